This design comes from an exercise in tuning for small area and a short achievable clock period on the open sky130 flow, not from production work.
RTL that was checked went through simulation tests only; none was proved equivalent to the original.
The runs stand in the order in which they began. Some may have run side by side, so a run need not build on the results above it, and the first need not be the original design.
Not every run is shown, and edits may drop behaviour that the tests do not exercise.
The RTL of runs 2 to 6 and 14 was laid out without a check of its function.
Power figures rest on the tool's default switching activity, not on a simulated workload.

==> flow/design.v <==
module addition_1(i_arg_A, i_arg_B, cache_status, cache_result);
	parameter M = 8;
	parameter K = 8;
	input logic [M-1:0] i_arg_A;
	input logic [M-1:0] i_arg_B;
	output logic [K-1:0] cache_result;
	output logic [3:0] cache_status;
	logic [M-1:0] cache_B;
	logic [M:0] cache;
	always_comb begin
		cache_status = 4'b0;
		cache_result = 8'b0;
		cache_B = ~(i_arg_B);
		cache = '0;
		if((i_arg_A[M-1] == 0) & (cache_B[M-1] == 0)) begin
			cache = i_arg_A + cache_B;
			if(cache[M-1] == 1) begin
				cache_status = 4'b1001;
				cache_result = 8'b0;
			end else begin
				cache_result = cache[M-1:0];
			end
		end
		if((i_arg_A[M-1] == 0) & (cache_B[M-1] == 1)) begin
			if((i_arg_A[M-2:0]) > cache_B[M-2:0]) begin
				cache_result = {1'b0, (i_arg_A[M-2:0] - cache_B[M-2:0])};
			end else begin
				cache_result = {1'b1, (cache_B[M-2:0] - i_arg_A[M-2:0])};
			end
		end
		if((i_arg_A[M-1] == 1) & (cache_B[M-1] == 0)) begin
			if((i_arg_A[M-2:0]) > cache_B[M-2:0]) begin
				cache_result = {1'b1, (i_arg_A[M-2:0] - cache_B[M-2:0])};
			end else begin
				cache_result = {1'b0, (cache_B[M-2:0] - i_arg_A[M-2:0])};
			end
		end
		if((i_arg_A[M-1] == 1) & (cache_B[M-1] == 1)) begin
			cache = i_arg_A[M-2:0] + cache_B[M-2:0];
			if(cache[M-1] == 1) begin
				cache_status = 4'b1001;
				cache_result = 8'b0;
			end else begin
				cache_result = {1'b1, cache[M-2:0]};
			end
		end
	end
endmodule
module division_1(i_arg_A, i_arg_B, cache_status, cache_result);
	parameter M = 8;
	parameter K = 8;
	input logic [M-1:0] i_arg_A;
	input logic [M-1:0] i_arg_B;
	output logic [K-1:0] cache_result;
	output logic [3:0] cache_status;
	always_comb begin
		cache_status = 4'b0;
		cache_result = 8'b0;
		if(i_arg_B == 8'b0) begin
			cache_status = 4'b1000;
			cache_result = 8'b0;
		end
		else begin
			if(i_arg_B[M-2:0] == '0) cache_result = {(i_arg_A[M-1] ^ i_arg_B[M-1]), {(M-1){1'b1}}};
			else cache_result = {(i_arg_A[M-1] ^ i_arg_B[M-1]), (i_arg_A[M-2:0] / i_arg_B[M-2:0])};
		end
	end	
endmodule
module right_shift_1(i_arg_A, i_arg_B, cache_status, cache_result);
	parameter M = 8;
	parameter K = 8;
	input logic [M-1:0] i_arg_A;
	input logic [M-1:0] i_arg_B;
	output logic [K-1:0] cache_result;
	output logic [3:0] cache_status;
	always_comb begin
		cache_status = 4'b0;
		cache_result = 8'b0;
		if(i_arg_B[M-1] == 0) begin
			cache_status = 4'b1000;
			cache_result = 8'b0;
		end
		else begin
			cache_result = i_arg_A >> ~(i_arg_B);
		end
	end
endmodule
module zm_to_u2(i_arg_A, i_arg_B, cache_status, cache_result);
	parameter M = 8;
	parameter K = 8;
	input logic [M-1:0] i_arg_A;
	input logic [M-1:0] i_arg_B;
	output logic [K-1:0] cache_result;
	output logic [3:0] cache_status;
	always_comb begin
		cache_status = 4'b0;
		cache_result = 8'b0;
		if(i_arg_A[M-1] == 0) begin
			cache_result = i_arg_A;
		end
		else begin
			cache_result = {1'b1, ~(i_arg_A[M-2:0]) + 1'b1};
		end
	end
endmodule
module absolute (i_arg_B, cache_result, cache_status);
    parameter M = 8;
    parameter K = 8;
    input logic signed [M-1:0] i_arg_B;
    output logic [K-1:0] cache_result;
    output logic [3:0] cache_status;
    always_comb
    begin
        cache_result = '0;
        cache_status = '0;
        begin
            if (i_arg_B >= 0) 
                begin
                    cache_result = i_arg_B;
                end 
            else 
                begin
                    cache_result = -i_arg_B;
                end
        end
        if (cache_result === (1 << M) - 1)
            cache_status[2] = 1;  
        if (~(^cache_result) && cache_result != 0)
            cache_status[1] = 1;  
        if (i_arg_B < -(2**(M-1)) || i_arg_B >= 2**(M-1)) begin
            cache_status[0] = 1;  
        end
    end
endmodule
module comparison_1 (i_arg_A, i_arg_B, cache_result, cache_status);
    parameter M = 8;
    parameter K = 8;
    input logic signed [M-1:0] i_arg_A;
    input logic signed [M-1:0] i_arg_B;
    output logic [K-1:0] cache_result;
    output logic [3:0] cache_status;
    always_comb 
    begin
        cache_status = '0;
        cache_result = '0;
        if ((~i_arg_A) >= i_arg_B) begin
            cache_result = 1;
            if (((i_arg_A >>> (M-1)) == 1) && ((i_arg_B >>> (M-1)) == 1) && ((cache_result >>> (K-1)) == 0) ||
            ((i_arg_A >>> (M-1)) == 0) && ((i_arg_B >>> (M-1)) == 0) && ((cache_result >>> (K-1)) == 1))
            begin
                cache_status[3] = 1;
            end
        end
    end
endmodule
module division (i_arg_A, i_arg_B, cache_result, cache_status);
    parameter M = 8;
    parameter K = 8;
    input logic signed [M-1:0] i_arg_A, i_arg_B;
    output logic [K-1:0] cache_result;
    output logic [3:0] cache_status;
    logic signed [K-1:0] s_divid;
    always_comb
    begin
        cache_status = '0;
        cache_result = '0;
        s_divid = '0;
        if (i_arg_B !== 0) 
        begin
            s_divid = i_arg_A / i_arg_B;
            if (s_divid <= K-1) 
            begin
                cache_result = s_divid;
            end 
            else
                cache_status[3] = 1;  
        end 
        else
            cache_status[0] = 1;
        if (cache_result === (1 << K) - 1)
            cache_status[2] = 1;  
        if (~(^cache_result) && cache_result != 0)
            cache_status[1] = 1;  
    end
endmodule
module right_shift_2 (i_arg_A, i_arg_B, cache_result, cache_status);
    parameter M = 8;
    parameter K = 8;
    input logic signed [M-1:0] i_arg_A, i_arg_B;
    output logic [K-1:0] cache_result;
    output logic [3:0] cache_status;
    logic [M-1:0] s_s;
    always_comb
    begin
        cache_result = '0;
        cache_status = '0;
        s_s = '0;
        if (i_arg_B >= 0)
        begin
            s_s = ~i_arg_A >> i_arg_B;
            if (s_s <= K-1)
            begin
                cache_result = s_s;
            end
            else
                cache_status[3] = 1;  
        end
        else
            cache_status[0] = 1;  
        if (cache_result === (1 << K) - 1)
            cache_status[2] = 1;  
        if (~(^cache_result) && cache_result != 0)
            cache_status[1] = 1;  
    end
endmodule
module add_bit(i_arg_A, i_arg_B, cache_status, cache_result);
	parameter M = 8;
	parameter K = 8;
	input logic [M-1:0] i_arg_A;
	input logic [M-1:0] i_arg_B;
	output logic [K-1:0] cache_result;
	output logic [3:0] cache_status;
	logic [M-1:0] sum;
	logic signed [M-1:0] s_A, s_B;
	always_comb begin
		cache_status = 4'b0;
		cache_result = 8'b0;
		sum = '0;
        s_A = $signed(i_arg_A);
        s_B = $signed(i_arg_B);
        if ((s_A + s_B) > ((2**(M-1)) - 1)) begin
        	cache_status = 4'b1001;
    		cache_result = 8'b0;
        end 
        else if ((s_A + s_B) < -(2**(M-1))) begin
        	cache_status = 4'b1001;
    		cache_result = 8'b0;
        end else begin
        sum = s_A + s_B;
        sum = (sum & ~(1 << s_B));
        cache_result = sum;
        end
	end
endmodule
module comparison_2(i_arg_A, i_arg_B, cache_status, cache_result);
	parameter M = 8;
	parameter K = 8;
	input logic [M-1:0] i_arg_A;
	input logic [M-1:0] i_arg_B;
	output logic [K-1:0] cache_result;
	output logic [3:0] cache_status;
	logic [M-1:0] comp_A, comp_B;
	always_comb begin
		cache_status = 4'b0;
		cache_result = 8'b0;
		comp_A = '0;
		comp_B = '0;
        if ((i_arg_A[M-1] == 1) && (i_arg_B[M-1] == 0)) 
        begin
        	cache_result = 2'b01; 
        end else 
        if (((i_arg_A[M-1] == 0) && (i_arg_B[M-1] == 1)) || (i_arg_A == i_arg_B)) 
        begin
             cache_result = 0;  
        end else if ((i_arg_A[M-1] == 0) && (i_arg_B[M-1] == 0)) 
        begin
        	if (i_arg_A < i_arg_B) 
        	begin
        		cache_result = 2'b01; 
        	end else 
        	begin 
            	cache_result = 0;
        	end
        end else if ((i_arg_A[M-1] == 1) && (i_arg_B[M-1] == 1)) 
        begin
            comp_A = i_arg_A;
            comp_B = i_arg_B;
            comp_A[M-1] = 0;
            comp_B[M-1] = 0;
        	if (comp_A > comp_B) 
        	begin
            	cache_result = 1;
        	end else 
        	begin
            	cache_result = 0;
        	end
        end
	end
endmodule
module sub_and_mul(i_arg_A, i_arg_B, cache_status, cache_result);
	parameter M = 8;
	parameter K = 8;
	input logic [M-1:0] i_arg_A;
	input logic [M-1:0] i_arg_B;
	output logic [K-1:0] cache_result;
	output logic [3:0] cache_status;
	logic [M-1:0] cache;
	logic [M-1:0] sum;
	logic signed [M-1:0] s_A, s_B;
	always_comb begin
		cache_status = 4'b0;
		cache_result = 8'b0;
		sum = '0;
		cache = (i_arg_B << 1);
        s_A = $signed(i_arg_A);
        s_B = $signed(cache);
        if ((s_A - s_B) > ((2**(M-1)) - 1)) 
        begin
        	cache_status = 4'b1001;
    		cache_result = 8'b0;
        end 
        else if ((s_A - s_B) < -(2**(M-1))) 
        begin
        	cache_status = 4'b1001;
    		cache_result = 8'b0;
        end else begin
        	sum = s_A - s_B;
        	cache_result = sum;
        end
	end
endmodule
module u2_to_zm(i_arg_A, i_arg_B, cache_status, cache_result);
	parameter M = 8;
	parameter K = 8;
	input logic [M-1:0] i_arg_A;
	input logic [M-1:0] i_arg_B;
	output logic [K-1:0] cache_result;
	output logic [3:0] cache_status;
	always_comb begin
		cache_status = 4'b0;
		cache_result = 8'b0;
    	if (i_arg_A == 8'b10000000) begin
    		cache_status = 4'b1001;
    		cache_result = {1'b1, ~(i_arg_A[M-2:0]) + 1'b1};
    	end
    	else if(i_arg_A[M-1] == 1) 
    	begin
        	cache_result = {1'b1, ~(i_arg_A[M-2:0]) + 1'b1};
    	end 
    	else begin
        	cache_result = i_arg_A;
    	end
	end
endmodule
module new_alu(i_op, i_arg_A, i_arg_B, i_clk, i_reset, o_result, o_status, o_op_rdy, o_alu_error);
	parameter N = 4;
	parameter M = 8;
	parameter K = 8;
	input logic [N-1:0] i_op;
	input logic [M-1:0] i_arg_A;
	input logic [M-1:0] i_arg_B;
	input logic i_clk;
	input logic i_reset;
	output logic [K-1:0] o_result;
	output logic [3:0] o_status;
	output logic o_op_rdy;
	output logic o_alu_error;
	logic [K-1:0] finale_cache_result;
	logic [3:0] finale_cache_status;
	logic cache_op_ready;
	logic cache_alu_error;
	logic [3:0] M_addition_status, M_division_status, M_right_shift_status, M_zm_to_u2_status;
	logic [M-1:0] M_addition_result, M_division_result, M_right_shift_result, M_zm_to_u2_result;
	logic [3:0] A_sub_and_mul_status, A_comparison_2_status, A_add_bit_status, A_u2_to_zm_status;
	logic [M-1:0] A_sub_and_mul_result, A_comparison_2_result, A_add_bit_result, A_u2_to_zm_result;
	logic [3:0] K_absolute_status, K_comparison_1_status, K_division_status, K_right_shift_2_status;
	logic [M-1:0] K_absolute_result, K_comparison_1_result, K_division_result, K_right_shift_2_result;
	addition_1 #(.M(M), .K(K)) mod_addition_1(.i_arg_A(i_arg_A), .i_arg_B(i_arg_B), .cache_status(M_addition_status), .cache_result(M_addition_result));
	division_1 #(.M(M), .K(K)) mod_division_1(.i_arg_A(i_arg_A), .i_arg_B(i_arg_B), .cache_status(M_division_status), .cache_result(M_division_result));
	right_shift_1 #(.M(M), .K(K)) mod_right_shift_1(.i_arg_A(i_arg_A), .i_arg_B(i_arg_B), .cache_status(M_right_shift_status), .cache_result(M_right_shift_result));
	zm_to_u2 #(.M(M), .K(K)) mod_zm_to_u2(.i_arg_A(i_arg_A), .i_arg_B(i_arg_B), .cache_status(M_zm_to_u2_status), .cache_result(M_zm_to_u2_result));
	sub_and_mul #(.M(M), .K(K)) mod_sub_and_mul(.i_arg_A(i_arg_A), .i_arg_B(i_arg_B), .cache_status(A_sub_and_mul_status), .cache_result(A_sub_and_mul_result));
	comparison_2 #(.M(M), .K(K)) mod_comparison_2(.i_arg_A(i_arg_A), .i_arg_B(i_arg_B), .cache_status(A_comparison_2_status), .cache_result(A_comparison_2_result));	
	add_bit #(.M(M), .K(K)) mod_add_bit(.i_arg_A(i_arg_A), .i_arg_B(i_arg_B), .cache_status(A_add_bit_status), .cache_result(A_add_bit_result));	
	u2_to_zm #(.M(M), .K(K)) mod_u2_to_zm(.i_arg_A(i_arg_A), .i_arg_B(i_arg_B), .cache_status(A_u2_to_zm_status), .cache_result(A_u2_to_zm_result));
	absolute #(.M(M), .K(K)) mod_absolute(.i_arg_B(i_arg_B), .cache_status(K_absolute_status), .cache_result(K_absolute_result));
	comparison_1 #(.M(M), .K(K)) mod_comparison_1(.i_arg_A(i_arg_A), .i_arg_B(i_arg_B), .cache_status(K_comparison_1_status), .cache_result(K_comparison_1_result));	
	division #(.M(M), .K(K)) mod_division(.i_arg_A(i_arg_A), .i_arg_B(i_arg_B), .cache_status(K_division_status), .cache_result(K_division_result));	
	right_shift_2 #(.M(M), .K(K)) mod_right_shift_2(.i_arg_A(i_arg_A), .i_arg_B(i_arg_B), .cache_status(K_right_shift_2_status), .cache_result(K_right_shift_2_result));
	always_comb begin
		finale_cache_status = 4'b0;
		finale_cache_result = 8'b0;
		cache_op_ready = 1'b0;
		cache_alu_error = 1'b0;
		case(i_op[3:2])
			2'b00 : begin
				case(i_op[1:0])
					2'b00 : begin
						finale_cache_status = M_right_shift_status;
						finale_cache_result = M_right_shift_result;
					end
					2'b01 : begin
						finale_cache_status = M_addition_status;
						finale_cache_result = M_addition_result;
					end
					2'b10 : begin
						finale_cache_status = M_division_status;
						finale_cache_result = M_division_result;
					end
					2'b11 : begin
						finale_cache_status = M_zm_to_u2_status;
						finale_cache_result = M_zm_to_u2_result;
					end
				endcase
			end
			2'b01 : begin
				case(i_op[1:0])
					2'b00 : begin
						finale_cache_status = A_sub_and_mul_status;
						finale_cache_result = A_sub_and_mul_result;
					end
					2'b01 : begin
						finale_cache_status = A_comparison_2_status;
						finale_cache_result = A_comparison_2_result;
					end
					2'b10 : begin
						finale_cache_status = A_add_bit_status;
						finale_cache_result = A_add_bit_result;
					end
					2'b11 : begin
						finale_cache_status = A_u2_to_zm_status;
						finale_cache_result = A_u2_to_zm_result;
					end
				endcase
			end
			2'b10 : begin
				case(i_op[1:0])
					2'b00 : begin
						finale_cache_status = K_absolute_status;
						finale_cache_result = K_absolute_result;
					end
					2'b01 : begin
						finale_cache_status = K_comparison_1_status;
						finale_cache_result = K_comparison_1_result;
					end
					2'b10 : begin
						finale_cache_status = K_division_status;
						finale_cache_result = K_division_result;
					end
					2'b11 : begin
						finale_cache_status = K_right_shift_2_status;
						finale_cache_result = K_right_shift_2_result;
					end
				endcase
			end
		endcase
		if(finale_cache_result == 8'b0) begin
			finale_cache_status[1] = 1'b1;
		end
		if(^finale_cache_result == 1'b1) begin
			finale_cache_status[2] = 1'b1;
		end
		if(i_reset == 1'b0) begin
			finale_cache_status = 4'b0;
			finale_cache_result = 8'b0;
		end
		if(finale_cache_status[0] == 1) begin
			cache_op_ready = 1'b0;
			cache_alu_error = 1'b1;
		end else begin
			cache_op_ready = 1'b1;
			cache_alu_error = 1'b0;
		end
	end
    always_ff @(posedge i_clk) begin
    	o_result <= finale_cache_result;
    	o_status <= finale_cache_status;
    	o_op_rdy <= cache_op_ready;
		o_alu_error <= cache_alu_error;
    end
endmodule
==> flow/run.sh <==
#!/bin/bash
# synth_recipe.tcl (not shown) runs the flow's synth.tcl, then flattens the netlist and writes it again
# the make line also repeats each setting of config.mk as NAME=value (left out here)
make -C /OpenROAD-flow-scripts/flow DESIGN_CONFIG=/design/flow/config.mk WORK_HOME=/design/flow/orfs CLKGATE_MAP_FILE= SYNTH_SCRIPT=/design/flow/synth_recipe.tcl finish
==> flow/config.mk <==
export PLATFORM = sky130hd
export DESIGN_NAME = new_alu
export DESIGN_NICKNAME = new_alu
export VERILOG_FILES = /design/flow/design.v
export SDC_FILE = /design/flow/constraint.sdc
export NUM_CORES = 4
export LEC_CHECK = 0
export CAP_MARGIN = 20
export CORE_MARGIN = 2
export CORE_UTILIZATION = 40
export SLEW_MARGIN = 20
==> flow/constraint.sdc <==
create_clock -name core_clock -period 18.0 [get_ports {i_clk}]
set_input_delay 3.6000 -clock core_clock [delete_from_list [all_inputs] [get_ports {i_clk}]]
set_output_delay 3.6000 -clock core_clock [all_outputs]
set_load 0.01 [all_outputs]
==> summary.md, run 1 <==
The flow ran to the end and the layout has no timing, DRC or antenna violations. The critical setup path kind is input port to flip-flop. The run gives 0 as the number of nets still failing antenna checks after routing. Clock-pin slew on the worst setup and hold paths: 0.04 ns. The starting utilization of the core area was 41.1%.

In this run the biggest area consumer among cell types represents 21.2% of the synthesized area. The most used flip-flop cell after synthesis is sky130_fd_sc_hd__dfxtp_1. By area the synthesized netlist is led by sky130_fd_sc_hd__ha_1 21%, sky130_fd_sc_hd__xnor2_1 6.7%, sky130_fd_sc_hd__a21oi_1 4.8%.

The die is 135 µm wide. STA puts the critical path data required time at 18.11 ns. The largest single stage delay on the critical path is 0.48 ns. The worst hold path belongs to the class input port to flip-flop. The logs give 0 for the final count of hold timing violations and 3.32 nW for the leakage power total. The worst endpoint data arrival time came out at 17.45 ns. No sink is reached through more buffers than the 2 on the longest clock path. The met2 usage was 41.3%; the synthesis warning total was 13.

After detailed routing, the average wire length per cell comes to 20.0 µm. The pin count of the biggest net entering global routing was 34; the vertical extent of the die was 135 µm. In this run, the clock network consumes 6.0% of the power. The cell sitting at the root of the clock tree is a sky130_fd_sc_hd__clkbuf_16.

The logs give 0 for the initial antenna violation count and 7960 µm² for the summed area of non-filler cells in the final layout. The number of cells on the worst hold path is 2. The overall global routing resource usage was 26.7%.

Max-cap violations in this run came to 0. In the post-synthesis netlist, the cell with the most instances is sky130_fd_sc_hd__ha_1. In the synthesized netlist the async set-or-reset flop fraction comes to 0%.

The count of state elements after synthesis was 13; the post-placement cell area was 7630 µm². Along the worst path, the maximum fanout reaches 9. STA classifies the critical path endpoint as a flip-flop. For the power dissipated by switching net loads, the log shows 334 µW. Relative to the synthesized area, the layout overhead comes to 16.5%. The CTS H-tree depth is 1, and the final clock period utilization by the worst path is 96.3%. The quantity of I/O buffers inserted on ports was 35. The routed design could run at a clock period as short as 17.34 ns.

On the critical path the largest part of the delay comes from compound AO/OA/AOI/OAI gates. Measured against its own limit, the worst slew margin works out to 31.0%. For the pin with the worst max-slew slack, the measured transition is 1.01 ns. The fraction of met1 tracks used by global routing was 37.6%; the total congestion overflow after global routing was 0. The aggregate negative setup slack came out at 0 ns. TritonCTS built the clock tree. Summed over all instances, the cell type with the most area after synthesis is sky130_fd_sc_hd__ha_1. Of the total power, the share spent switching nets is 50.4%. For the detailed-route DRC error count, the log shows 0.

The detailed router finished its first iteration with 862 violations. The tree built by TritonCTS fans out to 13 sinks. STA classifies the critical path startpoint as an input port. The number of iterations in the first detailed-routing pass came out at 5.

Summing over every cut layer, the via total after detailed routing is 7708. The worst-case hold path end point was o_result[0]. Counting the fill cells in the layout gives 1722. In this run, synthesis inferred 0 flip-flops with an integrated enable.

The share of total power in sequential cells was 5.0%. After floorplanning, the core was sized to cover 16600 µm². On the critical path, the stage with the largest delay is an instance of sky130_fd_sc_hd__clkdlybuf4s50_1. The number of placement rows is 47.

The tools report the final setup violation count as 0. Most frequent cell on the critical path: sky130_fd_sc_hd__ha_1. For the final number of max-transition violations, the log shows 0. The startpoint identified for the worst hold timing path is i_reset. The fraction of final layout cells sized beyond drive strength 1 came out at 12.9%. For the via count of the first global-routing pass, the log shows 7105. The critical path launch point was i_arg_B[1]. The net count of the finished layout is 1165. The placer congestion estimate came out at 1.01.

The distinct cell type count of the synthesized netlist came out at 86. The first global-routing pass estimated 38500 µm of wire. The internal power summed over all cells is 329 µW, and the half-perimeter wire length after detailed placement is 20000 µm.

Together, buffers and inverters on the worst path number 4. For the sequential-to-total area share from yosys stat, the log shows 3.81%. The floorplan step defined a die boundary enclosing 18200 µm². During I/O placement, the number of pins put on the boundary was 36. Clock tree synthesis inserted a total of 3 buffers. After global routing, the most crowded layer is met2. The tools report the maximum ir drop on the vdd rail as 0.0634 mV. In the synthesized netlist, the cells that appear most often are 116 x sky130_fd_sc_hd__ha_1, 87 x sky130_fd_sc_hd__nor2_1, 79 x sky130_fd_sc_hd__nand2_1. The logs give 958 for the cell count after synthesis and 57.7 MHz for the maximum clock frequency.

After detailed routing, the number of vias per cell comes to 6.21. Of the total power, combinational logic draws 89.0%. Dividing total power by cell area gives a power density of 83.3 nW/µm². Global routing consumed, on the met3 layer, 3.90% of the routing resources. The post-synthesis average cell area is 7.14 µm². The tools report the antenna cell count as 0. Wires add up to 24900 µm. The synthesized area came out at 6840 µm².
==> power groups by stage <==
stage	clock network, mW	logic [mW]	registers (mW)
floorplan	0	0.408	0.0353
global placement	0	0.538	0.0334
detailed placement	0	0.541	0.0334
CTS	0.0408	0.545	0.0329
global route	0.0418	0.654	0.0330
finish	0.0401	0.591	0.0329
==> state kept, by name, indices dropped and copies added, names as in the netlist <==
register	count
o_result	8
o_op_rdy	1
o_status	4
==> per-layer routing <==
metal,share of wire [%],vias to the layer above
met5,0,-
li1,-,3718
met1,44,3557
met2,43,356
met4,3.8,0
met3,8.9,77
==> stage by stage <==
| stage | instances | hold WS, ns | total power [mW] | worst slack, ns | util (%) |
|---|---|---|---|---|---|
| 2_1_floorplan | 962 | 3.71 | 0.444 | 0.245 | - |
| 3_3_place_gp | 1224 | 4.33 | 0.572 | 0.225 | 45.9 |
| 3_5_place_dp | 1224 | 4.33 | 0.574 | -0.225 | 45.9 |
| 4_1_cts | 1228 | 4.10 | 0.619 | 0.119 | 46.4 |
| 5_1_grt | 1242 | 4.12 | 0.729 | -0.172 | 47.9 |
| 6_report | 1242 | 4.12 | 0.664 | 0.663 | 47.9 |
==> cell type report <==
type	instances	area (µm²)	share of cell area, %
Multi-Input combinational cell	848	6320	79.4
Inverter	66	248	3.11
Timing Repair Buffer	91	781	9.80
Clock buffer	4	78.8	0.990
Tap cell	220	275	3.46
Sequential cell	13	260	3.27
==> worst max-delay path by stage <==
stage | end | slack (ns) | depth (start not counted)
6_report | o_status[1] | 0.66 | 60
3_5_place_dp | o_status[1] | -0.22 | 65
5_1_grt | o_status[1] | -0.17 | 64
4_1_cts | o_status[1] | 0.12 | 65
3_3_place_gp | o_status[1] | 0.23 | 65
2_1_floorplan | o_status[1] | 0.25 | 64
==> cell usage in the layout (no fill, tap or decap), types with 11 or more instances in the layout <==
master / instances
sky130_fd_sc_hd__clkdlybuf4s50_1: 34
sky130_fd_sc_hd__buf_4: 54
sky130_fd_sc_hd__ha_1: 113
sky130_fd_sc_hd__o31ai_1: 17
sky130_fd_sc_hd__nand4_1: 11
sky130_fd_sc_hd__xnor2_1: 50
sky130_fd_sc_hd__a211oi_1: 22
sky130_fd_sc_hd__dfxtp_1: 13
sky130_fd_sc_hd__nand3_1: 15
sky130_fd_sc_hd__nand2_1: 78
sky130_fd_sc_hd__a21o_1: 17
sky130_fd_sc_hd__o21a_1: 34
sky130_fd_sc_hd__o211ai_1: 20
sky130_fd_sc_hd__nor2_1: 84
sky130_fd_sc_hd__nor2b_1: 11
sky130_fd_sc_hd__mux2_2: 19
sky130_fd_sc_hd__inv_1: 61
sky130_fd_sc_hd__a21oi_1: 65
sky130_fd_sc_hd__o21ai_0: 54
sky130_fd_sc_hd__nor3_1: 35
==> what timing repair did <==
item / 4_1_cts / 5_1_grt
hold buffers: 0 / 0
resized for setup: 2 / 32
setup buffers: 0 / 14
endpoints found under the setup margin: 1 / 2
pin swaps: 0 / 16
==> kinds of logic (layout without fill, tap and decap cells) <==
logic type,after synthesis,after routing,share of synthesized area [%]
AOI/OAI and AO/OA,330,330,33.3
and+or+nand+nor,303,303,21.6
adders and majority gates,120,120,22.4
buffers and inverters,101,161,5.97
xor gates and xnor gates,58,58,7.43
muxes,32,32,5.44
DFF,13,13,3.81
other,1,5,0.0549
==> run 2, diff against run 1 <==
==> flow/design.v (replaced) <==
module alu_core(i_op, i_arg_A, i_arg_B, res, st);
  input  [3:0] i_op;
  input  [7:0] i_arg_A;
  input  [7:0] i_arg_B;
  output [7:0] res;
  output [3:0] st;
  wire new_n33, new_n34, new_n35, new_n36, new_n37, new_n38, new_n39,
    new_n40, new_n41, new_n42, new_n43, new_n44, new_n45, new_n46, new_n47,
    new_n48, new_n49, new_n50, new_n51, new_n52, new_n53, new_n54, new_n55,
    new_n56, new_n57, new_n58, new_n59, new_n60, new_n61, new_n62, new_n63,
    new_n64, new_n65, new_n66, new_n67, new_n68, new_n69, new_n70, new_n71,
    new_n72, new_n73, new_n74, new_n75, new_n76, new_n77, new_n78, new_n79,
    new_n80, new_n81, new_n82, new_n83, new_n84, new_n85, new_n86, new_n87,
    new_n88, new_n89, new_n90, new_n91, new_n92, new_n93, new_n94, new_n95,
    new_n96, new_n97, new_n98, new_n99, new_n100, new_n101, new_n102,
    new_n103, new_n104, new_n105, new_n106, new_n107, new_n108, new_n109,
    new_n110, new_n111, new_n112, new_n113, new_n114, new_n115, new_n116,
    new_n117, new_n118, new_n119, new_n120, new_n121, new_n122, new_n123,
    new_n124, new_n125, new_n126, new_n127, new_n128, new_n129, new_n130,
    new_n131, new_n132, new_n133, new_n134, new_n135, new_n136, new_n137,
    new_n138, new_n139, new_n140, new_n141, new_n142, new_n143, new_n144,
    new_n145, new_n146, new_n147, new_n148, new_n149, new_n150, new_n151,
    new_n152, new_n153, new_n154, new_n155, new_n156, new_n157, new_n158,
    new_n159, new_n160, new_n161, new_n162, new_n163, new_n164, new_n165,
    new_n166, new_n167, new_n168, new_n169, new_n170, new_n171, new_n172,
    new_n173, new_n174, new_n175, new_n176, new_n177, new_n178, new_n179,
    new_n180, new_n181, new_n182, new_n183, new_n184, new_n185, new_n186,
    new_n187, new_n188, new_n189, new_n190, new_n191, new_n192, new_n193,
    new_n194, new_n195, new_n196, new_n197, new_n198, new_n199, new_n200,
    new_n201, new_n202, new_n203, new_n204, new_n205, new_n206, new_n207,
    new_n208, new_n209, new_n210, new_n211, new_n212, new_n213, new_n214,
    new_n215, new_n216, new_n217, new_n218, new_n219, new_n220, new_n221,
    new_n222, new_n223, new_n224, new_n225, new_n226, new_n227, new_n228,
    new_n229, new_n230, new_n231, new_n232, new_n233, new_n234, new_n235,
    new_n236, new_n237, new_n238, new_n239, new_n240, new_n241, new_n242,
    new_n243, new_n244, new_n245, new_n246, new_n247, new_n248, new_n249,
    new_n250, new_n251, new_n252, new_n253, new_n254, new_n255, new_n256,
    new_n257, new_n258, new_n259, new_n260, new_n261, new_n262, new_n263,
    new_n264, new_n265, new_n266, new_n267, new_n268, new_n269, new_n270,
    new_n271, new_n272, new_n273, new_n274, new_n275, new_n276, new_n277,
    new_n278, new_n279, new_n280, new_n281, new_n282, new_n283, new_n284,
    new_n285, new_n286, new_n287, new_n288, new_n289, new_n290, new_n291,
    new_n292, new_n293, new_n294, new_n295, new_n296, new_n297, new_n298,
    new_n299, new_n300, new_n301, new_n302, new_n303, new_n304, new_n305,
    new_n306, new_n307, new_n308, new_n309, new_n310, new_n311, new_n312,
    new_n313, new_n314, new_n315, new_n316, new_n317, new_n318, new_n319,
    new_n320, new_n321, new_n322, new_n323, new_n324, new_n325, new_n326,
    new_n327, new_n328, new_n329, new_n330, new_n331, new_n332, new_n333,
    new_n334, new_n335, new_n336, new_n337, new_n338, new_n339, new_n340,
    new_n341, new_n342, new_n343, new_n344, new_n345, new_n346, new_n347,
    new_n348, new_n349, new_n350, new_n351, new_n352, new_n353, new_n354,
    new_n355, new_n356, new_n357, new_n358, new_n359, new_n360, new_n361,
    new_n362, new_n363, new_n364, new_n365, new_n366, new_n367, new_n368,
    new_n369, new_n370, new_n371, new_n372, new_n373, new_n374, new_n375,
    new_n376, new_n377, new_n378, new_n379, new_n380, new_n381, new_n382,
    new_n383, new_n384, new_n385, new_n386, new_n387, new_n388, new_n389,
    new_n390, new_n391, new_n392, new_n393, new_n394, new_n395, new_n396,
    new_n397, new_n398, new_n399, new_n400, new_n401, new_n402, new_n403,
    new_n404, new_n405, new_n406, new_n407, new_n408, new_n409, new_n410,
    new_n411, new_n412, new_n413, new_n414, new_n415, new_n416, new_n417,
    new_n418, new_n419, new_n420, new_n421, new_n422, new_n423, new_n424,
    new_n425, new_n426, new_n427, new_n428, new_n429, new_n430, new_n431,
    new_n432, new_n433, new_n434, new_n435, new_n436, new_n437, new_n438,
    new_n439, new_n440, new_n441, new_n442, new_n443, new_n444, new_n445,
    new_n446, new_n447, new_n448, new_n449, new_n450, new_n451, new_n452,
    new_n453, new_n454, new_n455, new_n456, new_n457, new_n458, new_n459,
    new_n460, new_n461, new_n462, new_n463, new_n464, new_n465, new_n466,
    new_n467, new_n468, new_n469, new_n470, new_n471, new_n472, new_n473,
    new_n474, new_n475, new_n476, new_n477, new_n478, new_n479, new_n480,
    new_n481, new_n482, new_n483, new_n484, new_n485, new_n486, new_n487,
    new_n488, new_n489, new_n490, new_n491, new_n492, new_n493, new_n494,
    new_n495, new_n496, new_n497, new_n498, new_n499, new_n500, new_n501,
    new_n502, new_n503, new_n504, new_n505, new_n506, new_n507, new_n508,
    new_n509, new_n510, new_n511, new_n512, new_n513, new_n514, new_n515,
    new_n516, new_n517, new_n518, new_n519, new_n520, new_n521, new_n522,
    new_n523, new_n524, new_n525, new_n526, new_n527, new_n528, new_n529,
    new_n530, new_n531, new_n532, new_n533, new_n534, new_n535, new_n536,
    new_n537, new_n538, new_n539, new_n540, new_n541, new_n542, new_n543,
    new_n544, new_n545, new_n546, new_n547, new_n548, new_n549, new_n550,
    new_n551, new_n552, new_n553, new_n554, new_n555, new_n556, new_n557,
    new_n558, new_n559, new_n560, new_n561, new_n562, new_n563, new_n564,
    new_n565, new_n566, new_n567, new_n568, new_n569, new_n570, new_n571,
    new_n572, new_n573, new_n574, new_n575, new_n576, new_n577, new_n578,
    new_n579, new_n580, new_n581, new_n582, new_n583, new_n584, new_n585,
    new_n586, new_n587, new_n588, new_n589, new_n590, new_n591, new_n592,
    new_n593, new_n594, new_n595, new_n596, new_n597, new_n598, new_n599,
    new_n600, new_n601, new_n602, new_n603, new_n604, new_n605, new_n606,
    new_n607, new_n608, new_n609, new_n610, new_n611, new_n612, new_n613,
    new_n615, new_n616, new_n617, new_n618, new_n619, new_n620, new_n621,
    new_n622, new_n623, new_n624, new_n625, new_n626, new_n627, new_n628,
    new_n629, new_n630, new_n631, new_n632, new_n633, new_n634, new_n635,
    new_n636, new_n637, new_n638, new_n639, new_n640, new_n641, new_n642,
    new_n643, new_n644, new_n645, new_n646, new_n647, new_n648, new_n649,
    new_n650, new_n651, new_n652, new_n653, new_n654, new_n655, new_n656,
    new_n658, new_n659, new_n660, new_n661, new_n662, new_n663, new_n664,
    new_n665, new_n666, new_n667, new_n668, new_n669, new_n670, new_n671,
    new_n672, new_n673, new_n674, new_n675, new_n676, new_n677, new_n678,
    new_n679, new_n680, new_n681, new_n682, new_n683, new_n684, new_n685,
    new_n686, new_n687, new_n688, new_n689, new_n690, new_n691, new_n692,
    new_n693, new_n695, new_n696, new_n697, new_n698, new_n699, new_n700,
    new_n701, new_n702, new_n703, new_n704, new_n705, new_n706, new_n707,
    new_n708, new_n709, new_n710, new_n711, new_n712, new_n713, new_n714,
    new_n715, new_n716, new_n717, new_n718, new_n719, new_n720, new_n721,
    new_n722, new_n723, new_n724, new_n726, new_n727, new_n728, new_n729,
    new_n730, new_n731, new_n732, new_n733, new_n734, new_n735, new_n736,
    new_n737, new_n738, new_n739, new_n740, new_n741, new_n742, new_n743,
    new_n744, new_n745, new_n746, new_n747, new_n748, new_n749, new_n750,
    new_n751, new_n752, new_n753, new_n755, new_n756, new_n757, new_n758,
    new_n759, new_n760, new_n761, new_n762, new_n763, new_n764, new_n765,
    new_n766, new_n767, new_n768, new_n769, new_n770, new_n771, new_n772,
    new_n773, new_n774, new_n775, new_n776, new_n777, new_n778, new_n779,
    new_n780, new_n781, new_n782, new_n783, new_n784, new_n786, new_n787,
    new_n788, new_n789, new_n790, new_n791, new_n792, new_n793, new_n794,
    new_n795, new_n796, new_n797, new_n798, new_n799, new_n800, new_n801,
    new_n802, new_n803, new_n804, new_n805, new_n806, new_n807, new_n808,
    new_n809, new_n810, new_n811, new_n812, new_n814, new_n815, new_n816,
    new_n817, new_n818, new_n819, new_n820, new_n821, new_n822, new_n823,
    new_n824, new_n825, new_n826, new_n827, new_n828, new_n829, new_n830,
    new_n831, new_n832, new_n833, new_n834, new_n835, new_n836, new_n837,
    new_n838, new_n839, new_n841, new_n842, new_n843, new_n844, new_n845,
    new_n846, new_n847, new_n848, new_n849, new_n850, new_n851, new_n853,
    new_n854, new_n855, new_n856, new_n857, new_n858, new_n859, new_n860,
    new_n861, new_n862, new_n863, new_n864, new_n865, new_n866, new_n867,
    new_n868, new_n869, new_n870, new_n871, new_n872, new_n873, new_n874,
    new_n875, new_n876, new_n877, new_n878, new_n880, new_n881, new_n882,
    new_n883, new_n885, new_n886, new_n887, new_n888, new_n889, new_n890,
    new_n891;
  assign new_n33 = ~i_op[0] & i_op[1];
  assign new_n34 = ~i_op[2] & i_op[3];
  assign new_n35 = new_n33 & new_n34;
  assign new_n36 = i_arg_B[5] & i_arg_B[7];
  assign new_n37 = ~i_arg_B[0] & ~i_arg_B[1];
  assign new_n38 = ~i_arg_B[2] & new_n37;
  assign new_n39 = ~i_arg_B[3] & new_n38;
  assign new_n40 = ~i_arg_B[4] & new_n39;
  assign new_n41 = i_arg_B[7] & ~new_n40;
  assign new_n42 = ~new_n36 & ~new_n41;
  assign new_n43 = ~i_arg_B[6] & new_n42;
  assign new_n44 = i_arg_B[6] & ~new_n42;
  assign new_n45 = ~new_n43 & ~new_n44;
  assign new_n46 = new_n35 & new_n45;
  assign new_n47 = i_arg_B[6] & ~new_n35;
  assign new_n48 = ~new_n46 & ~new_n47;
  assign new_n49 = i_arg_B[7] & ~new_n37;
  assign new_n50 = ~i_arg_B[2] & new_n49;
  assign new_n51 = i_arg_B[2] & ~new_n49;
  assign new_n52 = ~new_n50 & ~new_n51;
  assign new_n53 = new_n35 & ~new_n52;
  assign new_n54 = i_arg_B[2] & ~new_n35;
  assign new_n55 = ~new_n53 & ~new_n54;
  assign new_n56 = i_arg_B[7] & new_n35;
  assign new_n57 = i_arg_B[1] & ~new_n56;
  assign new_n58 = i_arg_B[0] & i_arg_B[1];
  assign new_n59 = new_n49 & ~new_n58;
  assign new_n60 = new_n35 & new_n59;
  assign new_n61 = ~new_n57 & ~new_n60;
  assign new_n62 = i_arg_B[5] & new_n41;
  assign new_n63 = ~i_arg_B[5] & ~new_n41;
  assign new_n64 = ~new_n62 & ~new_n63;
  assign new_n65 = new_n35 & new_n64;
  assign new_n66 = i_arg_B[5] & ~new_n35;
  assign new_n67 = ~new_n65 & ~new_n66;
  assign new_n68 = new_n48 & new_n67;
  assign new_n69 = ~i_arg_B[4] & ~new_n35;
  assign new_n70 = i_arg_B[7] & ~new_n39;
  assign new_n71 = i_arg_B[4] & new_n70;
  assign new_n72 = ~i_arg_B[4] & ~new_n70;
  assign new_n73 = ~new_n71 & ~new_n72;
  assign new_n74 = new_n35 & ~new_n73;
  assign new_n75 = ~new_n69 & ~new_n74;
  assign new_n76 = new_n68 & ~new_n75;
  assign new_n77 = i_arg_B[7] & ~new_n38;
  assign new_n78 = i_arg_B[3] & new_n77;
  assign new_n79 = ~i_arg_B[3] & ~new_n77;
  assign new_n80 = ~new_n78 & ~new_n79;
  assign new_n81 = new_n35 & new_n80;
  assign new_n82 = i_arg_B[3] & ~new_n35;
  assign new_n83 = ~new_n81 & ~new_n82;
  assign new_n84 = new_n76 & new_n83;
  assign new_n85 = new_n55 & new_n84;
  assign new_n86 = new_n61 & new_n85;
  assign new_n87 = ~i_arg_A[0] & ~i_arg_A[1];
  assign new_n88 = ~i_arg_A[2] & new_n87;
  assign new_n89 = ~i_arg_A[3] & new_n88;
  assign new_n90 = ~i_arg_A[4] & new_n89;
  assign new_n91 = ~i_arg_A[5] & new_n90;
  assign new_n92 = i_arg_A[7] & new_n91;
  assign new_n93 = ~i_arg_A[6] & new_n92;
  assign new_n94 = new_n35 & new_n93;
  assign new_n95 = new_n85 & new_n94;
  assign new_n96 = ~new_n86 & ~new_n95;
  assign new_n97 = i_arg_B[0] & ~new_n96;
  assign new_n98 = i_arg_A[7] & ~new_n91;
  assign new_n99 = i_arg_A[6] & new_n98;
  assign new_n100 = ~i_arg_A[6] & ~new_n98;
  assign new_n101 = ~new_n99 & ~new_n100;
  assign new_n102 = new_n35 & new_n101;
  assign new_n103 = i_arg_A[6] & ~new_n35;
  assign new_n104 = ~new_n102 & ~new_n103;
  assign new_n105 = ~new_n97 & ~new_n104;
  assign new_n106 = new_n61 & new_n105;
  assign new_n107 = i_arg_A[7] & ~new_n90;
  assign new_n108 = i_arg_A[5] & new_n107;
  assign new_n109 = ~i_arg_A[5] & ~new_n107;
  assign new_n110 = ~new_n108 & ~new_n109;
  assign new_n111 = new_n35 & new_n110;
  assign new_n112 = i_arg_A[5] & ~new_n35;
  assign new_n113 = ~new_n111 & ~new_n112;
  assign new_n114 = i_arg_B[0] & new_n113;
  assign new_n115 = ~new_n61 & ~new_n105;
  assign new_n116 = ~new_n106 & ~new_n115;
  assign new_n117 = ~new_n114 & new_n116;
  assign new_n118 = ~new_n106 & ~new_n117;
  assign new_n119 = new_n55 & ~new_n118;
  assign new_n120 = i_arg_B[0] & new_n86;
  assign new_n121 = new_n94 & ~new_n120;
  assign new_n122 = new_n61 & new_n121;
  assign new_n123 = i_arg_B[0] & ~new_n122;
  assign new_n124 = new_n104 & new_n123;
  assign new_n125 = ~new_n96 & ~new_n124;
  assign new_n126 = ~new_n61 & new_n125;
  assign new_n127 = new_n121 & ~new_n126;
  assign new_n128 = ~new_n119 & ~new_n127;
  assign new_n129 = new_n84 & ~new_n118;
  assign new_n130 = ~new_n85 & ~new_n129;
  assign new_n131 = ~new_n128 & ~new_n130;
  assign new_n132 = new_n114 & ~new_n116;
  assign new_n133 = ~new_n117 & ~new_n132;
  assign new_n134 = new_n131 & new_n133;
  assign new_n135 = new_n105 & ~new_n131;
  assign new_n136 = ~new_n119 & ~new_n130;
  assign new_n137 = new_n127 & ~new_n136;
  assign new_n138 = ~new_n134 & ~new_n135;
  assign new_n139 = ~new_n55 & new_n138;
  assign new_n140 = ~i_arg_A[4] & ~new_n35;
  assign new_n141 = i_arg_A[7] & ~new_n89;
  assign new_n142 = i_arg_A[4] & new_n141;
  assign new_n143 = ~i_arg_A[4] & ~new_n141;
  assign new_n144 = ~new_n142 & ~new_n143;
  assign new_n145 = new_n35 & ~new_n144;
  assign new_n146 = ~new_n140 & ~new_n145;
  assign new_n147 = i_arg_B[0] & ~new_n146;
  assign new_n148 = i_arg_B[0] & new_n131;
  assign new_n149 = ~new_n113 & ~new_n148;
  assign new_n150 = new_n113 & new_n148;
  assign new_n151 = ~new_n149 & ~new_n150;
  assign new_n152 = new_n61 & ~new_n151;
  assign new_n153 = ~new_n61 & new_n151;
  assign new_n154 = ~new_n152 & ~new_n153;
  assign new_n155 = ~new_n147 & new_n154;
  assign new_n156 = new_n55 & ~new_n138;
  assign new_n157 = ~new_n152 & ~new_n156;
  assign new_n158 = ~new_n155 & new_n157;
  assign new_n159 = ~new_n139 & ~new_n158;
  assign new_n160 = new_n83 & new_n159;
  assign new_n161 = ~new_n137 & ~new_n160;
  assign new_n162 = ~new_n83 & ~new_n159;
  assign new_n163 = new_n76 & ~new_n162;
  assign new_n164 = ~new_n161 & new_n163;
  assign new_n165 = new_n135 & ~new_n164;
  assign new_n166 = ~new_n134 & ~new_n165;
  assign new_n167 = ~new_n83 & new_n166;
  assign new_n168 = ~new_n151 & ~new_n164;
  assign new_n169 = new_n147 & ~new_n154;
  assign new_n170 = ~new_n155 & ~new_n169;
  assign new_n171 = new_n164 & new_n170;
  assign new_n172 = ~new_n168 & ~new_n171;
  assign new_n173 = new_n55 & ~new_n172;
  assign new_n174 = ~new_n55 & new_n172;
  assign new_n175 = ~new_n173 & ~new_n174;
  assign new_n176 = i_arg_B[0] & new_n164;
  assign new_n177 = new_n146 & ~new_n176;
  assign new_n178 = ~new_n146 & new_n176;
  assign new_n179 = ~new_n177 & ~new_n178;
  assign new_n180 = new_n61 & ~new_n179;
  assign new_n181 = ~i_arg_A[3] & ~new_n35;
  assign new_n182 = i_arg_A[7] & ~new_n88;
  assign new_n183 = i_arg_A[3] & new_n182;
  assign new_n184 = ~i_arg_A[3] & ~new_n182;
  assign new_n185 = ~new_n183 & ~new_n184;
  assign new_n186 = new_n35 & ~new_n185;
  assign new_n187 = ~new_n181 & ~new_n186;
  assign new_n188 = i_arg_B[0] & ~new_n187;
  assign new_n189 = ~new_n61 & new_n179;
  assign new_n190 = ~new_n180 & ~new_n189;
  assign new_n191 = ~new_n188 & new_n190;
  assign new_n192 = ~new_n180 & ~new_n191;
  assign new_n193 = new_n175 & ~new_n192;
  assign new_n194 = new_n83 & ~new_n166;
  assign new_n195 = ~new_n173 & ~new_n194;
  assign new_n196 = ~new_n193 & new_n195;
  assign new_n197 = ~new_n167 & ~new_n196;
  assign new_n198 = ~new_n160 & new_n163;
  assign new_n199 = new_n137 & ~new_n198;
  assign new_n200 = ~new_n75 & new_n199;
  assign new_n201 = ~new_n197 & ~new_n200;
  assign new_n202 = new_n68 & new_n137;
  assign new_n203 = ~new_n76 & ~new_n202;
  assign new_n204 = ~new_n201 & ~new_n203;
  assign new_n205 = new_n165 & ~new_n204;
  assign new_n206 = new_n68 & new_n75;
  assign new_n207 = new_n197 & new_n206;
  assign new_n208 = new_n76 & ~new_n197;
  assign new_n209 = new_n199 & ~new_n208;
  assign new_n210 = ~new_n207 & new_n209;
  assign new_n211 = new_n68 & new_n210;
  assign new_n212 = ~new_n134 & ~new_n205;
  assign new_n213 = new_n75 & new_n212;
  assign new_n214 = ~new_n179 & ~new_n204;
  assign new_n215 = new_n188 & ~new_n190;
  assign new_n216 = ~new_n191 & ~new_n215;
  assign new_n217 = new_n204 & new_n216;
  assign new_n218 = ~new_n214 & ~new_n217;
  assign new_n219 = new_n55 & ~new_n218;
  assign new_n220 = ~new_n55 & new_n218;
  assign new_n221 = ~new_n219 & ~new_n220;
  assign new_n222 = i_arg_B[0] & new_n204;
  assign new_n223 = new_n187 & ~new_n222;
  assign new_n224 = ~new_n187 & new_n222;
  assign new_n225 = ~new_n223 & ~new_n224;
  assign new_n226 = new_n61 & ~new_n225;
  assign new_n227 = ~i_arg_A[2] & ~new_n35;
  assign new_n228 = i_arg_A[7] & ~new_n87;
  assign new_n229 = i_arg_A[2] & new_n228;
  assign new_n230 = ~i_arg_A[2] & ~new_n228;
  assign new_n231 = ~new_n229 & ~new_n230;
  assign new_n232 = new_n35 & ~new_n231;
  assign new_n233 = ~new_n227 & ~new_n232;
  assign new_n234 = i_arg_B[0] & ~new_n233;
  assign new_n235 = ~new_n61 & new_n225;
  assign new_n236 = ~new_n226 & ~new_n235;
  assign new_n237 = ~new_n234 & new_n236;
  assign new_n238 = ~new_n226 & ~new_n237;
  assign new_n239 = new_n221 & ~new_n238;
  assign new_n240 = ~new_n219 & ~new_n239;
  assign new_n241 = new_n172 & ~new_n204;
  assign new_n242 = ~new_n175 & new_n192;
  assign new_n243 = ~new_n193 & ~new_n242;
  assign new_n244 = new_n204 & ~new_n243;
  assign new_n245 = ~new_n241 & ~new_n244;
  assign new_n246 = ~new_n83 & ~new_n245;
  assign new_n247 = ~new_n240 & ~new_n246;
  assign new_n248 = ~new_n75 & ~new_n212;
  assign new_n249 = new_n83 & new_n245;
  assign new_n250 = ~new_n248 & ~new_n249;
  assign new_n251 = ~new_n247 & new_n250;
  assign new_n252 = ~new_n213 & ~new_n251;
  assign new_n253 = new_n48 & new_n252;
  assign new_n254 = ~new_n67 & ~new_n199;
  assign new_n255 = new_n253 & ~new_n254;
  assign new_n256 = ~new_n211 & ~new_n255;
  assign new_n257 = new_n205 & new_n256;
  assign new_n258 = new_n68 & ~new_n252;
  assign new_n259 = ~new_n67 & new_n253;
  assign new_n260 = new_n210 & ~new_n259;
  assign new_n261 = ~new_n258 & new_n260;
  assign new_n262 = new_n48 & new_n261;
  assign new_n263 = ~new_n48 & ~new_n199;
  assign new_n264 = ~new_n134 & ~new_n257;
  assign new_n265 = ~new_n67 & new_n264;
  assign new_n266 = ~new_n245 & new_n256;
  assign new_n267 = ~new_n246 & ~new_n249;
  assign new_n268 = new_n240 & new_n267;
  assign new_n269 = ~new_n240 & ~new_n267;
  assign new_n270 = ~new_n268 & ~new_n269;
  assign new_n271 = ~new_n256 & new_n270;
  assign new_n272 = ~new_n266 & ~new_n271;
  assign new_n273 = ~new_n75 & new_n272;
  assign new_n274 = new_n75 & ~new_n272;
  assign new_n275 = ~new_n273 & ~new_n274;
  assign new_n276 = new_n218 & new_n256;
  assign new_n277 = ~new_n221 & new_n238;
  assign new_n278 = ~new_n239 & ~new_n277;
  assign new_n279 = ~new_n256 & ~new_n278;
  assign new_n280 = ~new_n276 & ~new_n279;
  assign new_n281 = new_n83 & new_n280;
  assign new_n282 = ~new_n83 & ~new_n280;
  assign new_n283 = ~new_n225 & new_n256;
  assign new_n284 = new_n234 & ~new_n236;
  assign new_n285 = ~new_n237 & ~new_n284;
  assign new_n286 = ~new_n256 & new_n285;
  assign new_n287 = ~new_n283 & ~new_n286;
  assign new_n288 = new_n55 & ~new_n287;
  assign new_n289 = ~new_n55 & new_n287;
  assign new_n290 = ~new_n288 & ~new_n289;
  assign new_n291 = i_arg_B[0] & ~new_n256;
  assign new_n292 = ~new_n233 & new_n291;
  assign new_n293 = new_n233 & ~new_n291;
  assign new_n294 = ~new_n292 & ~new_n293;
  assign new_n295 = new_n61 & ~new_n294;
  assign new_n296 = ~i_arg_A[1] & ~new_n35;
  assign new_n297 = i_arg_A[0] & i_arg_A[7];
  assign new_n298 = ~i_arg_A[1] & ~new_n297;
  assign new_n299 = i_arg_A[1] & new_n297;
  assign new_n300 = ~new_n298 & ~new_n299;
  assign new_n301 = new_n35 & ~new_n300;
  assign new_n302 = ~new_n296 & ~new_n301;
  assign new_n303 = i_arg_B[0] & ~new_n302;
  assign new_n304 = ~new_n61 & new_n294;
  assign new_n305 = ~new_n295 & ~new_n304;
  assign new_n306 = ~new_n303 & new_n305;
  assign new_n307 = ~new_n295 & ~new_n306;
  assign new_n308 = new_n290 & ~new_n307;
  assign new_n309 = ~new_n288 & ~new_n308;
  assign new_n310 = ~new_n282 & ~new_n309;
  assign new_n311 = ~new_n281 & ~new_n310;
  assign new_n312 = new_n275 & ~new_n311;
  assign new_n313 = new_n67 & ~new_n264;
  assign new_n314 = ~new_n273 & ~new_n313;
  assign new_n315 = ~new_n312 & new_n314;
  assign new_n316 = ~new_n265 & ~new_n315;
  assign new_n317 = ~new_n263 & new_n316;
  assign new_n318 = ~new_n262 & ~new_n317;
  assign new_n319 = new_n257 & new_n318;
  assign new_n320 = ~new_n134 & ~new_n319;
  assign new_n321 = new_n48 & ~new_n320;
  assign new_n322 = new_n272 & new_n318;
  assign new_n323 = ~new_n275 & new_n311;
  assign new_n324 = ~new_n312 & ~new_n323;
  assign new_n325 = ~new_n318 & new_n324;
  assign new_n326 = ~new_n322 & ~new_n325;
  assign new_n327 = ~new_n67 & new_n326;
  assign new_n328 = ~new_n48 & new_n320;
  assign new_n329 = new_n67 & ~new_n326;
  assign new_n330 = ~new_n280 & new_n318;
  assign new_n331 = ~new_n281 & ~new_n282;
  assign new_n332 = ~new_n309 & new_n331;
  assign new_n333 = new_n309 & ~new_n331;
  assign new_n334 = ~new_n332 & ~new_n333;
  assign new_n335 = ~new_n318 & ~new_n334;
  assign new_n336 = ~new_n330 & ~new_n335;
  assign new_n337 = new_n75 & ~new_n336;
  assign new_n338 = new_n294 & new_n318;
  assign new_n339 = new_n303 & ~new_n305;
  assign new_n340 = ~new_n306 & ~new_n339;
  assign new_n341 = ~new_n318 & ~new_n340;
  assign new_n342 = ~new_n338 & ~new_n341;
  assign new_n343 = new_n55 & new_n342;
  assign new_n344 = ~i_arg_A[0] & i_arg_B[0];
  assign new_n345 = new_n61 & ~new_n344;
  assign new_n346 = ~new_n61 & new_n344;
  assign new_n347 = i_arg_B[0] & ~new_n318;
  assign new_n348 = new_n302 & new_n347;
  assign new_n349 = ~new_n302 & ~new_n347;
  assign new_n350 = ~new_n348 & ~new_n349;
  assign new_n351 = ~new_n346 & new_n350;
  assign new_n352 = ~new_n345 & ~new_n351;
  assign new_n353 = ~new_n343 & new_n352;
  assign new_n354 = ~new_n55 & ~new_n342;
  assign new_n355 = new_n287 & new_n318;
  assign new_n356 = ~new_n290 & new_n307;
  assign new_n357 = ~new_n308 & ~new_n356;
  assign new_n358 = ~new_n318 & ~new_n357;
  assign new_n359 = ~new_n355 & ~new_n358;
  assign new_n360 = ~new_n83 & ~new_n359;
  assign new_n361 = ~new_n354 & ~new_n360;
  assign new_n362 = ~new_n353 & new_n361;
  assign new_n363 = ~new_n75 & new_n336;
  assign new_n364 = new_n83 & new_n359;
  assign new_n365 = ~new_n363 & ~new_n364;
  assign new_n366 = ~new_n362 & new_n365;
  assign new_n367 = ~new_n337 & ~new_n366;
  assign new_n368 = ~new_n329 & ~new_n367;
  assign new_n369 = ~new_n328 & ~new_n368;
  assign new_n370 = ~new_n327 & new_n369;
  assign new_n371 = new_n48 & new_n316;
  assign new_n372 = ~new_n318 & ~new_n371;
  assign new_n373 = new_n261 & ~new_n372;
  assign new_n374 = ~new_n370 & ~new_n373;
  assign new_n375 = ~new_n321 & new_n374;
  assign new_n376 = ~i_arg_B[5] & ~i_arg_B[6];
  assign new_n377 = ~i_arg_B[3] & ~i_arg_B[7];
  assign new_n378 = ~i_arg_B[4] & new_n377;
  assign new_n379 = new_n376 & new_n378;
  assign new_n380 = ~i_arg_B[2] & new_n379;
  assign new_n381 = new_n37 & new_n380;
  assign new_n382 = ~i_op[2] & ~i_op[3];
  assign new_n383 = new_n33 & new_n382;
  assign new_n384 = ~new_n381 & new_n383;
  assign new_n385 = ~i_arg_A[7] & ~i_arg_B[7];
  assign new_n386 = i_arg_A[7] & i_arg_B[7];
  assign new_n387 = ~new_n385 & ~new_n386;
  assign new_n388 = ~new_n131 & ~new_n164;
  assign new_n389 = ~new_n125 & new_n388;
  assign new_n390 = ~new_n204 & new_n389;
  assign new_n391 = ~new_n387 & ~new_n390;
  assign new_n392 = new_n40 & new_n376;
  assign new_n393 = new_n391 & ~new_n392;
  assign new_n394 = new_n35 & ~new_n392;
  assign new_n395 = new_n56 & new_n93;
  assign new_n396 = ~new_n394 & ~new_n395;
  assign new_n397 = ~new_n393 & ~new_n396;
  assign new_n398 = ~new_n384 & ~new_n397;
  assign new_n399 = ~new_n375 & ~new_n398;
  assign new_n400 = ~i_op[0] & ~i_op[1];
  assign new_n401 = i_op[2] & ~i_op[3];
  assign new_n402 = new_n400 & new_n401;
  assign new_n403 = ~i_arg_B[5] & new_n402;
  assign new_n404 = i_op[0] & ~i_op[1];
  assign new_n405 = ~i_op[3] & new_n404;
  assign new_n406 = ~i_op[2] & ~new_n387;
  assign new_n407 = new_n405 & ~new_n406;
  assign new_n408 = i_arg_B[6] & new_n407;
  assign new_n409 = ~i_arg_B[6] & ~new_n407;
  assign new_n410 = ~new_n408 & ~new_n409;
  assign new_n411 = ~new_n402 & new_n410;
  assign new_n412 = ~new_n403 & ~new_n411;
  assign new_n413 = i_arg_A[6] & ~new_n412;
  assign new_n414 = ~i_arg_A[6] & new_n412;
  assign new_n415 = ~new_n413 & ~new_n414;
  assign new_n416 = i_arg_B[4] & new_n402;
  assign new_n417 = ~i_arg_B[5] & new_n407;
  assign new_n418 = i_arg_B[5] & ~new_n407;
  assign new_n419 = ~new_n417 & ~new_n418;
  assign new_n420 = ~new_n402 & new_n419;
  assign new_n421 = ~new_n416 & ~new_n420;
  assign new_n422 = i_arg_A[5] & new_n421;
  assign new_n423 = ~i_arg_A[5] & ~new_n421;
  assign new_n424 = ~i_arg_B[3] & new_n402;
  assign new_n425 = i_arg_B[4] & new_n407;
  assign new_n426 = ~i_arg_B[4] & ~new_n407;
  assign new_n427 = ~new_n425 & ~new_n426;
  assign new_n428 = ~new_n402 & new_n427;
  assign new_n429 = ~new_n424 & ~new_n428;
  assign new_n430 = i_arg_A[4] & ~new_n429;
  assign new_n431 = ~i_arg_A[4] & new_n429;
  assign new_n432 = ~new_n430 & ~new_n431;
  assign new_n433 = i_arg_B[2] & new_n402;
  assign new_n434 = ~i_arg_B[3] & new_n407;
  assign new_n435 = i_arg_B[3] & ~new_n407;
  assign new_n436 = ~new_n434 & ~new_n435;
  assign new_n437 = ~new_n402 & new_n436;
  assign new_n438 = ~new_n433 & ~new_n437;
  assign new_n439 = i_arg_A[3] & new_n438;
  assign new_n440 = ~i_arg_A[3] & ~new_n438;
  assign new_n441 = i_arg_B[1] & new_n402;
  assign new_n442 = ~i_arg_B[2] & new_n407;
  assign new_n443 = i_arg_B[2] & ~new_n407;
  assign new_n444 = ~new_n442 & ~new_n443;
  assign new_n445 = ~new_n402 & new_n444;
  assign new_n446 = ~new_n441 & ~new_n445;
  assign new_n447 = i_arg_A[2] & new_n446;
  assign new_n448 = ~i_arg_A[2] & ~new_n446;
  assign new_n449 = ~new_n447 & ~new_n448;
  assign new_n450 = ~i_arg_B[0] & new_n402;
  assign new_n451 = i_arg_B[1] & ~new_n407;
  assign new_n452 = ~i_arg_B[1] & new_n407;
  assign new_n453 = ~new_n451 & ~new_n452;
  assign new_n454 = ~new_n402 & ~new_n453;
  assign new_n455 = ~new_n450 & ~new_n454;
  assign new_n456 = i_arg_A[1] & ~new_n455;
  assign new_n457 = ~i_arg_A[1] & new_n455;
  assign new_n458 = ~new_n456 & ~new_n457;
  assign new_n459 = i_arg_B[0] & new_n407;
  assign new_n460 = ~i_arg_B[0] & ~new_n407;
  assign new_n461 = ~new_n459 & ~new_n460;
  assign new_n462 = ~new_n402 & ~new_n461;
  assign new_n463 = i_arg_A[0] & ~new_n462;
  assign new_n464 = ~i_arg_A[0] & new_n462;
  assign new_n465 = ~new_n463 & ~new_n464;
  assign new_n466 = i_op[2] & ~i_arg_A[7];
  assign new_n467 = ~new_n406 & ~new_n466;
  assign new_n468 = new_n405 & ~new_n467;
  assign new_n469 = ~new_n402 & ~new_n468;
  assign new_n470 = new_n465 & ~new_n469;
  assign new_n471 = ~new_n463 & ~new_n470;
  assign new_n472 = new_n458 & ~new_n471;
  assign new_n473 = ~new_n456 & ~new_n472;
  assign new_n474 = new_n449 & ~new_n473;
  assign new_n475 = ~new_n447 & ~new_n474;
  assign new_n476 = ~new_n440 & ~new_n475;
  assign new_n477 = ~new_n439 & ~new_n476;
  assign new_n478 = new_n432 & ~new_n477;
  assign new_n479 = ~new_n430 & ~new_n478;
  assign new_n480 = ~new_n423 & ~new_n479;
  assign new_n481 = ~new_n422 & ~new_n480;
  assign new_n482 = new_n415 & ~new_n481;
  assign new_n483 = ~new_n413 & ~new_n482;
  assign new_n484 = ~i_arg_B[6] & new_n402;
  assign new_n485 = i_arg_B[7] & ~new_n405;
  assign new_n486 = ~new_n402 & new_n485;
  assign new_n487 = ~new_n484 & ~new_n486;
  assign new_n488 = ~new_n483 & new_n487;
  assign new_n489 = new_n483 & ~new_n487;
  assign new_n490 = ~new_n488 & ~new_n489;
  assign new_n491 = ~i_arg_A[7] & ~new_n490;
  assign new_n492 = i_arg_B[6] & new_n491;
  assign new_n493 = i_arg_A[7] & ~new_n405;
  assign new_n494 = ~new_n490 & ~new_n493;
  assign new_n495 = new_n490 & new_n493;
  assign new_n496 = ~new_n494 & ~new_n495;
  assign new_n497 = i_arg_A[7] & ~i_arg_B[6];
  assign new_n498 = new_n496 & new_n497;
  assign new_n499 = ~new_n492 & ~new_n498;
  assign new_n500 = new_n402 & new_n499;
  assign new_n501 = i_op[0] & i_op[1];
  assign new_n502 = ~i_op[3] & new_n501;
  assign new_n503 = ~new_n500 & ~new_n502;
  assign new_n504 = i_arg_A[0] & ~new_n503;
  assign new_n505 = ~new_n465 & new_n469;
  assign new_n506 = ~new_n470 & ~new_n505;
  assign new_n507 = new_n387 & ~new_n496;
  assign new_n508 = new_n382 & new_n404;
  assign new_n509 = ~new_n507 & new_n508;
  assign new_n510 = i_arg_B[7] & new_n496;
  assign new_n511 = ~new_n491 & ~new_n510;
  assign new_n512 = ~new_n387 & ~new_n511;
  assign new_n513 = new_n401 & ~new_n512;
  assign new_n514 = new_n33 & new_n513;
  assign new_n515 = ~new_n381 & new_n514;
  assign new_n516 = ~new_n509 & ~new_n515;
  assign new_n517 = new_n506 & ~new_n516;
  assign new_n518 = ~new_n386 & new_n496;
  assign new_n519 = new_n34 & ~new_n385;
  assign new_n520 = new_n404 & new_n519;
  assign new_n521 = ~new_n518 & new_n520;
  assign new_n522 = new_n401 & new_n404;
  assign new_n523 = new_n511 & new_n522;
  assign new_n524 = new_n34 & new_n400;
  assign new_n525 = i_arg_B[0] & new_n524;
  assign new_n526 = ~new_n523 & ~new_n525;
  assign new_n527 = ~new_n521 & new_n526;
  assign new_n528 = ~new_n517 & new_n527;
  assign new_n529 = ~new_n504 & new_n528;
  assign new_n530 = new_n382 & new_n400;
  assign new_n531 = i_arg_B[3] & new_n530;
  assign new_n532 = i_arg_B[4] & new_n36;
  assign new_n533 = i_arg_B[6] & new_n532;
  assign new_n534 = new_n531 & new_n533;
  assign new_n535 = ~i_arg_B[0] & ~new_n534;
  assign new_n536 = i_arg_B[0] & new_n534;
  assign new_n537 = ~new_n535 & ~new_n536;
  assign new_n538 = i_arg_A[6] & ~new_n534;
  assign new_n539 = ~i_arg_A[6] & new_n534;
  assign new_n540 = ~new_n538 & ~new_n539;
  assign new_n541 = new_n537 & ~new_n540;
  assign new_n542 = i_arg_A[5] & ~new_n534;
  assign new_n543 = ~i_arg_A[5] & new_n534;
  assign new_n544 = ~new_n542 & ~new_n543;
  assign new_n545 = ~new_n537 & ~new_n544;
  assign new_n546 = ~new_n541 & ~new_n545;
  assign new_n547 = ~i_arg_B[1] & ~new_n534;
  assign new_n548 = i_arg_B[1] & new_n534;
  assign new_n549 = ~new_n547 & ~new_n548;
  assign new_n550 = ~new_n546 & new_n549;
  assign new_n551 = i_arg_B[2] & new_n534;
  assign new_n552 = ~i_arg_B[2] & ~new_n534;
  assign new_n553 = ~new_n551 & ~new_n552;
  assign new_n554 = ~i_arg_A[3] & ~new_n534;
  assign new_n555 = i_arg_A[3] & new_n534;
  assign new_n556 = ~new_n554 & ~new_n555;
  assign new_n557 = ~new_n537 & new_n556;
  assign new_n558 = ~i_arg_A[4] & ~new_n534;
  assign new_n559 = i_arg_A[4] & new_n534;
  assign new_n560 = ~new_n558 & ~new_n559;
  assign new_n561 = new_n537 & new_n560;
  assign new_n562 = ~new_n557 & ~new_n561;
  assign new_n563 = ~new_n549 & ~new_n562;
  assign new_n564 = ~new_n553 & ~new_n563;
  assign new_n565 = ~new_n550 & new_n564;
  assign new_n566 = ~i_arg_A[7] & ~new_n534;
  assign new_n567 = i_arg_A[7] & new_n534;
  assign new_n568 = ~new_n566 & ~new_n567;
  assign new_n569 = ~new_n537 & ~new_n568;
  assign new_n570 = ~new_n549 & new_n569;
  assign new_n571 = new_n553 & new_n570;
  assign new_n572 = ~new_n565 & ~new_n571;
  assign new_n573 = ~new_n537 & new_n560;
  assign new_n574 = new_n537 & ~new_n544;
  assign new_n575 = ~new_n573 & ~new_n574;
  assign new_n576 = ~new_n549 & new_n575;
  assign new_n577 = new_n537 & ~new_n568;
  assign new_n578 = ~new_n537 & new_n540;
  assign new_n579 = ~new_n577 & ~new_n578;
  assign new_n580 = ~new_n576 & new_n579;
  assign new_n581 = new_n546 & ~new_n549;
  assign new_n582 = new_n580 & ~new_n581;
  assign new_n583 = ~new_n569 & new_n582;
  assign new_n584 = ~new_n553 & ~new_n583;
  assign new_n585 = new_n572 & ~new_n584;
  assign new_n586 = new_n34 & new_n501;
  assign new_n587 = new_n379 & new_n586;
  assign new_n588 = new_n585 & new_n587;
  assign new_n589 = ~new_n534 & ~new_n588;
  assign new_n590 = new_n549 & ~new_n579;
  assign new_n591 = ~new_n576 & ~new_n590;
  assign new_n592 = new_n553 & ~new_n591;
  assign new_n593 = new_n537 & ~new_n556;
  assign new_n594 = i_arg_A[2] & ~new_n534;
  assign new_n595 = ~i_arg_A[2] & new_n534;
  assign new_n596 = ~new_n594 & ~new_n595;
  assign new_n597 = ~new_n537 & new_n596;
  assign new_n598 = ~new_n593 & ~new_n597;
  assign new_n599 = new_n549 & new_n598;
  assign new_n600 = i_arg_A[1] & ~new_n534;
  assign new_n601 = ~i_arg_A[1] & new_n534;
  assign new_n602 = ~new_n600 & ~new_n601;
  assign new_n603 = new_n537 & new_n602;
  assign new_n604 = ~i_arg_A[0] & new_n37;
  assign new_n605 = i_arg_A[0] & new_n536;
  assign new_n606 = ~new_n604 & ~new_n605;
  assign new_n607 = ~new_n603 & new_n606;
  assign new_n608 = ~new_n549 & new_n607;
  assign new_n609 = ~new_n553 & ~new_n608;
  assign new_n610 = ~new_n599 & new_n609;
  assign new_n611 = ~new_n592 & ~new_n610;
  assign new_n612 = ~new_n589 & ~new_n611;
  assign new_n613 = new_n529 & ~new_n612;
  assign res[0] = new_n399 | ~new_n613;
  assign new_n615 = ~new_n318 & new_n384;
  assign new_n616 = i_arg_B[1] & ~i_arg_B[7];
  assign new_n617 = ~new_n59 & ~new_n616;
  assign new_n618 = new_n524 & ~new_n617;
  assign new_n619 = ~new_n458 & new_n471;
  assign new_n620 = ~new_n472 & ~new_n619;
  assign new_n621 = i_arg_B[0] & ~i_arg_B[1];
  assign new_n622 = new_n380 & new_n621;
  assign new_n623 = new_n514 & ~new_n622;
  assign new_n624 = ~new_n500 & ~new_n623;
  assign new_n625 = new_n620 & ~new_n624;
  assign new_n626 = new_n549 & new_n562;
  assign new_n627 = ~new_n537 & ~new_n602;
  assign new_n628 = new_n537 & ~new_n596;
  assign new_n629 = ~new_n549 & ~new_n628;
  assign new_n630 = ~new_n627 & new_n629;
  assign new_n631 = ~new_n626 & ~new_n630;
  assign new_n632 = ~new_n553 & ~new_n631;
  assign new_n633 = new_n549 & new_n569;
  assign new_n634 = ~new_n581 & ~new_n633;
  assign new_n635 = new_n553 & ~new_n634;
  assign new_n636 = ~new_n632 & ~new_n635;
  assign new_n637 = ~new_n589 & ~new_n636;
  assign new_n638 = new_n300 & new_n502;
  assign new_n639 = ~new_n637 & ~new_n638;
  assign new_n640 = ~new_n625 & new_n639;
  assign new_n641 = ~new_n618 & new_n640;
  assign new_n642 = ~new_n387 & new_n496;
  assign new_n643 = new_n506 & new_n642;
  assign new_n644 = new_n620 & new_n643;
  assign new_n645 = ~new_n507 & new_n620;
  assign new_n646 = ~new_n643 & ~new_n645;
  assign new_n647 = new_n508 & ~new_n646;
  assign new_n648 = ~new_n644 & new_n647;
  assign new_n649 = new_n641 & ~new_n648;
  assign new_n650 = ~new_n615 & new_n649;
  assign new_n651 = ~new_n391 & new_n394;
  assign new_n652 = ~new_n375 & new_n387;
  assign new_n653 = new_n318 & new_n652;
  assign new_n654 = ~new_n318 & ~new_n652;
  assign new_n655 = ~new_n653 & ~new_n654;
  assign new_n656 = new_n651 & ~new_n655;
  assign res[1] = ~new_n650 | new_n656;
  assign new_n658 = ~new_n256 & new_n384;
  assign new_n659 = ~new_n449 & new_n473;
  assign new_n660 = ~new_n474 & ~new_n659;
  assign new_n661 = ~new_n506 & ~new_n620;
  assign new_n662 = new_n642 & ~new_n661;
  assign new_n663 = new_n660 & new_n662;
  assign new_n664 = ~new_n507 & new_n660;
  assign new_n665 = ~new_n662 & ~new_n664;
  assign new_n666 = new_n508 & ~new_n665;
  assign new_n667 = ~new_n663 & new_n666;
  assign new_n668 = ~new_n52 & new_n524;
  assign new_n669 = new_n231 & new_n502;
  assign new_n670 = ~new_n668 & ~new_n669;
  assign new_n671 = new_n549 & new_n575;
  assign new_n672 = ~new_n549 & ~new_n598;
  assign new_n673 = ~new_n553 & ~new_n672;
  assign new_n674 = ~new_n671 & new_n673;
  assign new_n675 = ~new_n549 & ~new_n579;
  assign new_n676 = new_n553 & ~new_n675;
  assign new_n677 = ~new_n674 & ~new_n676;
  assign new_n678 = ~new_n589 & new_n677;
  assign new_n679 = new_n670 & ~new_n678;
  assign new_n680 = ~new_n667 & new_n679;
  assign new_n681 = ~i_arg_B[0] & i_arg_B[1];
  assign new_n682 = new_n380 & new_n681;
  assign new_n683 = new_n514 & ~new_n682;
  assign new_n684 = ~new_n500 & ~new_n683;
  assign new_n685 = new_n660 & ~new_n684;
  assign new_n686 = new_n680 & ~new_n685;
  assign new_n687 = ~new_n658 & new_n686;
  assign new_n688 = new_n318 & new_n375;
  assign new_n689 = new_n387 & ~new_n688;
  assign new_n690 = new_n256 & new_n689;
  assign new_n691 = ~new_n256 & ~new_n689;
  assign new_n692 = ~new_n690 & ~new_n691;
  assign new_n693 = new_n651 & ~new_n692;
  assign res[2] = ~new_n687 | new_n693;
  assign new_n695 = new_n204 & new_n384;
  assign new_n696 = ~new_n660 & new_n661;
  assign new_n697 = new_n642 & ~new_n696;
  assign new_n698 = ~new_n439 & ~new_n440;
  assign new_n699 = new_n475 & ~new_n698;
  assign new_n700 = ~new_n475 & new_n698;
  assign new_n701 = ~new_n699 & ~new_n700;
  assign new_n702 = new_n697 & new_n701;
  assign new_n703 = ~new_n507 & new_n701;
  assign new_n704 = ~new_n697 & ~new_n703;
  assign new_n705 = new_n508 & ~new_n704;
  assign new_n706 = ~new_n702 & new_n705;
  assign new_n707 = new_n58 & new_n380;
  assign new_n708 = new_n514 & ~new_n707;
  assign new_n709 = ~new_n500 & ~new_n708;
  assign new_n710 = new_n701 & ~new_n709;
  assign new_n711 = new_n534 & ~new_n572;
  assign new_n712 = new_n185 & new_n502;
  assign new_n713 = ~new_n711 & ~new_n712;
  assign new_n714 = new_n80 & new_n524;
  assign new_n715 = new_n713 & ~new_n714;
  assign new_n716 = ~new_n710 & new_n715;
  assign new_n717 = ~new_n706 & new_n716;
  assign new_n718 = ~new_n695 & new_n717;
  assign new_n719 = new_n256 & new_n688;
  assign new_n720 = new_n387 & ~new_n719;
  assign new_n721 = new_n204 & new_n720;
  assign new_n722 = ~new_n204 & ~new_n720;
  assign new_n723 = new_n651 & ~new_n722;
  assign new_n724 = ~new_n721 & new_n723;
  assign res[3] = ~new_n718 | new_n724;
  assign new_n726 = new_n164 & new_n384;
  assign new_n727 = ~new_n432 & new_n477;
  assign new_n728 = ~new_n478 & ~new_n727;
  assign new_n729 = i_arg_B[2] & new_n379;
  assign new_n730 = new_n37 & new_n729;
  assign new_n731 = new_n514 & ~new_n730;
  assign new_n732 = ~new_n500 & ~new_n731;
  assign new_n733 = new_n728 & ~new_n732;
  assign new_n734 = new_n696 & ~new_n701;
  assign new_n735 = new_n642 & ~new_n734;
  assign new_n736 = new_n728 & new_n735;
  assign new_n737 = ~new_n507 & new_n728;
  assign new_n738 = ~new_n735 & ~new_n737;
  assign new_n739 = ~new_n736 & ~new_n738;
  assign new_n740 = new_n508 & new_n739;
  assign new_n741 = new_n551 & ~new_n591;
  assign new_n742 = new_n73 & new_n524;
  assign new_n743 = ~new_n741 & ~new_n742;
  assign new_n744 = new_n144 & new_n502;
  assign new_n745 = new_n743 & ~new_n744;
  assign new_n746 = ~new_n740 & new_n745;
  assign new_n747 = ~new_n733 & new_n746;
  assign new_n748 = ~new_n726 & new_n747;
  assign new_n749 = new_n387 & ~new_n722;
  assign new_n750 = new_n164 & new_n749;
  assign new_n751 = ~new_n164 & ~new_n749;
  assign new_n752 = ~new_n750 & ~new_n751;
  assign new_n753 = new_n651 & new_n752;
  assign res[4] = ~new_n748 | new_n753;
  assign new_n755 = ~new_n422 & ~new_n423;
  assign new_n756 = new_n479 & ~new_n755;
  assign new_n757 = ~new_n479 & new_n755;
  assign new_n758 = ~new_n756 & ~new_n757;
  assign new_n759 = new_n621 & new_n729;
  assign new_n760 = new_n514 & ~new_n759;
  assign new_n761 = ~new_n500 & ~new_n760;
  assign new_n762 = new_n758 & ~new_n761;
  assign new_n763 = new_n131 & new_n384;
  assign new_n764 = new_n110 & new_n502;
  assign new_n765 = new_n64 & new_n524;
  assign new_n766 = ~new_n764 & ~new_n765;
  assign new_n767 = ~new_n763 & new_n766;
  assign new_n768 = ~new_n762 & new_n767;
  assign new_n769 = ~new_n728 & new_n734;
  assign new_n770 = new_n642 & ~new_n769;
  assign new_n771 = ~new_n507 & new_n758;
  assign new_n772 = ~new_n770 & ~new_n771;
  assign new_n773 = new_n758 & new_n770;
  assign new_n774 = new_n508 & ~new_n773;
  assign new_n775 = ~new_n772 & new_n774;
  assign new_n776 = new_n551 & ~new_n634;
  assign new_n777 = ~new_n775 & ~new_n776;
  assign new_n778 = new_n768 & new_n777;
  assign new_n779 = ~new_n164 & new_n722;
  assign new_n780 = new_n387 & ~new_n779;
  assign new_n781 = new_n131 & new_n780;
  assign new_n782 = ~new_n131 & ~new_n780;
  assign new_n783 = ~new_n781 & ~new_n782;
  assign new_n784 = new_n651 & new_n783;
  assign res[5] = ~new_n778 | new_n784;
  assign new_n786 = ~new_n415 & new_n481;
  assign new_n787 = ~new_n482 & ~new_n786;
  assign new_n788 = new_n681 & new_n729;
  assign new_n789 = new_n514 & ~new_n788;
  assign new_n790 = ~new_n758 & new_n769;
  assign new_n791 = new_n642 & ~new_n790;
  assign new_n792 = new_n509 & ~new_n791;
  assign new_n793 = ~new_n500 & ~new_n792;
  assign new_n794 = ~new_n789 & new_n793;
  assign new_n795 = new_n787 & ~new_n794;
  assign new_n796 = new_n508 & new_n791;
  assign new_n797 = ~new_n787 & new_n796;
  assign new_n798 = new_n125 & new_n384;
  assign new_n799 = new_n551 & new_n675;
  assign new_n800 = new_n45 & new_n524;
  assign new_n801 = new_n101 & new_n502;
  assign new_n802 = ~new_n800 & ~new_n801;
  assign new_n803 = ~new_n799 & new_n802;
  assign new_n804 = ~new_n798 & new_n803;
  assign new_n805 = ~new_n797 & new_n804;
  assign new_n806 = ~new_n795 & new_n805;
  assign new_n807 = new_n388 & new_n722;
  assign new_n808 = new_n387 & ~new_n807;
  assign new_n809 = new_n125 & new_n808;
  assign new_n810 = ~new_n125 & ~new_n808;
  assign new_n811 = ~new_n809 & ~new_n810;
  assign new_n812 = new_n651 & new_n811;
  assign res[6] = ~new_n806 | new_n812;
  assign new_n814 = new_n58 & new_n729;
  assign new_n815 = new_n514 & ~new_n814;
  assign new_n816 = ~new_n500 & ~new_n815;
  assign new_n817 = ~new_n496 & ~new_n816;
  assign new_n818 = i_arg_B[0] & ~new_n94;
  assign new_n819 = new_n86 & ~new_n818;
  assign new_n820 = new_n387 & ~new_n390;
  assign new_n821 = ~new_n819 & ~new_n820;
  assign new_n822 = ~new_n720 & new_n821;
  assign new_n823 = new_n394 & ~new_n822;
  assign new_n824 = ~new_n787 & new_n790;
  assign new_n825 = ~new_n496 & ~new_n824;
  assign new_n826 = ~i_arg_B[7] & new_n825;
  assign new_n827 = i_arg_B[7] & ~new_n825;
  assign new_n828 = ~new_n826 & ~new_n827;
  assign new_n829 = new_n509 & new_n828;
  assign new_n830 = new_n384 & new_n387;
  assign new_n831 = i_arg_B[7] & new_n524;
  assign new_n832 = new_n392 & new_n831;
  assign new_n833 = ~new_n830 & ~new_n832;
  assign new_n834 = new_n551 & new_n570;
  assign new_n835 = i_arg_A[7] & new_n502;
  assign new_n836 = ~new_n834 & ~new_n835;
  assign new_n837 = new_n833 & new_n836;
  assign new_n838 = ~new_n829 & new_n837;
  assign new_n839 = ~new_n823 & new_n838;
  assign res[7] = new_n817 | ~new_n839;
  assign new_n841 = new_n507 & new_n508;
  assign new_n842 = new_n33 & new_n512;
  assign new_n843 = new_n93 & new_n501;
  assign new_n844 = ~new_n842 & ~new_n843;
  assign new_n845 = new_n401 & ~new_n844;
  assign new_n846 = new_n402 & ~new_n499;
  assign new_n847 = ~new_n845 & ~new_n846;
  assign new_n848 = ~new_n841 & new_n847;
  assign new_n849 = i_arg_B[7] & new_n586;
  assign new_n850 = new_n35 & new_n381;
  assign new_n851 = ~new_n849 & ~new_n850;
  assign st[0] = ~new_n848 | ~new_n851;
  assign new_n853 = ~res[2] & ~res[3];
  assign new_n854 = res[2] & res[3];
  assign new_n855 = ~new_n853 & ~new_n854;
  assign new_n856 = ~res[0] & ~res[1];
  assign new_n857 = res[0] & res[1];
  assign new_n858 = ~new_n856 & ~new_n857;
  assign new_n859 = new_n855 & ~new_n858;
  assign new_n860 = ~new_n855 & new_n858;
  assign new_n861 = ~new_n859 & ~new_n860;
  assign new_n862 = ~res[4] & ~res[5];
  assign new_n863 = res[4] & res[5];
  assign new_n864 = ~new_n862 & ~new_n863;
  assign new_n865 = ~res[6] & ~res[7];
  assign new_n866 = res[6] & res[7];
  assign new_n867 = ~new_n865 & ~new_n866;
  assign new_n868 = new_n864 & ~new_n867;
  assign new_n869 = ~new_n864 & new_n867;
  assign new_n870 = ~new_n868 & ~new_n869;
  assign new_n871 = ~new_n861 & ~new_n870;
  assign new_n872 = new_n861 & new_n870;
  assign new_n873 = ~new_n871 & ~new_n872;
  assign new_n874 = new_n34 & ~new_n873;
  assign new_n875 = ~new_n34 & new_n853;
  assign new_n876 = new_n856 & new_n875;
  assign new_n877 = new_n865 & new_n876;
  assign new_n878 = new_n862 & new_n877;
  assign st[1] = new_n874 | new_n878;
  assign new_n880 = new_n854 & new_n857;
  assign new_n881 = new_n863 & new_n866;
  assign new_n882 = new_n880 & new_n881;
  assign new_n883 = new_n35 & new_n882;
  assign st[2] = new_n873 | new_n883;
  assign new_n885 = new_n383 & new_n392;
  assign new_n886 = ~new_n530 & ~new_n885;
  assign new_n887 = ~i_arg_B[7] & ~new_n886;
  assign new_n888 = ~new_n585 & new_n587;
  assign new_n889 = ~new_n887 & ~new_n888;
  assign new_n890 = new_n848 & new_n889;
  assign new_n891 = new_n391 & new_n394;
  assign st[3] = ~new_n890 | new_n891;
endmodule
module new_alu(i_op, i_arg_A, i_arg_B, i_clk, i_reset, o_result, o_status, o_op_rdy, o_alu_error);
	input  logic [3:0] i_op;
	input  logic [7:0] i_arg_A;
	input  logic [7:0] i_arg_B;
	input  logic       i_clk;
	input  logic       i_reset;
	output logic [7:0] o_result;
	output logic [3:0] o_status;
	output logic       o_op_rdy;
	output logic       o_alu_error;
	logic [7:0] res;
	logic [3:0] st;
	alu_core core(.i_op(i_op), .i_arg_A(i_arg_A), .i_arg_B(i_arg_B), .res(res), .st(st));
	always_ff @(posedge i_clk) begin
		if (!i_reset) begin
			o_result <= 8'd0;
			o_status <= 4'd0;
		end else begin
			o_result <= res;
			o_status <= st;
		end
	end
	assign o_alu_error = o_status[0];
	assign o_op_rdy = ~o_status[0];
endmodule
==> summary.md, run 2 <==
The post-route netlist has 13.9% of its cells at a drive strength greater than 1. Counting along the longest clock path gives a buffer depth of 2. The flip-flop count of the largest register after layout is 8, and the relative slew slack is 34.1%. The run gives 4690 µm² as the synthesized area.

For the via count of the first global-routing pass, the log shows 5059. The number of iterations in the first detailed-routing pass was 6; the starting utilization of the core area was 41.0%. After detailed routing, the average wire length per cell comes to 20.8 µm.

The number of antenna diodes in the final layout is 0. Based on the critical path, the design can be clocked at up to 58.5 MHz. The cell chosen for the clock root was sky130_fd_sc_hd__clkbuf_16. The share of total power in sequential cells is 11.4%, and the vertical extent of the die is 112 µm. The class of the most critical hold timing path is input port to flip-flop. Summed over all nets, the switching power comes to 129 µW. Aggregate negative setup slack: 0 ns.

The critical setup path kind is input port to flip-flop. The worst setup path is launched from an input port. In the final design database the tool counted 755 nets. Leaving out fill and tap cells, the most frequent cells in the layout are 76 x sky130_fd_sc_hd__nor2_1, 65 x sky130_fd_sc_hd__nand2_1, 51 x sky130_fd_sc_hd__a21oi_1.

The first routing iteration left 609 violations. The number of top-level design ports came out at 36. Global routing finished with a remaining overflow of 0. Number of nets still failing antenna checks after routing: 0. The final clock period utilization by the worst path works out to 95.0%. Via-per-instance ratio: 6.43. TritonCTS sink count: 12. The run gives 1 as the CTS H-tree depth.

In the final layout, the registers with the most flip-flops are o_result (8), o_status (4). The dominant cell by count in the synthesized netlist is sky130_fd_sc_hd__nor2_1. The post-synthesis average cell area was 6.91 µm²; the die outline width was 112 µm. The internal portion of the total power is 138 µW. In the routed design, unresolved DRC markers number 0.

The run gives 0.901 ns as the final worst setup slack. Of all nets on the critical path, the largest fanout is 10. TritonCTS created 3 clock buffers.

The synthesized design contains 0 enable-type register cells. The final count of hold timing violations is 0, and the fill cell total of the finished layout is 1200. Combinational logic burns 71.6% of the power. The synthesis warning total is 1, and the placer congestion estimate is 0.966. The power density over the cells came out at 48.8 nW/µm². The tools report the total wire length as 17500 µm. Summed over all instances, the cell type with the most area after synthesis is sky130_fd_sc_hd__nor2_1. The quantity of I/O buffers inserted on ports is 35.

The total area inside the core boundary comes to 11400 µm². The number of placement rows is 39, and the half-perimeter wire length after detailed placement is 13700 µm. The logs give 0 for the initial antenna violation count and 0.126 ns for the setup slack at placement. STA classifies the critical path endpoint as a flip-flop.

The layout-stage area growth over the synthesis result was 17.0%; the clock power share was 16.9%. Clock-pin slew was measured on the worst setup and hold paths at 0.04 ns. The run gives 0 as the final number of max-transition violations. The flip-flop cell with the highest count after synthesis was sky130_fd_sc_hd__dfxtp_1.

After clock tree synthesis, the flow added hold-fix buffers numbering 0. Summing the sequential cell areas from Yosys gives 5.13% of the chip area. Ranked by flip-flop count, first place goes to o_result.

The cell that appears most often on the critical path is sky130_fd_sc_hd__nor2_1. Subtracting the final worst setup slack from the clock period gives 17.10 ns. The flow ran to the end and the layout has no timing, DRC or antenna violations.

The maximum ir drop on the vdd rail is 0.0712 mV. The pin count of the biggest net entering global routing is 26, and the worst endpoint data arrival time is 17.21 ns. The largest incremental delay on the critical path was 0.49 ns; the via count of the routed design was 5417. For this design the static power due to leakage is 2.12 nW. Summed over its instances, the top area cell type makes up 6.17% of the synthesized netlist area. TritonCTS built the clock tree.

Leaving out fill and tap cells, the most frequent cell in the layout is sky130_fd_sc_hd__nor2_1. Global routing used 27.1% of the available tracks. Data on the critical path is required at its endpoint by 18.11 ns.

Sorting the synthesized cells by area gives the leading types as sky130_fd_sc_hd__nor2_1 6.2%, sky130_fd_sc_hd__fa_1 6.0%, sky130_fd_sc_hd__a21oi_1 5.4%. Synthesis instantiated 92 different standard cells from the library. The share of flip-flops with an asynchronous set or reset was 0%. The tool flagged a number of max-cap violations equal to 0. The die covers 12600 µm². The run gives 678 as the cell count after synthesis.

The first global-routing pass estimated 27700 µm of wire. The slew at the pin with the worst max-slew slack is 0.987 ns, and the final setup violation count is 0. Ranked by instance count, the synthesized netlist is headed by 77 x sky130_fd_sc_hd__nor2_1, 65 x sky130_fd_sc_hd__nand2_1, 51 x sky130_fd_sc_hd__a21oi_1. Critical-path cell with the highest stage delay: sky130_fd_sc_hd__clkdlybuf4s50_1. The count of state elements after synthesis came out at 12. The switching part of the total was 48.3%.
-- run 2: cell count changes in the layout (fill, tap and decap cells not counted), moves of 11 or more --
| cell | delta |
|---|---|
| sky130_fd_sc_hd__mux2_2 | -16 |
| sky130_fd_sc_hd__inv_1 | -32 |
| sky130_fd_sc_hd__buf_4 | -28 |
| sky130_fd_sc_hd__nor3_1 | -20 |
| sky130_fd_sc_hd__o21ai_0 | -11 |
| sky130_fd_sc_hd__a21o_1 | -11 |
| sky130_fd_sc_hd__a21oi_1 | -14 |
| sky130_fd_sc_hd__xnor2_1 | -22 |
| sky130_fd_sc_hd__o21a_1 | -23 |
| sky130_fd_sc_hd__ha_1 | -94 |
| sky130_fd_sc_hd__nand2_1 | -13 |
| sky130_fd_sc_hd__o31ai_1 | -16 |
-- run 2: worst paths after layout --
kind,from,end,slack (ns),cells past startpoint
worst max-delay path,i_op[2],o_status[1],0.90,60
worst min-delay path,i_op[0],o_status[0],3.96,4
-- run 2: cell type report --
class                      instances  area, µm²  area share, %
clock buffer                       4       88.8           1.62
inverter                          35        131           2.40
multi-input combinational        586       4260           77.7
sequential                        12        240           4.38
tap                              143        179           3.26
timing repair buffer              62        582           10.6
-- run 2: metal layers --
layer | vias to the layer above | part of all wire [%] | GRT usage (%)
met4 | 0 | 3.3 | 9.35
met2 | 274 | 44 | 41.6
met1 | 2576 | 46 | 39.8
met5 | - | 0 | 0
li1 | 2524 | - | -
met3 | 43 | 7.0 | 2.27
-- run 2: metrics by stage --
stage | util [%] | cell area (µm²) | cells | hold WS (ns) | power [mW]
6_report | 48.0 | 5480 | 842 | 3.96 | 0.267
5_1_grt | 48.0 | 5480 | 842 | 3.98 | 0.288
4_1_cts | 46.0 | 5250 | 834 | 4.12 | 0.256
3_5_place_dp | 45.2 | 5160 | 830 | 4.34 | 0.210
3_3_place_gp | 45.2 | 5160 | 830 | 4.34 | 0.208
2_1_floorplan | - | 4690 | 678 | 3.90 | 0.161
-- run 2: critical path: cells and delay by family --
family	cells	cell delay (ns)
simple gates	14	2.60
compound gates	24	5.12
fa+ha+maj	11	3.45
xor+xnor	3	0.53
mux	3	0.92
buf+inv	5	0.97
-- run 2: cell families after synthesis --
logic type      count (synthesis)  share of synthesized area [%]
xor+xnor                       44                           8.70
flops                          12                           5.13
mux                            20                           4.59
fa+ha+maj                      33                           11.1
simple gates                  253                           27.2
buf+inv                        81                           7.23
compound gates                235                           36.1
-- run 2: repair_timing --
| action | 4_1_cts | 5_1_grt |
|---|---|---|
| buffers inserted | 0 | 7 |
| gates resized for setup | 0 | 36 |
| setup endpoints to repair | 0 | 4 |
-- run 2: power by group through the flow --
| stage | Clock [mW] | Sequential, mW | Combinational (mW) |
|---|---|---|---|
| after CTS | 0.0461 | 0.0307 | 0.180 |
| after global routing | 0.0471 | 0.0308 | 0.210 |
| after detailed placement | 0 | 0.0312 | 0.179 |
| after global placement | 0 | 0.0311 | 0.177 |
| after floorplan | 0 | 0.0328 | 0.128 |
| final | 0.0452 | 0.0306 | 0.192 |
==> run 3, diff against run 2 <==
--- a/flow/config.mk
+++ b/flow/config.mk
@@ -6,4 +6,5 @@
 export NUM_CORES = 4
 export LEC_CHECK = 0
+export ABC_AREA = 1
 export CAP_MARGIN = 20
 export CORE_MARGIN = 2
==> summary.md, run 3 <==
Entering global routing, the biggest net connects 20 pins. The cell that appears most often on the critical path is sky130_fd_sc_hd__nand2_1. The top cell type by area accounts for 15.5% of the synthesized area. In this run the worst path has a maximum fanout of 10. The tools report the area of the die as 10300 µm². The largest individual stage delay along the critical path comes from the cell sky130_fd_sc_hd__clkdlybuf4s50_1. The run finished with no timing, DRC or antenna violations. For the total congestion overflow after global routing, the log shows 0. Final number of max-transition violations: 0. The layout-stage area growth over the synthesis result works out to 12.7%. For this block, the initial DRC count from the detailed router was 374. The relative slew slack is 50.7%. The repair_antennas step left the layout with diodes totalling 0. The tools report the max-cap violation count as 0.

Flip-flop cell with the highest count after synthesis: sky130_fd_sc_hd__dfxtp_1. Summing the areas of all fa, ha and maj instances in the mapped netlist gives 13.6% of the synthesized area. In the layout the commonest cells are 157 x sky130_fd_sc_hd__nand2_1, 99 x sky130_fd_sc_hd__inv_1, 55 x sky130_fd_sc_hd__nor2_1.

For the first-pass GRT wire length, the log shows 20800 µm. The post-synthesis share of cell area spent on xor and xnor gates works out to 5.48%. After layout, the minimum clock period comes to 15.55 ns. Across every metal layer, demand over resource in global routing totals 25.4%.

The tools report the number of nets still failing antenna checks after routing as 0. The internal power summed over all cells is 99.3 µW, and the vertical extent of the die is 102 µm. Sequential cells were found to cover 6.30% of the synthesized design area. In this run, synthesis produced a sequential element count of 12. The logs give 0 for the final count of hold timing violations and 103 µW for the power dissipated by switching net loads. For the worst setup path, the data arrival time is 15.67 ns. The summed area of non-filler cells in the final layout is 4300 µm², and the TritonCTS sink count is 12. The dominant cell by count in the synthesized netlist was sky130_fd_sc_hd__nand2_1. By area the synthesized netlist is led by sky130_fd_sc_hd__nand2_1 15%, sky130_fd_sc_hd__inv_1 9.7%, sky130_fd_sc_hd__fa_1 7.4%. In this run the worst setup path terminates at o_status[2].

Quantity of I/O buffers inserted on ports: 35. The floorplan has 35 rows. Counting along the longest clock path gives a buffer depth of 2. After Yosys synthesis, and, or, nand and nor cells account for 40.5% of the synthesized area. By area, the combinational part of the netlist is dominated by simple AND/OR/NAND/NOR gates. For the post-placement cell area, the log shows 4260 µm².

The final layout contains 730 nets. The aggregate negative setup slack was 0 ns; the synthesized area was 3810 µm². The largest registers in the layout are o_result (8), o_status (4). For this design the top-level I/O count stands at 36.

Critical path launch point: i_arg_B[1]. Synthesis instantiated 50 different standard cells from the library. The CTS H-tree depth is 1, and the post-synthesis average cell area is 5.90 µm². For the pin with the worst max-slew slack, the measured transition is 0.730 ns. Via count of the first global-routing pass: 4080.

By count the netlist is led by 157 x sky130_fd_sc_hd__nand2_1, 99 x sky130_fd_sc_hd__inv_1, 55 x sky130_fd_sc_hd__nor2_1. The routed layout has 4321 vias. Leaving out fill and tap cells, the most frequent cell in the layout is sky130_fd_sc_hd__nand2_1. Setup repair after global routing left no endpoint under its margin.

The placer congestion estimate is 0.942, and the critical path data required time is 18.13 ns. The design draws 202 µW. For the leakage power total, the log shows 2.11 nW. The first detailed-routing pass took 5 iterations. Counting the buffers created by CTS gives 3. The tools report the post-cts repair resize count as 0. The critical path is of the input port to flip-flop type.

For this run, the slowest stage of the critical path takes 0.70 ns. The clock-pin slew on the worst setup and hold paths is 0.04 ns. The flip-flop count of the largest register after layout was 8; the starting utilization of the core area was 41.3%. The class of the most critical hold timing path was input port to flip-flop.

The post-CTS setup buffer count is 0, and the synthesis warning total is 1. The half-perimeter wire length after detailed placement was 10500 µm; the final setup violation count was 0. The number of flops mapped to enable cells by yosys was 0.

Measured along the x axis, the die boundary spans 102 µm. The routed design has 12600 µm of wire. Combinational logic is responsible for 74.0% of the overall power. TritonCTS built the clock tree. The wire length per cell after detailed routing was 15.7 µm; the core footprint was 9240 µm². The final non-filler cell total is 802. After clock tree synthesis, the flow added hold-fix buffers numbering 0. The origin of the worst min-delay path is i_reset. The root buffer cell chosen for the clock tree is sky130_fd_sc_hd__clkbuf_8. STA classifies the critical path startpoint as an input port.

After synthesis, the share of flip-flops with an asynchronous set or reset is 0%. After detailed routing, the number of vias per cell comes to 5.39. The final clock period utilization by the worst path is 86.4%, and the final worst hold slack is 3.97 ns. Maximum clock frequency: 64.3 MHz. The post-synthesis compound-gate area fraction is 19.8%, and the cell count after synthesis is 646. The worst hold path passes through 3 cells. The tools report the kind of capture point of the worst setup path as a flip-flop.

Power spread over the standard cell area amounts to 47.0 nW/µm². For this run, design rule violations remaining after detail routing come to 0. Across the VDD grid, the largest voltage drop is 0.0211 mV. The logs give 10.9% for the clock power share and 15.1% for the share of total power in sequential cells. For the initial antenna violation count, the log shows 0.

The synthesized design spends more area on one cell type than any other, namely sky130_fd_sc_hd__nand2_1. The mux share of post-synthesis cell area is 0.788%. Net switching is 50.9% of the power. The number of placed instances, taps included is 799. Counting flops per register, the top entry is o_result.

In the final layout, the share of cells above drive strength 1 is 10.3%.
run 3: cell count changes after synthesis, sizes merged, moves of 11 or more:
cell and change:
nand2 +117, inv +80, a21oi -33, nand3 +27, xnor2 -24, buf -17
clkbuf -17, nor2 -17, a211oi -14, and2 -11, mux2i -11, nor3 -11
o21a -11
run 3: kinds of logic after synthesis:
logic type / after synthesis
AND/OR/NAND/NOR: 324
buffers and inverters: 128
AO/OA/AOI/OAI: 123
adder cells (fa/ha/maj): 33
XOR/XNOR: 23
flip-flops: 12
multiplexers: 3
run 3: worst min path at each step:
stage	to	slack, ns
after CTS	o_status[2]	3.97
after global routing	o_status[2]	4.00
after global placement	o_status[2]	4.22
after detailed placement	o_status[2]	4.21
after floorplan	o_status[2]	3.70
final	o_status[2]	3.97
run 3: final cells by class:
| class | count | area, µm² |
|---|---|---|
| fillers | 1007 | 4940 |
| repair buffers | 36 | 358 |
| clock buffers | 3 | 41.3 |
| well taps | 129 | 161 |
| inverters | 116 | 438 |
| flip-flops and latches | 12 | 240 |
| multi-input cells | 506 | 3060 |
run 3: per-stage QoR:
stage / setup slack, ns / utilization, %
final: 2.45 / 46.5
after CTS: 2.49 / 46.5
after global routing: 1.04 / 46.5
after detailed placement: 2.26 / 46.1
after global placement: 2.49 / 46.1
after floorplan: 4.30 / -
run 3: layer usage:
layer  up-vias  wire [µm]  part of all wire, %  global-route usage (%)
met3        12        736                  5.8                    1.45
met4         0        197                  1.6                    4.99
li1       2168          -                    -                       -
met2       137       5740                   46                    42.4
met5         -          0                    0                       0
met1      2004       5930                   47                    36.4
run 3: worst max-delay path, delay by kind of cell:
family	cells	cell delay (ns)
AOI/OAI and AO/OA	7	0.82
xor gates and xnor gates	6	1.08
adders and majority gates	12	3.98
buffers and inverters	9	1.22
and+or+nand+nor	52	4.92
run 3: power groups by stage:
stage | clock (mW) | combinational [mW] | sequential, mW
after global routing | 0.0236 | 0.170 | 0.0308
after global placement | 0 | 0.146 | 0.0310
final | 0.0219 | 0.150 | 0.0306
after floorplan | 0 | 0.104 | 0.0329
after CTS | 0.0227 | 0.148 | 0.0306
after detailed placement | 0 | 0.147 | 0.0311
==> run 4, diff against run 3 <==
--- a/flow/config.mk
+++ b/flow/config.mk
@@ -6,5 +6,6 @@
 export NUM_CORES = 4
 export LEC_CHECK = 0
-export ABC_AREA = 1
+export ABC_AREA = 0
+export ABC_CLOCK_PERIOD_IN_PS = 6000
 export CAP_MARGIN = 20
 export CORE_MARGIN = 2
==> summary.md, run 4 <==
The worst setup path is of the input port to flip-flop kind. The cell area that synthesis handed to floorplanning was 4690 µm². The tools report the detailed-route DRC error count as 0. The floorplan has 39 rows. The number of placed instances, taps included, is 830. The number of flops mapped to enable cells by yosys was 0; the antenna cell count was 0.

The run gives 12 as the TritonCTS sink count. After synthesis, the netlist uses 92 different library cells. The cell chosen for the clock root is sky130_fd_sc_hd__clkbuf_16. Number of cells on the worst hold path: 4.

Routability-driven placement finished with a final weighted congestion of 0.966. For this configuration, the core starts out at a cell density of 41.0%. Ranked by instance count, the synthesized netlist is headed by 77 x sky130_fd_sc_hd__nor2_1, 65 x sky130_fd_sc_hd__nand2_1, 51 x sky130_fd_sc_hd__a21oi_1. At the worst endpoint, the required time is 18.11 ns. Counting stages on the worst path, the most repeated cell is sky130_fd_sc_hd__nor2_1. Leaving out fill and tap cells, the most frequent cell in the layout is sky130_fd_sc_hd__nor2_1.

In the final routed layout, each cell accounts on average for 20.8 µm. The routed layout has 5417 vias. The worst setup path is captured at a flip-flop.

Ranked by total cell area, the synthesized netlist is headed by sky130_fd_sc_hd__nor2_1 6.2%, sky130_fd_sc_hd__fa_1 6.0%, sky130_fd_sc_hd__a21oi_1 5.4%. After synthesis, flip-flops and latches occupy 5.13% of the total area. The switching part of the total is 48.3%, and the CTS H-tree depth is 1. The number of nets still failing antenna checks after routing is 0, and the layout-stage area growth over the synthesis result is 17.0%. The class of the most critical hold timing path is input port to flip-flop. Entering global routing, the biggest net connects 26 pins.

Flip-flop cell with the highest count after synthesis: sky130_fd_sc_hd__dfxtp_1. In this run the worst path has a maximum fanout of 10. Before antenna repair, the detailed router went through 6 iterations. The top-area cell type share of the netlist area was 6.17%; the maximum ir drop on the vdd rail was 0.0712 mV. The fraction of power consumed by combinational cells was 71.6%. The critical-path cell with the highest stage delay is sky130_fd_sc_hd__clkdlybuf4s50_1.

The power dissipated by switching net loads came out at 129 µW. In the finished design, the share of the clock period the worst path needs comes to 95.0%. In the final layout, the share of cells above drive strength 1 is 13.9%. The largest total area in the synthesized netlist belongs to sky130_fd_sc_hd__nor2_1. The synthesized design contains 12 register bits. Setup violations remaining at the end of the flow were counted as 0.

The worst setup path is launched from an input port. For the pin with the worst max-slew slack, the measured transition is 0.987 ns. The logs give 755 for the number of nets in the finished design and 58.5 MHz for the maximum clock frequency. The run gives 11400 µm² as the core footprint. In the layout the commonest cells are 76 x sky130_fd_sc_hd__nor2_1, 65 x sky130_fd_sc_hd__nand2_1, 51 x sky130_fd_sc_hd__a21oi_1. The floorplan step defined a die boundary enclosing 12600 µm². Using the TritonRoute via totals, the vias-per-cell ratio works out to 6.43. The synthesis warning total is 1, and the clock-pin slew on the worst setup and hold paths is 0.04 ns.

Global routing used 27.1% of the available tracks. The run gives 0 as the final count of hold timing violations. The total congestion overflow after global routing came out at 0.

The flow ran to the end and the layout has no timing, DRC or antenna violations. In the synthesized netlist the async set-or-reset flop fraction comes to 0%. The share of total power in sequential cells is 11.4%. For the final number of max-transition violations, the log shows 0.

The leakage power total came out at 2.12 nW. In this run, the number of DRC markers left after iteration 0 of detailed routing was 609. The buffer depth of the longest clock path came out at 2.

In the post-synthesis netlist, the cell with the most instances is sky130_fd_sc_hd__nor2_1. The half-perimeter wire length after detailed placement came out at 13700 µm. The register with the most flip-flops in the layout has 8 of them.

Headroom to the max-slew limit came out at 34.1%. The tool flagged a number of max-cap violations equal to 0. The tools report the post-route total power as 267 µW.

The initial antenna violation count is 0. The register with the most flip-flops in the final layout is o_result. Counting every instance in the synthesized netlist gives 678. The number of top-level design ports was 36; the post-synthesis average cell area was 6.91 µm². In the final layout, the registers with the most flip-flops are o_result (8), o_status (4).

The number of clock buffers added by TritonCTS is 3. The largest incremental delay on the critical path is 0.49 ns, and the via count of the first global-routing pass is 5059. The logs give 27700 µm for the first-pass GRT wire length and 138 µW for the internal power summed over all cells. The run gives 17.21 ns as the worst endpoint data arrival time. Dividing total power by cell area gives a power density of 48.8 nW/µm². The clock network burns 16.9% of the power. Hold timing on the final database bottoms out at a slack of 3.96 ns. The quantity of I/O buffers inserted on ports was 35. The aggregate negative setup slack came out at 0 ns. The die is 112 µm wide. TritonCTS built the clock tree. The vertical extent of the die came out at 112 µm.

Final critical-path required period: 17.10 ns. The placed instances occupy a cell area of 5160 µm². Summing all non-filler instances in the final layout gives an area of 5480 µm². The final non-filler cell total was 842; the total wire length was 17500 µm.
[run 4: final timing paths]
| check | slack (ns) | end | startpoint |
|---|---|---|---|
| setup / recovery | 0.90 | o_status[1] | i_op[2] |
| hold / removal | 3.96 | o_status[0] | i_op[0] |
[run 4: stage by stage]
stage	setup slack (ns)	utilization, %
final	0.901	48.0
after global routing	-0.0277	48.0
after CTS	0.299	46.0
after detailed placement	0.126	45.2
after global placement	0.444	45.2
after floorplan	2.30	-
[run 4: critical path, delay by kind of cell]
family	cells	cell delay [ns]
AO/OA/AOI/OAI	24	5.12
adder cells (fa/ha/maj)	11	3.45
AND/OR/NAND/NOR	14	2.60
buffers and inverters	5	0.97
multiplexers	3	0.92
XOR/XNOR	3	0.53
[run 4: routing by layer]
layer / share of wire [%] / vias up / GRT usage (%)
li1: - / 2524 / -
met1: 46 / 2576 / 39.8
met2: 44 / 274 / 41.6
met3: 7.0 / 43 / 2.27
met4: 3.3 / 0 / 9.35
met5: 0 / - / 0
[run 4: power by group through the flow]
stage                     Combinational, mW  Sequential [mW]  Clock, mW
final                                 0.192           0.0306     0.0452
after global routing                  0.210           0.0308     0.0471
after CTS                             0.180           0.0307     0.0461
after detailed placement              0.179           0.0312          0
after global placement                0.177           0.0311          0
after floorplan                       0.128           0.0328          0
[run 4: what timing repair did]
action                     4_1_cts  5_1_grt
hold buffers                     0        0
setup endpoints to repair        0        4
setup buffers                    0        7
resized for setup                0       36
[run 4: cell type report]
type                            instances  area [µm²]
Sequential cell                        12         240
Tap cell                              143         179
Fill cell                            1200        5940
Multi-Input combinational cell        586        4260
Clock buffer                            4        88.8
Timing Repair Buffer                   62         582
Inverter                               35         131
[run 4: cell families after synthesis]
kind of cell,count (synthesis),synth area share [%]
xor+xnor,44,8.70
mux,20,4.59
buf+inv,81,7.23
simple gates,253,27.2
compound gates,235,36.1
fa+ha+maj,33,11.1
flops,12,5.13
==> run 5, diff against run 4 <==
--- a/flow/config.mk
+++ b/flow/config.mk
@@ -6,5 +6,5 @@
 export NUM_CORES = 4
 export LEC_CHECK = 0
-export ABC_AREA = 0
+export ABC_AREA = 1
 export ABC_CLOCK_PERIOD_IN_PS = 6000
 export CAP_MARGIN = 20
==> summary.md, run 5 <==
The flow ran to the end and the layout has no timing, DRC or antenna violations. The top cell type by area accounts for 15.5% of the synthesized area. Once the clock tree was built, the setup fixing pass inserted 0 buffers.

The worst setup path is captured at a flip-flop. In this run the static leakage power is 2.11 nW. The number of clock buffers inserted by TritonCTS came out at 3. The final count of hold timing violations is 0, and the number of nets still failing antenna checks after routing is 0.

Entering global routing, the biggest net connects 20 pins. TritonCTS built the clock tree. VDD sags by at most 0.0211 mV.

For the area of the die, the log shows 10300 µm². The min-delay analysis places its worst path in the category input port to flip-flop. In this run the tightest slew margin relative to its limit is 50.7%. The logs give 18.13 ns for the critical path data required time and 0 for the initial antenna violation count.

A synthesized cell averages 5.90 µm². The detailed router used layers up to and including met4. The final clock period utilization by the worst path is 86.4%. The worst hold path begins at i_reset. For this run, design rule violations remaining after detail routing come to 0. The placed instances occupy a cell area of 4260 µm². Summed over all nets, wire length on met3 after detailed routing comes to 736 µm.

The maximum fanout encountered on the critical timing path was 10; the synthesized area was 3810 µm². The final critical-path required period was 15.55 ns. The path with the worst hold slack has its endpoint at o_status[2].

Summing the sequential cell areas from Yosys gives 6.30% of the chip area. Most frequent standard cell in the layout excluding fill and tap cells: sky130_fd_sc_hd__nand2_1. Half-perimeter wire length after detailed placement: 10500 µm. Pin placement for this block handled 36 I/O pins. The first global-routing pass estimated 20800 µm of wire. For the cell count after synthesis, the log shows 646.

Setup violations remaining at the end of the flow were counted as 0. The distinct cell type count of the synthesized netlist is 50, and the final number of max-transition violations is 0. In this design, the stage delay of the slowest critical-path cell is 0.70 ns. The tools report the cell chosen for the clock root as sky130_fd_sc_hd__clkbuf_8. The setup slack at placement was 2.26 ns.

The critical path in this run is classified as input port to flip-flop. For this run, the total global-route usage over all layers was measured as 25.4%. The flip-flop count of the largest register after layout was 8. Detailed routing inserted a total of 4321 vias. The register with the most flip-flops in the final layout is o_result.

Summing all flip-flop and latch instances after layout gives 240 µm². The die is 102 µm wide. The die is 102 µm tall. The number of cells on the worst hold path was 3; the fill cell total of the finished layout was 1007. The run gives 1 as the synthesis warning total.

The count of state elements after synthesis is 12, and the wire length the detailed router placed on met1 is 5930 µm. The critical path launch point type is an input port. The maximum clock frequency is 64.3 MHz, and the iteration-0 DRC count of the detailed router is 374. The quantity of I/O buffers inserted on ports is 35, and the number of iterations in the first detailed-routing pass is 5.

The TritonCTS sink count came out at 12. Across the run, the number of max-cap violations was 0. The logs give 3060 µm² for the area of the multi-input gates and 2 for the buffer depth of the longest clock path. Dividing the detail-routed wire length by the instance count gives 15.7 µm. The number of placement rows came out at 35. The largest individual stage delay along the critical path comes from the cell sky130_fd_sc_hd__clkdlybuf4s50_1.

The post-cts repair resize count was 0. The slew at the pin with the worst max-slew slack works out to 0.730 ns. The share of flip-flops with an asynchronous set or reset was 0%. Among all cell types in the netlist, the one instantiated most often is sky130_fd_sc_hd__nand2_1. By area the synthesized netlist is led by sky130_fd_sc_hd__nand2_1 15%, sky130_fd_sc_hd__inv_1 9.7%, sky130_fd_sc_hd__fa_1 7.4%.

Setup repair after global routing left no endpoint under its margin. The tools report the number of nets in the finished design as 730. The biggest area contributor in the post-synthesis netlist is sky130_fd_sc_hd__nand2_1.

Summed over all layers, the routed wires come to 12600 µm. The fraction of final layout cells sized beyond drive strength 1 came out at 10.3%. The core region is 9240 µm². The largest registers in the layout are o_result (8), o_status (4). The clock-pin slew on the worst setup and hold paths was 0.04 ns; the layout-stage area growth over the synthesis result was 12.7%.

Once the floorplan was initialized, standard cells occupied 41.3% of the core. The number of flops mapped to enable cells by yosys was 0; the total length of routed met2 wires was 5740 µm. For the CTS H-tree depth, the log shows 1. The logs give 4080 for the via count of the first global-routing pass and 0 ns for the aggregate negative setup slack. For this run, the leading register cell type out of synthesis is sky130_fd_sc_hd__dfxtp_1. Data on the critical path arrives at its endpoint at 15.67 ns.

Sorting the synthesized cells by how often they occur yields 157 x sky130_fd_sc_hd__nand2_1, 99 x sky130_fd_sc_hd__inv_1, 55 x sky130_fd_sc_hd__nor2_1. The most numerous cell type found on the critical path is sky130_fd_sc_hd__nand2_1. For this run the aggregate overflow at the end of global routing stands at 0.

In the routed layout, each cell is associated on average with a via count of 5.39. The post-route total power came out at 202 µW. The top cell types in the final layout, fill and taps aside, are 157 x sky130_fd_sc_hd__nand2_1, 99 x sky130_fd_sc_hd__inv_1, 55 x sky130_fd_sc_hd__nor2_1. The tools report the placer congestion estimate as 0.942. 0 antenna diodes ended up in the layout. Power spread over the standard cell area amounts to 47.0 nW/µm². The final worst setup slack is 2.45 ns, and the summed area of non-filler cells in the final layout is 4300 µm².

The number of hold buffers added after CTS was 0.
run 5: power breakdown:
| group | total (mW) | switching [mW] | internal (mW) |
|---|---|---|---|
| Combinational | 0.150 | 0.0948 | 0.0548 |
| Clock | 0.0219 | 0.00741 | 0.0145 |
| Sequential | 0.0306 | 0.000661 | 0.0299 |
| Total | 0.202 | 0.103 | 0.0993 |
run 5: critical path, delay by kind of cell:
| family | cells | cell delay (ns) |
|---|---|---|
| AND/OR/NAND/NOR | 52 | 4.92 |
| buffers and inverters | 9 | 1.22 |
| XOR/XNOR | 6 | 1.08 |
| adder cells (fa/ha/maj) | 12 | 3.98 |
| AO/OA/AOI/OAI | 7 | 0.82 |
run 5: layout make-up:
type / count / area share (%)
timing repair buffer: 36 / 8.33
clock buffer: 3 / 0.961
multi-input combinational: 506 / 71.2
sequential: 12 / 5.59
tap: 129 / 3.76
inverter: 116 / 10.2
run 5: worst max-delay path by stage:
| stage | startpoint | end | slack (ns) | cells past startpoint |
|---|---|---|---|---|
| after global placement | i_arg_B[1] | o_status[2] | 2.49 | 86 |
| final | i_arg_B[1] | o_status[2] | 2.45 | 86 |
| after floorplan | i_arg_B[1] | o_status[2] | 4.30 | 86 |
| after detailed placement | i_arg_B[1] | o_status[2] | 2.26 | 86 |
| after CTS | i_arg_B[1] | o_status[2] | 2.49 | 86 |
| after global routing | i_arg_B[1] | o_status[2] | 1.04 | 86 |
run 5: logic make-up after synthesis:
group	share of synthesized area (%)
and+or+nand+nor	40.5
xor gates and xnor gates	5.48
adders and majority gates	13.6
muxes	0.788
AOI/OAI and AO/OA	19.8
DFF	6.30
buffers and inverters	13.5
run 5: routing by layer:
metal | track usage [%] | up-vias
met1 | 36.4 | 2004
li1 | - | 2168
met5 | 0 | -
met3 | 1.45 | 12
met2 | 42.4 | 137
met4 | 4.99 | 0
run 5: through the flow:
step	util, %	instances	hold WS (ns)
floorplan	-	646	3.70
global placement	46.1	799	4.22
detailed placement	46.1	799	4.21
CTS	46.5	802	3.97
global route	46.5	802	4.00
finish	46.5	802	3.97
==> run 6: too many edits to list; what changed since run 5 <==
flow/design.v: 1013 -> 1382 lines; modules unchanged: 1
  alu_core: edited, 988 -> 1357 lines, shown in part
==> module alu_core as of run 6, first 28 of 1357 lines <==
module alu_core(i_op, i_arg_A, i_arg_B, res, st);
  input  [3:0] i_op;
  input  [7:0] i_arg_A;
  input  [7:0] i_arg_B;
  output [7:0] res;
  output [3:0] st;
  wire new_n33, new_n34, new_n35, new_n36, new_n37, new_n38, new_n39,
    new_n40, new_n41, new_n42, new_n43, new_n44, new_n45, new_n46, new_n47,
    new_n48, new_n49, new_n50, new_n51, new_n52, new_n53, new_n54, new_n55,
    new_n56, new_n57, new_n58, new_n59, new_n60, new_n61, new_n62, new_n63,
    new_n64, new_n65, new_n66, new_n67, new_n68, new_n69, new_n70, new_n71,
    new_n72, new_n73, new_n74, new_n75, new_n76, new_n77, new_n78, new_n79,
    new_n80, new_n81, new_n82, new_n83, new_n84, new_n85, new_n86, new_n87,
    new_n88, new_n89, new_n90, new_n91, new_n92, new_n93, new_n94, new_n95,
    new_n96, new_n97, new_n98, new_n99, new_n100, new_n101, new_n102,
    new_n103, new_n104, new_n105, new_n106, new_n107, new_n108, new_n109,
    new_n110, new_n111, new_n112, new_n113, new_n114, new_n115, new_n116,
    new_n117, new_n118, new_n119, new_n120, new_n121, new_n122, new_n123,
    new_n124, new_n125, new_n126, new_n127, new_n128, new_n129, new_n130,
    new_n131, new_n132, new_n133, new_n134, new_n135, new_n136, new_n137,
    new_n138, new_n139, new_n140, new_n141, new_n142, new_n143, new_n144,
    new_n145, new_n146, new_n147, new_n148, new_n149, new_n150, new_n151,
    new_n152, new_n153, new_n154, new_n155, new_n156, new_n157, new_n158,
    new_n159, new_n160, new_n161, new_n162, new_n163, new_n164, new_n165,
    new_n166, new_n167, new_n168, new_n169, new_n170, new_n171, new_n172,
    new_n173, new_n174, new_n175, new_n176, new_n177, new_n178, new_n179,
    new_n180, new_n181, new_n182, new_n183, new_n184, new_n185, new_n186,
    new_n187, new_n188, new_n189, new_n190, new_n191, new_n192, new_n193,
removed: flow/run.sh
==> flow/flow/run.sh (new file) <==
#!/bin/bash
# The standard layout, with Yosys's full/half-adder cell extraction turned off
# (ADDER_MAP_FILE empty) so that ABC maps the adders' logic with the rest.
set -euo pipefail
bash standard.sh ADDER_MAP_FILE= finish > standard.log 2>&1
==> flow/standard.sh (new file) <==
#!/bin/bash
# synth_recipe.tcl (not shown) runs the flow's synth.tcl, then flattens the netlist and writes it again
# the make line also repeats each setting of config.mk as NAME=value (left out here)
make -C /OpenROAD-flow-scripts/flow DESIGN_CONFIG=/design/flow/config.mk WORK_HOME=/design/flow/orfs CLKGATE_MAP_FILE= SYNTH_SCRIPT=/design/flow/synth_recipe.tcl "${@:-finish}"
--- a/flow/config.mk
+++ b/flow/config.mk
@@ -7,5 +7,4 @@
 export LEC_CHECK = 0
 export ABC_AREA = 1
-export ABC_CLOCK_PERIOD_IN_PS = 6000
 export CAP_MARGIN = 20
 export CORE_MARGIN = 2
==> summary.md, run 6 <==
The slowest stage of the critical path belongs to the cell sky130_fd_sc_hd__clkdlybuf4s50_1. The logs give 0 for the final count of hold timing violations and 0 ns for the aggregate negative setup slack. Across every metal layer, demand over resource in global routing totals 25.8%.

For the distinct cell type count of the synthesized netlist, the log shows 56. The number of antenna diodes in the final layout is 0. Of the available clock period, the critical path in the final layout requires 56.7%. The die covers 11800 µm².

The worst pin sits at a relative slew slack of 36.9%. The flip-flop count of the largest register after layout came out at 8. Maximum clock frequency: 98.0 MHz. Among all flip-flop cells after synthesis, the most frequent one is sky130_fd_sc_hd__dfxtp_1.

The detailed-route DRC error count was 0. Clock-pin slew was measured on the worst setup and hold paths at 0.05 ns. Routability-driven placement finished with a final weighted congestion of 0.953. TritonCTS built the clock tree.

The tools report the buffer depth of the longest clock path as 2. The flow ran to the end and the layout has no timing, DRC or antenna violations. The synthesized design spends more area on one cell type than any other, namely sky130_fd_sc_hd__nand2_1. The floorplan step set the die width to 109 µm. The critical path launch point type is an input port.

The logs give 5 for the number of iterations in the first detailed-routing pass and 20 for the pin count of the biggest net entering global routing. The post-route netlist has 9.77% of its cells at a drive strength greater than 1. Number of flops mapped to enable cells by yosys: 0. Leaving out fill and tap cells, the most frequent cell in the layout is sky130_fd_sc_hd__nand2_1. The CTS H-tree depth was 1. The routed layout has 5620 vias. The share of flip-flops with an asynchronous set or reset was 0%. Sorting the synthesized cells by area gives the leading types as sky130_fd_sc_hd__nand2_1 25%, sky130_fd_sc_hd__nand3_1 12%, sky130_fd_sc_hd__inv_1 8.4%.

The register with the most flip-flops was o_result. The run gives 3 as the number of clock buffers inserted by TritonCTS. Class of the most critical hold timing path: input port to flip-flop. The power density over the cells was 46.8 nW/µm². The worst setup path is captured at a flip-flop. The tools report the worst endpoint data arrival time as 10.37 ns.

The worst setup path is of the input port to flip-flop kind. STA puts the critical path data required time at 18.16 ns. The hold-fix buffer count after cts was 0; the max-cap violation count was 0.

The logs give 10800 µm² for the core footprint and 229 µW for the post-route total power. The final worst hold slack was 4.00 ns. The maximum fanout encountered on the critical timing path is 14, and the synthesis warning total is 1.

Setup repair after global routing left no endpoint under its margin. Dividing the synthesized area by the synthesized cell count gives 5.13 µm². The number of placement rows is 38, and the via count of the first global-routing pass is 4956.

The cell area that synthesis handed to floorplanning was 4400 µm². The final layout contains routed wiring with a total length of 14900 µm. The initial antenna violation count was 0; the sequential-to-total area share from yosys stat was 5.47%. Once detailed placement completed, the half-perimeter wirelength came to 12200 µm.

For this run, the slowest stage of the critical path takes 0.69 ns. 36 I/O pins were placed. For the pin with the worst max-slew slack, the measured transition is 0.939 ns.

The net count of the finished layout is 903. The post-cts repair resize count was 0. The dominant cell by count in the synthesized netlist was sky130_fd_sc_hd__nand2_1. The cell sitting at the root of the clock tree is a sky130_fd_sc_hd__clkbuf_8. Using the TritonRoute via totals, the vias-per-cell ratio works out to 5.51.

The final critical-path required period is 10.21 ns, and the vertical extent of the die is 109 µm. After technology mapping, the gate count stands at 856. In this run, synthesis produced a sequential element count of 12. In this design, the critical path's most frequently occurring cell is sky130_fd_sc_hd__nand2_1.

For this run the aggregate overflow at the end of global routing stands at 0. Number of nets still failing antenna checks after routing: 0. The maximum ir drop on the vdd rail was 0.0366 mV; the final setup violation count was 0. The starting utilization of the core area is 40.7%. The post-CTS setup buffer count was 0; the layout-stage area growth over the synthesis result was 11.4%. Summed over its instances, the top area cell type makes up 24.8% of the synthesized netlist area. The largest registers in the layout are o_result (8), o_status (4). The library cells used most frequently in the layout, excluding fill and tap cells, are 290 x sky130_fd_sc_hd__nand2_1, 108 x sky130_fd_sc_hd__nand3_1, 98 x sky130_fd_sc_hd__inv_1. The first global-routing pass estimated 24800 µm of wire. TritonCTS sink count: 12. By count the netlist is led by 290 x sky130_fd_sc_hd__nand2_1, 108 x sky130_fd_sc_hd__nand3_1, 98 x sky130_fd_sc_hd__inv_1. In this run the tool buffered the top-level ports with 35 buffer cells. For the final number of max-transition violations, the log shows 0.

The wire length per cell after detailed routing is 14.6 µm, and the iteration-0 DRC count of the detailed router is 536. Summed over all cells, the static leakage comes to 2.50 nW.
## run 6: changes by cell type after synthesis, moves of 5 or more
cell,change
sky130_fd_sc_hd__a21oi_1,+5
sky130_fd_sc_hd__a31oi_1,-6
sky130_fd_sc_hd__fa_1,-14
sky130_fd_sc_hd__ha_1,-19
sky130_fd_sc_hd__nand2_1,+133
sky130_fd_sc_hd__nand3_1,+60
sky130_fd_sc_hd__nor2_1,+11
sky130_fd_sc_hd__o21ai_1,+5
sky130_fd_sc_hd__or2_2,+9
sky130_fd_sc_hd__xor2_1,+15
## run 6: power breakdown
part	switching (mW)	leakage (nW)	internal, mW
combinational	0.114	2.38	0.0578
clock	0.00832	0.0288	0.0192
sequential	0.000616	0.0982	0.0294
total	0.123	2.50	0.106
## run 6: worst max-delay path: cells and delay by family
kind | cells | cell delay, ns
compound gates | 2 | 0.33
buf+inv | 4 | 1.03
simple gates | 43 | 5.35
## run 6: cell type report
| type | instances | area, µm² |
|---|---|---|
| fillers | 1220 | 5900 |
| multi-input cells | 707 | 3600 |
| inverters | 120 | 455 |
| repair buffers | 37 | 365 |
| flip-flops and latches | 12 | 240 |
| well taps | 140 | 175 |
| clock buffers | 4 | 55.1 |
## run 6: worst paths after layout
path | start | end | cells past startpoint
min | i_reset | o_status[2] | 3
max | i_arg_B[2] | o_status[1] | 49
## run 6: per-layer routing
layer	global-route usage, %	up-vias	routed length (µm)
met2	41.1	243	6430
met5	0	-	0
met4	4.49	0	183
li1	-	2850	-
met3	0.777	18	1100
met1	39.1	2509	7200
## run 6: cell families after synthesis
kind of cell               synth area share (%)
adders and majority gates                 0.455
AOI/OAI and AO/OA                          18.0
and+or+nand+nor                            56.0
DFF                                        5.47
xor gates and xnor gates                   7.54
buffers and inverters                      12.6
## run 6: metrics by stage
| step | cells | setup WS (ns) | util, % | cell area (µm²) |
|---|---|---|---|---|
| global placement | 1016 | 7.68 | 44.8 | 4840 |
| finish | 1020 | 7.79 | 45.4 | 4890 |
| detailed placement | 1016 | 7.70 | 44.8 | 4840 |
| global route | 1020 | 7.07 | 45.4 | 4890 |
| floorplan | 856 | 9.87 | - | 4400 |
| CTS | 1020 | 7.92 | 45.4 | 4890 |
==> run 7: too many edits to list; what changed since run 6 <==
flow/design.v: 1382 -> 1087 lines; modules unchanged: 1
  alu_core: edited, 1357 -> 1062 lines, shown in part
==> module alu_core as of run 7, first 28 of 1062 lines <==
module alu_core(i_op, i_arg_A, i_arg_B, res, st);
  input  [3:0] i_op;
  input  [7:0] i_arg_A;
  input  [7:0] i_arg_B;
  output [7:0] res;
  output [3:0] st;
  wire new_n33, new_n34, new_n35, new_n36, new_n37, new_n38, new_n39,
    new_n40, new_n41, new_n42, new_n43, new_n44, new_n45, new_n46, new_n47,
    new_n48, new_n49, new_n50, new_n51, new_n52, new_n53, new_n54, new_n55,
    new_n56, new_n57, new_n58, new_n59, new_n60, new_n61, new_n62, new_n63,
    new_n64, new_n65, new_n66, new_n67, new_n68, new_n69, new_n70, new_n71,
    new_n72, new_n73, new_n74, new_n75, new_n76, new_n77, new_n78, new_n79,
    new_n80, new_n81, new_n82, new_n83, new_n84, new_n85, new_n86, new_n87,
    new_n88, new_n89, new_n90, new_n91, new_n92, new_n93, new_n94, new_n95,
    new_n96, new_n97, new_n98, new_n99, new_n100, new_n101, new_n102,
    new_n103, new_n104, new_n105, new_n106, new_n107, new_n108, new_n109,
    new_n110, new_n111, new_n112, new_n113, new_n114, new_n115, new_n116,
    new_n117, new_n118, new_n119, new_n120, new_n121, new_n122, new_n123,
    new_n124, new_n125, new_n126, new_n127, new_n128, new_n129, new_n130,
    new_n131, new_n132, new_n133, new_n134, new_n135, new_n136, new_n137,
    new_n138, new_n139, new_n140, new_n141, new_n142, new_n143, new_n144,
    new_n145, new_n146, new_n147, new_n148, new_n149, new_n150, new_n151,
    new_n152, new_n153, new_n154, new_n155, new_n156, new_n157, new_n158,
    new_n159, new_n160, new_n161, new_n162, new_n163, new_n164, new_n165,
    new_n166, new_n167, new_n168, new_n169, new_n170, new_n171, new_n172,
    new_n173, new_n174, new_n175, new_n176, new_n177, new_n178, new_n179,
    new_n180, new_n181, new_n182, new_n183, new_n184, new_n185, new_n186,
    new_n187, new_n188, new_n189, new_n190, new_n191, new_n192, new_n193,
==> summary.md, run 7 <==
The flow ran to the end and the layout has no timing, DRC or antenna violations. Critical setup path kind: input port to flip-flop. Relative to the synthesized area, the layout overhead comes to 12.1%. For this run, the slowest stage of the critical path takes 0.86 ns. The commonest cells after synthesis are 268 x sky130_fd_sc_hd__nand2_1, 108 x sky130_fd_sc_hd__inv_1, 99 x sky130_fd_sc_hd__nand3_1. The run gives 0 ns as the aggregate negative setup slack.

The most numerous cell type found on the critical path is sky130_fd_sc_hd__nand2_1. The synthesized area is 4160 µm². The run gives 7.94 ns as the final worst setup slack.

After clock tree synthesis, the flow added hold-fix buffers numbering 0. The largest registers in the layout are o_result (8), o_status (4). Input and output buffers added on the ports amount to 35. After clock tree synthesis, the repair step resized 0 gates. The final count of hold timing violations was 0. The tools report the origin of the worst min-delay path as i_reset.

TritonCTS built the clock tree. After detailed routing, the average wire length per cell comes to 15.7 µm. The tools report the TritonCTS sink count as 12.

The run gives 5107 as the via count of the first global-routing pass. At the worst endpoint, the arrival time is 10.23 ns. The total area inside the core boundary comes to 10200 µm². In this run the worst hold path is classified as input port to flip-flop. The initial utilization of the core area, before any placement, comes to 40.8%. The final number of max-transition violations came out at 0. In this run, synthesis inferred 0 flip-flops with an integrated enable. Die outline width: 106 µm. The post-CTS setup buffer count was 0. The top-area cell type share of the netlist area is 24.2%, and the final clock period utilization by the worst path is 55.9%. The critical-path cell with the highest stage delay was sky130_fd_sc_hd__clkdlybuf4s50_1. The flip-flop count of the largest register after layout is 8, and the antenna cell count is 0.

The congestion estimate from routability-driven global placement came to 0.960. The tree is rooted in a sky130_fd_sc_hd__clkbuf_8. Number of placement rows: 37. The maximum fanout encountered on the critical timing path is 22. The pin count of the biggest net entering global routing was 23.

The via-per-instance ratio came out at 5.48. The summed area of non-filler cells in the final layout is 4660 µm², and the buffer depth of the longest clock path is 2. The flip-flop cell with the highest count after synthesis was sky130_fd_sc_hd__dfxtp_1.

At the worst endpoint, the required time is 18.17 ns. The total wire length is 15400 µm, and the number of nets in the finished design is 866. The maximum clock frequency is 99.4 MHz, and the detailed-route DRC error count is 0. The tools report the cell count after synthesis as 816.

The vertical extent of the die works out to 106 µm. The logs give 11200 µm² for the area of the die and 1 for the CTS H-tree depth. Yosys mapped the design onto 50 distinct sky130hd cell types. The relative slew slack is 41.5%. Synthesis warning total: 1.

For this run the aggregate overflow at the end of global routing stands at 0. The overall global routing resource usage was 27.5%; the post-synthesis average cell area was 5.09 µm². The clock period could shrink to 10.06 ns. After clock tree synthesis, the clock-pin slew on the worst setup and hold paths is 0.05 ns. The worst setup path is captured at a flip-flop.

At the placement stage, the worst setup path has a slack of 7.86 ns. The share of flip-flops with an asynchronous set or reset works out to 0%. Setup repair after global routing left no endpoint under its margin.

The register with the most flip-flops in the final layout is o_result. Of the cells placed in the final design, the portion with a size suffix greater than 1 is 9.86%. For the initial antenna violation count, the log shows 0. Synthesis inferred 12 register bits.

In the post-synthesis netlist, the biggest area contributors are sky130_fd_sc_hd__nand2_1 24%, sky130_fd_sc_hd__nand3_1 12%, sky130_fd_sc_hd__inv_1 9.8%. Max-cap violation count: 0. In this run the cell area measured after placement is 4620 µm².

Counting the buffers created by CTS gives 3. The top cell type by total area after synthesis is sky130_fd_sc_hd__nand2_1. The detail route stage leaves a number of antenna-violating nets equal to 0.

The first TritonRoute pass finished after 6 iterations. At the pin with the least slew margin, the transition time is 0.875 ns. Sequential cells were found to cover 5.78% of the synthesized design area.

Across the VDD grid, the largest voltage drop is 0.0426 mV. Most frequent standard cell in the layout excluding fill and tap cells: sky130_fd_sc_hd__nand2_1. The power density over the cells came out at 46.7 nW/µm². The top cell types in the final layout, fill and taps aside, are 268 x sky130_fd_sc_hd__nand2_1, 108 x sky130_fd_sc_hd__inv_1, 99 x sky130_fd_sc_hd__nand3_1. The half-perimeter wire length after detailed placement came out at 12900 µm. Counting instances, the worst hold path has a depth of 2. The dominant cell by count in the synthesized netlist was sky130_fd_sc_hd__nand2_1. The logs give 2.42 nW for the leakage power total and 25200 µm for the first-pass GRT wire length. The number of top-level design ports was 36.

For this block, the via count after detailed routing is 5362. The path with the worst hold slack has its endpoint at o_status[3]. The detailed router finished its first iteration with 377 violations. Setup violations remaining at the end of the flow were counted as 0.

STA classifies the critical path startpoint as an input port.
run 7: cell count changes after synthesis, sizes merged, moves of 5 or more:
cell and change:
xor2 -8, or2 +5, o21ai -14, nand2 -16
nor2 -5, buf -7, nand3 -7
run 7: cell type report:
| cell class | count | area, µm² |
|---|---|---|
| Clock buffer | 3 | 41.3 |
| Fill cell | 1157 | 5530 |
| Inverter | 120 | 450 |
| Multi-Input combinational cell | 672 | 3410 |
| Sequential cell | 12 | 240 |
| Tap cell | 136 | 170 |
| Timing Repair Buffer | 35 | 350 |
run 7: per-layer routing:
layer  wire, µm  vias up  part of all wire [%]  GRT usage (%)
li1           -     2720                     -              -
met4        422        0                   2.7           7.71
met5          0        -                     0              0
met1       6860     2418                    45           35.8
met2       7200      192                    47           47.8
met3        893       32                   5.8           3.43
run 7: per-stage QoR:
| step | cells | power, mW | utilization (%) | hold WS, ns |
|---|---|---|---|---|
| 5_1_grt | 978 | 0.239 | 45.7 | 3.95 |
| 2_1_floorplan | 816 | 0.146 | - | 3.72 |
| 3_5_place_dp | 975 | 0.191 | 45.3 | 4.19 |
| 4_1_cts | 978 | 0.216 | 45.7 | 3.94 |
| 3_3_place_gp | 975 | 0.191 | 45.3 | 4.18 |
| 6_report | 978 | 0.217 | 45.7 | 3.94 |
run 7: critical path: cells and delay by family:
family / cells / cell delay, ns
AOI/OAI and AO/OA: 2 / 0.41
buffers and inverters: 4 / 1.14
and+or+nand+nor: 42 / 5.06
run 7: logic make-up after synthesis:
group	count (synthesis)	share of synthesized area, %
AOI/OAI and AO/OA	120	17.9
xor gates and xnor gates	31	6.53
buffers and inverters	132	12.2
DFF	12	5.78
muxes	1	0.241
and+or+nand+nor	520	57.3
run 7: worst max-delay path by stage:
| stage | slack (ns) | endpoint | startpoint |
|---|---|---|---|
| after floorplan | 10.16 | o_status[1] | i_arg_A[7] |
| after CTS | 8.08 | o_status[1] | i_arg_B[0] |
| final | 7.94 | o_status[1] | i_arg_B[0] |
| after global placement | 8.03 | o_status[1] | i_arg_B[0] |
| after detailed placement | 7.86 | o_status[1] | i_arg_B[0] |
| after global routing | 7.28 | o_status[1] | i_arg_B[0] |
run 7: report_power, final:
part / internal [mW] / leakage (nW) / switching [mW]
sequential: 0.0296 / 0.0983 / 0.000913
clock: 0.0147 / 0.0216 / 0.00878
combinational: 0.0550 / 2.30 / 0.108
==> run 8, diff against run 7 <==
==> flow/flow/run.sh (replaced) <==
#!/bin/bash
# The standard layout, with two changes:
# - Yosys's full/half-adder cell extraction off (ADDER_MAP_FILE empty), so that
#   ABC maps the adders' logic together with the rest;
# - repair_timing aims at 9 ns of setup slack (SETUP_SLACK_MARGIN), i.e. it
#   keeps sizing and buffering until the paths fit in 18 - 9 ns.
set -euo pipefail
bash standard.sh ADDER_MAP_FILE= SETUP_SLACK_MARGIN=9 finish > standard.log 2>&1
==> summary.md, run 8 <==
The quantity of I/O buffers inserted on ports came out at 35. For this run, the number of standard cells in the final layout without fillers is 1024. The worst setup path is launched from an input port. The most frequent cell on the critical path is sky130_fd_sc_hd__nand2_1.

The count of nets left with antenna violations once routing finished came out at 0. The count of state elements after synthesis was 12; the number of clock buffers inserted by TritonCTS was 3. The tools report the critical path launch point as i_arg_B[1]. The startpoint identified for the worst hold timing path is i_op[2].

The placer congestion estimate is 0.960, and the via count of the first global-routing pass is 5144. The number of placement rows is 37, and the power density over the cells is 44.9 nW/µm². In this run the biggest area consumer among cell types represents 24.2% of the synthesized area.

The routed layout has 5665 vias. In the final timing run, aggregate negative setup slack is 0 ns. The logs give 36 for the number of top-level design ports and 0 for the initial antenna violation count. After filler insertion, the fill cell instance count of the layout stands at 1098. Among all flip-flop cells after synthesis, the most frequent one is sky130_fd_sc_hd__dfxtp_1. TritonCTS built the clock tree. The core footprint was 10200 µm²; the final setup violation count was 0. The run gives 4160 µm² as the synthesized area. Final number of max-transition violations: 0.

The final layout contains routed wiring with a total length of 16400 µm. For the leakage power total, the log shows 2.81 nW. The dominant cell by count in the synthesized netlist was sky130_fd_sc_hd__nand2_1.

Of all cell types, the one taking the most synthesized area is sky130_fd_sc_hd__nand2_1. The tree is rooted in a sky130_fd_sc_hd__clkbuf_8. The initial utilization of the core area, before any placement, comes to 40.8%. The final count of hold timing violations is 0, and the CTS H-tree depth is 1. The die outline width came out at 106 µm. In the layout the commonest cells are 242 x sky130_fd_sc_hd__nand2_1, 98 x sky130_fd_sc_hd__inv_1, 84 x sky130_fd_sc_hd__nand3_1. Entering global routing, the biggest net connects 23 pins. Setup repair after global routing left no endpoint under its margin.

Along the worst hold path, the cell count comes to 4. Synthesis produced 816 cells. Of the synthesized area, sequential elements account for 5.78%. The area of the die was 11200 µm². The worst path needs 8.58 ns of the cycle, external delays included. Along the worst path, the maximum fanout reaches 9. Critical setup path kind: input port to flip-flop. After global routing the overflow that remains totals 0. Of the available clock period, the critical path in the final layout requires 47.7%. On the worst path, the slowest cell contributes a delay of 0.26 ns. In the final routed layout, each cell accounts on average for 16.1 µm.

In the final layout, the registers with the most flip-flops are o_result (8), o_status (4). The first global-routing pass estimated 25400 µm of wire. Max-cap violations in this run came to 0.

The run gives 7.86 ns as the setup slack at placement. The overall global routing resource usage came out at 27.7%. On the critical path, the stage with the largest delay is an instance of sky130_fd_sc_hd__or2_0. The slew at the pin with the worst max-slew slack is 0.789 ns. Timing would allow up to 117 MHz. Across the VDD grid, the largest voltage drop is 0.0426 mV.

The post-route netlist has 23.9% of its cells at a drive strength greater than 1. The floorplan step set the die height to 106 µm. The run gives 12900 µm as the half-perimeter wire length after detailed placement. The flip-flop count of the largest register after layout is 8.

Data on the critical path arrives at its endpoint at 8.75 ns. The run gives 50 as the distinct cell type count of the synthesized netlist. The layout-stage area growth over the synthesis result was 30.1%. The tools report the kind of capture point of the worst setup path as a flip-flop.

The critical path data required time was 18.17 ns. The number of iterations in the first detailed-routing pass is 5, and the clock-pin slew on the worst setup and hold paths is 0.05 ns. The register with the most flip-flops was o_result.

After layout, the worst setup slack is 9.42 ns. The number of antenna diodes in the final layout is 0. For this run, design rule violations remaining after detail routing come to 0. Clock tree synthesis found a total of 12 sinks.

The run finished with no timing, DRC or antenna violations. The logs give 1 for the synthesis warning total and 2 for the buffer depth of the longest clock path. The run gives 396 as the iteration-0 DRC count of the detailed router. The average instance in the mapped netlist occupies 5.09 µm². The most frequent standard cell in the layout excluding fill and tap cells is sky130_fd_sc_hd__nand2_1. The number of nets in the finished design was 912. The relative slew slack is 47.2%.

The path class of the tightest hold or removal check is input port to flip-flop. After synthesis, the share of flip-flops with an asynchronous set or reset is 0%. The commonest cells after synthesis are 268 x sky130_fd_sc_hd__nand2_1, 108 x sky130_fd_sc_hd__inv_1, 99 x sky130_fd_sc_hd__nand3_1. Sorting the synthesized cells by area gives the leading types as sky130_fd_sc_hd__nand2_1 24%, sky130_fd_sc_hd__nand3_1 12%, sky130_fd_sc_hd__inv_1 9.8%. Counting flops with a built-in enable in the synthesized netlist gives 0. In the routed layout, each cell is associated on average with a via count of 5.53. The number of placed instances, taps included was 975.
run 8: cell counts after synthesis:
Identical to the previous run, type by type.
run 8: report_power, final:
part	internal (mW)	total (mW)	leakage (nW)	switching (mW)
Sequential	0.0296	0.0305	0.0983	0.000910
Clock	0.0146	0.0233	0.0216	0.00865
Combinational	0.0672	0.189	2.69	0.121
Total	0.111	0.242	2.81	0.131
run 8: worst paths after layout:
check	to	slack (ns)
worst min-delay path	o_status[1]	3.75
worst max-delay path	o_status[1]	9.42
run 8: worst max-delay path, delay by kind of cell:
kind | cells | cell delay [ns]
AND/OR/NAND/NOR | 40 | 3.82
buffers and inverters | 6 | 0.75
AO/OA/AOI/OAI | 4 | 0.56
run 8: final cells by class:
type	instances	area (µm²)	area share (%)
tap	136	170	3.15
clock buffer	3	41.3	0.764
multi-input combinational	672	3800	70.3
timing repair buffer	81	692	12.8
inverter	120	462	8.54
sequential	12	240	4.44
run 8: kinds of logic (layout without fill, tap and decap cells):
group / Yosys count / count (layout) / synth area share (%)
XOR/XNOR: 31 / 31 / 6.53
multiplexers: 1 / 1 / 0.241
flip-flops: 12 / 12 / 5.78
AND/OR/NAND/NOR: 520 / 520 / 57.3
buffers and inverters: 132 / 204 / 12.2
AO/OA/AOI/OAI: 120 / 120 / 17.9
run 8: timing repair:
action	in CTS	in global routing
pin swaps	6	29
setup endpoints to repair	10	7
buffers inserted	9	37
gates resized for setup	38	119
hold buffers	0	0
run 8: stage by stage:
stage	util (%)	power [mW]	instance area [µm²]	hold slack [ns]
after floorplan	-	0.146	4160	3.72
after global placement	45.3	0.191	4620	4.18
after detailed placement	45.3	0.191	4620	4.19
after CTS	47.2	0.220	4800	3.91
after global routing	53.1	0.264	5410	3.76
final	53.1	0.242	5410	3.75
run 8: routing by layer:
layer	GRT usage (%)	vias up	part of all wire, %	wire (µm)
met4	7.24	0	2.6	421
met2	48.8	200	48	7970
met1	35.8	2610	44	7260
met3	3.25	35	4.8	786
met5	0	-	0	0
li1	-	2820	-	-
==> run 9, diff against run 8 <==
==> flow/flow/run.sh (replaced) <==
#!/bin/bash
# The standard layout (standard.sh), with these changes:
# - Yosys's full/half-adder cell extraction off (ADDER_MAP_FILE empty), so that
#   ABC maps the adders' logic together with the rest;
# - the port buffers are sky130_fd_sc_hd__buf_2 cells;
# - repair_timing aims at 9 ns of setup slack (SETUP_SLACK_MARGIN).
set -euo pipefail
bash standard.sh ADDER_MAP_FILE= "BUFFER_PORTS_ARGS=-buffer_cell sky130_fd_sc_hd__buf_2" SETUP_SLACK_MARGIN=9 finish > standard.log 2>&1
--- a/flow/config.mk
+++ b/flow/config.mk
@@ -9,4 +9,4 @@
 export CAP_MARGIN = 20
 export CORE_MARGIN = 2
-export CORE_UTILIZATION = 40
+export CORE_UTILIZATION = 70
 export SLEW_MARGIN = 20
==> summary.md, run 9 <==
TritonCTS built the clock tree. After clock tree synthesis, the clock-pin slew on the worst setup and hold paths is 0.06 ns. The number of nets in the finished design was 901. The most common cell in the synthesized netlist is sky130_fd_sc_hd__nand2_1.

The run gives 5820 µm² as the core footprint. The maximum fanout encountered on the critical timing path works out to 22. Prior to clock tree synthesis, the placed netlist has a worst setup slack of 8.83 ns. The fraction of final layout cells sized beyond drive strength 1 came out at 23.3%.

The via count of the routed design was 6303; the CTS H-tree depth was 1. In this run the tool buffered the top-level ports with 35 buffer cells. The final worst setup slack was 8.89 ns. Using the TritonRoute via totals, the vias-per-cell ratio works out to 6.62. The first global-routing pass estimated 22700 µm of wire. Synthesis produced a netlist whose cell count is 816. After synthesis, the cell types taking the most area are sky130_fd_sc_hd__nand2_1 24%, sky130_fd_sc_hd__nand3_1 12%, sky130_fd_sc_hd__inv_1 9.8%.

Relative to the synthesized area, the layout overhead comes to 20.2%. The synthesis warning total is 1, and the pin count of the biggest net entering global routing is 23. The design draws 240 µW. The run gives 9.28 ns as the worst endpoint data arrival time. The critical path launch point type was an input port. Global routing finished with a remaining overflow of 0.

After synthesis the cells add up to 4160 µm². For the number of iterations in the first detailed-routing pass, the log shows 8. Ranked by instance count, the synthesized netlist is headed by 268 x sky130_fd_sc_hd__nand2_1, 108 x sky130_fd_sc_hd__inv_1, 99 x sky130_fd_sc_hd__nand3_1. The final count of hold timing violations was 0. For the pin with the worst max-slew slack, the measured transition is 0.724 ns.

Leaving out fill and tap cells, the most frequent cell in the layout is sky130_fd_sc_hd__nand2_1. The HPWL after detailed placement is 11400 µm. TritonCTS created 3 clock buffers.

The tools report the placer congestion estimate as 1.06. Setup violations remaining at the end of the flow were counted as 0. The layout has 386 filler cells. Buffers inserted to repair hold after CTS numbered 0. The TritonCTS sink count came out at 12.

Once the floorplan was initialized, standard cells occupied 71.5% of the core. The maximum ir drop on the vdd rail came out at 0.0743 mV. The class of the most critical hold timing path is input port to flip-flop. In this run the core area contains 28 standard-cell rows. The worst path in the final design needs a cycle of 9.11 ns, including I/O delays and setup. For the overall global routing resource usage, the log shows 43.2%. The largest registers in the layout are o_result (8), o_status (4).

Among all flip-flop cells after synthesis, the most frequent one is sky130_fd_sc_hd__dfxtp_1. The worst setup path is captured at a flip-flop. The critical path data required time was 18.18 ns; the relative slew slack was 51.6%.

The iteration-0 DRC count of the detailed router is 1041. The maximum clock frequency is 110 MHz, and the share of flip-flops with an asynchronous set or reset is 0%. The post-synthesis average cell area was 5.09 µm². The biggest area contributor in the post-synthesis netlist is sky130_fd_sc_hd__nand2_1.

For the final non-filler cell total, the log shows 952. The number of flops mapped to enable cells by yosys is 0. Dividing the final minimum period by the clock period gives 50.6%. The largest single stage delay on the critical path is 0.30 ns.

The logs give 4370 µm² for the post-placement cell area and 4941 for the via count of the first global-routing pass. Counting along the longest clock path gives a buffer depth of 2. After routing the design area is 4990 µm². The sequential-to-total area share from yosys stat is 5.78%. The most frequent cell on the critical path was sky130_fd_sc_hd__nand2_1. Together, buffers and inverters on the worst path number 6.

The antenna cell count was 0; the total wire length was 16600 µm. The leakage power total was 2.66 nW; the top-area cell type share of the netlist area was 24.2%. The slowest stage of the critical path belongs to the cell sky130_fd_sc_hd__clkbuf_4.

CTS placed an instance of sky130_fd_sc_hd__clkbuf_8 at the clock tree root. In the final timing run, aggregate negative setup slack is 0 ns. The flip-flop count of the largest register after layout came out at 8. More flip-flops sit in one register than any other, and that register is o_result. Setup repair after global routing left no endpoint under its margin. The initial antenna violation count is 0, and the count of state elements after synthesis is 12. Broken down by cell family, the worst path's largest delay share belongs to simple AND/OR/NAND/NOR gates. The area of the die is 6570 µm², and the number of placed instances, taps included is 914. The critical setup path kind is input port to flip-flop.

The run gives 0 as the number of nets still failing antenna checks after routing. The tool flagged a number of max-cap violations equal to 0. Power density over the cells: 48.1 nW/µm². The number of different library cells used by synthesis comes to 50. The die is 81.0 µm wide. From bottom edge to top edge, the die measures 81.0 µm. Final number of max-transition violations: 0.

In the layout the commonest cells are 251 x sky130_fd_sc_hd__nand2_1, 102 x sky130_fd_sc_hd__inv_1, 85 x sky130_fd_sc_hd__nand3_1. The flow ran to the end and the layout has no timing, DRC or antenna violations. The wire length per cell after detailed routing is 17.4 µm.

For this run, design rule violations remaining after detail routing come to 0. In this run the count of I/O pins placed on the die edge is 36.
[run 9: cell types whose count changed in the layout (fill, tap and decap cells not counted), sizes merged]
cell and change:
buf +18, clkbuf -1, clkdlybuf4s18 -1, clkdlybuf4s50 -18, clkinvlp +2, dlymetal6s2s -9
inv -2
[run 9: per-stage QoR]
step,hold slack (ns),util (%)
finish,3.58,85.9
detailed placement,3.82,75.1
CTS,3.57,75.8
global route,3.60,85.9
global placement,3.82,75.1
floorplan,3.72,-
[run 9: cell type report]
type,count,area [µm²],area share [%]
Multi-Input combinational cell,672,3700,74.2
Inverter,120,467,9.35
Timing Repair Buffer,70,448,8.97
Sequential cell,12,240,4.81
Tap cell,75,93.8,1.88
Clock buffer,3,41.3,0.827
[run 9: power by group]
group	internal [mW]	total, mW	switching (mW)
Sequential	0.0296	0.0303	0.000769
Clock	0.0148	0.0254	0.0106
Combinational	0.0591	0.184	0.125
Total	0.103	0.240	0.136
[run 9: final timing paths]
check	from	to	depth (start not counted)	slack, ns
worst max-delay path	i_arg_B[0]	o_status[1]	51	8.89
worst min-delay path	i_reset	o_status[3]	2	3.58
[run 9: metal layers]
layer	vias up	GRT usage, %	share of wire, %
li1	2791	-	-
met1	2671	54.2	34
met3	209	8.00	14
met4	0	25.9	8.8
met5	-	0	0
met2	632	68.3	43
[run 9: cell families after synthesis]
| kind of cell | synth area share [%] |
|---|---|
| and+or+nand+nor | 57.3 |
| buffers and inverters | 12.2 |
| AOI/OAI and AO/OA | 17.9 |
| xor gates and xnor gates | 6.53 |
| DFF | 5.78 |
| muxes | 0.241 |
[run 9: timing repair]
action / 4_1_cts / 5_1_grt
resized for setup: 0 / 84
setup endpoints to repair: 0 / 4
buffers inserted: 0 / 35
==> run 10, diff against run 9 <==
==> flow/flow/run.sh (replaced) <==
#!/bin/bash
# The standard layout (standard.sh), with these changes:
# - Yosys's full/half-adder cell extraction off (ADDER_MAP_FILE empty), so that
#   ABC maps the adders' logic together with the rest;
# - the port buffers are sky130_fd_sc_hd__buf_2 cells;
# - repair_timing aims at 0 ns of setup slack (SETUP_SLACK_MARGIN).
set -euo pipefail
bash standard.sh ADDER_MAP_FILE= "BUFFER_PORTS_ARGS=-buffer_cell sky130_fd_sc_hd__buf_2" SETUP_SLACK_MARGIN=0 finish > standard.log 2>&1
==> summary.md, run 10 <==
The cell chosen for the clock root is sky130_fd_sc_hd__clkbuf_8. The tools report the fill cell total of the finished layout as 501. The CTS H-tree depth is 1. By instance count, the leading cell after synthesis is sky130_fd_sc_hd__nand2_1. After clock tree synthesis, the clock-pin slew on the worst setup and hold paths is 0.05 ns. The largest incremental delay on the critical path is 0.39 ns. The net count of the finished layout is 866. Post-CTS repair changed the size of 0 cells. Entering global routing, the biggest net connects 23 pins.

The register with the most flip-flops in the layout has 8 of them. For this design, the sink count on the clock tree is 12. The run gives 0 as the total congestion overflow after global routing. The fraction of final layout cells sized beyond drive strength 1 works out to 14.0%.

The total buffers and inverters traversed by the critical path was 4. The logs give 36 for the number of top-level design ports and 110 MHz for the maximum clock frequency. At the end of the flow the core is filled with cells to 75.8%. The via count of the first global-routing pass is 4941. The largest registers in the layout are o_result (8), o_status (4).

Synthesis warning total: 1. The run gives 3 as the number of clock buffers inserted by TritonCTS. The origin of the worst min-delay path is i_reset.

For the placer congestion estimate, the log shows 1.06. The clock passes through at most 2 buffers. The logs give 636 for the iteration-0 DRC count of the detailed router and 0 for the final number of max-transition violations.

For this block, the via count after detailed routing is 5607. The run gives 0 as the number of nets still failing antenna checks after routing. The slowest stage of the critical path belongs to the cell sky130_fd_sc_hd__nand2_1. The tools report the kind of capture point of the worst setup path as a flip-flop.

The tools report the final setup violation count as 0. After synthesis, the share of flip-flops with an asynchronous set or reset is 0%. The first detailed-routing pass took 8 iterations.

The run gives 9.28 ns as the worst endpoint data arrival time. For the finished layout, the period the worst path requires is 9.10 ns. The critical path in this run is classified as input port to flip-flop. For the half-perimeter wire length after detailed placement, the log shows 11400 µm. Buffers inserted to repair hold after CTS numbered 0. With fillers left out, the area of the finished cells amounts to 4410 µm².

The top cell type by total area after synthesis is sky130_fd_sc_hd__nand2_1. Counting every instance in the synthesized netlist gives 816. IR analysis of the VDD net gives a maximum drop of 0.0702 mV. The run gives 28 as the number of placement rows.

The logs give 6570 µm² for the area of the die and 0 ns for the aggregate negative setup slack. The top cell types in the final layout, fill and taps aside, are 268 x sky130_fd_sc_hd__nand2_1, 108 x sky130_fd_sc_hd__inv_1, 99 x sky130_fd_sc_hd__nand3_1. Class of the most critical hold timing path: input port to flip-flop. In this run the cell area of the synthesized design comes to 4160 µm².

By count the netlist is led by 268 x sky130_fd_sc_hd__nand2_1, 108 x sky130_fd_sc_hd__inv_1, 99 x sky130_fd_sc_hd__nand3_1. The post-CTS setup buffer count was 0; the starting utilization of the core area was 71.5%. The post-synthesis average cell area works out to 5.09 µm².

The first global-routing pass estimated 22700 µm of wire. For this run, design rule violations remaining after detail routing come to 0. Power density over the cells: 48.1 nW/µm². Ranked by total cell area, the synthesized netlist is headed by sky130_fd_sc_hd__nand2_1 24%, sky130_fd_sc_hd__nand3_1 12%, sky130_fd_sc_hd__inv_1 9.8%. The initial antenna violation count was 0. The total wire length was 13900 µm. Leaving out fill and tap cells, the most frequent cell in the layout is sky130_fd_sc_hd__nand2_1.

Using the TritonRoute via totals, the vias-per-cell ratio works out to 6.11. The most numerous cell type found on the critical path is sky130_fd_sc_hd__nand2_1. Of all nets on the critical path, the largest fanout is 22.

The final count of hold timing violations came out at 0. At the pin with the least slew margin, the transition time is 0.739 ns. Max-cap violations in this run came to 0.

The flow ran to the end and the layout has no timing, DRC or antenna violations. The tools report the relative slew slack as 50.6%. Measured along the x axis, the die boundary spans 81.0 µm. The wire length per cell after detailed routing works out to 15.2 µm. The distinct cell type count of the synthesized netlist is 50, and the number of cells on the worst hold path is 2. The die is 81.0 µm tall.

The quantity of I/O buffers inserted on ports works out to 35. The core footprint was 5820 µm²; the layout-stage area growth over the synthesis result was 6.08%. On the critical path the largest part of the delay comes from simple AND/OR/NAND/NOR gates.

Setup repair after global routing left no endpoint under its margin. More flip-flops sit in one register than any other, and that register is o_result. The completed layout was analyzed and its total power is 212 µW. The number of flops mapped to enable cells by yosys is 0, and the critical path data required time is 18.17 ns. For this run, the leading register cell type out of synthesis is sky130_fd_sc_hd__dfxtp_1. Of the available clock period, the critical path in the final layout requires 50.6%. The sequential-to-total area share from yosys stat is 5.78%, and the leakage power total is 2.44 nW. The worst setup path is launched from an input port. Overall global routing resource usage: 43.2%. The top-area cell type share of the netlist area was 24.2%; the post-placement cell area was 4370 µm². The synthesized design contains 12 register bits. TritonCTS built the clock tree. The repair_antennas step left the layout with diodes totalling 0. The worst-case hold path end point was o_status[3].
-- run 10: cell counts after synthesis --
Identical to the previous run, type by type.
-- run 10: cells by family after synthesis --
logic type,synth area share (%)
AO/OA/AOI/OAI,17.9
AND/OR/NAND/NOR,57.3
XOR/XNOR,6.53
flip-flops,5.78
buffers and inverters,12.2
multiplexers,0.241
-- run 10: how the worst max path moves through the flow --
stage / start / to / slack (ns) / depth (start not counted)
after floorplan: i_arg_A[7] / o_status[1] / 10.16 / 45
after global placement: i_arg_B[0] / o_status[1] / 8.99 / 49
after CTS: i_arg_B[0] / o_status[1] / 9.06 / 49
after detailed placement: i_arg_B[0] / o_status[1] / 8.83 / 49
after global routing: i_arg_B[0] / o_status[1] / 8.29 / 52
final: i_arg_B[0] / o_status[1] / 8.90 / 49
-- run 10: metrics by stage --
step | instances | hold WS [ns] | worst slack [ns]
after floorplan | 816 | 3.72 | 10.16
after global placement | 914 | 3.82 | 8.99
after detailed placement | 914 | 3.82 | 8.83
after CTS | 917 | 3.57 | 9.06
after global routing | 917 | 3.60 | 8.29
final | 917 | 3.59 | 8.90
-- run 10: report_power, final --
part           switching (mW)  total [mW]  internal, mW
combinational           0.107       0.157        0.0498
sequential           0.000726      0.0303        0.0296
clock                 0.00982      0.0246        0.0147
-- run 10: layout make-up --
cell class	count	area (µm²)	area share (%)
Sequential cell	12	240	5.45
Tap cell	75	93.8	2.13
Clock buffer	3	41.3	0.937
Inverter	120	450	10.2
Timing Repair Buffer	35	175	3.97
Multi-Input combinational cell	672	3410	77.3
-- run 10: metal layers --
layer / GRT usage (%) / vias to the layer above / part of all wire [%]
li1: - / 2719 / -
met1: 54.2 / 2412 / 39
met2: 68.3 / 399 / 45
met3: 8.00 / 77 / 11
met4: 25.9 / 0 / 5.5
met5: 0 / - / 0
==> run 11, diff against run 10 <==
==> flow/flow/run.sh (replaced) <==
#!/bin/bash
# The standard layout (standard.sh), with these changes:
# - Yosys's full/half-adder cell extraction off (ADDER_MAP_FILE empty), so that
#   ABC maps the adders' logic together with the rest;
# - the port buffers are sky130_fd_sc_hd__buf_2 cells;
# - extra make settings: RECOVER_POWER=100 SETUP_SLACK_MARGIN=8.5
set -euo pipefail
bash standard.sh ADDER_MAP_FILE= "BUFFER_PORTS_ARGS=-buffer_cell sky130_fd_sc_hd__buf_2" RECOVER_POWER=100 SETUP_SLACK_MARGIN=8.5 finish > standard.log 2>&1
==> summary.md, run 11 <==
The flow ran to the end and the layout has no timing, DRC or antenna violations. The filler cells instantiated in the layout total 520. The flip-flop count of the largest register after layout was 8; the max-cap violation count was 0.

The post-route netlist has 11.3% of its cells at a drive strength greater than 1. The half-perimeter wire length after detailed placement came out at 11400 µm. After synthesis, the cell types taking the most area are sky130_fd_sc_hd__nand2_1 24%, sky130_fd_sc_hd__nand3_1 12%, sky130_fd_sc_hd__inv_1 9.8%. Measured along the x axis, the die boundary spans 81.0 µm. In the detailed route, the total length drawn on met2 is 6150 µm. After the flow finishes, the layout carries non-filler instances totaling 917. For this run, the post-layout net count is 866. The critical path launch point type was an input port. The class of the most critical hold timing path is input port to flip-flop. The register with the most flip-flops was o_result. The synthesis warning total came out at 1. The final critical-path required period came out at 9.68 ns. The top routing layer in use is met4.

The clock passes through at most 2 buffers. A synthesized cell averages 5.09 µm². Buffers inserted during clock tree synthesis total 3. The post-synthesis compound-gate area fraction is 17.9%.

STA classifies the critical path endpoint as a flip-flop. The run gives 4941 as the via count of the first global-routing pass. For the worst endpoint data arrival time, the log shows 9.85 ns. Global routing finished with a remaining overflow of 0.

For this design, the sink count on the clock tree is 12. The wire length the detailed router placed on met1 was 5360 µm; the quantity of I/O buffers inserted on ports was 35. In the layout the commonest cells are 269 x sky130_fd_sc_hd__nand2_1, 110 x sky130_fd_sc_hd__inv_1, 100 x sky130_fd_sc_hd__nand3_1.

Wire segments on met3 add up to 1630 µm in the final route. The share of total power dissipated in the clock network is 11.7%. For this block, the initial DRC count from the detailed router was 573. In the routed design, unresolved DRC markers number 0.

The worst path meets setup with 8.32 ns of slack. The critical-path cell with the highest stage delay was sky130_fd_sc_hd__clkbuf_1. The power density over the cells was 48.2 nW/µm²; the initial antenna violation count was 0. For the utilization after layout, the log shows 75.1%.

The run gives 5672 as the via count of the routed design. The logs give 914 for the number of placed instances, taps included and 71.5% for the starting utilization of the core area. The largest total area in the synthesized netlist belongs to sky130_fd_sc_hd__nand2_1.

The share of synthesized area in the top cell type comes to 24.2%. Sequential cells burn 14.4% of the power. Counting instances in the post-synthesis netlist gives the leading cell types as 268 x sky130_fd_sc_hd__nand2_1, 108 x sky130_fd_sc_hd__inv_1, 99 x sky130_fd_sc_hd__nand3_1. The final clock period utilization by the worst path works out to 53.8%.

In the final layout, the registers with the most flip-flops are o_result (8), o_status (4). The die is 81.0 µm tall. The tools report the critical path data required time as 18.17 ns. Setup repair after global routing left no endpoint under its margin. The run gives 816 as the cell count after synthesis.

Prior to clock tree synthesis, the placed netlist has a worst setup slack of 8.83 ns. The critical path in this run is classified as input port to flip-flop. The layout-stage area growth over the synthesis result came out at 5.12%. The run gives 1 as the CTS H-tree depth. The mux share of post-synthesis cell area was 0.241%; the post-synthesis adder-cell area fraction was 0%.

The relative slew slack is 50.6%, and the leakage power total is 2.38 nW. The core footprint was 5820 µm²; the wire length per cell after detailed routing was 15.3 µm. After detailed routing, the number of vias per cell comes to 6.19.

For the final setup violation count, the log shows 0. The flip-flop cell with the highest count after synthesis is sky130_fd_sc_hd__dfxtp_1. In the synthesized netlist the async set-or-reset flop fraction comes to 0%. The library cell used most frequently in the layout, excluding fill and tap cells, is sky130_fd_sc_hd__nand2_1. For the final routed database, the setup TNS stands at 0 ns. After clock tree synthesis, the clock-pin slew on the worst setup and hold paths is 0.05 ns. The first global-routing pass estimated 22700 µm of wire. TritonCTS built the clock tree.

Entering global routing, the biggest net connects 23 pins. The count of state elements after synthesis works out to 12. The maximum ir drop on the vdd rail is 0.0697 mV, and the synthesized area is 4160 µm². The total wire length is 14000 µm. The tools report the cell chosen for the clock root as sky130_fd_sc_hd__clkbuf_8. Of the total synthesized cell area, the portion taken by XOR and XNOR cells is 6.53%.

The logs give 5.78% for the sequential-to-total area share from yosys stat and 118 µW for the power dissipated by switching net loads. Dominant cell by count in the synthesized netlist: sky130_fd_sc_hd__nand2_1. Final count of hold timing violations: 0. The internal portion of the total power is 92.8 µW. The die covers 6570 µm². In this run the remaining antenna-violating nets after routing total 0. The congestion estimate from routability-driven global placement came to 1.06.

Maximum fanout encountered on the critical timing path: 9. Combinational family with the most area after synthesis: simple AND/OR/NAND/NOR gates. The final number of max-transition violations is 0, and the hold-fix buffer count after cts is 0.

The number of antenna diodes in the final layout is 0. 36 I/O pins were placed. In this design, the stage delay of the slowest critical-path cell is 0.38 ns. Switching part of the total: 55.9%. The tools report the maximum clock frequency as 103 MHz.

The share of synthesized cell area in and, or, nand and nor gates works out to 57.3%. The run gives 43.2% as the overall global routing resource usage. Per report_power, the combinational group accounts for 73.9% of the total.

By instance count, the cell type seen most on the critical path is sky130_fd_sc_hd__nand2_1. The number of placement rows is 28. For the pin with the worst max-slew slack, the measured transition is 0.739 ns. Distinct cell type count of the synthesized netlist: 50. The design draws 210 µW.

The first detailed-routing pass ran for 6 iterations. In this run, synthesis inferred 0 flip-flops with an integrated enable.
-- run 11: cell counts after synthesis --
Identical to the previous run, type by type.
-- run 11: metrics by stage --
| step | hold WS, ns | area, µm² |
|---|---|---|
| after floorplan | 3.72 | 4160 |
| after global placement | 3.82 | 4370 |
| after detailed placement | 3.82 | 4370 |
| after CTS | 3.57 | 4410 |
| after global routing | 3.60 | 4370 |
| final | 3.58 | 4370 |
-- run 11: worst paths after layout --
| path | start | end | depth (start not counted) |
|---|---|---|---|
| hold / removal | i_reset | o_status[3] | 2 |
| setup / recovery | i_arg_A[7] | o_status[1] | 47 |
-- run 11: cell families after synthesis --
logic type	after synthesis
compound gates	120
simple gates	520
flops	12
mux	1
buf+inv	132
xor+xnor	31
-- run 11: power groups by stage --
| stage | combinational (mW) | clock (mW) | sequential (mW) |
|---|---|---|---|
| 5_1_grt | 0.173 | 0.0261 | 0.0307 |
| 3_3_place_gp | 0.148 | 0 | 0.0306 |
| 2_1_floorplan | 0.114 | 0 | 0.0325 |
| 3_5_place_dp | 0.152 | 0 | 0.0309 |
| 4_1_cts | 0.152 | 0.0250 | 0.0303 |
| 6_report | 0.155 | 0.0246 | 0.0304 |
-- run 11: metal layers --
layer	GRT usage, %	vias up
li1	-	2722
met4	25.9	0
met1	54.2	2417
met5	0	-
met3	8.00	95
met2	68.3	438
-- run 11: timing repair --
action,4_1_cts,5_1_grt
buffers inserted,0,0
resized for setup,0,2
setup endpoints to repair,0,2
-- run 11: critical path, delay by kind of cell --
kind | cells | cell delay (ns)
AO/OA/AOI/OAI | 10 | 1.79
buffers and inverters | 6 | 1.07
AND/OR/NAND/NOR | 31 | 3.39
-- run 11: area by class of cell --
cell class                 count  area (µm²)  share of cell area, %
sequential                    12         240                   5.50
clock buffer                   3        41.3                  0.945
multi-input combinational    672        3380                   77.5
timing repair buffer          35         159                   3.64
tap                           75        93.8                   2.15
inverter                     120         450                   10.3
## Run 12: large edit since run 11, in outline
flow/design.v: 1087 -> 1136 lines; modules unchanged: 0
  alu_core: edited, 1062 -> 1088 lines, shown in part
  new_alu: edited, 25 -> 48 lines
==> module alu_core, changes in run 12, first 30 of 2138 lines <==
@@ -1,1062 +1,1088 @@
-module alu_core(i_op, i_arg_A, i_arg_B, res, st);
-  input  [3:0] i_op;
-  input  [7:0] i_arg_A;
-  input  [7:0] i_arg_B;
+module alu_core(i_op, i_arg_A, i_arg_B, res, ctl);
+  input [3:0] i_op;
+  input [7:0] i_arg_A;
+  input [7:0] i_arg_B;
   output [7:0] res;
-  output [3:0] st;
-  wire new_n33, new_n34, new_n35, new_n36, new_n37, new_n38, new_n39,
-    new_n40, new_n41, new_n42, new_n43, new_n44, new_n45, new_n46, new_n47,
-    new_n48, new_n49, new_n50, new_n51, new_n52, new_n53, new_n54, new_n55,
-    new_n56, new_n57, new_n58, new_n59, new_n60, new_n61, new_n62, new_n63,
-    new_n64, new_n65, new_n66, new_n67, new_n68, new_n69, new_n70, new_n71,
-    new_n72, new_n73, new_n74, new_n75, new_n76, new_n77, new_n78, new_n79,
-    new_n80, new_n81, new_n82, new_n83, new_n84, new_n85, new_n86, new_n87,
-    new_n88, new_n89, new_n90, new_n91, new_n92, new_n93, new_n94, new_n95,
-    new_n96, new_n97, new_n98, new_n99, new_n100, new_n101, new_n102,
-    new_n103, new_n104, new_n105, new_n106, new_n107, new_n108, new_n109,
-    new_n110, new_n111, new_n112, new_n113, new_n114, new_n115, new_n116,
-    new_n117, new_n118, new_n119, new_n120, new_n121, new_n122, new_n123,
-    new_n124, new_n125, new_n126, new_n127, new_n128, new_n129, new_n130,
-    new_n131, new_n132, new_n133, new_n134, new_n135, new_n136, new_n137,
-    new_n138, new_n139, new_n140, new_n141, new_n142, new_n143, new_n144,
-    new_n145, new_n146, new_n147, new_n148, new_n149, new_n150, new_n151,
-    new_n152, new_n153, new_n154, new_n155, new_n156, new_n157, new_n158,
-    new_n159, new_n160, new_n161, new_n162, new_n163, new_n164, new_n165,
-    new_n166, new_n167, new_n168, new_n169, new_n170, new_n171, new_n172,
==> module new_alu as of run 12 <==
module new_alu(i_op, i_arg_A, i_arg_B, i_clk, i_reset, o_result, o_status, o_op_rdy, o_alu_error);
	input  logic [3:0] i_op;
	input  logic [7:0] i_arg_A;
	input  logic [7:0] i_arg_B;
	input  logic       i_clk;
	input  logic       i_reset;
	output logic [7:0] o_result;
	output logic [3:0] o_status;
	output logic       o_op_rdy;
	output logic       o_alu_error;
	logic [7:0] res;
	logic [4:0] ctl;
	alu_core core(.i_op(i_op), .i_arg_A(i_arg_A), .i_arg_B(i_arg_B), .res(res), .ctl(ctl));
	logic [7:0] r_res;
	logic r_neg, r_st3, r_st0;
	logic [1:0] r_cls;
	always_ff @(posedge i_clk) begin
		if (!i_reset) begin
			r_res <= 8'd0;
			r_neg <= 1'b0;
			r_st3 <= 1'b0;
			r_st0 <= 1'b0;
			r_cls <= 2'b01;
		end else begin
			r_res <= res;
			r_neg <= ctl[4];
			r_cls <= ctl[3:2];
			r_st3 <= ctl[1];
			r_st0 <= ctl[0];
		end
	end
	logic [7:0] low;
	always_comb
		for (int i = 0; i < 8; i++) begin
			low[i] = 1'b0;
			for (int j = 0; j < i; j++)
				low[i] = low[i] | r_res[j];
		end
	assign o_result = r_res ^ ({8{r_neg}} & low);
	logic par;
	assign par = ^o_result;
	assign o_status = {r_st3,
	                   par | (r_cls == 2'b11 && o_result == 8'hFF),
	                   r_cls[1] ? ~par : (~r_cls[0] && o_result == 8'd0),
	                   r_st0};
	assign o_alu_error = r_st0;
	assign o_op_rdy = ~r_st0;
endmodule
==> flow/flow/run.sh (replaced) <==
#!/bin/bash
# The standard layout (standard.sh), with two changes:
# - Yosys's full/half-adder cell extraction is off (ADDER_MAP_FILE empty), so
#   that ABC maps the adders' logic together with the rest of the logic;
# - the port buffers are sky130_fd_sc_hd__buf_2 cells (BUFFER_PORTS_ARGS).
set -euo pipefail
bash standard.sh ADDER_MAP_FILE= "BUFFER_PORTS_ARGS=-buffer_cell sky130_fd_sc_hd__buf_2" finish > standard.log 2>&1
==> summary.md, run 12 <==
The cell area that synthesis handed to floorplanning was 4240 µm². The run finished with no timing, DRC or antenna violations. For the iteration-0 DRC count of the detailed router, the log shows 569.

The top cell type by total area after synthesis was sky130_fd_sc_hd__nand2_1. The logs give 21700 µm for the first-pass GRT wire length and 0 for the post-CTS setup buffer count. After clock tree synthesis, the clock-pin slew on the worst setup and hold paths is 0.06 ns.

The core footprint came out at 5890 µm². The logs give 0 for the hold-fix buffer count after cts and 780 for the cell count after synthesis. The slowest stage of the critical path belongs to the cell sky130_fd_sc_hd__xor2_2. Counting I/O delays and the setup requirement, the final critical path takes 8.10 ns. The sequential-to-total area share from yosys stat was 6.13%. The pin count of the biggest net entering global routing is 20. The overall global routing resource usage is 41.6%, and the placer congestion estimate is 1.08. The detailed-route DRC error count came out at 0. The commonest cells after synthesis are 228 x sky130_fd_sc_hd__nand2_1, 92 x sky130_fd_sc_hd__inv_1, 71 x sky130_fd_sc_hd__nand3_1.

The dominant cell by count in the synthesized netlist was sky130_fd_sc_hd__nand2_1. The final number of max-transition violations is 0, and the final count of hold timing violations is 0. The number of top-level design ports was 36. The floorplan step set the die width to 81.9 µm. The flip-flop count of the largest register after layout was 8; the vertical extent of the die was 81.9 µm. In the final layout, the registers with the most flip-flops are r_res (8), r_cls (2).

In this run the worst path has a maximum fanout of 11. In the synthesized netlist the dominant register cell turns out to be sky130_fd_sc_hd__dfxtp_1. The first TritonRoute pass finished after 7 iterations. The initial antenna violation count is 0. The tools report the total wire length as 14000 µm.

Setup repair after global routing left no endpoint under its margin. The worst setup path is of the input port to flip-flop kind. The layout-stage area growth over the synthesis result came out at 5.87%.

The worst setup path is launched from an input port. The synthesis warning total was 1; the power density over the cells was 48.2 nW/µm². r_res holds more flip-flops than any other register.

For this block, the via count after detailed routing is 5445. The top cell types in the final layout, fill and taps aside, are 228 x sky130_fd_sc_hd__nand2_1, 92 x sky130_fd_sc_hd__inv_1, 71 x sky130_fd_sc_hd__nand3_1. The die covers 6700 µm². The tools report the cell chosen for the clock root as sky130_fd_sc_hd__clkbuf_8. Critical path launch point: i_op[2]. Averaged over all synthesized cells, the footprint is 5.44 µm². The worst path uses 45.0% of the clock period. Via-per-instance ratio: 6.18. At the pin with the least slew margin, the transition time is 0.727 ns. Total congestion overflow after global routing: 0. The share of flip-flops with an asynchronous set or reset is 0%. The worst setup path is captured at a flip-flop. The largest single stage delay on the critical path is 0.57 ns. Setup violations remaining at the end of the flow were counted as 0.

The wire length per cell after detailed routing works out to 15.9 µm. The number of nets still failing antenna checks after routing is 0, and the max-cap violation count is 0. For hold timing, the worst endpoint is r_cls[0].

Timing would allow up to 123 MHz. At the worst endpoint, the required time is 18.19 ns. Distinct cell type count of the synthesized netlist: 54.

Class of the most critical hold timing path: input port to flip-flop. The fraction of final layout cells sized beyond drive strength 1 works out to 17.7%. Once the clock tree was built, the resizer swapped 0 gates to a different size.

After synthesis, the cell types taking the most area are sky130_fd_sc_hd__nand2_1 20%, sky130_fd_sc_hd__nand3_1 8.4%, sky130_fd_sc_hd__inv_1 8.1%. For the final routed database, the setup TNS stands at 0 ns. The logs give 4755 for the via count of the first global-routing pass and 72.1% for the starting utilization of the core area.

TritonCTS built the clock tree. Relative slew slack: 51.4%. The logs give 0 for the antenna cell count and 11400 µm for the half-perimeter wire length after detailed placement. Origin of the worst min-delay path: i_reset. At the end of the flow, the number of nets in the layout was 829. Clock tree synthesis inserted a total of 3 buffers. Maximum ir drop on the vdd rail: 0.0373 mV. Summed over all cells, the static leakage comes to 2.38 nW.

Input and output buffers added on the ports amount to 35. Counting stages on the worst path, the most repeated cell is sky130_fd_sc_hd__nand2_1. The buffer depth of the longest clock path is 2, and the number of flops mapped to enable cells by yosys is 0. The tools report the CTS H-tree depth as 1.

The worst hold path passes through 2 cells. The run gives 8.29 ns as the worst endpoint data arrival time. The synthesized design devotes to its leading area cell type 20.2% of total area.

The floorplan has 28 rows. The library cell used most frequently in the layout, excluding fill and tap cells, is sky130_fd_sc_hd__nand2_1. The TritonCTS sink count was 13. Setup slack closes at 9.90 ns. Timing analysis after detailed placement gives a worst setup slack of 9.81 ns.

In this run, synthesis produced a sequential element count of 13.
run 12: worst max-delay path, delay by kind of cell:
kind,cells,cell delay (ns)
AO/OA/AOI/OAI,4,0.62
XOR/XNOR,1,0.57
buffers and inverters,4,0.43
AND/OR/NAND/NOR,32,3.01
run 12: routing by layer:
metal	GRT usage [%]	vias to the layer above	wire length, µm
li1	-	2599	-
met1	47.7	2371	5350
met2	68.9	385	6330
met3	9.34	90	1440
met4	27.2	0	868
met5	0	-	0
run 12: stage by stage:
step	util, %	power (mW)	hold slack [ns]	std cells	instance area (µm²)
after floorplan	-	0.150	3.67	780	4240
after global placement	75.6	0.180	3.81	877	4450
after detailed placement	75.6	0.184	3.82	877	4450
after CTS	76.3	0.211	3.56	881	4490
after global routing	76.3	0.234	3.57	881	4490
final	76.3	0.216	3.56	881	4490
run 12: worst max-delay path by stage:
stage	slack (ns)	endpoint
finish	9.90	r_res[0]
CTS	10.02	r_res[0]
floorplan	10.87	r_res[0]
detailed placement	9.81	r_res[0]
global placement	9.95	r_res[0]
global route	9.42	r_res[1]
run 12: kinds of logic after synthesis:
kind of cell | after synthesis | share of synthesized area (%)
compound gates | 143 | 21.5
xor+xnor | 49 | 11.3
buf+inv | 127 | 11.9
flops | 13 | 6.13
mux | 1 | 0.236
simple gates | 447 | 48.9
run 12: cell type report:
cell class,instances,area (µm²)
Fill cell,502,1390
Timing Repair Buffer,36,183
Tap cell,75,93.8
Clock buffer,3,41.3
Sequential cell,13,260
Clock inverter,1,5.00
Inverter,113,427
Multi-Input combinational cell,640,3480
run 12: where the power goes:
part	internal (mW)	total (mW)	leakage, nW	switching [mW]
logic	0.0512	0.157	2.25	0.106
clock network	0.0153	0.0275	0.0255	0.0121
registers	0.0306	0.0320	0.106	0.00137
==> run 13, diff against run 12 <==
--- a/flow/config.mk
+++ b/flow/config.mk
@@ -10,3 +10,4 @@
 export CORE_MARGIN = 2
 export CORE_UTILIZATION = 70
+export PLACE_DENSITY = 0.85
 export SLEW_MARGIN = 20
==> summary.md, run 13 <==
The flow ran to the end and the layout has no timing, DRC or antenna violations. More flip-flops sit in one register than any other, and that register is r_res. During I/O placement, the number of pins put on the boundary was 36. For the distinct cell type count of the synthesized netlist, the log shows 54. Number of placement rows: 28. The via count of the routed design was 5388; the maximum ir drop on the vdd rail was 0.0343 mV. The tools report the worst endpoint data arrival time as 8.24 ns. The top cell type by total area after synthesis was sky130_fd_sc_hd__nand2_1. The class of the most critical hold timing path was input port to flip-flop. The family with the most delay on the worst path was simple AND/OR/NAND/NOR gates. The run gives 9.94 ns as the final worst setup slack.

The number of iterations in the first detailed-routing pass is 6. 0 antenna diodes ended up in the layout. By area the synthesized netlist is led by sky130_fd_sc_hd__nand2_1 20%, sky130_fd_sc_hd__nand3_1 8.4%, sky130_fd_sc_hd__inv_1 8.1%. The tools report the aggregate negative setup slack as 0 ns. The most frequent cell on the critical path was sky130_fd_sc_hd__nand2_1. The post-placement cell area was 4450 µm²; the post-CTS setup buffer count was 0. The clock-pin slew on the worst setup and hold paths works out to 0.05 ns. The detail route stage leaves a number of antenna-violating nets equal to 0.

After synthesis the netlist holds a flip-flop and latch count of 13. For this run, the top clock speed supported by timing is 124 MHz. For this run, asynchronously set or reset flops after synthesis account for 0%. The final worst hold slack came out at 3.57 ns.

Ranked by instance count, the synthesized netlist is headed by 228 x sky130_fd_sc_hd__nand2_1, 92 x sky130_fd_sc_hd__inv_1, 71 x sky130_fd_sc_hd__nand3_1. Setup repair after global routing left no endpoint under its margin. The congestion estimate from routability-driven global placement came to 1.12. The number of flops mapped to enable cells by yosys is 0, and the via count of the first global-routing pass is 4762. The worst pin sits at a relative slew slack of 51.9%. The run gives 0 as the final number of max-transition violations.

The worst setup path is launched from an input port. The tree is rooted in a sky130_fd_sc_hd__clkbuf_8. The CTS H-tree depth was 1; the number of clock buffers inserted by TritonCTS was 3. The setup slack at placement was 9.84 ns; the core footprint was 5890 µm².

In the final layout, the multi-input gates occupy 3480 µm². Cells with a size suffix above 1 make up 17.6% of the layout. The area of the die is 6700 µm², and the slew at the pin with the worst max-slew slack is 0.720 ns. The run gives 72.1% as the starting utilization of the core area. In this run the static leakage power is 2.37 nW.

The first-pass GRT wire length is 21600 µm. For the max-cap violation count, the log shows 0. The worst setup path is of the input port to flip-flop kind. The worst setup path is captured at a flip-flop. The run gives 11300 µm as the half-perimeter wire length after detailed placement.

The filler cells instantiated in the layout total 512. The via-per-instance ratio works out to 6.12. For the final count of hold timing violations, the log shows 0. Most frequent standard cell in the layout excluding fill and tap cells: sky130_fd_sc_hd__nand2_1. The quantity of I/O buffers inserted on ports was 35; the vertical extent of the die was 81.9 µm. The layout-stage area growth over the synthesis result is 5.84%, and the post-synthesis average cell area is 5.44 µm².

The design draws 215 µW. The logs give 18.17 ns for the critical path data required time and 13 for the TritonCTS sink count. The total buffers and inverters traversed by the critical path was 4. Setup violations remaining at the end of the flow were counted as 0. For the total congestion overflow after global routing, the log shows 0. Critical-path cell with the highest stage delay: sky130_fd_sc_hd__xor2_2. The cell count after synthesis was 780. Across every metal layer, demand over resource in global routing totals 40.8%. The largest registers in the layout are r_res (8), r_cls (2). The run gives 20 as the pin count of the biggest net entering global routing.

TritonCTS built the clock tree. The final clock period utilization by the worst path came out at 44.8%. The register with the most flip-flops in the layout has 8 of them. The run gives 494 as the iteration-0 DRC count of the detailed router. Dominant cell by count in the synthesized netlist: sky130_fd_sc_hd__nand2_1. For the synthesis warning total, the log shows 1.

The final critical-path required period works out to 8.06 ns. Among all flip-flop cells after synthesis, the most frequent one is sky130_fd_sc_hd__dfxtp_1. For this design the ratio of total power to cell area is 47.8 nW/µm². The buffer depth of the longest clock path is 2. The wire length per cell after detailed routing was 15.6 µm; the post-cts repair resize count was 0. For the number of nets in the finished design, the log shows 829. The maximum fanout encountered on the critical timing path came out at 11. The library cells used most frequently in the layout, excluding fill and tap cells, are 228 x sky130_fd_sc_hd__nand2_1, 92 x sky130_fd_sc_hd__inv_1, 71 x sky130_fd_sc_hd__nand3_1.

The sequential-to-total area share from yosys stat was 6.13%; the summed area of non-filler cells in the final layout was 4490 µm². The initial antenna violation count came out at 0. Across the whole layout, storage elements account for 260 µm².

The top-area cell type share of the netlist area works out to 20.2%. Measured along the x axis, the die boundary spans 81.9 µm. The detailed-route DRC error count is 0.

The synthesized area is 4240 µm², and the largest incremental delay on the critical path is 0.57 ns. The total wire length is 13700 µm. In this run, post-CTS hold repair placed 0 buffers.
[run 13: worst paths after layout]
kind | startpoint | end | slack, ns | cells past startpoint
setup / recovery | i_op[2] | r_res[0] | 9.94 | 41
hold / removal | i_reset | r_cls[0] | 3.57 | 2
[run 13: routing by layer]
metal / global-route usage (%) / vias to the layer above / share of wire (%) / wire (µm)
li1: - / 2595 / - / -
met1: 49.5 / 2335 / 38 / 5200
met2: 67.0 / 380 / 45 / 6120
met3: 7.80 / 78 / 11 / 1560
met4: 23.5 / 0 / 6.2 / 845
met5: 0 / - / 0 / 0
[run 13: metrics by stage]
step	instances	util, %
finish	881	76.3
global route	881	76.3
CTS	881	76.3
detailed placement	877	75.6
global placement	877	75.6
floorplan	780	-
[run 13: cell families (layout without fill, tap and decap cells)]
family | after synthesis | after routing | synth area share (%)
buffers and inverters | 127 | 153 | 11.9
flip-flops | 13 | 13 | 6.13
AND/OR/NAND/NOR | 447 | 447 | 48.9
multiplexers | 1 | 1 | 0.236
AO/OA/AOI/OAI | 143 | 143 | 21.5
XOR/XNOR | 49 | 49 | 11.3
[run 13: area by class of cell]
type,instances,area share [%]
clock buffer,4,1.00
sequential,13,5.79
multi-input combinational,640,77.5
timing repair buffer,36,4.07
inverter,113,9.50
tap,75,2.09
[run 13: power breakdown]
group / internal (mW) / switching, mW
registers: 0.0306 / 0.00121
logic: 0.0512 / 0.106
clock network: 0.0156 / 0.00963
total: 0.0974 / 0.117
==> run 14, diff against run 13 <==
==> flow/design.v (replaced) <==
module alu_core(i_op, i_arg_A, i_arg_B, res, ctl);
  input [3:0] i_op;
  input [7:0] i_arg_A;
  input [7:0] i_arg_B;
  output [7:0] res;
  output [4:0] ctl;
  wire new_n34, new_n37, new_n38, new_n39, new_n40, new_n41, new_n42,
    new_n43, new_n44, new_n45, new_n46, new_n47, new_n48, new_n49, new_n50,
    new_n51, new_n52, new_n53, new_n54, new_n55, new_n56, new_n57, new_n58,
    new_n59, new_n60, new_n61, new_n62, new_n63, new_n64, new_n65, new_n66,
    new_n67, new_n68, new_n69, new_n70, new_n71, new_n72, new_n73, new_n74,
    new_n75, new_n76, new_n77, new_n78, new_n79, new_n80, new_n81, new_n82,
    new_n83, new_n84, new_n85, new_n86, new_n87, new_n88, new_n89, new_n90,
    new_n91, new_n92, new_n93, new_n94, new_n95, new_n96, new_n97, new_n98,
    new_n99, new_n100, new_n101, new_n102, new_n103, new_n104, new_n105,
    new_n106, new_n107, new_n108, new_n109, new_n110, new_n111, new_n112,
    new_n113, new_n114, new_n115, new_n116, new_n117, new_n118, new_n119,
    new_n120, new_n121, new_n122, new_n123, new_n124, new_n125, new_n126,
    new_n127, new_n128, new_n129, new_n130, new_n131, new_n132, new_n133,
    new_n134, new_n135, new_n136, new_n137, new_n138, new_n139, new_n140,
    new_n141, new_n142, new_n143, new_n144, new_n145, new_n146, new_n147,
    new_n148, new_n149, new_n150, new_n151, new_n152, new_n153, new_n154,
    new_n155, new_n156, new_n157, new_n158, new_n159, new_n160, new_n161,
    new_n162, new_n163, new_n164, new_n165, new_n166, new_n167, new_n168,
    new_n169, new_n170, new_n171, new_n172, new_n173, new_n174, new_n175,
    new_n176, new_n177, new_n178, new_n179, new_n180, new_n181, new_n182,
    new_n183, new_n184, new_n185, new_n186, new_n187, new_n188, new_n189,
    new_n190, new_n191, new_n192, new_n193, new_n194, new_n195, new_n196,
    new_n197, new_n198, new_n199, new_n200, new_n201, new_n202, new_n203,
    new_n204, new_n205, new_n206, new_n207, new_n208, new_n209, new_n210,
    new_n211, new_n212, new_n213, new_n214, new_n215, new_n216, new_n217,
    new_n218, new_n219, new_n220, new_n221, new_n222, new_n223, new_n224,
    new_n225, new_n226, new_n227, new_n228, new_n229, new_n230, new_n231,
    new_n232, new_n233, new_n234, new_n235, new_n236, new_n237, new_n238,
    new_n239, new_n240, new_n241, new_n242, new_n243, new_n244, new_n245,
    new_n246, new_n247, new_n248, new_n249, new_n250, new_n251, new_n252,
    new_n253, new_n254, new_n255, new_n256, new_n257, new_n258, new_n259,
    new_n260, new_n261, new_n262, new_n263, new_n264, new_n265, new_n266,
    new_n267, new_n268, new_n269, new_n270, new_n271, new_n272, new_n273,
    new_n274, new_n275, new_n276, new_n277, new_n278, new_n279, new_n280,
    new_n281, new_n282, new_n283, new_n284, new_n285, new_n286, new_n287,
    new_n288, new_n289, new_n290, new_n291, new_n292, new_n293, new_n294,
    new_n295, new_n296, new_n297, new_n298, new_n299, new_n300, new_n301,
    new_n302, new_n303, new_n304, new_n305, new_n306, new_n307, new_n308,
    new_n309, new_n310, new_n311, new_n312, new_n313, new_n314, new_n315,
    new_n316, new_n317, new_n318, new_n319, new_n320, new_n321, new_n322,
    new_n323, new_n324, new_n325, new_n326, new_n327, new_n328, new_n329,
    new_n330, new_n331, new_n332, new_n333, new_n334, new_n335, new_n336,
    new_n337, new_n338, new_n339, new_n340, new_n341, new_n342, new_n343,
    new_n344, new_n345, new_n346, new_n347, new_n348, new_n349, new_n350,
    new_n351, new_n352, new_n353, new_n354, new_n355, new_n356, new_n357,
    new_n358, new_n359, new_n360, new_n361, new_n362, new_n363, new_n364,
    new_n365, new_n366, new_n367, new_n368, new_n369, new_n370, new_n371,
    new_n372, new_n373, new_n374, new_n375, new_n376, new_n377, new_n378,
    new_n379, new_n380, new_n381, new_n382, new_n383, new_n384, new_n385,
    new_n386, new_n387, new_n388, new_n389, new_n390, new_n391, new_n392,
    new_n393, new_n394, new_n395, new_n396, new_n397, new_n398, new_n399,
    new_n400, new_n401, new_n402, new_n403, new_n404, new_n405, new_n406,
    new_n407, new_n408, new_n409, new_n410, new_n411, new_n412, new_n413,
    new_n414, new_n415, new_n416, new_n417, new_n418, new_n419, new_n420,
    new_n421, new_n422, new_n423, new_n424, new_n425, new_n426, new_n427,
    new_n428, new_n429, new_n430, new_n431, new_n432, new_n433, new_n434,
    new_n435, new_n436, new_n437, new_n438, new_n439, new_n440, new_n441,
    new_n442, new_n443, new_n444, new_n445, new_n446, new_n447, new_n448,
    new_n449, new_n450, new_n451, new_n452, new_n453, new_n454, new_n455,
    new_n456, new_n457, new_n458, new_n459, new_n460, new_n461, new_n462,
    new_n463, new_n464, new_n465, new_n466, new_n467, new_n468, new_n469,
    new_n470, new_n471, new_n472, new_n473, new_n474, new_n475, new_n476,
    new_n477, new_n478, new_n479, new_n480, new_n481, new_n482, new_n483,
    new_n484, new_n485, new_n486, new_n487, new_n488, new_n489, new_n490,
    new_n491, new_n492, new_n493, new_n494, new_n495, new_n496, new_n497,
    new_n498, new_n499, new_n500, new_n501, new_n502, new_n503, new_n504,
    new_n505, new_n506, new_n507, new_n508, new_n509, new_n510, new_n511,
    new_n512, new_n513, new_n514, new_n515, new_n516, new_n517, new_n518,
    new_n519, new_n520, new_n521, new_n522, new_n523, new_n524, new_n525,
    new_n526, new_n527, new_n528, new_n529, new_n530, new_n531, new_n532,
    new_n533, new_n534, new_n535, new_n536, new_n537, new_n538, new_n539,
    new_n540, new_n541, new_n542, new_n543, new_n544, new_n545, new_n546,
    new_n547, new_n548, new_n549, new_n550, new_n551, new_n552, new_n553,
    new_n554, new_n555, new_n556, new_n557, new_n558, new_n559, new_n560,
    new_n561, new_n562, new_n563, new_n564, new_n565, new_n566, new_n567,
    new_n568, new_n569, new_n570, new_n571, new_n572, new_n573, new_n574,
    new_n575, new_n576, new_n577, new_n578, new_n579, new_n580, new_n581,
    new_n582, new_n583, new_n584, new_n585, new_n586, new_n587, new_n588,
    new_n589, new_n590, new_n591, new_n592, new_n593, new_n594, new_n595,
    new_n596, new_n597, new_n598, new_n599, new_n600, new_n601, new_n602,
    new_n603, new_n604, new_n605, new_n606, new_n607, new_n608, new_n609,
    new_n610, new_n611, new_n612, new_n613, new_n614, new_n615, new_n616,
    new_n617, new_n618, new_n619, new_n620, new_n621, new_n622, new_n623,
    new_n624, new_n625, new_n626, new_n627, new_n628, new_n629, new_n630,
    new_n631, new_n632, new_n633, new_n634, new_n635, new_n636, new_n637,
    new_n638, new_n639, new_n640, new_n641, new_n642, new_n643, new_n644,
    new_n645, new_n646, new_n647, new_n648, new_n649, new_n650, new_n651,
    new_n652, new_n653, new_n654, new_n655, new_n656, new_n657, new_n658,
    new_n659, new_n660, new_n661, new_n662, new_n663, new_n664, new_n665,
    new_n666, new_n667, new_n668, new_n669, new_n670, new_n671, new_n672,
    new_n673, new_n674, new_n675, new_n676, new_n677, new_n678, new_n679,
    new_n680, new_n681, new_n682, new_n683, new_n684, new_n685, new_n686,
    new_n687, new_n688, new_n689, new_n690, new_n691, new_n692, new_n693,
    new_n694, new_n695, new_n696, new_n697, new_n698, new_n699, new_n700,
    new_n701, new_n702, new_n703, new_n704, new_n705, new_n706, new_n707,
    new_n708, new_n709, new_n710, new_n711, new_n712, new_n713, new_n714,
    new_n715, new_n716, new_n717, new_n718, new_n719, new_n720, new_n721,
    new_n722, new_n723, new_n724, new_n725, new_n726, new_n727, new_n728,
    new_n729, new_n730, new_n731, new_n732, new_n733, new_n734, new_n735,
    new_n737, new_n738, new_n739, new_n740, new_n741, new_n742, new_n743,
    new_n744, new_n745, new_n746, new_n747, new_n748, new_n749, new_n750,
    new_n751, new_n752, new_n753, new_n754, new_n755, new_n756, new_n757,
    new_n758, new_n759, new_n760, new_n761, new_n762, new_n763, new_n764,
    new_n765, new_n766, new_n767, new_n768, new_n769, new_n771, new_n772,
    new_n773, new_n774, new_n775, new_n776, new_n777, new_n778, new_n779,
    new_n780, new_n781, new_n782, new_n783, new_n784, new_n785, new_n786,
    new_n787, new_n788, new_n789, new_n790, new_n791, new_n792, new_n793,
    new_n794, new_n795, new_n797, new_n798, new_n799, new_n800, new_n801,
    new_n802, new_n803, new_n804, new_n805, new_n806, new_n807, new_n808,
    new_n809, new_n811, new_n812, new_n813, new_n814, new_n815, new_n816,
    new_n818, new_n819, new_n820, new_n821, new_n822, new_n823, new_n824,
    new_n825, new_n826, new_n827, new_n828, new_n829, new_n830, new_n831,
    new_n832, new_n833, new_n834, new_n835, new_n837, new_n838, new_n839,
    new_n840, new_n841, new_n842, new_n843, new_n844, new_n845, new_n846,
    new_n847, new_n848, new_n849, new_n850, new_n851, new_n852, new_n853,
    new_n855, new_n856, new_n857, new_n858, new_n859, new_n860, new_n861,
    new_n862, new_n863, new_n864, new_n865, new_n866, new_n867, new_n868,
    new_n869, new_n870, new_n871, new_n872, new_n874, new_n875, new_n876,
    new_n877, new_n878, new_n879, new_n880, new_n881, new_n882, new_n883,
    new_n884, new_n885, new_n886, new_n887, new_n888, new_n889, new_n890,
    new_n891, new_n892, new_n893, new_n894, new_n895, new_n896, new_n897,
    new_n899, new_n900, new_n901, new_n902, new_n903, new_n904, new_n905,
    new_n906, new_n907, new_n908, new_n909, new_n911, new_n912, new_n913,
    new_n914, new_n915, new_n916, new_n917, new_n918;
  assign new_n34 = ~i_op[0] & i_op[1];
  assign ctl[3] = ~i_op[2] & i_op[3];
  assign ctl[2] = new_n34 & ctl[3];
  assign new_n37 = ~i_arg_B[0] & ~i_arg_B[1];
  assign new_n38 = ~i_arg_B[2] & new_n37;
  assign new_n39 = ~i_arg_B[3] & ~i_arg_B[4];
  assign new_n40 = new_n38 & new_n39;
  assign new_n41 = ~i_arg_B[5] & ~i_arg_B[6];
  assign new_n42 = new_n40 & new_n41;
  assign new_n43 = ctl[2] & ~new_n42;
  assign new_n44 = i_arg_A[7] & i_arg_B[7];
  assign new_n45 = ~i_arg_A[7] & ~i_arg_B[7];
  assign new_n46 = ~new_n44 & ~new_n45;
  assign new_n47 = ~i_arg_A[0] & ~i_arg_A[1];
  assign new_n48 = ~i_arg_A[2] & new_n47;
  assign new_n49 = ~i_arg_A[3] & new_n48;
  assign new_n50 = ~i_arg_A[4] & new_n49;
  assign new_n51 = ~i_arg_A[5] & new_n50;
  assign new_n52 = i_op[0] & i_op[1];
  assign new_n53 = ~i_op[3] & new_n52;
  assign new_n54 = ~ctl[2] & ~new_n53;
  assign new_n55 = i_arg_A[7] & ~new_n54;
  assign new_n56 = ~new_n51 & new_n55;
  assign new_n57 = i_arg_A[6] & ~new_n56;
  assign new_n58 = ~i_arg_A[6] & new_n56;
  assign new_n59 = ~new_n57 & ~new_n58;
  assign new_n60 = i_arg_B[7] & ctl[3];
  assign new_n61 = ~i_op[0] & new_n60;
  assign new_n62 = ~new_n37 & new_n61;
  assign new_n63 = i_arg_B[2] & ~new_n62;
  assign new_n64 = ~i_arg_B[2] & new_n62;
  assign new_n65 = ~new_n63 & ~new_n64;
  assign new_n66 = ~new_n59 & new_n65;
  assign new_n67 = i_arg_B[0] & i_arg_B[1];
  assign new_n68 = new_n62 & ~new_n67;
  assign new_n69 = i_arg_B[1] & ~new_n61;
  assign new_n70 = ~new_n68 & ~new_n69;
  assign new_n71 = ~new_n50 & new_n55;
  assign new_n72 = i_arg_A[5] & ~new_n71;
  assign new_n73 = ~i_arg_A[5] & new_n71;
  assign new_n74 = ~new_n72 & ~new_n73;
  assign new_n75 = ~new_n70 & ~new_n74;
  assign new_n76 = new_n66 & new_n75;
  assign new_n77 = i_arg_A[7] & new_n51;
  assign new_n78 = ~i_arg_A[6] & new_n77;
  assign new_n79 = ctl[2] & new_n78;
  assign new_n80 = new_n59 & ~new_n79;
  assign new_n81 = new_n70 & ~new_n74;
  assign new_n82 = ~new_n65 & ~new_n79;
  assign new_n83 = ~new_n38 & new_n61;
  assign new_n84 = i_arg_B[3] & ~new_n83;
  assign new_n85 = ~i_arg_B[3] & new_n83;
  assign new_n86 = ~new_n84 & ~new_n85;
  assign new_n87 = ~new_n82 & new_n86;
  assign new_n88 = ~new_n81 & ~new_n87;
  assign new_n89 = ~new_n66 & new_n88;
  assign new_n90 = new_n65 & new_n86;
  assign new_n91 = new_n70 & new_n90;
  assign new_n92 = ~new_n89 & ~new_n91;
  assign new_n93 = ~new_n80 & new_n92;
  assign new_n94 = ~new_n49 & new_n55;
  assign new_n95 = i_arg_A[4] & ~new_n94;
  assign new_n96 = ~i_arg_A[4] & new_n94;
  assign new_n97 = ~new_n95 & ~new_n96;
  assign new_n98 = ~new_n93 & new_n97;
  assign new_n99 = ~new_n76 & ~new_n98;
  assign new_n100 = i_arg_B[0] & ~new_n99;
  assign new_n101 = ~new_n70 & new_n74;
  assign new_n102 = new_n97 & new_n101;
  assign new_n103 = new_n79 & new_n86;
  assign new_n104 = new_n65 & new_n103;
  assign new_n105 = new_n102 & new_n104;
  assign new_n106 = ~i_arg_B[0] & i_arg_B[1];
  assign new_n107 = new_n90 & new_n106;
  assign new_n108 = new_n74 & new_n107;
  assign new_n109 = ~i_arg_B[5] & new_n40;
  assign new_n110 = new_n61 & ~new_n109;
  assign new_n111 = i_arg_B[6] & new_n110;
  assign new_n112 = ~i_arg_B[6] & ~new_n110;
  assign new_n113 = ~new_n111 & ~new_n112;
  assign new_n114 = ~new_n40 & new_n61;
  assign new_n115 = ~i_arg_B[5] & ~new_n114;
  assign new_n116 = i_arg_B[5] & new_n114;
  assign new_n117 = ~new_n115 & ~new_n116;
  assign new_n118 = ~new_n113 & ~new_n117;
  assign new_n119 = ~i_arg_B[3] & new_n38;
  assign new_n120 = new_n61 & ~new_n119;
  assign new_n121 = i_arg_B[4] & ~new_n120;
  assign new_n122 = ~i_arg_B[4] & new_n120;
  assign new_n123 = ~new_n121 & ~new_n122;
  assign new_n124 = new_n118 & new_n123;
  assign new_n125 = new_n59 & ~new_n65;
  assign new_n126 = ~new_n37 & ~new_n81;
  assign new_n127 = new_n125 & ~new_n126;
  assign new_n128 = ~new_n79 & ~new_n86;
  assign new_n129 = ~new_n101 & ~new_n125;
  assign new_n130 = ~new_n66 & ~new_n129;
  assign new_n131 = ~new_n103 & new_n130;
  assign new_n132 = ~new_n128 & ~new_n131;
  assign new_n133 = ~new_n127 & new_n132;
  assign new_n134 = new_n124 & new_n133;
  assign new_n135 = ~new_n108 & new_n134;
  assign new_n136 = ~new_n105 & new_n135;
  assign new_n137 = ~new_n100 & new_n136;
  assign new_n138 = i_arg_B[0] & new_n97;
  assign new_n139 = ~new_n81 & new_n138;
  assign new_n140 = ~new_n103 & new_n139;
  assign new_n141 = ~new_n101 & ~new_n140;
  assign new_n142 = ~new_n59 & ~new_n65;
  assign new_n143 = ~new_n141 & new_n142;
  assign new_n144 = ~new_n86 & ~new_n101;
  assign new_n145 = ~new_n37 & ~new_n144;
  assign new_n146 = new_n66 & ~new_n145;
  assign new_n147 = ~new_n139 & new_n146;
  assign new_n148 = ~new_n143 & ~new_n147;
  assign new_n149 = new_n124 & ~new_n148;
  assign new_n150 = new_n124 & ~new_n128;
  assign new_n151 = ~new_n59 & ~new_n150;
  assign new_n152 = ~new_n149 & ~new_n151;
  assign new_n153 = new_n86 & ~new_n152;
  assign new_n154 = ~new_n86 & new_n152;
  assign new_n155 = ~new_n153 & ~new_n154;
  assign new_n156 = new_n70 & ~new_n97;
  assign new_n157 = ~new_n125 & ~new_n156;
  assign new_n158 = ~new_n87 & ~new_n157;
  assign new_n159 = ~new_n37 & new_n150;
  assign new_n160 = ~new_n158 & new_n159;
  assign new_n161 = ~new_n74 & ~new_n160;
  assign new_n162 = i_arg_B[0] & new_n59;
  assign new_n163 = new_n75 & ~new_n97;
  assign new_n164 = ~new_n102 & ~new_n163;
  assign new_n165 = new_n104 & ~new_n164;
  assign new_n166 = new_n162 & new_n165;
  assign new_n167 = ~new_n66 & ~new_n79;
  assign new_n168 = new_n86 & ~new_n167;
  assign new_n169 = ~new_n125 & new_n168;
  assign new_n170 = new_n75 & ~new_n169;
  assign new_n171 = ~new_n65 & new_n74;
  assign new_n172 = new_n103 & new_n171;
  assign new_n173 = new_n70 & new_n172;
  assign new_n174 = ~new_n170 & ~new_n173;
  assign new_n175 = new_n138 & ~new_n174;
  assign new_n176 = ~new_n166 & ~new_n175;
  assign new_n177 = new_n124 & ~new_n176;
  assign new_n178 = ~i_arg_B[0] & new_n86;
  assign new_n179 = new_n66 & ~new_n178;
  assign new_n180 = ~new_n128 & new_n179;
  assign new_n181 = ~new_n103 & ~new_n180;
  assign new_n182 = new_n124 & ~new_n138;
  assign new_n183 = new_n101 & new_n182;
  assign new_n184 = new_n103 & ~new_n125;
  assign new_n185 = new_n183 & ~new_n184;
  assign new_n186 = ~new_n181 & new_n185;
  assign new_n187 = ~new_n177 & ~new_n186;
  assign new_n188 = ~new_n161 & new_n187;
  assign new_n189 = new_n65 & ~new_n188;
  assign new_n190 = ~new_n79 & new_n86;
  assign new_n191 = new_n81 & new_n142;
  assign new_n192 = new_n66 & new_n101;
  assign new_n193 = ~new_n191 & ~new_n192;
  assign new_n194 = new_n190 & ~new_n193;
  assign new_n195 = new_n65 & new_n74;
  assign new_n196 = ~new_n70 & ~new_n195;
  assign new_n197 = ~new_n125 & ~new_n196;
  assign new_n198 = new_n103 & ~new_n197;
  assign new_n199 = ~new_n194 & ~new_n198;
  assign new_n200 = new_n124 & ~new_n199;
  assign new_n201 = new_n97 & ~new_n200;
  assign new_n202 = ~new_n182 & ~new_n201;
  assign new_n203 = new_n81 & new_n125;
  assign new_n204 = ~new_n76 & ~new_n203;
  assign new_n205 = new_n132 & new_n204;
  assign new_n206 = i_arg_B[0] & new_n205;
  assign new_n207 = ~new_n97 & ~new_n206;
  assign new_n208 = ~new_n202 & ~new_n207;
  assign new_n209 = new_n70 & ~new_n208;
  assign new_n210 = ~new_n48 & new_n55;
  assign new_n211 = ~i_arg_A[3] & ~new_n210;
  assign new_n212 = i_arg_A[3] & new_n210;
  assign new_n213 = ~new_n211 & ~new_n212;
  assign new_n214 = i_arg_B[0] & ~new_n213;
  assign new_n215 = ~new_n70 & new_n208;
  assign new_n216 = ~new_n209 & ~new_n215;
  assign new_n217 = ~new_n214 & new_n216;
  assign new_n218 = ~new_n209 & ~new_n217;
  assign new_n219 = ~new_n65 & new_n188;
  assign new_n220 = ~new_n189 & ~new_n219;
  assign new_n221 = ~new_n218 & new_n220;
  assign new_n222 = ~new_n189 & ~new_n221;
  assign new_n223 = new_n155 & ~new_n222;
  assign new_n224 = ~new_n130 & ~new_n138;
  assign new_n225 = ~new_n86 & ~new_n224;
  assign new_n226 = ~new_n119 & new_n124;
  assign new_n227 = ~new_n225 & new_n226;
  assign new_n228 = new_n79 & ~new_n227;
  assign new_n229 = new_n123 & new_n228;
  assign new_n230 = ~new_n153 & ~new_n229;
  assign new_n231 = ~new_n223 & new_n230;
  assign new_n232 = new_n79 & new_n118;
  assign new_n233 = ~new_n124 & ~new_n232;
  assign new_n234 = ~new_n231 & ~new_n233;
  assign new_n235 = ~new_n74 & new_n90;
  assign new_n236 = ~new_n79 & new_n235;
  assign new_n237 = ~new_n82 & new_n178;
  assign new_n238 = ~new_n236 & ~new_n237;
  assign new_n239 = ~new_n59 & ~new_n238;
  assign new_n240 = new_n87 & ~new_n126;
  assign new_n241 = ~new_n166 & ~new_n240;
  assign new_n242 = ~new_n239 & new_n241;
  assign new_n243 = new_n124 & ~new_n242;
  assign new_n244 = ~new_n91 & ~new_n104;
  assign new_n245 = new_n124 & ~new_n244;
  assign new_n246 = ~new_n162 & new_n245;
  assign new_n247 = ~new_n243 & ~new_n246;
  assign new_n248 = ~new_n234 & new_n247;
  assign new_n249 = ~new_n137 & new_n248;
  assign new_n250 = ~new_n46 & ~new_n249;
  assign new_n251 = new_n43 & ~new_n250;
  assign new_n252 = new_n39 & new_n41;
  assign new_n253 = ~i_arg_B[7] & new_n252;
  assign new_n254 = new_n38 & new_n253;
  assign new_n255 = ~i_op[2] & ~i_op[3];
  assign new_n256 = new_n34 & new_n255;
  assign new_n257 = ~new_n254 & new_n256;
  assign new_n258 = ~new_n251 & ~new_n257;
  assign new_n259 = i_arg_B[7] & new_n79;
  assign new_n260 = ~new_n42 & new_n250;
  assign new_n261 = new_n259 & ~new_n260;
  assign new_n262 = new_n258 & ~new_n261;
  assign new_n263 = ~new_n117 & new_n123;
  assign new_n264 = new_n117 & ~new_n123;
  assign new_n265 = ~new_n263 & ~new_n264;
  assign new_n266 = ~new_n86 & ~new_n123;
  assign new_n267 = ~new_n65 & ~new_n86;
  assign new_n268 = ~new_n90 & ~new_n267;
  assign new_n269 = ~i_arg_B[0] & new_n65;
  assign new_n270 = ~new_n70 & ~new_n269;
  assign new_n271 = new_n268 & new_n270;
  assign new_n272 = ~new_n267 & ~new_n271;
  assign new_n273 = new_n86 & new_n123;
  assign new_n274 = ~new_n272 & ~new_n273;
  assign new_n275 = ~new_n266 & ~new_n274;
  assign new_n276 = new_n265 & ~new_n275;
  assign new_n277 = new_n118 & ~new_n276;
  assign new_n278 = ~new_n265 & new_n275;
  assign new_n279 = ~new_n276 & ~new_n278;
  assign new_n280 = new_n228 & ~new_n279;
  assign new_n281 = ~new_n266 & ~new_n273;
  assign new_n282 = new_n272 & ~new_n281;
  assign new_n283 = ~new_n272 & new_n281;
  assign new_n284 = ~new_n282 & ~new_n283;
  assign new_n285 = new_n152 & new_n284;
  assign new_n286 = ~new_n268 & ~new_n270;
  assign new_n287 = ~new_n271 & ~new_n286;
  assign new_n288 = ~new_n188 & ~new_n287;
  assign new_n289 = new_n188 & new_n287;
  assign new_n290 = ~new_n288 & ~new_n289;
  assign new_n291 = ~new_n65 & ~new_n106;
  assign new_n292 = new_n65 & new_n106;
  assign new_n293 = ~new_n291 & ~new_n292;
  assign new_n294 = ~new_n208 & new_n293;
  assign new_n295 = i_arg_B[0] & new_n70;
  assign new_n296 = ~new_n106 & ~new_n295;
  assign new_n297 = new_n213 & new_n296;
  assign new_n298 = ~new_n47 & new_n55;
  assign new_n299 = i_arg_A[2] & ~new_n298;
  assign new_n300 = ~i_arg_A[2] & new_n298;
  assign new_n301 = ~new_n299 & ~new_n300;
  assign new_n302 = i_arg_B[0] & new_n301;
  assign new_n303 = ~new_n213 & ~new_n296;
  assign new_n304 = ~new_n297 & ~new_n303;
  assign new_n305 = ~new_n302 & new_n304;
  assign new_n306 = ~new_n297 & ~new_n305;
  assign new_n307 = new_n208 & ~new_n293;
  assign new_n308 = ~new_n294 & ~new_n307;
  assign new_n309 = ~new_n306 & new_n308;
  assign new_n310 = ~new_n294 & ~new_n309;
  assign new_n311 = new_n290 & ~new_n310;
  assign new_n312 = ~new_n152 & ~new_n284;
  assign new_n313 = ~new_n288 & ~new_n312;
  assign new_n314 = ~new_n311 & new_n313;
  assign new_n315 = ~new_n285 & ~new_n314;
  assign new_n316 = new_n280 & new_n315;
  assign new_n317 = new_n277 & new_n316;
  assign new_n318 = ~new_n117 & new_n228;
  assign new_n319 = new_n59 & ~new_n123;
  assign new_n320 = new_n123 & ~new_n152;
  assign new_n321 = new_n86 & ~new_n188;
  assign new_n322 = new_n65 & ~new_n208;
  assign new_n323 = new_n70 & new_n213;
  assign new_n324 = ~new_n70 & ~new_n213;
  assign new_n325 = ~new_n323 & ~new_n324;
  assign new_n326 = ~new_n302 & new_n325;
  assign new_n327 = ~new_n323 & ~new_n326;
  assign new_n328 = ~new_n65 & new_n208;
  assign new_n329 = ~new_n322 & ~new_n328;
  assign new_n330 = ~new_n327 & new_n329;
  assign new_n331 = ~new_n322 & ~new_n330;
  assign new_n332 = ~new_n86 & new_n188;
  assign new_n333 = ~new_n321 & ~new_n332;
  assign new_n334 = ~new_n331 & new_n333;
  assign new_n335 = ~new_n321 & ~new_n334;
  assign new_n336 = ~new_n320 & new_n335;
  assign new_n337 = ~new_n319 & ~new_n336;
  assign new_n338 = ~new_n318 & ~new_n337;
  assign new_n339 = new_n117 & ~new_n228;
  assign new_n340 = ~new_n113 & ~new_n339;
  assign new_n341 = ~new_n338 & new_n340;
  assign new_n342 = new_n118 & new_n337;
  assign new_n343 = new_n341 & ~new_n342;
  assign new_n344 = new_n228 & ~new_n234;
  assign new_n345 = ~new_n343 & new_n344;
  assign new_n346 = ~new_n317 & ~new_n345;
  assign new_n347 = new_n113 & new_n346;
  assign new_n348 = new_n327 & ~new_n329;
  assign new_n349 = ~new_n330 & ~new_n348;
  assign new_n350 = new_n341 & new_n349;
  assign new_n351 = ~new_n208 & ~new_n341;
  assign new_n352 = ~new_n234 & ~new_n351;
  assign new_n353 = ~new_n350 & new_n352;
  assign new_n354 = ~new_n228 & ~new_n278;
  assign new_n355 = ~new_n280 & ~new_n315;
  assign new_n356 = new_n277 & ~new_n355;
  assign new_n357 = ~new_n354 & new_n356;
  assign new_n358 = new_n214 & ~new_n216;
  assign new_n359 = ~new_n217 & ~new_n358;
  assign new_n360 = new_n234 & ~new_n359;
  assign new_n361 = ~new_n357 & ~new_n360;
  assign new_n362 = ~new_n353 & new_n361;
  assign new_n363 = new_n306 & ~new_n308;
  assign new_n364 = ~new_n309 & ~new_n363;
  assign new_n365 = new_n357 & new_n364;
  assign new_n366 = ~new_n362 & ~new_n365;
  assign new_n367 = new_n86 & ~new_n366;
  assign new_n368 = new_n302 & ~new_n325;
  assign new_n369 = ~new_n326 & ~new_n368;
  assign new_n370 = new_n341 & new_n369;
  assign new_n371 = new_n213 & ~new_n341;
  assign new_n372 = ~new_n234 & ~new_n371;
  assign new_n373 = ~new_n370 & new_n372;
  assign new_n374 = ~i_arg_B[0] & new_n213;
  assign new_n375 = ~new_n214 & ~new_n374;
  assign new_n376 = new_n234 & new_n375;
  assign new_n377 = ~new_n357 & ~new_n376;
  assign new_n378 = ~new_n373 & new_n377;
  assign new_n379 = new_n302 & ~new_n304;
  assign new_n380 = ~new_n305 & ~new_n379;
  assign new_n381 = new_n357 & new_n380;
  assign new_n382 = ~new_n378 & ~new_n381;
  assign new_n383 = new_n65 & ~new_n382;
  assign new_n384 = i_arg_A[0] & new_n55;
  assign new_n385 = i_arg_A[1] & new_n384;
  assign new_n386 = ~i_arg_A[1] & ~new_n384;
  assign new_n387 = ~new_n385 & ~new_n386;
  assign new_n388 = i_arg_B[0] & ~new_n387;
  assign new_n389 = ~new_n70 & new_n388;
  assign new_n390 = new_n70 & ~new_n388;
  assign new_n391 = ~new_n234 & new_n341;
  assign new_n392 = ~new_n357 & ~new_n391;
  assign new_n393 = i_arg_B[0] & ~new_n392;
  assign new_n394 = new_n301 & new_n393;
  assign new_n395 = ~new_n301 & ~new_n393;
  assign new_n396 = ~new_n394 & ~new_n395;
  assign new_n397 = ~new_n390 & new_n396;
  assign new_n398 = ~new_n389 & ~new_n397;
  assign new_n399 = ~new_n383 & ~new_n398;
  assign new_n400 = ~new_n86 & new_n366;
  assign new_n401 = ~new_n65 & new_n382;
  assign new_n402 = ~new_n400 & ~new_n401;
  assign new_n403 = ~new_n399 & new_n402;
  assign new_n404 = ~new_n188 & ~new_n341;
  assign new_n405 = new_n331 & ~new_n333;
  assign new_n406 = ~new_n334 & ~new_n405;
  assign new_n407 = new_n341 & new_n406;
  assign new_n408 = ~new_n404 & ~new_n407;
  assign new_n409 = ~new_n234 & ~new_n408;
  assign new_n410 = new_n218 & ~new_n220;
  assign new_n411 = ~new_n221 & ~new_n410;
  assign new_n412 = new_n234 & new_n411;
  assign new_n413 = ~new_n357 & ~new_n412;
  assign new_n414 = ~new_n409 & new_n413;
  assign new_n415 = ~new_n290 & new_n310;
  assign new_n416 = ~new_n311 & ~new_n415;
  assign new_n417 = new_n357 & ~new_n416;
  assign new_n418 = ~new_n414 & ~new_n417;
  assign new_n419 = new_n123 & new_n418;
  assign new_n420 = ~new_n403 & ~new_n419;
  assign new_n421 = ~new_n367 & new_n420;
  assign new_n422 = ~new_n123 & ~new_n418;
  assign new_n423 = ~new_n152 & ~new_n341;
  assign new_n424 = ~new_n155 & new_n222;
  assign new_n425 = ~new_n223 & new_n234;
  assign new_n426 = ~new_n424 & new_n425;
  assign new_n427 = ~new_n423 & ~new_n426;
  assign new_n428 = new_n117 & new_n427;
  assign new_n429 = ~new_n422 & ~new_n428;
  assign new_n430 = ~new_n421 & new_n429;
  assign new_n431 = ~new_n117 & ~new_n427;
  assign new_n432 = ~new_n113 & ~new_n346;
  assign new_n433 = ~new_n431 & ~new_n432;
  assign new_n434 = ~new_n430 & new_n433;
  assign new_n435 = ~new_n347 & ~new_n434;
  assign new_n436 = ~new_n113 & ~new_n427;
  assign new_n437 = new_n86 & ~new_n382;
  assign new_n438 = ~i_arg_A[0] & i_arg_B[0];
  assign new_n439 = ~i_arg_A[1] & new_n438;
  assign new_n440 = new_n387 & ~new_n438;
  assign new_n441 = ~new_n70 & ~new_n440;
  assign new_n442 = ~new_n439 & ~new_n441;
  assign new_n443 = new_n65 & new_n442;
  assign new_n444 = ~new_n65 & ~new_n442;
  assign new_n445 = ~new_n396 & ~new_n444;
  assign new_n446 = ~new_n443 & ~new_n445;
  assign new_n447 = ~new_n437 & new_n446;
  assign new_n448 = ~new_n123 & new_n366;
  assign new_n449 = ~new_n86 & new_n382;
  assign new_n450 = ~new_n448 & ~new_n449;
  assign new_n451 = ~new_n447 & new_n450;
  assign new_n452 = ~new_n117 & new_n418;
  assign new_n453 = new_n123 & ~new_n366;
  assign new_n454 = ~new_n452 & ~new_n453;
  assign new_n455 = ~new_n451 & new_n454;
  assign new_n456 = new_n113 & new_n427;
  assign new_n457 = new_n117 & ~new_n418;
  assign new_n458 = ~new_n456 & ~new_n457;
  assign new_n459 = ~new_n455 & new_n458;
  assign new_n460 = new_n346 & ~new_n459;
  assign new_n461 = ~new_n436 & new_n460;
  assign new_n462 = ~new_n435 & ~new_n461;
  assign new_n463 = new_n113 & new_n276;
  assign new_n464 = new_n113 & new_n117;
  assign new_n465 = ~new_n118 & ~new_n464;
  assign new_n466 = ~new_n264 & ~new_n276;
  assign new_n467 = ~new_n465 & new_n466;
  assign new_n468 = new_n465 & ~new_n466;
  assign new_n469 = ~new_n467 & ~new_n468;
  assign new_n470 = ~new_n427 & ~new_n469;
  assign new_n471 = new_n279 & ~new_n418;
  assign new_n472 = new_n427 & new_n469;
  assign new_n473 = ~new_n279 & new_n418;
  assign new_n474 = ~new_n287 & ~new_n382;
  assign new_n475 = ~new_n296 & ~new_n440;
  assign new_n476 = ~new_n439 & ~new_n475;
  assign new_n477 = new_n293 & new_n476;
  assign new_n478 = ~new_n293 & ~new_n476;
  assign new_n479 = ~new_n396 & ~new_n478;
  assign new_n480 = ~new_n477 & ~new_n479;
  assign new_n481 = ~new_n474 & new_n480;
  assign new_n482 = new_n284 & new_n366;
  assign new_n483 = new_n287 & new_n382;
  assign new_n484 = ~new_n482 & ~new_n483;
  assign new_n485 = ~new_n481 & new_n484;
  assign new_n486 = ~new_n284 & ~new_n366;
  assign new_n487 = ~new_n485 & ~new_n486;
  assign new_n488 = ~new_n473 & new_n487;
  assign new_n489 = ~new_n472 & ~new_n488;
  assign new_n490 = ~new_n471 & new_n489;
  assign new_n491 = new_n123 & ~new_n274;
  assign new_n492 = ~new_n113 & new_n491;
  assign new_n493 = new_n465 & ~new_n492;
  assign new_n494 = ~new_n463 & new_n493;
  assign new_n495 = ~new_n346 & ~new_n494;
  assign new_n496 = ~new_n490 & ~new_n495;
  assign new_n497 = ~new_n470 & new_n496;
  assign new_n498 = new_n346 & new_n493;
  assign new_n499 = ~new_n464 & ~new_n498;
  assign new_n500 = ~new_n497 & new_n499;
  assign new_n501 = ~new_n463 & new_n500;
  assign new_n502 = ~new_n462 & ~new_n501;
  assign new_n503 = ~new_n262 & ~new_n502;
  assign new_n504 = ~i_op[0] & ~i_op[1];
  assign new_n505 = i_arg_B[3] & i_arg_B[4];
  assign new_n506 = new_n255 & new_n505;
  assign new_n507 = i_arg_B[5] & i_arg_B[7];
  assign new_n508 = i_arg_B[6] & new_n507;
  assign new_n509 = new_n506 & new_n508;
  assign new_n510 = new_n504 & new_n509;
  assign new_n511 = ctl[3] & new_n52;
  assign new_n512 = new_n253 & new_n511;
  assign new_n513 = ~i_arg_B[0] & ~new_n510;
  assign new_n514 = i_arg_B[0] & new_n510;
  assign new_n515 = ~new_n513 & ~new_n514;
  assign new_n516 = ~i_arg_A[4] & ~new_n510;
  assign new_n517 = i_arg_A[4] & new_n510;
  assign new_n518 = ~new_n516 & ~new_n517;
  assign new_n519 = new_n515 & new_n518;
  assign new_n520 = ~i_arg_A[3] & ~new_n510;
  assign new_n521 = i_arg_A[3] & new_n510;
  assign new_n522 = ~new_n520 & ~new_n521;
  assign new_n523 = ~new_n515 & new_n522;
  assign new_n524 = ~new_n519 & ~new_n523;
  assign new_n525 = i_arg_B[1] & ~new_n510;
  assign new_n526 = ~i_arg_B[1] & new_n510;
  assign new_n527 = ~new_n525 & ~new_n526;
  assign new_n528 = ~new_n524 & new_n527;
  assign new_n529 = ~i_arg_B[2] & ~new_n510;
  assign new_n530 = i_arg_B[2] & new_n510;
  assign new_n531 = ~new_n529 & ~new_n530;
  assign new_n532 = ~i_arg_A[6] & ~new_n510;
  assign new_n533 = i_arg_A[6] & new_n510;
  assign new_n534 = ~new_n532 & ~new_n533;
  assign new_n535 = new_n515 & new_n534;
  assign new_n536 = ~i_arg_A[5] & ~new_n510;
  assign new_n537 = i_arg_A[5] & new_n510;
  assign new_n538 = ~new_n536 & ~new_n537;
  assign new_n539 = ~new_n515 & new_n538;
  assign new_n540 = ~new_n535 & ~new_n539;
  assign new_n541 = ~new_n527 & ~new_n540;
  assign new_n542 = ~new_n531 & ~new_n541;
  assign new_n543 = ~new_n528 & new_n542;
  assign new_n544 = ~i_arg_A[7] & ~new_n510;
  assign new_n545 = i_arg_A[7] & new_n510;
  assign new_n546 = ~new_n544 & ~new_n545;
  assign new_n547 = ~new_n515 & ~new_n546;
  assign new_n548 = new_n527 & new_n547;
  assign new_n549 = new_n531 & new_n548;
  assign new_n550 = ~new_n543 & ~new_n549;
  assign new_n551 = new_n515 & new_n538;
  assign new_n552 = ~new_n515 & new_n518;
  assign new_n553 = ~new_n551 & ~new_n552;
  assign new_n554 = new_n527 & new_n553;
  assign new_n555 = new_n515 & new_n546;
  assign new_n556 = ~new_n515 & new_n534;
  assign new_n557 = ~new_n555 & ~new_n556;
  assign new_n558 = new_n527 & new_n540;
  assign new_n559 = ~new_n547 & ~new_n558;
  assign new_n560 = ~new_n557 & new_n559;
  assign new_n561 = ~new_n554 & new_n560;
  assign new_n562 = ~new_n531 & ~new_n561;
  assign new_n563 = new_n550 & ~new_n562;
  assign new_n564 = new_n512 & new_n563;
  assign new_n565 = ~new_n510 & ~new_n564;
  assign new_n566 = ~i_arg_A[2] & ~new_n510;
  assign new_n567 = i_arg_A[2] & new_n510;
  assign new_n568 = ~new_n566 & ~new_n567;
  assign new_n569 = ~new_n515 & ~new_n568;
  assign new_n570 = new_n515 & ~new_n522;
  assign new_n571 = ~new_n569 & ~new_n570;
  assign new_n572 = ~new_n527 & ~new_n571;
  assign new_n573 = ~i_arg_A[1] & ~new_n510;
  assign new_n574 = i_arg_A[1] & new_n510;
  assign new_n575 = ~new_n573 & ~new_n574;
  assign new_n576 = new_n515 & new_n575;
  assign new_n577 = i_arg_A[0] & new_n513;
  assign new_n578 = new_n527 & ~new_n577;
  assign new_n579 = ~i_arg_A[0] & new_n514;
  assign new_n580 = new_n578 & ~new_n579;
  assign new_n581 = ~new_n576 & new_n580;
  assign new_n582 = ~new_n531 & ~new_n581;
  assign new_n583 = ~new_n572 & new_n582;
  assign new_n584 = ~new_n527 & new_n557;
  assign new_n585 = ~new_n554 & ~new_n584;
  assign new_n586 = new_n531 & new_n585;
  assign new_n587 = ~new_n583 & ~new_n586;
  assign new_n588 = ~new_n565 & new_n587;
  assign new_n589 = new_n42 & new_n259;
  assign new_n590 = ctl[3] & new_n504;
  assign new_n591 = i_arg_B[0] & new_n590;
  assign new_n592 = i_arg_A[0] & new_n53;
  assign new_n593 = ~new_n591 & ~new_n592;
  assign new_n594 = ~new_n589 & new_n593;
  assign new_n595 = ~new_n588 & new_n594;
  assign new_n596 = i_op[0] & ~i_op[1];
  assign new_n597 = ~i_op[3] & new_n596;
  assign new_n598 = ~i_op[2] & ~new_n46;
  assign new_n599 = new_n597 & ~new_n598;
  assign new_n600 = ~i_arg_B[0] & new_n599;
  assign new_n601 = i_op[2] & ~i_op[3];
  assign new_n602 = new_n504 & new_n601;
  assign new_n603 = i_arg_B[0] & ~new_n599;
  assign new_n604 = ~new_n602 & ~new_n603;
  assign new_n605 = ~new_n600 & new_n604;
  assign new_n606 = i_arg_A[0] & ~new_n605;
  assign new_n607 = ~i_arg_A[0] & new_n605;
  assign new_n608 = ~new_n606 & ~new_n607;
  assign new_n609 = i_arg_B[5] & new_n602;
  assign new_n610 = ~i_arg_B[6] & new_n599;
  assign new_n611 = i_arg_B[6] & ~new_n599;
  assign new_n612 = ~new_n610 & ~new_n611;
  assign new_n613 = ~new_n602 & new_n612;
  assign new_n614 = ~new_n609 & ~new_n613;
  assign new_n615 = ~i_arg_A[6] & ~new_n614;
  assign new_n616 = i_arg_A[6] & new_n614;
  assign new_n617 = ~new_n615 & ~new_n616;
  assign new_n618 = i_arg_B[3] & new_n602;
  assign new_n619 = ~i_arg_B[4] & new_n599;
  assign new_n620 = i_arg_B[4] & ~new_n599;
  assign new_n621 = ~new_n619 & ~new_n620;
  assign new_n622 = ~new_n602 & new_n621;
  assign new_n623 = ~new_n618 & ~new_n622;
  assign new_n624 = i_arg_A[4] & new_n623;
  assign new_n625 = ~i_arg_A[4] & ~new_n623;
  assign new_n626 = ~new_n624 & ~new_n625;
  assign new_n627 = i_arg_B[4] & new_n602;
  assign new_n628 = ~i_arg_B[5] & new_n599;
  assign new_n629 = i_arg_B[5] & ~new_n599;
  assign new_n630 = ~new_n628 & ~new_n629;
  assign new_n631 = ~new_n602 & new_n630;
  assign new_n632 = ~new_n627 & ~new_n631;
  assign new_n633 = ~i_arg_A[5] & ~new_n632;
  assign new_n634 = i_arg_A[5] & new_n632;
  assign new_n635 = ~new_n633 & ~new_n634;
  assign new_n636 = new_n626 & new_n635;
  assign new_n637 = new_n617 & new_n636;
  assign new_n638 = ~i_arg_B[2] & new_n602;
  assign new_n639 = ~i_arg_B[3] & new_n599;
  assign new_n640 = i_arg_B[3] & ~new_n599;
  assign new_n641 = ~new_n639 & ~new_n640;
  assign new_n642 = ~new_n602 & ~new_n641;
  assign new_n643 = ~new_n638 & ~new_n642;
  assign new_n644 = ~i_arg_A[3] & new_n643;
  assign new_n645 = i_arg_A[3] & ~new_n643;
  assign new_n646 = ~i_arg_B[1] & new_n602;
  assign new_n647 = ~i_arg_B[2] & new_n599;
  assign new_n648 = i_arg_B[2] & ~new_n599;
  assign new_n649 = ~new_n647 & ~new_n648;
  assign new_n650 = ~new_n602 & ~new_n649;
  assign new_n651 = ~new_n646 & ~new_n650;
  assign new_n652 = i_arg_A[2] & ~new_n651;
  assign new_n653 = ~new_n645 & ~new_n652;
  assign new_n654 = ~new_n644 & ~new_n653;
  assign new_n655 = ~new_n644 & ~new_n645;
  assign new_n656 = ~i_arg_A[2] & new_n651;
  assign new_n657 = ~new_n652 & ~new_n656;
  assign new_n658 = ~i_arg_B[0] & new_n602;
  assign new_n659 = ~i_arg_B[1] & new_n599;
  assign new_n660 = i_arg_B[1] & ~new_n599;
  assign new_n661 = ~new_n659 & ~new_n660;
  assign new_n662 = ~new_n602 & ~new_n661;
  assign new_n663 = ~new_n658 & ~new_n662;
  assign new_n664 = i_arg_A[1] & ~new_n663;
  assign new_n665 = ~i_arg_A[1] & new_n663;
  assign new_n666 = new_n606 & ~new_n665;
  assign new_n667 = ~new_n664 & ~new_n666;
  assign new_n668 = new_n657 & ~new_n667;
  assign new_n669 = new_n655 & new_n668;
  assign new_n670 = ~new_n654 & ~new_n669;
  assign new_n671 = new_n637 & ~new_n670;
  assign new_n672 = ~new_n624 & ~new_n634;
  assign new_n673 = ~new_n615 & ~new_n633;
  assign new_n674 = ~new_n672 & new_n673;
  assign new_n675 = ~new_n616 & ~new_n674;
  assign new_n676 = ~new_n671 & new_n675;
  assign new_n677 = ~i_op[2] & new_n597;
  assign new_n678 = ~new_n46 & new_n677;
  assign new_n679 = ~new_n676 & new_n678;
  assign new_n680 = i_op[0] & i_arg_A[7];
  assign new_n681 = ~i_op[1] & new_n601;
  assign new_n682 = ~new_n680 & new_n681;
  assign new_n683 = ~new_n679 & ~new_n682;
  assign new_n684 = new_n608 & ~new_n683;
  assign new_n685 = ~new_n608 & new_n683;
  assign new_n686 = ~new_n684 & ~new_n685;
  assign new_n687 = ~new_n606 & ~new_n684;
  assign new_n688 = ~new_n665 & ~new_n687;
  assign new_n689 = ~new_n664 & ~new_n688;
  assign new_n690 = new_n657 & ~new_n689;
  assign new_n691 = new_n653 & ~new_n690;
  assign new_n692 = ~new_n644 & ~new_n691;
  assign new_n693 = new_n637 & new_n692;
  assign new_n694 = new_n675 & ~new_n693;
  assign new_n695 = i_arg_B[7] & ~new_n597;
  assign new_n696 = ~new_n602 & ~new_n695;
  assign new_n697 = i_arg_B[6] & new_n602;
  assign new_n698 = ~new_n696 & ~new_n697;
  assign new_n699 = new_n694 & new_n698;
  assign new_n700 = ~new_n694 & ~new_n698;
  assign new_n701 = ~new_n699 & ~new_n700;
  assign new_n702 = ~i_arg_A[7] & ~new_n701;
  assign new_n703 = i_arg_B[6] & new_n702;
  assign new_n704 = i_arg_A[7] & ~new_n597;
  assign new_n705 = ~new_n701 & new_n704;
  assign new_n706 = new_n701 & ~new_n704;
  assign new_n707 = ~new_n705 & ~new_n706;
  assign new_n708 = i_arg_A[7] & ~new_n707;
  assign new_n709 = ~i_arg_B[6] & new_n708;
  assign new_n710 = ~new_n703 & ~new_n709;
  assign new_n711 = new_n602 & new_n710;
  assign new_n712 = i_arg_B[7] & ~new_n707;
  assign new_n713 = ~new_n702 & ~new_n712;
  assign new_n714 = ~new_n46 & ~new_n713;
  assign new_n715 = new_n34 & ~new_n714;
  assign new_n716 = new_n601 & new_n715;
  assign new_n717 = ~new_n254 & new_n716;
  assign new_n718 = ~new_n711 & ~new_n717;
  assign new_n719 = new_n686 & ~new_n718;
  assign new_n720 = ~new_n46 & new_n676;
  assign new_n721 = ~new_n686 & ~new_n720;
  assign new_n722 = new_n46 & new_n707;
  assign new_n723 = ~new_n720 & ~new_n722;
  assign new_n724 = new_n686 & ~new_n723;
  assign new_n725 = new_n255 & ~new_n724;
  assign new_n726 = ~new_n721 & new_n725;
  assign new_n727 = new_n601 & new_n713;
  assign new_n728 = ~new_n44 & ~new_n707;
  assign new_n729 = ctl[3] & ~new_n45;
  assign new_n730 = ~new_n728 & new_n729;
  assign new_n731 = ~new_n727 & ~new_n730;
  assign new_n732 = ~new_n726 & new_n731;
  assign new_n733 = new_n596 & ~new_n732;
  assign new_n734 = ~new_n719 & ~new_n733;
  assign new_n735 = new_n595 & new_n734;
  assign res[0] = new_n503 | ~new_n735;
  assign new_n737 = ~new_n258 & new_n435;
  assign new_n738 = new_n676 & new_n678;
  assign new_n739 = ~new_n664 & ~new_n665;
  assign new_n740 = new_n687 & new_n739;
  assign new_n741 = ~new_n687 & ~new_n739;
  assign new_n742 = ~new_n740 & ~new_n741;
  assign new_n743 = new_n738 & new_n742;
  assign new_n744 = new_n53 & new_n387;
  assign new_n745 = ~new_n70 & new_n590;
  assign new_n746 = ~new_n527 & new_n547;
  assign new_n747 = ~new_n558 & ~new_n746;
  assign new_n748 = new_n531 & new_n747;
  assign new_n749 = ~new_n515 & new_n575;
  assign new_n750 = new_n515 & new_n568;
  assign new_n751 = ~new_n749 & ~new_n750;
  assign new_n752 = new_n527 & new_n751;
  assign new_n753 = new_n524 & ~new_n527;
  assign new_n754 = ~new_n531 & ~new_n753;
  assign new_n755 = ~new_n752 & new_n754;
  assign new_n756 = ~new_n748 & ~new_n755;
  assign new_n757 = ~new_n565 & new_n756;
  assign new_n758 = ~new_n745 & ~new_n757;
  assign new_n759 = ~new_n744 & new_n758;
  assign new_n760 = ~new_n743 & new_n759;
  assign new_n761 = i_arg_B[0] & ~i_arg_B[1];
  assign new_n762 = ~i_arg_B[2] & new_n253;
  assign new_n763 = new_n761 & new_n762;
  assign new_n764 = new_n716 & ~new_n763;
  assign new_n765 = new_n677 & new_n723;
  assign new_n766 = ~new_n711 & ~new_n765;
  assign new_n767 = ~new_n764 & new_n766;
  assign new_n768 = ~new_n742 & ~new_n767;
  assign new_n769 = new_n760 & ~new_n768;
  assign res[1] = new_n737 | ~new_n769;
  assign new_n771 = new_n53 & ~new_n301;
  assign new_n772 = ~new_n657 & new_n689;
  assign new_n773 = ~new_n690 & ~new_n772;
  assign new_n774 = new_n106 & new_n762;
  assign new_n775 = new_n716 & ~new_n774;
  assign new_n776 = ~new_n711 & ~new_n775;
  assign new_n777 = new_n773 & ~new_n776;
  assign new_n778 = ~new_n720 & ~new_n773;
  assign new_n779 = ~new_n723 & new_n773;
  assign new_n780 = new_n677 & ~new_n779;
  assign new_n781 = ~new_n778 & new_n780;
  assign new_n782 = ~new_n258 & ~new_n392;
  assign new_n783 = ~new_n527 & new_n553;
  assign new_n784 = new_n527 & ~new_n571;
  assign new_n785 = ~new_n531 & ~new_n784;
  assign new_n786 = ~new_n783 & new_n785;
  assign new_n787 = new_n527 & new_n557;
  assign new_n788 = new_n531 & ~new_n787;
  assign new_n789 = ~new_n786 & ~new_n788;
  assign new_n790 = ~new_n565 & new_n789;
  assign new_n791 = ~new_n65 & new_n590;
  assign new_n792 = ~new_n790 & ~new_n791;
  assign new_n793 = ~new_n782 & new_n792;
  assign new_n794 = ~new_n781 & new_n793;
  assign new_n795 = ~new_n777 & new_n794;
  assign res[2] = new_n771 | ~new_n795;
  assign new_n797 = ~new_n652 & ~new_n690;
  assign new_n798 = ~new_n655 & ~new_n797;
  assign new_n799 = new_n655 & new_n797;
  assign new_n800 = ~new_n798 & ~new_n799;
  assign new_n801 = new_n67 & new_n762;
  assign new_n802 = new_n716 & ~new_n801;
  assign new_n803 = new_n766 & ~new_n802;
  assign new_n804 = ~new_n800 & ~new_n803;
  assign new_n805 = ~new_n723 & ~new_n800;
  assign new_n806 = new_n738 & ~new_n805;
  assign new_n807 = new_n53 & new_n213;
  assign new_n808 = ~new_n86 & new_n590;
  assign new_n809 = ~new_n807 & ~new_n808;
  assign ctl[4] = new_n43 & new_n46;
  assign new_n811 = ~new_n257 & ~ctl[4];
  assign new_n812 = new_n234 & ~new_n811;
  assign new_n813 = new_n510 & ~new_n550;
  assign new_n814 = ~new_n812 & ~new_n813;
  assign new_n815 = new_n809 & new_n814;
  assign new_n816 = ~new_n806 & new_n815;
  assign res[3] = new_n804 | ~new_n816;
  assign new_n818 = new_n626 & new_n692;
  assign new_n819 = ~new_n626 & ~new_n692;
  assign new_n820 = ~new_n818 & ~new_n819;
  assign new_n821 = i_arg_B[2] & new_n253;
  assign new_n822 = new_n37 & new_n821;
  assign new_n823 = new_n716 & ~new_n822;
  assign new_n824 = new_n766 & ~new_n823;
  assign new_n825 = new_n820 & ~new_n824;
  assign new_n826 = new_n137 & ~new_n258;
  assign new_n827 = ~new_n123 & new_n590;
  assign new_n828 = new_n53 & ~new_n97;
  assign new_n829 = ~new_n827 & ~new_n828;
  assign new_n830 = ~new_n826 & new_n829;
  assign new_n831 = ~new_n825 & new_n830;
  assign new_n832 = ~new_n723 & new_n820;
  assign new_n833 = new_n738 & ~new_n832;
  assign new_n834 = new_n530 & ~new_n585;
  assign new_n835 = ~new_n833 & ~new_n834;
  assign res[4] = ~new_n831 | ~new_n835;
  assign new_n837 = ~new_n624 & ~new_n818;
  assign new_n838 = new_n635 & new_n837;
  assign new_n839 = ~new_n635 & ~new_n837;
  assign new_n840 = ~new_n838 & ~new_n839;
  assign new_n841 = new_n761 & new_n821;
  assign new_n842 = new_n716 & ~new_n841;
  assign new_n843 = new_n766 & ~new_n842;
  assign new_n844 = ~new_n840 & ~new_n843;
  assign new_n845 = new_n530 & ~new_n747;
  assign new_n846 = new_n117 & new_n590;
  assign new_n847 = new_n53 & ~new_n74;
  assign new_n848 = ~new_n846 & ~new_n847;
  assign new_n849 = ~new_n845 & new_n848;
  assign new_n850 = new_n243 & ~new_n258;
  assign new_n851 = new_n738 & new_n840;
  assign new_n852 = ~new_n850 & ~new_n851;
  assign new_n853 = new_n849 & new_n852;
  assign res[5] = new_n844 | ~new_n853;
  assign new_n855 = new_n106 & new_n821;
  assign new_n856 = new_n716 & ~new_n855;
  assign new_n857 = new_n766 & ~new_n856;
  assign new_n858 = new_n672 & ~new_n818;
  assign new_n859 = ~new_n633 & ~new_n858;
  assign new_n860 = ~new_n617 & new_n859;
  assign new_n861 = new_n617 & ~new_n859;
  assign new_n862 = ~new_n860 & ~new_n861;
  assign new_n863 = ~new_n857 & ~new_n862;
  assign new_n864 = new_n530 & new_n787;
  assign new_n865 = new_n113 & new_n590;
  assign new_n866 = new_n53 & ~new_n59;
  assign new_n867 = ~new_n865 & ~new_n866;
  assign new_n868 = ~new_n864 & new_n867;
  assign new_n869 = new_n246 & ~new_n258;
  assign new_n870 = new_n738 & new_n862;
  assign new_n871 = ~new_n869 & ~new_n870;
  assign new_n872 = new_n868 & new_n871;
  assign res[6] = new_n863 | ~new_n872;
  assign new_n874 = new_n67 & new_n821;
  assign new_n875 = new_n716 & ~new_n874;
  assign new_n876 = ~new_n711 & ~new_n875;
  assign new_n877 = new_n707 & ~new_n876;
  assign new_n878 = new_n530 & new_n548;
  assign new_n879 = i_arg_A[7] & new_n53;
  assign new_n880 = new_n46 & new_n257;
  assign new_n881 = ~new_n879 & ~new_n880;
  assign new_n882 = ~new_n878 & new_n881;
  assign new_n883 = new_n60 & new_n504;
  assign new_n884 = new_n42 & new_n883;
  assign new_n885 = i_arg_B[0] & ~new_n78;
  assign new_n886 = new_n91 & new_n124;
  assign new_n887 = ~new_n885 & new_n886;
  assign new_n888 = new_n251 & new_n887;
  assign new_n889 = new_n44 & new_n676;
  assign new_n890 = new_n46 & ~new_n708;
  assign new_n891 = new_n45 & ~new_n676;
  assign new_n892 = new_n677 & ~new_n891;
  assign new_n893 = ~new_n890 & new_n892;
  assign new_n894 = ~new_n889 & new_n893;
  assign new_n895 = ~new_n888 & ~new_n894;
  assign new_n896 = ~new_n884 & new_n895;
  assign new_n897 = new_n882 & new_n896;
  assign res[7] = new_n877 | ~new_n897;
  assign new_n899 = ctl[2] & new_n254;
  assign new_n900 = new_n504 & ~new_n710;
  assign new_n901 = new_n34 & new_n714;
  assign new_n902 = new_n52 & new_n78;
  assign new_n903 = ~new_n901 & ~new_n902;
  assign new_n904 = ~new_n900 & new_n903;
  assign new_n905 = new_n601 & ~new_n904;
  assign new_n906 = new_n677 & new_n722;
  assign new_n907 = ~new_n905 & ~new_n906;
  assign new_n908 = i_arg_B[7] & new_n511;
  assign new_n909 = new_n907 & ~new_n908;
  assign ctl[0] = new_n899 | ~new_n909;
  assign new_n911 = new_n512 & ~new_n563;
  assign new_n912 = i_op[1] & ~new_n42;
  assign new_n913 = ~i_op[0] & new_n255;
  assign new_n914 = ~new_n912 & new_n913;
  assign new_n915 = ~i_arg_B[7] & new_n914;
  assign new_n916 = ~new_n911 & ~new_n915;
  assign new_n917 = new_n43 & new_n250;
  assign new_n918 = new_n907 & ~new_n917;
  assign ctl[1] = ~new_n916 | ~new_n918;
endmodule
module new_alu(i_op, i_arg_A, i_arg_B, i_clk, i_reset, o_result, o_status, o_op_rdy, o_alu_error);
	input  logic [3:0] i_op;
	input  logic [7:0] i_arg_A;
	input  logic [7:0] i_arg_B;
	input  logic       i_clk;
	input  logic       i_reset;
	output logic [7:0] o_result;
	output logic [3:0] o_status;
	output logic       o_op_rdy;
	output logic       o_alu_error;
	logic [7:0] res;
	logic [4:0] ctl;
	alu_core core(.i_op(i_op), .i_arg_A(i_arg_A), .i_arg_B(i_arg_B), .res(res), .ctl(ctl));
	logic [7:0] r_res;
	logic r_neg, r_st3, r_st0;
	logic [1:0] r_cls;
	always_ff @(posedge i_clk) begin
		if (!i_reset) begin
			r_res <= 8'd0;
			r_neg <= 1'b0;
			r_st3 <= 1'b0;
			r_st0 <= 1'b0;
			r_cls <= 2'b01;
		end else begin
			r_res <= res;
			r_neg <= ctl[4];
			r_cls <= ctl[3:2];
			r_st3 <= ctl[1];
			r_st0 <= ctl[0];
		end
	end
	logic [7:0] low;
	always_comb
		for (int i = 0; i < 8; i++) begin
			low[i] = 1'b0;
			for (int j = 0; j < i; j++)
				low[i] = low[i] | r_res[j];
		end
	assign o_result = r_res ^ ({8{r_neg}} & low);
	logic par;
	assign par = ^o_result;
	assign o_status = {r_st3,
	                   par | (r_cls == 2'b11 && o_result == 8'hFF),
	                   r_cls[1] ? ~par : (~r_cls[0] && o_result == 8'd0),
	                   r_st0};
	assign o_alu_error = r_st0;
	assign o_op_rdy = ~r_st0;
endmodule
==> summary.md, run 14 <==
TritonCTS built the clock tree. The most common cell in the synthesized netlist is sky130_fd_sc_hd__nand2_1. Across all layers, the routed design uses 5616 vias. Ranked by instance count, the synthesized netlist is headed by 239 x sky130_fd_sc_hd__nand2_1, 87 x sky130_fd_sc_hd__inv_1, 63 x sky130_fd_sc_hd__nand3_1. The design draws 206 µW.

After clock tree synthesis, the clock-pin slew on the worst setup and hold paths is 0.06 ns. The synthesized netlist occupies a cell area of 4420 µm². The library cells used most frequently in the layout, excluding fill and tap cells, are 239 x sky130_fd_sc_hd__nand2_1, 87 x sky130_fd_sc_hd__inv_1, 63 x sky130_fd_sc_hd__nand3_1.

Port buffering added 35 buffers. The synthesized design contains 0 enable-type register cells. Layout-stage area growth over the synthesis result: 4.59%. Family with the most delay on the worst path: simple AND/OR/NAND/NOR gates. The aggregate negative setup slack came out at 0 ns. Switching part of the total: 54.5%. For the finished layout, the period the worst path requires is 7.47 ns. The tools report the via count of the first global-routing pass as 5085. The tool flagged a number of max-cap violations equal to 0.

Once detailed placement completed, the half-perimeter wirelength came to 11200 µm. In this run the static leakage power is 2.41 nW. The final count of hold timing violations was 0. The summed area of non-filler cells in the final layout was 4620 µm².

The floorplan has 28 rows. In this run the clock root is driven by a sky130_fd_sc_hd__clkbuf_8. Dividing the detail-routed wire length by the instance count gives 15.4 µm.

The routed design has 14000 µm of wire. For the buffer depth of the longest clock path, the log shows 2. Along the worst hold path, the cell count comes to 2. The run gives 0 as the detailed-route DRC error count.

In the final design database the tool counted 855 nets. At the placement stage, the worst setup path has a slack of 10.47 ns. The critical path is of the input port to flip-flop type. The clock power share was 12.6%. The final setup violation count came out at 0. The tools report the CTS H-tree depth as 1. The most frequent standard cell in the layout excluding fill and tap cells is sky130_fd_sc_hd__nand2_1. The initial utilization of the core area, before any placement, comes to 73.3%. Measured along the y axis, the die boundary spans 83.4 µm. The logs give 3 for the number of clock buffers inserted by TritonCTS and 0 for the initial antenna violation count. Global routing used 39.1% of the available tracks across all layers. Synthesis handed over a netlist of 808 instances.

Class of the most critical hold timing path: input port to flip-flop. Setup repair after global routing left no endpoint under its margin. Of the available clock period, the critical path in the final layout requires 41.5%.

Registers are responsible for 15.4% of the overall power. The tools report the first-pass GRT wire length as 23200 µm. Based on the critical path, the design can be clocked at up to 134 MHz.

The number of top-level design ports was 36; the final number of max-transition violations was 0. For this design the ratio of total power to cell area is 44.6 nW/µm². The top-area cell type share of the netlist area came out at 20.3%. Across the VDD grid, the largest voltage drop is 0.0643 mV.

The placer congestion estimate came out at 1.10. For this design the total switching power over the nets is 112 µW. For this design, the sink count on the clock tree is 13. The die outline width is 83.4 µm. The distinct cell type count of the synthesized netlist came out at 59. The iteration-0 DRC count of the detailed router is 763, and the largest incremental delay on the critical path is 0.34 ns. The internal power summed over all cells came out at 93.7 µW. By area the synthesized netlist is led by sky130_fd_sc_hd__nand2_1 20%, sky130_fd_sc_hd__inv_1 7.4%, sky130_fd_sc_hd__nand3_1 7.1%. Kind of capture point of the worst setup path: a flip-flop. The via-per-instance ratio is 6.19, and the post-placement cell area is 4570 µm². The register with the most flip-flops was r_res.

Post-CTS repair changed the size of 0 cells. Along the worst path, the maximum fanout reaches 18. The most used flip-flop cell after synthesis is sky130_fd_sc_hd__dfxtp_1.

The critical path launch point type is an input port. The fraction of final layout cells sized beyond drive strength 1 was 19.2%. The startpoint identified for the worst hold timing path is i_reset. The region available for standard cell placement spans 6030 µm².

Entering global routing, the biggest net connects 19 pins. The critical path contains buffers and inverters numbering 6 combined. Buffers inserted to repair hold after CTS numbered 0. The most frequent cell on the critical path was sky130_fd_sc_hd__nand2_1. Flip-flop count of the largest register after layout: 8.

The largest registers in the layout are r_res (8), r_cls (2). Once detail routing completed, the nets flagged for antenna violations numbered 0. Top cell type by total area after synthesis: sky130_fd_sc_hd__nand2_1. The logs give 54.1% for the relative slew slack and 72.0% for the fraction of power consumed by combinational cells. Worst-case hold path end point: r_cls[0]. Of all flip-flops after synthesis, the portion carrying an async set or reset was 0%. The final worst setup slack is 10.53 ns, and the synthesis warning total is 1.

Global routing finished with a remaining overflow of 0. The slew at the pin with the worst max-slew slack was 0.687 ns; the post-synthesis average cell area was 5.47 µm². Sequential-to-total area share from yosys stat: 5.89%.

After synthesis the netlist holds a flip-flop and latch count of 13. For the worst setup path, the data arrival time is 7.59 ns. The slowest stage of the critical path is the sky130_fd_sc_hd__clkinv_2 cell. 0 antenna diodes ended up in the layout. The tools report the fill cell total of the finished layout as 543. For this run, the detailed router's first-pass iteration total came to 7. Data on the critical path is required at its endpoint by 18.13 ns.

The flow ran to the end and the layout has no timing, DRC or antenna violations. The die covers 6960 µm². The post-CTS setup buffer count was 0.
-- run 14: layout make-up --
type	count	area (µm²)	area share (%)
clock buffers	4	45.0	0.975
flip-flops and latches	13	260	5.63
repair buffers	35	175	3.79
multi-input cells	669	3630	78.5
well taps	75	93.8	2.03
inverters	111	418	9.05
-- run 14: per-layer routing --
metal | track usage, % | vias to the layer above | wire (µm)
met5 | 0 | - | 0
met4 | 12.8 | 0 | 403
met3 | 3.88 | 56 | 1770
met2 | 65.1 | 393 | 6270
met1 | 52.9 | 2476 | 5540
li1 | - | 2691 | -
-- run 14: worst max path at each step --
stage               start        to  slack (ns)  cells past startpoint
4_1_cts        i_arg_B[0]  r_res[0]       10.67                     37
5_1_grt        i_arg_B[0]  r_res[0]       10.04                     37
2_1_floorplan  i_arg_B[7]  r_res[1]       11.51                     33
6_report       i_arg_B[0]  r_res[0]       10.53                     36
3_3_place_gp   i_arg_B[0]  r_res[0]       10.55                     37
3_5_place_dp   i_arg_B[0]  r_res[0]       10.47                     36
-- run 14: power by group through the flow --
stage	logic (mW)	registers, mW	clock network, mW
6_report	0.148	0.0317	0.0260
4_1_cts	0.144	0.0316	0.0263
3_5_place_dp	0.143	0.0322	0
3_3_place_gp	0.140	0.0322	0
5_1_grt	0.163	0.0318	0.0272
2_1_floorplan	0.112	0.0321	0
-- run 14: kinds of logic (layout without fill, tap and decap cells) --
group           after synthesis  after routing  share of synthesized area [%]
xor+xnor                     38             38                           7.71
simple gates                482            482                           53.9
mux                           2              2                          0.453
buf+inv                     126            150                           12.0
flops                        13             13                           5.89
compound gates              147            147                           20.0
-- run 14: stage by stage --
step                std cells  hold slack (ns)  utilization [%]
CTS                       907             3.57             76.7
finish                    907             3.57             76.7
floorplan                 808             3.67                -
detailed placement        903             3.83             75.9
global route              907             3.58             76.7
global placement          903             3.81             75.9
==> run 15, diff against run 14 <==
==> flow/design.v (replaced) <==
module alu_core(i_op, i_arg_A, i_arg_B, res, ctl);
  input [3:0] i_op;
  input [7:0] i_arg_A;
  input [7:0] i_arg_B;
  output [7:0] res;
  output [4:0] ctl;
  wire new_n35, new_n36, new_n37, new_n38, new_n39, new_n40, new_n41,
    new_n42, new_n43, new_n44, new_n45, new_n46, new_n47, new_n48, new_n49,
    new_n50, new_n51, new_n52, new_n54, new_n55, new_n56, new_n57, new_n58,
    new_n59, new_n60, new_n61, new_n62, new_n63, new_n64, new_n65, new_n66,
    new_n67, new_n68, new_n69, new_n70, new_n71, new_n72, new_n73, new_n74,
    new_n75, new_n76, new_n77, new_n78, new_n79, new_n80, new_n81, new_n82,
    new_n83, new_n84, new_n85, new_n86, new_n87, new_n88, new_n89, new_n90,
    new_n91, new_n92, new_n93, new_n94, new_n95, new_n96, new_n97, new_n98,
    new_n99, new_n100, new_n101, new_n102, new_n103, new_n104, new_n105,
    new_n106, new_n107, new_n108, new_n109, new_n110, new_n111, new_n112,
    new_n113, new_n114, new_n115, new_n116, new_n117, new_n118, new_n119,
    new_n120, new_n121, new_n122, new_n123, new_n124, new_n125, new_n126,
    new_n127, new_n128, new_n129, new_n130, new_n131, new_n132, new_n133,
    new_n134, new_n135, new_n136, new_n137, new_n138, new_n139, new_n140,
    new_n141, new_n142, new_n143, new_n144, new_n145, new_n146, new_n147,
    new_n148, new_n149, new_n150, new_n151, new_n152, new_n153, new_n154,
    new_n155, new_n156, new_n157, new_n158, new_n159, new_n160, new_n161,
    new_n162, new_n163, new_n164, new_n165, new_n166, new_n167, new_n168,
    new_n169, new_n170, new_n171, new_n172, new_n173, new_n174, new_n175,
    new_n176, new_n177, new_n178, new_n179, new_n180, new_n181, new_n182,
    new_n183, new_n184, new_n185, new_n186, new_n187, new_n188, new_n189,
    new_n190, new_n191, new_n192, new_n193, new_n194, new_n195, new_n196,
    new_n197, new_n198, new_n199, new_n200, new_n201, new_n202, new_n203,
    new_n204, new_n205, new_n206, new_n207, new_n208, new_n209, new_n210,
    new_n211, new_n212, new_n213, new_n214, new_n215, new_n216, new_n217,
    new_n218, new_n219, new_n220, new_n221, new_n222, new_n223, new_n224,
    new_n225, new_n226, new_n227, new_n228, new_n229, new_n230, new_n231,
    new_n232, new_n233, new_n234, new_n235, new_n236, new_n237, new_n238,
    new_n239, new_n240, new_n241, new_n242, new_n243, new_n244, new_n245,
    new_n246, new_n247, new_n248, new_n249, new_n250, new_n251, new_n252,
    new_n253, new_n254, new_n255, new_n256, new_n257, new_n258, new_n259,
    new_n260, new_n261, new_n262, new_n263, new_n264, new_n265, new_n266,
    new_n267, new_n268, new_n269, new_n270, new_n271, new_n272, new_n273,
    new_n274, new_n275, new_n276, new_n277, new_n278, new_n279, new_n280,
    new_n281, new_n282, new_n283, new_n284, new_n285, new_n286, new_n287,
    new_n288, new_n289, new_n290, new_n291, new_n292, new_n293, new_n294,
    new_n295, new_n296, new_n297, new_n298, new_n299, new_n300, new_n301,
    new_n302, new_n303, new_n304, new_n305, new_n306, new_n307, new_n308,
    new_n309, new_n310, new_n311, new_n312, new_n313, new_n314, new_n315,
    new_n316, new_n317, new_n318, new_n319, new_n320, new_n321, new_n322,
    new_n323, new_n324, new_n325, new_n326, new_n327, new_n328, new_n329,
    new_n330, new_n331, new_n332, new_n333, new_n334, new_n335, new_n336,
    new_n337, new_n338, new_n339, new_n340, new_n341, new_n342, new_n343,
    new_n344, new_n345, new_n346, new_n347, new_n348, new_n349, new_n350,
    new_n351, new_n352, new_n353, new_n354, new_n355, new_n356, new_n357,
    new_n358, new_n359, new_n360, new_n361, new_n362, new_n363, new_n364,
    new_n365, new_n366, new_n367, new_n368, new_n369, new_n370, new_n371,
    new_n372, new_n373, new_n374, new_n375, new_n376, new_n377, new_n378,
    new_n379, new_n380, new_n381, new_n382, new_n383, new_n384, new_n385,
    new_n386, new_n387, new_n388, new_n389, new_n390, new_n391, new_n392,
    new_n393, new_n394, new_n395, new_n396, new_n397, new_n398, new_n399,
    new_n400, new_n401, new_n402, new_n403, new_n404, new_n405, new_n406,
    new_n407, new_n408, new_n409, new_n410, new_n411, new_n412, new_n413,
    new_n414, new_n415, new_n416, new_n417, new_n418, new_n419, new_n420,
    new_n421, new_n422, new_n423, new_n424, new_n425, new_n426, new_n427,
    new_n428, new_n429, new_n430, new_n431, new_n432, new_n433, new_n434,
    new_n435, new_n436, new_n437, new_n438, new_n439, new_n440, new_n441,
    new_n442, new_n443, new_n444, new_n445, new_n446, new_n447, new_n448,
    new_n449, new_n450, new_n451, new_n452, new_n453, new_n454, new_n455,
    new_n456, new_n457, new_n458, new_n459, new_n460, new_n461, new_n462,
    new_n463, new_n464, new_n465, new_n466, new_n467, new_n468, new_n469,
    new_n470, new_n471, new_n472, new_n473, new_n474, new_n475, new_n476,
    new_n477, new_n478, new_n479, new_n480, new_n481, new_n482, new_n483,
    new_n484, new_n485, new_n486, new_n487, new_n488, new_n489, new_n490,
    new_n491, new_n492, new_n493, new_n494, new_n495, new_n496, new_n497,
    new_n498, new_n499, new_n500, new_n501, new_n502, new_n503, new_n504,
    new_n505, new_n506, new_n507, new_n508, new_n509, new_n510, new_n511,
    new_n512, new_n513, new_n514, new_n515, new_n516, new_n517, new_n518,
    new_n519, new_n520, new_n521, new_n522, new_n523, new_n524, new_n525,
    new_n526, new_n527, new_n528, new_n529, new_n530, new_n531, new_n532,
    new_n533, new_n534, new_n535, new_n536, new_n537, new_n538, new_n539,
    new_n540, new_n541, new_n542, new_n543, new_n544, new_n545, new_n546,
    new_n547, new_n548, new_n549, new_n550, new_n551, new_n552, new_n553,
    new_n554, new_n555, new_n556, new_n557, new_n558, new_n559, new_n560,
    new_n561, new_n562, new_n563, new_n564, new_n565, new_n566, new_n567,
    new_n568, new_n569, new_n570, new_n571, new_n572, new_n573, new_n574,
    new_n575, new_n576, new_n577, new_n578, new_n579, new_n580, new_n581,
    new_n582, new_n583, new_n584, new_n585, new_n586, new_n587, new_n588,
    new_n589, new_n590, new_n591, new_n592, new_n593, new_n594, new_n595,
    new_n596, new_n597, new_n598, new_n599, new_n600, new_n601, new_n602,
    new_n603, new_n604, new_n605, new_n606, new_n607, new_n608, new_n609,
    new_n610, new_n611, new_n612, new_n613, new_n614, new_n615, new_n616,
    new_n617, new_n618, new_n619, new_n620, new_n621, new_n622, new_n623,
    new_n624, new_n625, new_n626, new_n627, new_n628, new_n629, new_n631,
    new_n632, new_n633, new_n634, new_n635, new_n636, new_n637, new_n638,
    new_n639, new_n640, new_n641, new_n642, new_n643, new_n644, new_n645,
    new_n646, new_n647, new_n648, new_n649, new_n650, new_n651, new_n652,
    new_n653, new_n654, new_n655, new_n656, new_n657, new_n658, new_n659,
    new_n660, new_n661, new_n662, new_n663, new_n664, new_n666, new_n667,
    new_n668, new_n669, new_n670, new_n671, new_n672, new_n673, new_n674,
    new_n675, new_n676, new_n677, new_n678, new_n679, new_n680, new_n681,
    new_n682, new_n683, new_n684, new_n686, new_n687, new_n688, new_n689,
    new_n690, new_n691, new_n692, new_n694, new_n695, new_n696, new_n697,
    new_n698, new_n699, new_n700, new_n701, new_n702, new_n703, new_n705,
    new_n706, new_n707, new_n708, new_n709, new_n710, new_n711, new_n712,
    new_n713, new_n714, new_n715, new_n716, new_n717, new_n718, new_n719,
    new_n721, new_n722, new_n723, new_n724, new_n725, new_n726, new_n727,
    new_n728, new_n729, new_n730, new_n731, new_n732, new_n733, new_n734,
    new_n735, new_n736, new_n738, new_n739, new_n740, new_n741, new_n742,
    new_n743, new_n744, new_n745, new_n746, new_n747, new_n748, new_n749,
    new_n750, new_n751, new_n752, new_n753, new_n755, new_n756, new_n757,
    new_n758, new_n759, new_n760, new_n761, new_n762, new_n763, new_n764,
    new_n765, new_n766, new_n767, new_n768, new_n769, new_n770, new_n771,
    new_n772, new_n774, new_n775, new_n776, new_n777, new_n778, new_n779,
    new_n780, new_n781, new_n782, new_n783, new_n784, new_n786, new_n787,
    new_n788, new_n789, new_n790, new_n791, new_n792;
  assign ctl[3] = ~i_op[2] & i_op[3];
  assign new_n35 = i_arg_B[7] & ctl[3];
  assign new_n36 = ~i_arg_B[0] & ~i_arg_B[1];
  assign new_n37 = new_n35 & ~new_n36;
  assign new_n38 = i_arg_B[2] & ~new_n37;
  assign new_n39 = ~i_arg_B[2] & new_n37;
  assign new_n40 = ~new_n38 & ~new_n39;
  assign new_n41 = i_arg_B[0] & ~i_arg_B[1];
  assign new_n42 = new_n35 & ~new_n41;
  assign new_n43 = ~i_arg_B[1] & ~new_n35;
  assign new_n44 = ~new_n42 & ~new_n43;
  assign new_n45 = i_arg_B[0] & new_n44;
  assign new_n46 = ~new_n36 & ~new_n45;
  assign new_n47 = ~i_arg_A[0] & ~i_arg_A[1];
  assign new_n48 = ~i_arg_A[2] & new_n47;
  assign new_n49 = ~i_arg_A[3] & new_n48;
  assign new_n50 = ~i_arg_A[4] & new_n49;
  assign new_n51 = ~i_arg_A[5] & new_n50;
  assign new_n52 = ~i_op[0] & i_op[1];
  assign ctl[2] = ctl[3] & new_n52;
  assign new_n54 = i_op[0] & i_op[1];
  assign new_n55 = ~i_op[3] & new_n54;
  assign new_n56 = ~ctl[2] & ~new_n55;
  assign new_n57 = i_arg_A[7] & ~new_n56;
  assign new_n58 = ~new_n51 & new_n57;
  assign new_n59 = i_arg_A[6] & ~new_n58;
  assign new_n60 = ~i_arg_A[6] & new_n58;
  assign new_n61 = ~new_n59 & ~new_n60;
  assign new_n62 = ~new_n49 & new_n57;
  assign new_n63 = i_arg_A[4] & ~new_n62;
  assign new_n64 = ~i_arg_A[4] & new_n62;
  assign new_n65 = ~new_n63 & ~new_n64;
  assign new_n66 = i_arg_B[0] & new_n65;
  assign new_n67 = new_n40 & ~new_n45;
  assign new_n68 = ~i_arg_B[0] & i_arg_B[1];
  assign new_n69 = ~i_arg_B[2] & new_n36;
  assign new_n70 = ~i_arg_B[3] & new_n69;
  assign new_n71 = new_n35 & ~new_n70;
  assign new_n72 = ~i_arg_B[3] & ~new_n71;
  assign new_n73 = i_arg_B[3] & new_n35;
  assign new_n74 = ~new_n69 & new_n73;
  assign new_n75 = ~new_n72 & ~new_n74;
  assign new_n76 = ~new_n44 & ~new_n68;
  assign new_n77 = ~new_n40 & ~new_n76;
  assign new_n78 = ~new_n75 & ~new_n77;
  assign new_n79 = ~new_n68 & new_n78;
  assign new_n80 = new_n67 & new_n79;
  assign new_n81 = ~i_arg_A[6] & i_arg_A[7];
  assign new_n82 = new_n51 & new_n81;
  assign new_n83 = ctl[2] & new_n82;
  assign new_n84 = ~new_n75 & new_n83;
  assign new_n85 = new_n40 & new_n84;
  assign new_n86 = ~new_n80 & ~new_n85;
  assign new_n87 = ~new_n50 & new_n57;
  assign new_n88 = i_arg_A[5] & ~new_n87;
  assign new_n89 = ~i_arg_A[5] & new_n87;
  assign new_n90 = ~new_n88 & ~new_n89;
  assign new_n91 = ~new_n44 & ~new_n90;
  assign new_n92 = new_n44 & new_n90;
  assign new_n93 = ~new_n84 & ~new_n92;
  assign new_n94 = ~new_n91 & new_n93;
  assign new_n95 = new_n86 & ~new_n94;
  assign new_n96 = new_n66 & ~new_n95;
  assign new_n97 = ~new_n76 & new_n90;
  assign new_n98 = new_n61 & new_n97;
  assign new_n99 = new_n40 & ~new_n98;
  assign new_n100 = ~new_n61 & ~new_n97;
  assign new_n101 = ~new_n84 & ~new_n100;
  assign new_n102 = ~new_n99 & new_n101;
  assign new_n103 = new_n40 & new_n45;
  assign new_n104 = ~new_n90 & new_n103;
  assign new_n105 = ~new_n61 & new_n104;
  assign new_n106 = new_n40 & new_n68;
  assign new_n107 = new_n90 & new_n106;
  assign new_n108 = ~i_arg_B[3] & ~i_arg_B[4];
  assign new_n109 = new_n69 & new_n108;
  assign new_n110 = new_n35 & ~new_n109;
  assign new_n111 = i_arg_B[5] & new_n35;
  assign new_n112 = ~new_n110 & ~new_n111;
  assign new_n113 = i_arg_B[6] & ~new_n112;
  assign new_n114 = ~i_arg_B[6] & new_n112;
  assign new_n115 = ~new_n113 & ~new_n114;
  assign new_n116 = ~i_arg_B[5] & ~new_n110;
  assign new_n117 = i_arg_B[5] & new_n110;
  assign new_n118 = ~new_n116 & ~new_n117;
  assign new_n119 = i_arg_B[4] & ~new_n71;
  assign new_n120 = ~i_arg_B[4] & new_n71;
  assign new_n121 = ~new_n119 & ~new_n120;
  assign new_n122 = ~new_n118 & new_n121;
  assign new_n123 = ~new_n115 & new_n122;
  assign new_n124 = new_n75 & ~new_n83;
  assign new_n125 = new_n123 & ~new_n124;
  assign new_n126 = ~new_n107 & new_n125;
  assign new_n127 = ~new_n105 & new_n126;
  assign new_n128 = ~new_n102 & new_n127;
  assign new_n129 = ~new_n96 & new_n128;
  assign new_n130 = new_n36 & new_n84;
  assign new_n131 = new_n129 & ~new_n130;
  assign new_n132 = i_arg_B[0] & new_n61;
  assign new_n133 = new_n123 & ~new_n132;
  assign new_n134 = ~new_n86 & new_n133;
  assign new_n135 = new_n61 & ~new_n76;
  assign new_n136 = i_arg_B[0] & new_n90;
  assign new_n137 = ~new_n135 & ~new_n136;
  assign new_n138 = new_n83 & new_n103;
  assign new_n139 = ~new_n137 & ~new_n138;
  assign new_n140 = ~new_n40 & ~new_n83;
  assign new_n141 = ~new_n75 & new_n123;
  assign new_n142 = ~new_n140 & new_n141;
  assign new_n143 = ~new_n139 & new_n142;
  assign new_n144 = ~new_n134 & ~new_n143;
  assign new_n145 = ~new_n131 & new_n144;
  assign new_n146 = ~new_n61 & new_n145;
  assign new_n147 = ~new_n40 & ~new_n68;
  assign new_n148 = ~new_n44 & new_n147;
  assign new_n149 = ~new_n65 & new_n148;
  assign new_n150 = ~new_n36 & ~new_n149;
  assign new_n151 = ~new_n145 & new_n150;
  assign new_n152 = ~i_arg_B[1] & ~i_arg_B[2];
  assign new_n153 = i_arg_B[1] & i_arg_B[2];
  assign new_n154 = ~new_n152 & ~new_n153;
  assign new_n155 = ~new_n68 & new_n154;
  assign new_n156 = new_n84 & new_n155;
  assign new_n157 = new_n151 & new_n156;
  assign new_n158 = ~new_n90 & ~new_n151;
  assign new_n159 = ~new_n66 & new_n97;
  assign new_n160 = new_n131 & new_n159;
  assign new_n161 = ~new_n158 & ~new_n160;
  assign new_n162 = ~new_n157 & new_n161;
  assign new_n163 = new_n75 & ~new_n155;
  assign new_n164 = ~new_n79 & ~new_n163;
  assign new_n165 = ~new_n80 & ~new_n164;
  assign new_n166 = new_n162 & new_n165;
  assign new_n167 = ~new_n162 & ~new_n165;
  assign new_n168 = ~new_n106 & ~new_n147;
  assign new_n169 = ~new_n48 & new_n57;
  assign new_n170 = i_arg_A[3] & ~new_n169;
  assign new_n171 = ~i_arg_A[3] & new_n169;
  assign new_n172 = ~new_n170 & ~new_n171;
  assign new_n173 = new_n46 & new_n172;
  assign new_n174 = ~new_n47 & new_n57;
  assign new_n175 = i_arg_A[2] & ~new_n174;
  assign new_n176 = ~i_arg_A[2] & new_n174;
  assign new_n177 = ~new_n175 & ~new_n176;
  assign new_n178 = i_arg_B[0] & new_n177;
  assign new_n179 = new_n76 & ~new_n173;
  assign new_n180 = new_n45 & new_n172;
  assign new_n181 = ~new_n179 & ~new_n180;
  assign new_n182 = new_n178 & ~new_n181;
  assign new_n183 = ~new_n173 & ~new_n182;
  assign new_n184 = ~new_n168 & ~new_n183;
  assign new_n185 = new_n66 & new_n129;
  assign new_n186 = i_arg_B[0] & new_n128;
  assign new_n187 = ~new_n65 & ~new_n186;
  assign new_n188 = ~new_n185 & ~new_n187;
  assign new_n189 = new_n168 & new_n183;
  assign new_n190 = new_n188 & ~new_n189;
  assign new_n191 = ~new_n184 & ~new_n190;
  assign new_n192 = ~new_n167 & ~new_n191;
  assign new_n193 = ~new_n166 & ~new_n192;
  assign new_n194 = ~new_n67 & new_n75;
  assign new_n195 = ~new_n78 & ~new_n194;
  assign new_n196 = new_n121 & ~new_n195;
  assign new_n197 = ~new_n121 & new_n195;
  assign new_n198 = ~new_n196 & ~new_n197;
  assign new_n199 = ~new_n193 & new_n198;
  assign new_n200 = new_n146 & ~new_n199;
  assign new_n201 = new_n76 & ~new_n178;
  assign new_n202 = new_n45 & new_n177;
  assign new_n203 = ~new_n172 & ~new_n202;
  assign new_n204 = ~new_n201 & ~new_n203;
  assign new_n205 = new_n40 & ~new_n204;
  assign new_n206 = ~new_n40 & new_n204;
  assign new_n207 = ~new_n188 & ~new_n206;
  assign new_n208 = ~new_n205 & ~new_n207;
  assign new_n209 = new_n75 & new_n208;
  assign new_n210 = new_n123 & ~new_n209;
  assign new_n211 = new_n83 & ~new_n210;
  assign new_n212 = new_n193 & ~new_n198;
  assign new_n213 = ~new_n211 & ~new_n212;
  assign new_n214 = ~new_n200 & new_n213;
  assign new_n215 = new_n121 & ~new_n194;
  assign new_n216 = ~new_n78 & ~new_n215;
  assign new_n217 = new_n123 & ~new_n216;
  assign new_n218 = ~new_n214 & new_n217;
  assign new_n219 = ~new_n46 & new_n218;
  assign new_n220 = ~new_n75 & ~new_n208;
  assign new_n221 = new_n162 & ~new_n220;
  assign new_n222 = ~new_n121 & ~new_n146;
  assign new_n223 = ~new_n209 & ~new_n222;
  assign new_n224 = ~new_n221 & new_n223;
  assign new_n225 = new_n121 & new_n146;
  assign new_n226 = ~new_n118 & new_n211;
  assign new_n227 = ~new_n225 & ~new_n226;
  assign new_n228 = ~new_n224 & new_n227;
  assign new_n229 = ~new_n115 & ~new_n228;
  assign new_n230 = new_n118 & ~new_n211;
  assign new_n231 = new_n229 & ~new_n230;
  assign new_n232 = new_n121 & new_n211;
  assign new_n233 = ~new_n180 & ~new_n188;
  assign new_n234 = ~new_n179 & ~new_n233;
  assign new_n235 = ~new_n40 & new_n234;
  assign new_n236 = ~new_n162 & ~new_n235;
  assign new_n237 = new_n40 & ~new_n234;
  assign new_n238 = ~new_n75 & new_n146;
  assign new_n239 = ~new_n237 & ~new_n238;
  assign new_n240 = ~new_n236 & new_n239;
  assign new_n241 = ~new_n121 & ~new_n211;
  assign new_n242 = new_n75 & ~new_n146;
  assign new_n243 = ~new_n241 & ~new_n242;
  assign new_n244 = ~new_n240 & new_n243;
  assign new_n245 = new_n232 & ~new_n244;
  assign new_n246 = ~new_n232 & new_n244;
  assign new_n247 = ~new_n245 & ~new_n246;
  assign new_n248 = new_n231 & new_n247;
  assign new_n249 = ~new_n201 & ~new_n202;
  assign new_n250 = new_n248 & new_n249;
  assign new_n251 = new_n231 & ~new_n247;
  assign new_n252 = i_arg_B[0] & new_n251;
  assign new_n253 = ~new_n218 & ~new_n252;
  assign new_n254 = ~new_n250 & new_n253;
  assign new_n255 = ~new_n219 & ~new_n254;
  assign new_n256 = new_n178 & new_n218;
  assign new_n257 = new_n172 & ~new_n256;
  assign new_n258 = ~new_n172 & new_n256;
  assign new_n259 = ~new_n257 & ~new_n258;
  assign new_n260 = new_n255 & new_n259;
  assign new_n261 = ~new_n255 & ~new_n259;
  assign new_n262 = ~new_n260 & ~new_n261;
  assign new_n263 = ~new_n40 & ~new_n262;
  assign new_n264 = i_arg_A[0] & new_n57;
  assign new_n265 = i_arg_A[1] & ~new_n264;
  assign new_n266 = ~i_arg_A[1] & new_n264;
  assign new_n267 = ~new_n265 & ~new_n266;
  assign new_n268 = i_arg_B[0] & new_n267;
  assign new_n269 = new_n76 & ~new_n268;
  assign new_n270 = ~new_n218 & ~new_n248;
  assign new_n271 = i_arg_B[0] & ~new_n270;
  assign new_n272 = new_n177 & ~new_n271;
  assign new_n273 = ~new_n177 & new_n271;
  assign new_n274 = ~new_n272 & ~new_n273;
  assign new_n275 = ~new_n269 & ~new_n274;
  assign new_n276 = new_n44 & new_n268;
  assign new_n277 = ~new_n275 & ~new_n276;
  assign new_n278 = ~new_n263 & new_n277;
  assign new_n279 = ~new_n184 & ~new_n189;
  assign new_n280 = new_n218 & ~new_n279;
  assign new_n281 = new_n181 & new_n251;
  assign new_n282 = ~new_n205 & ~new_n206;
  assign new_n283 = new_n248 & new_n282;
  assign new_n284 = ~new_n218 & ~new_n283;
  assign new_n285 = ~new_n281 & new_n284;
  assign new_n286 = ~new_n280 & ~new_n285;
  assign new_n287 = new_n188 & new_n286;
  assign new_n288 = ~new_n188 & ~new_n286;
  assign new_n289 = ~new_n287 & ~new_n288;
  assign new_n290 = ~new_n75 & ~new_n289;
  assign new_n291 = new_n40 & new_n262;
  assign new_n292 = ~new_n290 & ~new_n291;
  assign new_n293 = ~new_n278 & new_n292;
  assign new_n294 = ~new_n235 & ~new_n237;
  assign new_n295 = new_n251 & new_n294;
  assign new_n296 = ~new_n209 & ~new_n220;
  assign new_n297 = new_n248 & new_n296;
  assign new_n298 = ~new_n295 & ~new_n297;
  assign new_n299 = ~new_n162 & new_n298;
  assign new_n300 = new_n162 & ~new_n298;
  assign new_n301 = ~new_n299 & ~new_n300;
  assign new_n302 = ~new_n218 & ~new_n301;
  assign new_n303 = ~new_n121 & ~new_n302;
  assign new_n304 = new_n75 & new_n289;
  assign new_n305 = ~new_n303 & ~new_n304;
  assign new_n306 = ~new_n293 & new_n305;
  assign new_n307 = new_n146 & ~new_n231;
  assign new_n308 = ~new_n118 & new_n307;
  assign new_n309 = new_n121 & new_n302;
  assign new_n310 = ~new_n308 & ~new_n309;
  assign new_n311 = ~new_n306 & new_n310;
  assign new_n312 = ~new_n83 & new_n115;
  assign new_n313 = new_n118 & ~new_n307;
  assign new_n314 = ~new_n312 & ~new_n313;
  assign new_n315 = ~new_n311 & new_n314;
  assign new_n316 = new_n118 & ~new_n121;
  assign new_n317 = ~new_n122 & ~new_n316;
  assign new_n318 = new_n216 & ~new_n317;
  assign new_n319 = ~new_n216 & new_n317;
  assign new_n320 = ~new_n318 & ~new_n319;
  assign new_n321 = new_n302 & new_n320;
  assign new_n322 = new_n165 & ~new_n262;
  assign new_n323 = i_arg_B[0] & new_n47;
  assign new_n324 = ~i_arg_A[0] & i_arg_B[0];
  assign new_n325 = ~new_n267 & ~new_n324;
  assign new_n326 = new_n46 & ~new_n325;
  assign new_n327 = ~new_n323 & ~new_n326;
  assign new_n328 = ~new_n168 & ~new_n327;
  assign new_n329 = new_n168 & new_n327;
  assign new_n330 = ~new_n274 & ~new_n329;
  assign new_n331 = ~new_n328 & ~new_n330;
  assign new_n332 = ~new_n322 & new_n331;
  assign new_n333 = ~new_n198 & ~new_n289;
  assign new_n334 = ~new_n165 & new_n262;
  assign new_n335 = ~new_n333 & ~new_n334;
  assign new_n336 = ~new_n332 & new_n335;
  assign new_n337 = new_n198 & new_n289;
  assign new_n338 = ~new_n302 & ~new_n320;
  assign new_n339 = ~new_n337 & ~new_n338;
  assign new_n340 = ~new_n336 & new_n339;
  assign new_n341 = ~new_n321 & ~new_n340;
  assign new_n342 = new_n321 & new_n340;
  assign new_n343 = ~new_n341 & ~new_n342;
  assign new_n344 = new_n315 & new_n343;
  assign new_n345 = new_n211 & ~new_n229;
  assign new_n346 = ~new_n216 & new_n308;
  assign new_n347 = ~new_n345 & ~new_n346;
  assign new_n348 = ~new_n344 & new_n347;
  assign new_n349 = new_n118 & ~new_n215;
  assign new_n350 = ~new_n115 & ~new_n349;
  assign new_n351 = ~new_n348 & new_n350;
  assign new_n352 = ~new_n115 & new_n345;
  assign new_n353 = ~new_n315 & ~new_n352;
  assign new_n354 = ~new_n75 & new_n262;
  assign new_n355 = new_n40 & new_n274;
  assign new_n356 = ~new_n76 & ~new_n325;
  assign new_n357 = ~new_n323 & ~new_n356;
  assign new_n358 = ~new_n355 & ~new_n357;
  assign new_n359 = ~new_n40 & ~new_n274;
  assign new_n360 = ~new_n358 & ~new_n359;
  assign new_n361 = ~new_n354 & ~new_n360;
  assign new_n362 = new_n75 & ~new_n262;
  assign new_n363 = ~new_n121 & new_n289;
  assign new_n364 = ~new_n362 & ~new_n363;
  assign new_n365 = ~new_n361 & new_n364;
  assign new_n366 = ~new_n118 & new_n302;
  assign new_n367 = new_n121 & ~new_n289;
  assign new_n368 = ~new_n366 & ~new_n367;
  assign new_n369 = ~new_n365 & new_n368;
  assign new_n370 = new_n118 & ~new_n302;
  assign new_n371 = new_n115 & ~new_n146;
  assign new_n372 = ~new_n370 & ~new_n371;
  assign new_n373 = ~new_n369 & new_n372;
  assign new_n374 = ~new_n115 & new_n307;
  assign new_n375 = ~new_n345 & ~new_n374;
  assign new_n376 = ~new_n373 & new_n375;
  assign new_n377 = new_n353 & ~new_n376;
  assign new_n378 = ~new_n351 & ~new_n377;
  assign new_n379 = i_arg_A[7] & i_arg_B[7];
  assign new_n380 = ~i_arg_A[7] & ~i_arg_B[7];
  assign new_n381 = ~new_n379 & ~new_n380;
  assign new_n382 = new_n145 & ~new_n251;
  assign new_n383 = ~new_n381 & ~new_n382;
  assign new_n384 = ~i_arg_B[5] & ~i_arg_B[6];
  assign new_n385 = new_n109 & new_n384;
  assign new_n386 = ctl[2] & ~new_n385;
  assign new_n387 = ~new_n383 & new_n386;
  assign new_n388 = ~i_op[2] & ~i_op[3];
  assign new_n389 = ~i_arg_B[7] & new_n385;
  assign new_n390 = new_n52 & ~new_n389;
  assign new_n391 = new_n388 & new_n390;
  assign new_n392 = ~new_n387 & ~new_n391;
  assign new_n393 = ~new_n378 & ~new_n392;
  assign new_n394 = i_op[0] & ~i_op[1];
  assign new_n395 = i_op[0] & i_arg_A[7];
  assign new_n396 = i_op[2] & ~new_n395;
  assign new_n397 = ~i_op[0] & ~i_op[1];
  assign new_n398 = i_op[2] & ~i_op[3];
  assign new_n399 = new_n397 & new_n398;
  assign new_n400 = ~i_op[3] & new_n394;
  assign new_n401 = ~i_op[2] & new_n400;
  assign new_n402 = ~new_n381 & new_n401;
  assign new_n403 = new_n400 & ~new_n402;
  assign new_n404 = ~new_n399 & ~new_n403;
  assign new_n405 = i_arg_B[6] & new_n404;
  assign new_n406 = ~i_arg_B[5] & new_n399;
  assign new_n407 = ~i_arg_B[6] & new_n403;
  assign new_n408 = ~new_n406 & ~new_n407;
  assign new_n409 = ~new_n405 & new_n408;
  assign new_n410 = ~i_arg_A[6] & new_n409;
  assign new_n411 = ~i_arg_B[5] & new_n404;
  assign new_n412 = i_arg_B[4] & new_n399;
  assign new_n413 = i_arg_B[5] & new_n403;
  assign new_n414 = ~new_n412 & ~new_n413;
  assign new_n415 = ~new_n411 & new_n414;
  assign new_n416 = ~i_arg_A[5] & ~new_n415;
  assign new_n417 = ~i_arg_B[4] & new_n404;
  assign new_n418 = i_arg_B[3] & new_n399;
  assign new_n419 = i_arg_B[4] & new_n403;
  assign new_n420 = ~new_n418 & ~new_n419;
  assign new_n421 = ~new_n417 & new_n420;
  assign new_n422 = i_arg_A[4] & new_n421;
  assign new_n423 = ~new_n416 & new_n422;
  assign new_n424 = i_arg_A[6] & ~new_n409;
  assign new_n425 = i_arg_A[5] & new_n415;
  assign new_n426 = ~new_n424 & ~new_n425;
  assign new_n427 = ~new_n423 & new_n426;
  assign new_n428 = ~new_n410 & ~new_n427;
  assign new_n429 = i_arg_B[3] & new_n404;
  assign new_n430 = ~i_arg_B[2] & new_n399;
  assign new_n431 = ~i_arg_B[3] & new_n403;
  assign new_n432 = ~new_n430 & ~new_n431;
  assign new_n433 = ~new_n429 & new_n432;
  assign new_n434 = i_arg_A[3] & ~new_n433;
  assign new_n435 = i_arg_B[2] & new_n404;
  assign new_n436 = ~i_arg_B[1] & new_n399;
  assign new_n437 = ~i_arg_B[2] & new_n403;
  assign new_n438 = ~new_n436 & ~new_n437;
  assign new_n439 = ~new_n435 & new_n438;
  assign new_n440 = ~i_arg_A[2] & new_n439;
  assign new_n441 = ~i_arg_B[1] & new_n404;
  assign new_n442 = i_arg_B[0] & new_n399;
  assign new_n443 = i_arg_B[1] & new_n403;
  assign new_n444 = ~new_n442 & ~new_n443;
  assign new_n445 = ~new_n441 & new_n444;
  assign new_n446 = ~i_arg_A[1] & ~new_n445;
  assign new_n447 = i_arg_B[0] & ~new_n403;
  assign new_n448 = i_arg_A[0] & new_n447;
  assign new_n449 = ~new_n446 & new_n448;
  assign new_n450 = i_arg_A[2] & ~new_n439;
  assign new_n451 = i_arg_A[1] & new_n445;
  assign new_n452 = ~new_n450 & ~new_n451;
  assign new_n453 = ~new_n449 & new_n452;
  assign new_n454 = ~new_n440 & ~new_n453;
  assign new_n455 = ~new_n434 & ~new_n454;
  assign new_n456 = ~new_n416 & ~new_n425;
  assign new_n457 = ~new_n410 & ~new_n424;
  assign new_n458 = new_n456 & new_n457;
  assign new_n459 = ~i_arg_A[4] & ~new_n421;
  assign new_n460 = ~new_n422 & ~new_n459;
  assign new_n461 = ~i_arg_A[3] & new_n433;
  assign new_n462 = new_n460 & ~new_n461;
  assign new_n463 = new_n458 & new_n462;
  assign new_n464 = ~new_n455 & new_n463;
  assign new_n465 = ~new_n428 & ~new_n464;
  assign new_n466 = ~new_n396 & new_n465;
  assign new_n467 = ~i_op[1] & ~new_n466;
  assign new_n468 = ~i_arg_B[0] & ~new_n404;
  assign new_n469 = ~new_n447 & ~new_n468;
  assign new_n470 = i_arg_A[0] & ~new_n469;
  assign new_n471 = ~i_arg_A[0] & new_n469;
  assign new_n472 = ~new_n470 & ~new_n471;
  assign new_n473 = new_n467 & ~new_n472;
  assign new_n474 = ~new_n467 & new_n472;
  assign new_n475 = ~new_n473 & ~new_n474;
  assign new_n476 = ~new_n440 & ~new_n450;
  assign new_n477 = ~new_n446 & ~new_n451;
  assign new_n478 = new_n467 & ~new_n471;
  assign new_n479 = ~new_n470 & ~new_n478;
  assign new_n480 = new_n477 & ~new_n479;
  assign new_n481 = ~new_n451 & ~new_n480;
  assign new_n482 = new_n476 & ~new_n481;
  assign new_n483 = ~new_n450 & ~new_n482;
  assign new_n484 = ~new_n461 & ~new_n483;
  assign new_n485 = ~new_n434 & ~new_n484;
  assign new_n486 = new_n460 & ~new_n485;
  assign new_n487 = new_n458 & new_n486;
  assign new_n488 = ~new_n428 & ~new_n487;
  assign new_n489 = ~i_arg_B[6] & new_n399;
  assign new_n490 = i_arg_B[7] & ~new_n400;
  assign new_n491 = ~new_n399 & new_n490;
  assign new_n492 = ~new_n489 & ~new_n491;
  assign new_n493 = new_n488 & ~new_n492;
  assign new_n494 = ~new_n488 & new_n492;
  assign new_n495 = ~new_n493 & ~new_n494;
  assign new_n496 = i_arg_A[7] & ~new_n400;
  assign new_n497 = new_n495 & ~new_n496;
  assign new_n498 = ~new_n495 & new_n496;
  assign new_n499 = ~new_n497 & ~new_n498;
  assign new_n500 = ~new_n381 & ~new_n499;
  assign new_n501 = ~new_n475 & new_n500;
  assign new_n502 = new_n381 & new_n499;
  assign new_n503 = new_n401 & ~new_n502;
  assign new_n504 = new_n475 & ~new_n500;
  assign new_n505 = new_n503 & ~new_n504;
  assign new_n506 = ~new_n501 & new_n505;
  assign new_n507 = i_arg_A[7] & ~new_n490;
  assign new_n508 = ~new_n381 & new_n495;
  assign new_n509 = new_n507 & ~new_n508;
  assign new_n510 = ~new_n507 & new_n508;
  assign new_n511 = ~new_n509 & ~new_n510;
  assign new_n512 = new_n398 & ~new_n511;
  assign new_n513 = ~new_n379 & ~new_n502;
  assign new_n514 = ctl[3] & ~new_n513;
  assign new_n515 = ~new_n512 & ~new_n514;
  assign new_n516 = ~new_n506 & new_n515;
  assign new_n517 = new_n394 & ~new_n516;
  assign new_n518 = i_arg_A[7] & ~i_arg_B[6];
  assign new_n519 = ~i_arg_A[7] & i_arg_B[6];
  assign new_n520 = ~new_n518 & ~new_n519;
  assign new_n521 = ~new_n495 & ~new_n520;
  assign new_n522 = new_n399 & ~new_n521;
  assign new_n523 = ~new_n381 & new_n511;
  assign new_n524 = new_n52 & new_n398;
  assign new_n525 = ~new_n523 & new_n524;
  assign new_n526 = ~new_n389 & new_n525;
  assign new_n527 = ~new_n522 & ~new_n526;
  assign new_n528 = ~new_n475 & ~new_n527;
  assign new_n529 = i_arg_B[5] & i_arg_B[6];
  assign new_n530 = i_arg_B[7] & new_n529;
  assign new_n531 = i_arg_B[3] & i_arg_B[4];
  assign new_n532 = new_n388 & new_n531;
  assign new_n533 = new_n397 & new_n532;
  assign new_n534 = new_n530 & new_n533;
  assign new_n535 = i_arg_B[1] & ~new_n534;
  assign new_n536 = ~i_arg_B[1] & new_n534;
  assign new_n537 = ~new_n535 & ~new_n536;
  assign new_n538 = ~i_arg_B[0] & ~new_n534;
  assign new_n539 = ~i_arg_A[7] & ~new_n538;
  assign new_n540 = i_arg_B[0] & new_n534;
  assign new_n541 = i_arg_A[7] & ~new_n540;
  assign new_n542 = ~new_n539 & ~new_n541;
  assign new_n543 = ~new_n537 & new_n542;
  assign new_n544 = ~i_arg_B[0] & new_n534;
  assign new_n545 = ~i_arg_A[6] & new_n544;
  assign new_n546 = ~i_arg_A[5] & new_n540;
  assign new_n547 = ~new_n545 & ~new_n546;
  assign new_n548 = i_arg_A[5] & new_n538;
  assign new_n549 = i_arg_B[0] & ~new_n534;
  assign new_n550 = i_arg_A[6] & new_n549;
  assign new_n551 = ~new_n548 & ~new_n550;
  assign new_n552 = new_n547 & new_n551;
  assign new_n553 = new_n537 & new_n552;
  assign new_n554 = ~new_n543 & ~new_n553;
  assign new_n555 = i_arg_A[5] & new_n544;
  assign new_n556 = i_arg_A[4] & new_n540;
  assign new_n557 = ~new_n555 & ~new_n556;
  assign new_n558 = ~i_arg_A[4] & new_n538;
  assign new_n559 = ~i_arg_A[5] & new_n549;
  assign new_n560 = ~new_n558 & ~new_n559;
  assign new_n561 = new_n557 & new_n560;
  assign new_n562 = new_n537 & ~new_n561;
  assign new_n563 = i_arg_A[6] & new_n540;
  assign new_n564 = i_arg_A[7] & new_n544;
  assign new_n565 = ~new_n563 & ~new_n564;
  assign new_n566 = ~i_arg_A[7] & new_n549;
  assign new_n567 = ~i_arg_A[6] & new_n538;
  assign new_n568 = ~new_n566 & ~new_n567;
  assign new_n569 = new_n565 & new_n568;
  assign new_n570 = ~new_n542 & new_n569;
  assign new_n571 = ~new_n562 & new_n570;
  assign new_n572 = new_n554 & new_n571;
  assign new_n573 = ~i_arg_B[2] & ~new_n572;
  assign new_n574 = new_n154 & ~new_n537;
  assign new_n575 = new_n552 & new_n574;
  assign new_n576 = ~new_n154 & new_n537;
  assign new_n577 = ~i_arg_A[4] & new_n544;
  assign new_n578 = ~i_arg_A[3] & new_n540;
  assign new_n579 = ~new_n577 & ~new_n578;
  assign new_n580 = i_arg_A[3] & new_n538;
  assign new_n581 = i_arg_A[4] & new_n549;
  assign new_n582 = ~new_n580 & ~new_n581;
  assign new_n583 = new_n579 & new_n582;
  assign new_n584 = new_n576 & new_n583;
  assign new_n585 = new_n154 & new_n537;
  assign new_n586 = new_n542 & new_n585;
  assign new_n587 = ~new_n584 & ~new_n586;
  assign new_n588 = ~new_n575 & new_n587;
  assign new_n589 = ~i_arg_B[7] & new_n108;
  assign new_n590 = new_n384 & new_n589;
  assign new_n591 = ctl[3] & new_n54;
  assign new_n592 = new_n590 & new_n591;
  assign new_n593 = new_n588 & new_n592;
  assign new_n594 = ~new_n573 & new_n593;
  assign new_n595 = ~new_n534 & ~new_n594;
  assign new_n596 = ~new_n537 & ~new_n569;
  assign new_n597 = ~new_n562 & ~new_n596;
  assign new_n598 = i_arg_B[2] & new_n534;
  assign new_n599 = ~i_arg_B[2] & ~new_n534;
  assign new_n600 = ~new_n598 & ~new_n599;
  assign new_n601 = ~new_n597 & new_n600;
  assign new_n602 = i_arg_A[3] & new_n544;
  assign new_n603 = i_arg_A[2] & new_n540;
  assign new_n604 = ~new_n602 & ~new_n603;
  assign new_n605 = ~i_arg_A[2] & new_n538;
  assign new_n606 = ~i_arg_A[3] & new_n549;
  assign new_n607 = ~new_n605 & ~new_n606;
  assign new_n608 = new_n604 & new_n607;
  assign new_n609 = new_n574 & ~new_n608;
  assign new_n610 = ~i_arg_A[1] & new_n68;
  assign new_n611 = ~i_arg_A[1] & new_n41;
  assign new_n612 = i_arg_A[0] & ~i_arg_B[1];
  assign new_n613 = ~new_n324 & ~new_n612;
  assign new_n614 = ~new_n611 & ~new_n613;
  assign new_n615 = ~new_n610 & ~new_n614;
  assign new_n616 = new_n576 & new_n615;
  assign new_n617 = ~new_n609 & ~new_n616;
  assign new_n618 = ~new_n601 & new_n617;
  assign new_n619 = ~new_n595 & ~new_n618;
  assign new_n620 = i_arg_B[7] & new_n385;
  assign new_n621 = new_n83 & new_n620;
  assign new_n622 = ctl[3] & new_n397;
  assign new_n623 = i_arg_B[0] & new_n622;
  assign new_n624 = i_arg_A[0] & new_n55;
  assign new_n625 = ~new_n623 & ~new_n624;
  assign new_n626 = ~new_n621 & new_n625;
  assign new_n627 = ~new_n619 & new_n626;
  assign new_n628 = ~new_n528 & new_n627;
  assign new_n629 = ~new_n517 & new_n628;
  assign res[0] = new_n393 | ~new_n629;
  assign new_n631 = ~new_n353 & ~new_n392;
  assign new_n632 = ~new_n500 & new_n503;
  assign new_n633 = ~new_n522 & ~new_n632;
  assign new_n634 = new_n590 & new_n633;
  assign new_n635 = ~i_arg_B[2] & new_n634;
  assign new_n636 = new_n41 & new_n635;
  assign new_n637 = ~new_n477 & new_n479;
  assign new_n638 = ~new_n480 & ~new_n637;
  assign new_n639 = ~new_n525 & new_n633;
  assign new_n640 = new_n638 & ~new_n639;
  assign new_n641 = ~new_n636 & new_n640;
  assign new_n642 = new_n402 & new_n465;
  assign new_n643 = ~new_n638 & new_n642;
  assign new_n644 = new_n554 & new_n600;
  assign new_n645 = new_n574 & ~new_n583;
  assign new_n646 = i_arg_A[1] & new_n538;
  assign new_n647 = i_arg_A[2] & new_n549;
  assign new_n648 = ~new_n646 & ~new_n647;
  assign new_n649 = new_n152 & ~new_n648;
  assign new_n650 = i_arg_B[0] & i_arg_B[1];
  assign new_n651 = ~i_arg_A[1] & new_n650;
  assign new_n652 = ~i_arg_A[2] & new_n68;
  assign new_n653 = ~new_n651 & ~new_n652;
  assign new_n654 = new_n598 & ~new_n653;
  assign new_n655 = ~new_n649 & ~new_n654;
  assign new_n656 = ~new_n645 & new_n655;
  assign new_n657 = ~new_n644 & new_n656;
  assign new_n658 = ~new_n595 & new_n657;
  assign new_n659 = ~new_n76 & new_n622;
  assign new_n660 = new_n55 & ~new_n267;
  assign new_n661 = ~new_n659 & ~new_n660;
  assign new_n662 = ~new_n658 & new_n661;
  assign new_n663 = ~new_n643 & new_n662;
  assign new_n664 = ~new_n641 & new_n663;
  assign res[1] = new_n631 | ~new_n664;
  assign new_n666 = new_n68 & new_n635;
  assign new_n667 = ~new_n476 & new_n481;
  assign new_n668 = ~new_n482 & ~new_n667;
  assign new_n669 = ~new_n639 & new_n668;
  assign new_n670 = ~new_n666 & new_n669;
  assign new_n671 = ~new_n270 & ~new_n392;
  assign new_n672 = new_n642 & ~new_n668;
  assign new_n673 = ~new_n561 & new_n574;
  assign new_n674 = new_n576 & ~new_n608;
  assign new_n675 = ~new_n569 & new_n585;
  assign new_n676 = ~new_n674 & ~new_n675;
  assign new_n677 = ~new_n673 & new_n676;
  assign new_n678 = ~new_n595 & ~new_n677;
  assign new_n679 = new_n55 & ~new_n177;
  assign new_n680 = ~new_n40 & new_n622;
  assign new_n681 = ~new_n679 & ~new_n680;
  assign new_n682 = ~new_n678 & new_n681;
  assign new_n683 = ~new_n672 & new_n682;
  assign new_n684 = ~new_n671 & new_n683;
  assign res[2] = new_n670 | ~new_n684;
  assign new_n686 = new_n635 & new_n650;
  assign new_n687 = ~new_n434 & ~new_n461;
  assign new_n688 = ~new_n483 & new_n687;
  assign new_n689 = new_n483 & ~new_n687;
  assign new_n690 = ~new_n688 & ~new_n689;
  assign new_n691 = ~new_n639 & new_n690;
  assign new_n692 = ~new_n686 & new_n691;
  assign ctl[4] = new_n381 & new_n386;
  assign new_n694 = ~new_n391 & ~ctl[4];
  assign new_n695 = new_n251 & ~new_n694;
  assign new_n696 = new_n642 & ~new_n690;
  assign new_n697 = new_n534 & ~new_n588;
  assign new_n698 = new_n75 & new_n622;
  assign new_n699 = new_n55 & ~new_n172;
  assign new_n700 = ~new_n698 & ~new_n699;
  assign new_n701 = ~new_n697 & new_n700;
  assign new_n702 = ~new_n696 & new_n701;
  assign new_n703 = ~new_n695 & new_n702;
  assign res[3] = new_n692 | ~new_n703;
  assign new_n705 = i_arg_B[2] & new_n634;
  assign new_n706 = new_n36 & new_n705;
  assign new_n707 = ~new_n460 & new_n485;
  assign new_n708 = ~new_n486 & ~new_n707;
  assign new_n709 = ~new_n639 & new_n708;
  assign new_n710 = ~new_n706 & new_n709;
  assign new_n711 = new_n131 & ~new_n392;
  assign new_n712 = new_n642 & ~new_n708;
  assign new_n713 = ~new_n597 & new_n598;
  assign new_n714 = ~new_n121 & new_n622;
  assign new_n715 = new_n55 & ~new_n65;
  assign new_n716 = ~new_n714 & ~new_n715;
  assign new_n717 = ~new_n713 & new_n716;
  assign new_n718 = ~new_n712 & new_n717;
  assign new_n719 = ~new_n711 & new_n718;
  assign res[4] = new_n710 | ~new_n719;
  assign new_n721 = new_n41 & new_n705;
  assign new_n722 = ~new_n422 & ~new_n486;
  assign new_n723 = new_n456 & ~new_n722;
  assign new_n724 = ~new_n456 & new_n722;
  assign new_n725 = ~new_n723 & ~new_n724;
  assign new_n726 = ~new_n639 & new_n725;
  assign new_n727 = ~new_n721 & new_n726;
  assign new_n728 = new_n143 & ~new_n392;
  assign new_n729 = new_n642 & ~new_n725;
  assign new_n730 = ~new_n554 & new_n598;
  assign new_n731 = new_n118 & new_n622;
  assign new_n732 = new_n55 & ~new_n90;
  assign new_n733 = ~new_n731 & ~new_n732;
  assign new_n734 = ~new_n730 & new_n733;
  assign new_n735 = ~new_n729 & new_n734;
  assign new_n736 = ~new_n728 & new_n735;
  assign res[5] = new_n727 | ~new_n736;
  assign new_n738 = new_n68 & new_n705;
  assign new_n739 = ~new_n425 & ~new_n723;
  assign new_n740 = new_n457 & new_n739;
  assign new_n741 = ~new_n457 & ~new_n739;
  assign new_n742 = ~new_n740 & ~new_n741;
  assign new_n743 = ~new_n639 & ~new_n742;
  assign new_n744 = ~new_n738 & new_n743;
  assign new_n745 = new_n642 & new_n742;
  assign new_n746 = new_n134 & ~new_n392;
  assign new_n747 = new_n55 & ~new_n61;
  assign new_n748 = new_n115 & new_n622;
  assign new_n749 = new_n153 & ~new_n565;
  assign new_n750 = ~new_n748 & ~new_n749;
  assign new_n751 = ~new_n747 & new_n750;
  assign new_n752 = ~new_n746 & new_n751;
  assign new_n753 = ~new_n745 & new_n752;
  assign res[6] = new_n744 | ~new_n753;
  assign new_n755 = i_arg_B[0] & new_n153;
  assign new_n756 = new_n590 & new_n755;
  assign new_n757 = new_n525 & ~new_n756;
  assign new_n758 = ~new_n522 & ~new_n757;
  assign new_n759 = new_n499 & ~new_n758;
  assign new_n760 = new_n503 & ~new_n511;
  assign new_n761 = new_n82 & new_n123;
  assign new_n762 = new_n80 & new_n761;
  assign new_n763 = new_n387 & new_n762;
  assign new_n764 = new_n153 & new_n540;
  assign new_n765 = ~new_n55 & ~new_n764;
  assign new_n766 = i_arg_A[7] & ~new_n765;
  assign new_n767 = new_n381 & new_n391;
  assign new_n768 = new_n620 & new_n622;
  assign new_n769 = ~new_n767 & ~new_n768;
  assign new_n770 = ~new_n766 & new_n769;
  assign new_n771 = ~new_n763 & new_n770;
  assign new_n772 = ~new_n760 & new_n771;
  assign res[7] = new_n759 | ~new_n772;
  assign new_n774 = new_n401 & new_n502;
  assign new_n775 = new_n52 & new_n523;
  assign new_n776 = new_n54 & new_n82;
  assign new_n777 = new_n397 & new_n521;
  assign new_n778 = ~new_n776 & ~new_n777;
  assign new_n779 = ~new_n775 & new_n778;
  assign new_n780 = new_n398 & ~new_n779;
  assign new_n781 = ~new_n774 & ~new_n780;
  assign new_n782 = new_n35 & new_n54;
  assign new_n783 = ctl[2] & new_n389;
  assign new_n784 = ~new_n782 & ~new_n783;
  assign ctl[0] = ~new_n781 | ~new_n784;
  assign new_n786 = ~i_op[0] & ~i_arg_B[7];
  assign new_n787 = new_n388 & new_n786;
  assign new_n788 = ~new_n390 & new_n787;
  assign new_n789 = ~new_n592 & ~new_n788;
  assign new_n790 = ~new_n594 & ~new_n789;
  assign new_n791 = new_n383 & new_n386;
  assign new_n792 = ~new_n790 & ~new_n791;
  assign ctl[1] = ~new_n781 | ~new_n792;
endmodule
module new_alu(i_op, i_arg_A, i_arg_B, i_clk, i_reset, o_result, o_status, o_op_rdy, o_alu_error);
	input  logic [3:0] i_op;
	input  logic [7:0] i_arg_A;
	input  logic [7:0] i_arg_B;
	input  logic       i_clk;
	input  logic       i_reset;
	output logic [7:0] o_result;
	output logic [3:0] o_status;
	output logic       o_op_rdy;
	output logic       o_alu_error;
	logic [7:0] res;
	logic [4:0] ctl;
	alu_core core(.i_op(i_op), .i_arg_A(i_arg_A), .i_arg_B(i_arg_B), .res(res), .ctl(ctl));
	logic [7:0] r_res;
	logic r_neg, r_st3, r_st0;
	logic [1:0] r_cls;
	always_ff @(posedge i_clk) begin
		if (!i_reset) begin
			r_res <= 8'd0;
			r_neg <= 1'b0;
			r_st3 <= 1'b0;
			r_st0 <= 1'b0;
			r_cls <= 2'b01;
		end else begin
			r_res <= res;
			r_neg <= ctl[4];
			r_cls <= ctl[3:2];
			r_st3 <= ctl[1];
			r_st0 <= ctl[0];
		end
	end
	logic [7:0] low;
	always_comb
		for (int i = 0; i < 8; i++) begin
			low[i] = 1'b0;
			for (int j = 0; j < i; j++)
				low[i] = low[i] | r_res[j];
		end
	assign o_result = r_res ^ ({8{r_neg}} & low);
	logic par;
	assign par = ^o_result;
	assign o_status = {r_st3,
	                   par | (r_cls == 2'b11 && o_result == 8'hFF),
	                   r_cls[1] ? ~par : (~r_cls[0] && o_result == 8'd0),
	                   r_st0};
	assign o_alu_error = r_st0;
	assign o_op_rdy = ~r_st0;
endmodule
==> summary.md, run 15 <==
The layout-stage area growth over the synthesis result came out at 5.84%. The worst hold path was traced through 2 stages. The critical-path cell with the highest stage delay was sky130_fd_sc_hd__a2111oi_0. The iteration-0 DRC count of the detailed router came out at 614. For this configuration, the core starts out at a cell density of 73.7%. The die is 78.0 µm wide. Using the TritonRoute via totals, the vias-per-cell ratio works out to 6.28. The final critical-path required period was 7.83 ns. Port buffering added 35 buffers. For the summed area of non-filler cells in the final layout, the log shows 4060 µm². The via count of the first global-routing pass is 4616, and the antenna cell count is 0. The aggregate negative setup slack was 0 ns.

Once detail routing completed, the nets flagged for antenna violations numbered 0. Across the run, the number of max-cap violations was 0. The worst setup path is captured at a flip-flop. The number of iterations in the first detailed-routing pass is 6.

STA classifies the critical path startpoint as an input port. For the fill cell total of the finished layout, the log shows 445. TritonCTS built the clock tree. The post-route total power came out at 185 µW. Summing every instance area after synthesis gives 3840 µm².

In the synthesized netlist, the number of instances is 741. The floorplan step defined a core boundary enclosing 5200 µm². Hold timing on the final database bottoms out at a slack of 3.57 ns.

The final number of max-transition violations was 0; the CTS H-tree depth was 1. Summing over every cut layer, the via total after detailed routing is 5265. The die is 78.0 µm tall. The maximum ir drop on the vdd rail was 0.0335 mV; the post-synthesis average cell area was 5.18 µm². Clock-pin slew was measured on the worst setup and hold paths at 0.05 ns.

The flip-flop cell with the highest count after synthesis was sky130_fd_sc_hd__dfxtp_1. For the TritonCTS sink count, the log shows 13. Register with the most flip-flops: r_res. For this design the top-level I/O count stands at 36. The class of the most critical hold timing path was input port to flip-flop.

Top-area cell type share of the netlist area: 23.9%. Timing analysis after detailed placement gives a worst setup slack of 10.28 ns. The run gives 0 as the post-cts repair resize count. Setup repair after global routing left no endpoint under its margin. The half-perimeter wire length after detailed placement came out at 10300 µm. The commonest cells after synthesis are 244 x sky130_fd_sc_hd__nand2_1, 95 x sky130_fd_sc_hd__inv_1, 70 x sky130_fd_sc_hd__nor2_1. Headroom to the max-slew limit came out at 48.0%.

The logs give 0 for the final setup violation count and 86.4 µW for the internal power summed over all cells. The origin of the worst min-delay path was i_reset. Registers are responsible for 17.2% of the overall power. Leaving out fill and tap cells, the most frequent cell in the layout is sky130_fd_sc_hd__nand2_1.

The flow ran to the end and the layout has no timing, DRC or antenna violations. The tools report the total wire length as 12700 µm. The worst hold path terminates at r_cls[0]. The final count of hold timing violations was 0. For the number of placement rows, the log shows 26. Hold-fix buffer count after cts: 0. The maximum fanout encountered on the critical timing path was 18; the flip-flop count of the largest register after layout was 8. The run gives 98.6 µW as the power dissipated by switching net loads. The run gives 18.09 ns as the critical path data required time. The tools report the number of nets in the finished design as 791. The final critical path takes up 43.5% of the cycle. At the pin with the least slew margin, the transition time is 0.775 ns. Yosys mapped the design onto 48 distinct sky130hd cell types. After layout, the worst setup slack is 10.17 ns.

In the final layout, the share of cells above drive strength 1 is 14.1%. In this run the deepest clock path goes through 2 buffers. The tools report the detailed-route DRC error count as 0. Leaving out fill and tap cells, the most frequent cells in the layout are 244 x sky130_fd_sc_hd__nand2_1, 95 x sky130_fd_sc_hd__inv_1, 70 x sky130_fd_sc_hd__nor2_1.

Sorting the synthesized cells by area gives the leading types as sky130_fd_sc_hd__nand2_1 24%, sky130_fd_sc_hd__inv_1 9.3%, sky130_fd_sc_hd__nand3_1 8.6%. The biggest area contributor in the post-synthesis netlist is sky130_fd_sc_hd__nand2_1. In this run switching power makes up 53.3% of total power. The first global-routing pass estimated 20700 µm of wire. The synthesized design contains 13 register bits.

For the synthesis warning total, the log shows 1. The tree is rooted in a sky130_fd_sc_hd__clkbuf_8. Counting stages on the worst path, the most repeated cell is sky130_fd_sc_hd__nand2_1.

Based on the critical path, the design can be clocked at up to 128 MHz. The share of flip-flops with an asynchronous set or reset is 0%, and the worst endpoint data arrival time is 7.92 ns. In this run, synthesis inferred 0 flip-flops with an integrated enable.

Power spread over the standard cell area amounts to 45.6 nW/µm². In this run, CTS created clock tree buffers numbering 3. Largest incremental delay on the critical path: 0.52 ns.

The dominant cell by count in the synthesized netlist is sky130_fd_sc_hd__nand2_1. The initial antenna violation count is 0, and the area of the die is 6090 µm². Summed over all layers, the global routing overflow is 0. The clock power share was 13.4%; the placer congestion estimate was 1.10. The overall global routing resource usage came out at 40.9%. The run gives 0 as the post-CTS setup buffer count.

Combinational logic burns 69.5% of the power. The pin count of the biggest net entering global routing is 19. In the final layout, the registers with the most flip-flops are r_res (8), r_cls (2). The wire length per cell after detailed routing was 15.1 µm; the sequential-to-total area share from yosys stat was 6.78%.

Critical setup path kind: input port to flip-flop. In this run the static leakage power is 2.18 nW. After detailed placement, the total cell area comes to 4020 µm².
## run 15: changes by cell type after synthesis, moves of 9 or more
cell / previous run / this run
sky130_fd_sc_hd__nor2_1: 61 / 70
sky130_fd_sc_hd__o21ai_1: 21 / 4
sky130_fd_sc_hd__xor2_1: 27 / 18
sky130_fd_sc_hd__a21oi_1: 42 / 24
sky130_fd_sc_hd__nand2_4: 12 / 1
sky130_fd_sc_hd__o22ai_1: 9 / 19
sky130_fd_sc_hd__nand2_2: 41 / 23
## run 15: cell type report
cell class | instances | area (µm²) | area share (%)
Clock buffer | 4 | 45.0 | 1.11
Multi-Input combinational cell | 605 | 3080 | 75.8
Sequential cell | 13 | 260 | 6.41
Inverter | 111 | 417 | 10.3
Tap cell | 70 | 87.6 | 2.16
Timing Repair Buffer | 35 | 175 | 4.31
## run 15: routing by layer
layer | up-vias | track usage [%] | part of all wire, %
li1 | 2486 | - | -
met3 | 90 | 5.40 | 13
met5 | - | 0 | 0
met2 | 423 | 67.4 | 44
met1 | 2266 | 52.8 | 38
met4 | 0 | 19.5 | 5.6
## run 15: critical path: cells and delay by family
family	cells	cell delay, ns
simple gates	23	2.64
buf+inv	4	0.86
compound gates	3	0.79
## run 15: worst max-delay path by stage
| stage | endpoint | slack, ns | start |
|---|---|---|---|
| floorplan | r_res[0] | 11.30 | i_op[0] |
| global placement | r_res[5] | 10.23 | i_arg_B[7] |
| detailed placement | r_res[5] | 10.28 | i_arg_B[0] |
| CTS | r_res[5] | 10.49 | i_arg_B[0] |
| global route | r_res[5] | 9.91 | i_arg_B[0] |
| finish | r_res[5] | 10.17 | i_arg_B[0] |
## run 15: cells by family (layout without fill, tap and decap cells)
group                  after synthesis  after routing  share of synthesized area (%)
XOR/XNOR                            26             26                           6.42
AO/OA/AOI/OAI                      112            112                           18.5
buffers and inverters              123            150                           13.0
flip-flops                          13             13                           6.78
AND/OR/NAND/NOR                    467            467                           55.3
## run 15: metrics by stage
stage	utilization, %	cells
after floorplan	-	741
after global placement	77.2	834
after detailed placement	77.2	834
after CTS	78.0	838
after global routing	78.0	838
final	78.0	838
## run 15: power groups by stage
stage	Sequential [mW]	Combinational, mW	Clock (mW)
after floorplan	0.0321	0.0943	0
after global placement	0.0322	0.121	0
after detailed placement	0.0323	0.124	0
after CTS	0.0317	0.124	0.0248
after global routing	0.0319	0.141	0.0270
final	0.0317	0.129	0.0247
==> run 16, diff against run 15 <==
--- a/flow/config.mk
+++ b/flow/config.mk
@@ -9,5 +9,5 @@
 export CAP_MARGIN = 20
 export CORE_MARGIN = 2
-export CORE_UTILIZATION = 70
+export CORE_UTILIZATION = 60
 export PLACE_DENSITY = 0.85
 export SLEW_MARGIN = 20
==> summary.md, run 16 <==
The via count of the first global-routing pass was 4684; the pin count of the biggest net entering global routing was 19. By instance count, the leading cell after synthesis is sky130_fd_sc_hd__nand2_1. For the worst setup path, the data arrival time is 8.17 ns. The clock drives 13 sinks. The startpoint identified for the worst hold timing path is i_reset.

A synthesized cell averages 5.18 µm². The root buffer cell chosen for the clock tree is sky130_fd_sc_hd__clkbuf_8. The overall global routing resource usage came out at 37.7%. The cell count after synthesis was 741.

After floorplanning, the core was sized to cover 6280 µm². For the final routed database, the setup TNS stands at 0 ns. Most frequent standard cell in the layout excluding fill and tap cells: sky130_fd_sc_hd__nand2_1. The first global-routing pass estimated 22000 µm of wire. The register with the most flip-flops in the layout has 8 of them. The placer congestion estimate was 1.07. Setup repair after global routing left no endpoint under its margin. The synthesized design contains 13 register bits. The largest registers in the layout are r_res (8), r_cls (2).

The critical path launch point is i_arg_B[0]. In the layout the commonest cells are 244 x sky130_fd_sc_hd__nand2_1, 95 x sky130_fd_sc_hd__inv_1, 70 x sky130_fd_sc_hd__nor2_1. After synthesis the cells add up to 3840 µm². Based on the critical path, the design can be clocked at up to 124 MHz. The run gives 0 as the final setup violation count.

The total congestion overflow after global routing was 0; the maximum fanout encountered on the critical timing path was 18. The class of the most critical hold timing path is input port to flip-flop. The tools report the number of clock buffers inserted by TritonCTS as 3.

The quantity of I/O buffers inserted on ports is 35, and the fraction of power consumed by combinational cells is 69.8%. The die is 84.0 µm wide. OpenSTA, run right after detailed placement, puts the worst setup slack at 9.91 ns.

The layout-stage area growth over the synthesis result was 6.06%; the post-CTS setup buffer count was 0. The power dissipated by switching net loads is 98.3 µW. Final number of max-transition violations: 0. Wires add up to 13400 µm. TritonCTS built the clock tree. After clock tree synthesis, the flow added hold-fix buffers numbering 0. The logs give 1 for the synthesis warning total and 13.1% for the clock power share.

The critical setup path kind is input port to flip-flop. For this run, the post-layout net count is 791. The CTS H-tree depth is 1.

In the routed design, unresolved DRC markers number 0. In the final layout, the share of cells above drive strength 1 is 14.1%. Initial antenna violation count: 0. After legalization and detailed placement, the total HPWL measured 11200 µm. By count the netlist is led by 244 x sky130_fd_sc_hd__nand2_1, 95 x sky130_fd_sc_hd__inv_1, 70 x sky130_fd_sc_hd__nor2_1.

The wire length per cell after detailed routing was 15.9 µm; the antenna cell count was 0. The number of flops mapped to enable cells by yosys works out to 0. Dividing the detail-routed via count by the number of cells gives 6.10.

The first TritonRoute pass finished after 6 iterations. Once the floorplan was initialized, standard cells occupied 61.1% of the core. The fill cell total of the finished layout came out at 625. The run gives 0 as the final count of hold timing violations. The clock-pin slew on the worst setup and hold paths works out to 0.05 ns.

The worst setup path is captured at a flip-flop. Ranked by flip-flop count, first place goes to r_res. The slew at the pin with the worst max-slew slack came out at 0.863 ns.

The worst pin sits at a relative slew slack of 41.0%. Sequential cells burn 17.2% of the power. The final critical-path required period works out to 8.09 ns.

The clock passes through at most 2 buffers. In this run the power density over the cells is 45.3 nW/µm². Row generation in the floorplan step produced 29 rows. The flip-flop cell with the highest count after synthesis was sky130_fd_sc_hd__dfxtp_1.

Net switching is 53.2% of the power. By area the synthesized netlist is led by sky130_fd_sc_hd__nand2_1 24%, sky130_fd_sc_hd__inv_1 9.3%, sky130_fd_sc_hd__nand3_1 8.6%. Top cell type by total area after synthesis: sky130_fd_sc_hd__nand2_1. The run gives 0 as the post-cts repair resize count. The utilization after layout came out at 64.8%. The tools report the critical path launch point type as an input port. For this block, the initial DRC count from the detailed router was 670. The tools report the worst-case hold path end point as r_cls[0].

For this run, asynchronously set or reset flops after synthesis account for 0%. The final worst setup slack was 9.91 ns; the distinct cell type count of the synthesized netlist was 48. The vertical extent of the die is 84.0 µm. Once detail routing completed, the nets flagged for antenna violations numbered 0. The area of the die came out at 7050 µm². Leakage power total: 2.18 nW.

The number of cells on the worst hold path works out to 2. The run gives 6.78% as the sequential-to-total area share from yosys stat. The run finished with no timing, DRC or antenna violations.

Of the post-synthesis cell area, the dominant cell type holds 23.9%. Max-cap violations in this run came to 0. During I/O placement, the number of pins put on the boundary was 36.

The maximum ir drop on the vdd rail was 0.0587 mV; the via count of the routed design was 5151. Data on the critical path is required at its endpoint by 18.09 ns. The final clock period utilization by the worst path is 44.9%.

Internal power comes to 86.3 µW.
run 16: cell counts after synthesis:
Identical to the previous run, type by type.
run 16: worst max-delay path by stage:
stage / end / slack, ns / depth (start not counted)
after detailed placement: r_res[5] / 9.91 / 28
after global routing: r_res[5] / 9.58 / 28
after floorplan: r_res[0] / 11.30 / 33
final: r_res[5] / 9.91 / 28
after global placement: r_res[5] / 9.74 / 28
after CTS: r_res[5] / 10.11 / 28
run 16: cells by family after synthesis:
group                  share of synthesized area [%]
XOR/XNOR                                        6.42
AND/OR/NAND/NOR                                 55.3
buffers and inverters                           13.0
flip-flops                                      6.78
AO/OA/AOI/OAI                                   18.5
run 16: power by group through the flow:
stage / Sequential (mW) / Clock (mW) / Combinational (mW)
finish: 0.0317 / 0.0241 / 0.129
global route: 0.0319 / 0.0267 / 0.142
CTS: 0.0317 / 0.0249 / 0.125
detailed placement: 0.0322 / 0 / 0.125
global placement: 0.0321 / 0 / 0.123
floorplan: 0.0321 / 0 / 0.0943
run 16: layer usage:
metal	GRT usage [%]	up-vias	part of all wire [%]
li1	-	2483	-
met1	47.3	2266	40
met2	62.5	344	45
met3	6.33	58	10
met4	17.3	0	4.6
met5	0	-	0
run 16: critical path, stage by stage:
cell	delay, ns
sky130_fd_sc_hd__buf_2	0.37
sky130_fd_sc_hd__inv_2	0.22
sky130_fd_sc_hd__nor2_1	0.35
sky130_fd_sc_hd__nand2_1	0.15
sky130_fd_sc_hd__nand2_1	0.15
sky130_fd_sc_hd__nand2_1	0.13
sky130_fd_sc_hd__nor2_1	0.23
sky130_fd_sc_hd__nand3_1	0.10
sky130_fd_sc_hd__nor2_1	0.14
sky130_fd_sc_hd__nor2_2	0.07
sky130_fd_sc_hd__nand4_1	0.14
sky130_fd_sc_hd__nand3_1	0.22
sky130_fd_sc_hd__nand2_1	0.12
sky130_fd_sc_hd__nand2_1	0.06
sky130_fd_sc_hd__inv_1	0.04
sky130_fd_sc_hd__nand2_1	0.05
sky130_fd_sc_hd__nand3_1	0.08
sky130_fd_sc_hd__nand2_2	0.09
sky130_fd_sc_hd__nor2_4	0.17
sky130_fd_sc_hd__nand2_1	0.08
sky130_fd_sc_hd__inv_2	0.08
sky130_fd_sc_hd__o21ai_0	0.16
sky130_fd_sc_hd__nand2_1	0.15
sky130_fd_sc_hd__nand2_1	0.15
sky130_fd_sc_hd__inv_1	0.11
sky130_fd_sc_hd__nor2_1	0.05
sky130_fd_sc_hd__a2111oi_0	0.77
sky130_fd_sc_hd__a21oi_1	0.16
run 16: through the flow:
step                      hold WS [ns]  area, µm²  instances  power (mW)
after floorplan                   3.67       3840        741       0.126
after global placement            3.82       4030        841       0.155
after detailed placement          3.83       4030        841       0.157
after CTS                         3.58       4070        845       0.182
after global routing              3.59       4070        845       0.201
final                             3.58       4070        845       0.185
run 16: area by class of cell:
class / instances / area, µm² / share of cell area (%)
clock buffers: 4 / 45.0 / 1.11
inverters: 111 / 417 / 10.2
multi-input cells: 605 / 3080 / 75.6
flip-flops and latches: 13 / 260 / 6.39
well taps: 77 / 96.3 / 2.37
repair buffers: 35 / 175 / 4.30
==> run 17, diff against run 16 <==
==> flow/flow/run.sh (replaced) <==
#!/bin/bash
# The standard layout (standard.sh), with two changes:
# - Yosys's full/half-adder cell extraction is off (ADDER_MAP_FILE empty), so
#   that ABC maps the adders' logic together with the rest of the logic;
# - the port buffers are sky130_fd_sc_hd__buf_1 cells (BUFFER_PORTS_ARGS).
set -euo pipefail
bash standard.sh ADDER_MAP_FILE= "BUFFER_PORTS_ARGS=-buffer_cell sky130_fd_sc_hd__buf_1" finish > standard.log 2>&1
--- a/flow/config.mk
+++ b/flow/config.mk
@@ -9,5 +9,5 @@
 export CAP_MARGIN = 20
 export CORE_MARGIN = 2
-export CORE_UTILIZATION = 60
+export CORE_UTILIZATION = 70
 export PLACE_DENSITY = 0.85
 export SLEW_MARGIN = 20
==> summary.md, run 17 <==
Leaving out fill and tap cells, the most frequent cell in the layout is sky130_fd_sc_hd__nand2_1. The maximum fanout encountered on the critical timing path works out to 13. Layout-stage area growth over the synthesis result: 4.92%. In the layout the commonest cells are 244 x sky130_fd_sc_hd__nand2_1, 95 x sky130_fd_sc_hd__inv_1, 70 x sky130_fd_sc_hd__nor2_1. The via-per-instance ratio came out at 6.31.

The tools report the CTS H-tree depth as 1. After synthesis, the mean cell area works out to 5.18 µm². The kind of capture point of the worst setup path was a flip-flop. Synthesis instantiated 48 different standard cells from the library. Setup repair after global routing left no endpoint under its margin. The total congestion overflow after global routing is 0. In this run the worst hold path is classified as input port to flip-flop. The logs give 36 for the number of top-level design ports and 0 for the final setup violation count. TritonCTS built the clock tree.

The wire length per cell after detailed routing is 15.6 µm, and the buffer depth of the longest clock path is 2. The most common cell in the synthesized netlist is sky130_fd_sc_hd__nand2_1. The flip-flop count of the largest register after layout came out at 8.

The die covers 6090 µm². The flip-flop cell with the highest count after synthesis was sky130_fd_sc_hd__dfxtp_1. The HPWL after detailed placement is 10500 µm.

Port buffering added 35 buffers. After clock tree synthesis, the repair step resized 0 gates. The clock drives 13 sinks. The post-CTS setup buffer count is 0. Count of state elements after synthesis: 13.

The first TritonRoute pass finished after 9 iterations. The startpoint identified for the worst hold timing path is i_reset. In the final layout, the registers with the most flip-flops are r_res (8), r_cls (2). For the final count of hold timing violations, the log shows 0. The logs give 0 for the detailed-route DRC error count and 18.10 ns for the critical path data required time. The largest single stage delay on the critical path is 0.73 ns.

For the pin with the worst max-slew slack, the measured transition is 0.804 ns. The synthesized area is 3840 µm². For this block, the routed nets add up to 13100 µm of wire. For this block, the via count after detailed routing is 5291.

After clock tree synthesis, the clock-pin slew on the worst setup and hold paths is 0.05 ns. The worst setup path is launched from an input port. The number of placement rows came out at 26.

The clock period could shrink to 8.02 ns. VDD sags by at most 0.0384 mV. The antenna cell count is 0. For this run, asynchronously set or reset flops after synthesis account for 0%. The tools report the pin count of the biggest net entering global routing as 19. The power density over the cells works out to 46.3 nW/µm². The utilization after layout was 77.4%.

The congestion estimate from routability-driven global placement came to 1.14. Max-cap violations in this run came to 0. In the synthesized netlist, the number of instances is 741.

For the maximum clock frequency, the log shows 125 MHz. In this run the biggest area consumer among cell types represents 23.9% of the synthesized area. The placed instances occupy a cell area of 3980 µm².

The final number of max-transition violations was 0; the initial antenna violation count was 0. The tree is rooted in a sky130_fd_sc_hd__clkbuf_8. The worst setup path is of the input port to flip-flop kind.

The first global-routing pass estimated 21300 µm of wire. The via count of the first global-routing pass came out at 4611. The number of nets still failing antenna checks after routing came out at 0. The commonest cells after synthesis are 244 x sky130_fd_sc_hd__nand2_1, 95 x sky130_fd_sc_hd__inv_1, 70 x sky130_fd_sc_hd__nor2_1. The cell that appears most often on the critical path is sky130_fd_sc_hd__nand2_1.

The run gives 3 as the number of clock buffers inserted by TritonCTS. The synthesis warning total is 1. The fraction of final layout cells sized beyond drive strength 1 works out to 9.75%.

The biggest area contributor in the post-synthesis netlist is sky130_fd_sc_hd__nand2_1. The summed area of non-filler cells in the final layout is 4030 µm². For this run, the total global-route usage over all layers was measured as 42.6%. The synthesized design contains 0 enable-type register cells. Summing the sequential cell areas from Yosys gives 6.78% of the chip area. For the final routed database, the setup TNS stands at 0 ns. The tools report the starting utilization of the core area as 73.7%. The worst hold path terminates at r_cls[0]. The flow ran to the end and the layout has no timing, DRC or antenna violations. The final clock period utilization by the worst path is 44.6%, and the core footprint is 5200 µm². Ranked by total cell area, the synthesized netlist is headed by sky130_fd_sc_hd__nand2_1 24%, sky130_fd_sc_hd__inv_1 9.3%, sky130_fd_sc_hd__nand3_1 8.6%. Counting flops per register, the top entry is r_res.

Counting both buffers and inverters, the worst setup path holds a total of 5. At the worst endpoint, the arrival time is 8.12 ns. Measured against its own limit, the worst slew margin works out to 45.0%. The critical-path cell with the highest stage delay was sky130_fd_sc_hd__a2111oi_0. The iteration-0 DRC count of the detailed router is 632, and the post-route total power is 186 µW. The die outline width works out to 78.0 µm. The family with the most delay on the worst path was simple AND/OR/NAND/NOR gates.

For this design the static power due to leakage is 2.07 nW. The final layout contains 792 nets. The number of hold buffers added after CTS was 0. The die is 78.0 µm tall. The number of cells on the worst hold path is 2.
## run 17: changes by cell type in the layout (fill, tap and decap cells not counted)
| cell | change |
|---|---|
| sky130_fd_sc_hd__clkinv_2 | +1 |
| sky130_fd_sc_hd__buf_1 | +35 |
| sky130_fd_sc_hd__buf_2 | -35 |
| sky130_fd_sc_hd__clkbuf_1 | -1 |
| sky130_fd_sc_hd__buf_4 | +1 |
## run 17: final cells by class
class / instances / area, µm²
clock buffers: 3 / 41.3
multi-input cells: 605 / 3080
well taps: 70 / 87.6
repair buffers: 36 / 139
clock inverters: 1 / 5.00
fillers: 432 / 1180
flip-flops and latches: 13 / 260
inverters: 111 / 417
## run 17: cell families after synthesis
| kind of cell | Yosys count | share of synthesized area, % |
|---|---|---|
| AND/OR/NAND/NOR | 467 | 55.3 |
| AO/OA/AOI/OAI | 112 | 18.5 |
| XOR/XNOR | 26 | 6.42 |
| flip-flops | 13 | 6.78 |
| buffers and inverters | 123 | 13.0 |
## run 17: worst max-delay path by stage
stage                     startpoint        to  slack [ns]  depth (start not counted)
after CTS                 i_arg_A[7]  r_res[5]       10.31                         23
after global routing      i_arg_B[7]  r_res[5]        9.75                         28
after global placement    i_arg_B[1]  r_res[5]       10.09                         28
final                     i_arg_B[1]  r_res[5]        9.98                         28
after floorplan              i_op[0]  r_res[0]       11.30                         33
after detailed placement  i_arg_A[7]  r_res[5]       10.09                         23
## run 17: layer usage
layer	routed length, µm	vias to the layer above	GRT usage (%)
met2	5930	401	71.9
met4	636	0	18.1
met1	4980	2320	54.1
met3	1520	81	5.98
li1	-	2489	-
met5	0	-	0
## run 17: stage by stage
stage	hold WS (ns)	std cells	setup slack [ns]
floorplan	3.67	741	11.30
global placement	3.82	835	10.09
detailed placement	3.83	835	10.09
CTS	3.58	839	10.31
global route	3.61	839	9.75
finish	3.58	839	9.98
## run 17: where the power goes
part | leakage, nW | internal, mW | switching, mW
sequential | 0.106 | 0.0306 | 0.00118
combinational | 1.94 | 0.0387 | 0.0898
clock | 0.0255 | 0.0153 | 0.0109
==> run 18, diff against run 17 <==
==> flow/flow/run.sh (replaced) <==
#!/bin/bash
# The standard layout (standard.sh), with two changes:
# - Yosys's full/half-adder cell extraction is off (ADDER_MAP_FILE empty), so
#   that ABC maps the adders' logic together with the rest of the logic;
# - the port buffers are sky130_fd_sc_hd__buf_2 cells (BUFFER_PORTS_ARGS).
set -euo pipefail
bash standard.sh ADDER_MAP_FILE= "BUFFER_PORTS_ARGS=-buffer_cell sky130_fd_sc_hd__buf_2" finish > standard.log 2>&1
--- a/flow/config.mk
+++ b/flow/config.mk
@@ -10,4 +10,5 @@
 export CORE_MARGIN = 2
 export CORE_UTILIZATION = 70
+export CTS_BUF_LIST = sky130_fd_sc_hd__clkbuf_2
 export PLACE_DENSITY = 0.85
 export SLEW_MARGIN = 20
==> summary.md, run 18 <==
The tools report the distinct cell type count of the synthesized netlist as 48. The run gives 97.8 µW as the power dissipated by switching net loads. The tools report the critical path launch point type as an input port. The die is 78.0 µm wide.

Top-area cell type share of the netlist area: 23.9%. The clock network is responsible for 8.1% of the overall power. No sink is reached through more buffers than the 2 on the longest clock path. For the pin with the worst max-slew slack, the measured transition is 0.777 ns. Summed over all cells, the static leakage comes to 2.17 nW.

The post-synthesis share of cell area spent on xor and xnor gates was 6.42%. The final clock period utilization by the worst path works out to 43.2%. The combinational family with the most area after synthesis is simple AND/OR/NAND/NOR gates. The initial utilization of the core area, before any placement, comes to 73.7%.

Setup repair after global routing left no endpoint under its margin. Most frequent standard cell in the layout excluding fill and tap cells: sky130_fd_sc_hd__nand2_1. For the number of nets in the finished design, the log shows 791. Ranked by flip-flop count, first place goes to r_res. Critical path data required time: 18.13 ns.

Once the clock tree was built, the resizer swapped 0 gates to a different size. The run gives 5200 µm² as the core footprint. Of all cell types, the one taking the most synthesized area is sky130_fd_sc_hd__nand2_1. The worst setup path is captured at a flip-flop. The critical path in this run is classified as input port to flip-flop. Post-synthesis adder-cell area fraction: 0%. The share of flip-flops with an asynchronous set or reset was 0%; the wire length per cell after detailed routing was 15.1 µm.

The congestion estimate from routability-driven global placement came to 1.10. Ranked by total cell area, the synthesized netlist is headed by sky130_fd_sc_hd__nand2_1 24%, sky130_fd_sc_hd__inv_1 9.3%, sky130_fd_sc_hd__nand3_1 8.6%. Based on the critical path, the design can be clocked at up to 129 MHz. The count of nets left with antenna violations once routing finished came out at 0. Dividing the detail-routed via count by the number of cells gives 6.29.

The run finished with no timing, DRC or antenna violations. By instance count, the cell type seen most on the critical path is sky130_fd_sc_hd__nand2_1. The final count of hold timing violations was 0; the max-cap violation count was 0. The relative slew slack came out at 47.8%. Summing over every cut layer, the via total after detailed routing is 5274. For this run, the detailed router's first-pass iteration total came to 14. The tools report the aggregate negative setup slack as 0 ns. Critical-path cell with the highest stage delay: sky130_fd_sc_hd__a2111oi_0. The largest incremental delay on the critical path is 0.49 ns.

The logs give 3 for the number of clock buffers inserted by TritonCTS and 7.90 ns for the worst endpoint data arrival time. Combinational cells account for 73.8% of the total power. The tools report the cell chosen for the clock root as sky130_fd_sc_hd__clkbuf_2. The share of synthesized cell area in and, or, nand and nor gates came out at 55.3%.

Final setup violation count: 0. The tools report the final number of max-transition violations as 0. The initial antenna violation count is 0. Subtracting the final worst setup slack from the clock period gives 7.77 ns. The number of flops mapped to enable cells by yosys was 0; the maximum ir drop on the vdd rail was 0.0327 mV.

Summing the areas of all compound-gate instances in the mapped netlist gives 18.5% of the synthesized area. The total overflow left after global routing is 0. The run gives 20700 µm as the first-pass GRT wire length.

The share of total power dissipated in sequential elements is 18.1%. The die is 78.0 µm tall. 36 I/O pins were placed. At the placement stage, the worst setup path has a slack of 10.28 ns.

Summed over all layers, the routed wires come to 12600 µm. sky130_fd_sc_hd__nand2_1 is the most common cell in the netlist. The tools report the cell count after synthesis as 741. After synthesis, flip-flops and latches occupy 6.78% of the total area. The largest registers in the layout are r_res (8), r_cls (2). Ranked by instance count, the synthesized netlist is headed by 244 x sky130_fd_sc_hd__nand2_1, 95 x sky130_fd_sc_hd__inv_1, 70 x sky130_fd_sc_hd__nor2_1. In this run the post-CTS setup repair buffer count came out at 0.

The mapped netlist covers 3840 µm². For this run, design rule violations remaining after detail routing come to 0. For the iteration-0 DRC count of the detailed router, the log shows 619. In this run the worst path has a maximum fanout of 18.

The path class of the tightest hold or removal check is input port to flip-flop. The layout-stage area growth over the synthesis result was 5.18%; the via count of the first global-routing pass was 4616. After clock tree synthesis, the flow added hold-fix buffers numbering 0. Detailed placement finished with a half-perimeter wire length of 10300 µm.

The repair_antennas step left the layout with diodes totalling 0. The flip-flop count of the largest register after layout was 8; the area of the die was 6090 µm². TritonCTS built the clock tree. Dividing total power by cell area gives a power density of 43.2 nW/µm². Across every metal layer, demand over resource in global routing totals 40.9%. Dividing the synthesized area by the synthesized cell count gives 5.18 µm². For the CTS H-tree depth, the log shows 1. The top cell types in the final layout, fill and taps aside, are 244 x sky130_fd_sc_hd__nand2_1, 95 x sky130_fd_sc_hd__inv_1, 70 x sky130_fd_sc_hd__nor2_1. The pin count of the biggest net entering global routing is 19, and the quantity of I/O buffers inserted on ports is 35. The portion of synthesized area spent on multiplexers is 0%. Count of state elements after synthesis: 13. The clock-pin slew on the worst setup and hold paths was 0.11 ns; the number of placement rows was 26. The switching part of the total is 56.1%. The flip-flop cell with the highest count after synthesis is sky130_fd_sc_hd__dfxtp_1. The logs give 76.6 µW for the internal power summed over all cells and 10.23 ns for the final worst setup slack. Cells with a size suffix above 1 make up 14.2% of the layout.

Clock tree synthesis found a total of 13 sinks. The run gives 1 as the synthesis warning total.
-- run 18: cell types whose count changed in the layout (fill, tap and decap cells not counted), sizes merged --
cell    delta
clkinv     -1
clkbuf     +1
buf        -1
-- run 18: critical path: cells and delay by family --
family / cells / cell delay, ns
simple gates: 23 / 2.65
compound gates: 3 / 0.76
buf+inv: 4 / 0.88
-- run 18: path summary, 6_finish.rpt --
kind                        from       end  cells past startpoint
worst max-delay path  i_arg_B[0]  r_res[5]                     30
worst min-delay path     i_reset  r_cls[0]                      2
-- run 18: layer usage --
metal / part of all wire [%] / wire length (µm) / vias up / track usage, %
li1: - / - / 2480 / -
met2: 44 / 5550 / 430 / 67.2
met3: 12 / 1560 / 95 / 5.40
met4: 5.6 / 705 / 0 / 20.0
met5: 0 / 0 / - / 0
met1: 38 / 4810 / 2269 / 52.7
-- run 18: logic make-up (layout without fill, tap and decap cells) --
kind of cell,count (synthesis),count (layout)
simple gates,467,467
buf+inv,123,150
compound gates,112,112
xor+xnor,26,26
flops,13,13
-- run 18: cell type report --
class | instances | area (µm²)
clock buffers | 4 | 20.0
well taps | 70 | 87.6
fillers | 450 | 1170
repair buffers | 35 | 175
flip-flops and latches | 13 | 260
multi-input cells | 605 | 3080
inverters | 111 | 417
-- run 18: metrics by stage --
| stage | cell area (µm²) | util [%] | hold slack, ns | power [mW] | instances |
|---|---|---|---|---|---|
| floorplan | 3840 | - | 3.67 | 0.126 | 741 |
| global placement | 4020 | 77.2 | 3.82 | 0.153 | 834 |
| detailed placement | 4020 | 77.2 | 3.82 | 0.156 | 834 |
| CTS | 4040 | 77.5 | 3.54 | 0.170 | 838 |
| global route | 4040 | 77.5 | 3.52 | 0.189 | 838 |
| finish | 4040 | 77.5 | 3.54 | 0.174 | 838 |
-- run 18: power groups by stage --
stage	logic (mW)	clock network, mW	registers, mW
after floorplan	0.0943	0	0.0321
after global routing	0.141	0.0168	0.0319
final	0.129	0.0142	0.0316
after global placement	0.121	0	0.0322
after detailed placement	0.124	0	0.0323
after CTS	0.124	0.0145	0.0316
==> run 19, diff against run 18 <==
==> flow/design.v (replaced) <==
module alu_core(i_op, i_arg_A, i_arg_B, res, ctl);
  input [3:0] i_op;
  input [7:0] i_arg_A;
  input [7:0] i_arg_B;
  output [7:0] res;
  output [4:0] ctl;
  wire new_n35, new_n37, new_n38, new_n39, new_n40, new_n41, new_n42,
    new_n43, new_n44, new_n45, new_n46, new_n47, new_n48, new_n49, new_n50,
    new_n51, new_n52, new_n53, new_n54, new_n55, new_n56, new_n57, new_n58,
    new_n59, new_n60, new_n61, new_n62, new_n63, new_n64, new_n65, new_n66,
    new_n67, new_n68, new_n69, new_n70, new_n71, new_n72, new_n73, new_n74,
    new_n75, new_n76, new_n77, new_n78, new_n79, new_n80, new_n81, new_n82,
    new_n83, new_n84, new_n85, new_n86, new_n87, new_n88, new_n89, new_n90,
    new_n91, new_n92, new_n93, new_n94, new_n95, new_n96, new_n97, new_n98,
    new_n99, new_n100, new_n101, new_n102, new_n103, new_n104, new_n105,
    new_n106, new_n107, new_n108, new_n109, new_n110, new_n111, new_n112,
    new_n113, new_n114, new_n115, new_n116, new_n117, new_n118, new_n119,
    new_n120, new_n121, new_n122, new_n123, new_n124, new_n125, new_n126,
    new_n127, new_n128, new_n129, new_n130, new_n131, new_n132, new_n133,
    new_n134, new_n135, new_n136, new_n137, new_n138, new_n139, new_n140,
    new_n141, new_n142, new_n143, new_n144, new_n145, new_n146, new_n147,
    new_n148, new_n149, new_n150, new_n151, new_n152, new_n153, new_n154,
    new_n155, new_n156, new_n157, new_n158, new_n159, new_n160, new_n161,
    new_n162, new_n163, new_n164, new_n165, new_n166, new_n167, new_n168,
    new_n169, new_n170, new_n171, new_n172, new_n173, new_n174, new_n175,
    new_n176, new_n177, new_n178, new_n179, new_n180, new_n181, new_n182,
    new_n183, new_n184, new_n185, new_n186, new_n187, new_n188, new_n189,
    new_n190, new_n191, new_n192, new_n193, new_n194, new_n195, new_n196,
    new_n197, new_n198, new_n199, new_n200, new_n201, new_n202, new_n203,
    new_n204, new_n205, new_n206, new_n207, new_n208, new_n209, new_n210,
    new_n211, new_n212, new_n213, new_n214, new_n215, new_n216, new_n217,
    new_n218, new_n219, new_n220, new_n221, new_n222, new_n223, new_n224,
    new_n225, new_n226, new_n227, new_n228, new_n229, new_n230, new_n231,
    new_n232, new_n233, new_n234, new_n235, new_n236, new_n237, new_n238,
    new_n239, new_n240, new_n241, new_n242, new_n243, new_n244, new_n245,
    new_n246, new_n247, new_n248, new_n249, new_n250, new_n251, new_n252,
    new_n253, new_n254, new_n255, new_n256, new_n257, new_n258, new_n259,
    new_n260, new_n261, new_n262, new_n263, new_n264, new_n265, new_n266,
    new_n267, new_n268, new_n269, new_n270, new_n271, new_n272, new_n273,
    new_n274, new_n275, new_n276, new_n277, new_n278, new_n279, new_n280,
    new_n281, new_n282, new_n283, new_n284, new_n285, new_n286, new_n287,
    new_n288, new_n289, new_n290, new_n291, new_n292, new_n293, new_n294,
    new_n295, new_n296, new_n297, new_n298, new_n299, new_n300, new_n301,
    new_n302, new_n303, new_n304, new_n305, new_n306, new_n307, new_n308,
    new_n309, new_n310, new_n311, new_n312, new_n313, new_n314, new_n315,
    new_n316, new_n317, new_n318, new_n319, new_n320, new_n321, new_n322,
    new_n323, new_n324, new_n325, new_n326, new_n327, new_n328, new_n329,
    new_n330, new_n331, new_n332, new_n333, new_n334, new_n335, new_n336,
    new_n337, new_n338, new_n339, new_n340, new_n341, new_n342, new_n343,
    new_n344, new_n345, new_n346, new_n347, new_n348, new_n349, new_n350,
    new_n351, new_n352, new_n353, new_n354, new_n355, new_n356, new_n357,
    new_n358, new_n359, new_n360, new_n361, new_n362, new_n363, new_n364,
    new_n365, new_n366, new_n367, new_n368, new_n369, new_n370, new_n371,
    new_n372, new_n373, new_n374, new_n375, new_n376, new_n377, new_n378,
    new_n379, new_n380, new_n381, new_n382, new_n383, new_n384, new_n385,
    new_n386, new_n387, new_n388, new_n389, new_n390, new_n391, new_n392,
    new_n393, new_n394, new_n395, new_n396, new_n397, new_n398, new_n399,
    new_n400, new_n401, new_n402, new_n403, new_n404, new_n405, new_n406,
    new_n407, new_n408, new_n409, new_n410, new_n411, new_n412, new_n413,
    new_n414, new_n415, new_n416, new_n417, new_n418, new_n419, new_n420,
    new_n421, new_n422, new_n423, new_n424, new_n425, new_n426, new_n427,
    new_n428, new_n429, new_n430, new_n431, new_n432, new_n433, new_n434,
    new_n435, new_n436, new_n437, new_n438, new_n439, new_n440, new_n441,
    new_n442, new_n443, new_n444, new_n445, new_n446, new_n447, new_n448,
    new_n449, new_n450, new_n451, new_n452, new_n453, new_n454, new_n455,
    new_n456, new_n457, new_n458, new_n459, new_n460, new_n461, new_n462,
    new_n463, new_n464, new_n465, new_n466, new_n467, new_n468, new_n469,
    new_n470, new_n471, new_n472, new_n473, new_n474, new_n475, new_n476,
    new_n477, new_n478, new_n479, new_n480, new_n481, new_n482, new_n483,
    new_n484, new_n485, new_n486, new_n487, new_n488, new_n489, new_n490,
    new_n491, new_n492, new_n493, new_n494, new_n495, new_n496, new_n497,
    new_n498, new_n499, new_n500, new_n501, new_n502, new_n503, new_n504,
    new_n505, new_n506, new_n507, new_n508, new_n509, new_n510, new_n511,
    new_n512, new_n513, new_n514, new_n515, new_n516, new_n517, new_n518,
    new_n519, new_n520, new_n521, new_n522, new_n523, new_n524, new_n525,
    new_n526, new_n527, new_n528, new_n529, new_n530, new_n531, new_n532,
    new_n533, new_n534, new_n535, new_n536, new_n537, new_n538, new_n539,
    new_n540, new_n541, new_n542, new_n543, new_n544, new_n545, new_n546,
    new_n547, new_n548, new_n549, new_n550, new_n551, new_n552, new_n553,
    new_n554, new_n555, new_n556, new_n557, new_n558, new_n559, new_n560,
    new_n561, new_n562, new_n563, new_n564, new_n565, new_n566, new_n567,
    new_n568, new_n569, new_n570, new_n571, new_n572, new_n573, new_n574,
    new_n575, new_n576, new_n577, new_n578, new_n579, new_n580, new_n581,
    new_n582, new_n583, new_n584, new_n585, new_n586, new_n588, new_n589,
    new_n590, new_n591, new_n592, new_n593, new_n594, new_n595, new_n596,
    new_n597, new_n598, new_n599, new_n600, new_n601, new_n602, new_n603,
    new_n604, new_n605, new_n606, new_n607, new_n608, new_n609, new_n610,
    new_n611, new_n612, new_n613, new_n614, new_n615, new_n616, new_n617,
    new_n618, new_n619, new_n620, new_n621, new_n622, new_n623, new_n624,
    new_n625, new_n626, new_n628, new_n629, new_n630, new_n631, new_n632,
    new_n633, new_n634, new_n635, new_n636, new_n637, new_n638, new_n639,
    new_n640, new_n641, new_n642, new_n643, new_n644, new_n645, new_n646,
    new_n647, new_n648, new_n649, new_n650, new_n651, new_n652, new_n653,
    new_n654, new_n655, new_n656, new_n657, new_n659, new_n660, new_n661,
    new_n662, new_n663, new_n664, new_n665, new_n666, new_n667, new_n668,
    new_n669, new_n670, new_n671, new_n672, new_n673, new_n674, new_n675,
    new_n677, new_n678, new_n679, new_n680, new_n681, new_n682, new_n683,
    new_n684, new_n685, new_n686, new_n687, new_n688, new_n689, new_n690,
    new_n691, new_n692, new_n694, new_n695, new_n696, new_n697, new_n698,
    new_n699, new_n700, new_n701, new_n702, new_n703, new_n704, new_n705,
    new_n706, new_n707, new_n708, new_n710, new_n711, new_n712, new_n713,
    new_n714, new_n715, new_n716, new_n717, new_n718, new_n719, new_n720,
    new_n721, new_n722, new_n723, new_n724, new_n725, new_n726, new_n728,
    new_n729, new_n730, new_n731, new_n732, new_n733, new_n734, new_n735,
    new_n736, new_n737, new_n738, new_n739, new_n740, new_n741, new_n742,
    new_n743, new_n744, new_n745, new_n746, new_n748, new_n749, new_n750,
    new_n751, new_n752, new_n754, new_n755, new_n756, new_n757, new_n758,
    new_n759, new_n760, new_n761;
  assign ctl[3] = ~i_op[2] & i_op[3];
  assign new_n35 = ~i_op[0] & i_op[1];
  assign ctl[2] = ctl[3] & new_n35;
  assign new_n37 = i_op[0] & i_op[1];
  assign new_n38 = ~i_op[3] & new_n37;
  assign new_n39 = ~ctl[2] & ~new_n38;
  assign new_n40 = i_arg_A[7] & ~new_n39;
  assign new_n41 = ~i_arg_A[0] & ~i_arg_A[1];
  assign new_n42 = ~i_arg_A[2] & new_n41;
  assign new_n43 = ~i_arg_A[3] & new_n42;
  assign new_n44 = ~i_arg_A[4] & new_n43;
  assign new_n45 = ~i_arg_A[5] & new_n44;
  assign new_n46 = new_n40 & ~new_n45;
  assign new_n47 = ~i_arg_A[6] & ~new_n46;
  assign new_n48 = new_n40 & new_n47;
  assign new_n49 = i_op[3] & new_n48;
  assign new_n50 = i_arg_B[7] & ctl[3];
  assign new_n51 = ~i_arg_B[0] & ~i_arg_B[2];
  assign new_n52 = ~i_arg_B[1] & new_n51;
  assign new_n53 = ~i_arg_B[3] & new_n52;
  assign new_n54 = ~i_arg_B[4] & new_n53;
  assign new_n55 = ~i_arg_B[5] & new_n54;
  assign new_n56 = new_n50 & ~new_n55;
  assign new_n57 = i_arg_B[6] & ~new_n56;
  assign new_n58 = ~i_arg_B[6] & new_n56;
  assign new_n59 = ~new_n57 & ~new_n58;
  assign new_n60 = ~new_n49 & ~new_n59;
  assign new_n61 = new_n50 & ~new_n54;
  assign new_n62 = i_arg_B[5] & ~new_n61;
  assign new_n63 = ~i_arg_B[5] & new_n61;
  assign new_n64 = ~new_n62 & ~new_n63;
  assign new_n65 = i_arg_A[6] & new_n46;
  assign new_n66 = ~new_n47 & ~new_n65;
  assign new_n67 = new_n50 & ~new_n52;
  assign new_n68 = i_arg_B[3] & new_n67;
  assign new_n69 = ~i_arg_B[3] & ~new_n67;
  assign new_n70 = ~new_n68 & ~new_n69;
  assign new_n71 = ~i_arg_B[0] & ~i_arg_B[1];
  assign new_n72 = i_arg_B[2] & new_n71;
  assign new_n73 = i_arg_B[2] & ~new_n50;
  assign new_n74 = ~i_arg_B[2] & new_n50;
  assign new_n75 = ~new_n73 & ~new_n74;
  assign new_n76 = ~new_n71 & ~new_n75;
  assign new_n77 = ~new_n72 & ~new_n76;
  assign new_n78 = ~new_n70 & ~new_n77;
  assign new_n79 = new_n49 & new_n78;
  assign new_n80 = i_arg_B[0] & i_arg_B[2];
  assign new_n81 = ~i_arg_B[1] & new_n80;
  assign new_n82 = i_arg_B[3] & ~new_n81;
  assign new_n83 = i_arg_B[0] & i_arg_B[1];
  assign new_n84 = ~i_arg_B[2] & new_n83;
  assign new_n85 = ~i_arg_B[3] & ~new_n84;
  assign new_n86 = ~new_n82 & ~new_n85;
  assign new_n87 = new_n66 & new_n86;
  assign new_n88 = ~new_n79 & ~new_n87;
  assign new_n89 = ~new_n66 & ~new_n77;
  assign new_n90 = ~i_arg_B[1] & ~new_n50;
  assign new_n91 = i_arg_B[1] & new_n50;
  assign new_n92 = ~new_n90 & ~new_n91;
  assign new_n93 = i_arg_B[0] & new_n92;
  assign new_n94 = ~i_arg_B[0] & i_arg_B[1];
  assign new_n95 = ~new_n93 & ~new_n94;
  assign new_n96 = ~i_arg_A[5] & ~new_n46;
  assign new_n97 = i_arg_A[5] & new_n40;
  assign new_n98 = ~new_n44 & new_n97;
  assign new_n99 = ~new_n96 & ~new_n98;
  assign new_n100 = ~new_n95 & ~new_n99;
  assign new_n101 = ~new_n89 & ~new_n100;
  assign new_n102 = new_n40 & ~new_n43;
  assign new_n103 = i_arg_A[4] & ~new_n102;
  assign new_n104 = ~i_arg_A[4] & new_n102;
  assign new_n105 = ~new_n103 & ~new_n104;
  assign new_n106 = i_arg_B[0] & new_n105;
  assign new_n107 = ~new_n75 & ~new_n92;
  assign new_n108 = new_n99 & new_n107;
  assign new_n109 = new_n106 & ~new_n108;
  assign new_n110 = new_n101 & ~new_n109;
  assign new_n111 = new_n88 & ~new_n110;
  assign new_n112 = ~new_n88 & new_n101;
  assign new_n113 = new_n59 & new_n64;
  assign new_n114 = new_n50 & ~new_n53;
  assign new_n115 = i_arg_B[4] & ~new_n114;
  assign new_n116 = ~i_arg_B[4] & new_n114;
  assign new_n117 = ~new_n115 & ~new_n116;
  assign new_n118 = new_n113 & new_n117;
  assign new_n119 = ~new_n49 & new_n70;
  assign new_n120 = new_n118 & ~new_n119;
  assign new_n121 = ~new_n112 & new_n120;
  assign new_n122 = ~new_n111 & new_n121;
  assign new_n123 = ~new_n66 & new_n72;
  assign new_n124 = new_n122 & ~new_n123;
  assign new_n125 = ~new_n70 & new_n118;
  assign new_n126 = ~new_n49 & ~new_n95;
  assign new_n127 = i_arg_B[0] & ~new_n66;
  assign new_n128 = new_n77 & ~new_n127;
  assign new_n129 = ~new_n126 & new_n128;
  assign new_n130 = new_n125 & new_n129;
  assign new_n131 = ~new_n49 & ~new_n77;
  assign new_n132 = i_arg_B[0] & ~new_n99;
  assign new_n133 = ~new_n66 & ~new_n95;
  assign new_n134 = ~new_n132 & ~new_n133;
  assign new_n135 = ~new_n131 & new_n134;
  assign new_n136 = new_n48 & new_n84;
  assign new_n137 = ~new_n135 & ~new_n136;
  assign new_n138 = new_n125 & ~new_n137;
  assign new_n139 = ~new_n130 & ~new_n138;
  assign new_n140 = ~new_n124 & new_n139;
  assign new_n141 = new_n66 & new_n140;
  assign new_n142 = ~i_arg_A[3] & ~new_n102;
  assign new_n143 = i_arg_A[3] & ~new_n42;
  assign new_n144 = new_n40 & new_n143;
  assign new_n145 = ~new_n142 & ~new_n144;
  assign new_n146 = new_n93 & ~new_n145;
  assign new_n147 = ~new_n71 & ~new_n92;
  assign new_n148 = ~new_n145 & new_n147;
  assign new_n149 = ~new_n95 & ~new_n146;
  assign new_n150 = ~new_n148 & ~new_n149;
  assign new_n151 = i_arg_B[0] & new_n122;
  assign new_n152 = ~new_n105 & new_n151;
  assign new_n153 = new_n105 & ~new_n151;
  assign new_n154 = ~new_n152 & ~new_n153;
  assign new_n155 = ~new_n150 & ~new_n154;
  assign new_n156 = ~new_n146 & ~new_n155;
  assign new_n157 = ~new_n77 & ~new_n156;
  assign new_n158 = i_arg_B[0] & ~i_arg_B[2];
  assign new_n159 = ~new_n71 & ~new_n83;
  assign new_n160 = ~new_n158 & ~new_n159;
  assign new_n161 = new_n49 & ~new_n160;
  assign new_n162 = ~new_n87 & ~new_n161;
  assign new_n163 = new_n125 & ~new_n162;
  assign new_n164 = ~new_n99 & ~new_n163;
  assign new_n165 = new_n88 & new_n92;
  assign new_n166 = i_arg_B[0] & ~new_n105;
  assign new_n167 = ~new_n135 & new_n166;
  assign new_n168 = ~new_n165 & new_n167;
  assign new_n169 = new_n106 & new_n165;
  assign new_n170 = ~new_n71 & ~new_n89;
  assign new_n171 = new_n125 & new_n170;
  assign new_n172 = ~new_n169 & new_n171;
  assign new_n173 = ~new_n168 & new_n172;
  assign new_n174 = ~new_n164 & ~new_n173;
  assign new_n175 = ~new_n157 & new_n174;
  assign new_n176 = ~new_n70 & new_n141;
  assign new_n177 = new_n77 & new_n156;
  assign new_n178 = ~new_n176 & ~new_n177;
  assign new_n179 = ~new_n175 & new_n178;
  assign new_n180 = ~new_n66 & new_n70;
  assign new_n181 = new_n120 & new_n180;
  assign new_n182 = new_n179 & ~new_n181;
  assign new_n183 = new_n49 & new_n113;
  assign new_n184 = ~new_n118 & ~new_n183;
  assign new_n185 = ~new_n180 & ~new_n184;
  assign new_n186 = ~new_n179 & ~new_n185;
  assign new_n187 = ~new_n182 & ~new_n186;
  assign new_n188 = new_n141 & ~new_n187;
  assign new_n189 = ~new_n64 & ~new_n188;
  assign new_n190 = ~new_n157 & ~new_n177;
  assign new_n191 = new_n187 & new_n190;
  assign new_n192 = new_n174 & ~new_n191;
  assign new_n193 = ~new_n174 & new_n191;
  assign new_n194 = ~new_n192 & ~new_n193;
  assign new_n195 = new_n40 & ~new_n41;
  assign new_n196 = ~i_arg_A[2] & ~new_n195;
  assign new_n197 = i_arg_A[2] & new_n195;
  assign new_n198 = ~new_n196 & ~new_n197;
  assign new_n199 = new_n93 & ~new_n198;
  assign new_n200 = i_arg_B[0] & new_n187;
  assign new_n201 = new_n145 & ~new_n200;
  assign new_n202 = ~new_n145 & new_n200;
  assign new_n203 = ~new_n201 & ~new_n202;
  assign new_n204 = new_n147 & ~new_n198;
  assign new_n205 = new_n95 & ~new_n204;
  assign new_n206 = new_n203 & ~new_n205;
  assign new_n207 = ~new_n199 & ~new_n206;
  assign new_n208 = new_n77 & new_n207;
  assign new_n209 = ~new_n77 & ~new_n207;
  assign new_n210 = ~new_n150 & new_n187;
  assign new_n211 = new_n154 & ~new_n210;
  assign new_n212 = ~new_n154 & new_n210;
  assign new_n213 = ~new_n211 & ~new_n212;
  assign new_n214 = ~new_n209 & ~new_n213;
  assign new_n215 = ~new_n208 & ~new_n214;
  assign new_n216 = new_n70 & new_n215;
  assign new_n217 = ~new_n194 & ~new_n216;
  assign new_n218 = ~new_n70 & ~new_n215;
  assign new_n219 = new_n117 & new_n188;
  assign new_n220 = ~new_n218 & ~new_n219;
  assign new_n221 = ~new_n217 & new_n220;
  assign new_n222 = ~new_n117 & ~new_n188;
  assign new_n223 = new_n183 & new_n222;
  assign new_n224 = new_n221 & ~new_n223;
  assign new_n225 = ~new_n49 & ~new_n64;
  assign new_n226 = new_n59 & ~new_n225;
  assign new_n227 = ~new_n222 & new_n226;
  assign new_n228 = ~new_n221 & ~new_n227;
  assign new_n229 = ~new_n224 & ~new_n228;
  assign new_n230 = ~new_n216 & ~new_n218;
  assign new_n231 = new_n229 & new_n230;
  assign new_n232 = new_n194 & new_n231;
  assign new_n233 = ~new_n194 & ~new_n231;
  assign new_n234 = ~new_n232 & ~new_n233;
  assign new_n235 = ~new_n117 & new_n234;
  assign new_n236 = new_n117 & ~new_n234;
  assign new_n237 = ~new_n208 & ~new_n209;
  assign new_n238 = new_n229 & new_n237;
  assign new_n239 = ~new_n213 & ~new_n238;
  assign new_n240 = new_n213 & new_n238;
  assign new_n241 = ~new_n239 & ~new_n240;
  assign new_n242 = new_n70 & new_n241;
  assign new_n243 = ~new_n199 & ~new_n205;
  assign new_n244 = new_n229 & new_n243;
  assign new_n245 = new_n203 & new_n244;
  assign new_n246 = ~new_n203 & ~new_n244;
  assign new_n247 = ~new_n245 & ~new_n246;
  assign new_n248 = ~new_n77 & new_n247;
  assign new_n249 = i_arg_A[0] & new_n40;
  assign new_n250 = i_arg_A[1] & ~new_n249;
  assign new_n251 = ~i_arg_A[1] & new_n249;
  assign new_n252 = ~new_n250 & ~new_n251;
  assign new_n253 = new_n93 & new_n252;
  assign new_n254 = ~new_n71 & new_n252;
  assign new_n255 = new_n95 & ~new_n254;
  assign new_n256 = i_arg_B[0] & new_n229;
  assign new_n257 = new_n198 & ~new_n256;
  assign new_n258 = ~new_n198 & new_n256;
  assign new_n259 = ~new_n257 & ~new_n258;
  assign new_n260 = ~new_n255 & new_n259;
  assign new_n261 = ~new_n253 & ~new_n260;
  assign new_n262 = ~new_n248 & new_n261;
  assign new_n263 = ~new_n70 & ~new_n241;
  assign new_n264 = new_n77 & ~new_n247;
  assign new_n265 = ~new_n263 & ~new_n264;
  assign new_n266 = ~new_n262 & new_n265;
  assign new_n267 = ~new_n242 & ~new_n266;
  assign new_n268 = ~new_n236 & ~new_n267;
  assign new_n269 = ~new_n235 & ~new_n268;
  assign new_n270 = ~new_n189 & new_n269;
  assign new_n271 = new_n188 & new_n221;
  assign new_n272 = ~new_n64 & ~new_n269;
  assign new_n273 = ~new_n271 & ~new_n272;
  assign new_n274 = new_n226 & ~new_n273;
  assign new_n275 = ~new_n270 & ~new_n274;
  assign new_n276 = ~new_n60 & ~new_n275;
  assign new_n277 = ~i_arg_B[2] & ~new_n83;
  assign new_n278 = i_arg_B[1] & i_arg_B[2];
  assign new_n279 = ~new_n277 & ~new_n278;
  assign new_n280 = ~new_n70 & new_n279;
  assign new_n281 = new_n70 & ~new_n279;
  assign new_n282 = ~new_n280 & ~new_n281;
  assign new_n283 = ~i_arg_A[0] & i_arg_B[0];
  assign new_n284 = ~new_n254 & ~new_n283;
  assign new_n285 = ~new_n41 & ~new_n94;
  assign new_n286 = new_n92 & new_n285;
  assign new_n287 = ~new_n284 & ~new_n286;
  assign new_n288 = new_n259 & new_n287;
  assign new_n289 = ~new_n259 & ~new_n287;
  assign new_n290 = ~i_arg_B[0] & ~new_n90;
  assign new_n291 = ~new_n75 & ~new_n290;
  assign new_n292 = new_n75 & new_n290;
  assign new_n293 = ~new_n291 & ~new_n292;
  assign new_n294 = ~new_n289 & ~new_n293;
  assign new_n295 = ~new_n288 & ~new_n294;
  assign new_n296 = new_n282 & new_n295;
  assign new_n297 = new_n247 & ~new_n296;
  assign new_n298 = ~new_n282 & ~new_n295;
  assign new_n299 = i_arg_B[3] & ~new_n277;
  assign new_n300 = ~i_arg_B[3] & ~new_n278;
  assign new_n301 = ~new_n299 & ~new_n300;
  assign new_n302 = new_n117 & ~new_n301;
  assign new_n303 = ~new_n117 & new_n301;
  assign new_n304 = ~new_n302 & ~new_n303;
  assign new_n305 = new_n241 & new_n304;
  assign new_n306 = ~new_n298 & ~new_n305;
  assign new_n307 = ~new_n297 & new_n306;
  assign new_n308 = new_n64 & ~new_n234;
  assign new_n309 = ~i_arg_B[4] & ~new_n299;
  assign new_n310 = i_arg_B[4] & ~new_n300;
  assign new_n311 = ~new_n309 & ~new_n310;
  assign new_n312 = new_n308 & ~new_n311;
  assign new_n313 = ~new_n241 & ~new_n304;
  assign new_n314 = ~new_n64 & new_n234;
  assign new_n315 = ~new_n64 & new_n311;
  assign new_n316 = ~new_n314 & ~new_n315;
  assign new_n317 = ~new_n313 & new_n316;
  assign new_n318 = ~new_n312 & new_n317;
  assign new_n319 = ~new_n307 & new_n318;
  assign new_n320 = ~new_n308 & new_n311;
  assign new_n321 = ~new_n227 & ~new_n311;
  assign new_n322 = ~new_n236 & new_n321;
  assign new_n323 = ~new_n320 & ~new_n322;
  assign new_n324 = new_n319 & ~new_n323;
  assign new_n325 = ~new_n319 & new_n323;
  assign new_n326 = ~new_n324 & ~new_n325;
  assign new_n327 = new_n276 & new_n326;
  assign new_n328 = new_n77 & ~new_n259;
  assign new_n329 = ~new_n92 & new_n285;
  assign new_n330 = ~new_n284 & ~new_n329;
  assign new_n331 = ~new_n328 & new_n330;
  assign new_n332 = new_n70 & new_n247;
  assign new_n333 = ~new_n77 & new_n259;
  assign new_n334 = ~new_n332 & ~new_n333;
  assign new_n335 = ~new_n331 & new_n334;
  assign new_n336 = new_n117 & ~new_n241;
  assign new_n337 = ~new_n70 & ~new_n247;
  assign new_n338 = ~new_n336 & ~new_n337;
  assign new_n339 = ~new_n335 & new_n338;
  assign new_n340 = ~new_n117 & new_n241;
  assign new_n341 = ~new_n314 & ~new_n340;
  assign new_n342 = ~new_n339 & new_n341;
  assign new_n343 = ~new_n59 & ~new_n141;
  assign new_n344 = new_n59 & ~new_n64;
  assign new_n345 = new_n141 & new_n344;
  assign new_n346 = ~new_n343 & ~new_n345;
  assign new_n347 = ~new_n308 & new_n346;
  assign new_n348 = ~new_n342 & new_n347;
  assign new_n349 = ~new_n276 & new_n348;
  assign new_n350 = new_n140 & ~new_n187;
  assign new_n351 = i_arg_A[7] & i_arg_B[7];
  assign new_n352 = ~i_arg_A[7] & ~i_arg_B[7];
  assign new_n353 = ~new_n351 & ~new_n352;
  assign new_n354 = ~new_n350 & ~new_n353;
  assign new_n355 = ~i_arg_B[6] & new_n55;
  assign new_n356 = ctl[2] & ~new_n355;
  assign new_n357 = ~new_n354 & new_n356;
  assign new_n358 = ~i_arg_B[7] & new_n355;
  assign new_n359 = new_n35 & ~new_n358;
  assign new_n360 = ~i_op[2] & ~i_op[3];
  assign new_n361 = new_n359 & new_n360;
  assign new_n362 = ~new_n357 & ~new_n361;
  assign new_n363 = new_n60 & ~new_n188;
  assign new_n364 = ~new_n362 & ~new_n363;
  assign new_n365 = ~new_n349 & new_n364;
  assign new_n366 = ~new_n327 & new_n365;
  assign new_n367 = i_op[2] & ~i_op[3];
  assign new_n368 = ~i_op[0] & new_n367;
  assign new_n369 = i_op[0] & ~i_op[1];
  assign new_n370 = new_n360 & new_n369;
  assign new_n371 = new_n353 & new_n370;
  assign new_n372 = ~new_n368 & ~new_n371;
  assign new_n373 = ~i_op[1] & ~i_op[3];
  assign new_n374 = i_arg_B[7] & ~new_n373;
  assign new_n375 = ~i_op[0] & ~i_op[1];
  assign new_n376 = ~i_arg_B[6] & new_n375;
  assign new_n377 = ~new_n374 & ~new_n376;
  assign new_n378 = new_n353 & ~new_n360;
  assign new_n379 = ~new_n353 & new_n360;
  assign new_n380 = i_op[0] & ~new_n379;
  assign new_n381 = ~new_n378 & new_n380;
  assign new_n382 = ~new_n375 & ~new_n381;
  assign new_n383 = ~i_arg_B[6] & new_n382;
  assign new_n384 = i_arg_B[5] & new_n375;
  assign new_n385 = i_arg_B[6] & new_n381;
  assign new_n386 = ~new_n384 & ~new_n385;
  assign new_n387 = ~new_n383 & new_n386;
  assign new_n388 = ~i_arg_A[6] & ~new_n387;
  assign new_n389 = i_arg_A[6] & new_n387;
  assign new_n390 = ~i_arg_B[5] & new_n382;
  assign new_n391 = i_arg_B[4] & new_n375;
  assign new_n392 = i_arg_B[5] & new_n381;
  assign new_n393 = ~new_n391 & ~new_n392;
  assign new_n394 = ~new_n390 & new_n393;
  assign new_n395 = i_arg_A[5] & new_n394;
  assign new_n396 = ~i_arg_A[5] & ~new_n394;
  assign new_n397 = ~new_n395 & ~new_n396;
  assign new_n398 = i_arg_B[4] & ~new_n381;
  assign new_n399 = ~i_arg_B[4] & new_n381;
  assign new_n400 = ~new_n398 & ~new_n399;
  assign new_n401 = ~new_n375 & new_n400;
  assign new_n402 = i_arg_B[3] & new_n375;
  assign new_n403 = ~new_n401 & ~new_n402;
  assign new_n404 = ~i_arg_A[4] & ~new_n403;
  assign new_n405 = i_arg_A[4] & new_n403;
  assign new_n406 = i_arg_B[3] & ~new_n381;
  assign new_n407 = ~i_arg_B[3] & new_n381;
  assign new_n408 = ~new_n406 & ~new_n407;
  assign new_n409 = ~new_n375 & new_n408;
  assign new_n410 = i_arg_B[2] & new_n375;
  assign new_n411 = ~new_n409 & ~new_n410;
  assign new_n412 = ~i_arg_A[3] & ~new_n411;
  assign new_n413 = i_arg_A[3] & new_n411;
  assign new_n414 = ~new_n412 & ~new_n413;
  assign new_n415 = i_arg_B[2] & ~new_n381;
  assign new_n416 = ~i_arg_B[2] & new_n381;
  assign new_n417 = ~new_n415 & ~new_n416;
  assign new_n418 = ~new_n375 & new_n417;
  assign new_n419 = i_arg_B[1] & new_n375;
  assign new_n420 = ~new_n418 & ~new_n419;
  assign new_n421 = ~i_arg_A[2] & ~new_n420;
  assign new_n422 = i_arg_A[2] & new_n420;
  assign new_n423 = i_arg_B[1] & ~new_n381;
  assign new_n424 = ~i_arg_B[1] & new_n381;
  assign new_n425 = ~new_n423 & ~new_n424;
  assign new_n426 = ~new_n375 & new_n425;
  assign new_n427 = i_arg_B[0] & new_n375;
  assign new_n428 = ~new_n426 & ~new_n427;
  assign new_n429 = ~i_arg_A[1] & ~new_n428;
  assign new_n430 = i_arg_A[1] & new_n428;
  assign new_n431 = ~new_n429 & ~new_n430;
  assign new_n432 = i_arg_B[0] & ~new_n381;
  assign new_n433 = ~i_arg_B[0] & new_n381;
  assign new_n434 = ~new_n432 & ~new_n433;
  assign new_n435 = ~new_n375 & new_n434;
  assign new_n436 = i_arg_A[0] & ~new_n435;
  assign new_n437 = i_op[0] & i_arg_A[7];
  assign new_n438 = i_op[2] & ~new_n437;
  assign new_n439 = ~i_arg_A[4] & new_n400;
  assign new_n440 = i_arg_A[3] & ~new_n408;
  assign new_n441 = i_arg_A[1] & ~new_n425;
  assign new_n442 = ~i_arg_A[1] & new_n425;
  assign new_n443 = i_arg_A[0] & ~new_n434;
  assign new_n444 = ~new_n442 & new_n443;
  assign new_n445 = ~new_n441 & ~new_n444;
  assign new_n446 = i_arg_A[2] & ~new_n445;
  assign new_n447 = new_n417 & ~new_n446;
  assign new_n448 = ~i_arg_A[3] & new_n408;
  assign new_n449 = ~i_arg_A[2] & new_n445;
  assign new_n450 = ~new_n448 & ~new_n449;
  assign new_n451 = ~new_n447 & new_n450;
  assign new_n452 = ~new_n440 & ~new_n451;
  assign new_n453 = ~new_n439 & ~new_n452;
  assign new_n454 = i_arg_A[4] & ~new_n400;
  assign new_n455 = ~new_n395 & ~new_n454;
  assign new_n456 = ~new_n453 & new_n455;
  assign new_n457 = ~new_n388 & ~new_n396;
  assign new_n458 = ~new_n456 & new_n457;
  assign new_n459 = ~new_n389 & ~new_n458;
  assign new_n460 = ~new_n438 & new_n459;
  assign new_n461 = ~i_op[1] & ~new_n460;
  assign new_n462 = ~i_arg_A[0] & new_n435;
  assign new_n463 = ~new_n436 & ~new_n462;
  assign new_n464 = new_n461 & new_n463;
  assign new_n465 = ~new_n436 & ~new_n464;
  assign new_n466 = new_n431 & new_n465;
  assign new_n467 = ~new_n429 & ~new_n466;
  assign new_n468 = ~new_n422 & ~new_n467;
  assign new_n469 = ~new_n421 & ~new_n468;
  assign new_n470 = new_n414 & ~new_n469;
  assign new_n471 = ~new_n412 & ~new_n470;
  assign new_n472 = ~new_n405 & ~new_n471;
  assign new_n473 = ~new_n404 & ~new_n472;
  assign new_n474 = new_n397 & new_n473;
  assign new_n475 = ~new_n395 & ~new_n474;
  assign new_n476 = ~new_n389 & new_n475;
  assign new_n477 = ~new_n388 & ~new_n476;
  assign new_n478 = ~new_n377 & ~new_n477;
  assign new_n479 = new_n377 & new_n477;
  assign new_n480 = ~new_n478 & ~new_n479;
  assign new_n481 = new_n370 & ~new_n480;
  assign new_n482 = new_n372 & ~new_n481;
  assign new_n483 = i_arg_A[7] & new_n478;
  assign new_n484 = ~i_arg_A[7] & ~new_n478;
  assign new_n485 = ~i_op[0] & ~new_n484;
  assign new_n486 = ~new_n483 & new_n485;
  assign new_n487 = ~new_n372 & ~new_n480;
  assign new_n488 = ~new_n486 & new_n487;
  assign new_n489 = ~new_n482 & ~new_n488;
  assign new_n490 = ~new_n461 & ~new_n463;
  assign new_n491 = new_n358 & new_n382;
  assign new_n492 = ~new_n464 & ~new_n491;
  assign new_n493 = ~new_n490 & new_n492;
  assign new_n494 = new_n489 & new_n493;
  assign new_n495 = i_arg_A[7] & new_n367;
  assign new_n496 = ~new_n50 & ~new_n495;
  assign new_n497 = ~new_n480 & new_n496;
  assign new_n498 = ~i_arg_B[7] & new_n367;
  assign new_n499 = i_arg_A[7] & ctl[3];
  assign new_n500 = ~new_n498 & ~new_n499;
  assign new_n501 = new_n480 & new_n500;
  assign new_n502 = new_n369 & ~new_n501;
  assign new_n503 = ~new_n497 & new_n502;
  assign new_n504 = new_n370 & new_n372;
  assign new_n505 = new_n459 & new_n504;
  assign new_n506 = i_arg_A[0] & ~i_arg_B[0];
  assign new_n507 = ~new_n283 & ~new_n506;
  assign new_n508 = new_n505 & new_n507;
  assign new_n509 = ~i_arg_B[6] & i_arg_B[7];
  assign new_n510 = new_n49 & new_n509;
  assign new_n511 = i_arg_A[4] & i_arg_B[0];
  assign new_n512 = i_arg_A[3] & ~i_arg_B[0];
  assign new_n513 = ~new_n511 & ~new_n512;
  assign new_n514 = i_arg_A[4] & ~new_n513;
  assign new_n515 = ~i_arg_B[1] & ~new_n514;
  assign new_n516 = i_arg_A[5] & ~new_n515;
  assign new_n517 = new_n277 & ~new_n516;
  assign new_n518 = ~i_arg_A[6] & ~i_arg_B[2];
  assign new_n519 = i_arg_A[7] & ~new_n518;
  assign new_n520 = i_arg_B[2] & ~new_n71;
  assign new_n521 = ~new_n519 & ~new_n520;
  assign new_n522 = ~new_n517 & ~new_n521;
  assign new_n523 = i_op[1] & ~i_arg_B[3];
  assign new_n524 = ~i_arg_B[4] & ~i_arg_B[5];
  assign new_n525 = ~i_arg_B[6] & ~i_arg_B[7];
  assign new_n526 = new_n524 & new_n525;
  assign new_n527 = new_n523 & new_n526;
  assign new_n528 = i_op[0] & ctl[3];
  assign new_n529 = new_n527 & new_n528;
  assign new_n530 = new_n522 & new_n529;
  assign new_n531 = i_arg_A[1] & i_arg_B[0];
  assign new_n532 = ~new_n506 & ~new_n531;
  assign new_n533 = ~i_arg_B[2] & ~new_n532;
  assign new_n534 = i_arg_A[5] & new_n80;
  assign new_n535 = ~i_arg_B[1] & ~new_n534;
  assign new_n536 = ~i_arg_B[0] & i_arg_B[2];
  assign new_n537 = i_arg_A[4] & new_n536;
  assign new_n538 = new_n535 & ~new_n537;
  assign new_n539 = ~new_n533 & new_n538;
  assign new_n540 = i_arg_A[2] & ~i_arg_B[0];
  assign new_n541 = i_arg_A[3] & i_arg_B[0];
  assign new_n542 = ~new_n540 & ~new_n541;
  assign new_n543 = ~i_arg_B[2] & ~new_n542;
  assign new_n544 = i_arg_A[6] & new_n536;
  assign new_n545 = i_arg_A[7] & new_n80;
  assign new_n546 = ~new_n544 & ~new_n545;
  assign new_n547 = i_arg_B[1] & new_n546;
  assign new_n548 = ~new_n543 & new_n547;
  assign new_n549 = ~new_n539 & ~new_n548;
  assign new_n550 = new_n530 & ~new_n549;
  assign new_n551 = i_arg_A[6] & i_arg_B[0];
  assign new_n552 = i_arg_A[7] & ~i_arg_B[0];
  assign new_n553 = ~new_n551 & ~new_n552;
  assign new_n554 = ~i_arg_B[1] & ~new_n553;
  assign new_n555 = i_arg_A[5] & ~i_arg_B[0];
  assign new_n556 = ~new_n511 & ~new_n555;
  assign new_n557 = i_arg_B[1] & ~new_n556;
  assign new_n558 = ~new_n554 & ~new_n557;
  assign new_n559 = ~i_arg_B[2] & new_n558;
  assign new_n560 = i_arg_B[3] & i_arg_B[5];
  assign new_n561 = i_arg_B[6] & i_arg_B[7];
  assign new_n562 = new_n560 & new_n561;
  assign new_n563 = new_n360 & new_n562;
  assign new_n564 = new_n391 & new_n563;
  assign new_n565 = i_arg_A[2] & i_arg_B[0];
  assign new_n566 = i_arg_B[2] & ~new_n565;
  assign new_n567 = ~new_n512 & new_n566;
  assign new_n568 = new_n564 & ~new_n567;
  assign new_n569 = ~new_n278 & new_n568;
  assign new_n570 = i_arg_A[1] & new_n94;
  assign new_n571 = new_n564 & new_n570;
  assign new_n572 = ~new_n569 & ~new_n571;
  assign new_n573 = ~new_n559 & ~new_n572;
  assign new_n574 = i_arg_B[2] & new_n564;
  assign new_n575 = new_n83 & new_n574;
  assign new_n576 = ~new_n38 & ~new_n575;
  assign new_n577 = i_arg_A[0] & ~new_n576;
  assign new_n578 = ctl[3] & new_n375;
  assign new_n579 = i_arg_B[0] & new_n578;
  assign new_n580 = ~new_n577 & ~new_n579;
  assign new_n581 = ~new_n573 & new_n580;
  assign new_n582 = ~new_n550 & new_n581;
  assign new_n583 = ~new_n510 & new_n582;
  assign new_n584 = ~new_n508 & new_n583;
  assign new_n585 = ~new_n503 & new_n584;
  assign new_n586 = ~new_n494 & new_n585;
  assign res[0] = new_n366 | ~new_n586;
  assign new_n588 = new_n276 & ~new_n362;
  assign new_n589 = ~i_arg_B[1] & new_n158;
  assign new_n590 = new_n527 & new_n589;
  assign new_n591 = ~new_n431 & ~new_n465;
  assign new_n592 = ~new_n466 & ~new_n591;
  assign new_n593 = ~new_n590 & ~new_n592;
  assign new_n594 = new_n489 & new_n593;
  assign new_n595 = new_n505 & new_n592;
  assign new_n596 = i_arg_A[1] & ~i_arg_B[1];
  assign new_n597 = i_arg_A[6] & ~new_n596;
  assign new_n598 = new_n51 & ~new_n597;
  assign new_n599 = ~i_arg_A[2] & ~i_arg_B[1];
  assign new_n600 = ~new_n513 & ~new_n599;
  assign new_n601 = ~i_arg_B[2] & ~new_n600;
  assign new_n602 = ~new_n71 & ~new_n553;
  assign new_n603 = i_arg_A[5] & new_n72;
  assign new_n604 = ~new_n83 & ~new_n603;
  assign new_n605 = ~new_n602 & new_n604;
  assign new_n606 = ~new_n601 & ~new_n605;
  assign new_n607 = new_n530 & ~new_n606;
  assign new_n608 = i_arg_A[7] & new_n158;
  assign new_n609 = i_arg_A[3] & new_n80;
  assign new_n610 = ~new_n537 & ~new_n609;
  assign new_n611 = ~new_n608 & new_n610;
  assign new_n612 = ~i_arg_B[1] & new_n611;
  assign new_n613 = ~i_arg_A[5] & new_n84;
  assign new_n614 = new_n278 & ~new_n531;
  assign new_n615 = ~new_n540 & new_n614;
  assign new_n616 = ~new_n613 & ~new_n615;
  assign new_n617 = new_n564 & new_n616;
  assign new_n618 = ~new_n612 & new_n617;
  assign new_n619 = ~new_n607 & ~new_n618;
  assign new_n620 = ~new_n598 & ~new_n619;
  assign new_n621 = ~new_n95 & new_n578;
  assign new_n622 = new_n38 & ~new_n252;
  assign new_n623 = ~new_n621 & ~new_n622;
  assign new_n624 = ~new_n620 & new_n623;
  assign new_n625 = ~new_n595 & new_n624;
  assign new_n626 = ~new_n594 & new_n625;
  assign res[1] = new_n588 | ~new_n626;
  assign new_n628 = ~new_n421 & ~new_n422;
  assign new_n629 = new_n467 & ~new_n628;
  assign new_n630 = ~new_n467 & new_n628;
  assign new_n631 = ~new_n629 & ~new_n630;
  assign new_n632 = i_arg_B[1] & new_n527;
  assign new_n633 = new_n51 & new_n632;
  assign new_n634 = ~new_n631 & ~new_n633;
  assign new_n635 = new_n489 & new_n634;
  assign new_n636 = new_n229 & ~new_n362;
  assign new_n637 = new_n505 & new_n631;
  assign new_n638 = new_n530 & new_n546;
  assign new_n639 = ~new_n564 & ~new_n638;
  assign new_n640 = ~i_arg_A[4] & new_n51;
  assign new_n641 = ~new_n568 & ~new_n640;
  assign new_n642 = i_arg_B[1] & ~new_n641;
  assign new_n643 = i_arg_B[2] & ~new_n556;
  assign new_n644 = new_n564 & ~new_n643;
  assign new_n645 = ~i_arg_B[1] & ~new_n543;
  assign new_n646 = ~new_n644 & new_n645;
  assign new_n647 = ~new_n613 & ~new_n646;
  assign new_n648 = ~new_n642 & new_n647;
  assign new_n649 = ~i_arg_B[2] & new_n553;
  assign new_n650 = ~new_n648 & ~new_n649;
  assign new_n651 = ~new_n639 & new_n650;
  assign new_n652 = ~new_n77 & new_n578;
  assign new_n653 = new_n38 & new_n198;
  assign new_n654 = ~new_n652 & ~new_n653;
  assign new_n655 = ~new_n651 & new_n654;
  assign new_n656 = ~new_n637 & new_n655;
  assign new_n657 = ~new_n636 & new_n656;
  assign res[2] = new_n635 | ~new_n657;
  assign new_n659 = new_n158 & new_n632;
  assign new_n660 = ~new_n414 & new_n469;
  assign new_n661 = ~new_n470 & ~new_n660;
  assign new_n662 = ~new_n659 & ~new_n661;
  assign new_n663 = new_n489 & new_n662;
  assign new_n664 = new_n187 & ~new_n362;
  assign new_n665 = new_n505 & new_n661;
  assign new_n666 = new_n38 & new_n145;
  assign new_n667 = i_arg_B[1] & new_n611;
  assign new_n668 = new_n535 & ~new_n544;
  assign new_n669 = new_n564 & ~new_n668;
  assign new_n670 = ~new_n667 & new_n669;
  assign new_n671 = new_n70 & new_n578;
  assign new_n672 = ~new_n670 & ~new_n671;
  assign new_n673 = ~new_n666 & new_n672;
  assign new_n674 = ~new_n665 & new_n673;
  assign new_n675 = ~new_n664 & new_n674;
  assign res[3] = new_n663 | ~new_n675;
  assign new_n677 = ~new_n404 & ~new_n405;
  assign new_n678 = new_n471 & ~new_n677;
  assign new_n679 = ~new_n471 & new_n677;
  assign new_n680 = ~new_n678 & ~new_n679;
  assign new_n681 = new_n72 & new_n527;
  assign new_n682 = ~new_n680 & ~new_n681;
  assign new_n683 = new_n489 & new_n682;
  assign new_n684 = new_n505 & new_n680;
  assign new_n685 = new_n124 & ~new_n362;
  assign new_n686 = new_n38 & ~new_n105;
  assign new_n687 = ~new_n117 & new_n578;
  assign new_n688 = ~new_n558 & new_n574;
  assign new_n689 = ~new_n687 & ~new_n688;
  assign new_n690 = ~new_n686 & new_n689;
  assign new_n691 = ~new_n685 & new_n690;
  assign new_n692 = ~new_n684 & new_n691;
  assign res[4] = new_n683 | ~new_n692;
  assign new_n694 = ~new_n397 & ~new_n473;
  assign new_n695 = ~new_n474 & ~new_n694;
  assign new_n696 = new_n81 & new_n527;
  assign new_n697 = new_n695 & ~new_n696;
  assign new_n698 = new_n489 & new_n697;
  assign new_n699 = new_n505 & ~new_n695;
  assign new_n700 = new_n138 & ~new_n362;
  assign new_n701 = new_n99 & ~new_n576;
  assign new_n702 = new_n159 & ~new_n546;
  assign new_n703 = new_n564 & new_n702;
  assign new_n704 = ~new_n64 & new_n578;
  assign new_n705 = ~new_n703 & ~new_n704;
  assign new_n706 = ~new_n701 & new_n705;
  assign new_n707 = ~new_n700 & new_n706;
  assign new_n708 = ~new_n699 & new_n707;
  assign res[5] = new_n698 | ~new_n708;
  assign new_n710 = ~new_n388 & ~new_n389;
  assign new_n711 = new_n475 & ~new_n710;
  assign new_n712 = ~new_n475 & new_n710;
  assign new_n713 = ~new_n711 & ~new_n712;
  assign new_n714 = new_n536 & new_n632;
  assign new_n715 = new_n713 & ~new_n714;
  assign new_n716 = new_n489 & new_n715;
  assign new_n717 = new_n505 & ~new_n713;
  assign new_n718 = new_n130 & ~new_n362;
  assign new_n719 = ~new_n59 & new_n578;
  assign new_n720 = new_n278 & ~new_n553;
  assign new_n721 = new_n564 & new_n720;
  assign new_n722 = new_n38 & new_n66;
  assign new_n723 = ~new_n721 & ~new_n722;
  assign new_n724 = ~new_n719 & new_n723;
  assign new_n725 = ~new_n718 & new_n724;
  assign new_n726 = ~new_n717 & new_n725;
  assign res[6] = new_n716 | ~new_n726;
  assign new_n728 = new_n80 & new_n632;
  assign new_n729 = ~new_n479 & ~new_n728;
  assign new_n730 = new_n486 & new_n729;
  assign new_n731 = new_n489 & new_n730;
  assign new_n732 = new_n48 & new_n101;
  assign new_n733 = new_n125 & new_n732;
  assign new_n734 = new_n357 & new_n733;
  assign new_n735 = ~new_n351 & ~new_n459;
  assign new_n736 = i_arg_B[7] & new_n459;
  assign new_n737 = new_n370 & ~new_n736;
  assign new_n738 = ~new_n735 & new_n737;
  assign new_n739 = new_n353 & new_n361;
  assign new_n740 = i_arg_A[7] & ~new_n576;
  assign new_n741 = i_arg_B[7] & new_n578;
  assign new_n742 = new_n355 & new_n741;
  assign new_n743 = ~new_n740 & ~new_n742;
  assign new_n744 = ~new_n739 & new_n743;
  assign new_n745 = ~new_n738 & new_n744;
  assign new_n746 = ~new_n734 & new_n745;
  assign res[7] = new_n731 | ~new_n746;
  assign new_n748 = i_op[2] & new_n48;
  assign new_n749 = ~new_n488 & ~new_n748;
  assign new_n750 = i_op[1] & new_n50;
  assign new_n751 = ~ctl[2] & ~new_n750;
  assign new_n752 = ~new_n359 & ~new_n751;
  assign ctl[0] = ~new_n749 | new_n752;
  assign new_n754 = ctl[2] & ~new_n54;
  assign new_n755 = new_n354 & new_n754;
  assign new_n756 = ~new_n522 & new_n529;
  assign new_n757 = ~i_op[0] & ~i_arg_B[7];
  assign new_n758 = new_n360 & new_n757;
  assign new_n759 = ~new_n359 & new_n758;
  assign new_n760 = ~new_n756 & ~new_n759;
  assign new_n761 = ~new_n755 & new_n760;
  assign ctl[1] = ~new_n749 | ~new_n761;
  assign ctl[4] = new_n353 & new_n356;
endmodule
module new_alu(i_op, i_arg_A, i_arg_B, i_clk, i_reset, o_result, o_status, o_op_rdy, o_alu_error);
	input  logic [3:0] i_op;
	input  logic [7:0] i_arg_A;
	input  logic [7:0] i_arg_B;
	input  logic       i_clk;
	input  logic       i_reset;
	output logic [7:0] o_result;
	output logic [3:0] o_status;
	output logic       o_op_rdy;
	output logic       o_alu_error;
	logic [7:0] res;
	logic [4:0] ctl;
	alu_core core(.i_op(i_op), .i_arg_A(i_arg_A), .i_arg_B(i_arg_B), .res(res), .ctl(ctl));
	logic [7:0] r_res;
	logic r_neg, r_st3, r_st0;
	logic [1:0] r_cls;
	always_ff @(posedge i_clk) begin
		if (!i_reset) begin
			r_res <= 8'd0;
			r_neg <= 1'b0;
			r_st3 <= 1'b0;
			r_st0 <= 1'b0;
			r_cls <= 2'b01;
		end else begin
			r_res <= res;
			r_neg <= ctl[4];
			r_cls <= ctl[3:2];
			r_st3 <= ctl[1];
			r_st0 <= ctl[0];
		end
	end
	logic [7:0] low;
	always_comb
		for (int i = 0; i < 8; i++) begin
			low[i] = 1'b0;
			for (int j = 0; j < i; j++)
				low[i] = low[i] | r_res[j];
		end
	assign o_result = r_res ^ ({8{r_neg}} & low);
	logic par;
	assign par = ^o_result;
	assign o_status = {r_st3,
	                   par | (r_cls == 2'b11 && o_result == 8'hFF),
	                   r_cls[1] ? ~par : (~r_cls[0] && o_result == 8'd0),
	                   r_st0};
	assign o_alu_error = r_st0;
	assign o_op_rdy = ~r_st0;
endmodule
--- a/flow/config.mk
+++ b/flow/config.mk
@@ -10,5 +10,4 @@
 export CORE_MARGIN = 2
 export CORE_UTILIZATION = 70
-export CTS_BUF_LIST = sky130_fd_sc_hd__clkbuf_2
 export PLACE_DENSITY = 0.85
 export SLEW_MARGIN = 20
==> summary.md, run 19 <==
The critical path launch point is i_arg_B[0]. After synthesis, the largest area contributor takes up 22.4% of total cell area. The dominant cell by count in the synthesized netlist is sky130_fd_sc_hd__nand2_1. Count of state elements after synthesis: 13. Entering global routing, the biggest net connects 25 pins.

The synthesized design contains 0 enable-type register cells. TritonCTS built the clock tree. The tree is rooted in a sky130_fd_sc_hd__clkbuf_8.

The TritonCTS sink count was 13. In the synthesized netlist, the number of instances is 680. The run gives 1 as the CTS H-tree depth.

The mux share of post-synthesis cell area is 0%. The register with the most flip-flops in the final layout is r_res. The clock-pin slew on the worst setup and hold paths is 0.05 ns. Summing the areas of all compound-gate instances in the mapped netlist gives 21.0% of the synthesized area.

Summed over all cells, the static leakage comes to 1.97 nW. The setup slack at placement is 9.67 ns, and the first-pass GRT wire length is 18800 µm. The distinct cell type count of the synthesized netlist is 51, and the post-CTS setup buffer count is 0.

STA classifies the critical path endpoint as a flip-flop. The tools report the number of nets still failing antenna checks after routing as 0. The power density over the cells was 54.2 nW/µm²; the final critical-path required period was 8.31 ns.

Final clock period utilization by the worst path: 46.2%. The synthesis warning total is 1, and the combined flip-flop and latch cell area is 260 µm². Row generation in the floorplan step produced 26 rows.

The most frequent standard cell in the layout excluding fill and tap cells is sky130_fd_sc_hd__nand2_1. For the final count of hold timing violations, the log shows 0. Once the clock tree was built, the resizer swapped 0 gates to a different size.

The maximum fanout encountered on the critical timing path came out at 24. Of the synthesized area, sequential elements account for 7.28%. Setup repair after global routing left no endpoint under its margin. The critical path is of the input port to flip-flop type.

The run gives 0 ns as the aggregate negative setup slack. The worst setup path is launched from an input port. The most used flip-flop cell after synthesis is sky130_fd_sc_hd__dfxtp_1. The initial antenna violation count is 0, and the die outline width is 75.5 µm.

The hold-fix buffer count after cts was 0; the share of synthesized cell area in and, or, nand and nor gates was 49.9%. The total congestion overflow after global routing was 0. The tools report the number of iterations in the first detailed-routing pass as 8. The logs give 4099 for the via count of the first global-routing pass and 0 for the antenna cell count. The largest registers in the layout are r_res (8), r_cls (2). The utilization after layout came out at 75.6%. After synthesis, the largest family of logic cells by area is simple AND/OR/NAND/NOR gates.

Dividing the detail-routed via count by the number of cells gives 6.40. Based on the critical path, the design can be clocked at up to 120 MHz. The final layout contains 725 nets. After synthesis, the cell types taking the most area are sky130_fd_sc_hd__nand2_1 22%, sky130_fd_sc_hd__inv_1 9.2%, sky130_fd_sc_hd__nand3_1 8.4%. VDD sags by at most 0.0435 mV.

The vertical extent of the die is 75.5 µm, and the max-cap violation count is 0. The final worst setup slack was 9.69 ns; the area of the die was 5700 µm². For the relative slew slack, the log shows 46.0%.

The run gives 5010 µm² as the core footprint. The area growth from synthesis to layout is 5.88%. After detailed routing, the total wire length is 12500 µm. The most frequent cell on the critical path is sky130_fd_sc_hd__nand2_1. The slew at the pin with the worst max-slew slack is 0.802 ns, and the wire length per cell after detailed routing is 16.2 µm. The post-synthesis average cell area came out at 5.26 µm². The via count of the routed design came out at 4940. The critical-path cell with the highest stage delay is sky130_fd_sc_hd__buf_2. The final number of max-transition violations came out at 0. For this design the top-level I/O count stands at 36. At the worst endpoint, the arrival time is 8.44 ns. The fraction of final layout cells sized beyond drive strength 1 is 13.1%.

The most critical setup path has its endpoint at r_res[1]. Buffer depth of the longest clock path: 2. Fill cells in the final layout number 460. Area of the multi-input gates: 2840 µm². The largest incremental delay on the critical path was 0.40 ns; the synthesized area was 3580 µm².

The iteration-0 DRC count of the detailed router was 608. The logs give 1.12 for the placer congestion estimate and 18.13 ns for the critical path data required time. The top cell type by total area after synthesis was sky130_fd_sc_hd__nand2_1. In the layout the commonest cells are 213 x sky130_fd_sc_hd__nand2_1, 88 x sky130_fd_sc_hd__inv_1, 60 x sky130_fd_sc_hd__nand3_1. The placed instances occupy a cell area of 3740 µm². Detailed placement ended at an HPWL of 9900 µm. Summing all non-filler instances in the final layout gives an area of 3790 µm². The quantity of I/O buffers inserted on ports is 35. Detailed-route DRC error count: 0. The flow ran to the end and the layout has no timing, DRC or antenna violations. Overall global routing resource usage: 42.3%.

Setup violations remaining at the end of the flow were counted as 0. The synthesized netlist devotes 8.32% of its cell area to XOR and XNOR gates. The tools report the starting utilization of the core area as 71.4%. By count the netlist is led by 213 x sky130_fd_sc_hd__nand2_1, 88 x sky130_fd_sc_hd__inv_1, 60 x sky130_fd_sc_hd__nand3_1. The post-synthesis adder-cell area fraction was 0%; the flip-flop count of the largest register after layout was 8. Counting the buffers created by CTS gives 3.

In the synthesized netlist the async set-or-reset flop fraction comes to 0%. The tightest min-delay check is of the input port to flip-flop type.
run 19: worst max-delay path, delay by kind of cell:
family,cells,cell delay [ns]
and+or+nand+nor,34,3.48
buffers and inverters,6,1.07
AOI/OAI and AO/OA,2,0.25
run 19: metal layers:
layer / share of wire, % / up-vias / track usage, %
li1: - / 2278 / -
met1: 37 / 2110 / 53.0
met2: 44 / 449 / 69.2
met3: 13 / 103 / 7.94
met4: 6.0 / 0 / 21.2
met5: 0 / - / 0
run 19: final cells by class:
type                       instances  share of cell area (%)
multi-input combinational        548                    74.9
inverter                         102                    10.1
sequential                        13                    6.87
timing repair buffer              35                    4.63
tap                               70                    2.31
clock buffer                       4                    1.19
run 19: how the worst min path moves through the flow:
stage          startpoint        to  depth (start not counted)
5_1_grt           i_reset  r_cls[0]                          2
2_1_floorplan     i_reset  r_cls[0]                          1
6_report          i_reset  r_cls[0]                          2
3_5_place_dp      i_reset  r_cls[0]                          2
4_1_cts           i_reset  r_cls[0]                          2
3_3_place_gp      i_reset  r_cls[0]                          2
run 19: power breakdown:
part / switching [mW] / leakage, nW / internal, mW
Sequential: 0.00142 / 0.106 / 0.0310
Combinational: 0.101 / 1.84 / 0.0466
Clock: 0.00972 / 0.0228 / 0.0156
Total: 0.112 / 1.97 / 0.0932
run 19: metrics by stage:
| step | hold slack [ns] | std cells | total power [mW] |
|---|---|---|---|
| after detailed placement | 3.84 | 768 | 0.174 |
| after global placement | 3.84 | 768 | 0.169 |
| after floorplan | 3.67 | 680 | 0.141 |
| after CTS | 3.59 | 772 | 0.199 |
| final | 3.59 | 772 | 0.205 |
| after global routing | 3.61 | 772 | 0.221 |
run 19: cells by family after synthesis:
group,after synthesis
DFF,13
and+or+nand+nor,396
buffers and inverters,119
xor gates and xnor gates,31
AOI/OAI and AO/OA,121
==> run 20, diff against run 19 <==
==> flow/design.v: back to that of run 15 <==
--- a/flow/config.mk
+++ b/flow/config.mk
@@ -10,4 +10,5 @@
 export CORE_MARGIN = 2
 export CORE_UTILIZATION = 70
+export CTS_BUF_LIST = sky130_fd_sc_hd__clkbuf_4
 export PLACE_DENSITY = 0.85
 export SLEW_MARGIN = 20
==> summary.md, run 20 <==
The number of iterations in the first detailed-routing pass was 13. The layout-stage area growth over the synthesis result was 5.45%. The tools report the cell chosen for the clock root as sky130_fd_sc_hd__clkbuf_4.

Yosys attributes the largest share of cell area to sky130_fd_sc_hd__nand2_1 24%, sky130_fd_sc_hd__inv_1 9.3%, sky130_fd_sc_hd__nand3_1 8.6%. The worst setup path is launched from an input port. The quantity of I/O buffers inserted on ports is 35. Gates resized during post-CTS repair numbered 0.

The cell area that synthesis handed to floorplanning was 3840 µm². The post-synthesis average cell area is 5.18 µm², and the starting utilization of the core area is 73.7%. The max-cap violation count was 0. For this block, the initial DRC count from the detailed router was 639. Slew at the pin with the worst max-slew slack: 0.789 ns. TritonCTS built the clock tree. In the final routed layout, each cell accounts on average for 15.1 µm. The power density over the cells came out at 44.1 nW/µm². The distinct cell type count of the synthesized netlist is 48, and the share of synthesized cell area in and, or, nand and nor gates is 55.3%. The wire-length estimate of the detail-placed layout is 10300 µm. The via count of the first global-routing pass came out at 4612. The flow ran to the end and the layout has no timing, DRC or antenna violations.

Setup repair after global routing left no endpoint under its margin. The number of flops mapped to enable cells by yosys was 0; the area of the die was 6090 µm². The tools report the antenna cell count as 0.

Summing the sequential cell areas from Yosys gives 6.78% of the chip area. No sink is reached through more buffers than the 2 on the longest clock path. The library cell used most frequently in the layout, excluding fill and tap cells, is sky130_fd_sc_hd__nand2_1.

Setup violations remaining at the end of the flow were counted as 0. In the finished design, the share of the clock period the worst path needs comes to 43.1%. The tools report the synthesis warning total as 1. The vertical extent of the die was 78.0 µm; the TritonCTS sink count was 13. Post-CTS timing repair inserted 0 buffers for setup. The tools report the detailed-route DRC error count as 0. The pin count of the biggest net entering global routing was 19.

Hold repair after CTS inserted 0 buffers. The run gives 1 as the CTS H-tree depth. The most frequent cell on the critical path is sky130_fd_sc_hd__nand2_1. In this run, CTS created clock tree buffers numbering 3.

The floorplan step set the die width to 78.0 µm. For the worst endpoint data arrival time, the log shows 7.88 ns. The run gives 0 as the final count of hold timing violations. The first-pass GRT wire length came out at 20700 µm. Of the post-synthesis cell area, the part taken by muxes is 0%.

The maximum fanout encountered on the critical timing path is 18. Across all layers, the routed design uses 5271 vias. Clock-pin slew on the worst setup and hold paths: 0.07 ns. The post-placement cell area is 4020 µm².

Pin placement for this block handled 36 I/O pins. After routing, the total negative slack on setup checks comes to 0 ns. Final critical-path required period: 7.75 ns.

The number of placement rows is 26, and the share of flip-flops with an asynchronous set or reset is 0%. The post-synthesis compound-gate area fraction is 18.5%, and the flip-flop count of the largest register after layout is 8. The number of nets in the finished design was 791. The final number of max-transition violations is 0. The overall global routing resource usage is 41.0%, and the via-per-instance ratio is 6.29. The final layout contains routed wiring with a total length of 12700 µm.

The count of state elements after synthesis works out to 13. In the layout the commonest cells are 244 x sky130_fd_sc_hd__nand2_1, 95 x sky130_fd_sc_hd__inv_1, 70 x sky130_fd_sc_hd__nor2_1. The initial antenna violation count came out at 0. The summed area of non-filler cells in the final layout was 4050 µm²; the fraction of final layout cells sized beyond drive strength 1 was 14.2%. The maximum clock frequency was 129 MHz; the largest incremental delay on the critical path was 0.49 ns. The run gives 0 as the number of nets still failing antenna checks after routing.

r_res holds more flip-flops than any other register. The largest registers in the layout are r_res (8), r_cls (2). Summed over its instances, the top area cell type makes up 23.9% of the synthesized netlist area. The worst setup path is captured at a flip-flop. The maximum ir drop on the vdd rail came out at 0.0331 mV. The critical path in this run is classified as input port to flip-flop. For the leakage power total, the log shows 2.17 nW.

At the worst endpoint, the required time is 18.13 ns. The core footprint is 5200 µm². Counting instances in the post-synthesis netlist gives the leading cell types as 244 x sky130_fd_sc_hd__nand2_1, 95 x sky130_fd_sc_hd__inv_1, 70 x sky130_fd_sc_hd__nor2_1. Class of the most critical hold timing path: input port to flip-flop. The post-synthesis adder-cell area fraction works out to 0%. The dominant cell by count in the synthesized netlist was sky130_fd_sc_hd__nand2_1. Synthesis produced a netlist whose cell count is 741. By area, the combinational part of the netlist is dominated by simple AND/OR/NAND/NOR gates. The biggest area contributor in the post-synthesis netlist is sky130_fd_sc_hd__nand2_1.

On the critical path, the stage with the largest delay is an instance of sky130_fd_sc_hd__a2111oi_0. The placer congestion estimate is 1.10. The post-synthesis share of cell area spent on xor and xnor gates was 6.42%. The relative slew slack is 47.0%. The most used flip-flop cell after synthesis is sky130_fd_sc_hd__dfxtp_1. The total congestion overflow after global routing was 0.
-- run 20: path summary, 6_finish.rpt --
| path | slack, ns | cells past startpoint | startpoint | end |
|---|---|---|---|---|
| max | 10.25 | 30 | i_arg_B[0] | r_res[5] |
| min | 3.54 | 2 | i_reset | r_cls[0] |
-- run 20: final cells by class --
type                            instances  area, µm²
Fill cell                             448       1160
Clock buffer                            4       30.0
Sequential cell                        13        260
Multi-Input combinational cell        605       3080
Timing Repair Buffer                   35        175
Inverter                              111        417
Tap cell                               70       87.6
-- run 20: metrics by stage --
stage,setup slack (ns),util [%],power (mW),instances,hold WS (ns)
floorplan,11.30,-,0.126,741,3.67
global placement,10.23,77.2,0.153,834,3.82
detailed placement,10.28,77.2,0.156,834,3.82
CTS,10.53,77.7,0.174,838,3.54
global route,9.97,77.7,0.194,838,3.53
finish,10.25,77.7,0.178,838,3.54
-- run 20: per-layer routing --
layer / global-route usage (%) / vias to the layer above / share of wire [%]
met5: 0 / - / 0
met4: 19.6 / 0 / 5.7
met3: 5.29 / 99 / 12
met2: 67.4 / 434 / 44
met1: 53.0 / 2247 / 38
li1: - / 2491 / -
-- run 20: power breakdown --
group | total [mW] | leakage [nW] | internal, mW | switching [mW]
Sequential | 0.0316 | 0.106 | 0.0305 | 0.00113
Clock | 0.0183 | 0.0184 | 0.0101 | 0.00826
Combinational | 0.129 | 2.05 | 0.0402 | 0.0883
-- run 20: critical path: cells and delay by family --
family,cells,cell delay (ns)
buffers and inverters,4,0.85
AOI/OAI and AO/OA,3,0.76
and+or+nand+nor,23,2.63
-- run 20: cell families after synthesis --
logic type,Yosys count
buffers and inverters,123
and+or+nand+nor,467
xor gates and xnor gates,26
AOI/OAI and AO/OA,112
DFF,13
==> run 21, diff against run 20 <==
==> flow/design.v: back to that of run 19 <==
==> summary.md, run 21 <==
In the final design database the tool counted 725 nets. In this run the worst path has a maximum fanout of 24. The core region is 5010 µm².

Setup repair after global routing left no endpoint under its margin. In this run the core area contains 26 standard-cell rows. In this run the horizontal extent of the chip is 75.5 µm. Maximum clock frequency: 121 MHz.

Critical setup path kind: input port to flip-flop. Of the post-synthesis cell area, the dominant cell type holds 22.4%. The clock-pin slew on the worst setup and hold paths was 0.07 ns.

Synthesis handed over a netlist of 680 instances. After synthesis the cells add up to 3580 µm². Signal routing reaches up to met4. The register with the most flip-flops in the final layout is r_res. TritonCTS built the clock tree.

The run gives 0 as the final count of hold timing violations. The wire length the detailed router placed on met1 is 4560 µm, and the wire length per cell after detailed routing is 16.2 µm. A synthesized cell averages 5.26 µm².

The register with the most flip-flops in the layout has 8 of them. The fraction of final layout cells sized beyond drive strength 1 was 13.2%. In this run, distinct cell masters in the synthesized netlist total 51. The tools report the area of the multi-input gates as 2840 µm². The post-CTS setup buffer count is 0. The tightest min-delay check is of the input port to flip-flop type. Summing the sequential cell areas from Yosys gives 7.28% of the chip area. 36 I/O pins were placed.

Final hold analysis gives a worst-case slack of 3.56 ns. For this run, the number of standard cells in the final layout without fillers is 772. For this design the static power due to leakage is 1.97 nW.

The final number of max-transition violations is 0, and the via-per-instance ratio is 6.34. The final worst setup slack is 9.70 ns. Clock tree synthesis selected as its root buffer the cell sky130_fd_sc_hd__clkbuf_4. The logs give 16.3% for the share of total power in sequential cells and 12500 µm for the total wire length. The final clock period utilization by the worst path is 46.1%.

For this block, the initial DRC count from the detailed router was 644. STA classifies the critical path startpoint as an input port. The internal portion of the total power is 87.6 µW. At the placement stage, the worst setup path has a slack of 9.67 ns.

For the via count of the first global-routing pass, the log shows 4096. The most frequent standard cell in the layout excluding fill and tap cells was sky130_fd_sc_hd__nand2_1. Ranked by total cell area, the synthesized netlist is headed by sky130_fd_sc_hd__nand2_1 22%, sky130_fd_sc_hd__inv_1 9.2%, sky130_fd_sc_hd__nand3_1 8.4%. Synthesis inferred 13 register bits. In this run the cell area measured after placement is 3740 µm². The power dissipated by switching net loads was 111 µW.

The synthesis warning total came out at 1. The tools report the area of the die as 5700 µm². For the total length of routed met2 wires, the log shows 5520 µm.

Leaving out fill and tap cells, the most frequent cells in the layout are 213 x sky130_fd_sc_hd__nand2_1, 88 x sky130_fd_sc_hd__inv_1, 60 x sky130_fd_sc_hd__nand3_1. Buffers inserted during clock tree synthesis total 3. The largest incremental delay on the critical path was 0.41 ns.

The TritonCTS sink count is 13. The combined flip-flop and latch cell area was 260 µm²; the max-cap violation count was 0. Across the VDD grid, the largest voltage drop is 0.0334 mV. The routed design uses 1750 µm of met3 wire. The vertical extent of the die works out to 75.5 µm.

The largest registers in the layout are r_res (8), r_cls (2). The initial antenna violation count was 0. The area growth from synthesis to layout is 5.46%.

STA puts the critical path data required time at 18.20 ns. For the fill cell total of the finished layout, the log shows 466. By count the netlist is led by 213 x sky130_fd_sc_hd__nand2_1, 88 x sky130_fd_sc_hd__inv_1, 60 x sky130_fd_sc_hd__nand3_1. The aggregate negative setup slack was 0 ns. The number of flops mapped to enable cells by yosys is 0.

Including well taps, the total number of placed cells is 768. The logs give 9 for the number of iterations in the first detailed-routing pass and 0 for the total congestion overflow after global routing. On the critical path, the stage with the largest delay is an instance of sky130_fd_sc_hd__buf_2. The half-perimeter wire length after detailed placement was 9900 µm; the CTS H-tree depth was 1. The overall global routing resource usage was 42.4%. Detailed-route DRC error count: 0. The most common cell in the synthesized netlist is sky130_fd_sc_hd__nand2_1. The count of nets left with antenna violations once routing finished came out at 0. Final setup violation count: 0. For this design, the CTS-stage hold fixing added 0 buffers. By instance count, the cell type seen most on the critical path is sky130_fd_sc_hd__nand2_1. Cells fill 75.3% of the core in the end. Subtracting the final worst setup slack from the clock period gives 8.30 ns. Per report_power, the combinational group accounts for 74.3% of the total.

The final route contains 4896 vias. STA classifies the critical path endpoint as a flip-flop. Slew at the pin with the worst max-slew slack: 0.779 ns. The run finished with no timing, DRC or antenna violations.

Post-route total power: 199 µW. The power density over the cells was 52.7 nW/µm². Once the clock tree was built, the resizer swapped 0 gates to a different size. Routability-driven placement finished with a final weighted congestion of 1.12.

The summed area of non-filler cells in the final layout was 3770 µm²; the relative slew slack was 47.6%. The quantity of I/O buffers inserted on ports came out at 35. The run gives 9.4% as the clock power share. Counting along the longest clock path gives a buffer depth of 2. Of the total power, the share spent switching nets is 55.9%. Data on the critical path arrives at its endpoint at 8.50 ns. The first global-routing pass estimated 18800 µm of wire. Among all flip-flop cells after synthesis, the most frequent one is sky130_fd_sc_hd__dfxtp_1. The share of flip-flops with an asynchronous set or reset was 0%; the starting utilization of the core area was 71.4%.

Entering global routing, the biggest net connects 25 pins. The top cell type by total area after synthesis is sky130_fd_sc_hd__nand2_1. The number of antenna diodes in the final layout is 0.
==> run 21: kinds of logic (layout without fill, tap and decap cells) <==
logic type	after synthesis	after routing	share of synthesized area (%)
compound gates	121	121	21.0
xor+xnor	31	31	8.32
buf+inv	119	141	13.4
flops	13	13	7.28
simple gates	396	396	49.9
==> run 21: worst paths after layout <==
path | from | to | slack [ns] | cells past startpoint
hold / removal | i_reset | r_cls[0] | 3.56 | 2
setup / recovery | i_arg_B[0] | r_res[0] | 9.70 | 42
==> run 21: final cells by class <==
| cell class | instances | share of cell area [%] |
|---|---|---|
| Multi-Input combinational cell | 548 | 75.2 |
| Inverter | 102 | 10.1 |
| Sequential cell | 13 | 6.90 |
| Timing Repair Buffer | 35 | 4.64 |
| Tap cell | 70 | 2.32 |
| Clock buffer | 4 | 0.796 |
==> run 21: power by group through the flow <==
stage | clock, mW | sequential [mW] | combinational, mW
floorplan | 0 | 0.0327 | 0.108
global placement | 0 | 0.0329 | 0.136
detailed placement | 0 | 0.0330 | 0.141
CTS | 0.0190 | 0.0323 | 0.142
global route | 0.0211 | 0.0325 | 0.161
finish | 0.0187 | 0.0323 | 0.148
==> run 21: critical path: cells and delay by family <==
family                 cells  cell delay [ns]
AO/OA/AOI/OAI              2             0.18
buffers and inverters      6             1.09
AND/OR/NAND/NOR           34             3.63
==> run 21: layer usage <==
layer	GRT usage (%)	vias to the layer above
met4	23.4	0
met2	68.5	421
li1	-	2276
met3	8.20	87
met5	0	-
met1	53.0	2112

==> what the ideal ports hide <==
Ports are ideal in the flow. The routed layouts listed here were re-timed in OpenROAD. Step 1, drivers: a clkbuf_16 drives i_clk and a buf_2 each remaining input, both assumed. Step 2 moves the port delays by t, midway between the first and last clock arrival at a register: inputs arrive t later, outputs are due t later. That takes back most of the time a late clock gives input paths. Slacks: ideal / step 1 / step 2; pairs: ideal / step 1.
| run | shift t [ns] | slack for setup (ns) | pins driven straight from the clock port |
|---|---|---|---|
| run 1 | 0.262 | 0.663 / 0.667 / 0.406 | 1 |
| run 2 | 0.268 | 0.901 / 0.897 / 0.629 | 1 |
| run 3 | 0.246 | 2.453 / 2.449 / 2.202 | 1 |
| run 4 | 0.268 | 0.901 / 0.897 / 0.629 | 1 |
| run 5 | 0.246 | 2.453 / 2.449 / 2.202 | 1 |
| run 6 | 0.249 | 7.794 / 7.791 / 7.542 | 1 |
| run 7 | 0.256 | 7.942 / 7.943 / 7.687 | 1 |
| run 8 | 0.255 | 9.420 / 9.420 / 9.166 | 1 |
| run 9 | 0.266 | 8.894 / 8.893 / 8.627 | 1 |
| run 10 | 0.260 | 8.899 / 8.898 / 8.638 | 1 |
| run 11 | 0.263 | 8.319 / 8.319 / 8.056 | 1 |
| run 12 | 0.272 | 9.901 / 9.901 / 9.629 | 1 |
| run 13 | 0.258 | 9.936 / 9.939 / 9.682 | 1 |
| run 14 | 0.264 | 10.534 / 10.537 / 10.273 | 1 |
| run 15 | 0.253 | 10.175 / 10.173 / 9.920 | 1 |
| run 16 | 0.252 | 9.912 / 9.896 / 9.644 | 1 |
| run 17 | 0.267 | 9.980 / 9.975 / 9.708 | 1 |
| run 18 | 0.268 | 10.228 / 10.223 / 9.955 | 1 |
| run 19 | 0.258 | 9.689 / 9.687 / 9.429 | 1 |
| run 20 | 0.280 | 10.250 / 10.245 / 9.965 | 1 |
| run 21 | 0.291 | 9.702 / 9.703 / 9.412 | 1 |
After both steps setup and hold are still met in every run listed. The setup slack of run 21, which loses most, moves by +0.001 ns with the drivers and by -0.290 ns with both steps.
